This design comes from an exercise in tuning for small area and a short achievable clock period on the open sky130 flow, not from production work.
At most, simulation tests tie the RTL to the original design; equivalence was not proved.
Order is by start time. A run may have started before the one above it ended, and the first run may already hold edits.
Some runs may be left out. An edit can pass the tests and still lose a function that they never use.
The RTL of runs 2, 3, 12, 21 to 26, 28, 34, 35 and 42 was laid out without a check of its function.
The flow treats the clock pin as an ideal source, which a real chip does not have.
Power is estimated from default activity; no workload was simulated.

<file path="config.mk">
export PLATFORM = sky130hd
export DESIGN_NAME = pe_mac
export DESIGN_NICKNAME = pe_mac
export VERILOG_FILES = /design/flow/design.v
export SDC_FILE = /design/flow/constraint.sdc
export NUM_CORES = 4
export LEC_CHECK = 0
export CAP_MARGIN = 20
export CORE_MARGIN = 2
export CORE_UTILIZATION = 40
export SLEW_MARGIN = 20
</file>
<file path="constraint.sdc">
create_clock -name core_clock -period 6.0 [get_ports {clk}]
set_input_delay 1.2000 -clock core_clock [delete_from_list [all_inputs] [get_ports {clk}]]
set_output_delay 1.2000 -clock core_clock [all_outputs]
set_load 0.01 [all_outputs]
</file>
<file path="design.v">
module pe_mac #(
  parameter int WA       = 16,     
  parameter int WB       = 16,     
  parameter int ACCW     = 40,     
  parameter int MULT_LAT = 1,      
  parameter int ADD_LAT  = 0       
) (
  input  logic                    clk,
  input  logic                    rst_n,
  input  logic                    in_valid,
  output logic                    in_ready,
  input  logic signed [WA-1:0]    a_in,
  input  logic signed [WB-1:0]    b_in,
  input  logic signed [ACCW-1:0]  psum_in,
  output logic                    out_valid,
  input  logic                    out_ready,
  output logic signed [WA-1:0]    a_out,
  output logic signed [WB-1:0]    b_out,
  output logic signed [ACCW-1:0]  psum_out
);
  localparam int PRODW = WA + WB;
  logic signed [WA-1:0]   a_reg;
  logic signed [WB-1:0]   b_reg;
  logic signed [ACCW-1:0] psum_reg;
  assign in_ready = out_ready;
  always_ff @(posedge clk) begin
    if (!rst_n) begin
      a_reg    <= '0;
      b_reg    <= '0;
      psum_reg <= '0;
    end else if (in_valid && in_ready) begin
      a_reg    <= a_in;
      b_reg    <= b_in;
      psum_reg <= psum_in;
    end
  end
  logic signed [PRODW-1:0] mult_pipe [0:MAX_MULT_PIPE-1];
  localparam int MAX_MULT_PIPE = (MULT_LAT>0)? MULT_LAT : 1;
  genvar i;
  generate
    if (MULT_LAT == 0) begin
      logic signed [PRODW-1:0] mult0;
      assign mult0 = a_reg * b_reg;
      assign mult_pipe[0] = mult0;
    end else begin
      for (i=0; i<MAX_MULT_PIPE; i=i+1) begin : mult_stages
        if (i==0) begin
          always_ff @(posedge clk) if (!rst_n) mult_pipe[i] <= '0; else mult_pipe[i] <= a_reg * b_reg; 
        end else begin
          always_ff @(posedge clk) if (!rst_n) mult_pipe[i] <= '0; else mult_pipe[i] <= mult_pipe[i-1];
        end
      end
    end
  endgenerate
  logic signed [ACCW-1:0] add_pipe [0:1];  
  logic signed [ACCW-1:0] mult_ext;
  assign mult_ext = $signed(mult_pipe[MAX_MULT_PIPE-1]);
  if (ADD_LAT == 0) begin : add_nopipe
    always_comb begin
      add_pipe[0] = psum_reg + mult_ext;
    end
    always_ff @(posedge clk) begin
      if (!rst_n) add_pipe[1] <= '0; else add_pipe[1] <= add_pipe[0];
    end
  end else begin : add_pipe_gen
    always_ff @(posedge clk) begin
      if (!rst_n) add_pipe[0] <= '0; else add_pipe[0] <= psum_reg + mult_ext;
      if (!rst_n) add_pipe[1] <= '0; else add_pipe[1] <= add_pipe[0];
    end
  end
  assign psum_out = add_pipe[1];
  assign a_out    = a_reg;
  assign b_out    = b_reg;
  logic valid_reg;
  always_ff @(posedge clk) begin
    if (!rst_n) valid_reg <= 1'b0;
    else valid_reg <= in_valid && in_ready;
  end
  logic [MAX_LAT-1:0] valid_pipe;
  localparam int MAX_LAT = MAX_MULT_PIPE + 2;  
  integer vp;
  always_ff @(posedge clk) begin
    if (!rst_n) valid_pipe <= '0;
    else begin
      valid_pipe <= {valid_pipe[MAX_LAT-2:0], valid_reg};
    end
  end
  assign out_valid = valid_pipe[MAX_LAT-1];
endmodule
</file>
<file path="run.sh">
#!/bin/bash
# synth_recipe.tcl (not shown) runs the flow's synth.tcl, then flattens the netlist and writes it again
# the make line also repeats each setting of config.mk as NAME=value (left out here)
make -C /OpenROAD-flow-scripts/flow DESIGN_CONFIG=/design/flow/config.mk WORK_HOME=/design/flow/orfs CLKGATE_MAP_FILE= SYNTH_SCRIPT=/design/flow/synth_recipe.tcl finish
</file>
==> results of run 1 <==
[area by class of cell]
type	count	area (sq um)
tap	525	657
inverter	303	1140
clock inverter	11	126
clock buffer	20	457
fill	3815	20000
timing repair buffer	262	2390
multi-input combinational	1312	11900
sequential	148	3040
[timing repair]
| item | 4_1_cts | 5_1_grt |
|---|---|---|
| gates resized for setup | 22 | 79 |
| buffers inserted | 0 | 23 |
| setup endpoints to repair | 6 | 11 |
| endpoints found under the hold margin | 0 | 0 |
| pin swaps | 0 | 37 |
[final timing paths]
kind / endpoint / slack (ns) / cells after the start
setup / recovery: mult_pipe[0][28] / 0.19 / 21
hold / removal: valid_pipe[1] / 0.43 / 1
hold reg to reg: valid_pipe[1] / 0.43 / 1
setup reg to reg: mult_pipe[0][28] / 0.19 / 21
[cell usage in the layout (no fill, tap or decap), types with 9 or more instances in the layout]
master and n:
nor2_1 85, ha_1 118, a211oi_1 9, buf_4 103, nand3_1 16, fa_2 12, clkdlybuf4s50_1 149, a21o_1 17
dfxtp_4 18, a21oi_1 131, dfxtp_2 11, and2_1 133, inv_1 296, nand2b_1 21, dfxtp_1 119, xor2_1 24
clkbuf_16 17, fa_1 251, nand2_1 293, o21ai_0 35, o21a_1 9, xnor2_1 32
[layer usage]
metal / track usage (%) / up-vias
met5: 0 / -
met4: 5.49 / 0
met3: 3.28 / 32
li1: - / 6121
met1: 28.8 / 5976
met2: 32.6 / 274
[kinds of logic after synthesis]
kind of cell	after synthesis	share of synthesized area (%)
AOI/OAI and AO/OA	274	10.5
and+or+nand+nor	593	17.0
xor gates and xnor gates	56	3.04
adders and majority gates	384	42.1
buffers and inverters	375	8.76
muxes	5	0.311
DFF	148	18.4
[stage by stage]
stage	worst slack (ns)	hold WS, ns	util [%]	std cells
6_report	0.193	0.435	49.6	2581
2_1_floorplan	0.0170	0.412	-	1835
5_1_grt	-0.0575	0.463	49.6	2581
3_3_place_gp	-0.0698	0.415	47.1	2528
4_1_cts	0.0103	0.432	48.6	2559
3_5_place_dp	-0.180	0.417	47.1	2528
[synth_stat cells (21+ instances only)]
cell        n
dfxtp_1   148
fa_1      263
and2_1    137
ha_1      121
nand2b_1   21
xor2_1     24
a21oi_1   135
o21ai_0    39
xnor2_1    32
nor2_1     85
nand2_1   296
inv_1     303
clkbuf_1   69
[power by group]
group	internal, mW	switching, mW	total, mW
clock	0.633	0.461	1.09
sequential	1.04	0.0480	1.09
combinational	0.336	0.377	0.713
total	2.01	0.887	2.90
==> results.txt, run 1 <==
starting density of the core=40.6%; Buf/Inv on CP=6; final hold vios=0; hold buffers post-CTS=0; post-DR wirelength/cell=15.8 um; clock latency on the worst-skew pair=0.46 ns; initial antenna violation count=0; DIE HEIGHT=between 200 and 250 um; Yosys cell types=52; area grow syn2layout=22.3%; core outline area=39700 sq um; Layout Skew=between 0.015 and 0.02 ns; crit path capture type=register; final wirelength=around 41000 um; ANT nets after route=0; Async SR Flop Fraction=0%; CTS tree=built; Mean Syn Cell Area=about 8.8 sq um; worst stage delay on the critical path=between 0.5 and 0.6 ns; post-synthesis register bit count=about 150; Die Wd=just over 200 um; RR Startpoint=b_reg[7]; Power, Total=~2.9 mW; number of port buffers=149; final setup vio count=0; largest net degree at the start of global routing=76; most used cell, CP=fa_1; mapped cell area=about 16000 sq um; row count=between 70 and 80; Worst EP arrival=6.13 ns; DRC=0; Synth top area share=32.7%; clk slew on worst S/H paths=roughly 0.06 ns; cell count after synthesis=1835; top_reg_cell synth=dfxtp_1; share of cells above drive strength 1=between 10 and 15%; Setup TNS=0 ns; max_slew headroom=a little over a third; GRT Residual Overflow=0; Post-DP Area=18700 sq um; HP Class=register to register; vias in the first global route=roughly 13000; status=complete, no violations; CTS Buf Count=17; MaxCap Viol Count=0; max-slew violations=0; routed vias=12400; Crit Path Max Fanout=5; IO Count=150; crit share post-route=96.8%; GPL Wtd Cong=a little under 0.9; WL met2=about 18000 um; post-synthesis sequential area ratio=about 18%; Post-synth EDFFs=0; Crit-path slowest cell=fa_1; H-tree Lvls=4; vias per cell=4.81; root buf cell=clkbuf_16; min-delay src=valid_pipe[0]; Sink Count=between 100 and 150; RSZ-0062 raised after global routing=true; area leader, netlist=fa_1; actual slew at the worst max-slew pin=0.950 ns; drt initial violations=533; max layer used=met4; met3 WL post-DR=1890 um; Peak VDD IR=roughly 0.19 mV; global-route wire length before repair=between 60000 and 70000 um; worst path cell trace=buf_6, buf_4, nand2_1, fa_1, inv_1, fa_1, fa_1, fa_1, fa_1, inv_1, fa_1, inv_1, ha_1, a21o_1, or2_2, o211a_1, o21ai_2, o21ai_2, buf_4, o2111ai_1, nand3_1; post-route cell area=roughly 20000 sq um; maximum clock insertion buffer count=2; Final Critical Period=approximately 5.8 ns; NumNets Final=about 2500; Lkg Pwr=about 9.4 nW; Overall Global Routing Usage=approximately a fifth; die area=about 42000 sq um; Synth warnings=3; Net Count, Synth=2295; Top Family by Delay on Critical Path=adder cells; Max Fclk=about 170 MHz; Synth area leaders=fa_1 (33%), dfxtp_1 (18%), ha_1 (9.4%); Critical Path Start Type=register; HPWL Detailed=33100 um; first-pass iteration count of the detailed router=5; critical path type=register to register; crit path from=b_reg[7]; ant diodes=0; routed length on met1=slightly above 20000 um; Cell Pwr Density=~150 nW/um^2; worst endpoint required time=roughly 6.3 ns
--- run 2: outline of the changes from run 1 ---
design.v: 89 -> 921 lines; modules unchanged: 0
  pe_mac: edited, 89 -> 921 lines, shown in part
==> module pe_mac, changes in run 2, first 68 of 975 lines <==
@@ -1,8 +1,8 @@
 module pe_mac #(
-  parameter int WA       = 16,     
-  parameter int WB       = 16,     
-  parameter int ACCW     = 40,     
-  parameter int MULT_LAT = 1,      
-  parameter int ADD_LAT  = 0       
+  parameter int WA       = 16,
+  parameter int WB       = 16,
+  parameter int ACCW     = 40,
+  parameter int MULT_LAT = 1,
+  parameter int ADD_LAT  = 0
 ) (
   input  logic                    clk,
@@ -19,71 +19,903 @@
   output logic signed [ACCW-1:0]  psum_out
 );
-  localparam int PRODW = WA + WB;
-  logic signed [WA-1:0]   a_reg;
-  logic signed [WB-1:0]   b_reg;
-  logic signed [ACCW-1:0] psum_reg;
+  logic        acc;
+  logic [15:0] A, B;
+  logic [39:0] P;           
+  logic [39:0] S;
+  logic [3:0]  V;
+  logic [39:0] psum_off;
   assign in_ready = out_ready;
+  assign acc      = in_valid & out_ready;
+  assign psum_off = {psum_in[39:31] - 9'd1, psum_in[30:0]};
   always_ff @(posedge clk) begin
     if (!rst_n) begin
-      a_reg    <= '0;
-      b_reg    <= '0;
-      psum_reg <= '0;
-    end else if (in_valid && in_ready) begin
-      a_reg    <= a_in;
-      b_reg    <= b_in;
-      psum_reg <= psum_in;
+      A <= '0;
+      B <= '0;
+      P <= 40'hFF80000000;
+    end else if (acc) begin
+      A <= a_in;
+      B <= b_in;
+      P <= psum_off;
     end
   end
-  logic signed [PRODW-1:0] mult_pipe [0:MAX_MULT_PIPE-1];
-  localparam int MAX_MULT_PIPE = (MULT_LAT>0)? MULT_LAT : 1;
-  genvar i;
-  generate
-    if (MULT_LAT == 0) begin
-      logic signed [PRODW-1:0] mult0;
-      assign mult0 = a_reg * b_reg;
-      assign mult_pipe[0] = mult0;
+  logic bo0;
+  logic bt0;
+  logic bn0;
+  logic pp0_0;
+  logic pp0_1;
+  logic pp0_2;
+  logic pp0_3;
+  logic pp0_4;
+  logic pp0_5;
+  logic pp0_6;
+  logic pp0_7;
+  logic pp0_8;
--- a/config.mk
+++ b/config.mk
@@ -9,3 +9,4 @@
 export CORE_MARGIN = 2
 export CORE_UTILIZATION = 40
+export SETUP_SLACK_MARGIN = 3.0
 export SLEW_MARGIN = 20
==> run 2 against run 1 <==
Compared with the run above:
- still clean on timing, DRC and antenna
- register-to-register slack improved by 2.3 ns
- cell count fell by 1.2%
- die area fell by 8.9%
- combinational power rose to 2.5 times the previous value
- first-iteration DRC count rose to 2.6 times the previous value
- critical path depth fell by 7
- power rose by 54%
- synthesized cell count rose by 5.8%
- clock skew fell by 0.0012 ns
- utilization rose by 2.6 points
- critical path type unchanged
- largest power group is now combinational cells
- highest routed layer unchanged
==> results.txt, run 2 <==
most frequent cells in the layout=nand2_1 (383), a21oi_1 (203), dfxtp_1 (148), clkdlybuf4s50_1 (144), nor2_1 (119); status=complete, no violations; min-delay src=V[0]; Max Fclk=289 MHz (+68%); post-synthesis register bit count=178 (+20%); Post-synth EDFFs=0 (unchanged); GRT Residual Overflow=0 (unchanged); Worst EP arrival=3.86 ns (-2.27 ns); number of port buffers=149 (unchanged); share of cells above drive strength 1=19.4% (+8.5 points); Synth top area share=24.3% (-8.4 points); Reg2Reg Capture Point=Ms[20]; mapped cell area=14700 sq um (-9.1%); Setup TNS=0 ns (unchanged); leading cell type in the layout, fill and taps excluded=nand2_1; RSZ-0062 raised after global routing=true; Power, Total=4.46 mW (+54%); post-route cell area=19000 sq um (-3.7%); RR Startpoint=B[5]; Cell Pwr Density=235 nW/um^2 (+60%); CTS Buf Count=17 (unchanged); final setup vio count=0 (unchanged); Lkg Pwr=7.44 nW (-21%); critical path type=register to register; final hold vios=0 (unchanged); Hold Path Stages=1 (unchanged); post-synthesis sequential area ratio=24.3% (+5.9 points); worst path cell trace=buf_12, buf_4, nand2_8, nand2_1, a21oi_1, nor2_1, a221oi_2, fa_1, inv_1, fa_1, fa_1, inv_1, fa_2, and2_1; Layout Skew=0.0152 ns (-0.00120 ns); Hold Path End=V[1]; crit path capture type=register; crit share post-route=57.7% (-39 points); clk slew on worst S/H paths=0.07 ns (about the same); Post-DP Area=16300 sq um (-13%); maximum clock insertion buffer count=2 (unchanged); count leader, synth=nand2_1; Die Wd=195 um (-4.5%); Overall Global Routing Usage=24.7% (+4.3 points); Sink Count=178 (+20%); multi-input combinational cell area=10800 sq um (-9.0%); Crit-path slowest cell=fa_2; worst reg-to-reg setup slack=2.54 ns (+2.34 ns); Synth warnings=1 (-2); max_slew headroom=34.6% (-1.8 points); initial antenna violation count=0 (unchanged); GPL Wtd Cong=0.896 (+2.2%); CTS tree=built; Yosys cell types=58 (+12%); drt initial violations=1360 (+160%); fill cell count=3430 (-10%); Mean Syn Cell Area=7.55 sq um (-14%); HPWL Detailed=31300 um (-5.6%); starting density of the core=40.3% (-0.24 points); Async SR Flop Fraction=0% (unchanged); post-DR wirelength/cell=18.9 um (+20%); area grow syn2layout=29.5%; NumNets Final=2314 (-7.6%); ANT nets after route=0 (unchanged); Critical Path Start Type=register; Crit Path Max Fanout=6 (+1); Synth area leaders=dfxtp_1 (24%), fa_1 (15%), nand2_1 (10%); routed vias=14200 (+14%); FF-to-FF path depth=14 (-33%); DRC=0 (unchanged); max-slew violations=0 (unchanged); top_reg_cell synth=dfxtp_1; root buf cell=clkbuf_16; actual slew at the worst max-slew pin=0.981 ns (+0.0307 ns); first-pass iteration count of the detailed router=5 (unchanged); Buf/Inv on CP=4 (-2); global-route wire length before repair=74100 um (+9.7%); cell count after synthesis=1942 (+5.8%); IO Count=150 (unchanged); die area=38200 sq um (-8.9%); H-tree Lvls=4 (unchanged); area leader, netlist=dfxtp_1; commonest cells in the netlist=nand2_1 (394), a21oi_1 (224), dfxtp_1 (178); Net Count, Synth=2188 (-4.7%); most used cell, CP=fa_1; MaxCap Viol Count=0 (unchanged); clock latency on the worst-skew pair=0.46 ns (about the same); vias per cell=5.56 (+16%); largest net degree at the start of global routing=87 (+14%); final wirelength=48300 um (+18%); worst stage delay on the critical path=0.51 ns (-0.06 ns); ant diodes=0 (unchanged); row count=70 (-4.1%); worst endpoint required time=6.40 ns (+0.07 ns); vias in the first global route=13400 (+2.8%); HP Class=register to register; Final Critical Period=3.46 ns (-2.34 ns); Top Family by Delay on Critical Path=adder cells; DIE HEIGHT=195 um (-4.5%); Reg area=3660 sq um (+20%); core outline area=36300 sq um (-8.5%); Peak VDD IR=0.225 mV (+20%)
## run 2: changes by cell type after synthesis, sizes merged, moves of 45 or more
cell / before / now
o21ai: 47 / 115
ha: 121 / 59
and2: 137 / 69
a22oi: 0 / 45
clkbuf: 69 / 148
nand2: 296 / 394
inv: 303 / 117
a21oi: 135 / 225
fa: 263 / 111
## run 2: logic make-up after synthesis
logic type / after synthesis / synth area share (%)
flip-flops: 178 / 24.3
multiplexers: 8 / 0.555
AO/OA/AOI/OAI: 524 / 21.5
adder cells (fa/ha/maj): 204 / 22.5
XOR/XNOR: 65 / 3.89
AND/OR/NAND/NOR: 657 / 19.1
buffers and inverters: 306 / 8.11
## run 2: layout make-up
type | instances | area share (%)
inverter | 117 | 2.34
timing repair inverter | 1 | 0.0396
tap | 468 | 3.09
clock buffer | 17 | 2.24
timing repair buffer | 290 | 15.2
sequential | 178 | 19.3
multi-input combinational | 1463 | 57.0
clock inverter | 15 | 0.890
## run 2: where the power goes
group          switching (mW)  leakage, nW  internal [mW]
clock                   0.546        0.297          0.627
sequential              0.125         1.48           1.35
combinational           0.987         5.66          0.824
total                    1.66         7.44           2.80
## run 2: repair_timing
action,CTS,global route
endpoints found under the hold margin,0,0
hold buffers,0,0
cloned,7,4
endpoints found under the setup margin,74,57
resized for setup,199,122
pin swaps,48,72
buffers inserted,70,34
## run 2: how the worst max path moves through the flow
stage / from / endpoint / cells after the start
after CTS: B[5] / Ms[18] / 11
after global routing: B[5] / Ms[17] / 12
final: B[5] / Ms[20] / 14
after global placement: B[7] / Ms[20] / 12
after detailed placement: B[7] / Ms[20] / 12
after floorplan: B[5] / Ms[14] / 15
## run 2: per-layer routing
| metal | vias up | GRT usage (%) | share of wire (%) |
|---|---|---|---|
| li1 | 6722 | - | - |
| met1 | 6717 | 34.2 | 45 |
| met2 | 631 | 38.9 | 44 |
| met3 | 110 | 4.04 | 6.7 |
| met4 | 0 | 8.91 | 3.7 |
| met5 | - | 0 | 0 |
## run 2: stage by stage
step                      worst slack (ns)  util (%)  hold WS [ns]  std cells
after floorplan                       2.54         -         0.412       1942
after global placement                1.77      44.9         0.429       2402
after detailed placement              1.73      44.9         0.427       2402
after CTS                             2.60      50.2         0.444       2511
after global routing                  2.45      52.2         0.459       2549
final                                 2.54      52.2         0.445       2549
==> run 3, diff against run 2 <==
--- a/config.mk
+++ b/config.mk
@@ -9,4 +9,3 @@
 export CORE_MARGIN = 2
 export CORE_UTILIZATION = 40
-export SETUP_SLACK_MARGIN = 3.0
 export SLEW_MARGIN = 20
==> run 3 against run 2 <==
Compared with the run above:
- routed wire length is 10% lower
- hold slack worse by 0.012 ns
- fmax is 19% lower
- highest routed layer unchanged
- count of clock-buffer cells in the layout up 1
==> results.txt, run 3 <==
area leader, netlist=dfxtp_1; worst hold slack=0.433 ns (-0.0123 ns); worst endpoint required time=6.35 ns (-0.05 ns); NumNets Final=2206 (-4.7%); fill cell count=3600 (+5.0%); clock latency on the worst-skew pair=0.46 ns (about the same); Synth warnings=1 (unchanged); H-tree Lvls=4 (unchanged); post-CTS setup buffers=0 (-100%); FF-to-FF path depth=12 (-2); CTS tree=built; share of cells above drive strength 1=4.26% (-15 points); Peak VDD IR=0.227 mV (+0.61%); final setup vio count=0 (unchanged); worst stage delay on the critical path=0.62 ns (+0.11 ns); Yosys cell types=58 (unchanged); Final Critical Period=4.25 ns (+0.789 ns); HP Class=register to register; MaxCap Viol Count=0 (unchanged); Reg2Reg Capture Point=Ms[14]; number of port buffers=149 (unchanged); Crit-path slowest cell=dfxtp_1; Cell Pwr Density=251 nW/um^2 (+6.9%); worst path cell trace=and2_1, nand2_1, a21oi_1, nor2_1, a221oi_1, fa_1, fa_1, inv_1, fa_1, inv_1, fa_1, and2_1; RR Startpoint=B[3]; Hold Path Stages=1 (unchanged); Post-synth EDFFs=0 (unchanged); root buf cell=clkbuf_16; cell count after synthesis=1942 (unchanged); leading cell type in the layout, fill and taps excluded=nand2_1; Clock Power Share=27.4% (+1.1 points); post_cts resized=0 (-100%); initial antenna violation count=1 (+1); vias in the first global route=12100 (-9.9%); max-slew violations=0 (unchanged); Mean Syn Cell Area=7.55 sq um (unchanged); post-synthesis sequential area ratio=24.3% (unchanged); critical path type=register to register; Setup TNS=0 ns (unchanged); RSZ-0062 raised after global routing=false; CTS Buf Count=17 (unchanged); HPWL Detailed=31800 um (+1.6%); most frequent cells in the layout=nand2_1 (393), a21oi_1 (224), dfxtp_1 (176), clkdlybuf4s50_1 (148), nor2_1 (124); cell-internal power=2.69 mW (-3.8%); Logic pwr share=38.1% (-2.5 points); actual slew at the worst max-slew pin=1.00 ns (+0.0191 ns); area grow syn2layout=15.2%; global-route wire length before repair=68400 um (-7.7%); row count=70 (unchanged); hold buffers post-CTS=0 (unchanged); commonest cells in the netlist=nand2_1 (394), a21oi_1 (224), dfxtp_1 (178); ant diodes=0 (unchanged); largest net degree at the start of global routing=74 (-15%); Die Wd=195 um (unchanged); Layout Skew=0.0165 ns (+0.00132 ns); first-pass iteration count of the detailed router=6 (+1); top_reg_cell synth=dfxtp_1; drt initial violations=1056 (-22%); count leader, synth=nand2_1; GPL Wtd Cong=0.881 (-1.7%); post-route cell area=16900 sq um (-11%); max_slew headroom=33.3% (-1.4 points); post-DR wirelength/cell=17.8 um (-6.1%); die area=38200 sq um (unchanged); vias per cell=5.41 (-2.8%); starting density of the core=40.3% (unchanged); Sink Count=178 (unchanged); Synth area leaders=dfxtp_1 (24%), fa_1 (15%), nand2_1 (10%); Net Count, Synth=2188 (unchanged); Overall Global Routing Usage=22.7% (-2.0 points); post-synthesis register bit count=178 (unchanged); Worst EP arrival=4.60 ns (+0.74 ns); Critical Path Start Type=register; crit share post-route=70.9% (+13 points); routed vias=13200 (-7.0%); Net Switching=1.55 mW (-6.8%); core outline area=36300 sq um (unchanged); DRC=0 (unchanged); final hold vios=0 (unchanged); ANT nets after route=0 (unchanged); Synth top area share=24.3% (unchanged); maximum clock insertion buffer count=2 (unchanged); final wirelength=43400 um (-10%); mapped cell area=14700 sq um (unchanged); crit path capture type=register; Sw Ratio=36.5% (-0.74 points); min-delay src=V[1]; Lkg Pwr=6.61 nW (-11%); DIE HEIGHT=195 um (unchanged); Crit Path Max Fanout=15 (+9); most used cell, CP=fa_1; Flop pwr share=34.6% (+1.6 points); Max Fclk=235 MHz (-19%); Power, Total=4.24 mW (-4.9%); GRT Residual Overflow=0 (unchanged); Async SR Flop Fraction=0% (unchanged); Post-DP Area=16300 sq um (-0.16%); IO Count=150 (unchanged); status=complete, no violations; clk slew on worst S/H paths=0.08 ns (about the same); Hold Path End=V[2]; worst reg-to-reg setup slack=1.75 ns (-0.79 ns)
run 3: cell counts after synthesis:
No cell type changed its count.
run 3: layout make-up:
type / count / area, sq um / share of cell area [%]
clock inverter: 12 / 149 / 0.882
inverter: 117 / 440 / 2.61
timing repair buffer: 188 / 1790 / 10.6
sequential: 178 / 3570 / 21.1
clock buffer: 18 / 439 / 2.60
multi-input combinational: 1458 / 9900 / 58.7
tap: 468 / 586 / 3.47
run 3: kinds of logic (layout without fill, tap and decap cells):
logic type               after synthesis  count (layout)  share of synthesized area [%]
XOR/XNOR                              65              65                           3.89
multiplexers                           8               8                          0.555
AND/OR/NAND/NOR                      657             657                           19.1
adder cells (fa/ha/maj)              204             204                           22.5
buffers and inverters                306             335                           8.11
AO/OA/AOI/OAI                        524             524                           21.5
flip-flops                           178             178                           24.3
run 3: critical path, delay by kind of cell (launching register included):
family	cells	cell delay, ns
DFF	1	0.62
adders and majority gates	4	2.01
buffers and inverters	2	0.11
and+or+nand+nor	4	0.85
AOI/OAI and AO/OA	2	0.54
run 3: per-layer routing:
layer / up-vias / part of all wire (%) / track usage [%]
li1: 6494 / - / -
met1: 6251 / 48 / 33.5
met2: 393 / 44 / 34.5
met3: 49 / 6.1 / 3.13
met4: 0 / 2.2 / 6.70
met5: - / 0 / 0
run 3: worst max path at each step:
stage	from	to	slack, ns	cells after the start
finish	B[3]	Ms[14]	1.75	12
global route	B[3]	Ms[14]	1.50	12
CTS	B[3]	Ms[14]	1.80	12
detailed placement	B[3]	Ms[14]	1.85	12
global placement	B[3]	Ms[14]	1.82	12
floorplan	B[2]	Ms[14]	2.11	14
run 3: power groups by stage:
stage          registers (mW)  logic [mW]  clock network [mW]
3_3_place_gp             1.49        1.58                   0
2_1_floorplan            1.49        1.03                   0
6_report                 1.46        1.61                1.16
5_1_grt                  1.49        1.82                1.23
3_5_place_dp             1.50        1.60                   0
4_1_cts                  1.47        1.61                1.18
run 3: through the flow:
stage | setup slack, ns | std cells | util (%)
floorplan | 2.11 | 1942 | -
global placement | 1.82 | 2409 | 44.8
detailed placement | 1.85 | 2409 | 44.8
CTS | 1.80 | 2439 | 46.4
global route | 1.50 | 2439 | 46.4
finish | 1.75 | 2439 | 46.4
==> run 4, diff against run 3 <==
--- a/design.v
+++ b/design.v
@@ -893,25 +893,365 @@
   assign mc_d[31] = 1'b0;
   always_ff @(posedge clk) begin
-    if (!rst_n) begin
-      Ms <= 32'h80000000;
-      Mc <= 32'h0;
-    end else begin
-      Ms <= ms_d;
-      Mc <= mc_d;
-    end
+    Ms <= ms_d;
+    Mc <= mc_d;
   end
+  logic rq, sclr;
+  always_ff @(posedge clk) rq <= ~rst_n;
+  assign sclr = ~rst_n | rq;
   logic [31:0] cs_s, cs_c;
   assign cs_s = P[31:0] ^ Ms ^ Mc;
   assign cs_c = (P[31:0] & Ms) | (P[31:0] & Mc) | (Ms & Mc);
-  logic [39:0] sum;
-  assign sum = {P[39:32], cs_s} + {7'd0, cs_c, 1'b0};
+  logic [39:0] xx, yy, sum;
+  assign xx = {P[39:32], cs_s};
+  assign yy = {7'd0, cs_c, 1'b0};
+  logic [39:0] a_g0, a_p0;
+  assign a_g0 = xx & yy;
+  assign a_p0 = xx ^ yy;
+  logic a_G0, a_P0;
+  assign a_G0 = a_g0[1] | (a_p0[1] & a_g0[0]);
+  assign a_P0 = a_p0[1] & a_p0[0];
+  logic a_G1, a_P1;
+  assign a_G1 = a_g0[3] | (a_p0[3] & a_g0[2]);
+  assign a_P1 = a_p0[3] & a_p0[2];
+  logic a_G2, a_P2;
+  assign a_G2 = a_g0[5] | (a_p0[5] & a_g0[4]);
+  assign a_P2 = a_p0[5] & a_p0[4];
+  logic a_G3, a_P3;
+  assign a_G3 = a_g0[7] | (a_p0[7] & a_g0[6]);
+  assign a_P3 = a_p0[7] & a_p0[6];
+  logic a_G4, a_P4;
+  assign a_G4 = a_g0[9] | (a_p0[9] & a_g0[8]);
+  assign a_P4 = a_p0[9] & a_p0[8];
+  logic a_G5, a_P5;
+  assign a_G5 = a_g0[11] | (a_p0[11] & a_g0[10]);
+  assign a_P5 = a_p0[11] & a_p0[10];
+  logic a_G6, a_P6;
+  assign a_G6 = a_g0[13] | (a_p0[13] & a_g0[12]);
+  assign a_P6 = a_p0[13] & a_p0[12];
+  logic a_G7, a_P7;
+  assign a_G7 = a_g0[15] | (a_p0[15] & a_g0[14]);
+  assign a_P7 = a_p0[15] & a_p0[14];
+  logic a_G8, a_P8;
+  assign a_G8 = a_g0[17] | (a_p0[17] & a_g0[16]);
+  assign a_P8 = a_p0[17] & a_p0[16];
+  logic a_G9, a_P9;
+  assign a_G9 = a_g0[19] | (a_p0[19] & a_g0[18]);
+  assign a_P9 = a_p0[19] & a_p0[18];
+  logic a_G10, a_P10;
+  assign a_G10 = a_g0[21] | (a_p0[21] & a_g0[20]);
+  assign a_P10 = a_p0[21] & a_p0[20];
+  logic a_G11, a_P11;
+  assign a_G11 = a_g0[23] | (a_p0[23] & a_g0[22]);
+  assign a_P11 = a_p0[23] & a_p0[22];
+  logic a_G12, a_P12;
+  assign a_G12 = a_g0[25] | (a_p0[25] & a_g0[24]);
+  assign a_P12 = a_p0[25] & a_p0[24];
+  logic a_G13, a_P13;
+  assign a_G13 = a_g0[27] | (a_p0[27] & a_g0[26]);
+  assign a_P13 = a_p0[27] & a_p0[26];
+  logic a_G14, a_P14;
+  assign a_G14 = a_g0[29] | (a_p0[29] & a_g0[28]);
+  assign a_P14 = a_p0[29] & a_p0[28];
+  logic a_G15, a_P15;
+  assign a_G15 = a_g0[31] | (a_p0[31] & a_g0[30]);
+  assign a_P15 = a_p0[31] & a_p0[30];
+  logic a_G16, a_P16;
+  assign a_G16 = a_g0[33] | (a_p0[33] & a_g0[32]);
+  assign a_P16 = a_p0[33] & a_p0[32];
+  logic a_G17, a_P17;
+  assign a_G17 = a_g0[35] | (a_p0[35] & a_g0[34]);
+  assign a_P17 = a_p0[35] & a_p0[34];
+  logic a_G18, a_P18;
+  assign a_G18 = a_g0[37] | (a_p0[37] & a_g0[36]);
+  assign a_P18 = a_p0[37] & a_p0[36];
+  logic a_G19, a_P19;
+  assign a_G19 = a_g0[39] | (a_p0[39] & a_g0[38]);
+  assign a_P19 = a_p0[39] & a_p0[38];
+  logic a_G20, a_P20;
+  assign a_G20 = a_g0[2] | (a_p0[2] & a_G0);
+  assign a_P20 = a_p0[2] & a_P0;
+  logic a_G21, a_P21;
+  assign a_G21 = a_G1 | (a_P1 & a_G0);
+  assign a_P21 = a_P1 & a_P0;
+  logic a_G22, a_P22;
+  assign a_G22 = a_g0[6] | (a_p0[6] & a_G2);
+  assign a_P22 = a_p0[6] & a_P2;
+  logic a_G23, a_P23;
+  assign a_G23 = a_G3 | (a_P3 & a_G2);
+  assign a_P23 = a_P3 & a_P2;
+  logic a_G24, a_P24;
+  assign a_G24 = a_g0[10] | (a_p0[10] & a_G4);
+  assign a_P24 = a_p0[10] & a_P4;
+  logic a_G25, a_P25;
+  assign a_G25 = a_G5 | (a_P5 & a_G4);
+  assign a_P25 = a_P5 & a_P4;
+  logic a_G26, a_P26;
+  assign a_G26 = a_g0[14] | (a_p0[14] & a_G6);
+  assign a_P26 = a_p0[14] & a_P6;
+  logic a_G27, a_P27;
+  assign a_G27 = a_G7 | (a_P7 & a_G6);
+  assign a_P27 = a_P7 & a_P6;
+  logic a_G28, a_P28;
+  assign a_G28 = a_g0[18] | (a_p0[18] & a_G8);
+  assign a_P28 = a_p0[18] & a_P8;
+  logic a_G29, a_P29;
+  assign a_G29 = a_G9 | (a_P9 & a_G8);
+  assign a_P29 = a_P9 & a_P8;
+  logic a_G30, a_P30;
+  assign a_G30 = a_g0[22] | (a_p0[22] & a_G10);
+  assign a_P30 = a_p0[22] & a_P10;
+  logic a_G31, a_P31;
+  assign a_G31 = a_G11 | (a_P11 & a_G10);
+  assign a_P31 = a_P11 & a_P10;
+  logic a_G32, a_P32;
+  assign a_G32 = a_g0[26] | (a_p0[26] & a_G12);
+  assign a_P32 = a_p0[26] & a_P12;
+  logic a_G33, a_P33;
+  assign a_G33 = a_G13 | (a_P13 & a_G12);
+  assign a_P33 = a_P13 & a_P12;
+  logic a_G34, a_P34;
+  assign a_G34 = a_g0[30] | (a_p0[30] & a_G14);
+  assign a_P34 = a_p0[30] & a_P14;
+  logic a_G35, a_P35;
+  assign a_G35 = a_G15 | (a_P15 & a_G14);
+  assign a_P35 = a_P15 & a_P14;
+  logic a_G36, a_P36;
+  assign a_G36 = a_g0[34] | (a_p0[34] & a_G16);
+  assign a_P36 = a_p0[34] & a_P16;
+  logic a_G37, a_P37;
+  assign a_G37 = a_G17 | (a_P17 & a_G16);
+  assign a_P37 = a_P17 & a_P16;
+  logic a_G38, a_P38;
+  assign a_G38 = a_g0[38] | (a_p0[38] & a_G18);
+  assign a_P38 = a_p0[38] & a_P18;
+  logic a_G39, a_P39;
+  assign a_G39 = a_G19 | (a_P19 & a_G18);
+  assign a_P39 = a_P19 & a_P18;
+  logic a_G40, a_P40;
+  assign a_G40 = a_g0[4] | (a_p0[4] & a_G21);
+  assign a_P40 = a_p0[4] & a_P21;
+  logic a_G41, a_P41;
+  assign a_G41 = a_G2 | (a_P2 & a_G21);
+  assign a_P41 = a_P2 & a_P21;
+  logic a_G42, a_P42;
+  assign a_G42 = a_G22 | (a_P22 & a_G21);
+  assign a_P42 = a_P22 & a_P21;
+  logic a_G43, a_P43;
+  assign a_G43 = a_G23 | (a_P23 & a_G21);
+  assign a_P43 = a_P23 & a_P21;
+  logic a_G44, a_P44;
+  assign a_G44 = a_g0[12] | (a_p0[12] & a_G25);
+  assign a_P44 = a_p0[12] & a_P25;
+  logic a_G45, a_P45;
+  assign a_G45 = a_G6 | (a_P6 & a_G25);
+  assign a_P45 = a_P6 & a_P25;
+  logic a_G46, a_P46;
+  assign a_G46 = a_G26 | (a_P26 & a_G25);
+  assign a_P46 = a_P26 & a_P25;
+  logic a_G47, a_P47;
+  assign a_G47 = a_G27 | (a_P27 & a_G25);
+  assign a_P47 = a_P27 & a_P25;
+  logic a_G48, a_P48;
+  assign a_G48 = a_g0[20] | (a_p0[20] & a_G29);
+  assign a_P48 = a_p0[20] & a_P29;
+  logic a_G49, a_P49;
+  assign a_G49 = a_G10 | (a_P10 & a_G29);
+  assign a_P49 = a_P10 & a_P29;
+  logic a_G50, a_P50;
+  assign a_G50 = a_G30 | (a_P30 & a_G29);
+  assign a_P50 = a_P30 & a_P29;
+  logic a_G51, a_P51;
+  assign a_G51 = a_G31 | (a_P31 & a_G29);
+  assign a_P51 = a_P31 & a_P29;
+  logic a_G52, a_P52;
+  assign a_G52 = a_g0[28] | (a_p0[28] & a_G33);
+  assign a_P52 = a_p0[28] & a_P33;
+  logic a_G53, a_P53;
+  assign a_G53 = a_G14 | (a_P14 & a_G33);
+  assign a_P53 = a_P14 & a_P33;
+  logic a_G54, a_P54;
+  assign a_G54 = a_G34 | (a_P34 & a_G33);
+  assign a_P54 = a_P34 & a_P33;
+  logic a_G55, a_P55;
+  assign a_G55 = a_G35 | (a_P35 & a_G33);
+  assign a_P55 = a_P35 & a_P33;
+  logic a_G56, a_P56;
+  assign a_G56 = a_g0[36] | (a_p0[36] & a_G37);
+  assign a_P56 = a_p0[36] & a_P37;
+  logic a_G57, a_P57;
+  assign a_G57 = a_G18 | (a_P18 & a_G37);
+  assign a_P57 = a_P18 & a_P37;
+  logic a_G58, a_P58;
+  assign a_G58 = a_G38 | (a_P38 & a_G37);
+  assign a_P58 = a_P38 & a_P37;
+  logic a_G59, a_P59;
+  assign a_G59 = a_G39 | (a_P39 & a_G37);
+  assign a_P59 = a_P39 & a_P37;
+  logic a_G60, a_P60;
+  assign a_G60 = a_g0[8] | (a_p0[8] & a_G43);
+  assign a_P60 = a_p0[8] & a_P43;
+  logic a_G61, a_P61;
+  assign a_G61 = a_G4 | (a_P4 & a_G43);
+  assign a_P61 = a_P4 & a_P43;
+  logic a_G62, a_P62;
+  assign a_G62 = a_G24 | (a_P24 & a_G43);
+  assign a_P62 = a_P24 & a_P43;
+  logic a_G63, a_P63;
+  assign a_G63 = a_G25 | (a_P25 & a_G43);
+  assign a_P63 = a_P25 & a_P43;
+  logic a_G64, a_P64;
+  assign a_G64 = a_G44 | (a_P44 & a_G43);
+  assign a_P64 = a_P44 & a_P43;
+  logic a_G65, a_P65;
+  assign a_G65 = a_G45 | (a_P45 & a_G43);
+  assign a_P65 = a_P45 & a_P43;
+  logic a_G66, a_P66;
+  assign a_G66 = a_G46 | (a_P46 & a_G43);
+  assign a_P66 = a_P46 & a_P43;
+  logic a_G67, a_P67;
+  assign a_G67 = a_G47 | (a_P47 & a_G43);
+  assign a_P67 = a_P47 & a_P43;
+  logic a_G68, a_P68;
+  assign a_G68 = a_g0[24] | (a_p0[24] & a_G51);
+  assign a_P68 = a_p0[24] & a_P51;
+  logic a_G69, a_P69;
+  assign a_G69 = a_G12 | (a_P12 & a_G51);
+  assign a_P69 = a_P12 & a_P51;
+  logic a_G70, a_P70;
+  assign a_G70 = a_G32 | (a_P32 & a_G51);
+  assign a_P70 = a_P32 & a_P51;
+  logic a_G71, a_P71;
+  assign a_G71 = a_G33 | (a_P33 & a_G51);
+  assign a_P71 = a_P33 & a_P51;
+  logic a_G72, a_P72;
+  assign a_G72 = a_G52 | (a_P52 & a_G51);
+  assign a_P72 = a_P52 & a_P51;
+  logic a_G73, a_P73;
+  assign a_G73 = a_G53 | (a_P53 & a_G51);
+  assign a_P73 = a_P53 & a_P51;
+  logic a_G74, a_P74;
+  assign a_G74 = a_G54 | (a_P54 & a_G51);
+  assign a_P74 = a_P54 & a_P51;
+  logic a_G75, a_P75;
+  assign a_G75 = a_G55 | (a_P55 & a_G51);
+  assign a_P75 = a_P55 & a_P51;
+  logic a_G76, a_P76;
+  assign a_G76 = a_g0[16] | (a_p0[16] & a_G67);
+  assign a_P76 = a_p0[16] & a_P67;
+  logic a_G77, a_P77;
+  assign a_G77 = a_G8 | (a_P8 & a_G67);
+  assign a_P77 = a_P8 & a_P67;
+  logic a_G78, a_P78;
+  assign a_G78 = a_G28 | (a_P28 & a_G67);
+  assign a_P78 = a_P28 & a_P67;
+  logic a_G79, a_P79;
+  assign a_G79 = a_G29 | (a_P29 & a_G67);
+  assign a_P79 = a_P29 & a_P67;
+  logic a_G80, a_P80;
+  assign a_G80 = a_G48 | (a_P48 & a_G67);
+  assign a_P80 = a_P48 & a_P67;
+  logic a_G81, a_P81;
+  assign a_G81 = a_G49 | (a_P49 & a_G67);
+  assign a_P81 = a_P49 & a_P67;
+  logic a_G82, a_P82;
+  assign a_G82 = a_G50 | (a_P50 & a_G67);
+  assign a_P82 = a_P50 & a_P67;
+  logic a_G83, a_P83;
+  assign a_G83 = a_G51 | (a_P51 & a_G67);
+  assign a_P83 = a_P51 & a_P67;
+  logic a_G84, a_P84;
+  assign a_G84 = a_G68 | (a_P68 & a_G67);
+  assign a_P84 = a_P68 & a_P67;
+  logic a_G85, a_P85;
+  assign a_G85 = a_G69 | (a_P69 & a_G67);
+  assign a_P85 = a_P69 & a_P67;
+  logic a_G86, a_P86;
+  assign a_G86 = a_G70 | (a_P70 & a_G67);
+  assign a_P86 = a_P70 & a_P67;
+  logic a_G87, a_P87;
+  assign a_G87 = a_G71 | (a_P71 & a_G67);
+  assign a_P87 = a_P71 & a_P67;
+  logic a_G88, a_P88;
+  assign a_G88 = a_G72 | (a_P72 & a_G67);
+  assign a_P88 = a_P72 & a_P67;
+  logic a_G89, a_P89;
+  assign a_G89 = a_G73 | (a_P73 & a_G67);
+  assign a_P89 = a_P73 & a_P67;
+  logic a_G90, a_P90;
+  assign a_G90 = a_G74 | (a_P74 & a_G67);
+  assign a_P90 = a_P74 & a_P67;
+  logic a_G91, a_P91;
+  assign a_G91 = a_G75 | (a_P75 & a_G67);
+  assign a_P91 = a_P75 & a_P67;
+  logic a_G92, a_P92;
+  assign a_G92 = a_g0[32] | (a_p0[32] & a_G91);
+  assign a_P92 = a_p0[32] & a_P91;
+  logic a_G93, a_P93;
+  assign a_G93 = a_G16 | (a_P16 & a_G91);
+  assign a_P93 = a_P16 & a_P91;
+  logic a_G94, a_P94;
+  assign a_G94 = a_G36 | (a_P36 & a_G91);
+  assign a_P94 = a_P36 & a_P91;
+  logic a_G95, a_P95;
+  assign a_G95 = a_G37 | (a_P37 & a_G91);
+  assign a_P95 = a_P37 & a_P91;
+  logic a_G96, a_P96;
+  assign a_G96 = a_G56 | (a_P56 & a_G91);
+  assign a_P96 = a_P56 & a_P91;
+  logic a_G97, a_P97;
+  assign a_G97 = a_G57 | (a_P57 & a_G91);
+  assign a_P97 = a_P57 & a_P91;
+  logic a_G98, a_P98;
+  assign a_G98 = a_G58 | (a_P58 & a_G91);
+  assign a_P98 = a_P58 & a_P91;
+  logic a_G99, a_P99;
+  assign a_G99 = a_G59 | (a_P59 & a_G91);
+  assign a_P99 = a_P59 & a_P91;
+  logic [39:0] a_cc;
+  assign a_cc[0] = 1'b0;
+  assign a_cc[1] = a_g0[0];
+  assign a_cc[2] = a_G0;
+  assign a_cc[3] = a_G20;
+  assign a_cc[4] = a_G21;
+  assign a_cc[5] = a_G40;
+  assign a_cc[6] = a_G41;
+  assign a_cc[7] = a_G42;
+  assign a_cc[8] = a_G43;
+  assign a_cc[9] = a_G60;
+  assign a_cc[10] = a_G61;
+  assign a_cc[11] = a_G62;
+  assign a_cc[12] = a_G63;
+  assign a_cc[13] = a_G64;
+  assign a_cc[14] = a_G65;
+  assign a_cc[15] = a_G66;
+  assign a_cc[16] = a_G67;
+  assign a_cc[17] = a_G76;
+  assign a_cc[18] = a_G77;
+  assign a_cc[19] = a_G78;
+  assign a_cc[20] = a_G79;
+  assign a_cc[21] = a_G80;
+  assign a_cc[22] = a_G81;
+  assign a_cc[23] = a_G82;
+  assign a_cc[24] = a_G83;
+  assign a_cc[25] = a_G84;
+  assign a_cc[26] = a_G85;
+  assign a_cc[27] = a_G86;
+  assign a_cc[28] = a_G87;
+  assign a_cc[29] = a_G88;
+  assign a_cc[30] = a_G89;
+  assign a_cc[31] = a_G90;
+  assign a_cc[32] = a_G91;
+  assign a_cc[33] = a_G92;
+  assign a_cc[34] = a_G93;
+  assign a_cc[35] = a_G94;
+  assign a_cc[36] = a_G95;
+  assign a_cc[37] = a_G96;
+  assign a_cc[38] = a_G97;
+  assign a_cc[39] = a_G98;
+  assign sum = a_p0 ^ a_cc;
   always_ff @(posedge clk) begin
-    if (!rst_n) begin
-      S <= '0;
-      V <= '0;
-    end else begin
-      S <= sum;
-      V <= {V[2:0], acc};
-    end
+    S <= sum & {40{~sclr}};
+    if (!rst_n) V <= '0;
+    else        V <= {V[2:0], acc};
   end
   assign a_out     = A;
--- a/config.mk
+++ b/config.mk
@@ -9,3 +9,4 @@
 export CORE_MARGIN = 2
 export CORE_UTILIZATION = 40
+export SETUP_SLACK_MARGIN = 3.0
 export SLEW_MARGIN = 20
==> run 4 against run 3 <==
Compared with the run above:
- still clean on timing, DRC and antenna
- worst setup slack improved by 0.93 ns
- sequential cell count did not move
- non-clock buffer count rose by 127
- fmax rose by 28%
- critical path type unchanged
- critical endpoint is now Ms[14]
- largest power group unchanged
- highest routed layer unchanged
==> results.txt, run 4 <==
clk slew on worst S/H paths=0.08 ns (about the same); Yosys cell types=57 (-1.7%); count leader, synth=nand2_1; DIE HEIGHT=186 um (-4.9%); worst endpoint required time=6.34 ns (about the same); Flop pwr share=32.0% (-2.6 points); initial antenna violation count=0 (-1); Critical Path Start Type=register; maximum clock insertion buffer count=2 (unchanged); Final Critical Period=3.32 ns (-0.934 ns); CTS Buf Count=17 (unchanged); cell-internal power=2.95 mW (+9.6%); setup ws final=2.68 ns (+0.934 ns); DRC=0 (unchanged); IO Count=150 (unchanged); Core Util, Final=55.6% (+9.1 points); final setup vio count=0 (unchanged); simple logic cell fraction of the synthesized area=16.8% (-2.4 points); Logic pwr share=42.3% (+4.2 points); post-synthesis sequential area ratio=26.9% (+2.6 points); routed vias=12400 (-6.1%); Crit-path slowest cell=fa_1; drt initial violations=1207 (+14%); Lkg Pwr=7.02 nW (+6.2%); leading cell type in the layout, fill and taps excluded=nand2_1; cell count after synthesis=1680 (-13%); Sink Count=178 (unchanged); post-synthesis register bit count=178 (unchanged); Mean Syn Cell Area=7.88 sq um (+4.4%); crit share post-route=55.3% (-16 points); hold buffers post-CTS=0 (unchanged); vias per cell=5.36 (-0.86%); global-route wire length before repair=63600 um (-7.0%); final hold vios=0 (unchanged); ANT nets after route=0 (unchanged); Crit Path Max Fanout=6 (-9); clock latency on the worst-skew pair=0.46 ns (about the same); mux share of post-synthesis cell area=0.624% (+0.069 points); top_reg_cell synth=dfxtp_1; pre-CTS setup slack=1.86 ns (+0.0128 ns); Max Fclk=301 MHz (+28%); Die Wd=186 um (-4.9%); worst path cell trace=xor2_2, and2_4, buf_4, a221oi_4, fa_1, fa_1, inv_1, fa_1, inv_1, fa_1; NumNets Final=2104 (-4.6%); Synth area leaders=dfxtp_1 (27%), fa_1 (17%), nand2_1 (11%); RSZ-0062 raised after global routing=true; area leader, netlist=dfxtp_1; core outline area=32500 sq um (-10%); most used cell, CP=fa_1; status=complete, no violations; commonest cells in the netlist=nand2_1 (386), a21oi_1 (199), dfxtp_1 (178); Sw Ratio=36.2% (-0.24 points); vias in the first global route=11700 (-3.3%); HP Class=register to register; xor/xnor share of the synthesized area=4.50% (+0.62 points); Cell Pwr Density=256 nW/um^2 (+1.9%); H-tree Lvls=4 (unchanged); largest net degree at the start of global routing=66 (-11%); row count=66 (-5.7%); MaxCap Viol Count=0 (unchanged); Setup TNS=0 ns (unchanged); area grow syn2layout=36.6%; max-slew violations=0 (unchanged); most frequent cells in the layout=nand2_1 (372), a21oi_1 (179), dfxtp_1 (146), clkdlybuf4s50_1 (144), buf_4 (128); Synth Area in Compound Gates=19.5% (-1.9 points); crit path capture type=register; share of cells above drive strength 1=23.8% (+20 points); max_slew headroom=46.7% (+13 points); Overall Global Routing Usage=23.9% (+1.2 points); Synth top area share=26.9% (+2.6 points); Net Switching=1.68 mW (+8.5%); GPL Wtd Cong=0.909 (+3.2%); FF-to-FF path depth=10 (-2); largest family of logic cells by synthesized area=adder cells; HPWL Detailed=26500 um (-17%); Net Count, Synth=1928 (-12%); Synth warnings=1 (unchanged); CTS tree=built; actual slew at the worst max-slew pin=0.797 ns (-0.203 ns); Post-synth EDFFs=0 (unchanged); worst stage delay on the critical path=0.52 ns (-0.10 ns); first-pass iteration count of the detailed router=6 (unchanged); starting density of the core=40.7% (+0.36 points); final wirelength=41900 um (-3.3%); Layout Skew=0.0146 ns (-0.00186 ns); mapped cell area=13200 sq um (-9.7%); fill cell count=2914 (-19%); GRT Residual Overflow=0 (unchanged); critical path type=register to register; Worst EP arrival=3.66 ns (-0.94 ns); die area=34600 sq um (-9.5%); Async SR Flop Fraction=0% (unchanged); post-DR wirelength/cell=18.2 um (+2.1%); Clock Power Share=25.8% (-1.6 points); ant diodes=0 (unchanged); Peak VDD IR=0.209 mV (-7.7%); root buf cell=clkbuf_16; Hold Path Stages=1 (unchanged); Power, Total=4.63 mW (+9.2%); Adder-Cell Fraction of Synth Area=23.4% (+0.89 points); number of port buffers=149 (unchanged)
==> run 4: timing repair <==
item / in CTS / in global routing
endpoints found under the setup margin: 76 / 50
pin swaps: 40 / 65
buffers inserted: 91 / 38
cloned: 7 / 4
gates resized for setup: 252 / 114
==> run 4: worst paths after layout <==
path / end / startpoint / slack (ns)
max: Ms[14] / B[4] / 2.68
min: V[2] / V[1] / 0.44
max reg2reg: Ms[14] / B[4] / 2.68
min reg2reg: V[2] / V[1] / 0.44
==> run 4: per-stage QoR <==
| stage | cells | area (sq um) | hold WS, ns |
|---|---|---|---|
| final | 2311 | 18100 | 0.437 |
| after global routing | 2311 | 18100 | 0.448 |
| after CTS | 2269 | 17200 | 0.440 |
| after detailed placement | 2139 | 14900 | 0.420 |
| after global placement | 2139 | 14900 | 0.415 |
| after floorplan | 1680 | 13500 | 0.349 |
==> run 4: power groups by stage <==
stage	clock, mW	sequential, mW	combinational [mW]
after floorplan	0	1.51	1.06
after global placement	0	1.52	1.51
after detailed placement	0	1.52	1.53
after CTS	1.22	1.48	1.71
after global routing	1.27	1.50	2.17
final	1.19	1.48	1.96
==> run 4: cell type report <==
| class | count | area [sq um] | share of cell area (%) |
|---|---|---|---|
| multi-input combinational | 1227 | 9800 | 54.2 |
| sequential | 178 | 3670 | 20.3 |
| timing repair buffer | 315 | 2990 | 16.6 |
| tap | 442 | 553 | 3.06 |
| clock buffer | 18 | 439 | 2.43 |
| inverter | 117 | 439 | 2.43 |
| clock inverter | 14 | 186 | 1.03 |
==> run 4: critical path: cells and delay by family, from the launching register on <==
family          cells  cell delay [ns]
compound gates      1             0.26
xor+xnor            1             0.19
fa+ha+maj           4             1.92
buf+inv             3             0.24
flops               1             0.39
simple gates        1             0.20
==> run 4: cells by family (layout without fill, tap and decap cells) <==
group / after synthesis / after routing
muxes: 8 / 8
xor gates and xnor gates: 68 / 68
and+or+nand+nor: 543 / 547
AOI/OAI and AO/OA: 423 / 423
adders and majority gates: 181 / 181
DFF: 178 / 178
buffers and inverters: 279 / 464
==> run 4: routing by layer <==
layer | vias up | track usage [%] | routed length, um
li1 | 5882 | - | -
met1 | 5868 | 32.3 | 18100
met2 | 553 | 37.2 | 18800
met3 | 84 | 6.20 | 3550
met4 | 0 | 8.03 | 1550
met5 | - | 0 | 0
==> run 5, diff against run 4 <==
--- a/config.mk
+++ b/config.mk
@@ -6,4 +6,5 @@
 export NUM_CORES = 4
 export LEC_CHECK = 0
+export ABC_AREA = 1
 export CAP_MARGIN = 20
 export CORE_MARGIN = 2
==> run 5 against run 4 <==
Compared with the run above:
- routed wire length down 18%
- power up 21%
- worst setup slack worse by 0.029 ns
- sequential share of layout area up 2.5 points
- still clean on timing, DRC and antenna
- critical endpoint is now Ms[18]
- sequential cell count unchanged
- cell count down 13%
- synthesized area down 7.7%
- largest power group unchanged
- die area down 7.5%
- first-iteration DRC count down 35%
- global-route usage down 1.9 points
- combinational power up 49%
==> results.txt, run 5 <==
post-synthesis register bit count=178 (unchanged); actual slew at the worst max-slew pin=0.687 ns (-0.109 ns); largest net degree at the start of global routing=58 (-12%); max_slew headroom=54.1% (+7.4 points); worst hold slack=0.412 ns (-0.0258 ns); final hold vios=0 (unchanged); Final Critical Period=3.35 ns (+0.0289 ns); final wirelength=34200 um (-18%); initial antenna violation count=0 (unchanged); Setup TNS=0 ns (unchanged); first-pass iteration count of the detailed router=5 (-1); number of port buffers=149 (unchanged); Die Wd=179 um (-3.8%); Async SR Flop Fraction=0% (unchanged); Synth warnings=1 (unchanged); routed vias=10300 (-17%); count leader, synth=inv_1; Cell Pwr Density=355 nW/um^2 (+39%); top_reg_cell synth=dfxtp_1; CTS tree=built; Lkg Pwr=7.16 nW (+1.9%); Synth area leaders=dfxtp_1 (29%), fa_1 (19%), xor2_1 (9.7%); clk slew on worst S/H paths=0.07 ns (about the same); final setup vio count=0 (unchanged); crit share post-route=55.8% (+0.48 points); GPL Wtd Cong=0.895 (-1.6%); DRC=0 (unchanged); die area=32000 sq um (-7.5%); Net Count, Synth=1696 (-12%); ant diodes=0 (unchanged); share of cells above drive strength 1=17.0% (-6.8 points); Synth top area share=29.2% (+2.2 points); post-DR wirelength/cell=17.0 um (-6.4%); vias in the first global route=10200 (-12%); Worst EP arrival=3.67 ns (about the same); maximum clock insertion buffer count=2 (unchanged); clock latency on the worst-skew pair=0.44 ns (-0.02 ns); post-synthesis sequential area ratio=29.2% (+2.2 points); Layout Skew=0.0185 ns (+0.00383 ns); RSZ-0062 raised after global routing=true; row count=63 (-4.5%); critical path type=register to register; area leader, netlist=dfxtp_1; core outline area=29900 sq um (-8.2%); GRT Residual Overflow=0 (unchanged); CTS Buf Count=17 (unchanged); DIE HEIGHT=179 um (-3.8%); MaxCap Viol Count=0 (unchanged); commonest cells in the netlist=inv_1 (186), dfxtp_1 (178), nand2_1 (154); crit path capture type=register; Max Fclk=299 MHz (-0.86%); area grow syn2layout=29.5%; HP Class=register to register; drt initial violations=787 (-35%); ANT nets after route=0 (unchanged); Overall Global Routing Usage=22.0% (-1.9 points); Post-synth EDFFs=0 (unchanged); Crit Path Max Fanout=5 (-1); Power, Total=5.62 mW (+21%); Sink Count=178 (unchanged); H-tree Lvls=4 (unchanged); cell count after synthesis=1448 (-14%); fill cell count=2741 (-5.9%); HPWL Detailed=24000 um (-9.7%); Mean Syn Cell Area=8.44 sq um (+7.1%); IO Count=150 (unchanged); Core Util, Final=53.0% (-2.6 points); worst endpoint required time=6.32 ns (-0.02 ns); max-slew violations=0 (unchanged); vias per cell=5.10 (-4.8%); NumNets Final=1861 (-12%); starting density of the core=40.9% (+0.23 points); Critical Path Start Type=register; most frequent cells in the layout=dfxtp_1 (163), inv_1 (163), clkdlybuf4s50_1 (146), nor2_1 (139), nand2_1 (133); global-route wire length before repair=54100 um (-15%); root buf cell=clkbuf_16; Yosys cell types=38 (-33%); status=complete, no violations; Peak VDD IR=0.229 mV (+9.4%); mapped cell area=12200 sq um (-7.7%)
run 5: cell count changes in the layout (fill, tap and decap cells not counted), sizes merged, moves of 26 or more:
cell    before  now
xnor2       30    4
xor2        38  135
nor2       102  145
a21oi      201   82
and2        26    0
nand2      386  164
a221oi      50    0
buf        164   82
inv        125  194
nand3        3   38
o22ai        1  119
a22oi       56    0
run 5: cell type report:
class | instances | area, sq um | share of cell area (%)
well taps | 390 | 488 | 3.08
multi-input cells | 979 | 8080 | 51.1
clock buffers | 19 | 443 | 2.80
clock inverters | 12 | 124 | 0.783
flip-flops and latches | 178 | 3600 | 22.8
inverters | 207 | 875 | 5.53
repair buffers | 230 | 2200 | 13.9
run 5: final timing paths:
| kind | from | to | slack, ns | depth (start not counted) |
|---|---|---|---|---|
| worst max register to register | B[7] | Ms[18] | 2.65 | 11 |
| worst min register to register | V[1] | V[2] | 0.41 | 2 |
| worst max-delay path | B[7] | Ms[18] | 2.65 | 11 |
| worst min-delay path | V[1] | V[2] | 0.41 | 2 |
run 5: what timing repair did:
item                                    in CTS  in global routing
pin swaps                                   49                 28
buffers inserted                            66                  9
hold buffers                                 0                  0
resized for setup                          123                 44
gates cloned                                 1                  0
endpoints found under the setup margin      41                 37
run 5: layer usage:
layer  share of wire (%)  wire length [um]  track usage, %
met4                 2.4               828            7.15
met5                   0                 0               0
met1                  46             15800            30.0
met3                 6.2              2120            4.18
met2                  45             15500            35.2
run 5: cells by family (layout without fill, tap and decap cells):
family,after synthesis,in the layout,synth area share (%)
simple gates,358,358,11.9
compound gates,309,310,14.5
buf+inv,292,468,9.86
flops,178,178,29.2
fa+ha+maj,172,172,24.6
xor+xnor,139,139,9.96
run 5: critical path: stages, from the launching register on:
cell     delay (ns)
dfxtp_4        0.39
buf_12         0.12
nand2_4        0.07
nand2_4        0.10
o21ai_4        0.10
o22ai_1        0.21
xor2_1         0.23
fa_1           0.48
fa_2           0.59
fa_1           0.42
inv_2          0.08
fa_2           0.43
run 5: per-stage QoR:
stage	worst slack [ns]	area, sq um	cells
floorplan	2.72	12500	1448
global placement	2.00	14000	1908
detailed placement	1.92	14000	1908
CTS	2.69	15600	2006
global route	2.59	15800	2015
finish	2.65	15800	2015
run 5: where the power goes:
part           switching (mW)  leakage [nW]  internal, mW
sequential              0.134          1.48          1.46
clock                   0.504         0.277         0.591
combinational            1.70          5.40          1.23
total                    2.33          7.16          3.28
==> run 6, diff against run 5 <==
==> flow/run.sh (new file) <==
#!/bin/bash
# Own flow: the standard layout, with the port buffers made of the
# smallest buffer cell (sky130_fd_sc_hd__buf_1) instead of the default.
set -euo pipefail
export BUFFER_PORTS_ARGS="-buffer_cell sky130_fd_sc_hd__buf_1"
bash standard.sh > standard.log 2>&1
==> standard.sh (new file) <==
#!/bin/bash
# synth_recipe.tcl (not shown) runs the flow's synth.tcl, then flattens the netlist and writes it again
# the make line also repeats each setting of config.mk as NAME=value (left out here)
make -C /OpenROAD-flow-scripts/flow DESIGN_CONFIG=/design/flow/config.mk WORK_HOME=/design/flow/orfs CLKGATE_MAP_FILE= SYNTH_SCRIPT=/design/flow/synth_recipe.tcl "${@:-finish}"
removed: run.sh
==> run 6 against run 5 <==
Compared with the run above:
- highest routed layer unchanged
- global-route usage rose by 0.098 points
- routed wire length fell by 0.49%
- hold slack barely moved
- design area fell by 5.6%
- synthesized area did not move
==> results.txt, run 6 <==
global-route wire length before repair=53900 um (-0.42%); vias in the first global route=10300 (+0.37%); root buf cell=clkbuf_16; initial antenna violation count=0 (unchanged); met1 GRT Util=29.4% (-0.59 points); cell-internal power=3.15 mW (-4.0%); final wirelength=34100 um (-0.49%); critical path type=register to register; DRC=0 (unchanged); Net Count, Synth=1696 (unchanged); Critical Path Start Type=register; Async SR Flop Fraction=0% (unchanged); starting density of the core=40.9% (unchanged); leading cell type in the layout, fill and taps excluded=inv_1; number of port buffers=149 (unchanged); count leader, synth=inv_1; row count=63 (unchanged); IO Count=150 (unchanged); GPL Wtd Cong=0.917 (+2.5%); RSZ-0062 raised after global routing=true; CTS tree=built; Layout Skew=0.0133 ns (-0.00520 ns); worst path cell trace=clkinvlp_4, o21ai_4, buf_4, o22ai_2, xor2_1, fa_1, fa_2, fa_1, inv_1, fa_1; worst reg-to-reg setup slack=2.65 ns (about the same); post-DR wirelength/cell=16.9 um (-0.24%); Crit Path Max Fanout=5 (unchanged); routed vias=10200 (-0.49%); status=complete, no violations; mapped cell area=12200 sq um (unchanged); most frequent cells in the layout=inv_1 (166), dfxtp_1 (162), buf_1 (148), nor2_1 (139), nand2_1 (135); xor/xnor share of the synthesized area=9.96% (unchanged); HPWL Detailed=23500 um (-2.1%); Synth area leaders=dfxtp_1 (29%), fa_1 (19%), xor2_1 (9.7%); Mean Syn Cell Area=8.44 sq um (unchanged); Worst EP arrival=3.68 ns (about the same); Sink Count=178 (unchanged); Synth Area in Compound Gates=14.5% (unchanged); Synth top area share=29.2% (unchanged); CTS Buf Count=17 (unchanged); clk slew on worst S/H paths=0.07 ns (about the same); largest net degree at the start of global routing=101 (+74%); GRT Residual Overflow=0 (unchanged); min-delay src=V[2]; share of cells above drive strength 1=17.2% (+0.11 points); crit path from=B[7]; final hold vios=0 (unchanged); Logic pwr share=50.9% (-1.2 points); commonest cells in the netlist=inv_1 (186), dfxtp_1 (178), nand2_1 (154); core outline area=29900 sq um (unchanged); first-pass iteration count of the detailed router=5 (unchanged); crit path capture type=register; most used cell, CP=fa_1; DIE HEIGHT=179 um (unchanged); fill cell count=2815 (+2.7%); Final Critical Period=3.35 ns (+0.00700 ns); post-synthesis register bit count=178 (unchanged); layer with the highest usage=met2; multi-input combinational cell area=8200 sq um (+1.4%); Reg2Reg Capture Point=Ms[15]; Yosys cell types=38 (unchanged); actual slew at the worst max-slew pin=0.987 ns (+0.300 ns); ANT nets after route=0 (unchanged); area leader, netlist=dfxtp_1; cell count after synthesis=1448 (unchanged); Sw Ratio=42.8% (+1.2 points); drt initial violations=679 (-14%); Reg area=3610 sq um (+0.10%); Hold Path Stages=2 (unchanged); Clock Power Share=20.1% (+0.6 points); Die Wd=179 um (unchanged); worst stage delay on the critical path=0.56 ns (-0.03 ns); GR Layer Usage met2=35.5% (+0.22 points); MaxCap Viol Count=0 (unchanged); Crit-path slowest cell=fa_2; final setup vio count=0 (unchanged); crit share post-route=55.9% (+0.12 points); NumNets Final=1855 (-0.32%); top_reg_cell synth=dfxtp_1; largest family of logic cells by synthesized area=adder cells; ant diodes=0 (unchanged); hold buffers post-CTS=0 (unchanged); Overall Global Routing Usage=22.1% (+0.098 points); FF-to-FF path depth=10 (-1); RR Startpoint=B[7]; post-synthesis sequential area ratio=29.2% (unchanged); Net Switching=2.36 mW (+0.97%); worst endpoint required time=6.33 ns (about the same); Synth warnings=1 (unchanged); Peak VDD IR=0.239 mV (+4.5%); maximum clock insertion buffer count=2 (unchanged); area grow syn2layout=22.2%; vias per cell=5.09 (-0.24%); Cell Pwr Density=369 nW/um^2 (+3.9%); GR Layer Usage met3=4.90% (+0.72 points); simple logic cell fraction of the synthesized area=11.9% (unchanged); Setup TNS=0 ns (unchanged); Flop pwr share=29.0% (+0.6 points); clock latency on the worst-skew pair=0.45 ns (about the same); Power, Total=5.51 mW (-2.0%); Lkg Pwr=6.71 nW (-6.2%); die area=32000 sq um (unchanged); max_slew headroom=34.1% (-20 points); Hold Path End=V[3]; mux share of post-synthesis cell area=0% (unchanged); Post-synth EDFFs=0 (unchanged); max-slew violations=0 (unchanged); H-tree Lvls=4 (unchanged); Adder-Cell Fraction of Synth Area=24.6% (unchanged); Max Fclk=298 MHz (-0.21%); HP Class=register to register
-- run 6: cell counts after synthesis --
Identical to the previous run, type by type.
-- run 6: worst max-delay path by stage --
stage / end / slack, ns / cells after the start
after floorplan: Ms[14] / 2.72 / 13
after global placement: Ms[15] / 1.93 / 11
after detailed placement: Ms[16] / 1.86 / 11
after CTS: Ms[14] / 2.72 / 12
after global routing: Ms[15] / 2.56 / 10
final: Ms[15] / 2.65 / 10
-- run 6: critical path, delay by kind of cell, from the launching register on --
family                     cells  cell delay, ns
DFF                            1            0.38
xor gates and xnor gates       1            0.24
buffers and inverters          3            0.43
adders and majority gates      4            1.86
AOI/OAI and AO/OA              2            0.33
-- run 6: routing by layer --
metal | wire, um | share of wire [%] | up-vias
met5 | 0 | 0 | -
li1 | - | - | 4979
met3 | 2080 | 6.1 | 62
met2 | 15300 | 45 | 356
met1 | 15700 | 46 | 4837
met4 | 972 | 2.9 | 0
-- run 6: timing repair --
item                                    CTS  global route
gates cloned                              3             1
pin swaps                                50            28
endpoints found under the setup margin   37            33
setup buffers                            61             5
gates resized for setup                 112            60
-- run 6: layout make-up --
cell class / instances / area share, %
clock buffer: 20 / 3.06
clock inverter: 12 / 0.813
inverter: 207 / 5.84
multi-input combinational: 982 / 54.9
sequential: 178 / 24.2
tap: 390 / 3.27
timing repair buffer: 221 / 7.93
-- run 6: cell families (layout without fill, tap and decap cells) --
kind of cell | count (synthesis) | count (layout)
buffers and inverters | 292 | 460
AO/OA/AOI/OAI | 309 | 311
AND/OR/NAND/NOR | 358 | 360
XOR/XNOR | 139 | 139
flip-flops | 178 | 178
adder cells (fa/ha/maj) | 172 | 172
-- run 6: stage by stage --
step | setup WS, ns | hold slack, ns | util, % | std cells | instance area, sq um
6_report | 2.65 | 0.412 | 50.0 | 2010 | 14900
5_1_grt | 2.56 | 0.451 | 50.0 | 2010 | 14900
4_1_cts | 2.72 | 0.416 | 49.0 | 2004 | 14600
3_5_place_dp | 1.86 | 0.398 | 43.9 | 1908 | 13100
3_3_place_gp | 1.93 | 0.393 | 43.9 | 1908 | 13100
2_1_floorplan | 2.72 | 0.352 | - | 1448 | 12500
-- run 6: power by group through the flow --
stage          Clock, mW  Combinational [mW]  Sequential [mW]
2_1_floorplan          0                1.96             1.64
3_3_place_gp           0                2.52             1.64
3_5_place_dp           0                2.60             1.64
4_1_cts             1.15                2.74             1.60
5_1_grt             1.20                3.28             1.62
6_report            1.11                2.80             1.60
==> run 7, diff against run 6 <==
--- a/config.mk
+++ b/config.mk
@@ -12,2 +12,3 @@
 export SETUP_SLACK_MARGIN = 3.0
 export SLEW_MARGIN = 20
+export TNS_END_PERCENT = 5
==> run 7 against run 6 <==
Compared with the run above:
- first-iteration DRC count rose by 15%
- synthesized area stayed put
- count of clock-buffer cells in the layout increased by 1
- utilization shrank 0.80 points
- routed wire length grew 0.36%
- still clean on timing, DRC and antenna
- critical path type unchanged
- register-to-register slack worse by 0.07 ns
- worst setup slack lost 0.066 ns
- clock power about the same
- largest power group unchanged
- fmax is 1.9% lower
- non-clock buffer count increased by 12
- synthesized cell count unchanged
- power decreased by 0.87%
==> results.txt, run 7 <==
CTS Buf Count=17 (unchanged); final hold vios=0 (unchanged); Overall Global Routing Usage=22.1% (-0.028 points); Cell Pwr Density=372 nW/um^2 (+0.75%); H-tree Lvls=4 (unchanged); vias in the first global route=9976 (-3.0%); Synth warnings=1 (unchanged); root buf cell=clkbuf_16; die area=32000 sq um (unchanged); Peak VDD IR=0.215 mV (-10%); crit path capture type=register; global-route wire length before repair=53700 um (-0.31%); final setup vio count=0 (unchanged); DRC=0 (unchanged); Die Wd=179 um (unchanged); Setup TNS=0 ns (unchanged); GPL Wtd Cong=0.920 (+0.34%); Max Fclk=292 MHz (-1.9%); Reg area=3600 sq um (-0.17%); status=complete, no violations; mapped cell area=12200 sq um (unchanged); ANT nets after route=0 (unchanged); drt initial violations=781 (+15%); first-pass iteration count of the detailed router=5 (unchanged); most frequent cells in the layout=inv_1 (177), dfxtp_1 (165), buf_1 (148), nor2_1 (139), nand2_1 (139); maximum clock insertion buffer count=2 (unchanged); Mean Syn Cell Area=8.44 sq um (unchanged); leading cell type in the layout, fill and taps excluded=inv_1; IO Count=150 (unchanged); post-synthesis sequential area ratio=29.2% (unchanged); area grow syn2layout=20.2%; initial antenna violation count=0 (unchanged); actual slew at the worst max-slew pin=1.00 ns (+0.0152 ns); Lkg Pwr=6.76 nW (+0.64%); Net Count, Synth=1696 (unchanged); fill cell count=2885 (+2.5%); CTS tree=built; Critical Path Start Type=register; share of cells above drive strength 1=14.1% (-3.0 points); multi-input combinational cell area=7840 sq um (-4.3%); crit share post-route=57.0% (+1.1 points); Synth area leaders=dfxtp_1 (29%), fa_1 (19%), xor2_1 (9.7%); number of port buffers=149 (unchanged); Core Util, Final=49.2% (-0.80 points); final wirelength=34200 um (+0.36%); ant diodes=0 (unchanged); Sink Count=178 (unchanged); count leader, synth=inv_1; core outline area=29900 sq um (unchanged); Hold Path Stages=2 (unchanged); area leader, netlist=dfxtp_1; post-DR wirelength/cell=16.9 um (about the same); row count=63 (unchanged); cell count after synthesis=1448 (unchanged); number of instances in the placed design=1909 (+0.052%); NumNets Final=1863 (+0.43%); post-synthesis register bit count=178 (unchanged); commonest cells in the netlist=inv_1 (186), dfxtp_1 (178), nand2_1 (154); Layout Skew=0.0137 ns (+0.000430 ns); Post-synth EDFFs=0 (unchanged); critical path type=register to register; Crit Path Max Fanout=5 (unchanged); starting density of the core=40.9% (unchanged); worst endpoint required time=6.40 ns (+0.07 ns); largest net degree at the start of global routing=55 (-46%); GRT Residual Overflow=0 (unchanged); RSZ-0062 raised after global routing=true; top_reg_cell synth=dfxtp_1; vias per cell=5.07 (-0.49%); DIE HEIGHT=179 um (unchanged); FF-to-FF path depth=13 (+3); Yosys cell types=38 (unchanged); HP Class=register to register; Async SR Flop Fraction=0% (unchanged); max_slew headroom=33.1% (-1.0 points); max-slew violations=0 (unchanged); Worst EP arrival=3.82 ns (+0.14 ns); MaxCap Viol Count=0 (unchanged); Synth top area share=29.2% (unchanged); routed vias=10200 (-0.098%); clk slew on worst S/H paths=0.07 ns (about the same); HPWL Detailed=23900 um (+1.7%); Finished Layout Cells=2018 (+0.40%); clock latency on the worst-skew pair=0.46 ns (about the same); Final Critical Period=3.42 ns (+0.0662 ns)
==> run 7: cell count changes in the layout (fill, tap and decap cells not counted), moves of 5 or more <==
| cell | before | now |
|---|---|---|
| inv_1 | 166 | 177 |
| o22ai_1 | 83 | 102 |
| buf_6 | 12 | 5 |
| buf_4 | 57 | 72 |
| fa_1 | 95 | 108 |
| o22ai_2 | 29 | 14 |
| nand2_4 | 16 | 11 |
| fa_2 | 19 | 6 |
| inv_2 | 15 | 6 |
==> run 7: area by class of cell <==
| type | instances | area share [%] |
|---|---|---|
| repair buffers | 233 | 8.87 |
| clock inverters | 11 | 0.852 |
| clock buffers | 21 | 3.20 |
| inverters | 207 | 5.84 |
| well taps | 390 | 3.32 |
| multi-input cells | 978 | 53.4 |
| flip-flops and latches | 178 | 24.5 |
==> run 7: through the flow <==
stage                     setup WS, ns  hold WS, ns  power [mW]  area [sq um]
after floorplan                   2.72        0.364        3.58         12400
after global placement            1.84        0.395        4.15         13000
after detailed placement          1.73        0.401        4.22         13000
after CTS                         2.65        0.417        5.45         14300
after global routing              2.49        0.434        6.02         14700
final                             2.58        0.414        5.46         14700
==> run 7: what timing repair did <==
item	in CTS	in global routing
endpoints found under the setup margin	41	36
resized for setup	72	46
gates cloned	0	1
pin swaps	21	32
setup buffers	53	23
hold buffers	0	0
==> run 7: logic make-up after synthesis <==
kind of cell	share of synthesized area [%]
XOR/XNOR	9.96
adder cells (fa/ha/maj)	24.6
flip-flops	29.2
AND/OR/NAND/NOR	11.9
buffers and inverters	9.86
AO/OA/AOI/OAI	14.5
==> run 7: final timing paths <==
kind                            startpoint  endpoint  slack [ns]
worst max register to register        B[7]    Ms[20]        2.58
worst min register to register        V[0]      V[1]        0.41
worst min-delay path                  V[0]      V[1]        0.41
worst max-delay path                  B[7]    Ms[20]        2.58
==> run 7: worst max-delay path, stage by stage, from the launching register on <==
cell and delay [ns]:
dfxtp_4 0.41, clkinvlp_4 0.16, nand2_2 0.11, o21ai_4 0.08, buf_6 0.12, buf_4 0.12
o22ai_2 0.10, xor2_1 0.23, fa_1 0.45, inv_1 0.08, fa_1 0.44, fa_1 0.50
inv_1 0.06, fa_1 0.52
==> run 7: layer usage <==
metal,track usage (%),vias up,routed length [um]
li1,-,4987,-
met1,30.6,4852,15700
met4,8.03,0,854
met3,3.46,48,2120
met2,34.9,337,15500
met5,0,-,0
==> run 7: where the power goes <==
part	switching (mW)	internal [mW]
Combinational	1.66	1.05
Sequential	0.136	1.46
Clock	0.496	0.649
Total	2.29	3.16
## Run 8: large edit since run 7, in outline
design.v: 1261 -> 1162 lines; modules unchanged: 0
  pe_mac: edited, 1261 -> 1154 lines, not shown
  pe_fa: new, 4 lines
  pe_ha: new, 4 lines
==> module pe_fa as of run 8 <==
module pe_fa (input logic a, input logic b, input logic c, output logic s, output logic co);
  assign s  = a ^ b ^ c;
  assign co = (a & b) | (a & c) | (b & c);
endmodule
==> module pe_ha as of run 8 <==
module pe_ha (input logic a, input logic b, output logic s, output logic co);
  assign s  = a ^ b;
  assign co = a & b;
endmodule
==> flow/run.sh (replaced) <==
#!/bin/bash
# Own flow: the standard layout (standard.sh, unchanged synthesis) with
#  - the port buffers made of the smallest buffer cell (buf_1), and
#  - useful skew for the internal M registers (flow/skew.tcl, run as the
#    PRE_CTS_TCL hook: it wraps clock_tree_synthesis and delays the clock of
#    Ms/Mc, which have no path from an input or to an output).
set -euo pipefail
here=$(pwd)
export BUFFER_PORTS_ARGS="-buffer_cell sky130_fd_sc_hd__buf_1"
export PRE_CTS_TCL="$here/flow/skew.tcl"

export SKEW_CELLS="clkbuf_2 clkbuf_2 clkbuf_4"
bash standard.sh > standard.log 2>&1
==> flow/skew.tcl (new file) <==
# Useful skew for the register-to-register paths A,B -> M -> S: the clock of
# the M registers (Ms, Mc), whose D and Q pins connect only to other
# registers through logic, is delayed by a chain of clock buffers after CTS,
# so the multiply stage borrows time from the accumulate stage.
rename clock_tree_synthesis my_cts_orig
proc clock_tree_synthesis {args} {
  my_cts_orig {*}$args
  # buffer cells of the delay chain, from the tree's leaf net to the registers
  set cells [expr {[info exists ::env(SKEW_CELLS)] ? $::env(SKEW_CELLS) : "clkbuf_2 clkbuf_4"}]
  set groups [dict create]
  foreach inst [get_cells -quiet {Ms[* Mc[*}] {
    set pin [get_pins -of_objects $inst -filter "name==CLK"]
    set net [get_nets -of_objects $pin]
    dict lappend groups [get_full_name $net] [list $pin [sta::sta_to_db_inst $inst]]
  }
  set block [ord::get_db_block]
  set k 0
  dict for {netname items} $groups {
    set xs 0; set ys 0; set pins {}
    foreach it $items {
      lappend pins [lindex $it 0]
      set bb [[lindex $it 1] getBBox]
      set xs [expr {$xs + (([$bb xMin] + [$bb xMax]) / 2)}]; set ys [expr {$ys + (([$bb yMin] + [$bb yMax]) / 2)}]
    }
    set n [llength $pins]
    set dbu [$block getDbUnitsPerMicron]
    set loc [list [expr {$xs / $n / double($dbu)}] [expr {$ys / $n / double($dbu)}]]
    set cur $netname
    # a stronger last buffer for a large group keeps the clock pin slew low
    set big [expr {[info exists ::env(SKEW_BIG)] ? $::env(SKEW_BIG) : 6}]
    set chain $cells
    if {$n > $big} { set chain [lreplace $chain end end clkbuf_8] }
    set s 0
    foreach cell $chain {
      insert_buffer -buffer_cell sky130_fd_sc_hd__$cell -net $cur -load_pins $pins -location $loc \
        -buffer_name skewbuf_${k}_$s -net_name skewnet_${k}_$s
      incr s
      set cur [get_full_name [get_nets -of_objects [lindex $pins 0]]]
    }
    puts "skew: $n M register clock pins of $netname behind $chain"
    incr k
  }
}
--- a/config.mk
+++ b/config.mk
@@ -12,3 +12,4 @@
 export SETUP_SLACK_MARGIN = 3.0
 export SLEW_MARGIN = 20
-export TNS_END_PERCENT = 5
+export SYNTH_HIERARCHICAL = 1
+export SYNTH_MINIMUM_KEEP_SIZE = 0
==> run 8 against run 7 <==
Compared with the run above:
- still clean on timing, DRC and antenna
- combinational power grew 4%
- worst setup slack gained 0.46 ns
- power grew 7.7%
- die area shrank 1.2%
- global-route usage shrank 1.5 points
- first-iteration DRC count shrank 18%
- largest power group unchanged
- highest routed layer unchanged
==> results.txt, run 8 <==
Crit-path slowest cell=fa_1; Sink Count=178 (unchanged); Mean Syn Cell Area=8.85 sq um (+4.8%); Setup TNS=0 ns (unchanged); Buf/Inv on CP=0 (-5); crit path capture type=register; core outline area=29700 sq um (-0.53%); post-synthesis sequential area ratio=29.5% (+0.35 points); cell count after synthesis=1365 (-5.7%); Cell Pwr Density=401 nW/um^2 (+8.0%); critical path type=register to register; actual slew at the worst max-slew pin=0.657 ns (-0.345 ns); largest net degree at the start of global routing=71 (+29%); crit share post-route=49.4% (-7.6 points); Peak VDD IR=0.193 mV (-10%); Top Family by Delay on Critical Path=adder cells; DRC=0 (unchanged); Synth warnings=7 (+6); Synth top area share=29.5% (+0.35 points); final wirelength=32500 um (-5.1%); Async SR Flop Fraction=0% (unchanged); global-route wire length before repair=50500 um (-5.9%); Final Critical Period=2.97 ns (-0.456 ns); most used cell, CP=fa_1; most frequent cells in the layout=dfxtp_1 (161), nor2_1 (155), buf_1 (148), fa_1 (120), nand2_1 (119); min-delay src=A[0]; worst stage delay on the critical path=0.58 ns (+0.06 ns); IO Count=150 (unchanged); Worst EP arrival=3.61 ns (-0.21 ns); die area=31600 sq um (-1.2%); Crit Path Max Fanout=11 (+6); final hold vios=0 (unchanged); Power, Total=5.88 mW (+7.7%); clock latency on the worst-skew pair=0.77 ns (+0.31 ns); HP Class=register to register; Core Util, Final=49.3% (+0.13 points); top_reg_cell synth=dfxtp_1; crit path from=B[1]; leading cell type in the layout, fill and taps excluded=dfxtp_1; post-DR wirelength/cell=16.5 um (-2.5%); Net Count, Synth=1620 (-4.5%); Post-synth EDFFs=0 (unchanged); initial antenna violation count=0 (unchanged); status=complete, no violations; Overall Global Routing Usage=20.6% (-1.5 points); NumNets Final=1818 (-2.4%); mapped cell area=12100 sq um (-1.2%); Layout Skew=0.351 ns (+0.338 ns); Critical Path Start Type=register; worst path cell trace=nand2_1, nand2_2, o21ai_4, o22ai_1, xor2_1, fa_1, fa_1, fa_1, fa_1; first-pass iteration count of the detailed router=7 (+2); CTS Buf Count=17 (unchanged); post-synthesis register bit count=178 (unchanged); number of port buffers=149 (unchanged); DIE HEIGHT=178 um (-0.58%); CTS tree=built; max-slew violations=0 (unchanged); Die Wd=178 um (-0.58%); ANT nets after route=0 (unchanged); vias per cell=5.09 (+0.47%); count leader, synth=dfxtp_1; max_slew headroom=56.2% (+23 points); area grow syn2layout=21.3%; RSZ-0062 raised after global routing=true; final setup vio count=0 (unchanged); Lkg Pwr=6.78 nW (+0.40%); worst hold slack=0.193 ns (-0.221 ns); worst endpoint required time=6.64 ns (+0.24 ns); vias in the first global route=9664 (-3.1%); GRT Residual Overflow=0 (unchanged); HPWL Detailed=22300 um (-6.6%); Max Fclk=337 MHz (+15%); row count=63 (unchanged); RR Startpoint=B[1]; GPL Wtd Cong=0.849 (-7.8%); hold buffers post-CTS=0 (unchanged); share of cells above drive strength 1=17.6% (+3.5 points); Synth area leaders=dfxtp_1 (30%), fa_1 (20%), xor2_1 (8.5%); commonest cells in the netlist=dfxtp_1 (178), nor2_1 (162), nand2_1 (135); routed vias=10000 (-2.1%); starting density of the core=40.6% (-0.27 points); clk slew on worst S/H paths=0.07 ns (about the same); Yosys cell types=40 (+5.3%); area leader, netlist=dfxtp_1; ant diodes=0 (unchanged); MaxCap Viol Count=0 (unchanged); drt initial violations=639 (-18%)
## run 8: changes by cell type after synthesis, sizes merged, moves of 6 or more
cell	change
a21oi	+12
clkinv	-14
fa	+7
inv	-67
nand2	-14
nand3	-7
nor2	+21
o21ai	+6
o22ai	-14
xor2	-18
## run 8: layer usage
layer	global-route usage [%]	vias to the layer above	wire [um]
met5	0	-	0
met4	7.17	0	523
met3	4.13	30	2030
met2	32.4	317	14900
met1	28.3	4806	15000
li1	-	4854	-
## run 8: path summary, 6_finish.rpt
path	depth (start not counted)	to	slack, ns
setup / recovery	9	Ms[16]	3.03
setup reg to reg	9	Ms[16]	3.03
hold reg to reg	2	Ms[0]	0.19
hold / removal	2	Ms[0]	0.19
## run 8: Yosys stat by module, one instance, submodules excluded
module  cell area, sq um  times used  cells  flops+latches
pe_mac             10100           1   1258            178
pe_ha               12.5          20      1              0
pe_fa               20.0          87      1              0
## run 8: final cells by class, clock buffers not listed
type	count	area [sq um]
fillers	2839	15100
well taps	390	488
multi-input cells	974	7930
repair buffers	226	1260
inverters	126	522
repair inverters	4	22.5
flip-flops and latches	178	3610
clock inverters	13	150
## run 8: worst register-to-register path, stage by stage, from the launching register on
cell and delay (ns):
dfxtp_4 0.42, nand2_1 0.17, nand2_2 0.12, o21ai_4 0.11
o22ai_1 0.16, xor2_1 0.23, fa_1 0.50, fa_1 0.49
fa_1 0.58, fa_1 0.40
## run 8: repair_timing
| action | CTS | global route |
|---|---|---|
| setup buffers | 39 | 33 |
| pin swaps | 9 | 10 |
| endpoints found under the setup margin | 33 | 22 |
| gates cloned | 2 | 2 |
| gates resized for setup | 28 | 27 |
## run 8: metrics by stage
stage | setup WS, ns | std cells | instance area (sq um)
final | 3.03 | 1966 | 14600
after global placement | 1.96 | 1821 | 12900
after global routing | 2.96 | 1966 | 14600
after floorplan | 2.87 | 1365 | 12300
after CTS | 3.00 | 1930 | 14200
after detailed placement | 1.88 | 1821 | 12900
## run 8: logic make-up after synthesis
kind of cell | after synthesis | share of synthesized area [%]
buffers and inverters | 213 | 7.74
adder cells (fa/ha/maj) | 179 | 26.1
AO/OA/AOI/OAI | 317 | 15.1
AND/OR/NAND/NOR | 356 | 12.7
XOR/XNOR | 122 | 8.85
flip-flops | 178 | 29.5
## run 8: where the power goes
part	internal, mW	switching, mW	leakage, nW
logic	1.14	1.68	4.85
registers	1.46	0.147	1.48
clock network	0.848	0.596	0.448
total	3.45	2.42	6.78
==> run 9, diff against run 8 <==
--- a/flow/run.sh
+++ b/flow/run.sh
@@ -10,4 +10,4 @@
 export PRE_CTS_TCL="$here/flow/skew.tcl"
 
-export SKEW_CELLS="clkbuf_2 clkbuf_2 clkbuf_4"
+export SKEW_CELLS="clkbuf_2 clkbuf_2 clkbuf_2 clkbuf_4"
 bash standard.sh > standard.log 2>&1
==> run 9 against run 8 <==
Compared with the run above:
- still clean on timing, DRC and antenna
- utilization fell by 0.58 points
- clock skew grew 0.083 ns
- fmax rose by 0.96%
- global-route usage shrank 0.15 points
==> results.txt, run 9 <==
mapped cell area=12100 sq um (unchanged); Hold Path End=Ms[0]; cell-internal power=3.52 mW (+1.9%); Die Wd=178 um (unchanged); Sink Count=178 (unchanged); GPL Wtd Cong=0.849 (unchanged); Layout Skew=0.434 ns (+0.0826 ns); Mean Syn Cell Area=8.85 sq um (unchanged); NumNets Final=1808 (-0.55%); DIE HEIGHT=178 um (unchanged); worst path cell trace=inv_1, o22ai_1, xor2_1, fa_1, fa_1, fa_1, fa_2; final setup vio count=0 (unchanged); FF-to-FF path depth=7 (-2); Lkg Pwr=6.75 nW (-0.48%); area grow syn2layout=19.9%; crit share post-route=49.0% (-0.47 points); final wirelength=32300 um (-0.58%); Hold Path Stages=2 (unchanged); actual slew at the worst max-slew pin=0.660 ns (+0.00302 ns); Post-DP Area=12900 sq um (unchanged); critical path type=register to register; count leader, synth=dfxtp_1; most used cell, CP=fa_1; DRC=0 (unchanged); Synth area leaders=dfxtp_1 (30%), fa_1 (20%), xor2_1 (8.5%); drt initial violations=608 (-4.9%); Setup TNS=0 ns (unchanged); first-pass iteration count of the detailed router=5 (-2); Max Fclk=340 MHz (+0.96%); top_reg_cell synth=dfxtp_1; IO Count=150 (unchanged); CTS tree=built; post-route cell area=14500 sq um (-1.2%); max_slew headroom=56.0% (-0.20 points); worst endpoint required time=6.78 ns (+0.14 ns); worst reg-to-reg setup slack=3.06 ns (+0.03 ns); Critical Path Start Type=register; final hold vios=0 (unchanged); CTS Buf Count=17 (unchanged); Power, Total=5.99 mW (+1.9%); Net Count, Synth=1620 (unchanged); Sw Ratio=41.2% (about the same); worst stage delay on the critical path=0.54 ns (-0.04 ns); core outline area=29700 sq um (unchanged); most frequent cells in the layout=dfxtp_1 (161), nor2_1 (155), buf_1 (148), nand2_1 (121), fa_1 (119); max-slew violations=0 (unchanged); Flop pwr share=26.9% (-0.5 points); Yosys cell types=40 (unchanged); ANT nets after route=0 (unchanged); number of port buffers=149 (unchanged); area leader, netlist=dfxtp_1; Peak VDD IR=0.200 mV (+3.6%); Crit Path Max Fanout=16 (+5); Reg2Reg Capture Point=Ms[13]; HPWL Detailed=22300 um (unchanged); Post-synth EDFFs=0 (unchanged); leading cell type in the layout, fill and taps excluded=dfxtp_1; Clock Power Share=25.4% (+0.8 points); fill cell count=2860 (+0.74%); post-synthesis register bit count=178 (unchanged); status=complete, no violations; RSZ-0062 raised after global routing=false; Synth top area share=29.5% (unchanged); vias in the first global route=9708 (+0.46%); HP Class=register to register; crit path capture type=register; ant diodes=0 (unchanged); die area=31600 sq um (unchanged); RR Startpoint=A[10]; Final Critical Period=2.94 ns (-0.0282 ns); Cell Pwr Density=414 nW/um^2 (+3.1%); clk slew on worst S/H paths=0.07 ns (about the same); Worst EP arrival=3.71 ns (+0.10 ns); initial antenna violation count=0 (unchanged); post-DR wirelength/cell=16.5 um (about the same); Async SR Flop Fraction=0% (unchanged); starting density of the core=40.6% (unchanged); routed vias=9985 (-0.22%); Crit-path slowest cell=fa_1; MaxCap Viol Count=0 (unchanged); clock latency on the worst-skew pair=0.86 ns (+0.09 ns); row count=63 (unchanged); vias per cell=5.10 (+0.29%); GRT Residual Overflow=0 (unchanged); cell count after synthesis=1365 (unchanged); commonest cells in the netlist=dfxtp_1 (178), nor2_1 (162), nand2_1 (135); global-route wire length before repair=50300 um (-0.48%); largest net degree at the start of global routing=71 (unchanged); Overall Global Routing Usage=20.5% (-0.15 points); share of cells above drive strength 1=16.6% (-1.0 points); min-delay src=A[0]; Synth warnings=7 (unchanged); post-synthesis sequential area ratio=29.5% (unchanged); Logic pwr share=47.7% (-0.3 points); Net Switching=2.47 mW (+1.8%)
## run 9: cell families (layout without fill, tap and decap cells)
| kind of cell | Yosys count | count (layout) | share of synthesized area, % |
|---|---|---|---|
| DFF | 178 | 178 | 29.5 |
| xor gates and xnor gates | 122 | 122 | 8.85 |
| adders and majority gates | 179 | 179 | 26.1 |
| AOI/OAI and AO/OA | 317 | 317 | 15.1 |
| buffers and inverters | 213 | 414 | 7.74 |
| and+or+nand+nor | 356 | 356 | 12.7 |
## run 9: timing repair
item,in CTS,in global routing
cloned,2,0
setup buffers,26,26
gates resized for setup,24,24
hold buffers,0,0
endpoints found under the setup margin,33,22
pin swaps,8,12
hold endpoints to repair,0,0
## run 9: layout make-up, clock buffers not listed
type	count	area (sq um)	share of cell area, %
Timing Repair inverter	2	10.0	0.0692
Timing Repair Buffer	206	1080	7.43
Clock inverter	13	150	1.04
Tap cell	390	488	3.37
Multi-Input combinational cell	974	7910	54.6
Sequential cell	178	3610	24.9
Inverter	126	503	3.47
## run 9: worst max-delay path, delay by kind of cell, from the launching register on
family                     cells  cell delay (ns)
DFF                            1             0.34
buffers and inverters          1             0.48
AOI/OAI and AO/OA              1             0.20
adders and majority gates      4             1.98
xor gates and xnor gates       1             0.25
## run 9: stage by stage
step                worst slack (ns)  hold slack (ns)  cells  utilization, %
floorplan                       2.87            0.352   1365               -
global placement                1.96            0.393   1821            43.4
detailed placement              1.88            0.397   1821            43.4
CTS                             3.03           0.0407   1929            47.5
global route                    2.98           0.0990   1956            48.7
finish                          3.06            0.102   1956            48.7
## run 9: worst max-delay path by stage
stage / startpoint / cells after the start / slack, ns / to
2_1_floorplan: B[7] / 10 / 2.87 / Ms[14]
3_3_place_gp: B[1] / 7 / 1.96 / Ms[18]
3_5_place_dp: B[1] / 7 / 1.88 / Ms[17]
4_1_cts: B[13] / 8 / 3.03 / Ms[20]
5_1_grt: Mc[10] / 11 / 2.98 / S[16]
6_report: A[10] / 7 / 3.06 / Ms[13]
## run 9: routing by layer
metal,up-vias,share of wire (%),global-route usage [%]
li1,4848,-,-
met1,4781,46,28.4
met2,327,46,32.3
met3,29,6.1,3.79
met4,0,1.3,6.56
met5,-,0,0
## run 9: power by group through the flow
| stage | logic, mW | registers (mW) | clock network (mW) |
|---|---|---|---|
| after detailed placement | 2.62 | 1.66 | 0 |
| final | 2.86 | 1.61 | 1.52 |
| after global routing | 3.26 | 1.64 | 1.63 |
| after CTS | 2.70 | 1.62 | 1.57 |
| after floorplan | 2.04 | 1.64 | 0 |
| after global placement | 2.55 | 1.66 | 0 |
## run 9: modules after synthesis (local to each module, per instance)
module,cell area [sq um],flops+latches,copies in the design
pe_fa,20.0,0,87
pe_ha,12.5,0,20
pe_mac,10100,178,1
==> run 10, diff against run 9 <==
--- a/config.mk
+++ b/config.mk
@@ -10,5 +10,5 @@
 export CORE_MARGIN = 2
 export CORE_UTILIZATION = 40
-export SETUP_SLACK_MARGIN = 3.0
+export SETUP_SLACK_MARGIN = 3.3
 export SLEW_MARGIN = 20
 export SYNTH_HIERARCHICAL = 1
==> run 10 against run 9 <==
Compared with the run above:
- synthesized area unchanged
- routed wire length up 13%
- sequential power about the same
- power up 16%
- cell count up 5.0%
- synthesized cell count unchanged
- critical path type unchanged
==> results.txt, run 10 <==
status=complete, no violations; max-slew violations=0 (unchanged); drt initial violations=788 (+30%); worst path cell trace=inv_6, o21ai_4, buf_4, o22ai_2, xor2_2, fa_1, fa_2, fa_1, fa_1; most frequent cells in the layout=dfxtp_1 (146), buf_1 (146), nor2_1 (145), buf_4 (109), xor2_1 (103); IO Count=150 (unchanged); commonest cells in the netlist=dfxtp_1 (178), nor2_1 (162), nand2_1 (135); Yosys cell types=40 (unchanged); Critical Path Start Type=register; Synth area leaders=dfxtp_1 (30%), fa_1 (20%), xor2_1 (8.5%); top_reg_cell synth=dfxtp_1; vias per cell=5.22 (+2.3%); Synth warnings=7 (unchanged); clk slew on worst S/H paths=0.08 ns (about the same); die area=31600 sq um (unchanged); DRC=0 (unchanged); area leader, netlist=dfxtp_1; ant diodes=0 (unchanged); max_slew headroom=50.9% (-5.0 points); Lkg Pwr=7.40 nW (+9.7%); MaxCap Viol Count=0 (unchanged); Overall Global Routing Usage=21.9% (+1.4 points); vias in the first global route=10400 (+7.1%); routed vias=10700 (+7.4%); CTS tree=built; mapped cell area=12100 sq um (unchanged); crit path capture type=register; worst endpoint required time=6.71 ns (-0.07 ns); Die Wd=178 um (unchanged); Max Fclk=343 MHz (+0.79%); Mean Syn Cell Area=8.85 sq um (unchanged); cell count after synthesis=1365 (unchanged); Sink Count=178 (unchanged); Post-synth EDFFs=0 (unchanged); Crit Path Max Fanout=6 (-10); core outline area=29700 sq um (unchanged); starting density of the core=40.6% (unchanged); ANT nets after route=0 (unchanged); Hold Path End=Ms[0]; Power, Total=6.94 mW (+16%); worst stage delay on the critical path=0.59 ns (+0.05 ns); share of cells above drive strength 1=33.3% (+17 points); HP Class=register to register; Async SR Flop Fraction=0% (unchanged); actual slew at the worst max-slew pin=0.736 ns (+0.0761 ns); Net Count, Synth=1620 (unchanged); GPL Wtd Cong=0.892 (+5.0%); final wirelength=36400 um (+13%); worst reg-to-reg setup slack=3.09 ns (+0.02 ns); post-synthesis sequential area ratio=29.5% (unchanged); FF-to-FF path depth=9 (+2); min-delay src=A[0]; Setup TNS=0 ns (unchanged); number of port buffers=149 (unchanged); multi-input combinational cell area=8980 sq um (+14%); crit share post-route=48.6% (-0.38 points); final hold vios=0 (unchanged); NumNets Final=1905 (+5.4%); row count=63 (unchanged); post-synthesis register bit count=178 (unchanged); GRT Residual Overflow=0 (unchanged); Reg area=3650 sq um (+1.1%); Peak VDD IR=0.270 mV (+35%); critical path type=register to register; Crit-path slowest cell=fa_2; count leader, synth=dfxtp_1; global-route wire length before repair=53900 um (+7.1%); initial antenna violation count=0 (unchanged); RSZ-0062 raised after global routing=true; Reg2Reg Capture Point=Ms[16]; Layout Skew=0.447 ns (+0.0128 ns); first-pass iteration count of the detailed router=7 (+2); clock latency on the worst-skew pair=0.86 ns (about the same); Synth top area share=29.5% (unchanged); DIE HEIGHT=178 um (unchanged); most used cell, CP=fa_1; post-DR wirelength/cell=17.7 um (+7.4%); Final Critical Period=2.91 ns (-0.0230 ns); fill cell count=2587 (-9.5%); crit path from=B[3]; largest net degree at the start of global routing=78 (+9.9%); Top Family by Delay on Critical Path=adder cells; Buf/Inv on CP=2 (+1); final setup vio count=0 (unchanged); Hold Path Stages=2 (unchanged); area grow syn2layout=37.2%; CTS Buf Count=17 (unchanged); Worst EP arrival=3.63 ns (-0.08 ns); RR Startpoint=B[3]; Cell Pwr Density=419 nW/um^2 (+1.3%); HPWL Detailed=22200 um (-0.28%)
## run 10: changes by cell type in the layout (fill, tap and decap cells not counted), sizes merged
cell	before	now
inv	124	123
clkinvlp	9	20
clkbuf	69	70
buf	204	295
nand2	150	151
clkinv	6	2
bufinv	2	0
## run 10: timing repair
action,4_1_cts,5_1_grt
hold buffers,0,0
endpoints found under the setup margin,78,70
gates resized for setup,113,206
buffers inserted,90,54
endpoints found under the hold margin,0,0
cloned,5,2
pin swaps,51,103
## run 10: how the worst max path moves through the flow
stage                        end  slack (ns)  cells after the start
after floorplan           Ms[14]        2.87                     10
after global placement    Ms[17]        1.98                      7
after detailed placement  Ms[17]        1.94                      7
after CTS                  S[16]        3.18                     11
after global routing       S[28]        3.05                     15
final                     Ms[16]        3.09                      9
## run 10: area by class of cell, clock buffers not listed
type,instances,area share [%]
well taps,390,2.95
repair buffers,299,12.0
clock inverters,14,0.786
multi-input cells,975,54.2
inverters,126,3.32
repair inverters,5,0.196
flip-flops and latches,178,22.0
## run 10: cell families after synthesis
group / after synthesis / synth area share, %
buffers and inverters: 213 / 7.74
XOR/XNOR: 122 / 8.85
adder cells (fa/ha/maj): 179 / 26.1
AND/OR/NAND/NOR: 356 / 12.7
AO/OA/AOI/OAI: 317 / 15.1
flip-flops: 178 / 29.5
## run 10: per-layer routing
layer / vias to the layer above / global-route usage [%] / share of wire (%)
li1: 5036 / - / -
met1: 5114 / 30.0 / 43
met2: 479 / 34.7 / 47
met3: 92 / 3.62 / 7.0
met4: 0 / 8.06 / 3.4
met5: - / 0 / 0
## run 10: worst register-to-register path, cell delays in order (launching register included)
cell     delay [ns]
dfxtp_4        0.43
inv_6          0.05
o21ai_4        0.24
buf_4          0.18
o22ai_2        0.08
xor2_2         0.26
fa_1           0.50
fa_2           0.59
fa_1           0.42
fa_1           0.43
## run 10: metrics by stage
stage	area, sq um	hold WS (ns)	cells	utilization (%)	worst slack [ns]
floorplan	12400	0.364	1365	-	2.87
global placement	12900	0.393	1822	43.5	1.98
detailed placement	12900	0.398	1822	43.5	1.94
CTS	15100	0.0925	1997	50.7	3.18
global route	16600	0.109	2053	55.7	3.05
finish	16600	0.100	2053	55.7	3.09
## run 10: modules after synthesis (local to each module, per instance)
module	cell area (sq um)	flip-flops and latches	times used	cells inside
pe_mac	10100	178	1	1258
pe_ha	12.5	0	20	1
pe_fa	20.0	0	87	1
## run 10: report_power, final
part,switching (mW),internal (mW)
Sequential,0.139,1.47
Combinational,2.14,1.67
Clock,0.662,0.855
Total,2.94,4.00
==> run 11: too many edits to list; what changed since run 10 <==
design.v: 1162 -> 1418 lines; modules unchanged: 2
  pe_mac: edited, 1154 -> 1410 lines, shown in part
==> module pe_mac, changes in run 11, first 110 of 610 lines <==
@@ -42,4 +42,20 @@
   logic bt0;
   logic bn0;
+  logic ax0_0;
+  logic ax0_1;
+  logic ax0_2;
+  logic ax0_3;
+  logic ax0_4;
+  logic ax0_5;
+  logic ax0_6;
+  logic ax0_7;
+  logic ax0_8;
+  logic ax0_9;
+  logic ax0_10;
+  logic ax0_11;
+  logic ax0_12;
+  logic ax0_13;
+  logic ax0_14;
+  logic ax0_15;
   logic pp0_0;
   logic pp0_1;
@@ -63,4 +79,20 @@
   logic bt1;
   logic bn1;
+  logic ax1_0;
+  logic ax1_1;
+  logic ax1_2;
+  logic ax1_3;
+  logic ax1_4;
+  logic ax1_5;
+  logic ax1_6;
+  logic ax1_7;
+  logic ax1_8;
+  logic ax1_9;
+  logic ax1_10;
+  logic ax1_11;
+  logic ax1_12;
+  logic ax1_13;
+  logic ax1_14;
+  logic ax1_15;
   logic pp1_0;
   logic pp1_1;
@@ -84,4 +116,20 @@
   logic bt2;
   logic bn2;
+  logic ax2_0;
+  logic ax2_1;
+  logic ax2_2;
+  logic ax2_3;
+  logic ax2_4;
+  logic ax2_5;
+  logic ax2_6;
+  logic ax2_7;
+  logic ax2_8;
+  logic ax2_9;
+  logic ax2_10;
+  logic ax2_11;
+  logic ax2_12;
+  logic ax2_13;
+  logic ax2_14;
+  logic ax2_15;
   logic pp2_0;
   logic pp2_1;
@@ -105,4 +153,20 @@
   logic bt3;
   logic bn3;
+  logic ax3_0;
+  logic ax3_1;
+  logic ax3_2;
+  logic ax3_3;
+  logic ax3_4;
+  logic ax3_5;
+  logic ax3_6;
+  logic ax3_7;
+  logic ax3_8;
+  logic ax3_9;
+  logic ax3_10;
+  logic ax3_11;
+  logic ax3_12;
+  logic ax3_13;
+  logic ax3_14;
+  logic ax3_15;
   logic pp3_0;
   logic pp3_1;
@@ -126,4 +190,20 @@
   logic bt4;
   logic bn4;
+  logic ax4_0;
+  logic ax4_1;
+  logic ax4_2;
+  logic ax4_3;
+  logic ax4_4;
+  logic ax4_5;
+  logic ax4_6;
+  logic ax4_7;
+  logic ax4_8;
+  logic ax4_9;
+  logic ax4_10;
+  logic ax4_11;
+  logic ax4_12;
+  logic ax4_13;
+  logic ax4_14;
+  logic ax4_15;
   logic pp4_0;
   logic pp4_1;
@@ -147,4 +227,20 @@
   logic bt5;
   logic bn5;
+  logic ax5_0;
+  logic ax5_1;
--- a/config.mk
+++ b/config.mk
@@ -10,5 +10,5 @@
 export CORE_MARGIN = 2
 export CORE_UTILIZATION = 40
-export SETUP_SLACK_MARGIN = 3.3
+export SETUP_SLACK_MARGIN = 3.0
 export SLEW_MARGIN = 20
 export SYNTH_HIERARCHICAL = 1
==> run 11 against run 10 <==
Compared with the run above:
- design area fell by 14%
- fmax shrank 1.1%
- highest routed layer unchanged
- sequential cell count did not move
- register-to-register slack got worse by 0.03 ns
- largest cell class unchanged
- critical path type unchanged
- hold slack better by 0.097 ns
- synthesized cell count shrank 1.7%
- die area is 0.76% lower
- critical path depth fell by 3
==> results.txt, run 11 <==
Post-synth EDFFs=0 (unchanged); final setup vio count=0 (unchanged); FF-to-FF path depth=6 (-3); Crit Path Max Fanout=11 (+5); DRC=0 (unchanged); Critical Path Start Type=register; vias in the first global route=9784 (-5.9%); Net Count, Synth=1604 (-0.99%); core outline area=29600 sq um (-0.53%); RSZ-0062 raised after global routing=false; Final Critical Period=2.95 ns (+0.0322 ns); worst reg-to-reg setup slack=3.05 ns (-0.03 ns); ant diodes=0 (unchanged); Hold Path End=Ms[2]; global-route wire length before repair=50200 um (-6.8%); Post-DP Area=13000 sq um (+0.36%); clock latency on the worst-skew pair=0.88 ns (+0.02 ns); actual slew at the worst max-slew pin=0.804 ns (+0.0683 ns); most frequent cells in the layout=nor2_1 (184), dfxtp_1 (152), buf_1 (148), fa_1 (120), xnor2_1 (114); Synth area leaders=dfxtp_1 (30%), fa_1 (20%), xnor2_1 (9.2%); area leader, netlist=dfxtp_1; NumNets Final=1763 (-7.5%); final wirelength=31500 um (-13%); post-DR wirelength/cell=16.6 um (-6.4%); Layout Skew=0.457 ns (+0.0106 ns); ANT nets after route=0 (unchanged); Worst EP arrival=3.65 ns (+0.02 ns); status=complete, no violations; Die Wd=177 um (-0.38%); routed vias=9609 (-10%); Hold Path Stages=2 (unchanged); fill cell count=2848 (+10%); top_reg_cell synth=dfxtp_1; max_slew headroom=46.3% (-4.6 points); number of port buffers=149 (unchanged); GPL Wtd Cong=0.898 (+0.67%); CTS tree=built; Core Util, Final=48.4% (-7.3 points); Sink Count=178 (unchanged); count leader, synth=nor2_1; area grow syn2layout=19.4%; HP Class=register to register; min-delay src=B[3]; CTS Buf Count=17 (unchanged); starting density of the core=40.5% (-0.10 points); critical path type=register to register; crit path capture type=register; vias per cell=5.05 (-3.3%); cell count after synthesis=1342 (-1.7%); share of cells above drive strength 1=15.7% (-18 points); Async SR Flop Fraction=0% (unchanged); mapped cell area=12000 sq um (-0.78%); MaxCap Viol Count=0 (unchanged); final hold vios=0 (unchanged); initial antenna violation count=0 (unchanged); post-synthesis register bit count=178 (unchanged); max-slew violations=0 (unchanged); row count=63 (unchanged); Lkg Pwr=5.98 nW (-19%); GRT Residual Overflow=0 (unchanged); largest net degree at the start of global routing=84 (+7.7%); HPWL Detailed=23200 um (+4.5%); post-synthesis sequential area ratio=29.7% (+0.23 points); drt initial violations=589 (-25%); Synth top area share=29.7% (+0.23 points); first-pass iteration count of the detailed router=7 (unchanged); Mean Syn Cell Area=8.93 sq um (+0.92%); RR Startpoint=A[5]; Yosys cell types=43 (+7.5%); Setup TNS=0 ns (unchanged); Synth warnings=7 (unchanged); Reg2Reg Capture Point=Ms[14]; Max Fclk=339 MHz (-1.1%); leading cell type in the layout, fill and taps excluded=nor2_1; Overall Global Routing Usage=20.9% (-1.0 points); worst endpoint required time=6.70 ns (about the same); Peak VDD IR=0.259 mV (-4.1%); crit share post-route=49.1% (+0.54 points); DIE HEIGHT=177 um (-0.38%); Cell Pwr Density=402 nW/um^2 (-4.1%); clk slew on worst S/H paths=0.07 ns (about the same); commonest cells in the netlist=nor2_1 (187), dfxtp_1 (178), xnor2_1 (126); IO Count=150 (unchanged); die area=31400 sq um (-0.76%); post-route cell area=14300 sq um (-14%)
[run 11: cell count changes in the layout (fill, tap and decap cells not counted), moves of 23 or more]
cell / before / now
nor2_1: 145 / 184
fa_1: 95 / 120
fa_2: 26 / 1
o22ai_1: 71 / 94
nand2_2: 37 / 13
xnor2_1: 5 / 114
nand2_1: 84 / 113
xor2_1: 103 / 10
buf_4: 109 / 18
[run 11: worst max-delay path by stage]
stage                     start      to  slack [ns]
after floorplan            B[5]  Ms[15]        2.99
after global placement     B[1]  Ms[18]        2.38
after detailed placement  B[15]  Ms[19]        2.27
after CTS                  B[0]  Ms[16]        3.00
after global routing      Mc[5]   S[16]        2.96
final                      A[5]  Ms[14]        3.05
[run 11: worst max-delay path, stage by stage (launching register included)]
cell and delay (ns):
dfxtp_1 0.84, xnor2_1 0.28, o22ai_2 0.14, fa_1 0.56
fa_1 0.45, fa_1 0.51, fa_1 0.41
[run 11: cell families (layout without fill, tap and decap cells)]
kind of cell    Yosys count  in the layout  synth area share [%]
compound gates          280            280                  13.4
xor+xnor                136            136                  9.94
fa+ha+maj               186            186                  27.0
buf+inv                 193            364                  6.71
flops                   178            178                  29.7
simple gates            369            369                  13.2
[run 11: power breakdown]
part           internal [mW]  leakage, nW  switching (mW)
clock                  0.929        0.489           0.602
combinational           1.06         4.01            1.53
sequential              1.45         1.48           0.178
total                   3.44         5.98            2.31
[run 11: through the flow]
stage	hold WS, ns	power [mW]	instances	worst slack (ns)
detailed placement	0.397	4.05	1809	2.27
floorplan	0.390	3.51	1342	2.99
global placement	0.394	3.98	1809	2.38
global route	0.219	6.32	1903	2.96
CTS	0.196	5.64	1889	3.00
finish	0.197	5.75	1903	3.05
[run 11: timing repair]
item                                    4_1_cts  5_1_grt
hold buffers                                  0        0
setup buffers                                 5       13
endpoints found under the setup margin       25       65
cloned                                        0        1
gates resized for setup                      11       55
pin swaps                                     2        6
[run 11: Yosys stat by module (local to each module, per instance)]
module	cells	flip-flops and latches
pe_mac	1235	178
pe_fa	1	0
pe_ha	1	0
[run 11: layout make-up, clock buffers not listed]
| class | count | area (sq um) | share of cell area, % |
|---|---|---|---|
| Clock inverter | 12 | 170 | 1.19 |
| Inverter | 115 | 458 | 3.20 |
| Multi-Input combinational cell | 971 | 8090 | 56.5 |
| Sequential cell | 178 | 3620 | 25.3 |
| Tap cell | 390 | 488 | 3.41 |
| Timing Repair Buffer | 173 | 767 | 5.36 |
| Timing Repair inverter | 1 | 5.00 | 0.0350 |
[run 11: routing by layer]
layer | GRT usage [%] | wire length, um
met2 | 35.3 | 15300
met5 | 0 | 0
met4 | 7.54 | 739
met3 | 3.84 | 1440
met1 | 26.5 | 14100
--- run 12: outline of the changes from run 11 ---
design.v: 1418 -> 1442 lines; modules unchanged: 2
  pe_mac: edited, 1410 -> 1434 lines, shown in part
==> module pe_mac, changes in run 12, first 53 of 506 lines <==
@@ -1118,284 +1118,308 @@
   assign a_P19 = a_p0[39] & a_p0[38];
   logic a_G20, a_P20;
-  assign a_G20 = a_g0[2] | (a_p0[2] & a_G0);
-  assign a_P20 = a_p0[2] & a_P0;
+  assign a_G20 = a_G1 | (a_P1 & a_G0);
+  assign a_P20 = a_P1 & a_P0;
   logic a_G21, a_P21;
-  assign a_G21 = a_G1 | (a_P1 & a_G0);
-  assign a_P21 = a_P1 & a_P0;
+  assign a_G21 = a_G2 | (a_P2 & a_G1);
+  assign a_P21 = a_P2 & a_P1;
   logic a_G22, a_P22;
-  assign a_G22 = a_g0[6] | (a_p0[6] & a_G2);
-  assign a_P22 = a_p0[6] & a_P2;
+  assign a_G22 = a_G3 | (a_P3 & a_G2);
+  assign a_P22 = a_P3 & a_P2;
   logic a_G23, a_P23;
-  assign a_G23 = a_G3 | (a_P3 & a_G2);
-  assign a_P23 = a_P3 & a_P2;
+  assign a_G23 = a_G4 | (a_P4 & a_G3);
+  assign a_P23 = a_P4 & a_P3;
   logic a_G24, a_P24;
-  assign a_G24 = a_g0[10] | (a_p0[10] & a_G4);
-  assign a_P24 = a_p0[10] & a_P4;
+  assign a_G24 = a_G5 | (a_P5 & a_G4);
+  assign a_P24 = a_P5 & a_P4;
   logic a_G25, a_P25;
-  assign a_G25 = a_G5 | (a_P5 & a_G4);
-  assign a_P25 = a_P5 & a_P4;
+  assign a_G25 = a_G6 | (a_P6 & a_G5);
+  assign a_P25 = a_P6 & a_P5;
   logic a_G26, a_P26;
-  assign a_G26 = a_g0[14] | (a_p0[14] & a_G6);
-  assign a_P26 = a_p0[14] & a_P6;
+  assign a_G26 = a_G7 | (a_P7 & a_G6);
+  assign a_P26 = a_P7 & a_P6;
   logic a_G27, a_P27;
-  assign a_G27 = a_G7 | (a_P7 & a_G6);
-  assign a_P27 = a_P7 & a_P6;
+  assign a_G27 = a_G8 | (a_P8 & a_G7);
+  assign a_P27 = a_P8 & a_P7;
   logic a_G28, a_P28;
-  assign a_G28 = a_g0[18] | (a_p0[18] & a_G8);
-  assign a_P28 = a_p0[18] & a_P8;
+  assign a_G28 = a_G9 | (a_P9 & a_G8);
+  assign a_P28 = a_P9 & a_P8;
   logic a_G29, a_P29;
-  assign a_G29 = a_G9 | (a_P9 & a_G8);
-  assign a_P29 = a_P9 & a_P8;
+  assign a_G29 = a_G10 | (a_P10 & a_G9);
+  assign a_P29 = a_P10 & a_P9;
   logic a_G30, a_P30;
==> run 12 against run 11 <==
Compared with the run above:
- synthesized cell count grew 3.4%
- critical path depth up 6
- largest power group unchanged
- highest routed layer unchanged
- fmax is 2.9% lower
- still clean on timing, DRC and antenna
- sequential share of layout area is 1.1 points lower
- critical path type unchanged
- first-iteration DRC count rose by 12%
- clock power is essentially flat
==> results.txt, run 12 <==
GRT Residual Overflow=0 (unchanged); Synth warnings=7 (unchanged); Sw Ratio=42.1% (+1.9 points); vias per cell=5.05 (about the same); DRC=0 (unchanged); crit path capture type=register; Layout Skew=0.481 ns (+0.0232 ns); count leader, synth=nor2_1; Mean Syn Cell Area=8.93 sq um (about the same); fill cell count=2900 (+1.8%); final setup vio count=0 (unchanged); first-pass iteration count of the detailed router=5 (-2); Synth top area share=28.8% (-0.96 points); Net Switching=2.71 mW (+17%); Lkg Pwr=6.22 nW (+4.0%); actual slew at the worst max-slew pin=0.748 ns (-0.0562 ns); CTS tree=built; post-DR wirelength/cell=17.4 um (+5.1%); HPWL Detailed=25600 um (+10%); commonest cells in the netlist=nor2_1 (200), dfxtp_1 (178), inv_1 (147); Net Count, Synth=1663 (+3.7%); worst stage delay on the critical path=0.55 ns (-0.29 ns); final wirelength=34100 um (+8.3%); CTS Buf Count=17 (unchanged); die area=32400 sq um (+3.3%); row count=64 (+1.6%); clk slew on worst S/H paths=0.08 ns (about the same); most used cell, CP=nor2_4; MaxCap Viol Count=0 (unchanged); global-route wire length before repair=53600 um (+6.8%); Clock Power Share=24.3% (-2.3 points); max_slew headroom=50.0% (+3.8 points); HP Class=register to register; initial antenna violation count=0 (unchanged); Logic pwr share=50.4% (+5.4 points); post-synthesis register bit count=178 (unchanged); cell-internal power=3.73 mW (+8.4%); Worst EP arrival=3.33 ns (-0.32 ns); DIE HEIGHT=180 um (+1.6%); max-slew violations=0 (unchanged); Cell Pwr Density=429 nW/um^2 (+6.7%); post-synthesis sequential area ratio=28.8% (-0.96 points); largest net degree at the start of global routing=68 (-19%); crit share post-route=50.6% (+1.5 points); top_reg_cell synth=dfxtp_1; Adder-Cell Fraction of Synth Area=28.2% (+1.2 points); NumNets Final=1828 (+3.7%); area leader, netlist=dfxtp_1; worst path cell trace=fa_1, ha_4, nand2_8, nor2_4, nand2_2, nand2_4, buf_4, nand3_2, inv_2, nor2_4, fa_2, nor2_1; Sink Count=178 (unchanged); ANT nets after route=0 (unchanged); Flop pwr share=25.3% (-3.0 points); GPL Wtd Cong=0.998 (+11%); critical path type=register to register; worst endpoint required time=6.30 ns (-0.40 ns); mux share of post-synthesis cell area=0% (unchanged); Crit Path Max Fanout=4 (-7); Yosys cell types=34 (-21%); IO Count=150 (unchanged); most frequent cells in the layout=nor2_1 (189), buf_1 (148), dfxtp_1 (146), xnor2_1 (122), inv_1 (120); drt initial violations=657 (+12%); starting density of the core=40.6% (+0.047 points); Peak VDD IR=0.235 mV (-9.2%); cell count after synthesis=1387 (+3.4%); xor/xnor share of the synthesized area=10.6% (+0.67 points); Async SR Flop Fraction=0% (unchanged); Max Fclk=330 MHz (-2.9%); final hold vios=0 (unchanged); Final Critical Period=3.03 ns (+0.0879 ns); area grow syn2layout=21.2%; ant diodes=0 (unchanged); Power, Total=6.43 mW (+12%); largest family of logic cells by synthesized area=adder cells; share of cells above drive strength 1=20.6% (+4.9 points); number of port buffers=149 (unchanged); vias in the first global route=10100 (+3.5%); Overall Global Routing Usage=21.2% (+0.37 points); leading cell type in the layout, fill and taps excluded=nor2_1; mapped cell area=12400 sq um (+3.3%); simple logic cell fraction of the synthesized area=12.2% (-1.0 points); RSZ-0062 raised after global routing=true; routed vias=9909 (+3.1%); clock latency on the worst-skew pair=0.90 ns (+0.02 ns); Synth Area in Compound Gates=11.3% (-2.1 points); Critical Path Start Type=register; core outline area=30500 sq um (+3.2%); status=complete, no violations; Die Wd=180 um (+1.6%); Synth area leaders=dfxtp_1 (29%), fa_1 (21%), xnor2_1 (9.1%); Setup TNS=0 ns (unchanged); Crit-path slowest cell=fa_2; Post-synth EDFFs=0 (unchanged)
-- run 12: cell count changes in the layout (fill, tap and decap cells not counted), sizes merged, moves of 7 or more --
cell   delta
inv      +46
a21oi    -25
nand3    -17
nand2    +13
nor2     +13
xor2     +12
fa       +11
buf       +7
-- run 12: critical path: cells and delay by family (launching register included) --
family / cells / cell delay (ns)
and+or+nand+nor: 7 / 0.53
buffers and inverters: 2 / 0.18
adders and majority gates: 3 / 1.39
DFF: 1 / 0.32
-- run 12: cell type report, clock buffers not listed --
cell class | count | area (sq um) | share of cell area, %
multi-input cells | 974 | 8550 | 57.0
flip-flops and latches | 178 | 3620 | 24.1
repair buffers | 180 | 823 | 5.49
inverters | 156 | 606 | 4.04
well taps | 396 | 495 | 3.30
clock inverters | 15 | 211 | 1.41
repair inverters | 1 | 5.00 | 0.0333
-- run 12: Yosys stat by module (local to each module, per instance) --
| module | times used | area, sq um |
|---|---|---|
| pe_fa | 87 | 20.0 |
| pe_ha | 20 | 12.5 |
| pe_mac | 1 | 10400 |
-- run 12: metal layers --
layer | part of all wire (%) | global-route usage, % | up-vias
met5 | 0 | 0 | -
met4 | 2.5 | 8.39 | 0
met3 | 5.1 | 3.73 | 52
met2 | 48 | 35.1 | 276
met1 | 45 | 27.6 | 4798
li1 | - | - | 4783
-- run 12: path summary, 6_finish.rpt --
path / to / slack [ns] / from / cells after the start
worst min register to register: Ms[2] / 0.22 / B[3] / 2
worst max register to register: S[24] / 2.97 / Ms[7] / 12
worst min-delay path: Ms[2] / 0.22 / B[3] / 2
worst max-delay path: S[24] / 2.97 / Ms[7] / 12
-- run 12: stage by stage --
| stage | instance area, sq um | setup slack [ns] | util, % | hold slack [ns] | std cells |
|---|---|---|---|---|---|
| floorplan | 12600 | 2.99 | - | 0.390 | 1387 |
| global placement | 13100 | 2.39 | 43.1 | 0.398 | 1858 |
| detailed placement | 13200 | 2.30 | 43.1 | 0.406 | 1858 |
| CTS | 14500 | 2.96 | 47.7 | 0.221 | 1943 |
| global route | 15000 | 2.83 | 49.2 | 0.233 | 1961 |
| finish | 15000 | 2.97 | 49.2 | 0.217 | 1961 |
-- run 12: power by group through the flow --
stage                     combinational (mW)  sequential (mW)  clock (mW)
final                                   3.24             1.63        1.56
after global routing                    3.63             1.66        1.66
after CTS                               2.89             1.63        1.60
after detailed placement                2.51             1.66           0
after global placement                  2.47             1.66           0
after floorplan                         1.87             1.63           0
-- run 12: timing repair --
action,in CTS,in global routing
setup endpoints to repair,53,46
pin swaps,36,46
gates resized for setup,96,96
cloned,0,1
hold buffers,0,0
buffers inserted,9,17
-- run 12: logic make-up after synthesis --
logic type,Yosys count
AOI/OAI and AO/OA,245
DFF,178
buffers and inverters,235
and+or+nand+nor,379
adders and majority gates,200
xor gates and xnor gates,150
==> run 13, diff against run 12 <==
==> design.v: back to that of run 11 <==
--- a/config.mk
+++ b/config.mk
@@ -10,4 +10,5 @@
 export CORE_MARGIN = 2
 export CORE_UTILIZATION = 40
+export CTS_BUF_LIST = sky130_fd_sc_hd__clkbuf_8
 export SETUP_SLACK_MARGIN = 3.0
 export SLEW_MARGIN = 20
==> run 13 against run 12 <==
Compared with the run above:
- highest routed layer unchanged
- critical endpoint is now Ms[14]
- clock skew shrank 0.037 ns
- sequential share of layout area grew 1.6 points
- sequential power is essentially flat
- routed wire length shrank 8.5%
==> results.txt, run 13 <==
min-delay src=B[3]; count leader, synth=nor2_1; cell count after synthesis=1342 (-3.2%); hold buffers post-CTS=0 (unchanged); RSZ-0062 raised after global routing=true; Max Fclk=339 MHz (+2.9%); post-route cell area=14100 sq um (-6.3%); clock latency on the worst-skew pair=0.89 ns (about the same); Synth warnings=7 (unchanged); final hold vios=0 (unchanged); Synth top area share=29.7% (+0.96 points); Clock Power Share=23.0% (-1.3 points); global-route wire length before repair=49900 um (-6.8%); simple logic cell fraction of the synthesized area=13.2% (+1.0 points); die area=31400 sq um (-3.2%); Crit Path Max Fanout=11 (+7); final setup vio count=0 (unchanged); top_reg_cell synth=dfxtp_1; Post-DP Area=13000 sq um (-1.3%); DIE HEIGHT=177 um (-1.6%); actual slew at the worst max-slew pin=0.874 ns (+0.125 ns); NumNets Final=1766 (-3.4%); area grow syn2layout=17.4%; drt initial violations=560 (-15%); area leader, netlist=dfxtp_1; ANT nets after route=0 (unchanged); DRC=0 (unchanged); Final Critical Period=2.95 ns (-0.0854 ns); core outline area=29600 sq um (-3.1%); first-pass iteration count of the detailed router=6 (+1); Adder-Cell Fraction of Synth Area=27.0% (-1.2 points); number of port buffers=149 (unchanged); worst path cell trace=xnor2_1, o22ai_2, fa_1, fa_1, fa_1, fa_1; Yosys cell types=43 (+26%); Layout Skew=0.444 ns (-0.0368 ns); xor/xnor share of the synthesized area=9.94% (-0.67 points); worst endpoint required time=6.73 ns (+0.43 ns); CTS Buf Count=17 (unchanged); starting density of the core=40.5% (-0.047 points); Mean Syn Cell Area=8.93 sq um (about the same); Net Count, Synth=1604 (-3.5%); Overall Global Routing Usage=20.7% (-0.49 points); Sink Count=178 (unchanged); Synth area leaders=dfxtp_1 (30%), fa_1 (20%), xnor2_1 (9.2%); IO Count=150 (unchanged); commonest cells in the netlist=nor2_1 (187), dfxtp_1 (178), xnor2_1 (126); Crit-path slowest cell=dfxtp_1; Peak VDD IR=0.232 mV (-1.4%); most frequent cells in the layout=nor2_1 (184), dfxtp_1 (153), buf_1 (148), fa_1 (121), nand2_1 (116); post-synthesis register bit count=178 (unchanged); Sw Ratio=41.3% (-0.79 points); Synth Area in Compound Gates=13.4% (+2.1 points); CTS tree=built; Die Wd=177 um (-1.6%); RR Startpoint=A[5]; row count=63 (-1.6%); crit path capture type=register; mapped cell area=12000 sq um (-3.2%); share of cells above drive strength 1=15.0% (-5.6 points); crit path from=A[5]; post-synthesis sequential area ratio=29.7% (+0.96 points); Net Switching=2.23 mW (-18%); largest family of logic cells by synthesized area=adder cells; Buf/Inv on CP=0 (-2); vias in the first global route=9657 (-4.7%); most used cell, CP=fa_1; largest net degree at the start of global routing=84 (+24%); initial antenna violation count=0 (unchanged); max_slew headroom=41.8% (-8.3 points); Cell Pwr Density=385 nW/um^2 (-10%); Worst EP arrival=3.68 ns (+0.35 ns); fill cell count=2863 (-1.3%); cell-internal power=3.18 mW (-15%); post-DR wirelength/cell=16.4 um (-5.8%); MaxCap Viol Count=0 (unchanged); Flop pwr share=30.1% (+4.8 points); Setup TNS=0 ns (unchanged); ant diodes=0 (unchanged); worst reg-to-reg setup slack=3.05 ns (+0.09 ns); Async SR Flop Fraction=0% (unchanged); crit share post-route=49.1% (-1.4 points); Critical Path Start Type=register; critical path type=register to register; final wirelength=31300 um (-8.5%); number of instances in the placed design=1809 (-2.6%); Finished Layout Cells=1906 (-2.8%); Post-synth EDFFs=0 (unchanged); max-slew violations=0 (unchanged); clk slew on worst S/H paths=0.10 ns (+0.02 ns); Logic pwr share=46.9% (-3.5 points); Top Family by Delay on Critical Path=adder cells; HP Class=register to register; leading cell type in the layout, fill and taps excluded=nor2_1; status=complete, no violations; worst stage delay on the critical path=0.85 ns (+0.30 ns); HPWL Detailed=23200 um (-9.5%); Lkg Pwr=5.91 nW (-5.1%); mux share of post-synthesis cell area=0% (unchanged); GPL Wtd Cong=0.898 (-10%); GRT Residual Overflow=0 (unchanged); vias per cell=5.05 (-0.13%); routed vias=9619 (-2.9%)
-- run 13: changes by cell type in the layout (fill, tap and decap cells not counted), moves of 10 or more --
cell	previous run	this run
fa_2	13	0
nand2_1	95	116
nand3_1	11	26
clkbuf_8	3	22
nand2_2	39	10
inv_1	120	98
inv_2	29	9
ha_4	21	11
clkbuf_16	17	0
a21oi_1	22	50
-- run 13: power by group through the flow --
stage                     logic, mW  clock network, mW  registers, mW
final                          2.54               1.24           1.63
after global routing           2.96               1.36           1.66
after CTS                      2.42               1.29           1.64
after detailed placement       2.37                  0           1.67
after global placement         2.31                  0           1.67
after floorplan                1.89                  0           1.63
-- run 13: tightest hold or removal path, stage by stage, from the launching register on --
cell	delay, ns
dfxtp_4	0.42
inv_1	0.11
nor2_1	0.05
-- run 13: per-module statistics from Yosys, one instance, submodules excluded --
module / copies in the design / flops+latches / area (sq um)
pe_mac: 1 / 178 / 9990
pe_fa: 87 / 0 / 20.0
pe_ha: 20 / 0 / 12.5
-- run 13: what timing repair did --
action                                 4_1_cts  5_1_grt
resized for setup                           15       39
setup buffers                                5       16
endpoints found under the hold margin        0        0
gates cloned                                 0        1
setup endpoints to repair                   25       36
pin swaps                                    1        4
-- run 13: per-stage QoR --
stage	total power [mW]	hold WS (ns)	setup WS (ns)	utilization [%]
floorplan	3.51	0.390	2.99	-
global placement	3.98	0.394	2.38	43.9
detailed placement	4.05	0.397	2.27	43.9
CTS	5.34	0.196	2.98	46.6
global route	5.97	0.221	2.95	47.6
finish	5.41	0.192	3.05	47.6
-- run 13: area by class of cell, clock buffers not listed --
cell class	count	area (sq um)	area share, %
Multi-Input combinational cell	971	8020	57.0
Sequential cell	178	3610	25.7
Timing Repair Buffer	176	790	5.61
Tap cell	390	488	3.47
Inverter	115	458	3.26
Clock inverter	13	174	1.24
Timing Repair inverter	1	5.00	0.0356
-- run 13: cell families after synthesis --
family,after synthesis
fa+ha+maj,186
buf+inv,193
flops,178
simple gates,369
compound gates,280
xor+xnor,136
-- run 13: final timing paths --
path                            depth (start not counted)      to
worst max-delay path                                    6  Ms[14]
worst min-delay path                                    2   Ms[2]
worst max register to register                          6  Ms[14]
worst min register to register                          2   Ms[2]
-- run 13: routing by layer --
layer,up-vias,track usage (%),wire [um]
met3,40,3.69,1650
li1,4735,-,-
met2,277,35.5,15300
met4,0,6.54,542
met5,-,0,0
met1,4567,26.5,13800
==> run 14, diff against run 13 <==
--- a/config.mk
+++ b/config.mk
@@ -9,5 +9,5 @@
 export CAP_MARGIN = 20
 export CORE_MARGIN = 2
-export CORE_UTILIZATION = 40
+export CORE_UTILIZATION = 55
 export CTS_BUF_LIST = sky130_fd_sc_hd__clkbuf_8
 export SETUP_SLACK_MARGIN = 3.0
==> run 14 against run 13 <==
Compared with the run above:
- still clean
- sequential power about the same
- hold slack better by 0.0016 ns
- fmax down 0.63%
- die area down 27%
- cell count down 5.9%
- power down 0.98%
- combinational power about the same
- routed wire length down 3.6%
- register-to-register slack worse by 0.02 ns
- sequential cell count unchanged
- worst setup slack worse by 0.019 ns
- sequential share of layout area up 0.34 points
- critical path type unchanged
- highest routed layer unchanged
==> results.txt, run 14 <==
Logic pwr share=46.9% (about the same); Finished Layout Cells=1793 (-5.9%); worst endpoint required time=6.75 ns (+0.02 ns); CTS tree=built; Buf/Inv on CP=0 (unchanged); Top Family by Delay on Critical Path=adder cells; Sw Ratio=42.2% (+0.95 points); actual slew at the worst max-slew pin=0.858 ns (-0.0160 ns); global-route wire length before repair=47300 um (-5.2%); Sink Count=178 (unchanged); IO Count=150 (unchanged); max_slew headroom=42.7% (+0.98 points); Synth warnings=7 (unchanged); cell count after synthesis=1342 (unchanged); Lkg Pwr=5.91 nW (about the same); Async SR Flop Fraction=0% (unchanged); Net Switching=2.26 mW (+1.3%); clk slew on worst S/H paths=0.11 ns (about the same); Setup TNS=0 ns (unchanged); share of cells above drive strength 1=14.8% (-0.22 points); count leader, synth=nor2_1; post-synthesis register bit count=178 (unchanged); post-DR wirelength/cell=16.8 um (+2.4%); Net Count, Synth=1604 (unchanged); critical path type=register to register; Cell Pwr Density=386 nW/um^2 (+0.38%); HP Class=register to register; final hold vios=0 (unchanged); worst hold slack=0.194 ns (+0.00157 ns); Clock Power Share=22.6% (-0.4 points); Overall Global Routing Usage=27.0% (+6.3 points); number of port buffers=149 (unchanged); Synth top area share=29.7% (unchanged); GPL Wtd Cong=0.909 (+1.3%); CTS Buf Count=17 (unchanged); Crit Path Max Fanout=11 (unchanged); Die Wd=152 um (-14%); DRC=0 (unchanged); post-route cell area=13900 sq um (-1.4%); RSZ-0062 raised after global routing=true; status=complete, no violations; vias per cell=5.37 (+6.3%); top_reg_cell synth=dfxtp_1; MaxCap Viol Count=0 (unchanged); routed vias=9622 (+0.031%); pre-CTS setup slack=2.29 ns (+0.0275 ns); number of instances in the placed design=1692 (-6.5%); drt initial violations=661 (+18%); setup ws final=3.03 ns (-0.0185 ns); final wirelength=30100 um (-3.6%); largest net degree at the start of global routing=69 (-18%); NumNets Final=1767 (+0.057%); ANT nets after route=0 (unchanged); Flop pwr share=30.4% (+0.3 points); post-synthesis sequential area ratio=29.7% (unchanged); mapped cell area=12000 sq um (unchanged); row count=53 (-16%); area leader, netlist=dfxtp_1; die area=23000 sq um (-27%); max-slew violations=0 (unchanged); Synth area leaders=dfxtp_1 (30%), fa_1 (20%), xnor2_1 (9.2%); Mean Syn Cell Area=8.93 sq um (unchanged); Final Critical Period=2.97 ns (+0.0185 ns); Yosys cell types=43 (unchanged); DIE HEIGHT=152 um (-14%); initial antenna violation count=0 (unchanged); crit path capture type=register; worst stage delay on the critical path=0.80 ns (-0.05 ns); ant diodes=0 (unchanged); cell-internal power=3.09 mW (-2.6%); GRT Residual Overflow=0 (unchanged); core outline area=21200 sq um (-28%); Layout Skew=0.458 ns (+0.0141 ns); hold buffers post-CTS=0 (unchanged); most used cell, CP=fa_1; HPWL Detailed=22000 um (-5.3%); clock latency on the worst-skew pair=0.91 ns (+0.02 ns); most frequent cells in the layout=nor2_1 (185), dfxtp_1 (155), buf_1 (148), fa_1 (121), nand2_1 (116); Post-synth EDFFs=0 (unchanged); Peak VDD IR=0.230 mV (-0.67%); vias in the first global route=9254 (-4.2%); Post-DP Area=12800 sq um (-1.2%); Critical Path Start Type=register; Crit-path slowest cell=dfxtp_1; crit share post-route=49.5% (+0.31 points); starting density of the core=56.5% (+16 points); first-pass iteration count of the detailed router=5 (-1); leading cell type in the layout, fill and taps excluded=nor2_1; Worst EP arrival=3.71 ns (+0.03 ns); final setup vio count=0 (unchanged); area grow syn2layout=15.8%; commonest cells in the netlist=nor2_1 (187), dfxtp_1 (178), xnor2_1 (126); Max Fclk=337 MHz (-0.63%); worst path cell trace=xnor2_1, o22ai_1, fa_1, fa_1, fa_1, fa_1
## run 14: cell types whose count changed in the layout (fill, tap and decap cells not counted), moves of 2 or more
| cell | change |
|---|---|
| inv_2 | +2 |
| ha_4 | -2 |
| inv_8 | +2 |
| clkinv_8 | +2 |
| ha_2 | -2 |
| clkinvlp_4 | -2 |
| o21ai_0 | +3 |
| buf_6 | +2 |
| ha_1 | +4 |
| dfxtp_2 | -2 |
| bufinv_16 | -2 |
| dfxtp_1 | +2 |
| o21ai_1 | -2 |
## run 14: stage by stage
stage / power (mW) / util [%]
4_1_cts: 5.31 / 64.1
6_report: 5.36 / 65.4
3_3_place_gp: 3.98 / 60.4
2_1_floorplan: 3.51 / -
5_1_grt: 5.86 / 65.4
3_5_place_dp: 4.04 / 60.4
## run 14: cell families (layout without fill, tap and decap cells)
| family | Yosys count | in the layout | share of synthesized area, % |
|---|---|---|---|
| flip-flops | 178 | 178 | 29.7 |
| AND/OR/NAND/NOR | 369 | 369 | 13.2 |
| adder cells (fa/ha/maj) | 186 | 186 | 27.0 |
| buffers and inverters | 193 | 369 | 6.71 |
| XOR/XNOR | 136 | 136 | 9.94 |
| AO/OA/AOI/OAI | 280 | 280 | 13.4 |
## run 14: repair_timing
action                                  in CTS  in global routing
setup buffers                                7                 17
endpoints found under the setup margin      25                 39
resized for setup                           15                 27
cloned                                       0                  1
pin swaps                                    2                  5
## run 14: area by class of cell, clock buffers not listed
cell class	count	area, sq um
multi-input combinational	971	7970
fill	1867	7350
sequential	178	3610
timing repair buffer	177	810
inverter	115	453
tap	275	344
clock inverter	14	161
timing repair inverter	1	5.00
## run 14: per-module statistics from Yosys, one instance, submodules excluded
module  cells inside  flip-flops and latches  copies in the design  area (sq um)
pe_fa              1                       0                    87          20.0
pe_ha              1                       0                    20          12.5
pe_mac          1235                     178                     1          9990
## run 14: path summary, 6_finish.rpt
path | start | to | slack (ns) | cells past startpoint
setup / recovery | A[14] | Ms[20] | 3.03 | 6
hold reg to reg | B[3] | Ms[2] | 0.19 | 2
hold / removal | B[3] | Ms[2] | 0.19 | 2
setup reg to reg | A[14] | Ms[20] | 3.03 | 6
## run 14: worst min-delay path, delay by kind of cell, from the launching register on
kind	cells	cell delay (ns)
buffers and inverters	1	0.11
flip-flops	1	0.43
AND/OR/NAND/NOR	1	0.05
## run 14: power by group through the flow
stage                     clock, mW  sequential, mW  combinational, mW
after floorplan                   0            1.63               1.89
after global placement            0            1.67               2.31
after CTS                      1.25            1.64               2.42
after detailed placement          0            1.67               2.37
after global routing           1.31            1.66               2.89
final                          1.21            1.63               2.51
## run 14: metal layers
| metal | part of all wire, % | up-vias | global-route usage [%] |
|---|---|---|---|
| met3 | 5.1 | 58 | 4.16 |
| met5 | 0 | - | 0 |
| met1 | 46 | 4540 | 37.3 |
| met2 | 46 | 295 | 43.8 |
| met4 | 2.7 | 0 | 8.80 |
| li1 | - | 4729 | - |
==> run 15, diff against run 14 <==
--- a/config.mk
+++ b/config.mk
@@ -9,7 +9,7 @@
 export CAP_MARGIN = 20
 export CORE_MARGIN = 2
-export CORE_UTILIZATION = 55
+export CORE_UTILIZATION = 40
 export CTS_BUF_LIST = sky130_fd_sc_hd__clkbuf_8
-export SETUP_SLACK_MARGIN = 3.0
+export SETUP_SLACK_MARGIN = 2.85
 export SLEW_MARGIN = 20
 export SYNTH_HIERARCHICAL = 1
==> run 15 against run 14 <==
Compared with the run above:
- still clean on timing, DRC and antenna
- design area decreased by 1.0%
- power decreased by 0.94%
- die area increased by 36%
- via count increased by 1.4%
- hold slack improved by 0.0047 ns
- combinational power decreased by 2%
- clock skew decreased by 0.014 ns
- synthesized area unchanged
- cell count increased by 6.5%
- first-iteration DRC count increased by 9.1%
- worst setup slack got worse by 0.15 ns
- critical path type unchanged
- critical endpoint is now Ms[17]
- largest cell class unchanged
- largest power group unchanged
==> results.txt, run 15 <==
mux share of post-synthesis cell area=0% (unchanged); Crit Path Max Fanout=11 (unchanged); final hold vios=0 (unchanged); routed vias=9752 (+1.4%); Max Fclk=321 MHz (-4.8%); crit path capture type=register; most used cell, CP=fa_1; Overall Global Routing Usage=21.1% (-6.0 points); Async SR Flop Fraction=0% (unchanged); worst path cell trace=xnor2_1, o22ai_1, fa_1, fa_1, fa_1, fa_1; Synth Area in Compound Gates=13.4% (unchanged); DIE HEIGHT=177 um (+17%); ANT nets after route=0 (unchanged); cell-internal power=3.12 mW (+0.76%); max-slew violations=0 (unchanged); actual slew at the worst max-slew pin=0.890 ns (+0.0328 ns); starting density of the core=40.5% (-16 points); Net Count, Synth=1604 (unchanged); Layout Skew=0.444 ns (-0.0141 ns); Yosys cell types=43 (unchanged); Synth warnings=7 (unchanged); Buf/Inv on CP=0 (unchanged); Synth area leaders=dfxtp_1 (30%), fa_1 (20%), xnor2_1 (9.2%); critical path type=register to register; Synth top area share=29.7% (unchanged); drt initial violations=721 (+9.1%); leading cell type in the layout, fill and taps excluded=nor2_1; commonest cells in the netlist=nor2_1 (187), dfxtp_1 (178), xnor2_1 (126); Critical Path Stages=6 (unchanged); Cell Pwr Density=386 nW/um^2 (+0.11%); fill cell count=2911 (+56%); die area=31400 sq um (+36%); setup ws final=2.88 ns (-0.149 ns); largest family of logic cells by synthesized area=adder cells; crit path from=A[8]; core outline area=29600 sq um (+39%); most frequent cells in the layout=nor2_1 (186), dfxtp_1 (165), buf_1 (148), xnor2_1 (126), fa_1 (121); first-pass iteration count of the detailed router=5 (unchanged); global-route wire length before repair=50200 um (+6.0%); Mean Syn Cell Area=8.93 sq um (unchanged); GPL Wtd Cong=0.923 (+1.5%); Flop pwr share=30.5% (about the same); HPWL Detailed=23600 um (+7.3%); row count=63 (+19%); status=complete, no violations; Critical Path Start Type=register; GRT Residual Overflow=0 (unchanged); crit path to=Ms[17]; post-synthesis sequential area ratio=29.7% (unchanged); Final Critical Period=3.12 ns (+0.149 ns); top_reg_cell synth=dfxtp_1; mapped cell area=12000 sq um (unchanged); FF-to-FF path depth=6 (unchanged); Logic pwr share=46.4% (-0.5 points); cell count after synthesis=1342 (unchanged); final setup vio count=0 (unchanged); DRC=0 (unchanged); crit share post-route=51.9% (+2.5 points); HP Class=register to register; post-synthesis register bit count=178 (unchanged); MaxCap Viol Count=0 (unchanged); simple logic cell fraction of the synthesized area=13.2% (unchanged); RR Startpoint=A[8]; worst reg-to-reg setup slack=2.88 ns (-0.15 ns); Worst EP arrival=3.85 ns (+0.14 ns); final wirelength=32300 um (+7.4%); Die Wd=177 um (+17%); worst endpoint required time=6.74 ns (about the same); number of port buffers=149 (unchanged); largest net degree at the start of global routing=84 (+22%); max_slew headroom=40.6% (-2.2 points); Reg2Reg Capture Point=Ms[17]; vias per cell=5.11 (-4.9%); xor/xnor share of the synthesized area=9.94% (unchanged); Power, Total=5.30 mW (-0.94%); worst hold slack=0.199 ns (+0.00472 ns); initial antenna violation count=1 (+1); vias in the first global route=9529 (+3.0%); Clock Power Share=23.1% (+0.5 points); Setup TNS=0 ns (unchanged); Crit-path slowest cell=dfxtp_1; number of instances in the placed design=1811 (+7.0%); area grow syn2layout=14.6%; Finished Layout Cells=1910 (+6.5%); area leader, netlist=dfxtp_1; IO Count=150 (unchanged); Adder-Cell Fraction of Synth Area=27.0% (unchanged); Peak VDD IR=0.184 mV (-20%); clk slew on worst S/H paths=0.10 ns (about the same); share of cells above drive strength 1=11.3% (-3.5 points); Sw Ratio=41.2% (-0.99 points); CTS Buf Count=17 (unchanged); worst stage delay on the critical path=0.92 ns (+0.12 ns); post-DR wirelength/cell=16.9 um (+0.78%); RSZ-0062 raised after global routing=true; Net Switching=2.19 mW (-3.3%); count leader, synth=nor2_1; Lkg Pwr=5.86 nW (-0.90%); Sink Count=178 (unchanged); CTS tree=built; NumNets Final=1770 (+0.17%); clock latency on the worst-skew pair=0.89 ns (-0.02 ns); Post-synth EDFFs=0 (unchanged); pre-CTS setup slack=1.97 ns (-0.326 ns); Top Family by Delay on Critical Path=adder cells
[run 15: cell counts after synthesis]
Identical to the previous run, type by type.
[run 15: worst min-delay path by stage]
stage	slack (ns)	endpoint	cells after the start	from
global route	0.21	Ms[2]	2	B[3]
CTS	0.19	Ms[2]	2	B[2]
finish	0.20	Ms[2]	2	B[2]
global placement	0.39	V[2]	2	V[1]
floorplan	0.39	V[1]	2	V[0]
detailed placement	0.40	V[2]	2	V[1]
[run 15: through the flow]
step | util [%] | area, sq um
after floorplan | - | 12100
after global placement | 43.1 | 12700
after detailed placement | 43.1 | 12700
after CTS | 45.6 | 13500
after global routing | 46.4 | 13700
final | 46.4 | 13700
[run 15: kinds of logic after synthesis]
group                      after synthesis
xor gates and xnor gates               136
DFF                                    178
buffers and inverters                  193
and+or+nand+nor                        369
AOI/OAI and AO/OA                      280
adders and majority gates              186
[run 15: worst min-delay path, delay by kind of cell (launching register included)]
kind | cells | cell delay, ns
DFF | 1 | 0.38
and+or+nand+nor | 1 | 0.04
adders and majority gates | 1 | 0.15
[run 15: layer usage]
| layer | GRT usage [%] | part of all wire [%] |
|---|---|---|
| met5 | 0 | 0 |
| met4 | 7.13 | 2.4 |
| met3 | 4.27 | 5.6 |
| met2 | 35.6 | 49 |
| met1 | 26.7 | 43 |
[run 15: power by group through the flow]
stage | combinational, mW | clock, mW | sequential (mW)
after floorplan | 1.85 | 0 | 1.63
after global placement | 2.31 | 0 | 1.66
after detailed placement | 2.37 | 0 | 1.66
after CTS | 2.40 | 1.27 | 1.63
after global routing | 2.84 | 1.35 | 1.65
final | 2.46 | 1.22 | 1.62
[run 15: layout make-up, clock buffers not listed]
cell class	count	area [sq um]	area share [%]
multi-input cells	971	7680	56.0
flip-flops and latches	178	3600	26.2
repair buffers	180	812	5.92
well taps	390	488	3.55
inverters	115	472	3.44
clock inverters	12	156	1.14
repair inverters	1	5.00	0.0365
diodes	1	2.50	0.0182
[run 15: modules after synthesis (local to each module, per instance)]
module	copies in the design	flip-flops and latches	cell area, sq um	cells inside
pe_ha	20	0	12.5	1
pe_mac	1	178	9990	1235
pe_fa	87	0	20.0	1
[run 15: timing repair]
action / CTS / global route
pin swaps: 0 / 4
setup endpoints to repair: 27 / 22
hold buffers: 0 / 0
gates resized for setup: 15 / 20
gates cloned: 0 / 1
setup buffers: 3 / 20
==> run 16, diff against run 15 <==
--- a/flow/run.sh
+++ b/flow/run.sh
@@ -10,4 +10,5 @@
 export PRE_CTS_TCL="$here/flow/skew.tcl"
 
-export SKEW_CELLS="clkbuf_2 clkbuf_2 clkbuf_2 clkbuf_4"
+export SKEW_CELLS="clkdlybuf4s25_1 clkbuf_4"
+export CTS_ARGS="-sink_clustering_enable -repair_clock_nets -buf_list sky130_fd_sc_hd__clkbuf_8 -dont_use_dummy_load"
 bash standard.sh > standard.log 2>&1
--- a/config.mk
+++ b/config.mk
@@ -9,7 +9,7 @@
 export CAP_MARGIN = 20
 export CORE_MARGIN = 2
-export CORE_UTILIZATION = 40
+export CORE_UTILIZATION = 55
 export CTS_BUF_LIST = sky130_fd_sc_hd__clkbuf_8
-export SETUP_SLACK_MARGIN = 2.85
+export SETUP_SLACK_MARGIN = 3.1
 export SLEW_MARGIN = 20
 export SYNTH_HIERARCHICAL = 1
==> run 16 against run 15 <==
Compared with the run above:
- power is 2.8% lower
- synthesized area unchanged
- synthesized cell count stayed put
- die area decreased by 27%
- register-to-register slack improved by 0.25 ns
- sequential share of layout area down 0.10 points
- critical path type unchanged
==> results.txt, run 16 <==
worst endpoint required time=6.73 ns (about the same); largest net degree at the start of global routing=84 (unchanged); largest family of logic cells by synthesized area=adder cells; share of cells above drive strength 1=14.0% (+2.7 points); Worst EP arrival=3.59 ns (-0.26 ns); core outline area=21200 sq um (-28%); ant diodes=0 (-1); Overall Global Routing Usage=27.2% (+6.1 points); worst stage delay on the critical path=0.85 ns (-0.07 ns); hold buffers post-CTS=0 (unchanged); status=complete, no violations; Core Util, Final=65.4% (+19 points); top_reg_cell synth=dfxtp_1; setup ws final=3.13 ns (+0.251 ns); HP Class=register to register; GPL Wtd Cong=0.889 (-3.7%); final wirelength=29900 um (-7.4%); first-pass iteration count of the detailed router=5 (unchanged); Post-synth EDFFs=0 (unchanged); ANT nets after route=0 (unchanged); area grow syn2layout=15.8%; post-synthesis sequential area ratio=29.7% (unchanged); xor/xnor share of the synthesized area=9.94% (unchanged); MaxCap Viol Count=0 (unchanged); count leader, synth=nor2_1; simple logic cell fraction of the synthesized area=13.2% (unchanged); Layout Skew=0.431 ns (-0.0128 ns); Die Wd=152 um (-14%); final hold vios=0 (unchanged); Final Critical Period=2.87 ns (-0.251 ns); max_slew headroom=45.2% (+4.6 points); clk slew on worst S/H paths=0.07 ns (-0.03 ns); DRC=0 (unchanged); Post-DP Area=12900 sq um (+1.5%); Async SR Flop Fraction=0% (unchanged); Critical Path Start Type=register; NumNets Final=1745 (-1.4%); IO Count=150 (unchanged); actual slew at the worst max-slew pin=0.821 ns (-0.0693 ns); Power, Total=5.15 mW (-2.8%); leading cell type in the layout, fill and taps excluded=nor2_1; fill cell count=1851 (-36%); Crit-path slowest cell=dfxtp_1; GRT Residual Overflow=0 (unchanged); most frequent cells in the layout=nor2_1 (184), dfxtp_1 (149), buf_1 (148), fa_1 (119), nand2_1 (115); commonest cells in the netlist=nor2_1 (187), dfxtp_1 (178), xnor2_1 (126); drt initial violations=650 (-9.8%); vias in the first global route=9230 (-3.1%); Setup TNS=0 ns (unchanged); Adder-Cell Fraction of Synth Area=27.0% (unchanged); Synth Area in Compound Gates=13.4% (unchanged); mapped cell area=12000 sq um (unchanged); Sink Count=178 (unchanged); Max Fclk=349 MHz (+8.7%); Net Count, Synth=1604 (unchanged); number of port buffers=149 (unchanged); DIE HEIGHT=152 um (-14%); die area=23000 sq um (-27%); Buf/Inv on CP=0 (unchanged); post-synthesis register bit count=178 (unchanged); multi-input combinational cell area=8180 sq um (+6.5%); Synth top area share=29.7% (unchanged); most used cell, CP=fa_1; Synth area leaders=dfxtp_1 (30%), fa_1 (20%), xnor2_1 (9.2%); Synth warnings=7 (unchanged); vias per cell=5.46 (+6.9%); Mean Syn Cell Area=8.93 sq um (unchanged); final setup vio count=0 (unchanged); pre-CTS setup slack=2.26 ns (+0.288 ns); Cell Pwr Density=372 nW/um^2 (-3.8%); initial antenna violation count=0 (-1); Reg area=3620 sq um (+0.63%); Peak VDD IR=0.212 mV (+15%); CTS tree=built; crit path capture type=register; clock latency on the worst-skew pair=0.85 ns (-0.04 ns); crit share post-route=47.8% (-4.2 points); cell count after synthesis=1342 (unchanged); critical path type=register to register; area leader, netlist=dfxtp_1; RSZ-0062 raised after global routing=true; global-route wire length before repair=47500 um (-5.2%); number of instances in the placed design=1693 (-6.5%); Yosys cell types=43 (unchanged); worst hold slack=0.172 ns (-0.0271 ns); max-slew violations=0 (unchanged); Finished Layout Cells=1756 (-8.1%); Crit Path Max Fanout=11 (unchanged); HPWL Detailed=22000 um (-6.8%); post-DR wirelength/cell=17.1 um (+0.73%); CTS Buf Count=17 (unchanged); post-route cell area=13900 sq um (+1.0%); starting density of the core=56.5% (+16 points); mux share of post-synthesis cell area=0% (unchanged); worst path cell trace=xnor2_2, o22ai_2, fa_1, fa_2, fa_1, fa_1; row count=53 (-16%); Lkg Pwr=5.78 nW (-1.4%); Top Family by Delay on Critical Path=adder cells; routed vias=9584 (-1.7%)
run 16: cell count changes in the layout (fill, tap and decap cells not counted), sizes merged:
cell and change:
clkbuf -34, clkdlybuf4s25 +11, clkinvlp -10, clkinv -4
inv +4, bufinv -3, buf -2, diode -1
run 16: layout make-up, clock buffers not listed:
type                       count  area share (%)
sequential                   178            26.1
multi-input combinational    971            59.0
tap                          275            2.48
inverter                     115            3.28
timing repair buffer         178            5.88
run 16: per-module statistics from Yosys, one instance, submodules excluded:
module	cell area, sq um	copies in the design
pe_fa	20.0	87
pe_ha	12.5	20
pe_mac	9990	1
run 16: worst register-to-register path, stage by stage, from the launching register on:
cell	delay [ns]
dfxtp_1	0.85
xnor2_2	0.20
o22ai_2	0.21
fa_1	0.48
fa_2	0.55
fa_1	0.42
fa_1	0.44
run 16: where the power goes:
part           leakage (nW)  internal (mW)  switching [mW]
Sequential             1.48           1.45           0.171
Combinational          4.07           1.09            1.54
Clock                 0.227          0.466           0.441
Total                  5.78           3.01            2.15
run 16: layer usage:
layer / GRT usage (%) / share of wire (%) / vias to the layer above
met1: 37.4 / 45 / 4543
met3: 4.25 / 5.5 / 56
li1: - / - / 4678
met4: 9.31 / 2.7 / 0
met5: 0 / 0 / -
met2: 43.9 / 46 / 307
run 16: kinds of logic (layout without fill, tap and decap cells):
kind of cell | count (synthesis) | after routing
simple gates | 369 | 369
compound gates | 280 | 280
buf+inv | 193 | 332
fa+ha+maj | 186 | 186
flops | 178 | 178
xor+xnor | 136 | 136
run 16: path summary, 6_finish.rpt:
| check | startpoint | cells after the start | to | slack, ns |
|---|---|---|---|---|
| max | A[6] | 6 | Ms[16] | 3.13 |
| min | B[3] | 2 | Ms[2] | 0.17 |
| max reg2reg | A[6] | 6 | Ms[16] | 3.13 |
| min reg2reg | B[3] | 2 | Ms[2] | 0.17 |
run 16: what timing repair did:
item                                    CTS  global route
pin swaps                                 2            21
gates resized for setup                  19            50
endpoints found under the setup margin   29            32
setup buffers                            10            14
==> run 17, diff against run 16 <==
--- a/config.mk
+++ b/config.mk
@@ -11,5 +11,5 @@
 export CORE_UTILIZATION = 55
 export CTS_BUF_LIST = sky130_fd_sc_hd__clkbuf_8
-export SETUP_SLACK_MARGIN = 3.1
+export SETUP_SLACK_MARGIN = 3.0
 export SLEW_MARGIN = 20
 export SYNTH_HIERARCHICAL = 1
==> run 17 against run 16 <==
Compared with the run above:
- utilization decreased by 1.2 points
- critical path type unchanged
- still clean on timing, DRC and antenna
- clock skew is 0.011 ns higher
- die area unchanged
- largest cell class unchanged
==> results.txt, run 17 <==
DIE HEIGHT=152 um (unchanged); row count=53 (unchanged); vias per cell=5.39 (-1.3%); final hold vios=0 (unchanged); Async SR Flop Fraction=0% (unchanged); ant diodes=0 (unchanged); DRC=0 (unchanged); Hold Path End=Ms[2]; starting density of the core=56.5% (unchanged); Hold Path Stages=2 (unchanged); worst reg-to-reg setup slack=3.05 ns (-0.08 ns); Final Critical Period=2.95 ns (+0.0835 ns); worst endpoint required time=6.68 ns (-0.05 ns); final wirelength=29900 um (-0.19%); drt initial violations=733 (+13%); hold buffers post-CTS=0 (unchanged); crit path capture type=register; post-synthesis register bit count=178 (unchanged); GRT Residual Overflow=0 (unchanged); Die Wd=152 um (unchanged); Worst EP arrival=3.63 ns (+0.04 ns); Cell Pwr Density=370 nW/um^2 (-0.54%); Lkg Pwr=5.71 nW (-1.1%); HPWL Detailed=22000 um (about the same); Reg2Reg Capture Point=Ms[20]; Net Count, Synth=1604 (unchanged); Layout Skew=0.442 ns (+0.0112 ns); Synth warnings=7 (unchanged); share of cells above drive strength 1=11.9% (-2.1 points); Overall Global Routing Usage=26.9% (-0.29 points); most frequent cells in the layout=nor2_1 (186), dfxtp_1 (153), buf_1 (148), fa_1 (120), nand2_1 (116); fill cell count=1877 (+1.4%); MaxCap Viol Count=0 (unchanged); RR Startpoint=B[5]; core outline area=21200 sq um (unchanged); Setup TNS=0 ns (unchanged); area grow syn2layout=13.6%; Power, Total=5.03 mW (-2.4%); post-route cell area=13600 sq um (-1.9%); vias in the first global route=9069 (-1.7%); worst hold slack=0.229 ns (+0.0569 ns); Peak VDD IR=0.228 mV (+7.6%); crit share post-route=49.2% (+1.4 points); ANT nets after route=0 (unchanged); global-route wire length before repair=46900 um (-1.3%); IO Count=150 (unchanged); HP Class=register to register; max_slew headroom=43.0% (-2.1 points); NumNets Final=1742 (-0.17%); top_reg_cell synth=dfxtp_1; status=complete, no violations; Core Util, Final=64.1% (-1.2 points); Post-synth EDFFs=0 (unchanged); post-synthesis sequential area ratio=29.7% (unchanged); die area=23000 sq um (unchanged); CTS tree=built; RSZ-0062 raised after global routing=true; actual slew at the worst max-slew pin=0.853 ns (+0.0319 ns); FF-to-FF path depth=9 (+3); first-pass iteration count of the detailed router=5 (unchanged); cell count after synthesis=1342 (unchanged); post-DR wirelength/cell=17.0 um (about the same); commonest cells in the netlist=nor2_1 (187), dfxtp_1 (178), xnor2_1 (126); Post-DP Area=12800 sq um (-0.82%); number of port buffers=149 (unchanged); CTS Buf Count=17 (unchanged); min-delay src=B[3]; Sink Count=178 (unchanged); Synth top area share=29.7% (unchanged); leading cell type in the layout, fill and taps excluded=nor2_1; Synth area leaders=dfxtp_1 (30%), fa_1 (20%), xnor2_1 (9.2%); largest net degree at the start of global routing=69 (-18%); clk slew on worst S/H paths=0.07 ns (about the same); Mean Syn Cell Area=8.93 sq um (unchanged); Yosys cell types=43 (unchanged); initial antenna violation count=0 (unchanged); final setup vio count=0 (unchanged); Max Fclk=339 MHz (-2.8%); area leader, netlist=dfxtp_1; critical path type=register to register; routed vias=9447 (-1.4%); mapped cell area=12000 sq um (unchanged); Crit Path Max Fanout=15 (+4); clock latency on the worst-skew pair=0.85 ns (about the same); Critical Path Start Type=register; max-slew violations=0 (unchanged); count leader, synth=nor2_1; GPL Wtd Cong=0.909 (+2.3%)
## run 17: cell counts after synthesis
Identical to the previous run, type by type.
## run 17: worst max-delay path by stage
stage,endpoint,slack (ns),depth (start not counted),from
CTS,Ms[19],2.99,11,B[15]
finish,Ms[20],3.05,9,B[5]
detailed placement,Ms[18],2.29,9,B[1]
global placement,Ms[20],2.37,9,B[15]
global route,S[9],2.94,11,Mc[7]
floorplan,Ms[15],2.99,11,B[5]
## run 17: layout make-up, clock buffers not listed
| class | instances | area (sq um) | share of cell area [%] |
|---|---|---|---|
| Inverter | 115 | 455 | 3.35 |
| Multi-Input combinational cell | 971 | 7970 | 58.6 |
| Sequential cell | 178 | 3610 | 26.6 |
| Tap cell | 275 | 344 | 2.53 |
| Timing Repair Buffer | 174 | 774 | 5.69 |
| Timing Repair inverter | 1 | 5.00 | 0.0368 |
## run 17: power by group
part           total, mW  switching [mW]  internal (mW)  leakage, nW
clock              0.888           0.436          0.452        0.222
combinational       2.52            1.49           1.03         4.01
sequential          1.63           0.177           1.45         1.48
total               5.03            2.10           2.93         5.71
## run 17: cells by family (layout without fill, tap and decap cells)
logic type | count (synthesis) | after routing | synth area share (%)
fa+ha+maj | 186 | 186 | 27.0
xor+xnor | 136 | 136 | 9.94
simple gates | 369 | 369 | 13.2
compound gates | 280 | 280 | 13.4
buf+inv | 193 | 329 | 6.71
flops | 178 | 178 | 29.7
## run 17: stage by stage
step | worst slack [ns] | instances
floorplan | 2.99 | 1342
global placement | 2.37 | 1692
detailed placement | 2.29 | 1692
CTS | 2.99 | 1740
global route | 2.94 | 1753
finish | 3.05 | 1753
## run 17: per-layer routing
layer / vias to the layer above / global-route usage [%] / share of wire, %
met1: 4459 / 37.2 / 47
met4: 0 / 8.19 / 2.4
li1: 4665 / - / -
met5: - / 0 / 0
met3: 38 / 4.04 / 5.1
met2: 285 / 43.8 / 46
## run 17: per-module statistics from Yosys (local to each module, per instance)
module | copies in the design | flip-flops and latches | cells inside | cell area, sq um
pe_fa | 87 | 0 | 1 | 20.0
pe_mac | 1 | 178 | 1235 | 9990
pe_ha | 20 | 0 | 1 | 12.5
## run 17: critical path: stages (launching register included)
cell	delay, ns
dfxtp_4	0.47
nor2_1	0.08
nand2_1	0.12
nand2_1	0.10
inv_2	0.24
o22ai_1	0.15
fa_1	0.56
fa_1	0.59
fa_1	0.44
fa_1	0.45
## run 17: what timing repair did
item,CTS,global route
gates resized for setup,13,29
buffers inserted,9,12
setup endpoints to repair,23,34
pin swaps,2,7
gates cloned,0,1
==> run 18, diff against run 17 <==
--- a/design.v
+++ b/design.v
@@ -857,13 +857,13 @@
   assign pp7_16 = (bo7 & ax7_15) | (bt7 & ax7_15);
   assign ns7 = ~pp7_16;
-  pe_ha u_ha0 (.a(pp0_10), .b(pp1_8), .s(hs0), .co(hc0));
+  pe_ha u_ha0 (.a(bn5), .b(pp0_10), .s(hs0), .co(hc0));
   pe_ha u_ha1 (.a(pp0_11), .b(pp1_9), .s(hs1), .co(hc1));
-  pe_fa u_fa2 (.a(pp0_12), .b(pp1_10), .c(pp2_8), .s(fs2), .co(fc2));
-  pe_ha u_ha3 (.a(pp3_6), .b(pp4_4), .s(hs3), .co(hc3));
+  pe_fa u_fa2 (.a(bn6), .b(pp0_12), .c(pp1_10), .s(fs2), .co(fc2));
+  pe_ha u_ha3 (.a(pp2_8), .b(pp3_6), .s(hs3), .co(hc3));
   pe_fa u_fa4 (.a(pp0_13), .b(pp1_11), .c(pp2_9), .s(fs4), .co(fc4));
   pe_ha u_ha5 (.a(pp3_7), .b(pp4_5), .s(hs5), .co(hc5));
-  pe_fa u_fa6 (.a(pp0_14), .b(pp1_12), .c(pp2_10), .s(fs6), .co(fc6));
-  pe_fa u_fa7 (.a(pp3_8), .b(pp4_6), .c(pp5_4), .s(fs7), .co(fc7));
-  pe_ha u_ha8 (.a(pp6_2), .b(pp7_0), .s(hs8), .co(hc8));
+  pe_fa u_fa6 (.a(bn7), .b(pp0_14), .c(pp1_12), .s(fs6), .co(fc6));
+  pe_fa u_fa7 (.a(pp2_10), .b(pp3_8), .c(pp4_6), .s(fs7), .co(fc7));
+  pe_ha u_ha8 (.a(pp5_4), .b(pp6_2), .s(hs8), .co(hc8));
   pe_fa u_fa9 (.a(pp0_15), .b(pp1_13), .c(pp2_11), .s(fs9), .co(fc9));
   pe_fa u_fa10 (.a(pp3_9), .b(pp4_7), .c(pp5_5), .s(fs10), .co(fc10));
@@ -875,109 +875,109 @@
   pe_fa u_fa16 (.a(pp3_11), .b(pp4_9), .c(pp5_7), .s(fs16), .co(fc16));
   pe_ha u_ha17 (.a(pp6_5), .b(pp7_3), .s(hs17), .co(hc17));
-  pe_fa u_fa18 (.a(ns0), .b(ns1), .c(pp2_14), .s(fs18), .co(fc18));
-  pe_fa u_fa19 (.a(pp3_12), .b(pp4_10), .c(pp5_8), .s(fs19), .co(fc19));
-  pe_ha u_ha20 (.a(pp6_6), .b(pp7_4), .s(hs20), .co(hc20));
-  pe_fa u_fa21 (.a(pp2_15), .b(pp3_13), .c(pp4_11), .s(fs21), .co(fc21));
-  pe_fa u_fa22 (.a(pp5_9), .b(pp6_7), .c(pp7_5), .s(fs22), .co(fc22));
-  pe_fa u_fa23 (.a(ns2), .b(pp3_14), .c(pp4_12), .s(fs23), .co(fc23));
-  pe_ha u_ha24 (.a(pp3_15), .b(pp4_13), .s(hs24), .co(hc24));
-  pe_ha u_ha25 (.a(pp0_6), .b(pp1_4), .s(hs25), .co(hc25));
+  pe_fa u_fa18 (.a(pp2_14), .b(pp3_12), .c(pp4_10), .s(fs18), .co(fc18));
+  pe_fa u_fa19 (.a(pp5_8), .b(pp6_6), .c(pp7_4), .s(fs19), .co(fc19));
+  pe_ha u_ha20 (.a(ns0), .b(ns1), .s(hs20), .co(hc20));
+  assign fs21 = 1'b1 ^ pp2_15 ^ pp3_13;
+  assign fc21 = (1'b1 & pp2_15) | (1'b1 & pp3_13) | (pp2_15 & pp3_13);
+  pe_fa u_fa22 (.a(pp4_11), .b(pp5_9), .c(pp6_7), .s(fs22), .co(fc22));
+  pe_fa u_fa23 (.a(pp3_14), .b(pp4_12), .c(pp5_10), .s(fs23), .co(fc23));
+  assign hs24 = 1'b1 ^ pp3_15;
+  assign hc24 = 1'b1 & pp3_15;
+  pe_ha u_ha25 (.a(bn3), .b(pp0_6), .s(hs25), .co(hc25));
   pe_ha u_ha26 (.a(pp0_7), .b(pp1_5), .s(hs26), .co(hc26));
-  pe_fa u_fa27 (.a(pp0_8), .b(pp1_6), .c(pp2_4), .s(fs27), .co(fc27));
-  pe_ha u_ha28 (.a(pp3_2), .b(pp4_0), .s(hs28), .co(hc28));
+  pe_fa u_fa27 (.a(bn4), .b(pp0_8), .c(pp1_6), .s(fs27), .co(fc27));
+  pe_ha u_ha28 (.a(pp2_4), .b(pp3_2), .s(hs28), .co(hc28));
   pe_fa u_fa29 (.a(pp0_9), .b(pp1_7), .c(pp2_5), .s(fs29), .co(fc29));
   pe_ha u_ha30 (.a(pp3_3), .b(pp4_1), .s(hs30), .co(hc30));
-  pe_fa u_fa31 (.a(pp2_6), .b(pp3_4), .c(pp4_2), .s(fs31), .co(fc31));
-  pe_fa u_fa32 (.a(pp5_0), .b(bn5), .c(hs0), .s(fs32), .co(fc32));
+  pe_fa u_fa31 (.a(pp1_8), .b(pp2_6), .c(pp3_4), .s(fs31), .co(fc31));
+  pe_fa u_fa32 (.a(pp4_2), .b(pp5_0), .c(hs0), .s(fs32), .co(fc32));
   pe_fa u_fa33 (.a(pp2_7), .b(pp3_5), .c(pp4_3), .s(fs33), .co(fc33));
-  pe_fa u_fa34 (.a(pp5_1), .b(hs1), .c(hc0), .s(fs34), .co(fc34));
-  pe_fa u_fa35 (.a(pp5_2), .b(pp6_0), .c(bn6), .s(fs35), .co(fc35));
-  pe_fa u_fa36 (.a(fs2), .b(hs3), .c(hc1), .s(fs36), .co(fc36));
-  pe_fa u_fa37 (.a(pp5_3), .b(pp6_1), .c(fs4), .s(fs37), .co(fc37));
-  pe_fa u_fa38 (.a(hs5), .b(fc2), .c(hc3), .s(fs38), .co(fc38));
-  pe_fa u_fa39 (.a(bn7), .b(fs6), .c(fs7), .s(fs39), .co(fc39));
-  pe_fa u_fa40 (.a(hs8), .b(fc4), .c(hc5), .s(fs40), .co(fc40));
-  pe_fa u_fa41 (.a(fs9), .b(fs10), .c(hs11), .s(fs41), .co(fc41));
-  pe_fa u_fa42 (.a(fc6), .b(fc7), .c(hc8), .s(fs42), .co(fc42));
-  pe_fa u_fa43 (.a(fs12), .b(fs13), .c(hs14), .s(fs43), .co(fc43));
-  pe_fa u_fa44 (.a(fc9), .b(fc10), .c(hc11), .s(fs44), .co(fc44));
-  pe_fa u_fa45 (.a(fs15), .b(fs16), .c(hs17), .s(fs45), .co(fc45));
-  pe_fa u_fa46 (.a(fc12), .b(fc13), .c(hc14), .s(fs46), .co(fc46));
-  pe_fa u_fa47 (.a(fs18), .b(fs19), .c(hs20), .s(fs47), .co(fc47));
-  pe_fa u_fa48 (.a(fc15), .b(fc16), .c(hc17), .s(fs48), .co(fc48));
-  assign fs49 = 1'b1 ^ fs21 ^ fs22;
-  assign fc49 = (1'b1 & fs21) | (1'b1 & fs22) | (fs21 & fs22);
-  pe_fa u_fa50 (.a(fc18), .b(fc19), .c(hc20), .s(fs50), .co(fc50));
-  pe_fa u_fa51 (.a(pp5_10), .b(pp6_8), .c(pp7_6), .s(fs51), .co(fc51));
-  pe_fa u_fa52 (.a(fs23), .b(fc21), .c(fc22), .s(fs52), .co(fc52));
-  pe_fa u_fa53 (.a(pp5_11), .b(pp6_9), .c(pp7_7), .s(fs53), .co(fc53));
-  assign fs54 = 1'b1 ^ hs24 ^ fc23;
-  assign fc54 = (1'b1 & hs24) | (1'b1 & fc23) | (hs24 & fc23);
-  pe_fa u_fa55 (.a(ns3), .b(pp4_14), .c(pp5_12), .s(fs55), .co(fc55));
-  pe_fa u_fa56 (.a(pp6_10), .b(pp7_8), .c(hc24), .s(fs56), .co(fc56));
-  pe_fa u_fa57 (.a(pp4_15), .b(pp5_13), .c(pp6_11), .s(fs57), .co(fc57));
-  assign hs58 = pp7_9 ^ 1'b1;
-  assign hc58 = pp7_9 & 1'b1;
-  pe_fa u_fa59 (.a(ns4), .b(pp5_14), .c(pp6_12), .s(fs59), .co(fc59));
-  pe_ha u_ha60 (.a(pp5_15), .b(pp6_13), .s(hs60), .co(hc60));
-  pe_ha u_ha61 (.a(pp0_4), .b(pp1_2), .s(hs61), .co(hc61));
+  pe_fa u_fa34 (.a(pp5_1), .b(hc0), .c(hs1), .s(fs34), .co(fc34));
+  pe_fa u_fa35 (.a(pp4_4), .b(pp5_2), .c(pp6_0), .s(fs35), .co(fc35));
+  pe_fa u_fa36 (.a(hc1), .b(hs3), .c(fs2), .s(fs36), .co(fc36));
+  pe_fa u_fa37 (.a(pp5_3), .b(pp6_1), .c(hc3), .s(fs37), .co(fc37));
+  pe_fa u_fa38 (.a(hs5), .b(fc2), .c(fs4), .s(fs38), .co(fc38));
+  pe_fa u_fa39 (.a(pp7_0), .b(hc5), .c(hs8), .s(fs39), .co(fc39));
+  pe_fa u_fa40 (.a(fc4), .b(fs6), .c(fs7), .s(fs40), .co(fc40));
+  pe_fa u_fa41 (.a(hc8), .b(hs11), .c(fc6), .s(fs41), .co(fc41));
+  pe_fa u_fa42 (.a(fc7), .b(fs9), .c(fs10), .s(fs42), .co(fc42));
+  pe_fa u_fa43 (.a(hc11), .b(hs14), .c(fc9), .s(fs43), .co(fc43));
+  pe_fa u_fa44 (.a(fc10), .b(fs12), .c(fs13), .s(fs44), .co(fc44));
+  pe_fa u_fa45 (.a(hc14), .b(hs17), .c(fc12), .s(fs45), .co(fc45));
+  pe_fa u_fa46 (.a(fc13), .b(fs15), .c(fs16), .s(fs46), .co(fc46));
+  pe_fa u_fa47 (.a(hc17), .b(fc15), .c(fc16), .s(fs47), .co(fc47));
+  pe_fa u_fa48 (.a(hs20), .b(fs18), .c(fs19), .s(fs48), .co(fc48));
+  pe_fa u_fa49 (.a(pp7_5), .b(hc20), .c(fc18), .s(fs49), .co(fc49));
+  pe_fa u_fa50 (.a(fc19), .b(fs21), .c(fs22), .s(fs50), .co(fc50));
+  pe_fa u_fa51 (.a(pp6_8), .b(pp7_6), .c(ns2), .s(fs51), .co(fc51));
+  pe_fa u_fa52 (.a(fc21), .b(fc22), .c(fs23), .s(fs52), .co(fc52));
+  pe_fa u_fa53 (.a(pp4_13), .b(pp5_11), .c(pp6_9), .s(fs53), .co(fc53));
+  pe_fa u_fa54 (.a(pp7_7), .b(hs24), .c(fc23), .s(fs54), .co(fc54));
+  pe_fa u_fa55 (.a(pp4_14), .b(pp5_12), .c(pp6_10), .s(fs55), .co(fc55));
+  pe_fa u_fa56 (.a(pp7_8), .b(ns3), .c(hc24), .s(fs56), .co(fc56));
+  assign fs57 = 1'b1 ^ pp4_15 ^ pp5_13;
+  assign fc57 = (1'b1 & pp4_15) | (1'b1 & pp5_13) | (pp4_15 & pp5_13);
+  pe_ha u_ha58 (.a(pp6_11), .b(pp7_9), .s(hs58), .co(hc58));
+  pe_fa u_fa59 (.a(pp5_14), .b(pp6_12), .c(pp7_10), .s(fs59), .co(fc59));
+  assign hs60 = 1'b1 ^ pp5_15;
+  assign hc60 = 1'b1 & pp5_15;
+  pe_ha u_ha61 (.a(bn2), .b(pp0_4), .s(hs61), .co(hc61));
   pe_ha u_ha62 (.a(pp0_5), .b(pp1_3), .s(hs62), .co(hc62));
-  pe_fa u_fa63 (.a(pp2_2), .b(pp3_0), .c(bn3), .s(fs63), .co(fc63));
-  pe_fa u_fa64 (.a(pp2_3), .b(pp3_1), .c(hs26), .s(fs64), .co(fc64));
-  pe_fa u_fa65 (.a(bn4), .b(fs27), .c(hs28), .s(fs65), .co(fc65));
-  pe_fa u_fa66 (.a(fs29), .b(hs30), .c(fc27), .s(fs66), .co(fc66));
-  pe_fa u_fa67 (.a(fs31), .b(fs32), .c(fc29), .s(fs67), .co(fc67));
-  pe_fa u_fa68 (.a(fs33), .b(fs34), .c(fc31), .s(fs68), .co(fc68));
-  pe_fa u_fa69 (.a(fs35), .b(fs36), .c(fc33), .s(fs69), .co(fc69));
-  pe_fa u_fa70 (.a(fs37), .b(fs38), .c(fc35), .s(fs70), .co(fc70));
-  pe_fa u_fa71 (.a(fs39), .b(fs40), .c(fc37), .s(fs71), .co(fc71));
-  pe_fa u_fa72 (.a(fs41), .b(fs42), .c(fc39), .s(fs72), .co(fc72));
-  pe_fa u_fa73 (.a(fs43), .b(fs44), .c(fc41), .s(fs73), .co(fc73));
-  pe_fa u_fa74 (.a(fs45), .b(fs46), .c(fc43), .s(fs74), .co(fc74));
-  pe_fa u_fa75 (.a(fs47), .b(fs48), .c(fc45), .s(fs75), .co(fc75));
-  pe_fa u_fa76 (.a(fs49), .b(fs50), .c(fc47), .s(fs76), .co(fc76));
-  pe_fa u_fa77 (.a(fs51), .b(fs52), .c(fc49), .s(fs77), .co(fc77));
-  pe_fa u_fa78 (.a(fs53), .b(fs54), .c(fc51), .s(fs78), .co(fc78));
-  pe_fa u_fa79 (.a(fs55), .b(fs56), .c(fc53), .s(fs79), .co(fc79));
-  pe_fa u_fa80 (.a(fs57), .b(hs58), .c(fc55), .s(fs80), .co(fc80));
-  pe_fa u_fa81 (.a(pp7_10), .b(fs59), .c(fc57), .s(fs81), .co(fc81));
-  assign fs82 = pp7_11 ^ 1'b1 ^ hs60;
-  assign fc82 = (pp7_11 & 1'b1) | (pp7_11 & hs60) | (1'b1 & hs60);
-  pe_fa u_fa83 (.a(ns5), .b(pp6_14), .c(pp7_12), .s(fs83), .co(fc83));
-  pe_ha u_ha84 (.a(pp6_15), .b(pp7_13), .s(hs84), .co(hc84));
-  pe_ha u_ha85 (.a(pp0_2), .b(pp1_0), .s(hs85), .co(hc85));
+  pe_fa u_fa63 (.a(pp1_4), .b(pp2_2), .c(pp3_0), .s(fs63), .co(fc63));
+  pe_fa u_fa64 (.a(pp2_3), .b(pp3_1), .c(hc25), .s(fs64), .co(fc64));
+  pe_fa u_fa65 (.a(pp4_0), .b(hc26), .c(hs28), .s(fs65), .co(fc65));
+  pe_fa u_fa66 (.a(hc28), .b(hs30), .c(fc27), .s(fs66), .co(fc66));
+  pe_fa u_fa67 (.a(hc30), .b(fc29), .c(fs31), .s(fs67), .co(fc67));
+  pe_fa u_fa68 (.a(fc31), .b(fs33), .c(fc32), .s(fs68), .co(fc68));
+  pe_fa u_fa69 (.a(fc33), .b(fs35), .c(fc34), .s(fs69), .co(fc69));
+  pe_fa u_fa70 (.a(fc35), .b(fs37), .c(fc36), .s(fs70), .co(fc70));
+  pe_fa u_fa71 (.a(fc37), .b(fs39), .c(fc38), .s(fs71), .co(fc71));
+  pe_fa u_fa72 (.a(fc39), .b(fs41), .c(fc40), .s(fs72), .co(fc72));
+  pe_fa u_fa73 (.a(fc41), .b(fs43), .c(fc42), .s(fs73), .co(fc73));
+  pe_fa u_fa74 (.a(fc43), .b(fs45), .c(fc44), .s(fs74), .co(fc74));
+  pe_fa u_fa75 (.a(fc45), .b(fs47), .c(fc46), .s(fs75), .co(fc75));
+  pe_fa u_fa76 (.a(fc47), .b(fs49), .c(fc48), .s(fs76), .co(fc76));
+  pe_fa u_fa77 (.a(fs51), .b(fc49), .c(fc50), .s(fs77), .co(fc77));
+  pe_fa u_fa78 (.a(fs53), .b(fc51), .c(fs54), .s(fs78), .co(fc78));
+  pe_fa u_fa79 (.a(fc53), .b(fs55), .c(fs56), .s(fs79), .co(fc79));
+  pe_fa u_fa80 (.a(hs58), .b(fc55), .c(fs57), .s(fs80), .co(fc80));
+  pe_fa u_fa81 (.a(ns4), .b(hc58), .c(fc57), .s(fs81), .co(fc81));
+  pe_fa u_fa82 (.a(pp6_13), .b(pp7_11), .c(hs60), .s(fs82), .co(fc82));
+  pe_fa u_fa83 (.a(pp6_14), .b(pp7_12), .c(ns5), .s(fs83), .co(fc83));
+  assign hs84 = 1'b1 ^ pp6_15;
+  assign hc84 = 1'b1 & pp6_15;
+  pe_ha u_ha85 (.a(bn1), .b(pp0_2), .s(hs85), .co(hc85));
   pe_ha u_ha86 (.a(pp0_3), .b(pp1_1), .s(hs86), .co(hc86));
-  pe_fa u_fa87 (.a(pp2_0), .b(bn2), .c(hs61), .s(fs87), .co(fc87));
-  pe_fa u_fa88 (.a(pp2_1), .b(hs62), .c(hc61), .s(fs88), .co(fc88));
-  pe_fa u_fa89 (.a(hs25), .b(fs63), .c(hc62), .s(fs89), .co(fc89));
-  pe_fa u_fa90 (.a(hc25), .b(fs64), .c(fc63), .s(fs90), .co(fc90));
-  pe_fa u_fa91 (.a(hc26), .b(fs65), .c(fc64), .s(fs91), .co(fc91));
-  pe_fa u_fa92 (.a(hc28), .b(fs66), .c(fc65), .s(fs92), .co(fc92));
-  pe_fa u_fa93 (.a(hc30), .b(fs67), .c(fc66), .s(fs93), .co(fc93));
-  pe_fa u_fa94 (.a(fc32), .b(fs68), .c(fc67), .s(fs94), .co(fc94));
-  pe_fa u_fa95 (.a(fc34), .b(fs69), .c(fc68), .s(fs95), .co(fc95));
-  pe_fa u_fa96 (.a(fc36), .b(fs70), .c(fc69), .s(fs96), .co(fc96));
-  pe_fa u_fa97 (.a(fc38), .b(fs71), .c(fc70), .s(fs97), .co(fc97));
-  pe_fa u_fa98 (.a(fc40), .b(fs72), .c(fc71), .s(fs98), .co(fc98));
-  pe_fa u_fa99 (.a(fc42), .b(fs73), .c(fc72), .s(fs99), .co(fc99));
-  pe_fa u_fa100 (.a(fc44), .b(fs74), .c(fc73), .s(fs100), .co(fc100));
-  pe_fa u_fa101 (.a(fc46), .b(fs75), .c(fc74), .s(fs101), .co(fc101));
-  pe_fa u_fa102 (.a(fc48), .b(fs76), .c(fc75), .s(fs102), .co(fc102));
-  pe_fa u_fa103 (.a(fc50), .b(fs77), .c(fc76), .s(fs103), .co(fc103));
-  pe_fa u_fa104 (.a(fc52), .b(fs78), .c(fc77), .s(fs104), .co(fc104));
+  pe_fa u_fa87 (.a(pp1_2), .b(pp2_0), .c(hs61), .s(fs87), .co(fc87));
+  pe_fa u_fa88 (.a(pp2_1), .b(hc61), .c(hs62), .s(fs88), .co(fc88));
+  pe_fa u_fa89 (.a(hc62), .b(hs25), .c(fs63), .s(fs89), .co(fc89));
+  pe_fa u_fa90 (.a(hs26), .b(fc63), .c(fs64), .s(fs90), .co(fc90));
+  pe_fa u_fa91 (.a(fs27), .b(fc64), .c(fs65), .s(fs91), .co(fc91));
+  pe_fa u_fa92 (.a(fs29), .b(fc65), .c(fs66), .s(fs92), .co(fc92));
+  pe_fa u_fa93 (.a(fc66), .b(fs32), .c(fs67), .s(fs93), .co(fc93));
+  pe_fa u_fa94 (.a(fs34), .b(fc67), .c(fs68), .s(fs94), .co(fc94));
+  pe_fa u_fa95 (.a(fs36), .b(fc68), .c(fs69), .s(fs95), .co(fc95));
+  pe_fa u_fa96 (.a(fs38), .b(fc69), .c(fs70), .s(fs96), .co(fc96));
+  pe_fa u_fa97 (.a(fs40), .b(fc70), .c(fs71), .s(fs97), .co(fc97));
+  pe_fa u_fa98 (.a(fs42), .b(fc71), .c(fs72), .s(fs98), .co(fc98));
+  pe_fa u_fa99 (.a(fs44), .b(fc72), .c(fs73), .s(fs99), .co(fc99));
+  pe_fa u_fa100 (.a(fs46), .b(fc73), .c(fs74), .s(fs100), .co(fc100));
+  pe_fa u_fa101 (.a(fs48), .b(fc74), .c(fs75), .s(fs101), .co(fc101));
+  pe_fa u_fa102 (.a(fs50), .b(fc75), .c(fs76), .s(fs102), .co(fc102));
+  pe_fa u_fa103 (.a(fs52), .b(fc76), .c(fs77), .s(fs103), .co(fc103));
+  pe_fa u_fa104 (.a(fc52), .b(fc77), .c(fs78), .s(fs104), .co(fc104));
   pe_fa u_fa105 (.a(fc54), .b(fs79), .c(fc78), .s(fs105), .co(fc105));
   pe_fa u_fa106 (.a(fc56), .b(fs80), .c(fc79), .s(fs106), .co(fc106));
-  pe_fa u_fa107 (.a(hc58), .b(fs81), .c(fc80), .s(fs107), .co(fc107));
-  pe_fa u_fa108 (.a(fc59), .b(fs82), .c(fc81), .s(fs108), .co(fc108));
+  pe_fa u_fa107 (.a(fs59), .b(fs81), .c(fc80), .s(fs107), .co(fc107));
+  pe_fa u_fa108 (.a(fc59), .b(fc81), .c(fs82), .s(fs108), .co(fc108));
   pe_fa u_fa109 (.a(hc60), .b(fs83), .c(fc82), .s(fs109), .co(fc109));
-  assign fs110 = 1'b1 ^ hs84 ^ fc83;
-  assign fc110 = (1'b1 & hs84) | (1'b1 & fc83) | (hs84 & fc83);
-  pe_fa u_fa111 (.a(ns6), .b(pp7_14), .c(hc84), .s(fs111), .co(fc111));
-  assign hs112 = pp7_15 ^ 1'b1;
-  assign hc112 = pp7_15 & 1'b1;
+  pe_fa u_fa110 (.a(pp7_13), .b(hs84), .c(fc83), .s(fs110), .co(fc110));
+  pe_fa u_fa111 (.a(pp7_14), .b(ns6), .c(hc84), .s(fs111), .co(fc111));
+  assign hs112 = 1'b1 ^ pp7_15;
+  assign hc112 = 1'b1 & pp7_15;
   logic [31:0] ms_d, mc_d, Ms, Mc;
-  assign ms_d[0] = pp0_0;
+  assign ms_d[0] = bn0;
   assign ms_d[1] = pp0_1;
-  assign ms_d[2] = bn1;
+  assign ms_d[2] = pp1_0;
   assign ms_d[3] = hs86;
   assign ms_d[4] = fs87;
@@ -1009,5 +1009,5 @@
   assign ms_d[30] = ns7;
   assign ms_d[31] = 1'b0;
-  assign mc_d[0] = bn0;
+  assign mc_d[0] = pp0_0;
   assign mc_d[1] = 1'b0;
   assign mc_d[2] = hs85;
==> run 18 against run 17 <==
Compared with the run above:
- clock power rose by 5.4%
- utilization rose by 0.31 points
- register-to-register slack barely moved
- power rose by 3.4%
- via count fell by 0.29%
==> results.txt, run 18 <==
mapped cell area=11900 sq um (-0.43%); worst stage delay on the critical path=0.51 ns (-0.08 ns); multi-input combinational cell area=7830 sq um (-1.7%); min-delay src=B[1]; cell count after synthesis=1328 (-1.0%); Reg area=3600 sq um (-0.35%); starting density of the core=56.4% (-0.066 points); Hold Path Stages=0 (-2); vias per cell=5.36 (-0.63%); crit path capture type=register; count leader, synth=nor2_1; Crit Path Max Fanout=12 (-3); top_reg_cell synth=dfxtp_1; DIE HEIGHT=151 um (-0.21%); Max Fclk=341 MHz (+0.46%); HPWL Detailed=23200 um (+5.6%); max-slew violations=0 (unchanged); Synth warnings=7 (unchanged); Async SR Flop Fraction=0% (unchanged); ANT nets after route=0 (unchanged); Buf/Inv on CP=1 (unchanged); GR Layer Usage met2=41.7% (-2.1 points); GPL Wtd Cong=0.930 (+2.4%); Final Critical Period=2.94 ns (-0.0136 ns); vias in the first global route=9070 (+0.011%); FF-to-FF path depth=7 (-2); post-synthesis sequential area ratio=29.9% (+0.13 points); ant diodes=0 (unchanged); Setup TNS=0 ns (unchanged); Synth area leaders=dfxtp_1 (30%), fa_1 (21%), xnor2_1 (9.5%); pre-CTS setup slack=2.05 ns (-0.248 ns); most frequent cells in the layout=nor2_1 (185), dfxtp_1 (163), buf_1 (148), xnor2_1 (130), fa_1 (121); clk slew on worst S/H paths=0.08 ns (about the same); area leader, netlist=dfxtp_1; crit share post-route=48.9% (-0.23 points); status=complete, no violations; Sink Count=178 (unchanged); number of port buffers=149 (unchanged); Overall Global Routing Usage=28.3% (+1.4 points); die area=22900 sq um (-0.42%); row count=53 (unchanged); Synth Area in Compound Gates=13.7% (+0.28 points); HP Class=register to register; CTS tree=built; largest family of logic cells by synthesized area=adder cells; final hold vios=0 (unchanged); GR Layer Usage met3=5.00% (+0.96 points); clock latency on the worst-skew pair=0.84 ns (about the same); Hold Path End=Ms[0]; leading cell type in the layout, fill and taps excluded=nor2_1; most used cell, CP=fa_1; commonest cells in the netlist=nor2_1 (188), dfxtp_1 (178), xnor2_1 (130); Reg2Reg Capture Point=Ms[13]; Lkg Pwr=5.68 nW (-0.52%); mux share of post-synthesis cell area=0% (unchanged); global-route wire length before repair=48900 um (+4.2%); critical path type=register to register; GRT Residual Overflow=0 (unchanged); Cell Pwr Density=381 nW/um^2 (+3.2%); share of cells above drive strength 1=11.7% (-0.25 points); initial antenna violation count=0 (unchanged); Critical Path Start Type=register; Net Count, Synth=1588 (-1.0%); RSZ-0062 raised after global routing=true; post-synthesis register bit count=178 (unchanged); Layout Skew=0.424 ns (-0.0183 ns); largest net degree at the start of global routing=83 (+20%); setup ws final=3.06 ns (+0.0136 ns); final wirelength=31400 um (+5.2%); post-DR wirelength/cell=17.9 um (+4.9%); first-pass iteration count of the detailed router=5 (unchanged); worst reg-to-reg setup slack=3.06 ns (about the same); core outline area=21200 sq um (-0.31%); simple logic cell fraction of the synthesized area=13.0% (-0.18 points); area grow syn2layout=14.3%; DRC=0 (unchanged); worst endpoint required time=6.69 ns (about the same); NumNets Final=1746 (+0.23%); Crit-path slowest cell=fa_1; Worst EP arrival=3.62 ns (about the same); met1 GRT Util=42.2% (+5.0 points); Synth top area share=29.9% (+0.13 points); RR Startpoint=B[2]; Die Wd=151 um (-0.21%); actual slew at the worst max-slew pin=0.868 ns (+0.0144 ns); Post-synth EDFFs=0 (unchanged); layer with the highest usage=met1; Peak VDD IR=0.203 mV (-11%); drt initial violations=626 (-15%); CTS Buf Count=17 (unchanged); Adder-Cell Fraction of Synth Area=27.0% (+0.032 points); Mean Syn Cell Area=8.98 sq um (+0.62%); fill cell count=1908 (+1.7%); worst path cell trace=ha_1, clkinvlp_4, o22ai_1, fa_1, fa_1, fa_1, fa_1; MaxCap Viol Count=0 (unchanged); max_slew headroom=42.1% (-0.95 points); xor/xnor share of the synthesized area=9.91% (-0.031 points); Critical Path Stages=7 (-2); final setup vio count=0 (unchanged); IO Count=150 (unchanged); Yosys cell types=40 (-7.0%); Top Family by Delay on Critical Path=adder cells; routed vias=9420 (-0.29%)
## run 18: cell count changes after synthesis, sizes merged, moves of 3 or more
| cell | previous run | this run |
|---|---|---|
| a21oi | 56 | 59 |
| ha | 65 | 61 |
| inv | 113 | 105 |
| nand2 | 133 | 129 |
| o21ai | 98 | 90 |
| o21bai | 2 | 6 |
| xnor2 | 126 | 130 |
| xor2 | 10 | 5 |
## run 18: cell families after synthesis
group,after synthesis
fa+ha+maj,184
flops,178
simple gates,363
buf+inv,185
compound gates,283
xor+xnor,135
## run 18: metrics by stage
stage	instance area, sq um	hold WS (ns)	total power, mW	instances	util [%]
2_1_floorplan	12000	0.389	3.50	1328	-
3_3_place_gp	12500	0.393	4.02	1679	59.2
3_5_place_dp	12500	0.400	4.06	1679	59.2
4_1_cts	13100	0.145	5.07	1727	62.1
5_1_grt	13600	0.144	5.71	1759	64.5
6_report	13600	0.150	5.20	1759	64.5
## run 18: area by class of cell, clock buffers not listed
| cell class | count | area share [%] |
|---|---|---|
| Timing Repair Buffer | 189 | 6.57 |
| Timing Repair inverter | 2 | 0.0918 |
| Tap cell | 275 | 2.52 |
| Multi-Input combinational cell | 965 | 57.5 |
| Inverter | 107 | 3.37 |
| Sequential cell | 178 | 26.4 |
## run 18: repair_timing
action                     4_1_cts  5_1_grt
buffers inserted                 5       30
setup endpoints to repair       42       32
gates cloned                     0        2
resized for setup               27       49
hold buffers                     0        0
pin swaps                        0        7
## run 18: worst max path at each step
stage,from,end,slack [ns]
final,B[2],Ms[13],3.06
after global routing,B[5],Ms[19],2.99
after CTS,B[3],Ms[19],2.96
after detailed placement,B[11],Ms[20],2.05
after global placement,B[1],Ms[17],2.14
after floorplan,B[13],Ms[20],3.00
## run 18: where the power goes
group,total (mW),internal (mW),leakage [nW],switching [mW]
Combinational,2.61,1.07,3.96,1.55
Clock,0.936,0.491,0.241,0.445
Sequential,1.65,1.45,1.48,0.197
Total,5.20,3.01,5.68,2.19
## run 18: routing by layer
layer | share of wire, % | routed length (um)
met5 | 0 | 0
met4 | 2.8 | 882
met3 | 7.0 | 2190
met2 | 43 | 13400
met1 | 48 | 15000
## run 18: Yosys stat by module (local to each module, per instance)
module  times used  cell area [sq um]  cells inside  flops+latches
pe_ha           18               12.5             1              0
pe_fa           89               20.0             1              0
pe_mac           1               9920          1221            178
==> run 19, diff against run 18 <==
==> design.v: back to that of run 11 <==
--- a/config.mk
+++ b/config.mk
@@ -11,6 +11,7 @@
 export CORE_UTILIZATION = 55
 export CTS_BUF_LIST = sky130_fd_sc_hd__clkbuf_8
-export SETUP_SLACK_MARGIN = 3.0
+export SETUP_SLACK_MARGIN = 3.15
 export SLEW_MARGIN = 20
 export SYNTH_HIERARCHICAL = 1
 export SYNTH_MINIMUM_KEEP_SIZE = 0
+export TNS_END_PERCENT = 20
==> run 19 against run 18 <==
Compared with the run above:
- utilization rose by 0.87 points
- first-iteration DRC count grew 6.9%
- sequential power about the same
- fmax rose by 0.99%
- sequential share of layout area shrank 0.32 points
- hold slack gained 0.010 ns
==> results.txt, run 19 <==
initial antenna violation count=0 (unchanged); Synth top area share=29.7% (-0.13 points); Core Util, Final=65.3% (+0.87 points); mapped cell area=12000 sq um (+0.43%); vias per cell=5.41 (+1.0%); setup ws final=3.09 ns (+0.0289 ns); starting density of the core=56.5% (+0.066 points); Mean Syn Cell Area=8.93 sq um (-0.62%); post-synthesis register bit count=178 (unchanged); max_slew headroom=49.0% (+6.9 points); row count=53 (unchanged); final wirelength=30500 um (-3.1%); DRC=0 (unchanged); Async SR Flop Fraction=0% (unchanged); drt initial violations=669 (+6.9%); actual slew at the worst max-slew pin=0.764 ns (-0.103 ns); critical path type=register to register; Yosys cell types=43 (+7.5%); global-route wire length before repair=47300 um (-3.2%); clock latency on the worst-skew pair=0.89 ns (+0.05 ns); final setup vio count=0 (unchanged); NumNets Final=1752 (+0.34%); leading cell type in the layout, fill and taps excluded=nor2_1; Net Count, Synth=1604 (+1.0%); RSZ-0062 raised after global routing=true; worst stage delay on the critical path=0.49 ns (-0.02 ns); CTS tree=built; Synth area leaders=dfxtp_1 (30%), fa_1 (20%), xnor2_1 (9.2%); CTS Buf Count=17 (unchanged); cell count after synthesis=1342 (+1.1%); Critical Path Stages=12 (+5); Synth warnings=7 (unchanged); area grow syn2layout=15.7%; Max Fclk=344 MHz (+0.99%); Sink Count=178 (unchanged); worst endpoint required time=6.34 ns (-0.35 ns); Post-DP Area=12900 sq um (+2.7%); worst reg-to-reg setup slack=3.09 ns (+0.03 ns); post-synthesis sequential area ratio=29.7% (-0.13 points); ant diodes=0 (unchanged); most frequent cells in the layout=nor2_1 (185), dfxtp_1 (151), buf_1 (148), fa_1 (119), xnor2_1 (113); Critical Path Start Type=register; HP Class=register to register; Hold Path Stages=2 (+2); crit path to=S[17]; number of port buffers=149 (unchanged); RR Startpoint=Ms[11]; max-slew violations=0 (unchanged); Crit Path Max Fanout=3 (-9); Layout Skew=0.466 ns (+0.0421 ns); Post-synth EDFFs=0 (unchanged); FF-to-FF path depth=12 (+5); Worst EP arrival=3.25 ns (-0.37 ns); commonest cells in the netlist=nor2_1 (187), dfxtp_1 (178), xnor2_1 (126); core outline area=21200 sq um (+0.31%); final hold vios=0 (unchanged); ANT nets after route=0 (unchanged); fill cell count=1893 (-0.79%); area leader, netlist=dfxtp_1; Top Family by Delay on Critical Path=adder cells; largest net degree at the start of global routing=84 (+1.2%); Die Wd=152 um (+0.21%); clk slew on worst S/H paths=0.08 ns (about the same); routed vias=9540 (+1.3%); Setup TNS=0 ns (unchanged); IO Count=150 (unchanged); share of cells above drive strength 1=14.0% (+2.3 points); MaxCap Viol Count=0 (unchanged); worst path cell trace=fa_1, ha_4, nand2_1, inv_1, nand2_2, nor3_4, nand2_4, nand2_8, inv_1, fa_1, xor2_1, nor2_1; die area=23000 sq um (+0.42%); Crit-path slowest cell=fa_1; HPWL Detailed=22100 um (-5.0%); worst hold slack=0.160 ns (+0.00997 ns); GPL Wtd Cong=0.900 (-3.2%); Overall Global Routing Usage=27.2% (-1.1 points); vias in the first global route=9241 (+1.9%); Peak VDD IR=0.214 mV (+5.5%); Reg2Reg Capture Point=S[17]; Final Critical Period=2.91 ns (-0.0289 ns); crit share post-route=48.4% (-0.48 points); first-pass iteration count of the detailed router=5 (unchanged); status=complete, no violations; top_reg_cell synth=dfxtp_1; pre-CTS setup slack=2.28 ns (+0.230 ns); Cell Pwr Density=373 nW/um^2 (-2.3%); Lkg Pwr=5.79 nW (+1.8%); post-DR wirelength/cell=17.3 um (-3.4%); GRT Residual Overflow=0 (unchanged); crit path capture type=register; DIE HEIGHT=152 um (+0.21%); count leader, synth=nor2_1; post-route cell area=13900 sq um (+1.7%); crit path from=Ms[11]; Buf/Inv on CP=2 (+1)
## run 19: final cells by class, clock buffers not listed
class                           count  area, sq um  share of cell area (%)
Timing Repair Buffer              182          855                    6.17
Sequential cell                   178         3620                    26.1
Multi-Input combinational cell    971         8100                    58.4
Tap cell                          275          344                    2.48
Inverter                          115          473                    3.41
Timing Repair inverter              1         7.51                  0.0542
## run 19: metal layers
layer	track usage, %	share of wire, %	vias to the layer above
li1	-	-	4674
met1	37.1	46	4512
met2	44.2	46	296
met3	4.34	5.4	58
met4	9.54	3.1	0
met5	0	0	-
## run 19: through the flow
step                      std cells  total power, mW
after global placement         1692             3.98
after detailed placement       1692             4.04
after CTS                      1746             5.04
after global routing           1763             5.65
after floorplan                1342             3.52
final                          1763             5.16
## run 19: where the power goes
group / switching [mW] / internal, mW
registers: 0.174 / 1.45
logic: 1.54 / 1.07
clock network: 0.446 / 0.475
total: 2.16 / 3.00
## run 19: timing repair
| action | 4_1_cts | 5_1_grt |
|---|---|---|
| buffers inserted | 13 | 16 |
| gates cloned | 0 | 1 |
| gates resized for setup | 26 | 52 |
| endpoints found under the setup margin | 33 | 81 |
| hold buffers | 0 | 0 |
| pin swaps | 1 | 2 |
## run 19: kinds of logic (layout without fill, tap and decap cells)
kind of cell | Yosys count | after routing | share of synthesized area, %
AOI/OAI and AO/OA | 280 | 280 | 13.4
xor gates and xnor gates | 136 | 136 | 9.94
adders and majority gates | 186 | 186 | 27.0
buffers and inverters | 193 | 339 | 6.71
DFF | 178 | 178 | 29.7
and+or+nand+nor | 369 | 369 | 13.2
## run 19: worst min path at each step
stage	startpoint	end	slack, ns
floorplan	V[0]	V[1]	0.39
global placement	V[2]	V[3]	0.39
detailed placement	V[2]	V[3]	0.40
CTS	B[3]	Ms[2]	0.21
global route	B[3]	Ms[2]	0.18
finish	B[3]	Ms[2]	0.16
## run 19: tightest hold or removal path, stage by stage, from the launching register on
cell,delay (ns)
dfxtp_4,0.37
inv_1,0.09
nor2_1,0.05
## run 19: modules after synthesis (local to each module, per instance)
module,area [sq um],cells inside,flip-flops and latches,copies in the design
pe_fa,20.0,1,0,87
pe_mac,9990,1235,178,1
pe_ha,12.5,1,0,20
==> run 20, diff against run 19 <==
==> design.v: back to that of run 18 <==
--- a/config.mk
+++ b/config.mk
@@ -11,7 +11,7 @@
 export CORE_UTILIZATION = 55
 export CTS_BUF_LIST = sky130_fd_sc_hd__clkbuf_8
-export SETUP_SLACK_MARGIN = 3.15
+export SETUP_SLACK_MARGIN = 3.2
 export SLEW_MARGIN = 20
 export SYNTH_HIERARCHICAL = 1
 export SYNTH_MINIMUM_KEEP_SIZE = 0
-export TNS_END_PERCENT = 20
+export TNS_END_PERCENT = 10
==> run 20 against run 19 <==
Compared with the run above:
- utilization hardly changed
- sequential share of layout area is 0.16 points higher
- synthesized cell count is 1.0% lower
- power is 2.6% higher
- largest power group unchanged
- synthesized area is 0.43% lower
- combinational power is 5% higher
- still clean on timing, DRC and antenna
- critical path type unchanged
==> results.txt, run 20 <==
status=complete, no violations; DIE HEIGHT=151 um (-0.21%); vias per cell=5.51 (+1.8%); number of port buffers=149 (unchanged); RSZ-0062 raised after global routing=true; commonest cells in the netlist=nor2_1 (188), dfxtp_1 (178), xnor2_1 (130); core outline area=21200 sq um (-0.31%); Setup TNS=0 ns (unchanged); vias in the first global route=9436 (+2.1%); Crit-path slowest cell=fa_1; worst stage delay on the critical path=0.50 ns (about the same); crit path capture type=register; mapped cell area=11900 sq um (-0.43%); hold buffers post-CTS=0 (unchanged); Top Family by Delay on Critical Path=adder cells; clock latency on the worst-skew pair=0.86 ns (-0.03 ns); CTS Buf Count=17 (unchanged); Net Count, Synth=1588 (-1.0%); routed vias=9640 (+1.0%); NumNets Final=1737 (-0.86%); MaxCap Viol Count=0 (unchanged); starting density of the core=56.4% (-0.066 points); Lkg Pwr=5.71 nW (-1.3%); GR Layer Usage met3=7.92% (+3.6 points); final hold vios=0 (unchanged); global-route wire length before repair=51400 um (+8.6%); worst path cell trace=fa_1, ha_4, nand2_4, nor2_2, nand3_1, nand2_2, nand2_4, nand2_8, inv_4, fa_2, nor2_1; Final Critical Period=2.85 ns (-0.0568 ns); post-synthesis sequential area ratio=29.9% (+0.13 points); leading cell type in the layout, fill and taps excluded=nor2_1; Peak VDD IR=0.197 mV (-7.7%); area grow syn2layout=15.8%; Async SR Flop Fraction=0% (unchanged); ANT nets after route=0 (unchanged); Buf/Inv on CP=1 (-1); largest net degree at the start of global routing=72 (-14%); GR Layer Usage met2=46.4% (+2.2 points); clk slew on worst S/H paths=0.09 ns (about the same); GRT Residual Overflow=0 (unchanged); Mean Syn Cell Area=8.98 sq um (+0.62%); share of cells above drive strength 1=15.3% (+1.3 points); Max Fclk=351 MHz (+2.0%); Power, Total=5.30 mW (+2.6%); die area=22900 sq um (-0.42%); CTS tree=built; fill cell count=1835 (-3.1%); Sink Count=178 (unchanged); worst hold slack=0.261 ns (+0.101 ns); met1 GRT Util=42.3% (+5.2 points); DRC=0 (unchanged); count leader, synth=nor2_1; Layout Skew=0.458 ns (-0.00756 ns); Die Wd=151 um (-0.21%); Crit Path Max Fanout=4 (+1); row count=53 (unchanged); Synth area leaders=dfxtp_1 (30%), fa_1 (21%), xnor2_1 (9.5%); Overall Global Routing Usage=30.2% (+3.0 points); max-slew violations=0 (unchanged); top_reg_cell synth=dfxtp_1; crit share post-route=47.5% (-0.95 points); cell count after synthesis=1328 (-1.0%); most frequent cells in the layout=nor2_1 (184), buf_1 (148), dfxtp_1 (142), xnor2_1 (122), fa_1 (111); Critical Path Start Type=register; IO Count=150 (unchanged); area leader, netlist=dfxtp_1; GPL Wtd Cong=0.945 (+5.0%); post-DR wirelength/cell=19.1 um (+11%); final setup vio count=0 (unchanged); Synth warnings=7 (unchanged); Yosys cell types=40 (-7.0%); max_slew headroom=38.6% (-10 points); HP Class=register to register; Worst EP arrival=3.17 ns (-0.08 ns); first-pass iteration count of the detailed router=7 (+2); initial antenna violation count=0 (unchanged); worst endpoint required time=6.32 ns (-0.02 ns); final wirelength=33400 um (+9.7%); critical path type=register to register; layer with the highest usage=met2; HPWL Detailed=24500 um (+11%); Synth top area share=29.9% (+0.13 points); post-synthesis register bit count=178 (unchanged); most used cell, CP=nand2_4; drt initial violations=575 (-14%); Post-synth EDFFs=0 (unchanged); ant diodes=0 (unchanged); Cell Pwr Density=383 nW/um^2 (+2.9%); actual slew at the worst max-slew pin=0.911 ns (+0.147 ns)
==> run 20: power breakdown <==
group / internal, mW / switching (mW)
clock: 0.452 / 0.455
sequential: 1.46 / 0.196
combinational: 1.12 / 1.62
==> run 20: layout make-up, clock buffers not listed <==
type                       instances  area, sq um  share of cell area (%)
multi-input combinational        965         8070                    58.4
inverter                         107          448                    3.24
timing repair inverter             2         12.5                  0.0906
tap                              275          344                    2.49
timing repair buffer             184          865                    6.26
sequential                       178         3630                    26.3
==> run 20: stage by stage <==
stage	cells	utilization (%)	setup slack (ns)	instance area, sq um
floorplan	1328	-	3.11	12400
global placement	1679	60.4	1.99	12800
detailed placement	1679	60.4	1.86	12800
CTS	1733	64.1	3.15	13600
global route	1750	65.3	3.05	13800
finish	1750	65.3	3.15	13800
==> run 20: path summary, 6_finish.rpt <==
check	from	cells past startpoint	slack (ns)	end
max	Ms[5]	11	3.15	S[16]
min	B[1]	1	0.26	Ms[0]
max reg2reg	Ms[5]	11	3.15	S[16]
min reg2reg	B[1]	1	0.26	Ms[0]
==> run 20: kinds of logic after synthesis <==
kind of cell	count (synthesis)	synth area share, %
and+or+nand+nor	363	13.0
AOI/OAI and AO/OA	283	13.7
buffers and inverters	185	6.49
adders and majority gates	184	27.0
DFF	178	29.9
xor gates and xnor gates	135	9.91
==> run 20: Yosys stat by module (local to each module, per instance) <==
| module | copies in the design | flops+latches | cells inside | area, sq um |
|---|---|---|---|---|
| pe_mac | 1 | 178 | 1221 | 9920 |
| pe_ha | 18 | 0 | 1 | 12.5 |
| pe_fa | 89 | 0 | 1 | 20.0 |
==> run 20: routing by layer <==
metal	vias up	wire, um
met5	-	0
met4	0	794
met3	43	2470
met2	335	14600
met1	4609	15500
li1	4653	-
==> run 20: repair_timing <==
action / CTS / global route
gates resized for setup: 50 / 53
setup buffers: 15 / 15
pin swaps: 15 / 12
endpoints found under the setup margin: 79 / 53
cloned: 0 / 2
==> run 21, diff against run 20 <==
--- a/design.v
+++ b/design.v
@@ -27,15 +27,12 @@
   assign in_ready = out_ready;
   assign acc      = in_valid & out_ready;
-  assign psum_off = {psum_in[39:31] - 9'd1, psum_in[30:0]};
+  assign psum_off = {psum_in[39:32], ~psum_in[31], psum_in[30:0]};
+  logic ld, hold;
+  assign ld   = rst_n & acc;
+  assign hold = rst_n & ~acc;
   always_ff @(posedge clk) begin
-    if (!rst_n) begin
-      A <= '0;
-      B <= '0;
-      P <= 40'hFF80000000;
-    end else if (acc) begin
-      A <= a_in;
-      B <= b_in;
-      P <= psum_off;
-    end
+    A <= (a_in & {16{ld}}) | (A & {16{hold}});
+    B <= (b_in & {16{ld}}) | (B & {16{hold}});
+    P <= (psum_off & {40{ld}}) | (P & {40{hold}}) | (40'h0080000000 & {40{~rst_n}});
   end
   logic bo0;
@@ -1052,6 +1049,6 @@
   assign cs_c = (P[31:0] & Ms) | (P[31:0] & Mc) | (Ms & Mc);
   logic [39:0] xx, yy, sum;
-  assign xx = {P[39:32], cs_s};
-  assign yy = {7'd0, cs_c, 1'b0};
+  assign xx = {P[39:32], P[31], cs_s[30:0]};
+  assign yy = {{8{P[31]}}, cs_c[30:0], 1'b0};
   logic [39:0] a_g0, a_p0;
   assign a_g0 = xx & yy;
--- a/flow/run.sh
+++ b/flow/run.sh
@@ -11,4 +11,4 @@
 
 export SKEW_CELLS="clkdlybuf4s25_1 clkbuf_4"
-export CTS_ARGS="-sink_clustering_enable -repair_clock_nets -buf_list sky130_fd_sc_hd__clkbuf_8 -dont_use_dummy_load"
+export CTS_ARGS="-sink_clustering_enable -repair_clock_nets -buf_list sky130_fd_sc_hd__clkbuf_8 -dont_use_dummy_load -sink_clustering_size 30 -sink_clustering_max_diameter 80"
 bash standard.sh > standard.log 2>&1
--- a/config.mk
+++ b/config.mk
@@ -11,7 +11,7 @@
 export CORE_UTILIZATION = 55
 export CTS_BUF_LIST = sky130_fd_sc_hd__clkbuf_8
-export SETUP_SLACK_MARGIN = 3.2
+export SETUP_SLACK_MARGIN = 3.1
 export SLEW_MARGIN = 20
 export SYNTH_HIERARCHICAL = 1
 export SYNTH_MINIMUM_KEEP_SIZE = 0
-export TNS_END_PERCENT = 10
+export TNS_END_PERCENT = 20
==> run 21 against run 20 <==
Compared with the run above:
- synthesized area hardly changed
- power is 24% lower
- first-iteration DRC count is 8.5% lower
- register-to-register slack worse by 0.07 ns
- clock power is 5.2% higher
- cell count is 1.4% lower
- clock skew is 0.0096 ns lower
- global-route usage is 3.0 points lower
- critical path type unchanged
- synthesized cell count is 1.1% lower
- largest cell class unchanged
- hold slack worse by 0.015 ns
- largest power group unchanged
- sequential share of layout area is 0.20 points higher
- routed wire length is 7.9% lower
==> results.txt, run 21 <==
Die Wd=151 um (about the same); leading cell type in the layout, fill and taps excluded=nand2_1; first-pass iteration count of the detailed router=5 (-2); cell-internal power=2.51 mW (-17%); post-DR wirelength/cell=17.8 um (-6.7%); DRC=0 (unchanged); Mean Syn Cell Area=9.08 sq um (+1.1%); MaxCap Viol Count=0 (unchanged); IO Count=150 (unchanged); critical path type=register to register; Finished Layout Cells=1726 (-1.4%); starting density of the core=56.3% (about the same); Cell Pwr Density=295 nW/um^2 (-23%); commonest cells in the netlist=nand2_1 (221), dfxtp_1 (178), xnor2_1 (129); hold buffers post-CTS=0 (unchanged); crit path capture type=register; HPWL Detailed=22100 um (-9.6%); core outline area=21200 sq um (unchanged); Worst EP arrival=3.25 ns (+0.08 ns); max-slew violations=0 (unchanged); worst stage delay on the critical path=0.45 ns (-0.05 ns); Reg area=3610 sq um (-0.48%); worst endpoint required time=6.33 ns (about the same); ANT nets after route=0 (unchanged); share of cells above drive strength 1=13.0% (-2.3 points); Net Switching=1.52 mW (-33%); Sink Count=178 (unchanged); top_reg_cell synth=dfxtp_1; Lkg Pwr=5.80 nW (+1.6%); Synth warnings=7 (unchanged); GRT Residual Overflow=0 (unchanged); largest net degree at the start of global routing=60 (-17%); most frequent cells in the layout=nand2_1 (210), dfxtp_1 (154), buf_1 (148), xnor2_1 (126), fa_1 (117); post-synthesis sequential area ratio=29.9% (about the same); routed vias=9480 (-1.7%); worst path cell trace=fa_1, ha_1, nand2_2, nor2_4, nand2_1, nor2_1, nand2_4, nand2_8, fa_2, inv_1, nor2_1; Logic pwr share=39.6% (-12 points); status=complete, no violations; number of port buffers=149 (unchanged); die area=22900 sq um (about the same); Final Critical Period=2.92 ns (+0.0684 ns); vias in the first global route=9198 (-2.5%); Crit-path slowest cell=fa_1; GPL Wtd Cong=0.986 (+4.3%); Synth area leaders=dfxtp_1 (30%), fa_1 (21%), xnor2_1 (9.5%); setup ws final=3.08 ns (-0.0684 ns); final setup vio count=0 (unchanged); actual slew at the worst max-slew pin=0.872 ns (-0.0387 ns); count leader, synth=nand2_1; area grow syn2layout=14.5%; Power, Total=4.03 mW (-24%); Overall Global Routing Usage=27.1% (-3.0 points); most used cell, CP=nor2_1; multi-input combinational cell area=8050 sq um (-0.29%); Max Fclk=343 MHz (-2.3%); ant diodes=0 (unchanged); CTS tree=built; crit share post-route=48.6% (+1.1 points); pre-CTS setup slack=2.32 ns (+0.464 ns); Net Count, Synth=1579 (-0.57%); vias per cell=5.49 (-0.29%); Sw Ratio=37.7% (-5.2 points); NumNets Final=1719 (-1.0%); Peak VDD IR=0.209 mV (+5.8%); Crit Path Max Fanout=4 (unchanged); final wirelength=30800 um (-7.9%); global-route wire length before repair=47300 um (-8.0%); Synth top area share=29.9% (about the same); number of instances in the placed design=1669 (-0.60%); RSZ-0062 raised after global routing=true; Yosys cell types=41 (+2.5%); row count=53 (unchanged); final hold vios=0 (unchanged); worst hold slack=0.246 ns (-0.0146 ns); DIE HEIGHT=151 um (about the same); mapped cell area=11900 sq um (about the same); fill cell count=1876 (+2.2%); Critical Path Start Type=register; max_slew headroom=41.8% (+3.1 points); post-synthesis register bit count=178 (unchanged); HP Class=register to register; area leader, netlist=dfxtp_1; Clock Power Share=23.7% (+6.6 points); CTS Buf Count=17 (unchanged); Flop pwr share=36.7% (+5.5 points); cell count after synthesis=1313 (-1.1%); Post-synth EDFFs=0 (unchanged); Setup TNS=0 ns (unchanged); clock latency on the worst-skew pair=0.87 ns (about the same); Async SR Flop Fraction=0% (unchanged); initial antenna violation count=0 (unchanged); Layout Skew=0.449 ns (-0.00955 ns); drt initial violations=526 (-8.5%); clk slew on worst S/H paths=0.10 ns (about the same)
==> run 21: changes by cell type after synthesis, sizes merged, moves of 2 or more <==
cell and delta:
nand2 +111, o21ai -53, nor2 -120, a21oi -12
o211ai -4, buf -3, and2 +2, ha +5
a21boi -3, nand3 +61
==> run 21: repair_timing <==
item	4_1_cts	5_1_grt
endpoints found under the hold margin	0	0
buffers inserted	3	12
gates cloned	0	1
resized for setup	26	45
pin swaps	8	20
setup endpoints to repair	25	62
==> run 21: cell families (layout without fill, tap and decap cells) <==
group | after synthesis | in the layout | share of synthesized area [%]
XOR/XNOR | 134 | 134 | 9.85
AO/OA/AOI/OAI | 212 | 212 | 10.7
buffers and inverters | 181 | 318 | 6.20
adder cells (fa/ha/maj) | 190 | 190 | 27.8
AND/OR/NAND/NOR | 418 | 419 | 15.6
flip-flops | 178 | 178 | 29.9
==> run 21: through the flow <==
step | utilization [%] | area [sq um]
2_1_floorplan | - | 12200
3_3_place_gp | 60.0 | 12700
3_5_place_dp | 60.0 | 12700
4_1_cts | 63.0 | 13300
5_1_grt | 64.5 | 13600
6_report | 64.5 | 13600
==> run 21: worst max-delay path, delay by kind of cell (launching register included) <==
family | cells | cell delay (ns)
buffers and inverters | 1 | 0.06
AND/OR/NAND/NOR | 7 | 0.77
adder cells (fa/ha/maj) | 3 | 1.25
flip-flops | 1 | 0.32
==> run 21: path summary, 6_finish.rpt <==
check / endpoint / slack, ns / depth (start not counted) / from
max: S[32] / 3.08 / 11 / Ms[24]
min: Ms[0] / 0.25 / 1 / B[1]
max reg2reg: S[32] / 3.08 / 11 / Ms[24]
min reg2reg: Ms[0] / 0.25 / 1 / B[1]
==> run 21: per-module statistics from Yosys, one instance, submodules excluded <==
module,copies in the design,area [sq um],flops+latches,cells inside
pe_fa,89,20.0,0,1
pe_ha,18,12.5,0,1
pe_mac,1,9910,178,1206
==> run 21: power groups by stage <==
stage	sequential, mW	combinational (mW)	clock [mW]
2_1_floorplan	1.49	1.07	0
3_3_place_gp	1.51	1.36	0
3_5_place_dp	1.51	1.38	0
4_1_cts	1.49	1.47	0.982
5_1_grt	1.50	1.81	1.03
6_report	1.48	1.60	0.954
==> run 21: final cells by class, clock buffers not listed <==
class                   instances  share of cell area, %
well taps                     275                   2.52
multi-input cells             955                   59.0
inverters                     106                   3.07
repair buffers                171                   5.48
flip-flops and latches        178                   26.5
==> run 21: layer usage <==
metal | GRT usage, % | wire length, um | vias to the layer above
met3 | 5.96 | 1890 | 55
met4 | 9.25 | 811 | 0
li1 | - | - | 4583
met1 | 36.3 | 14000 | 4541
met2 | 43.8 | 14100 | 301
met5 | 0 | 0 | -
==> run 22, diff against run 21 <==
--- a/flow/run.sh
+++ b/flow/run.sh
@@ -11,4 +11,4 @@
 
 export SKEW_CELLS="clkdlybuf4s25_1 clkbuf_4"
-export CTS_ARGS="-sink_clustering_enable -repair_clock_nets -buf_list sky130_fd_sc_hd__clkbuf_8 -dont_use_dummy_load -sink_clustering_size 30 -sink_clustering_max_diameter 80"
+export CTS_ARGS="-sink_clustering_enable -repair_clock_nets -buf_list sky130_fd_sc_hd__clkbuf_8 -dont_use_dummy_load"
 bash standard.sh > standard.log 2>&1
==> run 22 against run 21 <==
Compared with the run above:
- synthesized cell count did not move
- die area did not move
- synthesized area did not move
- still clean on timing, DRC and antenna
- highest routed layer unchanged
- fmax did not move
- cell count did not move
==> results.txt, run 22 <==
ANT nets after route=0 (unchanged); actual slew at the worst max-slew pin=0.872 ns (unchanged); Synth top area share=29.9% (unchanged); Hold Path End=Ms[0]; IO Count=150 (unchanged); die area=22900 sq um (unchanged); CTS Buf Count=17 (unchanged); mapped cell area=11900 sq um (unchanged); post-DR wirelength/cell=17.8 um (unchanged); initial antenna violation count=0 (unchanged); Net Switching=1.52 mW (unchanged); leading cell type in the layout, fill and taps excluded=nand2_1; Cell Pwr Density=295 nW/um^2 (unchanged); Layout Skew=0.449 ns (unchanged); Finished Layout Cells=1726 (unchanged); Yosys cell types=41 (unchanged); clock latency on the worst-skew pair=0.87 ns (about the same); post-synthesis register bit count=178 (unchanged); FF-to-FF path depth=11 (unchanged); Hold Path Stages=1 (unchanged); status=complete, no violations; GRT Residual Overflow=0 (unchanged); HPWL Detailed=22100 um (unchanged); count leader, synth=nand2_1; critical path type=register to register; Overall Global Routing Usage=27.1% (unchanged); Sw Ratio=37.7% (unchanged); hold buffers post-CTS=0 (unchanged); clk slew on worst S/H paths=0.10 ns (about the same); final setup vio count=0 (unchanged); number of port buffers=149 (unchanged); share of cells above drive strength 1=13.0% (unchanged); DRC=0 (unchanged); GPL Wtd Cong=0.986 (unchanged); max_slew headroom=41.8% (unchanged); area grow syn2layout=14.5% (unchanged); Synth area leaders=dfxtp_1 (30%), fa_1 (21%), xnor2_1 (9.5%); Peak VDD IR=0.209 mV (unchanged); Setup TNS=0 ns (unchanged); worst endpoint required time=6.33 ns (about the same); Flop pwr share=36.7% (about the same); min-delay src=B[1]; Logic pwr share=39.6% (about the same); Post-synth EDFFs=0 (unchanged); Mean Syn Cell Area=9.08 sq um (unchanged); commonest cells in the netlist=nand2_1 (221), dfxtp_1 (178), xnor2_1 (129); starting density of the core=56.3% (unchanged); Net Count, Synth=1579 (unchanged); max-slew violations=0 (unchanged); HP Class=register to register; number of instances in the placed design=1669 (unchanged); Sink Count=178 (unchanged); final wirelength=30800 um (unchanged); vias per cell=5.49 (unchanged); Crit Path Max Fanout=4 (unchanged); RR Startpoint=Ms[24]; Synth warnings=7 (unchanged); crit path capture type=register; pre-CTS setup slack=2.32 ns (unchanged); top_reg_cell synth=dfxtp_1; Worst EP arrival=3.25 ns (about the same); cell-internal power=2.51 mW (unchanged); area leader, netlist=dfxtp_1; largest net degree at the start of global routing=60 (unchanged); routed vias=9480 (unchanged); worst reg-to-reg setup slack=3.08 ns (about the same); CTS tree=built; first-pass iteration count of the detailed router=5 (unchanged); Reg2Reg Capture Point=S[32]; MaxCap Viol Count=0 (unchanged); global-route wire length before repair=47300 um (unchanged); Clock Power Share=23.7% (about the same); most frequent cells in the layout=nand2_1 (210), dfxtp_1 (154), buf_1 (148), xnor2_1 (126), fa_1 (117); core outline area=21200 sq um (unchanged); post-synthesis sequential area ratio=29.9% (unchanged); Critical Path Start Type=register; Core Util, Final=64.5% (unchanged); setup ws final=3.08 ns (unchanged); ant diodes=0 (unchanged); NumNets Final=1719 (unchanged); Final Critical Period=2.92 ns (unchanged); cell count after synthesis=1313 (unchanged); Async SR Flop Fraction=0% (unchanged); RSZ-0062 raised after global routing=true; vias in the first global route=9198 (unchanged); crit share post-route=48.6% (unchanged); final hold vios=0 (unchanged); Power, Total=4.03 mW (unchanged); row count=53 (unchanged); Max Fclk=343 MHz (unchanged); Die Wd=151 um (unchanged); DIE HEIGHT=151 um (unchanged); Lkg Pwr=5.80 nW (unchanged); drt initial violations=526 (unchanged)
## run 22: cell counts in the layout (fill, tap and decap cells not counted)
Identical to the previous run, type by type.
## run 22: modules after synthesis (local to each module, per instance)
module	times used	area, sq um
pe_mac	1	9910
pe_fa	89	20.0
pe_ha	18	12.5
## run 22: cell type report, clock buffers not listed
type,instances,area [sq um]
sequential,178,3610
multi-input combinational,955,8050
tap,275,344
inverter,106,419
fill,1876,7510
timing repair buffer,171,748
## run 22: power groups by stage
| stage | registers [mW] | clock network (mW) | logic [mW] |
|---|---|---|---|
| 3_5_place_dp | 1.51 | 0 | 1.38 |
| 2_1_floorplan | 1.49 | 0 | 1.07 |
| 3_3_place_gp | 1.51 | 0 | 1.36 |
| 4_1_cts | 1.49 | 0.982 | 1.47 |
| 5_1_grt | 1.50 | 1.03 | 1.81 |
| 6_report | 1.48 | 0.954 | 1.60 |
## run 22: cells by family (layout without fill, tap and decap cells)
kind of cell / Yosys count / after routing / synth area share [%]
AOI/OAI and AO/OA: 212 / 212 / 10.7
and+or+nand+nor: 418 / 419 / 15.6
buffers and inverters: 181 / 318 / 6.20
DFF: 178 / 178 / 29.9
adders and majority gates: 190 / 190 / 27.8
xor gates and xnor gates: 134 / 134 / 9.85
## run 22: worst max-delay path by stage
| stage | from | to | slack, ns | cells past startpoint |
|---|---|---|---|---|
| global placement | B[15] | Ms[15] | 2.41 | 9 |
| finish | Ms[24] | S[32] | 3.08 | 11 |
| global route | Ms[24] | S[32] | 2.96 | 11 |
| CTS | Ms[13] | S[32] | 3.06 | 13 |
| floorplan | B[9] | Ms[19] | 3.09 | 8 |
| detailed placement | B[15] | Ms[15] | 2.32 | 9 |
## run 22: what timing repair did
item                       4_1_cts  5_1_grt
setup buffers                    3       12
hold endpoints to repair         0        0
resized for setup               26       45
pin swaps                        8       20
setup endpoints to repair       25       62
cloned                           0        1
## run 22: through the flow
stage	hold WS [ns]	instance area, sq um
global route	0.249	13600
finish	0.246	13600
CTS	0.248	13300
floorplan	0.380	12200
detailed placement	0.398	12700
global placement	0.393	12700
## run 22: worst max-delay path, stage by stage, from the launching register on
cell	delay, ns
dfxtp_1	0.32
fa_1	0.45
ha_1	0.38
nand2_2	0.11
nor2_4	0.17
nand2_1	0.10
nor2_1	0.19
nand2_4	0.09
nand2_8	0.07
fa_2	0.42
inv_1	0.06
nor2_1	0.04
## run 22: metal layers
layer | part of all wire (%) | global-route usage, % | up-vias
li1 | - | - | 4583
met4 | 2.6 | 9.25 | 0
met3 | 6.2 | 5.96 | 55
met1 | 45 | 36.3 | 4541
met2 | 46 | 43.8 | 301
met5 | 0 | 0 | -
==> run 23, diff against run 22 <==
--- a/design.v
+++ b/design.v
@@ -21,5 +21,5 @@
   logic        acc;
   logic [15:0] A, B;
-  logic [39:0] P;           
+  logic [39:0] P;
   logic [39:0] S;
   logic [3:0]  V;
@@ -28,12 +28,60 @@
   assign acc      = in_valid & out_ready;
   assign psum_off = {psum_in[39:32], ~psum_in[31], psum_in[30:0]};
-  logic ld, hold;
-  assign ld   = rst_n & acc;
-  assign hold = rst_n & ~acc;
+  logic [7:0] BN, BO, BT, bn_in, bo_in, bt_in;
+  assign bn_in[0] = b_in[1];
+  assign bo_in[0] = b_in[0] ^ 1'b0;
+  assign bt_in[0] = (b_in[1] & ~b_in[0] & ~1'b0) | (~b_in[1] & b_in[0] & 1'b0);
+  assign bn_in[1] = b_in[3];
+  assign bo_in[1] = b_in[2] ^ b_in[1];
+  assign bt_in[1] = (b_in[3] & ~b_in[2] & ~b_in[1]) | (~b_in[3] & b_in[2] & b_in[1]);
+  assign bn_in[2] = b_in[5];
+  assign bo_in[2] = b_in[4] ^ b_in[3];
+  assign bt_in[2] = (b_in[5] & ~b_in[4] & ~b_in[3]) | (~b_in[5] & b_in[4] & b_in[3]);
+  assign bn_in[3] = b_in[7];
+  assign bo_in[3] = b_in[6] ^ b_in[5];
+  assign bt_in[3] = (b_in[7] & ~b_in[6] & ~b_in[5]) | (~b_in[7] & b_in[6] & b_in[5]);
+  assign bn_in[4] = b_in[9];
+  assign bo_in[4] = b_in[8] ^ b_in[7];
+  assign bt_in[4] = (b_in[9] & ~b_in[8] & ~b_in[7]) | (~b_in[9] & b_in[8] & b_in[7]);
+  assign bn_in[5] = b_in[11];
+  assign bo_in[5] = b_in[10] ^ b_in[9];
+  assign bt_in[5] = (b_in[11] & ~b_in[10] & ~b_in[9]) | (~b_in[11] & b_in[10] & b_in[9]);
+  assign bn_in[6] = b_in[13];
+  assign bo_in[6] = b_in[12] ^ b_in[11];
+  assign bt_in[6] = (b_in[13] & ~b_in[12] & ~b_in[11]) | (~b_in[13] & b_in[12] & b_in[11]);
+  assign bn_in[7] = b_in[15];
+  assign bo_in[7] = b_in[14] ^ b_in[13];
+  assign bt_in[7] = (b_in[15] & ~b_in[14] & ~b_in[13]) | (~b_in[15] & b_in[14] & b_in[13]);
   always_ff @(posedge clk) begin
-    A <= (a_in & {16{ld}}) | (A & {16{hold}});
-    B <= (b_in & {16{ld}}) | (B & {16{hold}});
-    P <= (psum_off & {40{ld}}) | (P & {40{hold}}) | (40'h0080000000 & {40{~rst_n}});
+    if (!rst_n) begin
+      A  <= '0;
+      BN <= '0;
+      BO <= '0;
+      BT <= '0;
+      P  <= 40'h0080000000;
+    end else if (acc) begin
+      A  <= a_in;
+      BN <= bn_in;
+      BO <= bo_in;
+      BT <= bt_in;
+      P  <= psum_off;
+    end
   end
+  assign B[1] = BN[0];
+  assign B[0] = BO[0];
+  assign B[3] = BN[1];
+  assign B[2] = BO[1] ^ BN[0];
+  assign B[5] = BN[2];
+  assign B[4] = BO[2] ^ BN[1];
+  assign B[7] = BN[3];
+  assign B[6] = BO[3] ^ BN[2];
+  assign B[9] = BN[4];
+  assign B[8] = BO[4] ^ BN[3];
+  assign B[11] = BN[5];
+  assign B[10] = BO[5] ^ BN[4];
+  assign B[13] = BN[6];
+  assign B[12] = BO[6] ^ BN[5];
+  assign B[15] = BN[7];
+  assign B[14] = BO[7] ^ BN[6];
   logic bo0;
   logic bt0;
@@ -558,24 +606,24 @@
   logic hs112;
   logic hc112;
-  assign bo0 = B[0] ^ 1'b0;
-  assign bt0 = (B[1] & ~B[0] & ~1'b0) | (~B[1] & B[0] & 1'b0);
-  assign bn0 = B[1] & ~(B[0] & 1'b0);
-  assign ax0_0 = A[0] ^ B[1];
-  assign ax0_1 = A[1] ^ B[1];
-  assign ax0_2 = A[2] ^ B[1];
-  assign ax0_3 = A[3] ^ B[1];
-  assign ax0_4 = A[4] ^ B[1];
-  assign ax0_5 = A[5] ^ B[1];
-  assign ax0_6 = A[6] ^ B[1];
-  assign ax0_7 = A[7] ^ B[1];
-  assign ax0_8 = A[8] ^ B[1];
-  assign ax0_9 = A[9] ^ B[1];
-  assign ax0_10 = A[10] ^ B[1];
-  assign ax0_11 = A[11] ^ B[1];
-  assign ax0_12 = A[12] ^ B[1];
-  assign ax0_13 = A[13] ^ B[1];
-  assign ax0_14 = A[14] ^ B[1];
-  assign ax0_15 = A[15] ^ B[1];
-  assign pp0_0 = (bo0 & ax0_0) | (bt0 & B[1]);
+  assign bo0 = BO[0];
+  assign bt0 = BT[0];
+  assign bn0 = BN[0] & (bo0 | bt0);
+  assign ax0_0 = A[0] ^ BN[0];
+  assign ax0_1 = A[1] ^ BN[0];
+  assign ax0_2 = A[2] ^ BN[0];
+  assign ax0_3 = A[3] ^ BN[0];
+  assign ax0_4 = A[4] ^ BN[0];
+  assign ax0_5 = A[5] ^ BN[0];
+  assign ax0_6 = A[6] ^ BN[0];
+  assign ax0_7 = A[7] ^ BN[0];
+  assign ax0_8 = A[8] ^ BN[0];
+  assign ax0_9 = A[9] ^ BN[0];
+  assign ax0_10 = A[10] ^ BN[0];
+  assign ax0_11 = A[11] ^ BN[0];
+  assign ax0_12 = A[12] ^ BN[0];
+  assign ax0_13 = A[13] ^ BN[0];
+  assign ax0_14 = A[14] ^ BN[0];
+  assign ax0_15 = A[15] ^ BN[0];
+  assign pp0_0 = (bo0 & ax0_0) | (bt0 & BN[0]);
   assign pp0_1 = (bo0 & ax0_1) | (bt0 & ax0_0);
   assign pp0_2 = (bo0 & ax0_2) | (bt0 & ax0_1);
@@ -595,24 +643,24 @@
   assign pp0_16 = (bo0 & ax0_15) | (bt0 & ax0_15);
   assign ns0 = ~pp0_16;
-  assign bo1 = B[2] ^ B[1];
-  assign bt1 = (B[3] & ~B[2] & ~B[1]) | (~B[3] & B[2] & B[1]);
-  assign bn1 = B[3] & ~(B[2] & B[1]);
-  assign ax1_0 = A[0] ^ B[3];
-  assign ax1_1 = A[1] ^ B[3];
-  assign ax1_2 = A[2] ^ B[3];
-  assign ax1_3 = A[3] ^ B[3];
-  assign ax1_4 = A[4] ^ B[3];
-  assign ax1_5 = A[5] ^ B[3];
-  assign ax1_6 = A[6] ^ B[3];
-  assign ax1_7 = A[7] ^ B[3];
-  assign ax1_8 = A[8] ^ B[3];
-  assign ax1_9 = A[9] ^ B[3];
-  assign ax1_10 = A[10] ^ B[3];
-  assign ax1_11 = A[11] ^ B[3];
-  assign ax1_12 = A[12] ^ B[3];
-  assign ax1_13 = A[13] ^ B[3];
-  assign ax1_14 = A[14] ^ B[3];
-  assign ax1_15 = A[15] ^ B[3];
-  assign pp1_0 = (bo1 & ax1_0) | (bt1 & B[3]);
+  assign bo1 = BO[1];
+  assign bt1 = BT[1];
+  assign bn1 = BN[1] & (bo1 | bt1);
+  assign ax1_0 = A[0] ^ BN[1];
+  assign ax1_1 = A[1] ^ BN[1];
+  assign ax1_2 = A[2] ^ BN[1];
+  assign ax1_3 = A[3] ^ BN[1];
+  assign ax1_4 = A[4] ^ BN[1];
+  assign ax1_5 = A[5] ^ BN[1];
+  assign ax1_6 = A[6] ^ BN[1];
+  assign ax1_7 = A[7] ^ BN[1];
+  assign ax1_8 = A[8] ^ BN[1];
+  assign ax1_9 = A[9] ^ BN[1];
+  assign ax1_10 = A[10] ^ BN[1];
+  assign ax1_11 = A[11] ^ BN[1];
+  assign ax1_12 = A[12] ^ BN[1];
+  assign ax1_13 = A[13] ^ BN[1];
+  assign ax1_14 = A[14] ^ BN[1];
+  assign ax1_15 = A[15] ^ BN[1];
+  assign pp1_0 = (bo1 & ax1_0) | (bt1 & BN[1]);
   assign pp1_1 = (bo1 & ax1_1) | (bt1 & ax1_0);
   assign pp1_2 = (bo1 & ax1_2) | (bt1 & ax1_1);
@@ -632,24 +680,24 @@
   assign pp1_16 = (bo1 & ax1_15) | (bt1 & ax1_15);
   assign ns1 = ~pp1_16;
-  assign bo2 = B[4] ^ B[3];
-  assign bt2 = (B[5] & ~B[4] & ~B[3]) | (~B[5] & B[4] & B[3]);
-  assign bn2 = B[5] & ~(B[4] & B[3]);
-  assign ax2_0 = A[0] ^ B[5];
-  assign ax2_1 = A[1] ^ B[5];
-  assign ax2_2 = A[2] ^ B[5];
-  assign ax2_3 = A[3] ^ B[5];
-  assign ax2_4 = A[4] ^ B[5];
-  assign ax2_5 = A[5] ^ B[5];
-  assign ax2_6 = A[6] ^ B[5];
-  assign ax2_7 = A[7] ^ B[5];
-  assign ax2_8 = A[8] ^ B[5];
-  assign ax2_9 = A[9] ^ B[5];
-  assign ax2_10 = A[10] ^ B[5];
-  assign ax2_11 = A[11] ^ B[5];
-  assign ax2_12 = A[12] ^ B[5];
-  assign ax2_13 = A[13] ^ B[5];
-  assign ax2_14 = A[14] ^ B[5];
-  assign ax2_15 = A[15] ^ B[5];
-  assign pp2_0 = (bo2 & ax2_0) | (bt2 & B[5]);
+  assign bo2 = BO[2];
+  assign bt2 = BT[2];
+  assign bn2 = BN[2] & (bo2 | bt2);
+  assign ax2_0 = A[0] ^ BN[2];
+  assign ax2_1 = A[1] ^ BN[2];
+  assign ax2_2 = A[2] ^ BN[2];
+  assign ax2_3 = A[3] ^ BN[2];
+  assign ax2_4 = A[4] ^ BN[2];
+  assign ax2_5 = A[5] ^ BN[2];
+  assign ax2_6 = A[6] ^ BN[2];
+  assign ax2_7 = A[7] ^ BN[2];
+  assign ax2_8 = A[8] ^ BN[2];
+  assign ax2_9 = A[9] ^ BN[2];
+  assign ax2_10 = A[10] ^ BN[2];
+  assign ax2_11 = A[11] ^ BN[2];
+  assign ax2_12 = A[12] ^ BN[2];
+  assign ax2_13 = A[13] ^ BN[2];
+  assign ax2_14 = A[14] ^ BN[2];
+  assign ax2_15 = A[15] ^ BN[2];
+  assign pp2_0 = (bo2 & ax2_0) | (bt2 & BN[2]);
   assign pp2_1 = (bo2 & ax2_1) | (bt2 & ax2_0);
   assign pp2_2 = (bo2 & ax2_2) | (bt2 & ax2_1);
@@ -669,24 +717,24 @@
   assign pp2_16 = (bo2 & ax2_15) | (bt2 & ax2_15);
   assign ns2 = ~pp2_16;
-  assign bo3 = B[6] ^ B[5];
-  assign bt3 = (B[7] & ~B[6] & ~B[5]) | (~B[7] & B[6] & B[5]);
-  assign bn3 = B[7] & ~(B[6] & B[5]);
-  assign ax3_0 = A[0] ^ B[7];
-  assign ax3_1 = A[1] ^ B[7];
-  assign ax3_2 = A[2] ^ B[7];
-  assign ax3_3 = A[3] ^ B[7];
-  assign ax3_4 = A[4] ^ B[7];
-  assign ax3_5 = A[5] ^ B[7];
-  assign ax3_6 = A[6] ^ B[7];
-  assign ax3_7 = A[7] ^ B[7];
-  assign ax3_8 = A[8] ^ B[7];
-  assign ax3_9 = A[9] ^ B[7];
-  assign ax3_10 = A[10] ^ B[7];
-  assign ax3_11 = A[11] ^ B[7];
-  assign ax3_12 = A[12] ^ B[7];
-  assign ax3_13 = A[13] ^ B[7];
-  assign ax3_14 = A[14] ^ B[7];
-  assign ax3_15 = A[15] ^ B[7];
-  assign pp3_0 = (bo3 & ax3_0) | (bt3 & B[7]);
+  assign bo3 = BO[3];
+  assign bt3 = BT[3];
+  assign bn3 = BN[3] & (bo3 | bt3);
+  assign ax3_0 = A[0] ^ BN[3];
+  assign ax3_1 = A[1] ^ BN[3];
+  assign ax3_2 = A[2] ^ BN[3];
+  assign ax3_3 = A[3] ^ BN[3];
+  assign ax3_4 = A[4] ^ BN[3];
+  assign ax3_5 = A[5] ^ BN[3];
+  assign ax3_6 = A[6] ^ BN[3];
+  assign ax3_7 = A[7] ^ BN[3];
+  assign ax3_8 = A[8] ^ BN[3];
+  assign ax3_9 = A[9] ^ BN[3];
+  assign ax3_10 = A[10] ^ BN[3];
+  assign ax3_11 = A[11] ^ BN[3];
+  assign ax3_12 = A[12] ^ BN[3];
+  assign ax3_13 = A[13] ^ BN[3];
+  assign ax3_14 = A[14] ^ BN[3];
+  assign ax3_15 = A[15] ^ BN[3];
+  assign pp3_0 = (bo3 & ax3_0) | (bt3 & BN[3]);
   assign pp3_1 = (bo3 & ax3_1) | (bt3 & ax3_0);
   assign pp3_2 = (bo3 & ax3_2) | (bt3 & ax3_1);
@@ -706,24 +754,24 @@
   assign pp3_16 = (bo3 & ax3_15) | (bt3 & ax3_15);
   assign ns3 = ~pp3_16;
-  assign bo4 = B[8] ^ B[7];
-  assign bt4 = (B[9] & ~B[8] & ~B[7]) | (~B[9] & B[8] & B[7]);
-  assign bn4 = B[9] & ~(B[8] & B[7]);
-  assign ax4_0 = A[0] ^ B[9];
-  assign ax4_1 = A[1] ^ B[9];
-  assign ax4_2 = A[2] ^ B[9];
-  assign ax4_3 = A[3] ^ B[9];
-  assign ax4_4 = A[4] ^ B[9];
-  assign ax4_5 = A[5] ^ B[9];
-  assign ax4_6 = A[6] ^ B[9];
-  assign ax4_7 = A[7] ^ B[9];
-  assign ax4_8 = A[8] ^ B[9];
-  assign ax4_9 = A[9] ^ B[9];
-  assign ax4_10 = A[10] ^ B[9];
-  assign ax4_11 = A[11] ^ B[9];
-  assign ax4_12 = A[12] ^ B[9];
-  assign ax4_13 = A[13] ^ B[9];
-  assign ax4_14 = A[14] ^ B[9];
-  assign ax4_15 = A[15] ^ B[9];
-  assign pp4_0 = (bo4 & ax4_0) | (bt4 & B[9]);
+  assign bo4 = BO[4];
+  assign bt4 = BT[4];
+  assign bn4 = BN[4] & (bo4 | bt4);
+  assign ax4_0 = A[0] ^ BN[4];
+  assign ax4_1 = A[1] ^ BN[4];
+  assign ax4_2 = A[2] ^ BN[4];
+  assign ax4_3 = A[3] ^ BN[4];
+  assign ax4_4 = A[4] ^ BN[4];
+  assign ax4_5 = A[5] ^ BN[4];
+  assign ax4_6 = A[6] ^ BN[4];
+  assign ax4_7 = A[7] ^ BN[4];
+  assign ax4_8 = A[8] ^ BN[4];
+  assign ax4_9 = A[9] ^ BN[4];
+  assign ax4_10 = A[10] ^ BN[4];
+  assign ax4_11 = A[11] ^ BN[4];
+  assign ax4_12 = A[12] ^ BN[4];
+  assign ax4_13 = A[13] ^ BN[4];
+  assign ax4_14 = A[14] ^ BN[4];
+  assign ax4_15 = A[15] ^ BN[4];
+  assign pp4_0 = (bo4 & ax4_0) | (bt4 & BN[4]);
   assign pp4_1 = (bo4 & ax4_1) | (bt4 & ax4_0);
   assign pp4_2 = (bo4 & ax4_2) | (bt4 & ax4_1);
@@ -743,24 +791,24 @@
   assign pp4_16 = (bo4 & ax4_15) | (bt4 & ax4_15);
   assign ns4 = ~pp4_16;
-  assign bo5 = B[10] ^ B[9];
-  assign bt5 = (B[11] & ~B[10] & ~B[9]) | (~B[11] & B[10] & B[9]);
-  assign bn5 = B[11] & ~(B[10] & B[9]);
-  assign ax5_0 = A[0] ^ B[11];
-  assign ax5_1 = A[1] ^ B[11];
-  assign ax5_2 = A[2] ^ B[11];
-  assign ax5_3 = A[3] ^ B[11];
-  assign ax5_4 = A[4] ^ B[11];
-  assign ax5_5 = A[5] ^ B[11];
-  assign ax5_6 = A[6] ^ B[11];
-  assign ax5_7 = A[7] ^ B[11];
-  assign ax5_8 = A[8] ^ B[11];
-  assign ax5_9 = A[9] ^ B[11];
-  assign ax5_10 = A[10] ^ B[11];
-  assign ax5_11 = A[11] ^ B[11];
-  assign ax5_12 = A[12] ^ B[11];
-  assign ax5_13 = A[13] ^ B[11];
-  assign ax5_14 = A[14] ^ B[11];
-  assign ax5_15 = A[15] ^ B[11];
-  assign pp5_0 = (bo5 & ax5_0) | (bt5 & B[11]);
+  assign bo5 = BO[5];
+  assign bt5 = BT[5];
+  assign bn5 = BN[5] & (bo5 | bt5);
+  assign ax5_0 = A[0] ^ BN[5];
+  assign ax5_1 = A[1] ^ BN[5];
+  assign ax5_2 = A[2] ^ BN[5];
+  assign ax5_3 = A[3] ^ BN[5];
+  assign ax5_4 = A[4] ^ BN[5];
+  assign ax5_5 = A[5] ^ BN[5];
+  assign ax5_6 = A[6] ^ BN[5];
+  assign ax5_7 = A[7] ^ BN[5];
+  assign ax5_8 = A[8] ^ BN[5];
+  assign ax5_9 = A[9] ^ BN[5];
+  assign ax5_10 = A[10] ^ BN[5];
+  assign ax5_11 = A[11] ^ BN[5];
+  assign ax5_12 = A[12] ^ BN[5];
+  assign ax5_13 = A[13] ^ BN[5];
+  assign ax5_14 = A[14] ^ BN[5];
+  assign ax5_15 = A[15] ^ BN[5];
+  assign pp5_0 = (bo5 & ax5_0) | (bt5 & BN[5]);
   assign pp5_1 = (bo5 & ax5_1) | (bt5 & ax5_0);
   assign pp5_2 = (bo5 & ax5_2) | (bt5 & ax5_1);
@@ -780,24 +828,24 @@
   assign pp5_16 = (bo5 & ax5_15) | (bt5 & ax5_15);
   assign ns5 = ~pp5_16;
-  assign bo6 = B[12] ^ B[11];
-  assign bt6 = (B[13] & ~B[12] & ~B[11]) | (~B[13] & B[12] & B[11]);
-  assign bn6 = B[13] & ~(B[12] & B[11]);
-  assign ax6_0 = A[0] ^ B[13];
-  assign ax6_1 = A[1] ^ B[13];
-  assign ax6_2 = A[2] ^ B[13];
-  assign ax6_3 = A[3] ^ B[13];
-  assign ax6_4 = A[4] ^ B[13];
-  assign ax6_5 = A[5] ^ B[13];
-  assign ax6_6 = A[6] ^ B[13];
-  assign ax6_7 = A[7] ^ B[13];
-  assign ax6_8 = A[8] ^ B[13];
-  assign ax6_9 = A[9] ^ B[13];
-  assign ax6_10 = A[10] ^ B[13];
-  assign ax6_11 = A[11] ^ B[13];
-  assign ax6_12 = A[12] ^ B[13];
-  assign ax6_13 = A[13] ^ B[13];
-  assign ax6_14 = A[14] ^ B[13];
-  assign ax6_15 = A[15] ^ B[13];
-  assign pp6_0 = (bo6 & ax6_0) | (bt6 & B[13]);
+  assign bo6 = BO[6];
+  assign bt6 = BT[6];
+  assign bn6 = BN[6] & (bo6 | bt6);
+  assign ax6_0 = A[0] ^ BN[6];
+  assign ax6_1 = A[1] ^ BN[6];
+  assign ax6_2 = A[2] ^ BN[6];
+  assign ax6_3 = A[3] ^ BN[6];
+  assign ax6_4 = A[4] ^ BN[6];
+  assign ax6_5 = A[5] ^ BN[6];
+  assign ax6_6 = A[6] ^ BN[6];
+  assign ax6_7 = A[7] ^ BN[6];
+  assign ax6_8 = A[8] ^ BN[6];
+  assign ax6_9 = A[9] ^ BN[6];
+  assign ax6_10 = A[10] ^ BN[6];
+  assign ax6_11 = A[11] ^ BN[6];
+  assign ax6_12 = A[12] ^ BN[6];
+  assign ax6_13 = A[13] ^ BN[6];
+  assign ax6_14 = A[14] ^ BN[6];
+  assign ax6_15 = A[15] ^ BN[6];
+  assign pp6_0 = (bo6 & ax6_0) | (bt6 & BN[6]);
   assign pp6_1 = (bo6 & ax6_1) | (bt6 & ax6_0);
   assign pp6_2 = (bo6 & ax6_2) | (bt6 & ax6_1);
@@ -817,24 +865,24 @@
   assign pp6_16 = (bo6 & ax6_15) | (bt6 & ax6_15);
   assign ns6 = ~pp6_16;
-  assign bo7 = B[14] ^ B[13];
-  assign bt7 = (B[15] & ~B[14] & ~B[13]) | (~B[15] & B[14] & B[13]);
-  assign bn7 = B[15] & ~(B[14] & B[13]);
-  assign ax7_0 = A[0] ^ B[15];
-  assign ax7_1 = A[1] ^ B[15];
-  assign ax7_2 = A[2] ^ B[15];
-  assign ax7_3 = A[3] ^ B[15];
-  assign ax7_4 = A[4] ^ B[15];
-  assign ax7_5 = A[5] ^ B[15];
-  assign ax7_6 = A[6] ^ B[15];
-  assign ax7_7 = A[7] ^ B[15];
-  assign ax7_8 = A[8] ^ B[15];
-  assign ax7_9 = A[9] ^ B[15];
-  assign ax7_10 = A[10] ^ B[15];
-  assign ax7_11 = A[11] ^ B[15];
-  assign ax7_12 = A[12] ^ B[15];
-  assign ax7_13 = A[13] ^ B[15];
-  assign ax7_14 = A[14] ^ B[15];
-  assign ax7_15 = A[15] ^ B[15];
-  assign pp7_0 = (bo7 & ax7_0) | (bt7 & B[15]);
+  assign bo7 = BO[7];
+  assign bt7 = BT[7];
+  assign bn7 = BN[7] & (bo7 | bt7);
+  assign ax7_0 = A[0] ^ BN[7];
+  assign ax7_1 = A[1] ^ BN[7];
+  assign ax7_2 = A[2] ^ BN[7];
+  assign ax7_3 = A[3] ^ BN[7];
+  assign ax7_4 = A[4] ^ BN[7];
+  assign ax7_5 = A[5] ^ BN[7];
+  assign ax7_6 = A[6] ^ BN[7];
+  assign ax7_7 = A[7] ^ BN[7];
+  assign ax7_8 = A[8] ^ BN[7];
+  assign ax7_9 = A[9] ^ BN[7];
+  assign ax7_10 = A[10] ^ BN[7];
+  assign ax7_11 = A[11] ^ BN[7];
+  assign ax7_12 = A[12] ^ BN[7];
+  assign ax7_13 = A[13] ^ BN[7];
+  assign ax7_14 = A[14] ^ BN[7];
+  assign ax7_15 = A[15] ^ BN[7];
+  assign pp7_0 = (bo7 & ax7_0) | (bt7 & BN[7]);
   assign pp7_1 = (bo7 & ax7_1) | (bt7 & ax7_0);
   assign pp7_2 = (bo7 & ax7_2) | (bt7 & ax7_1);
--- a/flow/run.sh
+++ b/flow/run.sh
@@ -10,5 +10,5 @@
 export PRE_CTS_TCL="$here/flow/skew.tcl"
 
-export SKEW_CELLS="clkdlybuf4s25_1 clkbuf_4"
+export SKEW_CELLS="clkbuf_2 clkbuf_4"
 export CTS_ARGS="-sink_clustering_enable -repair_clock_nets -buf_list sky130_fd_sc_hd__clkbuf_8 -dont_use_dummy_load"
 bash standard.sh > standard.log 2>&1
--- a/config.mk
+++ b/config.mk
@@ -11,5 +11,5 @@
 export CORE_UTILIZATION = 55
 export CTS_BUF_LIST = sky130_fd_sc_hd__clkbuf_8
-export SETUP_SLACK_MARGIN = 3.1
+export SETUP_SLACK_MARGIN = 3.2
 export SLEW_MARGIN = 20
 export SYNTH_HIERARCHICAL = 1
==> run 23 against run 22 <==
Compared with the run above:
- cell count is 3.8% higher
- combinational power up 12%
- first-iteration DRC count increased by 19%
- sequential power increased by 8%
- critical path depth decreased by 5
- power increased by 5.6%
- via count rose by 3.1%
==> results.txt, run 23 <==
status=complete, no violations; row count=54 (+1.9%); die area=23600 sq um (+3.1%); RR Startpoint=BO[7]; share of cells above drive strength 1=13.8% (+0.73 points); mapped cell area=12300 sq um (+3.2%); Hold Path Stages=1 (unchanged); MaxCap Viol Count=0 (unchanged); most used cell, CP=fa_1; Final Critical Period=2.80 ns (-0.122 ns); min-delay src=BT[7]; vias in the first global route=9327 (+1.4%); drt initial violations=624 (+19%); hold buffers post-CTS=0 (unchanged); Net Switching=1.63 mW (+7.4%); Power, Total=4.26 mW (+5.6%); number of port buffers=149 (unchanged); Sink Count=186 (+4.5%); IO Count=150 (unchanged); worst path cell trace=clkinvlp_4, o22ai_1, fa_1, fa_1, fa_1, fa_1; routed vias=9776 (+3.1%); count leader, synth=dfxtp_1; Layout Skew=0.260 ns (-0.189 ns); vias per cell=5.46 (-0.68%); HP Class=register to register; Critical Path Stages=6 (-5); Flop pwr share=37.5% (+0.8 points); crit path from=BO[7]; Overall Global Routing Usage=25.9% (-1.3 points); RSZ-0062 raised after global routing=true; fill cell count=1969 (+5.0%); post-synthesis register bit count=186 (+4.5%); post-DR wirelength/cell=17.1 um (-4.0%); top_reg_cell synth=dfxtp_1; Yosys cell types=43 (+4.9%); area grow syn2layout=14.0%; Cell Pwr Density=303 nW/um^2 (+2.8%); clock latency on the worst-skew pair=0.69 ns (-0.18 ns); Lkg Pwr=5.85 nW (+0.95%); GPL Wtd Cong=0.897 (-9.0%); worst endpoint required time=6.50 ns (+0.17 ns); leading cell type in the layout, fill and taps excluded=nor2_1; area leader, netlist=dfxtp_1; DIE HEIGHT=154 um (+1.6%); Finished Layout Cells=1792 (+3.8%); largest net degree at the start of global routing=74 (+23%); worst stage delay on the critical path=0.52 ns (+0.07 ns); Crit Path Max Fanout=9 (+5); max-slew violations=0 (unchanged); Die Wd=154 um (+1.6%); ant diodes=0 (unchanged); Mean Syn Cell Area=9.05 sq um (-0.28%); clk slew on worst S/H paths=0.10 ns (about the same); Peak VDD IR=0.137 mV (-34%); Sw Ratio=38.3% (+0.64 points); ANT nets after route=0 (unchanged); Net Count, Synth=1618 (+2.5%); DRC=0 (unchanged); core outline area=21900 sq um (+3.5%); most frequent cells in the layout=nor2_1 (172), dfxtp_1 (158), buf_1 (149), xnor2_1 (122), fa_1 (119); Synth warnings=7 (unchanged); Synth top area share=30.3% (+0.37 points); crit share post-route=46.6% (-2.0 points); final wirelength=30700 um (-0.31%); CTS tree=built; Max Fclk=358 MHz (+4.4%); GRT Residual Overflow=0 (unchanged); FF-to-FF path depth=6 (-5); Crit-path slowest cell=fa_1; multi-input combinational cell area=8090 sq um (+0.54%); Post-synth EDFFs=0 (unchanged); pre-CTS setup slack=2.60 ns (+0.273 ns); Clock Power Share=20.2% (-3.5 points); critical path type=register to register; Buf/Inv on CP=1 (unchanged); initial antenna violation count=0 (unchanged); Logic pwr share=42.4% (+2.8 points); max_slew headroom=41.6% (-0.14 points); crit path capture type=register; NumNets Final=1773 (+3.1%); commonest cells in the netlist=dfxtp_1 (186), nor2_1 (173), fa_1 (124); Synth area leaders=dfxtp_1 (30%), fa_1 (20%), xnor2_1 (8.8%); starting density of the core=56.2% (-0.15 points); Top Family by Delay on Critical Path=adder cells; Reg area=3780 sq um (+4.8%); number of instances in the placed design=1717 (+2.9%); Critical Path Start Type=register; Async SR Flop Fraction=0% (unchanged); Setup TNS=0 ns (unchanged); post-synthesis sequential area ratio=30.3% (+0.37 points); actual slew at the worst max-slew pin=0.875 ns (+0.00239 ns); CTS Buf Count=17 (unchanged); cell count after synthesis=1359 (+3.5%); worst reg-to-reg setup slack=3.20 ns (+0.12 ns); HPWL Detailed=22400 um (+1.3%); cell-internal power=2.63 mW (+4.5%); Worst EP arrival=3.30 ns (+0.05 ns); global-route wire length before repair=48200 um (+2.0%); final hold vios=0 (unchanged); first-pass iteration count of the detailed router=7 (+2); setup ws final=3.20 ns (+0.122 ns); final setup vio count=0 (unchanged)
-- run 23: worst register-to-register path, cell delays in order (launching register included) --
cell	delay [ns]
dfxtp_1	0.45
clkinvlp_4	0.23
o22ai_1	0.31
fa_1	0.51
fa_1	0.41
fa_1	0.52
fa_1	0.40
-- run 23: path summary, 6_finish.rpt --
check                              end
worst max-delay path            Ms[19]
worst min-delay path            Ms[30]
worst max register to register  Ms[19]
worst min register to register  Ms[30]
-- run 23: through the flow --
stage	cell area [sq um]	hold WS [ns]	util, %
4_1_cts	13600	0.334	62.2
5_1_grt	14000	0.428	64.1
6_report	14000	0.393	64.1
2_1_floorplan	12400	0.390	-
3_5_place_dp	12900	0.403	59.1
3_3_place_gp	12900	0.398	59.1
-- run 23: final cells by class, clock buffers not listed --
type | count | share of cell area [%]
multi-input combinational | 975 | 57.7
sequential | 186 | 27.0
timing repair buffer | 192 | 6.50
inverter | 120 | 3.50
tap | 280 | 2.50
-- run 23: power groups by stage --
stage	Combinational (mW)	Clock, mW	Sequential (mW)
6_report	1.80	0.858	1.60
3_3_place_gp	1.57	0	1.62
3_5_place_dp	1.59	0	1.62
4_1_cts	1.66	0.884	1.60
2_1_floorplan	1.25	0	1.58
5_1_grt	2.04	0.932	1.62
-- run 23: kinds of logic (layout without fill, tap and decap cells) --
| logic type | Yosys count | after routing | share of synthesized area (%) |
|---|---|---|---|
| xor gates and xnor gates | 140 | 140 | 9.97 |
| and+or+nand+nor | 351 | 351 | 12.7 |
| DFF | 186 | 186 | 30.3 |
| adders and majority gates | 183 | 183 | 26.2 |
| buffers and inverters | 198 | 351 | 6.43 |
| AOI/OAI and AO/OA | 301 | 301 | 14.5 |
-- run 23: what timing repair did --
action                                  in CTS  in global routing
pin swaps                                    6                 24
gates resized for setup                     54                 48
setup buffers                               10                 26
endpoints found under the setup margin      39                 27
-- run 23: Yosys stat by module, one instance, submodules excluded --
module | times used | area [sq um] | cells
pe_fa | 89 | 20.0 | 1
pe_ha | 18 | 12.5 | 1
pe_mac | 1 | 10300 | 1252
-- run 23: per-layer routing --
layer | share of wire [%] | up-vias | GRT usage [%]
li1 | - | 4786 | -
met2 | 43 | 321 | 38.3
met5 | 0 | - | 0
met1 | 49 | 4634 | 39.0
met4 | 2.0 | 0 | 8.21
met3 | 6.0 | 35 | 4.23
==> run 24, diff against run 23 <==
--- a/flow/run.sh
+++ b/flow/run.sh
@@ -10,5 +10,5 @@
 export PRE_CTS_TCL="$here/flow/skew.tcl"
 
-export SKEW_CELLS="clkbuf_2 clkbuf_4"
+export SKEW_CELLS="clkdlybuf4s25_1 clkbuf_4"
 export CTS_ARGS="-sink_clustering_enable -repair_clock_nets -buf_list sky130_fd_sc_hd__clkbuf_8 -dont_use_dummy_load"
 bash standard.sh > standard.log 2>&1
==> run 24 against run 23 <==
Compared with the run above:
- still clean
- sequential power about the same
- clock skew up 0.17 ns
- global-route usage rose by 0.21 points
- hold slack worse by 0.16 ns
- fmax down 4.8%
- routed wire length shrank 0.65%
- combinational power hardly changed
- largest power group unchanged
==> results.txt, run 24 <==
vias per cell=5.48 (+0.42%); number of port buffers=149 (unchanged); Net Count, Synth=1618 (unchanged); Yosys cell types=43 (unchanged); starting density of the core=56.2% (unchanged); Cell Pwr Density=311 nW/um^2 (+2.7%); top_reg_cell synth=dfxtp_1; crit share post-route=49.0% (+2.4 points); Post-synth EDFFs=0 (unchanged); critical path type=register to register; MaxCap Viol Count=0 (unchanged); final hold vios=0 (unchanged); worst endpoint required time=6.37 ns (-0.13 ns); Overall Global Routing Usage=26.1% (+0.21 points); setup ws final=3.06 ns (-0.142 ns); Sink Count=186 (unchanged); core outline area=21900 sq um (unchanged); Final Critical Period=2.94 ns (+0.142 ns); Synth top area share=30.3% (unchanged); clock latency on the worst-skew pair=0.85 ns (+0.16 ns); worst hold slack=0.236 ns (-0.156 ns); HPWL Detailed=22400 um (unchanged); Finished Layout Cells=1770 (-1.2%); row count=54 (unchanged); vias in the first global route=9370 (+0.46%); Max Fclk=340 MHz (-4.8%); NumNets Final=1751 (-1.2%); area leader, netlist=dfxtp_1; global-route wire length before repair=48500 um (+0.70%); share of cells above drive strength 1=11.0% (-2.7 points); leading cell type in the layout, fill and taps excluded=nor2_1; GPL Wtd Cong=0.897 (unchanged); final wirelength=30500 um (-0.65%); max-slew violations=0 (unchanged); initial antenna violation count=0 (unchanged); routed vias=9697 (-0.81%); commonest cells in the netlist=dfxtp_1 (186), nor2_1 (173), fa_1 (124); CTS tree=built; post-route cell area=13900 sq um (-0.98%); area grow syn2layout=12.9%; hold buffers post-CTS=0 (unchanged); ant diodes=0 (unchanged); most frequent cells in the layout=nor2_1 (171), dfxtp_1 (166), buf_1 (148), xnor2_1 (122); DRC=0 (unchanged); status=complete, no violations; Post-DP Area=12900 sq um (unchanged); RSZ-0062 raised after global routing=true; final setup vio count=0 (unchanged); Crit Path Max Fanout=4 (-5); post-synthesis register bit count=186 (unchanged); post-synthesis sequential area ratio=30.3% (unchanged); cell count after synthesis=1359 (unchanged); die area=23600 sq um (unchanged); Setup TNS=0 ns (unchanged); Synth area leaders=dfxtp_1 (30%), fa_1 (20%), xnor2_1 (8.8%); pre-CTS setup slack=2.60 ns (unchanged); DIE HEIGHT=154 um (unchanged); clk slew on worst S/H paths=0.10 ns (about the same); number of instances in the placed design=1717 (unchanged); Peak VDD IR=0.143 mV (+4.3%); Layout Skew=0.428 ns (+0.168 ns); first-pass iteration count of the detailed router=7 (unchanged); drt initial violations=521 (-17%); post-DR wirelength/cell=17.2 um (+0.59%); IO Count=150 (unchanged); Core Util, Final=63.4% (-0.63 points); actual slew at the worst max-slew pin=0.918 ns (+0.0437 ns); ANT nets after route=0 (unchanged); HP Class=register to register; largest net degree at the start of global routing=74 (unchanged); Power, Total=4.33 mW (+1.6%); Async SR Flop Fraction=0% (unchanged); GRT Residual Overflow=0 (unchanged); Worst EP arrival=3.31 ns (about the same); Lkg Pwr=5.77 nW (-1.5%); crit path capture type=register; Mean Syn Cell Area=9.05 sq um (unchanged); max_slew headroom=38.7% (-2.9 points); CTS Buf Count=17 (unchanged); Critical Path Start Type=register; Synth warnings=7 (unchanged); Die Wd=154 um (unchanged); count leader, synth=dfxtp_1; mapped cell area=12300 sq um (unchanged)
[run 24: modules after synthesis, one instance, submodules excluded]
module / cells / copies in the design / area (sq um)
pe_mac: 1252 / 1 / 10300
pe_fa: 1 / 89 / 20.0
pe_ha: 1 / 18 / 12.5
[run 24: power by group]
group | internal [mW] | total [mW] | switching [mW]
registers | 1.44 | 1.59 | 0.158
logic | 0.781 | 1.82 | 1.04
clock network | 0.459 | 0.908 | 0.449
[run 24: repair_timing]
item,in CTS,in global routing
resized for setup,30,51
pin swaps,10,22
buffers inserted,4,10
endpoints found under the setup margin,37,61
[run 24: logic make-up (layout without fill, tap and decap cells)]
logic type,count (synthesis),after routing,share of synthesized area (%)
fa+ha+maj,183,183,26.2
buf+inv,198,329,6.43
simple gates,351,351,12.7
flops,186,186,30.3
compound gates,301,301,14.5
xor+xnor,140,140,9.97
[run 24: final cells by class, clock buffers not listed]
cell class / count / area (sq um)
Multi-Input combinational cell: 975 / 8120
Fill cell: 1987 / 8000
Sequential cell: 186 / 3750
Timing Repair Buffer: 170 / 732
Inverter: 120 / 482
Tap cell: 280 / 350
[run 24: per-layer routing]
metal  GRT usage (%)  share of wire (%)
met3            4.14                6.6
met2            39.1                 43
met5               0                  0
met4            7.99                2.2
met1            39.0                 49
[run 24: path summary, 6_finish.rpt]
check	start	to	slack, ns	cells after the start
worst max-delay path	Mc[5]	S[32]	3.06	13
worst min-delay path	BT[7]	Ms[30]	0.24	1
worst max register to register	Mc[5]	S[32]	3.06	13
worst min register to register	BT[7]	Ms[30]	0.24	1
[run 24: worst max-delay path: stages, from the launching register on]
cell     delay (ns)
dfxtp_2        0.33
fa_1           0.55
ha_4           0.23
nand2_2        0.06
nand2_2        0.08
a21oi_4        0.17
nand2_4        0.10
nand2_4        0.10
nand2_8        0.07
nand2_8        0.09
nand2_8        0.06
fa_2           0.52
inv_1          0.04
nor2_1         0.07
==> run 25, diff against run 24 <==
--- a/flow/run.sh
+++ b/flow/run.sh
@@ -10,5 +10,5 @@
 export PRE_CTS_TCL="$here/flow/skew.tcl"
 
-export SKEW_CELLS="clkdlybuf4s25_1 clkbuf_4"
+export SKEW_CELLS="clkbuf_2 clkbuf_4"
 export CTS_ARGS="-sink_clustering_enable -repair_clock_nets -buf_list sky130_fd_sc_hd__clkbuf_8 -dont_use_dummy_load"
 bash standard.sh > standard.log 2>&1
--- a/config.mk
+++ b/config.mk
@@ -11,7 +11,7 @@
 export CORE_UTILIZATION = 55
 export CTS_BUF_LIST = sky130_fd_sc_hd__clkbuf_8
-export SETUP_SLACK_MARGIN = 3.2
+export SETUP_SLACK_MARGIN = 3.3
 export SLEW_MARGIN = 20
 export SYNTH_HIERARCHICAL = 1
 export SYNTH_MINIMUM_KEEP_SIZE = 0
-export TNS_END_PERCENT = 20
+export TNS_END_PERCENT = 5
==> run 25 against run 24 <==
Compared with the run above:
- utilization up 1.5 points
- fmax up 2.9%
- register-to-register slack better by 0.08 ns
- sequential power about the same
- largest cell class unchanged
==> results.txt, run 25 <==
status=complete, no violations; row count=54 (unchanged); commonest cells in the netlist=dfxtp_1 (186), nor2_1 (173), fa_1 (124); post-DR wirelength/cell=17.4 um (+1.2%); NumNets Final=1794 (+2.5%); Adder-Cell Fraction of Synth Area=26.2% (unchanged); simple logic cell fraction of the synthesized area=12.7% (unchanged); actual slew at the worst max-slew pin=0.717 ns (-0.201 ns); core outline area=21900 sq um (unchanged); final setup vio count=0 (unchanged); crit path capture type=register; Reg2Reg Capture Point=S[32]; DIE HEIGHT=154 um (unchanged); GR Layer Usage met3=4.76% (+0.62 points); Synth area leaders=dfxtp_1 (30%), fa_1 (20%), xnor2_1 (8.8%); clock latency on the worst-skew pair=0.69 ns (-0.16 ns); Synth warnings=7 (unchanged); worst endpoint required time=6.32 ns (-0.05 ns); largest net degree at the start of global routing=71 (-4.1%); area grow syn2layout=15.5%; Sink Count=186 (unchanged); Worst EP arrival=3.18 ns (-0.13 ns); HPWL Detailed=22800 um (+1.8%); first-pass iteration count of the detailed router=5 (-2); area leader, netlist=dfxtp_1; xor/xnor share of the synthesized area=9.97% (unchanged); crit path to=S[32]; largest family of logic cells by synthesized area=adder cells; GR Layer Usage met2=38.6% (-0.47 points); global-route wire length before repair=48800 um (+0.47%); Reg area=3800 sq um (+1.3%); leading cell type in the layout, fill and taps excluded=nor2_1; count leader, synth=dfxtp_1; post-synthesis sequential area ratio=30.3% (unchanged); ant diodes=0 (unchanged); drt initial violations=713 (+37%); Final Critical Period=2.86 ns (-0.0820 ns); RR Startpoint=Mc[5]; most frequent cells in the layout=nor2_1 (173), dfxtp_1 (156), buf_1 (148), o22ai_1 (122), xnor2_1 (121); Max Fclk=350 MHz (+2.9%); FF-to-FF path depth=13 (unchanged); Cell Pwr Density=305 nW/um^2 (-2.1%); Post-synth EDFFs=0 (unchanged); RSZ-0062 raised after global routing=true; Net Count, Synth=1618 (unchanged); share of cells above drive strength 1=15.3% (+4.3 points); crit share post-route=47.6% (-1.4 points); top_reg_cell synth=dfxtp_1; CTS tree=built; Crit Path Max Fanout=6 (+2); post-route cell area=14200 sq um (+2.3%); Synth top area share=30.3% (unchanged); critical path type=register to register; post-synthesis register bit count=186 (unchanged); final hold vios=0 (unchanged); cell count after synthesis=1359 (unchanged); MaxCap Viol Count=0 (unchanged); crit path from=Mc[5]; met1 GRT Util=39.7% (+0.66 points); fill cell count=1905 (-4.1%); Synth Area in Compound Gates=14.5% (unchanged); initial antenna violation count=0 (unchanged); Lkg Pwr=5.93 nW (+2.9%); Async SR Flop Fraction=0% (unchanged); max-slew violations=0 (unchanged); starting density of the core=56.2% (unchanged); Core Util, Final=64.9% (+1.5 points); Peak VDD IR=0.128 mV (-11%); multi-input combinational cell area=8120 sq um (about the same); Layout Skew=0.282 ns (-0.146 ns); vias per cell=5.47 (-0.15%); worst reg-to-reg setup slack=3.14 ns (+0.08 ns); DRC=0 (unchanged); max_slew headroom=51.7% (+13 points); mapped cell area=12300 sq um (unchanged); Mean Syn Cell Area=9.05 sq um (unchanged); Setup TNS=0 ns (unchanged); number of port buffers=149 (unchanged); IO Count=150 (unchanged); Yosys cell types=43 (unchanged); CTS Buf Count=17 (unchanged); routed vias=9918 (+2.3%); GPL Wtd Cong=0.900 (+0.30%); vias in the first global route=9404 (+0.36%); GRT Residual Overflow=0 (unchanged); final wirelength=31600 um (+3.7%); Post-DP Area=13000 sq um (about the same); Overall Global Routing Usage=26.2% (+0.11 points); layer with the highest usage=met1; HP Class=register to register; ANT nets after route=0 (unchanged); mux share of post-synthesis cell area=0% (unchanged); Critical Path Start Type=register; Power, Total=4.33 mW (+0.17%); clk slew on worst S/H paths=0.09 ns (about the same); Die Wd=154 um (unchanged); die area=23600 sq um (unchanged)
## run 25: cell counts after synthesis
No cell type changed its count.
## run 25: modules after synthesis, one instance, submodules excluded
module  cells inside  flip-flops and latches
pe_ha              1                       0
pe_fa              1                       0
pe_mac          1252                     186
## run 25: report_power, final
part	internal [mW]	switching [mW]	leakage, nW
Clock	0.410	0.456	0.229
Sequential	1.43	0.158	1.55
Combinational	0.823	1.05	4.16
## run 25: how the worst min path moves through the flow
stage | slack, ns | to | depth (start not counted) | from
finish | 0.36 | Ms[30] | 1 | BT[7]
global placement | 0.40 | V[3] | 2 | V[2]
detailed placement | 0.40 | V[3] | 2 | V[2]
floorplan | 0.39 | V[1] | 2 | V[0]
CTS | 0.37 | Ms[30] | 1 | BT[7]
global route | 0.35 | Ms[30] | 1 | BT[7]
## run 25: critical path, cell delays in order, from the launching register on
cell and delay, ns:
dfxtp_2 0.33, fa_1 0.49, ha_4 0.31, nand2_1 0.08
nor2_1 0.19, nand3_4 0.10, nand2_4 0.12, nand2_4 0.08
nand2_8 0.09, nand2_8 0.06, nand2_8 0.10, fa_2 0.43
inv_1 0.06, nor2_1 0.04
## run 25: cell families after synthesis
group	after synthesis
compound gates	301
xor+xnor	140
fa+ha+maj	183
buf+inv	198
flops	186
simple gates	351
## run 25: routing by layer
layer | routed length, um | up-vias
met5 | 0 | -
met4 | 694 | 0
met1 | 15500 | 4645
met3 | 2160 | 54
li1 | - | 4833
met2 | 13300 | 386
## run 25: repair_timing
action / CTS / global route
hold buffers: 0 / 0
setup buffers: 2 / 54
pin swaps: 6 / 25
gates cloned: 1 / 1
gates resized for setup: 32 / 70
setup endpoints to repair: 39 / 63
## run 25: cell type report, clock buffers not listed
class | instances | area share (%)
timing repair buffer | 211 | 7.30
tap | 280 | 2.47
sequential | 186 | 26.7
multi-input combinational | 976 | 57.1
inverter | 120 | 3.54
timing repair inverter | 1 | 0.0352
## run 25: through the flow
stage	worst slack, ns	hold WS (ns)	instances
global route	3.06	0.352	1813
finish	3.14	0.364	1813
CTS	3.14	0.367	1758
detailed placement	2.64	0.400	1716
floorplan	3.21	0.390	1359
global placement	2.63	0.395	1716
==> run 26, diff against run 25 <==
--- a/config.mk
+++ b/config.mk
@@ -15,3 +15,3 @@
 export SYNTH_HIERARCHICAL = 1
 export SYNTH_MINIMUM_KEEP_SIZE = 0
-export TNS_END_PERCENT = 5
+export TNS_END_PERCENT = 20
==> run 26 against run 25 <==
Compared with the run above:
- clock skew decreased by 0.013 ns
- design area is 1.5% higher
- largest cell class unchanged
- die area unchanged
- global-route usage is 0.62 points higher
- critical endpoint unchanged
- critical path type unchanged
- synthesized area unchanged
- power grew 1.0%
- sequential share of layout area down 0.26 points
- first-iteration DRC count fell by 14%
- via count is 0.79% lower
==> results.txt, run 26 <==
vias per cell=5.44 (-0.51%); routed vias=9840 (-0.79%); actual slew at the worst max-slew pin=0.790 ns (+0.0721 ns); Critical Path Stages=13 (unchanged); first-pass iteration count of the detailed router=6 (+1); worst reg-to-reg setup slack=3.19 ns (+0.04 ns); vias in the first global route=9416 (+0.13%); Final Critical Period=2.81 ns (-0.0421 ns); max_slew headroom=47.3% (-4.4 points); Mean Syn Cell Area=9.05 sq um (unchanged); crit path from=Mc[11]; number of port buffers=149 (unchanged); Lkg Pwr=5.98 nW (+0.74%); Post-synth EDFFs=0 (unchanged); Setup TNS=0 ns (unchanged); post-synthesis sequential area ratio=30.3% (unchanged); Crit Path Max Fanout=4 (-2); row count=54 (unchanged); count leader, synth=dfxtp_1; RSZ-0062 raised after global routing=true; starting density of the core=56.2% (unchanged); Overall Global Routing Usage=26.8% (+0.62 points); Core Util, Final=65.9% (+0.99 points); post-synthesis register bit count=186 (unchanged); Yosys cell types=43 (unchanged); Crit-path slowest cell=fa_1; Cell Pwr Density=303 nW/um^2 (-0.48%); FF-to-FF path depth=13 (unchanged); leading cell type in the layout, fill and taps excluded=nor2_1; CTS tree=built; RR Startpoint=Mc[11]; Top Family by Delay on Critical Path=adder cells; NumNets Final=1789 (-0.28%); setup ws final=3.19 ns (+0.0421 ns); GRT Residual Overflow=0 (unchanged); multi-input combinational cell area=8310 sq um (+2.3%); share of cells above drive strength 1=17.8% (+2.5 points); max-slew violations=0 (unchanged); worst stage delay on the critical path=0.51 ns (+0.02 ns); ANT nets after route=0 (unchanged); clk slew on worst S/H paths=0.10 ns (about the same); crit path to=S[32]; post-DR wirelength/cell=17.4 um (-0.21%); Critical Path Start Type=register; most frequent cells in the layout=nor2_1 (171), dfxtp_1 (149), buf_1 (148), o22ai_1 (118), xnor2_1 (115); MaxCap Viol Count=0 (unchanged); Layout Skew=0.269 ns (-0.0126 ns); top_reg_cell synth=dfxtp_1; final wirelength=31400 um (-0.48%); clock latency on the worst-skew pair=0.70 ns (about the same); Peak VDD IR=0.150 mV (+17%); largest net degree at the start of global routing=71 (unchanged); final setup vio count=0 (unchanged); worst path cell trace=fa_1, ha_4, nand2_2, inv_2, nand2_4, nor3_4, nand2_4, nand2_8, nand2_8, nand2_8, fa_2, inv_2, nor2_2; drt initial violations=611 (-14%); number of instances in the placed design=1715 (-0.058%); area grow syn2layout=17.2%; Async SR Flop Fraction=0% (unchanged); DRC=0 (unchanged); Power, Total=4.38 mW (+1.0%); pre-CTS setup slack=2.60 ns (-0.0393 ns); mapped cell area=12300 sq um (unchanged); die area=23600 sq um (unchanged); crit path capture type=register; crit share post-route=46.9% (-0.70 points); HP Class=register to register; most used cell, CP=nand2_8; GPL Wtd Cong=0.889 (-1.2%); worst endpoint required time=6.32 ns (about the same); critical path type=register to register; fill cell count=1885 (-1.0%); Die Wd=154 um (unchanged); initial antenna violation count=0 (unchanged); cell count after synthesis=1359 (unchanged); final hold vios=0 (unchanged); Max Fclk=355 MHz (+1.5%); IO Count=150 (unchanged); Net Count, Synth=1618 (unchanged); Synth warnings=7 (unchanged); Synth top area share=30.3% (unchanged); Reg area=3820 sq um (+0.56%); HPWL Detailed=22800 um (-0.23%); Finished Layout Cells=1808 (-0.28%); Reg2Reg Capture Point=S[32]; ant diodes=0 (unchanged); Worst EP arrival=3.13 ns (-0.05 ns); Buf/Inv on CP=2 (+1); DIE HEIGHT=154 um (unchanged); Synth area leaders=dfxtp_1 (30%), fa_1 (20%), xnor2_1 (8.8%); status=complete, no violations; global-route wire length before repair=49800 um (+2.2%); core outline area=21900 sq um (unchanged); Sink Count=186 (unchanged); area leader, netlist=dfxtp_1; CTS Buf Count=17 (unchanged); commonest cells in the netlist=dfxtp_1 (186), nor2_1 (173), fa_1 (124)
==> run 26: cell counts after synthesis <==
No cell type changed its count.
==> run 26: cell families (layout without fill, tap and decap cells) <==
group / after synthesis / count (layout) / share of synthesized area (%)
flip-flops: 186 / 186 / 30.3
buffers and inverters: 198 / 366 / 6.43
XOR/XNOR: 140 / 140 / 9.97
AO/OA/AOI/OAI: 301 / 301 / 14.5
AND/OR/NAND/NOR: 351 / 352 / 12.7
adder cells (fa/ha/maj): 183 / 183 / 26.2
==> run 26: worst min-delay path by stage <==
stage	from	end	slack [ns]	cells past startpoint
after global placement	V[2]	V[3]	0.39	2
after floorplan	V[0]	V[1]	0.39	2
after detailed placement	V[2]	V[3]	0.40	2
after CTS	BT[7]	Ms[30]	0.35	1
final	BT[7]	Ms[30]	0.34	1
after global routing	BT[7]	Ms[30]	0.36	1
==> run 26: metal layers <==
metal	vias to the layer above	GRT usage, %	share of wire, %
met2	322	40.6	43
met4	0	6.42	1.6
met5	-	0	0
met1	4655	40.1	48
met3	33	5.05	6.9
li1	4830	-	-
==> run 26: cell type report, clock buffers not listed <==
cell class	count	area share, %
flip-flops and latches	186	26.5
multi-input cells	976	57.6
repair buffers	209	7.37
inverters	120	3.48
well taps	280	2.43
==> run 26: metrics by stage <==
step | hold slack (ns) | instance area, sq um
final | 0.343 | 14400
after detailed placement | 0.400 | 13000
after global placement | 0.392 | 13000
after CTS | 0.350 | 13800
after floorplan | 0.390 | 12500
after global routing | 0.356 | 14400
==> run 26: what timing repair did <==
action                                  CTS  global route
pin swaps                                19            30
resized for setup                        80            83
hold buffers                              0             0
gates cloned                              1             1
endpoints found under the setup margin   37            83
buffers inserted                         21            33
==> run 26: Yosys stat by module, one instance, submodules excluded <==
module / flip-flops and latches / copies in the design
pe_fa: 0 / 89
pe_mac: 186 / 1
pe_ha: 0 / 18
==> run 26: power by group <==
group | switching (mW) | internal [mW] | leakage (nW)
combinational | 1.10 | 0.860 | 4.21
sequential | 0.153 | 1.43 | 1.55
clock | 0.438 | 0.397 | 0.220
total | 1.69 | 2.69 | 5.98
==> run 27, diff against run 26 <==
==> design.v: back to that of run 18 <==
--- a/flow/run.sh
+++ b/flow/run.sh
@@ -10,5 +10,5 @@
 export PRE_CTS_TCL="$here/flow/skew.tcl"
 
-export SKEW_CELLS="clkbuf_2 clkbuf_4"
+export SKEW_CELLS="clkdlybuf4s25_1 clkbuf_4"
 export CTS_ARGS="-sink_clustering_enable -repair_clock_nets -buf_list sky130_fd_sc_hd__clkbuf_8 -dont_use_dummy_load"
 bash standard.sh > standard.log 2>&1
--- a/config.mk
+++ b/config.mk
@@ -11,5 +11,5 @@
 export CORE_UTILIZATION = 55
 export CTS_BUF_LIST = sky130_fd_sc_hd__clkbuf_8
-export SETUP_SLACK_MARGIN = 3.3
+export SETUP_SLACK_MARGIN = 3.1
 export SLEW_MARGIN = 20
 export SYNTH_HIERARCHICAL = 1
==> run 27 against run 26 <==
Compared with the run above:
- fmax fell by 3.3%
- critical path type unchanged
- first-iteration DRC count rose by 6.5%
- via count fell by 3.9%
- largest power group unchanged
- still clean on timing, DRC and antenna
- largest cell class unchanged
==> results.txt, run 27 <==
status=complete, no violations; final wirelength=31500 um (about the same); Finished Layout Cells=1731 (-4.3%); clock latency on the worst-skew pair=0.87 ns (+0.17 ns); share of cells above drive strength 1=11.6% (-6.2 points); vias in the first global route=8871 (-5.8%); Peak VDD IR=0.197 mV (+32%); leading cell type in the layout, fill and taps excluded=nor2_1; NumNets Final=1718 (-4.0%); Overall Global Routing Usage=28.3% (+1.5 points); number of instances in the placed design=1679 (-2.1%); top_reg_cell synth=dfxtp_1; Die Wd=151 um (-1.5%); Flop pwr share=31.4% (-4.8 points); ANT nets after route=0 (unchanged); critical path type=register to register; ant diodes=0 (unchanged); count leader, synth=nor2_1; worst stage delay on the critical path=0.57 ns (+0.06 ns); DIE HEIGHT=151 um (-1.5%); HP Class=register to register; post-DR wirelength/cell=18.2 um (+4.5%); final hold vios=0 (unchanged); Sw Ratio=42.6% (+4.1 points); vias per cell=5.46 (+0.39%); routed vias=9458 (-3.9%); most frequent cells in the layout=nor2_1 (185), dfxtp_1 (156), buf_1 (148), xnor2_1 (125), fa_1 (115); Sink Count=178 (-4.3%); Net Switching=2.23 mW (+32%); crit path capture type=register; Logic pwr share=51.3% (+6.6 points); number of port buffers=149 (unchanged); commonest cells in the netlist=nor2_1 (188), dfxtp_1 (178), xnor2_1 (130); Post-DP Area=12700 sq um (-2.3%); Mean Syn Cell Area=8.98 sq um (-0.77%); Worst EP arrival=3.60 ns (+0.47 ns); MaxCap Viol Count=0 (unchanged); CTS tree=built; worst path cell trace=ha_1, inv_2, o22ai_1, fa_1, fa_1, fa_1, fa_1; CTS Buf Count=17 (unchanged); Synth top area share=29.9% (-0.40 points); DRC=0 (unchanged); Cell Pwr Density=388 nW/um^2 (+28%); pre-CTS setup slack=2.24 ns (-0.355 ns); Yosys cell types=40 (-7.0%); hold buffers post-CTS=0 (unchanged); most used cell, CP=fa_1; cell count after synthesis=1328 (-2.3%); cell-internal power=3.00 mW (+12%); Post-synth EDFFs=0 (unchanged); mapped cell area=11900 sq um (-3.0%); core outline area=21200 sq um (-3.4%); post-synthesis sequential area ratio=29.9% (-0.40 points); GRT Residual Overflow=0 (unchanged); Lkg Pwr=5.59 nW (-6.5%); Critical Path Start Type=register; post-route cell area=13500 sq um (-6.5%); clk slew on worst S/H paths=0.07 ns (-0.03 ns); IO Count=150 (unchanged); Crit-path slowest cell=dfxtp_4; max-slew violations=0 (unchanged); Synth warnings=7 (unchanged); drt initial violations=651 (+6.5%); row count=53 (-1.9%); GPL Wtd Cong=0.985 (+11%); Net Count, Synth=1588 (-1.9%); Synth area leaders=dfxtp_1 (30%), fa_1 (21%), xnor2_1 (9.5%); worst endpoint required time=6.69 ns (+0.37 ns); final setup vio count=0 (unchanged); crit share post-route=48.5% (+1.6 points); first-pass iteration count of the detailed router=5 (-1); Max Fclk=344 MHz (-3.3%); Async SR Flop Fraction=0% (unchanged); die area=22900 sq um (-3.0%); post-synthesis register bit count=178 (-4.3%); actual slew at the worst max-slew pin=0.782 ns (-0.00766 ns); max_slew headroom=47.8% (+0.50 points); setup ws final=3.09 ns (-0.0948 ns); RSZ-0062 raised after global routing=true; Setup TNS=0 ns (unchanged); area grow syn2layout=13.1%; Clock Power Share=17.3% (-1.8 points); Layout Skew=0.452 ns (+0.183 ns); Crit Path Max Fanout=22 (+18); Final Critical Period=2.91 ns (+0.0948 ns); initial antenna violation count=0 (unchanged); global-route wire length before repair=48300 um (-3.1%); largest net degree at the start of global routing=72 (+1.4%); area leader, netlist=dfxtp_1; HPWL Detailed=23400 um (+2.9%); starting density of the core=56.4% (+0.20 points)
## run 27: changes by cell type after synthesis, sizes merged, moves of 8 or more
cell / delta
buf: +18
clkbuf: -18
nor2: +13
xor2: -12
a21oi: -10
dfxtp: -8
o221ai: -8
o22ai: -8
## run 27: power by group through the flow
stage,Combinational (mW),Clock (mW),Sequential [mW]
4_1_cts,2.50,0.929,1.65
5_1_grt,3.07,0.978,1.67
3_5_place_dp,2.43,0,1.68
2_1_floorplan,1.90,0,1.63
3_3_place_gp,2.38,0,1.68
6_report,2.69,0.904,1.64
## run 27: metal layers
layer  vias to the layer above  share of wire, %  global-route usage [%]
li1                       4615                 -                       -
met2                       356                44                    42.3
met1                      4456                47                    42.0
met4                         0               1.5                    7.10
met3                        31               7.6                    5.93
met5                         -                 0                       0
## run 27: cells by family (layout without fill, tap and decap cells)
family                     Yosys count  count (layout)  synth area share, %
xor gates and xnor gates           135             135                 9.91
buffers and inverters              185             313                 6.49
AOI/OAI and AO/OA                  283             283                 13.7
DFF                                178             178                 29.9
adders and majority gates          184             184                 27.0
and+or+nand+nor                    363             363                 13.0
## run 27: path summary, 6_finish.rpt
kind | startpoint | to | slack, ns | depth (start not counted)
worst min register to register | B[3] | Ms[2] | 0.17 | 2
worst max-delay path | B[9] | Ms[18] | 3.09 | 7
worst max register to register | B[9] | Ms[18] | 3.09 | 7
worst min-delay path | B[3] | Ms[2] | 0.17 | 2
## run 27: area by class of cell, clock buffers not listed
cell class / count / area [sq um]
Fill cell: 1872 / 7660
Inverter: 107 / 427
Multi-Input combinational cell: 965 / 7920
Sequential cell: 178 / 3610
Tap cell: 275 / 344
Timing Repair Buffer: 169 / 746
## run 27: Yosys stat by module (local to each module, per instance)
| module | flops+latches | cells inside | cell area (sq um) | times used |
|---|---|---|---|---|
| pe_fa | 0 | 1 | 20.0 | 89 |
| pe_ha | 0 | 1 | 12.5 | 18 |
| pe_mac | 178 | 1221 | 9920 | 1 |
## run 27: metrics by stage
step                      total power [mW]  utilization [%]  hold WS [ns]
after floorplan                       3.53                -         0.389
after global placement                4.06             59.8         0.393
after detailed placement              4.11             59.8         0.401
after CTS                             5.08             62.5         0.225
after global routing                  5.73             63.8         0.180
final                                 5.23             63.8         0.175
## run 27: worst max-delay path: cells and delay by family, from the launching register on
kind / cells / cell delay, ns
AOI/OAI and AO/OA: 1 / 0.16
adders and majority gates: 5 / 2.17
buffers and inverters: 1 / 0.23
DFF: 1 / 0.57
## run 27: repair_timing
action | 4_1_cts | 5_1_grt
hold endpoints to repair | 0 | 0
cloned | 0 | 0
pin swaps | 1 | 14
resized for setup | 25 | 42
endpoints found under the setup margin | 40 | 35
setup buffers | 5 | 10
==> run 28, diff against run 27 <==
==> design.v: back to that of run 23 <==
--- a/flow/run.sh
+++ b/flow/run.sh
@@ -10,5 +10,5 @@
 export PRE_CTS_TCL="$here/flow/skew.tcl"
 
-export SKEW_CELLS="clkdlybuf4s25_1 clkbuf_4"
+export SKEW_CELLS="clkbuf_2 clkbuf_4"
 export CTS_ARGS="-sink_clustering_enable -repair_clock_nets -buf_list sky130_fd_sc_hd__clkbuf_8 -dont_use_dummy_load"
 bash standard.sh > standard.log 2>&1
--- a/config.mk
+++ b/config.mk
@@ -9,7 +9,7 @@
 export CAP_MARGIN = 20
 export CORE_MARGIN = 2
-export CORE_UTILIZATION = 55
+export CORE_UTILIZATION = 68
 export CTS_BUF_LIST = sky130_fd_sc_hd__clkbuf_8
-export SETUP_SLACK_MARGIN = 3.1
+export SETUP_SLACK_MARGIN = 3.2
 export SLEW_MARGIN = 20
 export SYNTH_HIERARCHICAL = 1
==> run 28 against run 27 <==
Compared with the run above:
- hold slack improved by 0.12 ns
- first-iteration DRC count is 10% higher
- still clean on timing, DRC and antenna
- design area grew 2.5%
- worst setup slack better by 0.089 ns
- clock skew fell by 0.16 ns
- via count grew 5.9%
- utilization grew 14 points
- highest routed layer unchanged
==> results.txt, run 28 <==
status=complete, no violations; share of cells above drive strength 1=13.2% (+1.6 points); Crit Path Max Fanout=4 (-82%); global-route wire length before repair=49400 um (+2.4%); Cell Pwr Density=310 nW/um^2 (-20%); Hold Path Stages=1 (-1); Mean Syn Cell Area=9.05 sq um (+0.77%); post-synthesis sequential area ratio=30.3% (+0.40 points); Async SR Flop Fraction=0% (unchanged); Logic pwr share=42.9% (-8.4 points); Sink Count=186 (+4.5%); RSZ-0062 raised after global routing=true; final setup vio count=0 (unchanged); Flop pwr share=37.4% (+6.0 points); row count=49 (-7.5%); Synth top area share=30.3% (+0.40 points); crit path capture type=register; die area=19200 sq um (-16%); CTS Buf Count=17 (unchanged); post-synthesis register bit count=186 (+4.5%); mapped cell area=12300 sq um (+3.1%); GPL Wtd Cong=0.940 (-4.6%); fill cell count=1267 (-32%); multi-input combinational cell area=8040 sq um (+1.5%); ANT nets after route=0 (unchanged); met3 WL post-DR=2550 um (+5.9%); DIE HEIGHT=139 um (-8.4%); Sw Ratio=39.0% (-3.6 points); GRT Residual Overflow=0 (unchanged); Clock Power Share=19.7% (+2.4 points); Lkg Pwr=5.80 nW (+3.7%); Peak VDD IR=0.240 mV (+22%); max_slew headroom=44.3% (-3.5 points); drt initial violations=718 (+10%); Overall Global Routing Usage=32.4% (+4.1 points); Power, Total=4.29 mW (-18%); Layout Skew=0.289 ns (-0.163 ns); FF-to-FF path depth=13 (+6); clk slew on worst S/H paths=0.09 ns (+0.02 ns); Net Switching=1.67 mW (-25%); final hold vios=0 (unchanged); post-DR wirelength/cell=18.0 um (-0.68%); number of port buffers=149 (unchanged); count leader, synth=dfxtp_1; ant diodes=0 (unchanged); Worst EP arrival=3.21 ns (-0.39 ns); top_reg_cell synth=dfxtp_1; Reg area=3780 sq um (+4.8%); starting density of the core=69.0% (+13 points); Post-DP Area=12900 sq um (+1.7%); Synth area leaders=dfxtp_1 (30%), fa_1 (20%), xnor2_1 (8.8%); Critical Path Start Type=register; worst endpoint required time=6.39 ns (-0.30 ns); CTS tree=built; DRC=0 (unchanged); Post-synth EDFFs=0 (unchanged); area leader, netlist=dfxtp_1; final wirelength=31300 um (-0.51%); most frequent cells in the layout=nor2_1 (173), dfxtp_1 (154), buf_1 (148), xnor2_1 (123), o22ai_1 (122); Synth warnings=7 (unchanged); Setup TNS=0 ns (unchanged); Yosys cell types=43 (+7.5%); actual slew at the worst max-slew pin=0.835 ns (+0.0526 ns); post-route cell area=13800 sq um (+2.5%); routed vias=10000 (+5.9%); Max Fclk=355 MHz (+3.2%); max-slew violations=0 (unchanged); routed length on met1=14000 um (-6.2%); initial antenna violation count=0 (unchanged); Core Util, Final=77.5% (+14 points); crit share post-route=47.0% (-1.5 points); vias in the first global route=9639 (+8.7%); max layer used=met4; Net Count, Synth=1618 (+1.9%); clock latency on the worst-skew pair=0.71 ns (-0.16 ns); area grow syn2layout=12.4%; core outline area=17800 sq um (-16%); Final Critical Period=2.82 ns (-0.0894 ns); NumNets Final=1766 (+2.8%); WL met2=14100 um (+2.9%); leading cell type in the layout, fill and taps excluded=nor2_1; commonest cells in the netlist=dfxtp_1 (186), nor2_1 (173), fa_1 (124); HPWL Detailed=22700 um (-3.1%); largest net degree at the start of global routing=71 (-1.4%); IO Count=150 (unchanged); vias per cell=5.77 (+5.7%); cell count after synthesis=1359 (+2.3%); cell-internal power=2.62 mW (-13%); Die Wd=139 um (-8.4%); first-pass iteration count of the detailed router=7 (+2); HP Class=register to register; critical path type=register to register; MaxCap Viol Count=0 (unchanged)
## run 28: cell types whose count changed after synthesis, moves of 7 or more
cell      change
a21oi_1       +8
xnor2_1       -7
o221ai_1      +8
nor2_1       -15
clkinv_1      +7
dfxtp_1       +8
o21ai_0       -7
xor2_1       +12
clkbuf_1     +17
buf_1         -7
o22ai_1       +8
## run 28: Yosys stat by module, one instance, submodules excluded
module | flip-flops and latches | cell area, sq um
pe_ha | 0 | 12.5
pe_fa | 0 | 20.0
pe_mac | 186 | 10300
## run 28: power groups by stage
stage               clock network, mW  logic (mW)  registers (mW)
finish                          0.844        1.84            1.60
global route                    0.904        2.06            1.63
CTS                             0.859        1.72            1.60
detailed placement                  0        1.60            1.63
global placement                    0        1.55            1.62
floorplan                           0        1.25            1.58
## run 28: critical path, stage by stage, from the launching register on
cell,delay [ns]
dfxtp_2,0.32
fa_1,0.58
ha_4,0.23
nand2_2,0.06
nand2_2,0.07
nand2_2,0.09
nand2_4,0.07
a21oi_4,0.19
nand2_8,0.10
nand2_8,0.09
nand2_8,0.05
fa_2,0.55
inv_2,0.03
nor2_1,0.07
## run 28: cell families after synthesis
logic type | after synthesis | synth area share (%)
buffers and inverters | 198 | 6.43
and+or+nand+nor | 351 | 12.7
xor gates and xnor gates | 140 | 9.97
AOI/OAI and AO/OA | 301 | 14.5
DFF | 186 | 30.3
adders and majority gates | 183 | 26.2
## run 28: timing repair
item	4_1_cts	5_1_grt
buffers inserted	6	25
gates cloned	1	1
pin swaps	13	20
hold buffers	0	0
setup endpoints to repair	40	35
resized for setup	43	45
## run 28: layer usage
metal,vias up,GRT usage [%]
li1,4773,-
met1,4742,45.7
met2,437,51.6
met3,60,7.07
met4,0,8.06
met5,-,0
## run 28: cell type report, clock buffers not listed
type                       instances  area share, %
tap                              229           2.07
timing repair inverter             1         0.0543
inverter                         120           3.56
timing repair buffer             185           6.01
sequential                       186           27.4
multi-input combinational        976           58.2
## run 28: worst paths after layout
check             start      to  slack [ns]
setup / recovery  Ms[9]   S[32]        3.18
hold / removal    BT[7]  Ms[30]        0.29
setup reg to reg  Ms[9]   S[32]        3.18
hold reg to reg   BT[7]  Ms[30]        0.29
## run 28: per-stage QoR
step                hold WS (ns)  worst slack, ns  cells
finish                     0.290             3.18   1734
global route               0.326             3.10   1734
floorplan                  0.390             3.14   1359
global placement           0.398             2.58   1664
detailed placement         0.403             2.53   1664
CTS                        0.286             3.17   1708
==> run 29, diff against run 28 <==
--- a/design.v
+++ b/design.v
@@ -28,29 +28,21 @@
   assign acc      = in_valid & out_ready;
   assign psum_off = {psum_in[39:32], ~psum_in[31], psum_in[30:0]};
-  logic [7:0] BN, BO, BT, bn_in, bo_in, bt_in;
+  logic [7:0] BN, BO, bn_in, bo_in;
   assign bn_in[0] = b_in[1];
   assign bo_in[0] = b_in[0] ^ 1'b0;
-  assign bt_in[0] = (b_in[1] & ~b_in[0] & ~1'b0) | (~b_in[1] & b_in[0] & 1'b0);
   assign bn_in[1] = b_in[3];
   assign bo_in[1] = b_in[2] ^ b_in[1];
-  assign bt_in[1] = (b_in[3] & ~b_in[2] & ~b_in[1]) | (~b_in[3] & b_in[2] & b_in[1]);
   assign bn_in[2] = b_in[5];
   assign bo_in[2] = b_in[4] ^ b_in[3];
-  assign bt_in[2] = (b_in[5] & ~b_in[4] & ~b_in[3]) | (~b_in[5] & b_in[4] & b_in[3]);
   assign bn_in[3] = b_in[7];
   assign bo_in[3] = b_in[6] ^ b_in[5];
-  assign bt_in[3] = (b_in[7] & ~b_in[6] & ~b_in[5]) | (~b_in[7] & b_in[6] & b_in[5]);
   assign bn_in[4] = b_in[9];
   assign bo_in[4] = b_in[8] ^ b_in[7];
-  assign bt_in[4] = (b_in[9] & ~b_in[8] & ~b_in[7]) | (~b_in[9] & b_in[8] & b_in[7]);
   assign bn_in[5] = b_in[11];
   assign bo_in[5] = b_in[10] ^ b_in[9];
-  assign bt_in[5] = (b_in[11] & ~b_in[10] & ~b_in[9]) | (~b_in[11] & b_in[10] & b_in[9]);
   assign bn_in[6] = b_in[13];
   assign bo_in[6] = b_in[12] ^ b_in[11];
-  assign bt_in[6] = (b_in[13] & ~b_in[12] & ~b_in[11]) | (~b_in[13] & b_in[12] & b_in[11]);
   assign bn_in[7] = b_in[15];
   assign bo_in[7] = b_in[14] ^ b_in[13];
-  assign bt_in[7] = (b_in[15] & ~b_in[14] & ~b_in[13]) | (~b_in[15] & b_in[14] & b_in[13]);
   always_ff @(posedge clk) begin
     if (!rst_n) begin
@@ -58,5 +50,4 @@
       BN <= '0;
       BO <= '0;
-      BT <= '0;
       P  <= 40'h0080000000;
     end else if (acc) begin
@@ -64,5 +55,4 @@
       BN <= bn_in;
       BO <= bo_in;
-      BT <= bt_in;
       P  <= psum_off;
     end
@@ -607,5 +597,5 @@
   logic hc112;
   assign bo0 = BO[0];
-  assign bt0 = BT[0];
+  assign bt0 = ~BO[0] & (BN[0] ^ 1'b0);
   assign bn0 = BN[0] & (bo0 | bt0);
   assign ax0_0 = A[0] ^ BN[0];
@@ -644,5 +634,5 @@
   assign ns0 = ~pp0_16;
   assign bo1 = BO[1];
-  assign bt1 = BT[1];
+  assign bt1 = ~BO[1] & (BN[1] ^ BN[0]);
   assign bn1 = BN[1] & (bo1 | bt1);
   assign ax1_0 = A[0] ^ BN[1];
@@ -681,5 +671,5 @@
   assign ns1 = ~pp1_16;
   assign bo2 = BO[2];
-  assign bt2 = BT[2];
+  assign bt2 = ~BO[2] & (BN[2] ^ BN[1]);
   assign bn2 = BN[2] & (bo2 | bt2);
   assign ax2_0 = A[0] ^ BN[2];
@@ -718,5 +708,5 @@
   assign ns2 = ~pp2_16;
   assign bo3 = BO[3];
-  assign bt3 = BT[3];
+  assign bt3 = ~BO[3] & (BN[3] ^ BN[2]);
   assign bn3 = BN[3] & (bo3 | bt3);
   assign ax3_0 = A[0] ^ BN[3];
@@ -755,5 +745,5 @@
   assign ns3 = ~pp3_16;
   assign bo4 = BO[4];
-  assign bt4 = BT[4];
+  assign bt4 = ~BO[4] & (BN[4] ^ BN[3]);
   assign bn4 = BN[4] & (bo4 | bt4);
   assign ax4_0 = A[0] ^ BN[4];
@@ -792,5 +782,5 @@
   assign ns4 = ~pp4_16;
   assign bo5 = BO[5];
-  assign bt5 = BT[5];
+  assign bt5 = ~BO[5] & (BN[5] ^ BN[4]);
   assign bn5 = BN[5] & (bo5 | bt5);
   assign ax5_0 = A[0] ^ BN[5];
@@ -829,5 +819,5 @@
   assign ns5 = ~pp5_16;
   assign bo6 = BO[6];
-  assign bt6 = BT[6];
+  assign bt6 = ~BO[6] & (BN[6] ^ BN[5]);
   assign bn6 = BN[6] & (bo6 | bt6);
   assign ax6_0 = A[0] ^ BN[6];
@@ -866,5 +856,5 @@
   assign ns6 = ~pp6_16;
   assign bo7 = BO[7];
-  assign bt7 = BT[7];
+  assign bt7 = ~BO[7] & (BN[7] ^ BN[6]);
   assign bn7 = BN[7] & (bo7 | bt7);
   assign ax7_0 = A[0] ^ BN[7];
==> run 29 against run 28 <==
Compared with the run above:
- first-iteration DRC count up 25%
- synthesized cell count down 4.3%
- still clean on timing, DRC and antenna
- combinational power increased by 47%
- sequential share of layout area is 1.2 points lower
==> results.txt, run 29 <==
status=complete, no violations; post-DR wirelength/cell=18.2 um (+1.1%); IO Count=150 (unchanged); max-slew violations=0 (unchanged); Setup TNS=0 ns (unchanged); Die Wd=136 um (-1.8%); number of port buffers=149 (unchanged); most frequent cells in the layout=nor2_1 (166), dfxtp_1 (149), buf_1 (148), xnor2_1 (123), fa_1 (117); clk slew on worst S/H paths=0.10 ns (about the same); HP Class=register to register; share of cells above drive strength 1=17.0% (+3.7 points); post-synthesis sequential area ratio=30.1% (-0.21 points); max_slew headroom=40.4% (-3.9 points); Overall Global Routing Usage=33.0% (+0.60 points); hold buffers post-CTS=0 (unchanged); actual slew at the worst max-slew pin=0.894 ns (+0.0590 ns); Async SR Flop Fraction=0% (unchanged); DRC=0 (unchanged); NumNets Final=1718 (-2.7%); Layout Skew=0.267 ns (-0.0218 ns); Crit Path Max Fanout=5 (+1); Synth area leaders=dfxtp_1 (30%), fa_1 (21%), xnor2_1 (9.9%); CTS Buf Count=17 (unchanged); fill cell count=1126 (-11%); crit path capture type=register; worst hold slack=0.381 ns (+0.0904 ns); clock latency on the worst-skew pair=0.70 ns (about the same); row count=48 (-2.0%); area grow syn2layout=17.5%; critical path type=register to register; largest net degree at the start of global routing=76 (+7.0%); Worst EP arrival=3.14 ns (-0.07 ns); starting density of the core=69.0% (about the same); vias in the first global route=9425 (-2.2%); mapped cell area=11900 sq um (-3.6%); Net Count, Synth=1560 (-3.6%); Cell Pwr Density=369 nW/um^2 (+19%); core outline area=17200 sq um (-3.7%); Max Fclk=357 MHz (+0.64%); multi-input combinational cell area=8290 sq um (+3.1%); Synth top area share=30.1% (-0.21 points); CTS tree=built; HPWL Detailed=20900 um (-8.0%); final setup vio count=0 (unchanged); worst endpoint required time=6.34 ns (-0.05 ns); die area=18500 sq um (-3.5%); routed vias=9996 (-0.16%); leading cell type in the layout, fill and taps excluded=nor2_1; GRT Residual Overflow=0 (unchanged); Yosys cell types=42 (-2.3%); cell count after synthesis=1301 (-4.3%); RSZ-0062 raised after global routing=true; post-synthesis register bit count=178 (-4.3%); Reg area=3640 sq um (-3.8%); Critical Path Start Type=register; MaxCap Viol Count=0 (unchanged); Lkg Pwr=5.71 nW (-1.5%); drt initial violations=896 (+25%); DIE HEIGHT=136 um (-1.8%); ANT nets after route=0 (unchanged); Peak VDD IR=0.343 mV (+43%); Post-synth EDFFs=0 (unchanged); area leader, netlist=dfxtp_1; count leader, synth=dfxtp_1; crit share post-route=46.7% (-0.30 points); final wirelength=30700 um (-2.0%); first-pass iteration count of the detailed router=7 (unchanged); top_reg_cell synth=dfxtp_1; final hold vios=0 (unchanged); initial antenna violation count=0 (unchanged); vias per cell=5.94 (+2.9%); Mean Syn Cell Area=9.11 sq um (+0.65%); GPL Wtd Cong=0.995 (+5.9%); Final Critical Period=2.80 ns (-0.0179 ns); Synth warnings=7 (unchanged); Sink Count=178 (-4.3%); commonest cells in the netlist=dfxtp_1 (178), nor2_1 (170), xnor2_1 (134); ant diodes=0 (unchanged); global-route wire length before repair=47000 um (-4.8%)
run 29: changes by cell type in the layout (fill, tap and decap cells not counted), sizes merged, moves of 10 or more:
| cell | change |
|---|---|
| inv | -20 |
| nand2 | -17 |
| xnor2 | +11 |
| o21ai | +10 |
| buf | +10 |
run 29: modules after synthesis (local to each module, per instance):
| module | copies in the design | cells | flip-flops and latches |
|---|---|---|---|
| pe_ha | 18 | 1 | 0 |
| pe_mac | 1 | 1194 | 178 |
| pe_fa | 89 | 1 | 0 |
run 29: metrics by stage:
stage | power, mW | worst slack [ns] | std cells | util [%] | instance area [sq um]
final | 5.14 | 3.20 | 1682 | 81.1 | 13900
after global routing | 5.53 | 3.12 | 1682 | 81.1 | 13900
after CTS | 4.88 | 3.18 | 1670 | 78.5 | 13500
after detailed placement | 3.87 | 2.42 | 1603 | 73.3 | 12600
after global placement | 3.78 | 2.53 | 1603 | 73.3 | 12600
after floorplan | 3.35 | 3.03 | 1301 | - | 12200
run 29: routing by layer:
| metal | wire length [um] | GRT usage [%] | vias up |
|---|---|---|---|
| li1 | - | - | 4624 |
| met1 | 12600 | 44.6 | 4734 |
| met2 | 14000 | 52.1 | 533 |
| met3 | 3150 | 8.20 | 105 |
| met4 | 987 | 11.3 | 0 |
| met5 | 0 | 0 | - |
run 29: worst paths after layout:
kind	startpoint	end	slack [ns]	cells past startpoint
worst min register to register	BN[1]	Ms[2]	0.38	2
worst min-delay path	BN[1]	Ms[2]	0.38	2
worst max register to register	Ms[5]	S[32]	3.20	13
worst max-delay path	Ms[5]	S[32]	3.20	13
run 29: report_power, final:
part | total [mW] | switching, mW | internal, mW
combinational | 2.70 | 1.54 | 1.15
clock | 0.834 | 0.431 | 0.404
sequential | 1.61 | 0.170 | 1.44
total | 5.14 | 2.14 | 3.00
run 29: what timing repair did:
item,CTS,global route
pin swaps,13,30
cloned,0,3
endpoints found under the hold margin,0,0
buffers inserted,30,9
resized for setup,60,78
setup endpoints to repair,31,35
run 29: logic make-up after synthesis:
family,after synthesis,synth area share (%)
XOR/XNOR,148,10.9
AND/OR/NAND/NOR,327,11.6
adder cells (fa/ha/maj),183,27.2
buffers and inverters,166,5.66
AO/OA/AOI/OAI,299,14.6
flip-flops,178,30.1
run 29: area by class of cell, clock buffers not listed:
type / count / area share [%]
flip-flops and latches: 178 / 26.1
repair buffers: 194 / 6.78
well taps: 225 / 2.02
multi-input cells: 959 / 59.5
inverters: 89 / 2.73
run 29: worst max-delay path, cell delays in order (launching register included):
cell and delay (ns):
dfxtp_1 0.36, fa_1 0.46, ha_4 0.32, nand2_1 0.10
nor2_2 0.13, nand3_2 0.11, nand2_4 0.13, nand2_4 0.08
nand2_8 0.08, nand2_4 0.07, nand2_8 0.07, fa_2 0.44
inv_2 0.07, nor2_2 0.03
==> run 30, diff against run 29 <==
--- a/flow/run.sh
+++ b/flow/run.sh
@@ -10,5 +10,5 @@
 export PRE_CTS_TCL="$here/flow/skew.tcl"
 
-export SKEW_CELLS="clkbuf_2 clkbuf_4"
+export SKEW_CELLS="clkdlybuf4s25_1 clkbuf_4"
 export CTS_ARGS="-sink_clustering_enable -repair_clock_nets -buf_list sky130_fd_sc_hd__clkbuf_8 -dont_use_dummy_load"
 bash standard.sh > standard.log 2>&1
==> run 30 against run 29 <==
Compared with the run above:
- still clean
- first-iteration DRC count is 20% lower
- sequential power hardly changed
- clock power is 6.6% higher
- critical endpoint unchanged
- highest routed layer unchanged
==> results.txt, run 30 <==
Synth warnings=7 (unchanged); share of cells above drive strength 1=13.9% (-3.1 points); Peak VDD IR=0.296 mV (-14%); Cell Pwr Density=387 nW/um^2 (+4.8%); clock latency on the worst-skew pair=0.88 ns (+0.18 ns); area grow syn2layout=15.3%; hold buffers post-CTS=0 (unchanged); starting density of the core=69.0% (unchanged); cell count after synthesis=1301 (unchanged); largest net degree at the start of global routing=76 (unchanged); final hold vios=0 (unchanged); Layout Skew=0.446 ns (+0.178 ns); ant diodes=0 (unchanged); routed vias=9751 (-2.5%); vias per cell=5.85 (-1.6%); vias in the first global route=9310 (-1.2%); area leader, netlist=dfxtp_1; DIE HEIGHT=136 um (unchanged); Lkg Pwr=5.58 nW (-2.3%); Max Fclk=339 MHz (-4.9%); Post-synth EDFFs=0 (unchanged); worst endpoint required time=6.41 ns (+0.07 ns); final setup vio count=0 (unchanged); CTS Buf Count=17 (unchanged); most frequent cells in the layout=nor2_1 (166), dfxtp_1 (160), buf_1 (148), xnor2_1 (134), fa_1 (116); number of port buffers=149 (unchanged); row count=48 (unchanged); critical path type=register to register; DRC=0 (unchanged); IO Count=150 (unchanged); Synth area leaders=dfxtp_1 (30%), fa_1 (21%), xnor2_1 (9.9%); top_reg_cell synth=dfxtp_1; status=complete, no violations; crit share post-route=49.1% (+2.4 points); number of instances in the placed design=1603 (unchanged); post-synthesis sequential area ratio=30.1% (unchanged); post-DR wirelength/cell=17.9 um (-2.1%); actual slew at the worst max-slew pin=0.921 ns (+0.0275 ns); Crit Path Max Fanout=3 (-2); worst stage delay on the critical path=0.54 ns (+0.08 ns); Net Count, Synth=1560 (unchanged); Yosys cell types=42 (unchanged); mapped cell area=11900 sq um (unchanged); max-slew violations=0 (unchanged); ANT nets after route=0 (unchanged); HPWL Detailed=20900 um (unchanged); final wirelength=29800 um (-2.9%); Critical Path Start Type=register; Sink Count=178 (unchanged); NumNets Final=1704 (-0.81%); initial antenna violation count=0 (unchanged); Overall Global Routing Usage=33.1% (+0.12 points); max_slew headroom=38.5% (-1.8 points); Final Critical Period=2.95 ns (+0.144 ns); crit path capture type=register; Setup TNS=0 ns (unchanged); commonest cells in the netlist=dfxtp_1 (178), nor2_1 (170), xnor2_1 (134); Mean Syn Cell Area=9.11 sq um (unchanged); Die Wd=136 um (unchanged); HP Class=register to register; Async SR Flop Fraction=0% (unchanged); CTS tree=built; Synth top area share=30.1% (unchanged); post-synthesis register bit count=178 (unchanged); Finished Layout Cells=1668 (-0.83%); GPL Wtd Cong=0.995 (unchanged); first-pass iteration count of the detailed router=8 (+1); die area=18500 sq um (unchanged); drt initial violations=714 (-20%); RSZ-0062 raised after global routing=true; Crit-path slowest cell=fa_2; leading cell type in the layout, fill and taps excluded=nor2_1; clk slew on worst S/H paths=0.10 ns (about the same); global-route wire length before repair=47000 um (about the same); MaxCap Viol Count=0 (unchanged); worst path cell trace=fa_1, ha_1, nand2_1, inv_2, nand2_2, nand2_4, a21oi_4, nand2_8, nand2_4, nand2_8, fa_2, inv_2, nor2_2; GRT Residual Overflow=0 (unchanged); Worst EP arrival=3.36 ns (+0.22 ns); core outline area=17200 sq um (unchanged); count leader, synth=dfxtp_1
==> run 30: cell count changes in the layout (fill, tap and decap cells not counted), sizes merged <==
cell	previous run	this run
o21ai	94	93
buf	192	181
nand3	26	25
inv	85	81
clkbuf	39	28
clkinv	3	5
clkinvlp	1	3
clkdlybuf4s25	0	10
==> run 30: area by class of cell, clock buffers not listed <==
| class | count | area, sq um |
|---|---|---|
| tap | 225 | 282 |
| inverter | 89 | 368 |
| sequential | 178 | 3600 |
| multi-input combinational | 957 | 8150 |
| fill | 1189 | 3510 |
| timing repair buffer | 182 | 828 |
==> run 30: repair_timing <==
item / in CTS / in global routing
gates cloned: 0 / 0
hold endpoints to repair: 0 / 0
setup endpoints to repair: 28 / 48
resized for setup: 45 / 48
pin swaps: 18 / 28
buffers inserted: 17 / 11
==> run 30: worst paths after layout <==
kind	start	slack [ns]	to	depth (start not counted)
worst max-delay path	Mc[10]	3.05	S[32]	13
worst min-delay path	BN[1]	0.29	Ms[2]	2
worst max register to register	Mc[10]	3.05	S[32]	13
worst min register to register	BN[1]	0.29	Ms[2]	2
==> run 30: metal layers <==
metal / up-vias / wire length, um / part of all wire [%] / track usage [%]
met2: 492 / 13400 / 45 / 51.6
met4: 0 / 976 / 3.3 / 13.8
met5: - / 0 / 0 / 0
met3: 85 / 2830 / 9.5 / 6.94
met1: 4594 / 12500 / 42 / 45.1
li1: 4580 / - / - / -
==> run 30: Yosys stat by module (local to each module, per instance) <==
module | times used | flip-flops and latches | cells | cell area [sq um]
pe_mac | 1 | 178 | 1194 | 9850
pe_ha | 18 | 0 | 1 | 12.5
pe_fa | 89 | 0 | 1 | 20.0
==> run 30: kinds of logic after synthesis <==
family,Yosys count,synth area share [%]
and+or+nand+nor,327,11.6
AOI/OAI and AO/OA,299,14.6
adders and majority gates,183,27.2
DFF,178,30.1
buffers and inverters,166,5.66
xor gates and xnor gates,148,10.9
==> run 30: metrics by stage <==
step / hold WS, ns / cell area (sq um) / utilization (%) / setup WS (ns) / total power [mW]
finish: 0.286 / 13700 / 79.6 / 3.05 / 5.29
global route: 0.283 / 13700 / 79.6 / 2.94 / 5.70
CTS: 0.280 / 13400 / 78.2 / 3.06 / 4.97
detailed placement: 0.403 / 12600 / 73.3 / 2.42 / 3.87
global placement: 0.395 / 12600 / 73.3 / 2.53 / 3.78
floorplan: 0.390 / 12200 / - / 3.03 / 3.35
==> run 30: critical path: cells and delay by family, from the launching register on <==
| family | cells | cell delay [ns] |
|---|---|---|
| compound gates | 1 | 0.19 |
| fa+ha+maj | 3 | 1.29 |
| buf+inv | 2 | 0.11 |
| flops | 1 | 0.35 |
| simple gates | 7 | 0.54 |
==> run 30: report_power, final <==
group / internal (mW) / leakage (nW) / total [mW] / switching (mW)
combinational: 1.20 / 3.88 / 2.77 / 1.57
clock: 0.448 / 0.219 / 0.889 / 0.440
sequential: 1.44 / 1.48 / 1.62 / 0.182
==> run 31, diff against run 30 <==
--- a/flow/run.sh
+++ b/flow/run.sh
@@ -10,5 +10,5 @@
 export PRE_CTS_TCL="$here/flow/skew.tcl"
 
-export SKEW_CELLS="clkdlybuf4s25_1 clkbuf_4"
+export SKEW_CELLS="clkbuf_2 clkbuf_4"
 export CTS_ARGS="-sink_clustering_enable -repair_clock_nets -buf_list sky130_fd_sc_hd__clkbuf_8 -dont_use_dummy_load"
 bash standard.sh > standard.log 2>&1
--- a/config.mk
+++ b/config.mk
@@ -11,7 +11,7 @@
 export CORE_UTILIZATION = 68
 export CTS_BUF_LIST = sky130_fd_sc_hd__clkbuf_8
-export SETUP_SLACK_MARGIN = 3.2
+export SETUP_SLACK_MARGIN = 3.25
 export SLEW_MARGIN = 20
 export SYNTH_HIERARCHICAL = 1
 export SYNTH_MINIMUM_KEEP_SIZE = 0
-export TNS_END_PERCENT = 20
+export TNS_END_PERCENT = 10
==> run 31 against run 30 <==
Compared with the run above:
- largest cell class unchanged
- sequential share of layout area down 0.20 points
- fmax up 3.7%
- critical path depth unchanged
- routed wire length up 2.8%
- highest routed layer unchanged
- still clean on timing, DRC and antenna
- worst setup slack improved by 0.11 ns
- combinational power about the same
- hold slack better by 0.091 ns
==> results.txt, run 31 <==
post-synthesis sequential area ratio=30.1% (unchanged); Synth Area in Compound Gates=14.6% (unchanged); clock latency on the worst-skew pair=0.72 ns (-0.16 ns); Top Family by Delay on Critical Path=adder cells; worst endpoint required time=6.39 ns (-0.02 ns); Max Fclk=352 MHz (+3.7%); Worst EP arrival=3.23 ns (-0.13 ns); final hold vios=0 (unchanged); CTS tree=built; IO Count=150 (unchanged); core outline area=17200 sq um (unchanged); ANT nets after route=0 (unchanged); crit share post-route=47.3% (-1.8 points); most used cell, CP=nand2_4; RSZ-0062 raised after global routing=true; Cell Pwr Density=377 nW/um^2 (-2.7%); Synth area leaders=dfxtp_1 (30%), fa_1 (21%), xnor2_1 (9.9%); final wirelength=30600 um (+2.8%); critical path type=register to register; drt initial violations=713 (-0.14%); cell count after synthesis=1301 (unchanged); area grow syn2layout=16.6%; crit path capture type=register; mapped cell area=11900 sq um (unchanged); count leader, synth=dfxtp_1; final setup vio count=0 (unchanged); Setup TNS=0 ns (unchanged); post-route cell area=13800 sq um (+1.1%); largest net degree at the start of global routing=78 (+2.6%); status=complete, no violations; GPL Wtd Cong=1.02 (+2.5%); area leader, netlist=dfxtp_1; vias in the first global route=9317 (+0.075%); CTS Buf Count=17 (unchanged); Adder-Cell Fraction of Synth Area=27.2% (unchanged); xor/xnor share of the synthesized area=10.9% (unchanged); MaxCap Viol Count=0 (unchanged); commonest cells in the netlist=dfxtp_1 (178), nor2_1 (170), xnor2_1 (134); pre-CTS setup slack=2.09 ns (-0.336 ns); Synth warnings=7 (unchanged); mux share of post-synthesis cell area=0% (unchanged); global-route wire length before repair=46500 um (-1.1%); simple logic cell fraction of the synthesized area=11.6% (unchanged); Overall Global Routing Usage=32.8% (-0.33 points); starting density of the core=69.0% (unchanged); Critical Path Start Type=register; DRC=0 (unchanged); row count=48 (unchanged); max-slew violations=0 (unchanged); Sink Count=178 (unchanged); Crit Path Max Fanout=6 (+3); Layout Skew=0.286 ns (-0.160 ns); worst path cell trace=fa_1, ha_4, nand2_1, nor2_1, nand3_4, nand2_4, nand2_4, nand2_8, nand2_4, nand2_8, fa_2, inv_1, nor2_1; number of port buffers=149 (unchanged); clk slew on worst S/H paths=0.10 ns (about the same); DIE HEIGHT=136 um (unchanged); top_reg_cell synth=dfxtp_1; Post-synth EDFFs=0 (unchanged); HPWL Detailed=20800 um (-0.63%); die area=18500 sq um (unchanged); Buf/Inv on CP=1 (-1); post-synthesis register bit count=178 (unchanged); GRT Residual Overflow=0 (unchanged); Die Wd=136 um (unchanged); max_slew headroom=55.4% (+17 points); vias per cell=5.84 (about the same); Async SR Flop Fraction=0% (unchanged); leading cell type in the layout, fill and taps excluded=nor2_1; initial antenna violation count=0 (unchanged); largest family of logic cells by synthesized area=adder cells; routed vias=9854 (+1.1%); Net Count, Synth=1560 (unchanged); post-DR wirelength/cell=18.2 um (+1.7%); Post-DP Area=12500 sq um (-0.44%); HP Class=register to register; Crit-path slowest cell=fa_1; worst stage delay on the critical path=0.50 ns (-0.04 ns); NumNets Final=1722 (+1.1%); first-pass iteration count of the detailed router=7 (-1); most frequent cells in the layout=nor2_1 (168), dfxtp_1 (154), buf_1 (148), xnor2_1 (134), fa_1 (120); hold buffers post-CTS=0 (unchanged); setup ws final=3.16 ns (+0.106 ns); Peak VDD IR=0.240 mV (-19%); Synth top area share=30.1% (unchanged); Mean Syn Cell Area=9.11 sq um (unchanged); worst reg-to-reg setup slack=3.16 ns (+0.11 ns); Power, Total=5.20 mW (-1.6%); Final Critical Period=2.84 ns (-0.106 ns); Lkg Pwr=5.66 nW (+1.5%); share of cells above drive strength 1=15.4% (+1.5 points); ant diodes=0 (unchanged); Yosys cell types=42 (unchanged); actual slew at the worst max-slew pin=0.662 ns (-0.259 ns)
run 31: final timing paths:
kind                             from    end  cells past startpoint
worst max-delay path            Ms[5]  S[32]                     13
worst min-delay path            BN[1]  Ms[2]                      2
worst min register to register  BN[1]  Ms[2]                      2
worst max register to register  Ms[5]  S[32]                     13
run 31: kinds of logic (layout without fill, tap and decap cells):
group,count (synthesis),in the layout
and+or+nand+nor,327,328
xor gates and xnor gates,148,148
buffers and inverters,166,325
adders and majority gates,183,183
AOI/OAI and AO/OA,299,299
DFF,178,178
run 31: power by group:
part	switching, mW	leakage [nW]	internal [mW]	total [mW]
logic	1.54	3.96	1.20	2.74
clock network	0.439	0.223	0.404	0.843
registers	0.177	1.48	1.44	1.62
total	2.15	5.66	3.05	5.20
run 31: final cells by class, clock buffers not listed:
class                      count  area [sq um]
fill                        1139          3360
inverter                      89           384
multi-input combinational    958          8150
sequential                   178          3620
tap                          225           282
timing repair buffer         198           986
timing repair inverter         1          7.51
run 31: layer usage:
metal | vias to the layer above | part of all wire (%) | GRT usage, % | wire length (um)
met3 | 92 | 9.5 | 7.72 | 2920
met2 | 500 | 45 | 49.9 | 13900
met1 | 4630 | 41 | 45.0 | 12700
met5 | - | 0 | 0 | 0
met4 | 0 | 3.6 | 14.4 | 1120
li1 | 4632 | - | - | -
run 31: worst reg2reg max path: stages (launching register included):
cell	delay, ns
dfxtp_1	0.31
fa_1	0.50
ha_4	0.31
nand2_1	0.10
nor2_1	0.23
nand3_4	0.11
nand2_4	0.12
nand2_4	0.08
nand2_8	0.09
nand2_4	0.07
nand2_8	0.08
fa_2	0.42
inv_1	0.06
nor2_1	0.04
run 31: repair_timing:
action | in CTS | in global routing
setup buffers | 28 | 15
hold endpoints to repair | 0 | 0
endpoints found under the setup margin | 63 | 68
gates cloned | 1 | 1
pin swaps | 5 | 23
gates resized for setup | 58 | 63
run 31: Yosys stat by module (local to each module, per instance):
module / flip-flops and latches / times used
pe_fa: 0 / 89
pe_ha: 0 / 18
pe_mac: 178 / 1
run 31: through the flow:
| stage | utilization [%] | hold slack [ns] | std cells |
|---|---|---|---|
| 6_report | 80.5 | 0.377 | 1686 |
| 5_1_grt | 80.5 | 0.375 | 1686 |
| 4_1_cts | 77.7 | 0.378 | 1670 |
| 3_5_place_dp | 73.0 | 0.402 | 1604 |
| 3_3_place_gp | 73.0 | 0.398 | 1604 |
| 2_1_floorplan | - | 0.390 | 1301 |
==> run 32, diff against run 31 <==
--- a/config.mk
+++ b/config.mk
@@ -11,5 +11,5 @@
 export CORE_UTILIZATION = 68
 export CTS_BUF_LIST = sky130_fd_sc_hd__clkbuf_8
-export SETUP_SLACK_MARGIN = 3.25
+export SETUP_SLACK_MARGIN = 3.15
 export SLEW_MARGIN = 20
 export SYNTH_HIERARCHICAL = 1
==> run 32 against run 31 <==
Compared with the run above:
- die area unchanged
- utilization decreased by 1.9 points
- worst setup slack got worse by 0.038 ns
- critical path type unchanged
==> results.txt, run 32 <==
cell count after synthesis=1301 (unchanged); largest net degree at the start of global routing=78 (unchanged); final setup vio count=0 (unchanged); CTS Buf Count=17 (unchanged); hold buffers post-CTS=0 (unchanged); setup ws final=3.12 ns (-0.0379 ns); crit share post-route=48.0% (+0.63 points); drt initial violations=720 (+0.98%); post-synthesis sequential area ratio=30.1% (unchanged); fill cell count=1219 (+7.0%); actual slew at the worst max-slew pin=0.617 ns (-0.0452 ns); Hold Path End=Ms[2]; Synth top area share=30.1% (unchanged); Critical Path Start Type=register; Post-synth EDFFs=0 (unchanged); RSZ-0062 raised after global routing=true; clk slew on worst S/H paths=0.07 ns (-0.03 ns); critical path type=register to register; pre-CTS setup slack=2.09 ns (unchanged); status=complete, no violations; DIE HEIGHT=136 um (unchanged); row count=48 (unchanged); Final Critical Period=2.88 ns (+0.0379 ns); Core Util, Final=78.6% (-1.9 points); Die Wd=136 um (unchanged); min-delay src=BN[1]; GPL Wtd Cong=1.02 (unchanged); CTS tree=built; Synth warnings=7 (unchanged); Net Count, Synth=1560 (unchanged); MaxCap Viol Count=0 (unchanged); most frequent cells in the layout=nor2_1 (169), dfxtp_1 (156), buf_1 (148), xnor2_1 (134), fa_1 (122); Async SR Flop Fraction=0% (unchanged); core outline area=17200 sq um (unchanged); Mean Syn Cell Area=9.11 sq um (unchanged); initial antenna violation count=0 (unchanged); DRC=0 (unchanged); final hold vios=0 (unchanged); share of cells above drive strength 1=12.7% (-2.7 points); Yosys cell types=42 (unchanged); vias in the first global route=9207 (-1.2%); Cell Pwr Density=369 nW/um^2 (-2.1%); routed vias=9656 (-2.0%); Peak VDD IR=0.237 mV (-1.6%); crit path capture type=register; starting density of the core=69.0% (unchanged); Overall Global Routing Usage=32.4% (-0.40 points); IO Count=150 (unchanged); multi-input combinational cell area=7960 sq um (-2.3%); Layout Skew=0.278 ns (-0.00822 ns); NumNets Final=1709 (-0.75%); Setup TNS=0 ns (unchanged); ant diodes=0 (unchanged); worst hold slack=0.393 ns (+0.0166 ns); area leader, netlist=dfxtp_1; Max Fclk=347 MHz (-1.3%); Crit Path Max Fanout=10 (+4); post-synthesis register bit count=178 (unchanged); area grow syn2layout=13.8%; commonest cells in the netlist=dfxtp_1 (178), nor2_1 (170), xnor2_1 (134); GRT Residual Overflow=0 (unchanged); Hold Path Stages=2 (unchanged); Reg area=3610 sq um (-0.28%); vias per cell=5.77 (-1.2%); final wirelength=29500 um (-3.6%); Synth area leaders=dfxtp_1 (30%), fa_1 (21%), xnor2_1 (9.9%); Power, Total=4.98 mW (-4.4%); leading cell type in the layout, fill and taps excluded=nor2_1; number of port buffers=149 (unchanged); max-slew violations=0 (unchanged); crit path from=BN[0]; top_reg_cell synth=dfxtp_1; first-pass iteration count of the detailed router=6 (-1); max_slew headroom=58.8% (+3.4 points); FF-to-FF path depth=7 (-6); RR Startpoint=BN[0]; post-DR wirelength/cell=17.6 um (-2.8%); Worst EP arrival=3.44 ns (+0.21 ns); Lkg Pwr=5.59 nW (-1.3%); HP Class=register to register; global-route wire length before repair=46000 um (-1.2%); clock latency on the worst-skew pair=0.71 ns (about the same); Reg2Reg Capture Point=Ms[18]; HPWL Detailed=20800 um (unchanged); ANT nets after route=0 (unchanged); count leader, synth=dfxtp_1; worst endpoint required time=6.56 ns (+0.17 ns); Sink Count=178 (unchanged); die area=18500 sq um (unchanged); mapped cell area=11900 sq um (unchanged); worst reg-to-reg setup slack=3.12 ns (-0.04 ns)
## run 32: cell count changes in the layout (fill, tap and decap cells not counted), sizes merged
cell	previous run	this run
nor2	174	173
buf	197	185
clkinv	6	5
clkinvlp	3	4
## run 32: repair_timing
| action | in CTS | in global routing |
|---|---|---|
| pin swaps | 4 | 12 |
| hold endpoints to repair | 0 | 0 |
| buffers inserted | 14 | 17 |
| endpoints found under the setup margin | 50 | 47 |
| gates resized for setup | 40 | 36 |
| cloned | 1 | 0 |
## run 32: kinds of logic after synthesis
logic type      synth area share [%]
simple gates                    11.6
compound gates                  14.6
fa+ha+maj                       27.2
flops                           30.1
buf+inv                         5.66
xor+xnor                        10.9
## run 32: metal layers
layer	wire, um	track usage, %	vias up
met5	0	0	-
met4	805	12.3	0
met3	2710	7.42	72
met2	13200	49.4	446
met1	12800	45.2	4540
li1	-	-	4598
## run 32: cell type report, clock buffers not listed
cell class | instances | area share, %
Inverter | 89 | 2.74
Multi-Input combinational cell | 957 | 59.0
Sequential cell | 178 | 26.7
Tap cell | 225 | 2.09
Timing Repair Buffer | 186 | 6.50
Timing Repair inverter | 1 | 0.0556
## run 32: worst max-delay path, cell delays in order, from the launching register on
cell	delay, ns
dfxtp_4	0.34
buf_4	0.19
o21ai_0	0.37
inv_1	0.17
fa_1	0.47
fa_1	0.49
fa_1	0.54
fa_1	0.40
## run 32: how the worst max path moves through the flow
stage	to	slack, ns	depth (start not counted)
6_report	Ms[18]	3.12	7
5_1_grt	Ms[16]	3.02	8
2_1_floorplan	Ms[17]	3.03	9
3_3_place_gp	S[26]	2.19	8
3_5_place_dp	S[26]	2.09	8
4_1_cts	S[32]	3.10	12
## run 32: stage by stage
step	std cells	instance area [sq um]
3_5_place_dp	1604	12500
3_3_place_gp	1604	12500
5_1_grt	1673	13500
6_report	1673	13500
2_1_floorplan	1301	12100
4_1_cts	1656	13100
## run 32: report_power, final
part           total [mW]  internal [mW]  switching (mW)
logic                2.52           1.07            1.45
registers            1.62           1.44           0.176
clock network       0.837          0.404           0.433
## run 32: Yosys stat by module, one instance, submodules excluded
module	copies in the design	cells inside
pe_ha	18	1
pe_fa	89	1
pe_mac	1	1194
==> run 33, diff against run 32 <==
--- a/config.mk
+++ b/config.mk
@@ -11,5 +11,5 @@
 export CORE_UTILIZATION = 68
 export CTS_BUF_LIST = sky130_fd_sc_hd__clkbuf_8
-export SETUP_SLACK_MARGIN = 3.15
+export SETUP_SLACK_MARGIN = 3.05
 export SLEW_MARGIN = 20
 export SYNTH_HIERARCHICAL = 1
==> run 33 against run 32 <==
Compared with the run above:
- worst setup slack got worse by 0.068 ns
- utilization shrank 1.0 points
- sequential cell count is the same
- design area decreased by 1.3%
- via count is 0.21% higher
- synthesized cell count unchanged
==> results.txt, run 33 <==
largest net degree at the start of global routing=78 (unchanged); Final Critical Period=2.95 ns (+0.0676 ns); Net Count, Synth=1560 (unchanged); area grow syn2layout=12.3%; initial antenna violation count=0 (unchanged); Synth warnings=7 (unchanged); IO Count=150 (unchanged); ANT nets after route=0 (unchanged); fill cell count=1216 (-0.25%); row count=48 (unchanged); final setup vio count=0 (unchanged); Power, Total=4.76 mW (-4.3%); core outline area=17200 sq um (unchanged); ant diodes=0 (unchanged); NumNets Final=1705 (-0.23%); worst endpoint required time=6.53 ns (-0.03 ns); DRC=0 (unchanged); Critical Path Start Type=register; RSZ-0062 raised after global routing=true; count leader, synth=dfxtp_1; Async SR Flop Fraction=0% (unchanged); leading cell type in the layout, fill and taps excluded=nor2_1; Mean Syn Cell Area=9.11 sq um (unchanged); vias in the first global route=9094 (-1.2%); number of port buffers=149 (unchanged); worst stage delay on the critical path=0.52 ns (-0.02 ns); first-pass iteration count of the detailed router=5 (-1); HP Class=register to register; Overall Global Routing Usage=33.1% (+0.72 points); crit path capture type=register; Buf/Inv on CP=1 (-1); crit share post-route=49.1% (+1.1 points); status=complete, no violations; final wirelength=30000 um (+1.5%); Worst EP arrival=3.47 ns (+0.03 ns); clk slew on worst S/H paths=0.07 ns (about the same); Layout Skew=0.264 ns (-0.0142 ns); Lkg Pwr=5.57 nW (-0.39%); post-synthesis register bit count=178 (unchanged); share of cells above drive strength 1=11.2% (-1.5 points); worst path cell trace=inv_1, a21oi_2, o21ai_4, o22ai_1, fa_1, fa_1, fa_1, fa_1; MaxCap Viol Count=0 (unchanged); mapped cell area=11900 sq um (unchanged); Reg area=3610 sq um (+0.17%); drt initial violations=761 (+5.7%); post-DR wirelength/cell=18.0 um (+1.7%); final hold vios=0 (unchanged); Finished Layout Cells=1669 (-0.24%); actual slew at the worst max-slew pin=0.728 ns (+0.110 ns); area leader, netlist=dfxtp_1; GRT Residual Overflow=0 (unchanged); post-synthesis sequential area ratio=30.1% (unchanged); Setup TNS=0 ns (unchanged); most used cell, CP=fa_1; Synth top area share=30.1% (unchanged); Die Wd=136 um (unchanged); vias per cell=5.80 (+0.45%); max-slew violations=0 (unchanged); most frequent cells in the layout=nor2_1 (170), dfxtp_1 (155), buf_1 (148), xnor2_1 (134), fa_1 (123); cell count after synthesis=1301 (unchanged); Max Fclk=339 MHz (-2.3%); HPWL Detailed=21400 um (+3.1%); number of instances in the placed design=1603 (-0.062%); global-route wire length before repair=47000 um (+2.3%); Yosys cell types=42 (unchanged); top_reg_cell synth=dfxtp_1; routed vias=9676 (+0.21%); Synth area leaders=dfxtp_1 (30%), fa_1 (21%), xnor2_1 (9.9%); GPL Wtd Cong=0.986 (-3.4%); Crit Path Max Fanout=12 (+2); Post-synth EDFFs=0 (unchanged); multi-input combinational cell area=7820 sq um (-1.8%); critical path type=register to register; clock latency on the worst-skew pair=0.69 ns (-0.02 ns); CTS Buf Count=17 (unchanged); commonest cells in the netlist=dfxtp_1 (178), nor2_1 (170), xnor2_1 (134); max_slew headroom=51.5% (-7.3 points); worst hold slack=0.259 ns (-0.134 ns); starting density of the core=69.0% (unchanged); DIE HEIGHT=136 um (unchanged); Crit-path slowest cell=fa_1; Peak VDD IR=0.207 mV (-13%); CTS tree=built; die area=18500 sq um (unchanged); Sink Count=178 (unchanged); Top Family by Delay on Critical Path=adder cells; Cell Pwr Density=357 nW/um^2 (-3.1%)
-- run 33: cell counts after synthesis --
Identical to the previous run, type by type.
-- run 33: repair_timing --
| action | in CTS | in global routing |
|---|---|---|
| pin swaps | 4 | 3 |
| setup buffers | 14 | 13 |
| cloned | 1 | 1 |
| hold buffers | 0 | 0 |
| setup endpoints to repair | 64 | 27 |
| gates resized for setup | 38 | 21 |
-- run 33: metrics by stage --
| step | util (%) | worst slack (ns) | area, sq um |
|---|---|---|---|
| global route | 77.5 | 2.93 | 13300 |
| global placement | 73.0 | 2.13 | 12500 |
| detailed placement | 73.0 | 1.94 | 12500 |
| CTS | 76.5 | 3.03 | 13100 |
| floorplan | - | 3.03 | 12100 |
| finish | 77.5 | 3.05 | 13300 |
-- run 33: area by class of cell, clock buffers not listed --
| class | count | area share [%] |
|---|---|---|
| Tap cell | 225 | 2.11 |
| Timing Repair Buffer | 181 | 6.24 |
| Timing Repair inverter | 1 | 0.0564 |
| Multi-Input combinational cell | 958 | 58.7 |
| Inverter | 89 | 2.84 |
| Sequential cell | 178 | 27.1 |
-- run 33: routing by layer --
metal,share of wire (%),vias up,track usage [%]
met5,0,-,0
met1,44,4539,46.3
li1,-,4590,-
met2,45,463,51.3
met4,2.8,0,10.4
met3,8.8,84,7.79
-- run 33: logic make-up after synthesis --
logic type	synth area share, %
AO/OA/AOI/OAI	14.6
buffers and inverters	5.66
AND/OR/NAND/NOR	11.6
adder cells (fa/ha/maj)	27.2
flip-flops	30.1
XOR/XNOR	10.9
-- run 33: final timing paths --
path	from	end	slack (ns)	cells past startpoint
worst max-delay path	BN[0]	Ms[15]	3.05	8
worst min register to register	BN[0]	Ms[0]	0.26	0
worst max register to register	BN[0]	Ms[15]	3.05	8
worst min-delay path	BN[0]	Ms[0]	0.26	0
-- run 33: report_power, final --
part           total [mW]  leakage [nW]  switching (mW)  internal [mW]
Sequential           1.62          1.48           0.178           1.44
Combinational        2.31          3.86            1.37          0.932
Clock               0.835         0.223           0.431          0.404
Total                4.76          5.57            1.98           2.78
-- run 33: Yosys stat by module, one instance, submodules excluded --
module,area (sq um),copies in the design,cells inside
pe_ha,12.5,18,1
pe_fa,20.0,89,1
pe_mac,9850,1,1194
--- run 34: outline of the changes from run 33 ---
design.v: 1453 -> 1398 lines; modules unchanged: 2
  pe_mac: edited, 1445 -> 1390 lines, shown in part
==> module pe_mac, changes in run 34, first 50 of 481 lines <==
@@ -1089,7 +1089,10 @@
   assign xx = {P[39:32], P[31], cs_s[30:0]};
   assign yy = {{8{P[31]}}, cs_c[30:0], 1'b0};
-  logic [39:0] a_g0, a_p0;
-  assign a_g0 = xx & yy;
-  assign a_p0 = xx ^ yy;
+  logic        c32;
+  logic [31:0] lo;
+  logic [7:0]  hi, an, orr, tk;
+  logic [31:0] a_g0, a_p0;
+  assign a_g0 = xx[31:0] & yy[31:0];
+  assign a_p0 = xx[31:0] ^ yy[31:0];
   logic a_G0, a_P0;
   assign a_G0 = a_g0[1] | (a_p0[1] & a_g0[0]);
@@ -1141,297 +1144,239 @@
   assign a_P15 = a_p0[31] & a_p0[30];
   logic a_G16, a_P16;
-  assign a_G16 = a_g0[33] | (a_p0[33] & a_g0[32]);
-  assign a_P16 = a_p0[33] & a_p0[32];
+  assign a_G16 = a_g0[2] | (a_p0[2] & a_G0);
+  assign a_P16 = a_p0[2] & a_P0;
   logic a_G17, a_P17;
-  assign a_G17 = a_g0[35] | (a_p0[35] & a_g0[34]);
-  assign a_P17 = a_p0[35] & a_p0[34];
+  assign a_G17 = a_G1 | (a_P1 & a_G0);
+  assign a_P17 = a_P1 & a_P0;
   logic a_G18, a_P18;
-  assign a_G18 = a_g0[37] | (a_p0[37] & a_g0[36]);
-  assign a_P18 = a_p0[37] & a_p0[36];
+  assign a_G18 = a_g0[6] | (a_p0[6] & a_G2);
+  assign a_P18 = a_p0[6] & a_P2;
   logic a_G19, a_P19;
-  assign a_G19 = a_g0[39] | (a_p0[39] & a_g0[38]);
-  assign a_P19 = a_p0[39] & a_p0[38];
+  assign a_G19 = a_G3 | (a_P3 & a_G2);
+  assign a_P19 = a_P3 & a_P2;
   logic a_G20, a_P20;
-  assign a_G20 = a_g0[2] | (a_p0[2] & a_G0);
-  assign a_P20 = a_p0[2] & a_P0;
+  assign a_G20 = a_g0[10] | (a_p0[10] & a_G4);
+  assign a_P20 = a_p0[10] & a_P4;
   logic a_G21, a_P21;
-  assign a_G21 = a_G1 | (a_P1 & a_G0);
-  assign a_P21 = a_P1 & a_P0;
+  assign a_G21 = a_G5 | (a_P5 & a_G4);
+  assign a_P21 = a_P5 & a_P4;
   logic a_G22, a_P22;
-  assign a_G22 = a_g0[6] | (a_p0[6] & a_G2);
-  assign a_P22 = a_p0[6] & a_P2;
+  assign a_G22 = a_g0[14] | (a_p0[14] & a_G6);
--- a/config.mk
+++ b/config.mk
@@ -11,5 +11,5 @@
 export CORE_UTILIZATION = 68
 export CTS_BUF_LIST = sky130_fd_sc_hd__clkbuf_8
-export SETUP_SLACK_MARGIN = 3.05
+export SETUP_SLACK_MARGIN = 3.15
 export SLEW_MARGIN = 20
 export SYNTH_HIERARCHICAL = 1
==> run 34 against run 33 <==
Compared with the run above:
- still clean
- synthesized area down 0.14%
- via count is 2.5% higher
- synthesized cell count rose by 0.69%
- register-to-register slack improved by 0.08 ns
- highest routed layer unchanged
==> results.txt, run 34 <==
status=complete, no violations; DRC=0 (unchanged); post-synthesis sequential area ratio=30.1% (+0.041 points); actual slew at the worst max-slew pin=0.906 ns (+0.178 ns); number of port buffers=149 (unchanged); Yosys cell types=40 (-4.8%); Synth area leaders=dfxtp_1 (30%), fa_1 (21%), xnor2_1 (9.8%); mapped cell area=11800 sq um (-0.14%); final hold vios=0 (unchanged); drt initial violations=813 (+6.8%); Hold Path Stages=2 (+2); Hold Path End=Ms[2]; GPL Wtd Cong=0.923 (-6.4%); Peak VDD IR=0.269 mV (+30%); global-route wire length before repair=49500 um (+5.3%); crit share post-route=47.7% (-1.4 points); NumNets Final=1735 (+1.8%); post-DR wirelength/cell=18.8 um (+4.8%); final wirelength=32100 um (+7.2%); ant diodes=0 (unchanged); core outline area=17200 sq um (unchanged); MaxCap Viol Count=0 (unchanged); commonest cells in the netlist=dfxtp_1 (178), nor2_1 (161), xnor2_1 (133); max-slew violations=0 (unchanged); worst endpoint required time=6.56 ns (+0.03 ns); top_reg_cell synth=dfxtp_1; max_slew headroom=39.6% (-12 points); area leader, netlist=dfxtp_1; Die Wd=136 um (about the same); count leader, synth=dfxtp_1; Reg2Reg Capture Point=Ms[13]; Worst EP arrival=3.43 ns (-0.04 ns); clk slew on worst S/H paths=0.08 ns (about the same); vias in the first global route=9562 (+5.1%); largest net degree at the start of global routing=76 (-2.6%); initial antenna violation count=0 (unchanged); Net Count, Synth=1561 (+0.064%); leading cell type in the layout, fill and taps excluded=nor2_1; FF-to-FF path depth=6 (-2); share of cells above drive strength 1=14.1% (+2.9 points); most used cell, CP=fa_1; Async SR Flop Fraction=0% (unchanged); post-synthesis register bit count=178 (unchanged); RSZ-0062 raised after global routing=true; die area=18500 sq um (-0.13%); Synth top area share=30.1% (+0.041 points); worst reg-to-reg setup slack=3.14 ns (+0.08 ns); Crit Path Max Fanout=18 (+6); Sink Count=178 (unchanged); final setup vio count=0 (unchanged); Core Util, Final=79.4% (+1.9 points); IO Count=150 (unchanged); Synth warnings=7 (unchanged); most frequent cells in the layout=nor2_1 (160), dfxtp_1 (155), buf_1 (148), xnor2_1 (132), fa_1 (120); Mean Syn Cell Area=9.04 sq um (-0.82%); CTS Buf Count=17 (unchanged); area grow syn2layout=15.2%; Post-synth EDFFs=0 (unchanged); GRT Residual Overflow=0 (unchanged); HP Class=register to register; HPWL Detailed=22200 um (+3.9%); ANT nets after route=0 (unchanged); Layout Skew=0.282 ns (+0.0187 ns); Final Critical Period=2.86 ns (-0.0844 ns); first-pass iteration count of the detailed router=6 (+1); Overall Global Routing Usage=35.1% (+2.0 points); worst hold slack=0.311 ns (+0.0517 ns); Critical Path Start Type=register; Max Fclk=349 MHz (+2.9%); row count=48 (unchanged); starting density of the core=68.9% (-0.095 points); Lkg Pwr=5.72 nW (+2.8%); crit path capture type=register; CTS tree=built; Cell Pwr Density=366 nW/um^2 (+2.3%); routed vias=9921 (+2.5%); vias per cell=5.81 (+0.25%); Setup TNS=0 ns (unchanged); min-delay src=BN[1]; RR Startpoint=BO[6]; Crit-path slowest cell=fa_1; critical path type=register to register; worst path cell trace=clkinv_2, a21oi_1, fa_1, fa_1, fa_1, fa_1; clock latency on the worst-skew pair=0.70 ns (about the same); cell count after synthesis=1310 (+0.69%); DIE HEIGHT=136 um (about the same); worst stage delay on the critical path=0.51 ns (about the same)
==> run 34: what timing repair did <==
action                                  4_1_cts  5_1_grt
gates cloned                                  1        1
endpoints found under the setup margin       49       41
buffers inserted                             26       20
hold buffers                                  0        0
pin swaps                                     8       13
gates resized for setup                      46       36
==> run 34: Yosys stat by module, one instance, submodules excluded <==
module	copies in the design	flops+latches	cells	area, sq um
pe_mac	1	178	1203	9830
pe_fa	89	0	1	20.0
pe_ha	18	0	1	12.5
==> run 34: cell type report, clock buffers not listed <==
type                       count  area (sq um)
tap                          225           282
multi-input combinational    956          7860
inverter                      99           423
timing repair buffer         206          1030
sequential                   178          3620
fill                        1152          3540
==> run 34: kinds of logic (layout without fill, tap and decap cells) <==
logic type	Yosys count	after routing	synth area share (%)
AO/OA/AOI/OAI	299	300	14.6
XOR/XNOR	146	146	10.8
adder cells (fa/ha/maj)	175	175	26.3
buffers and inverters	177	348	6.17
flip-flops	178	178	30.1
AND/OR/NAND/NOR	335	335	12.0
==> run 34: per-layer routing <==
| layer | vias up | GRT usage (%) | wire [um] |
|---|---|---|---|
| li1 | 4672 | - | - |
| met1 | 4699 | 48.2 | 13800 |
| met2 | 493 | 55.2 | 14800 |
| met3 | 57 | 9.28 | 2810 |
| met4 | 0 | 10.3 | 723 |
| met5 | - | 0 | 0 |
==> run 34: worst max-delay path by stage <==
stage                start     end  cells past startpoint
floorplan            BN[7]  Ms[19]                     10
global placement     BN[0]  Ms[18]                      7
detailed placement   BN[0]  Ms[17]                      7
CTS                  BN[3]  Ms[14]                      9
global route        Ms[19]   S[39]                     14
finish               BO[6]  Ms[13]                      6
==> run 34: worst max-delay path, delay by kind of cell (launching register included) <==
family,cells,cell delay [ns]
fa+ha+maj,4,1.79
compound gates,1,0.38
buf+inv,1,0.33
flops,1,0.47
==> run 34: metrics by stage <==
step	area (sq um)	instances	setup slack, ns	total power, mW
after global placement	12500	1616	2.04	3.80
after CTS	13300	1686	3.14	4.89
final	13600	1707	3.14	4.99
after global routing	13600	1707	3.08	5.39
after detailed placement	12500	1616	1.91	3.91
after floorplan	12100	1310	3.03	3.38
==> run 34: report_power, final <==
part           switching [mW]  leakage [nW]  internal [mW]
clock network           0.466         0.246          0.433
registers               0.170          1.48           1.44
logic                    1.49          4.00          0.996
==> run 35, diff against run 34 <==
--- a/flow/run.sh
+++ b/flow/run.sh
@@ -10,5 +10,5 @@
 export PRE_CTS_TCL="$here/flow/skew.tcl"
 
-export SKEW_CELLS="clkbuf_2 clkbuf_4"
+export SKEW_CELLS="clkdlybuf4s25_1 clkbuf_4"
 export CTS_ARGS="-sink_clustering_enable -repair_clock_nets -buf_list sky130_fd_sc_hd__clkbuf_8 -dont_use_dummy_load"
 bash standard.sh > standard.log 2>&1
--- a/config.mk
+++ b/config.mk
@@ -11,5 +11,5 @@
 export CORE_UTILIZATION = 68
 export CTS_BUF_LIST = sky130_fd_sc_hd__clkbuf_8
-export SETUP_SLACK_MARGIN = 3.15
+export SETUP_SLACK_MARGIN = 3.25
 export SLEW_MARGIN = 20
 export SYNTH_HIERARCHICAL = 1
==> run 35 against run 34 <==
Compared with the run above:
- still clean
- global-route usage shrank 0.33 points
- hold slack lost 0.095 ns
- power grew 9.3%
- cell count shrank 1.1%
- worst setup slack lost 0.040 ns
- synthesized cell count is the same
- first-iteration DRC count grew 7.9%
- utilization grew 0.71 points
- sequential cell count is the same
- register-to-register slack lost 0.04 ns
- design area grew 0.89%
- fmax shrank 1.4%
- highest routed layer unchanged
==> results.txt, run 35 <==
status=complete, no violations; post-DR wirelength/cell=19.5 um (+3.4%); leading cell type in the layout, fill and taps excluded=nor2_1; worst path cell trace=fa_1, ha_4, nand2_2, nor2_2, nand3_2, nand2_4, nand2_4, nand2_8, inv_2, fa_2, nor2_1; crit share post-route=48.4% (+0.67 points); count leader, synth=dfxtp_1; Synth warnings=7 (unchanged); worst stage delay on the critical path=0.51 ns (about the same); Yosys cell types=40 (unchanged); clk slew on worst S/H paths=0.08 ns (about the same); drt initial violations=877 (+7.9%); IO Count=150 (unchanged); DIE HEIGHT=136 um (unchanged); crit path from=Mc[7]; final wirelength=32900 um (+2.3%); row count=48 (unchanged); Hold Path End=Ms[2]; number of port buffers=149 (unchanged); RSZ-0062 raised after global routing=true; commonest cells in the netlist=dfxtp_1 (178), nor2_1 (161), xnor2_1 (133); Final Critical Period=2.90 ns (+0.0399 ns); post-synthesis register bit count=178 (unchanged); Async SR Flop Fraction=0% (unchanged); GRT Residual Overflow=0 (unchanged); min-delay src=BN[1]; Layout Skew=0.461 ns (+0.179 ns); vias per cell=5.96 (+2.5%); worst reg-to-reg setup slack=3.10 ns (-0.04 ns); Top Family by Delay on Critical Path=adder cells; cell count after synthesis=1310 (unchanged); Net Count, Synth=1561 (unchanged); Hold Path Stages=2 (unchanged); ant diodes=0 (unchanged); die area=18500 sq um (unchanged); Worst EP arrival=3.20 ns (-0.23 ns); most frequent cells in the layout=nor2_1 (156), dfxtp_1 (153), buf_1 (148), xnor2_1 (133), fa_1 (119); final setup vio count=0 (unchanged); MaxCap Viol Count=0 (unchanged); Max Fclk=345 MHz (-1.4%); Post-DP Area=12500 sq um (unchanged); CTS Buf Count=17 (unchanged); RR Startpoint=Mc[7]; HPWL Detailed=22200 um (unchanged); Critical Path Start Type=register; mapped cell area=11800 sq um (unchanged); first-pass iteration count of the detailed router=7 (+1); Synth top area share=30.1% (unchanged); Peak VDD IR=0.288 mV (+6.7%); post-route cell area=13800 sq um (+0.89%); global-route wire length before repair=49100 um (-0.77%); max_slew headroom=39.1% (-0.43 points); Buf/Inv on CP=1 (unchanged); core outline area=17200 sq um (unchanged); NumNets Final=1717 (-1.0%); Setup TNS=0 ns (unchanged); HP Class=register to register; clock latency on the worst-skew pair=0.87 ns (+0.17 ns); area grow syn2layout=16.2%; Synth area leaders=dfxtp_1 (30%), fa_1 (21%), xnor2_1 (9.8%); routed vias=10100 (+1.4%); Crit Path Max Fanout=4 (-14); Overall Global Routing Usage=34.8% (-0.33 points); hold buffers post-CTS=0 (unchanged); initial antenna violation count=0 (unchanged); CTS tree=built; post-synthesis sequential area ratio=30.1% (unchanged); share of cells above drive strength 1=14.5% (+0.38 points); starting density of the core=68.9% (unchanged); max-slew violations=0 (unchanged); critical path type=register to register; Lkg Pwr=5.61 nW (-2.0%); Mean Syn Cell Area=9.04 sq um (unchanged); area leader, netlist=dfxtp_1; Post-synth EDFFs=0 (unchanged); largest net degree at the start of global routing=76 (unchanged); final hold vios=0 (unchanged); worst endpoint required time=6.30 ns (-0.26 ns); Sink Count=178 (unchanged); crit path capture type=register; FF-to-FF path depth=11 (+5); Reg2Reg Capture Point=S[16]; GPL Wtd Cong=0.923 (unchanged); Crit-path slowest cell=fa_2; vias in the first global route=9550 (-0.13%); DRC=0 (unchanged); Cell Pwr Density=396 nW/um^2 (+8.3%); most used cell, CP=nand2_4; actual slew at the worst max-slew pin=0.912 ns (+0.00648 ns); Die Wd=136 um (unchanged); ANT nets after route=0 (unchanged); top_reg_cell synth=dfxtp_1
[run 35: cell count changes in the layout (fill, tap and decap cells not counted), moves of 4 or more]
| cell | before | now |
|---|---|---|
| buf_4 | 53 | 35 |
| nand2_1 | 105 | 87 |
| nand2_2 | 7 | 24 |
| ha_1 | 48 | 34 |
| ha_4 | 4 | 18 |
| clkbuf_2 | 14 | 1 |
| clkdlybuf4s25_1 | 0 | 13 |
| dfxtp_2 | 12 | 19 |
| o22ai_1 | 108 | 114 |
| o22ai_2 | 12 | 6 |
| dfxtp_4 | 11 | 6 |
| nor2_1 | 160 | 156 |
[run 35: per-module statistics from Yosys (local to each module, per instance)]
| module | cells inside | times used | flip-flops and latches | cell area [sq um] |
|---|---|---|---|---|
| pe_mac | 1203 | 1 | 178 | 9830 |
| pe_fa | 1 | 89 | 0 | 20.0 |
| pe_ha | 1 | 18 | 0 | 12.5 |
[run 35: worst reg2reg max path, stage by stage, from the launching register on]
cell	delay [ns]
dfxtp_2	0.33
fa_1	0.50
ha_4	0.32
nand2_2	0.06
nor2_2	0.12
nand3_2	0.09
nand2_4	0.12
nand2_4	0.08
nand2_8	0.12
inv_2	0.05
fa_2	0.51
nor2_1	0.05
[run 35: cell type report, clock buffers not listed]
cell class,instances,area [sq um]
multi-input cells,955,8090
repair buffers,189,888
well taps,225,282
flip-flops and latches,178,3610
fillers,1110,3410
inverters,99,409
[run 35: repair_timing]
action,in CTS,in global routing
setup endpoints to repair,68,49
buffers inserted,21,9
pin swaps,16,25
resized for setup,48,59
[run 35: power by group]
| group | internal (mW) | switching, mW | leakage, nW |
|---|---|---|---|
| Sequential | 1.44 | 0.182 | 1.48 |
| Clock | 0.492 | 0.474 | 0.241 |
| Combinational | 1.22 | 1.65 | 3.89 |
| Total | 3.15 | 2.30 | 5.61 |
[run 35: worst max-delay path by stage]
stage          slack [ns]     end  depth (start not counted)
2_1_floorplan        3.03  Ms[19]                         10
3_3_place_gp         2.04  Ms[18]                          7
3_5_place_dp         1.91  Ms[17]                          7
4_1_cts              3.15   S[16]                         11
5_1_grt              2.96   S[16]                         11
6_report             3.10   S[16]                         11
[run 35: cell families (layout without fill, tap and decap cells)]
logic type | count (synthesis) | in the layout | synth area share [%]
compound gates | 299 | 299 | 14.6
xor+xnor | 146 | 146 | 10.8
fa+ha+maj | 175 | 175 | 26.3
buf+inv | 177 | 331 | 6.17
flops | 178 | 178 | 30.1
simple gates | 335 | 335 | 12.0
[run 35: metal layers]
metal / global-route usage, % / wire, um / share of wire [%]
met2: 54.9 / 15300 / 47
met4: 9.72 / 623 / 1.9
met3: 9.32 / 2910 / 8.8
met5: 0 / 0 / 0
met1: 47.7 / 14000 / 43
[run 35: through the flow]
stage	std cells	setup WS [ns]	hold slack [ns]	utilization [%]	power (mW)
global route	1689	2.96	0.211	80.1	5.84
finish	1689	3.10	0.216	80.1	5.45
global placement	1616	2.04	0.395	73.1	3.80
CTS	1680	3.15	0.179	77.8	4.99
detailed placement	1616	1.91	0.408	73.1	3.91
floorplan	1310	3.03	0.390	-	3.38
==> run 36, diff against run 35 <==
==> design.v: back to that of run 29 <==
--- a/flow/run.sh
+++ b/flow/run.sh
@@ -10,5 +10,5 @@
 export PRE_CTS_TCL="$here/flow/skew.tcl"
 
-export SKEW_CELLS="clkdlybuf4s25_1 clkbuf_4"
-export CTS_ARGS="-sink_clustering_enable -repair_clock_nets -buf_list sky130_fd_sc_hd__clkbuf_8 -dont_use_dummy_load"
+export SKEW_CELLS="clkbuf_2 clkbuf_4"
+export CTS_ARGS='-sink_clustering_enable -repair_clock_nets -buf_list {sky130_fd_sc_hd__clkbuf_4 sky130_fd_sc_hd__clkbuf_8} -dont_use_dummy_load'
 bash standard.sh > standard.log 2>&1
--- a/config.mk
+++ b/config.mk
@@ -11,5 +11,5 @@
 export CORE_UTILIZATION = 68
 export CTS_BUF_LIST = sky130_fd_sc_hd__clkbuf_8
-export SETUP_SLACK_MARGIN = 3.25
+export SETUP_SLACK_MARGIN = 3.15
 export SLEW_MARGIN = 20
 export SYNTH_HIERARCHICAL = 1
==> run 36 against run 35 <==
Compared with the run above:
- combinational power shrank 12%
- die area up 0.13%
- still clean on timing, DRC and antenna
- hold slack improved by 0.18 ns
- synthesized area grew 0.14%
==> results.txt, run 36 <==
status=complete, no violations; first-pass iteration count of the detailed router=6 (-1); number of port buffers=149 (unchanged); mux share of post-synthesis cell area=0% (unchanged); Overall Global Routing Usage=32.4% (-2.4 points); max_slew headroom=58.8% (+20 points); worst path cell trace=buf_4, o21ai_0, inv_1, fa_1, fa_1, fa_1, fa_1; RSZ-0062 raised after global routing=true; Final Critical Period=2.88 ns (-0.0231 ns); row count=48 (unchanged); final setup vio count=0 (unchanged); Yosys cell types=42 (+5.0%); Worst EP arrival=3.44 ns (+0.24 ns); crit path capture type=register; starting density of the core=69.0% (+0.095 points); cell count after synthesis=1301 (-0.69%); vias per cell=5.77 (-3.1%); HP Class=register to register; Setup TNS=0 ns (unchanged); actual slew at the worst max-slew pin=0.617 ns (-0.295 ns); Hold Path End=Ms[2]; final wirelength=29500 um (-10%); most frequent cells in the layout=nor2_1 (169), dfxtp_1 (156), buf_1 (148), xnor2_1 (134), fa_1 (122); IO Count=150 (unchanged); crit share post-route=48.0% (-0.38 points); routed vias=9656 (-4.0%); count leader, synth=dfxtp_1; FF-to-FF path depth=7 (-4); die area=18500 sq um (+0.13%); area grow syn2layout=13.8%; worst endpoint required time=6.56 ns (+0.26 ns); MaxCap Viol Count=0 (unchanged); clock latency on the worst-skew pair=0.71 ns (-0.16 ns); min-delay src=BN[1]; Crit-path slowest cell=fa_1; max-slew violations=0 (unchanged); vias in the first global route=9207 (-3.6%); global-route wire length before repair=46000 um (-6.5%); post-DR wirelength/cell=17.6 um (-9.3%); CTS tree=built; largest net degree at the start of global routing=78 (+2.6%); RR Startpoint=BN[0]; critical path type=register to register; Cell Pwr Density=369 nW/um^2 (-6.9%); post-synthesis sequential area ratio=30.1% (-0.041 points); Die Wd=136 um (about the same); Crit Path Max Fanout=10 (+6); HPWL Detailed=20800 um (-6.6%); mapped cell area=11900 sq um (+0.14%); most used cell, CP=fa_1; Adder-Cell Fraction of Synth Area=27.2% (+0.87 points); Finished Layout Cells=1673 (-0.95%); pre-CTS setup slack=2.09 ns (+0.180 ns); GPL Wtd Cong=1.02 (+11%); Sink Count=178 (unchanged); Synth Area in Compound Gates=14.6% (about the same); number of instances in the placed design=1604 (-0.74%); GRT Residual Overflow=0 (unchanged); final hold vios=0 (unchanged); Async SR Flop Fraction=0% (unchanged); Mean Syn Cell Area=9.11 sq um (+0.83%); Post-synth EDFFs=0 (unchanged); CTS Buf Count=17 (unchanged); setup ws final=3.12 ns (+0.0231 ns); DIE HEIGHT=136 um (about the same); Critical Path Start Type=register; commonest cells in the netlist=dfxtp_1 (178), nor2_1 (170), xnor2_1 (134); Reg2Reg Capture Point=Ms[18]; clk slew on worst S/H paths=0.07 ns (about the same); Hold Path Stages=2 (unchanged); post-synthesis register bit count=178 (unchanged); xor/xnor share of the synthesized area=10.9% (+0.13 points); Peak VDD IR=0.237 mV (-18%); simple logic cell fraction of the synthesized area=11.6% (-0.44 points); share of cells above drive strength 1=12.7% (-1.8 points); top_reg_cell synth=dfxtp_1; worst reg-to-reg setup slack=3.12 ns (+0.02 ns); area leader, netlist=dfxtp_1; drt initial violations=720 (-18%); DRC=0 (unchanged); Net Count, Synth=1560 (-0.064%); Lkg Pwr=5.59 nW (-0.39%); Synth top area share=30.1% (-0.041 points); Max Fclk=347 MHz (+0.80%); fill cell count=1219 (+9.8%); initial antenna violation count=0 (unchanged); core outline area=17200 sq um (unchanged); Synth area leaders=dfxtp_1 (30%), fa_1 (21%), xnor2_1 (9.9%); NumNets Final=1709 (-0.47%); ant diodes=0 (unchanged); Layout Skew=0.278 ns (-0.183 ns); largest family of logic cells by synthesized area=adder cells; worst hold slack=0.393 ns (+0.178 ns); worst stage delay on the critical path=0.54 ns (+0.03 ns); ANT nets after route=0 (unchanged); Synth warnings=7 (unchanged); leading cell type in the layout, fill and taps excluded=nor2_1
-- run 36: cell type report, clock buffers not listed --
class / count / area [sq um] / share of cell area, %
multi-input cells: 957 / 7960 / 59.0
repair buffers: 186 / 877 / 6.50
inverters: 89 / 370 / 2.74
flip-flops and latches: 178 / 3610 / 26.7
well taps: 225 / 282 / 2.09
repair inverters: 1 / 7.51 / 0.0556
-- run 36: logic make-up after synthesis --
kind of cell,count (synthesis)
compound gates,299
fa+ha+maj,183
flops,178
simple gates,327
xor+xnor,148
buf+inv,166
-- run 36: stage by stage --
stage               power, mW  utilization, %  area [sq um]
floorplan                3.33               -         12100
global placement         3.77            73.0         12500
detailed placement       3.85            73.0         12500
CTS                      4.72            76.6         13100
global route             5.40            78.6         13500
finish                   4.98            78.6         13500
-- run 36: metal layers --
metal	vias to the layer above	part of all wire (%)	wire length, um	track usage [%]
li1	4598	-	-	-
met3	72	9.2	2710	7.42
met5	-	0	0	0
met2	446	45	13200	49.4
met1	4540	43	12800	45.2
met4	0	2.7	805	12.3
-- run 36: timing repair --
action                                 CTS  global route
endpoints found under the hold margin    0             0
pin swaps                                4            12
resized for setup                       40            36
hold buffers                             0             0
buffers inserted                        14            17
cloned                                   1             0
setup endpoints to repair               50            47
-- run 36: worst max-delay path by stage --
stage                      from  cells after the start  endpoint  slack (ns)
after CTS                 Ms[3]                     12     S[32]        3.10
after floorplan           BN[3]                      9    Ms[17]        3.03
after detailed placement  rst_n                      8     S[26]        2.09
after global placement    rst_n                      8     S[26]        2.19
final                     BN[0]                      7    Ms[18]        3.12
after global routing      BN[5]                      8    Ms[16]        3.02
-- run 36: worst max-delay path: cells and delay by family (launching register included) --
family	cells	cell delay, ns
buffers and inverters	2	0.36
flip-flops	1	0.34
AO/OA/AOI/OAI	1	0.37
adder cells (fa/ha/maj)	4	1.90
-- run 36: Yosys stat by module, one instance, submodules excluded --
module | cell area, sq um | copies in the design | flops+latches
pe_fa | 20.0 | 89 | 0
pe_ha | 12.5 | 18 | 0
pe_mac | 9850 | 1 | 178
-- run 36: power by group --
group	switching [mW]	leakage, nW	internal (mW)	total (mW)
Combinational	1.45	3.89	1.07	2.52
Sequential	0.176	1.48	1.44	1.62
Clock	0.433	0.223	0.404	0.837
Total	2.06	5.59	2.92	4.98
==> run 37, diff against run 36 <==
--- a/flow/run.sh
+++ b/flow/run.sh
@@ -11,4 +11,4 @@
 
 export SKEW_CELLS="clkbuf_2 clkbuf_4"
-export CTS_ARGS='-sink_clustering_enable -repair_clock_nets -buf_list {sky130_fd_sc_hd__clkbuf_4 sky130_fd_sc_hd__clkbuf_8} -dont_use_dummy_load'
+export CTS_ARGS="-sink_clustering_enable -repair_clock_nets -buf_list sky130_fd_sc_hd__clkbuf_8 -dont_use_dummy_load"
 bash standard.sh > standard.log 2>&1
--- a/config.mk
+++ b/config.mk
@@ -11,4 +11,6 @@
 export CORE_UTILIZATION = 68
 export CTS_BUF_LIST = sky130_fd_sc_hd__clkbuf_8
+export GPL_ROUTABILITY_DRIVEN = 0
+export PLACE_DENSITY = 0.8
 export SETUP_SLACK_MARGIN = 3.15
 export SLEW_MARGIN = 20
==> run 37 against run 36 <==
Compared with the run above:
- critical path depth fell by 1
- via count rose by 11%
- worst setup slack got worse by 0.16 ns
- highest routed layer unchanged
- clock power rose by 2%
- critical endpoint is now Ms[20]
- still clean on timing, DRC and antenna
- cell count rose by 1.7%
- register-to-register slack got worse by 0.16 ns
==> results.txt, run 37 <==
Max Fclk=329 MHz (-5.4%); area leader, netlist=dfxtp_1; largest family of logic cells by synthesized area=adder cells; Synth area leaders=dfxtp_1 (30%), fa_1 (21%), xnor2_1 (9.9%); Sink Count=178 (unchanged); cell-internal power=2.89 mW (-0.99%); Peak VDD IR=0.188 mV (-21%); hold buffers post-CTS=0 (unchanged); mux share of post-synthesis cell area=0% (unchanged); global-route wire length before repair=49400 um (+7.5%); worst path cell trace=xnor2_1, o22ai_1, fa_1, fa_2, fa_1, fa_1; ant diodes=0 (unchanged); RSZ-0062 raised after global routing=true; Synth Area in Compound Gates=14.6% (unchanged); critical path type=register to register; count leader, synth=dfxtp_1; commonest cells in the netlist=dfxtp_1 (178), nor2_1 (170), xnor2_1 (134); max_slew headroom=40.6% (-18 points); fill cell count=1042 (-15%); Final Critical Period=3.04 ns (+0.164 ns); Flop pwr share=32.3% (-0.2 points); RR Startpoint=A[7]; Finished Layout Cells=1701 (+1.7%); final wirelength=35000 um (+19%); DIE HEIGHT=136 um (unchanged); crit share post-route=50.7% (+2.7 points); HP Class=register to register; Net Count, Synth=1560 (unchanged); Post-synth EDFFs=0 (unchanged); Sw Ratio=42.4% (+1.1 points); Reg2Reg Capture Point=Ms[20]; Setup TNS=0 ns (unchanged); share of cells above drive strength 1=15.7% (+2.9 points); Yosys cell types=42 (unchanged); Synth warnings=7 (unchanged); Synth top area share=30.1% (unchanged); ANT nets after route=0 (unchanged); largest net degree at the start of global routing=78 (unchanged); Crit-path slowest cell=dfxtp_2; GRT Residual Overflow=0 (unchanged); leading cell type in the layout, fill and taps excluded=nor2_1; Lkg Pwr=5.78 nW (+3.3%); starting density of the core=69.0% (unchanged); Critical Path Start Type=register; crit path capture type=register; post-DR wirelength/cell=20.6 um (+17%); number of instances in the placed design=1604 (unchanged); Async SR Flop Fraction=0% (unchanged); core outline area=17200 sq um (unchanged); Net Switching=2.13 mW (+3.4%); actual slew at the worst max-slew pin=0.890 ns (+0.273 ns); area grow syn2layout=17.3%; Worst EP arrival=3.58 ns (+0.14 ns); DRC=0 (unchanged); CTS tree=built; drt initial violations=1613 (+120%); Mean Syn Cell Area=9.11 sq um (unchanged); top_reg_cell synth=dfxtp_1; Layout Skew=0.262 ns (-0.0161 ns); worst reg-to-reg setup slack=2.96 ns (-0.16 ns); simple logic cell fraction of the synthesized area=11.6% (unchanged); worst stage delay on the critical path=0.66 ns (+0.12 ns); initial antenna violation count=1 (+1); mapped cell area=11900 sq um (unchanged); Overall Global Routing Usage=34.6% (+2.2 points); xor/xnor share of the synthesized area=10.9% (unchanged); cell count after synthesis=1301 (unchanged); Clock Power Share=17.0% (+0.2 points); Buf/Inv on CP=0 (-2); status=complete, no violations; most used cell, CP=fa_1; worst endpoint required time=6.53 ns (-0.03 ns); Critical Path Stages=6 (-1); MaxCap Viol Count=0 (unchanged); HPWL Detailed=20800 um (+0.15%); most frequent cells in the layout=nor2_1 (170), dfxtp_1 (155), buf_1 (148), xnor2_1 (130), fa_1 (115); first-pass iteration count of the detailed router=8 (+2); final hold vios=0 (unchanged); row count=48 (unchanged); die area=18500 sq um (unchanged); Hold Path Stages=2 (unchanged); Top Family by Delay on Critical Path=adder cells; FF-to-FF path depth=6 (-1); clock latency on the worst-skew pair=0.69 ns (-0.02 ns); max-slew violations=0 (unchanged); Die Wd=136 um (unchanged); Adder-Cell Fraction of Synth Area=27.2% (unchanged); NumNets Final=1737 (+1.6%); crit path from=A[7]; vias in the first global route=9875 (+7.3%); post-synthesis sequential area ratio=30.1% (unchanged); final setup vio count=0 (unchanged); clk slew on worst S/H paths=0.09 ns (+0.02 ns); CTS Buf Count=17 (unchanged); Logic pwr share=50.7% (about the same); post-synthesis register bit count=178 (unchanged); IO Count=150 (unchanged); number of port buffers=149 (unchanged); vias per cell=6.31 (+9.3%); routed vias=10700 (+11%); crit path to=Ms[20]; Crit Path Max Fanout=11 (+1); Cell Pwr Density=361 nW/um^2 (-2.1%)
==> run 37: area by class of cell, clock buffers not listed <==
class,instances,area (sq um),area share [%]
inverters,89,380,2.74
well taps,225,282,2.03
repair buffers,210,1140,8.19
multi-input cells,960,8090,58.2
flip-flops and latches,178,3610,26.0
==> run 37: repair_timing <==
action	CTS	global route
pin swaps	10	14
buffers inserted	25	28
setup endpoints to repair	39	46
cloned	3	2
gates resized for setup	59	50
==> run 37: how the worst min path moves through the flow <==
stage          startpoint    to  slack, ns
6_report             V[0]  V[1]       0.42
5_1_grt              V[2]  V[3]       0.43
4_1_cts              V[0]  V[1]       0.42
3_5_place_dp         V[0]  V[1]       0.40
3_3_place_gp         V[1]  V[2]       0.39
2_1_floorplan        V[0]  V[1]       0.39
==> run 37: cell families (layout without fill, tap and decap cells) <==
| kind of cell | count (synthesis) | in the layout |
|---|---|---|
| buffers and inverters | 166 | 338 |
| AOI/OAI and AO/OA | 299 | 301 |
| and+or+nand+nor | 327 | 328 |
| xor gates and xnor gates | 148 | 148 |
| adders and majority gates | 183 | 183 |
| DFF | 178 | 178 |
==> run 37: power by group through the flow <==
stage	Combinational, mW	Sequential [mW]	Clock, mW
after global placement	2.11	1.65	0
after CTS	2.33	1.62	0.853
after floorplan	1.72	1.61	0
after global routing	2.84	1.65	0.912
final	2.54	1.62	0.854
after detailed placement	2.21	1.65	0
==> run 37: worst register-to-register path: cells and delay by family (launching register included) <==
| kind | cells | cell delay [ns] |
|---|---|---|
| fa+ha+maj | 4 | 1.96 |
| flops | 1 | 0.66 |
| xor+xnor | 1 | 0.30 |
| compound gates | 1 | 0.19 |
==> run 37: Yosys stat by module (local to each module, per instance) <==
module / area (sq um) / cells inside
pe_mac: 9850 / 1194
pe_fa: 20.0 / 1
pe_ha: 12.5 / 1
==> run 37: through the flow <==
step           hold slack (ns)  setup slack [ns]  instance area [sq um]  power [mW]  utilization [%]
3_5_place_dp             0.401              1.99                  12500        3.86             73.0
3_3_place_gp             0.392              2.15                  12500        3.75             73.0
5_1_grt                  0.434              2.91                  13900        5.39             80.9
4_1_cts                  0.420              3.10                  13400        4.80             78.1
6_report                 0.417              2.96                  13900        5.02             80.9
2_1_floorplan            0.390              3.03                  12100        3.33                -
==> run 37: layer usage <==
layer / share of wire [%] / global-route usage [%] / wire length, um
met5: 0 / 0 / 0
met4: 5.6 / 14.8 / 1960
met3: 13 / 8.50 / 4560
met2: 44 / 52.6 / 15300
met1: 38 / 47.4 / 13200
==> run 38, diff against run 37 <==
--- a/flow/run.sh
+++ b/flow/run.sh
@@ -10,5 +10,5 @@
 export PRE_CTS_TCL="$here/flow/skew.tcl"
 
-export SKEW_CELLS="clkbuf_2 clkbuf_4"
+export SKEW_CELLS="clkbuf_1 clkbuf_2 clkbuf_4"
 export CTS_ARGS="-sink_clustering_enable -repair_clock_nets -buf_list sky130_fd_sc_hd__clkbuf_8 -dont_use_dummy_load"
 bash standard.sh > standard.log 2>&1
--- a/config.mk
+++ b/config.mk
@@ -11,6 +11,4 @@
 export CORE_UTILIZATION = 68
 export CTS_BUF_LIST = sky130_fd_sc_hd__clkbuf_8
-export GPL_ROUTABILITY_DRIVEN = 0
-export PLACE_DENSITY = 0.8
 export SETUP_SLACK_MARGIN = 3.15
 export SLEW_MARGIN = 20
==> run 38 against run 37 <==
Compared with the run above:
- worst setup slack better by 0.097 ns
- die area stayed put
- cell count is 1.5% lower
- power is 2.0% higher
- hold slack worse by 0.032 ns
- via count is 9.8% lower
- largest cell class unchanged
==> results.txt, run 38 <==
Post-synth EDFFs=0 (unchanged); post-synthesis register bit count=178 (unchanged); leading cell type in the layout, fill and taps excluded=nor2_1; GPL Wtd Cong=roughly 1; worst endpoint required time=6.64 ns (+0.11 ns); clk slew on worst S/H paths=0.06 ns (-0.03 ns); Crit-path slowest cell=a21oi_1; worst stage delay on the critical path=0.51 ns (-0.15 ns); ant diodes=0 (unchanged); core outline area=17200 sq um (unchanged); Setup TNS=0 ns (unchanged); Synth top area share=30.1% (unchanged); most frequent cells in the layout=nor2_1 (168), dfxtp_1 (161), buf_1 (148), xnor2_1 (134), fa_1 (120); routed vias=9680 (-9.8%); NumNets Final=1711 (-1.5%); ANT nets after route=0 (unchanged); number of port buffers=149 (unchanged); status=complete, no violations; final hold vios=0 (unchanged); initial antenna violation count=0 (-1); CTS tree=built; row count=48 (unchanged); Critical Path Start Type=register; HP Class=register to register; largest net degree at the start of global routing=78 (unchanged); max-slew violations=0 (unchanged); post-synthesis sequential area ratio=30.1% (unchanged); Async SR Flop Fraction=0% (unchanged); vias per cell=5.78 (-8.4%); GRT Residual Overflow=0 (unchanged); commonest cells in the netlist=dfxtp_1 (178), nor2_1 (170), xnor2_1 (134); DRC=0 (unchanged); Synth warnings=7 (unchanged); count leader, synth=dfxtp_1; Worst EP arrival=3.59 ns (about the same); mapped cell area=11900 sq um (unchanged); Mean Syn Cell Area=9.11 sq um (unchanged); Power, Total=5.12 mW (+2.0%); Sink Count=178 (unchanged); Yosys cell types=42 (unchanged); starting density of the core=69.0% (unchanged); CTS Buf Count=17 (unchanged); crit path capture type=register; max_slew headroom=45.6% (+5.1 points); most used cell, CP=fa_1; fill cell count=1194 (+15%); die area=18500 sq um (unchanged); crit share post-route=49.1% (-1.6 points); DIE HEIGHT=136 um (unchanged); IO Count=150 (unchanged); area leader, netlist=dfxtp_1; Net Count, Synth=1560 (unchanged); actual slew at the worst max-slew pin=0.814 ns (-0.0761 ns); Cell Pwr Density=379 nW/um^2 (+5.1%); final wirelength=29400 um (-16%); Lkg Pwr=5.53 nW (-4.2%); Buf/Inv on CP=1 (+1); MaxCap Viol Count=0 (unchanged); post-DR wirelength/cell=17.6 um (-15%); Peak VDD IR=0.261 mV (+39%); cell count after synthesis=1301 (unchanged); first-pass iteration count of the detailed router=5 (-3); vias in the first global route=9189 (-6.9%); Die Wd=136 um (unchanged); Layout Skew=0.384 ns (+0.122 ns); Top Family by Delay on Critical Path=adder cells; critical path type=register to register; Crit Path Max Fanout=18 (+7); drt initial violations=672 (-58%); area grow syn2layout=13.9%; Synth area leaders=dfxtp_1 (30%), fa_1 (21%), xnor2_1 (9.9%); RSZ-0062 raised after global routing=true; global-route wire length before repair=45800 um (-7.4%); Max Fclk=340 MHz (+3.3%); hold buffers post-CTS=0 (unchanged); top_reg_cell synth=dfxtp_1; Final Critical Period=2.94 ns (-0.0972 ns); worst path cell trace=clkinv_1, a21oi_1, fa_1, fa_1, fa_1, fa_1; share of cells above drive strength 1=12.7% (-3.0 points); final setup vio count=0 (unchanged); clock latency on the worst-skew pair=0.82 ns (+0.13 ns); HPWL Detailed=20800 um (-0.15%); Overall Global Routing Usage=32.2% (-2.4 points)
[run 38: routing by layer]
| metal | vias up | GRT usage (%) | share of wire, % | wire length, um |
|---|---|---|---|---|
| li1 | 4601 | - | - | - |
| met1 | 4525 | 45.2 | 43 | 12800 |
| met2 | 481 | 47.9 | 44 | 13100 |
| met3 | 73 | 7.79 | 9.3 | 2730 |
| met4 | 0 | 13.5 | 2.9 | 842 |
| met5 | - | 0 | 0 | 0 |
[run 38: cell type report, clock buffers not listed]
class	count	area, sq um	share of cell area (%)
multi-input combinational	957	8040	59.5
sequential	178	3600	26.7
timing repair buffer	178	782	5.79
tap	225	282	2.09
timing repair inverter	1	7.51	0.0556
inverter	89	368	2.72
[run 38: power breakdown]
part | total [mW] | switching [mW] | internal [mW]
sequential | 1.63 | 0.185 | 1.44
combinational | 2.61 | 1.48 | 1.13
clock | 0.884 | 0.453 | 0.431
total | 5.12 | 2.11 | 3.01
[run 38: cell families after synthesis]
family / synth area share [%]
AOI/OAI and AO/OA: 14.6
xor gates and xnor gates: 10.9
adders and majority gates: 27.2
buffers and inverters: 5.66
DFF: 30.1
and+or+nand+nor: 11.6
[run 38: worst register-to-register path, cell delays in order (launching register included)]
cell and delay (ns):
dfxtp_1 0.40, clkinv_1 0.40, a21oi_1 0.51, fa_1 0.49, fa_1 0.42, fa_1 0.51
fa_1 0.40
[run 38: metrics by stage]
step | cells | worst slack [ns] | instance area, sq um | hold slack, ns | utilization, %
3_3_place_gp | 1604 | 2.19 | 12500 | 0.398 | 73.0
2_1_floorplan | 1301 | 3.03 | 12100 | 0.390 | -
4_1_cts | 1658 | 3.07 | 13100 | 0.377 | 76.3
3_5_place_dp | 1604 | 2.09 | 12500 | 0.402 | 73.0
5_1_grt | 1675 | 2.90 | 13500 | 0.385 | 78.6
6_report | 1675 | 3.06 | 13500 | 0.385 | 78.6
[run 38: path summary, 6_finish.rpt]
path         start  endpoint  slack (ns)  cells past startpoint
max          BO[7]    Ms[15]        3.06                      6
min reg2reg  BN[0]     Ms[0]        0.39                      1
max reg2reg  BO[7]    Ms[15]        3.06                      6
min          BN[0]     Ms[0]        0.39                      1
[run 38: modules after synthesis, one instance, submodules excluded]
| module | cell area (sq um) | cells | flops+latches | copies in the design |
|---|---|---|---|---|
| pe_mac | 9850 | 1194 | 178 | 1 |
| pe_fa | 20.0 | 1 | 0 | 89 |
| pe_ha | 12.5 | 1 | 0 | 18 |
[run 38: what timing repair did]
| action | CTS | global route |
|---|---|---|
| pin swaps | 5 | 21 |
| setup buffers | 6 | 17 |
| gates cloned | 1 | 0 |
| setup endpoints to repair | 48 | 49 |
| gates resized for setup | 26 | 50 |
==> run 39, diff against run 38 <==
--- a/flow/run.sh
+++ b/flow/run.sh
@@ -10,5 +10,5 @@
 export PRE_CTS_TCL="$here/flow/skew.tcl"
 
-export SKEW_CELLS="clkbuf_1 clkbuf_2 clkbuf_4"
+export SKEW_CELLS="clkbuf_2 clkbuf_4"
 export CTS_ARGS="-sink_clustering_enable -repair_clock_nets -buf_list sky130_fd_sc_hd__clkbuf_8 -dont_use_dummy_load"
 bash standard.sh > standard.log 2>&1
--- a/config.mk
+++ b/config.mk
@@ -7,10 +7,10 @@
 export LEC_CHECK = 0
 export ABC_AREA = 1
-export CAP_MARGIN = 20
+export CAP_MARGIN = 5
 export CORE_MARGIN = 2
 export CORE_UTILIZATION = 68
 export CTS_BUF_LIST = sky130_fd_sc_hd__clkbuf_8
 export SETUP_SLACK_MARGIN = 3.15
-export SLEW_MARGIN = 20
+export SLEW_MARGIN = 5
 export SYNTH_HIERARCHICAL = 1
 export SYNTH_MINIMUM_KEEP_SIZE = 0
==> run 39 against run 38 <==
Compared with the run above:
- still clean
- via count is 0.25% lower
- sequential share of layout area is 0.056 points higher
- clock power is 5.3% lower
- routed wire length is 0.27% higher
- fmax is 2.3% higher
- design area hardly changed
- power is 2.8% lower
- global-route usage is 0.19 points higher
- sequential power hardly changed
- utilization hardly changed
- largest cell class unchanged
==> results.txt, run 39 <==
max_slew headroom=58.8% (+13 points); actual slew at the worst max-slew pin=0.617 ns (-0.197 ns); Mean Syn Cell Area=9.11 sq um (unchanged); RR Startpoint=BN[0]; ANT nets after route=0 (unchanged); NumNets Final=1709 (-0.12%); FF-to-FF path depth=7 (+1); worst hold slack=0.393 ns (+0.00830 ns); routed vias=9656 (-0.25%); Net Count, Synth=1560 (unchanged); Crit-path slowest cell=fa_1; worst stage delay on the critical path=0.54 ns (+0.03 ns); min-delay src=BN[1]; final wirelength=29500 um (+0.27%); initial antenna violation count=0 (unchanged); starting density of the core=69.0% (unchanged); MaxCap Viol Count=0 (unchanged); most frequent cells in the layout=nor2_1 (169), dfxtp_1 (156), buf_1 (148), xnor2_1 (134), fa_1 (122); post-synthesis register bit count=178 (unchanged); post-route cell area=13500 sq um (about the same); number of instances in the placed design=1604 (unchanged); first-pass iteration count of the detailed router=6 (+1); area leader, netlist=dfxtp_1; most used cell, CP=fa_1; Yosys cell types=42 (unchanged); Overall Global Routing Usage=32.4% (+0.19 points); critical path type=register to register; CTS Buf Count=17 (unchanged); post-DR wirelength/cell=17.6 um (+0.39%); hold buffers post-CTS=0 (unchanged); Final Critical Period=2.88 ns (-0.0664 ns); Crit Path Max Fanout=10 (-8); worst reg-to-reg setup slack=3.12 ns (+0.07 ns); ant diodes=0 (unchanged); max-slew violations=0 (unchanged); Sink Count=178 (unchanged); Peak VDD IR=0.237 mV (-9.5%); core outline area=17200 sq um (unchanged); share of cells above drive strength 1=12.7% (+0.018 points); Power, Total=4.98 mW (-2.8%); largest net degree at the start of global routing=78 (unchanged); Synth warnings=7 (unchanged); Lkg Pwr=5.59 nW (+1.0%); post-synthesis sequential area ratio=30.1% (unchanged); number of port buffers=149 (unchanged); DIE HEIGHT=136 um (unchanged); Synth top area share=30.1% (unchanged); row count=48 (unchanged); leading cell type in the layout, fill and taps excluded=nor2_1; Cell Pwr Density=369 nW/um^2 (-2.8%); Post-DP Area=12500 sq um (unchanged); DRC=0 (unchanged); cell count after synthesis=1301 (unchanged); Finished Layout Cells=1673 (-0.12%); top_reg_cell synth=dfxtp_1; Async SR Flop Fraction=0% (unchanged); clock latency on the worst-skew pair=0.71 ns (-0.11 ns); GPL Wtd Cong=1.02 (unchanged); vias per cell=5.77 (-0.13%); Reg2Reg Capture Point=Ms[18]; final setup vio count=0 (unchanged); crit share post-route=48.0% (-1.1 points); HP Class=register to register; Hold Path End=Ms[2]; Layout Skew=0.278 ns (-0.106 ns); Post-synth EDFFs=0 (unchanged); final hold vios=0 (unchanged); Hold Path Stages=2 (+1); drt initial violations=720 (+7.1%); RSZ-0062 raised after global routing=true; global-route wire length before repair=46000 um (+0.44%); setup ws final=3.12 ns (+0.0664 ns); commonest cells in the netlist=dfxtp_1 (178), nor2_1 (170), xnor2_1 (134); HPWL Detailed=20800 um (unchanged); CTS tree=built; Core Util, Final=78.6% (about the same); Synth area leaders=dfxtp_1 (30%), fa_1 (21%), xnor2_1 (9.9%); IO Count=150 (unchanged); mapped cell area=11900 sq um (unchanged); Setup TNS=0 ns (unchanged); area grow syn2layout=13.8% (about the same); status=complete, no violations; pre-CTS setup slack=2.09 ns (unchanged); Critical Path Start Type=register; Worst EP arrival=3.44 ns (-0.15 ns); crit path capture type=register; worst path cell trace=buf_4, o21ai_0, inv_1, fa_1, fa_1, fa_1, fa_1; Max Fclk=347 MHz (+2.3%); vias in the first global route=9207 (+0.20%); worst endpoint required time=6.56 ns (-0.08 ns); die area=18500 sq um (unchanged); clk slew on worst S/H paths=0.07 ns (about the same); count leader, synth=dfxtp_1; GRT Residual Overflow=0 (unchanged); Die Wd=136 um (unchanged)
run 39: critical path: cells and delay by family (launching register included):
family,cells,cell delay (ns)
adders and majority gates,4,1.90
AOI/OAI and AO/OA,1,0.37
buffers and inverters,2,0.36
DFF,1,0.34
run 39: final cells by class, clock buffers not listed:
class                           instances  area [sq um]
Multi-Input combinational cell        957          7960
Fill cell                            1219          3680
Sequential cell                       178          3610
Timing Repair Buffer                  186           877
Inverter                               89           370
Tap cell                              225           282
Timing Repair inverter                  1          7.51
run 39: timing repair:
action	CTS	global route
hold endpoints to repair	0	0
endpoints found under the setup margin	50	47
pin swaps	4	12
resized for setup	40	36
setup buffers	14	17
cloned	1	0
run 39: how the worst max path moves through the flow:
| stage | from | to | slack, ns | cells after the start |
|---|---|---|---|---|
| finish | BN[0] | Ms[18] | 3.12 | 7 |
| global route | BN[5] | Ms[16] | 3.02 | 8 |
| CTS | Ms[3] | S[32] | 3.10 | 12 |
| detailed placement | rst_n | S[26] | 2.09 | 8 |
| global placement | rst_n | S[26] | 2.19 | 8 |
| floorplan | BN[3] | Ms[17] | 3.03 | 9 |
run 39: cells by family after synthesis:
| kind of cell | share of synthesized area [%] |
|---|---|
| AND/OR/NAND/NOR | 11.6 |
| AO/OA/AOI/OAI | 14.6 |
| adder cells (fa/ha/maj) | 27.2 |
| flip-flops | 30.1 |
| buffers and inverters | 5.66 |
| XOR/XNOR | 10.9 |
run 39: power by group:
| part | internal (mW) | switching, mW |
|---|---|---|
| clock network | 0.404 | 0.433 |
| registers | 1.44 | 0.176 |
| logic | 1.07 | 1.45 |
| total | 2.92 | 2.06 |
run 39: metal layers:
| metal | track usage [%] | vias up | wire [um] |
|---|---|---|---|
| li1 | - | 4598 | - |
| met1 | 45.2 | 4540 | 12800 |
| met2 | 49.4 | 446 | 13200 |
| met3 | 7.42 | 72 | 2710 |
| met4 | 12.3 | 0 | 805 |
| met5 | 0 | - | 0 |
run 39: modules after synthesis, one instance, submodules excluded:
module	times used	flops+latches	cells inside
pe_mac	1	178	1194
pe_fa	89	0	1
pe_ha	18	0	1
==> run 40, diff against run 39 <==
--- a/config.mk
+++ b/config.mk
@@ -7,10 +7,10 @@
 export LEC_CHECK = 0
 export ABC_AREA = 1
-export CAP_MARGIN = 5
+export CAP_MARGIN = 20
 export CORE_MARGIN = 2
-export CORE_UTILIZATION = 68
+export CORE_UTILIZATION = 76
 export CTS_BUF_LIST = sky130_fd_sc_hd__clkbuf_8
 export SETUP_SLACK_MARGIN = 3.15
-export SLEW_MARGIN = 5
+export SLEW_MARGIN = 20
 export SYNTH_HIERARCHICAL = 1
 export SYNTH_MINIMUM_KEEP_SIZE = 0
==> run 40 against run 39 <==
Compared with the run above:
- register-to-register slack lost 0.16 ns
- largest power group unchanged
- routed wire length up 27%
- clock power rose by 4.7%
- critical path type unchanged
- clock skew down 0.013 ns
- global-route usage up 9.2 points
- critical endpoint is now Ms[21]
- worst setup slack got worse by 0.16 ns
- still clean on timing, DRC and antenna
- cell count down 2.1%
==> results.txt, run 40 <==
Yosys cell types=42 (unchanged); Overall Global Routing Usage=41.6% (+9.2 points); fill cell count=685 (-44%); Finished Layout Cells=1638 (-2.1%); Synth top area share=30.1% (unchanged); RR Startpoint=BN[5]; core outline area=15200 sq um (-11%); simple logic cell fraction of the synthesized area=11.6% (unchanged); Net Count, Synth=1560 (unchanged); share of cells above drive strength 1=13.6% (+0.88 points); ant diodes=0 (unchanged); Crit-path slowest cell=fa_1; HP Class=register to register; row count=45 (-6.3%); min-delay src=V[0]; Max Fclk=329 MHz (-5.3%); Flop pwr share=30.5% (-2.0 points); hold buffers post-CTS=0 (unchanged); cell-internal power=2.99 mW (+2.4%); area leader, netlist=dfxtp_1; vias per cell=6.66 (+15%); DRC=0 (unchanged); MaxCap Viol Count=0 (unchanged); final setup vio count=0 (unchanged); post-synthesis register bit count=178 (unchanged); Setup TNS=0 ns (unchanged); status=complete, no violations; clock latency on the worst-skew pair=0.70 ns (about the same); post-DR wirelength/cell=22.9 um (+30%); largest family of logic cells by synthesized area=adder cells; Top Family by Delay on Critical Path=adder cells; post-route cell area=13500 sq um (+0.22%); most frequent cells in the layout=nor2_1 (169), dfxtp_1 (156), buf_1 (148), xnor2_1 (133), fa_1 (121); vias in the first global route=10100 (+10%); mapped cell area=11900 sq um (unchanged); Synth area leaders=dfxtp_1 (30%), fa_1 (21%), xnor2_1 (9.9%); Post-DP Area=12500 sq um (-0.49%); starting density of the core=78.0% (+9.0 points); Core Util, Final=89.0% (+10 points); first-pass iteration count of the detailed router=8 (+2); DIE HEIGHT=129 um (-5.2%); Mean Syn Cell Area=9.11 sq um (unchanged); largest net degree at the start of global routing=78 (unchanged); Power, Total=5.38 mW (+8.2%); Synth Area in Compound Gates=14.6% (unchanged); GRT Residual Overflow=0 (unchanged); die area=16600 sq um (-10%); post-synthesis sequential area ratio=30.1% (unchanged); number of port buffers=149 (unchanged); Lkg Pwr=5.60 nW (+0.26%); Sink Count=178 (unchanged); Buf/Inv on CP=2 (unchanged); worst endpoint required time=6.53 ns (-0.03 ns); Post-synth EDFFs=0 (unchanged); crit path from=BN[5]; critical path type=register to register; area grow syn2layout=14.1%; worst stage delay on the critical path=0.51 ns (-0.03 ns); most used cell, CP=fa_1; number of instances in the placed design=1565 (-2.4%); GPL Wtd Cong=0.983 (-3.7%); max-slew violations=0 (unchanged); worst path cell trace=inv_2, nand2_1, nand3_4, buf_12, o22ai_1, fa_1, fa_1, fa_1, fa_1; IO Count=150 (unchanged); xor/xnor share of the synthesized area=10.9% (unchanged); cell count after synthesis=1301 (unchanged); actual slew at the worst max-slew pin=0.790 ns (+0.173 ns); CTS Buf Count=17 (unchanged); Cell Pwr Density=398 nW/um^2 (+7.9%); top_reg_cell synth=dfxtp_1; Sw Ratio=44.5% (+3.1 points); RSZ-0062 raised after global routing=true; worst hold slack=0.457 ns (+0.0635 ns); Layout Skew=0.265 ns (-0.0133 ns); NumNets Final=1711 (+0.12%); global-route wire length before repair=52200 um (+14%); setup ws final=2.96 ns (-0.161 ns); Worst EP arrival=3.57 ns (+0.13 ns); final wirelength=37600 um (+27%); count leader, synth=dfxtp_1; Adder-Cell Fraction of Synth Area=27.2% (unchanged); Peak VDD IR=0.244 mV (+3.0%); Crit Path Max Fanout=12 (+2); leading cell type in the layout, fill and taps excluded=nor2_1; Async SR Flop Fraction=0% (unchanged); drt initial violations=1235 (+72%); initial antenna violation count=0 (unchanged); Die Wd=129 um (-5.2%); routed vias=10900 (+13%); Final Critical Period=3.04 ns (+0.161 ns); Net Switching=2.39 mW (+16%); clk slew on worst S/H paths=0.11 ns (+0.04 ns); Synth warnings=7 (unchanged); Critical Path Start Type=register; Clock Power Share=16.3% (-0.5 points); final hold vios=0 (unchanged); pre-CTS setup slack=1.94 ns (-0.148 ns); CTS tree=built; crit share post-route=50.7% (+2.7 points); crit path capture type=register; max_slew headroom=47.3% (-11 points); commonest cells in the netlist=dfxtp_1 (178), nor2_1 (170), xnor2_1 (134); mux share of post-synthesis cell area=0% (unchanged); Logic pwr share=53.2% (+2.5 points); HPWL Detailed=23000 um (+11%); ANT nets after route=0 (unchanged)
==> run 40: cell type report, clock buffers not listed <==
| cell class | instances | area (sq um) | share of cell area, % |
|---|---|---|---|
| Inverter | 89 | 368 | 2.72 |
| Multi-Input combinational cell | 957 | 8040 | 59.4 |
| Sequential cell | 178 | 3610 | 26.7 |
| Tap cell | 188 | 235 | 1.74 |
| Timing Repair Buffer | 186 | 871 | 6.44 |
| Timing Repair inverter | 1 | 7.51 | 0.0555 |
==> run 40: path summary, 6_finish.rpt <==
kind | to | slack, ns | cells past startpoint
max | Ms[21] | 2.96 | 9
min | V[1] | 0.46 | 2
max reg2reg | Ms[21] | 2.96 | 9
min reg2reg | V[1] | 0.46 | 2
==> run 40: layer usage <==
layer	routed length, um	vias up	share of wire [%]	global-route usage, %
met4	2630	0	7.0	21.2
met3	4470	280	12	10.9
met1	13400	5144	36	52.0
li1	-	4593	-	-
met5	0	-	0	0
met2	17100	890	45	67.4
==> run 40: per-module statistics from Yosys, one instance, submodules excluded <==
module  cells  flip-flops and latches  area (sq um)  copies in the design
pe_fa       1                       0          20.0                    89
pe_mac   1194                     178          9850                     1
pe_ha       1                       0          12.5                    18
==> run 40: repair_timing <==
item / in CTS / in global routing
setup endpoints to repair: 67 / 43
buffers inserted: 20 / 13
pin swaps: 5 / 11
resized for setup: 45 / 43
cloned: 1 / 0
==> run 40: kinds of logic after synthesis <==
logic type / Yosys count
flip-flops: 178
AO/OA/AOI/OAI: 299
XOR/XNOR: 148
AND/OR/NAND/NOR: 327
adder cells (fa/ha/maj): 183
buffers and inverters: 166
==> run 40: worst reg2reg max path: stages, from the launching register on <==
cell and delay [ns]:
dfxtp_4 0.49, inv_2 0.13, nand2_1 0.14, nand3_4 0.19
buf_12 0.21, o22ai_1 0.30, fa_1 0.29, fa_1 0.44
fa_1 0.51, fa_1 0.41
==> run 40: power groups by stage <==
stage | logic [mW] | clock network (mW) | registers (mW)
after floorplan | 1.72 | 0 | 1.61
after global placement | 2.09 | 0 | 1.65
after detailed placement | 2.27 | 0 | 1.66
after CTS | 2.38 | 0.848 | 1.63
after global routing | 3.09 | 0.921 | 1.66
final | 2.87 | 0.876 | 1.64
==> run 41, diff against run 40 <==
--- a/config.mk
+++ b/config.mk
@@ -9,5 +9,5 @@
 export CAP_MARGIN = 20
 export CORE_MARGIN = 2
-export CORE_UTILIZATION = 76
+export CORE_UTILIZATION = 55
 export CTS_BUF_LIST = sky130_fd_sc_hd__clkbuf_8
 export SETUP_SLACK_MARGIN = 3.15
==> run 41 against run 40 <==
Compared with the run above:
- design area rose by 1.8%
- clock power fell by 5.7%
- sequential power fell by 2%
- sequential cell count did not move
- synthesized cell count did not move
- power fell by 8.3%
- worst setup slack improved by 0.15 ns
- synthesized area did not move
- fmax rose by 5.2%
- routed wire length fell by 20%
- combinational power fell by 13%
- critical endpoint is now Ms[16]
- highest routed layer unchanged
==> results.txt, run 41 <==
Adder-Cell Fraction of Synth Area=27.2% (unchanged); area leader, netlist=dfxtp_1; worst reg-to-reg setup slack=3.11 ns (+0.15 ns); met1 GRT Util=38.0% (-14 points); most frequent cells in the layout=nor2_1 (169), dfxtp_1 (159), buf_1 (148), xnor2_1 (133), fa_1 (118); clock latency on the worst-skew pair=0.70 ns (about the same); largest net degree at the start of global routing=76 (-2.6%); worst stage delay on the critical path=0.76 ns (+0.25 ns); starting density of the core=56.2% (-22 points); Critical Path Start Type=register; ANT nets after route=0 (unchanged); most used cell, CP=fa_1; largest family of logic cells by synthesized area=adder cells; area grow syn2layout=16.2%; Cell Pwr Density=358 nW/um^2 (-10%); xor/xnor share of the synthesized area=10.9% (unchanged); critical path type=register to register; DIE HEIGHT=151 um (+17%); first-pass iteration count of the detailed router=5 (-3); Core Util, Final=65.3% (-24 points); core outline area=21100 sq um (+39%); cell count after synthesis=1301 (unchanged); cell-internal power=2.90 mW (-2.8%); CTS tree=built; count leader, synth=dfxtp_1; worst path cell trace=xnor2_1, o22ai_1, ha_1, fa_1, fa_1, fa_1; commonest cells in the netlist=dfxtp_1 (178), nor2_1 (170), xnor2_1 (134); ant diodes=0 (unchanged); Sw Ratio=41.1% (-3.3 points); crit path from=A[2]; Setup TNS=0 ns (unchanged); DRC=0 (unchanged); status=complete, no violations; GR Layer Usage met2=42.8% (-25 points); vias per cell=5.44 (-18%); Synth warnings=7 (unchanged); multi-input combinational cell area=8070 sq um (+0.40%); mapped cell area=11900 sq um (unchanged); RSZ-0062 raised after global routing=true; routed vias=9458 (-13%); post-DR wirelength/cell=17.2 um (-25%); Synth Area in Compound Gates=14.6% (unchanged); layer with the highest usage=met2; CTS Buf Count=17 (unchanged); crit path to=Ms[16]; pre-CTS setup slack=1.98 ns (+0.0457 ns); GPL Wtd Cong=0.889 (-9.5%); Overall Global Routing Usage=27.1% (-15 points); crit share post-route=48.2% (-2.5 points); fill cell count=1830 (+170%); Worst EP arrival=3.40 ns (-0.17 ns); Reg2Reg Capture Point=Ms[16]; Post-synth EDFFs=0 (unchanged); top_reg_cell synth=dfxtp_1; Net Switching=2.03 mW (-15%); number of port buffers=149 (unchanged); drt initial violations=603 (-51%); Sink Count=178 (unchanged); final hold vios=0 (unchanged); GRT Residual Overflow=0 (unchanged); Reg area=3600 sq um (-0.17%); Crit Path Max Fanout=11 (-1); Logic pwr share=50.8% (-2.4 points); initial antenna violation count=0 (unchanged); setup ws final=3.11 ns (+0.151 ns); Clock Power Share=16.7% (+0.4 points); crit path capture type=register; max-slew violations=0 (unchanged); NumNets Final=1724 (+0.76%); Flop pwr share=32.5% (+2.0 points); share of cells above drive strength 1=14.5% (+0.90 points); worst endpoint required time=6.51 ns (-0.02 ns); Synth area leaders=dfxtp_1 (30%), fa_1 (21%), xnor2_1 (9.9%); GR Layer Usage met3=5.15% (-5.7 points); global-route wire length before repair=47200 um (-9.7%); Lkg Pwr=5.69 nW (+1.5%); Yosys cell types=42 (unchanged); simple logic cell fraction of the synthesized area=11.6% (unchanged); row count=53 (+18%); Peak VDD IR=0.227 mV (-7.0%); FF-to-FF path depth=6 (-3); Max Fclk=346 MHz (+5.2%); leading cell type in the layout, fill and taps excluded=nor2_1; Net Count, Synth=1560 (unchanged); clk slew on worst S/H paths=0.08 ns (-0.03 ns); Mean Syn Cell Area=9.11 sq um (unchanged); Synth top area share=30.1% (unchanged); Final Critical Period=2.89 ns (-0.151 ns); MaxCap Viol Count=0 (unchanged); max_slew headroom=44.2% (-3.1 points); Layout Skew=0.274 ns (+0.00906 ns); Async SR Flop Fraction=0% (unchanged); mux share of post-synthesis cell area=0% (unchanged); Die Wd=151 um (+17%); final wirelength=29900 um (-20%); final setup vio count=0 (unchanged); post-synthesis sequential area ratio=30.1% (unchanged); Crit-path slowest cell=dfxtp_1; Power, Total=4.94 mW (-8.3%); RR Startpoint=A[2]; post-synthesis register bit count=178 (unchanged); vias in the first global route=9030 (-11%); actual slew at the worst max-slew pin=0.838 ns (+0.0472 ns); HP Class=register to register; die area=22700 sq um (+37%); HPWL Detailed=21400 um (-7.0%); IO Count=150 (unchanged)
run 41: layout make-up, clock buffers not listed:
class / count / area share, %
inverter: 89 / 2.75
timing repair inverter: 1 / 0.0363
multi-input combinational: 959 / 58.6
tap: 275 / 2.50
timing repair buffer: 199 / 7.16
sequential: 178 / 26.2
run 41: stage by stage:
stage	hold slack [ns]	instance area, sq um	instances
finish	0.411	13800	1738
global route	0.424	13800	1738
CTS	0.407	13400	1715
detailed placement	0.397	12600	1654
global placement	0.393	12600	1654
floorplan	0.390	12100	1301
run 41: worst max-delay path, delay by kind of cell, from the launching register on:
| kind | cells | cell delay, ns |
|---|---|---|
| fa+ha+maj | 4 | 1.76 |
| flops | 1 | 0.76 |
| compound gates | 1 | 0.26 |
| xor+xnor | 1 | 0.18 |
run 41: routing by layer:
metal / wire length, um / up-vias
li1: - / 4635
met3: 2020 / 38
met1: 13800 / 4459
met4: 573 / 0
met5: 0 / -
met2: 13600 / 326
run 41: power by group through the flow:
stage                     registers (mW)  logic [mW]  clock network [mW]
after floorplan                     1.61        1.72                   0
after global placement              1.65        2.18                   0
after detailed placement            1.65        2.21                   0
after CTS                           1.60        2.34               0.855
after global routing                1.63        2.85               0.905
final                               1.60        2.51               0.826
run 41: modules after synthesis (local to each module, per instance):
module	flops+latches	cells inside	area, sq um	copies in the design
pe_mac	178	1194	9850	1
pe_ha	0	1	12.5	18
pe_fa	0	1	20.0	89
run 41: kinds of logic (layout without fill, tap and decap cells):
logic type / count (synthesis) / in the layout
AOI/OAI and AO/OA: 299 / 301
xor gates and xnor gates: 148 / 148
adders and majority gates: 183 / 183
buffers and inverters: 166 / 326
DFF: 178 / 178
and+or+nand+nor: 327 / 327
run 41: worst min-delay path by stage:
stage	startpoint	cells past startpoint	slack [ns]	end
finish	V[0]	2	0.41	V[1]
global route	V[0]	2	0.42	V[1]
CTS	V[1]	2	0.41	V[2]
detailed placement	V[0]	2	0.40	V[1]
global placement	V[0]	2	0.39	V[1]
floorplan	V[0]	2	0.39	V[1]
run 41: timing repair:
item,in CTS,in global routing
setup buffers,21,22
gates cloned,3,1
gates resized for setup,56,40
endpoints found under the setup margin,40,23
pin swaps,11,15
hold buffers,0,0
==> run 42, diff against run 41 <==
--- a/design.v
+++ b/design.v
@@ -598,5 +598,5 @@
   assign bo0 = BO[0];
   assign bt0 = ~BO[0] & (BN[0] ^ 1'b0);
-  assign bn0 = BN[0] & (bo0 | bt0);
+  assign bn0 = BN[0] & (BO[0] | ~1'b0);
   assign ax0_0 = A[0] ^ BN[0];
   assign ax0_1 = A[1] ^ BN[0];
@@ -635,5 +635,5 @@
   assign bo1 = BO[1];
   assign bt1 = ~BO[1] & (BN[1] ^ BN[0]);
-  assign bn1 = BN[1] & (bo1 | bt1);
+  assign bn1 = BN[1] & (BO[1] | ~BN[0]);
   assign ax1_0 = A[0] ^ BN[1];
   assign ax1_1 = A[1] ^ BN[1];
@@ -672,5 +672,5 @@
   assign bo2 = BO[2];
   assign bt2 = ~BO[2] & (BN[2] ^ BN[1]);
-  assign bn2 = BN[2] & (bo2 | bt2);
+  assign bn2 = BN[2] & (BO[2] | ~BN[1]);
   assign ax2_0 = A[0] ^ BN[2];
   assign ax2_1 = A[1] ^ BN[2];
@@ -709,5 +709,5 @@
   assign bo3 = BO[3];
   assign bt3 = ~BO[3] & (BN[3] ^ BN[2]);
-  assign bn3 = BN[3] & (bo3 | bt3);
+  assign bn3 = BN[3] & (BO[3] | ~BN[2]);
   assign ax3_0 = A[0] ^ BN[3];
   assign ax3_1 = A[1] ^ BN[3];
@@ -746,5 +746,5 @@
   assign bo4 = BO[4];
   assign bt4 = ~BO[4] & (BN[4] ^ BN[3]);
-  assign bn4 = BN[4] & (bo4 | bt4);
+  assign bn4 = BN[4] & (BO[4] | ~BN[3]);
   assign ax4_0 = A[0] ^ BN[4];
   assign ax4_1 = A[1] ^ BN[4];
@@ -783,5 +783,5 @@
   assign bo5 = BO[5];
   assign bt5 = ~BO[5] & (BN[5] ^ BN[4]);
-  assign bn5 = BN[5] & (bo5 | bt5);
+  assign bn5 = BN[5] & (BO[5] | ~BN[4]);
   assign ax5_0 = A[0] ^ BN[5];
   assign ax5_1 = A[1] ^ BN[5];
@@ -820,5 +820,5 @@
   assign bo6 = BO[6];
   assign bt6 = ~BO[6] & (BN[6] ^ BN[5]);
-  assign bn6 = BN[6] & (bo6 | bt6);
+  assign bn6 = BN[6] & (BO[6] | ~BN[5]);
   assign ax6_0 = A[0] ^ BN[6];
   assign ax6_1 = A[1] ^ BN[6];
@@ -857,5 +857,5 @@
   assign bo7 = BO[7];
   assign bt7 = ~BO[7] & (BN[7] ^ BN[6]);
-  assign bn7 = BN[7] & (bo7 | bt7);
+  assign bn7 = BN[7] & (BO[7] | ~BN[6]);
   assign ax7_0 = A[0] ^ BN[7];
   assign ax7_1 = A[1] ^ BN[7];
--- a/config.mk
+++ b/config.mk
@@ -9,5 +9,5 @@
 export CAP_MARGIN = 20
 export CORE_MARGIN = 2
-export CORE_UTILIZATION = 55
+export CORE_UTILIZATION = 68
 export CTS_BUF_LIST = sky130_fd_sc_hd__clkbuf_8
 export SETUP_SLACK_MARGIN = 3.15
==> run 42 against run 41 <==
Compared with the run above:
- clock skew is 0.029 ns higher
- synthesized area is 1.6% higher
- highest routed layer unchanged
- power is 5.6% higher
- utilization is 15 points higher
- design area is 0.99% higher
- critical endpoint is now Ms[13]
==> results.txt, run 42 <==
post-synthesis register bit count=178 (unchanged); crit path capture type=register; Die Wd=137 um (-9.1%); Worst EP arrival=3.40 ns (about the same); RR Startpoint=BO[6]; crit share post-route=47.8% (-0.33 points); CTS tree=built; most frequent cells in the layout=nor2_1 (178), dfxtp_1 (151), buf_1 (148), xnor2_1 (134), fa_1 (120); clock latency on the worst-skew pair=0.71 ns (about the same); Final Critical Period=2.87 ns (-0.0199 ns); post-synthesis sequential area ratio=29.6% (-0.47 points); Post-synth EDFFs=0 (unchanged); cell count after synthesis=1314 (+1.0%); HP Class=register to register; Net Count, Synth=1580 (+1.3%); Peak VDD IR=0.245 mV (+8.1%); pre-CTS setup slack=2.20 ns (+0.219 ns); RSZ-0062 raised after global routing=true; Lkg Pwr=5.78 nW (+1.7%); worst path cell trace=clkinv_4, ha_1, nor2_1, fa_1, fa_1, fa_1, fa_1; Setup TNS=0 ns (unchanged); worst stage delay on the critical path=0.51 ns (-0.25 ns); routed vias=9888 (+4.5%); vias in the first global route=9013 (-0.19%); drt initial violations=814 (+35%); actual slew at the worst max-slew pin=0.761 ns (-0.0766 ns); Synth area leaders=dfxtp_1 (30%), fa_1 (21%), xnor2_1 (9.8%); ANT nets after route=0 (unchanged); final hold vios=0 (unchanged); row count=48 (-9.4%); most used cell, CP=fa_1; starting density of the core=69.6% (+13 points); Crit Path Max Fanout=18 (+7); GRT Residual Overflow=0 (unchanged); post-DR wirelength/cell=18.0 um (+4.7%); max-slew violations=0 (unchanged); share of cells above drive strength 1=16.1% (+1.6 points); CTS Buf Count=17 (unchanged); number of port buffers=149 (unchanged); critical path type=register to register; area leader, netlist=dfxtp_1; Sink Count=178 (unchanged); final wirelength=30600 um (+2.3%); clk slew on worst S/H paths=0.07 ns (about the same); largest net degree at the start of global routing=75 (-1.3%); Overall Global Routing Usage=32.3% (+5.2 points); commonest cells in the netlist=dfxtp_1 (178), nor2_1 (178), xnor2_1 (135); Async SR Flop Fraction=0% (unchanged); DRC=0 (unchanged); top_reg_cell synth=dfxtp_1; core outline area=17300 sq um (-18%); mapped cell area=12000 sq um (+1.6%); met1 GRT Util=48.1% (+10 points); Power, Total=5.21 mW (+5.6%); GPL Wtd Cong=0.931 (+4.6%); GR Layer Usage met3=6.04% (+0.89 points); Core Util, Final=80.4% (+15 points); Max Fclk=348 MHz (+0.69%); Yosys cell types=43 (+2.4%); DIE HEIGHT=137 um (-9.1%); Layout Skew=0.302 ns (+0.0287 ns); IO Count=150 (unchanged); worst endpoint required time=6.53 ns (+0.02 ns); setup ws final=3.13 ns (+0.0199 ns); Mean Syn Cell Area=9.17 sq um (+0.59%); first-pass iteration count of the detailed router=5 (unchanged); Synth top area share=29.6% (-0.47 points); Synth warnings=7 (unchanged); Post-DP Area=12700 sq um (+0.62%); die area=18800 sq um (-17%); Critical Path Start Type=register; Crit-path slowest cell=fa_1; status=complete, no violations; post-route cell area=13900 sq um (+0.99%); GR Layer Usage met2=48.6% (+5.8 points); layer with the highest usage=met2; initial antenna violation count=0 (unchanged); global-route wire length before repair=46300 um (-1.8%); MaxCap Viol Count=0 (unchanged); max_slew headroom=49.2% (+5.0 points); final setup vio count=0 (unchanged); Cell Pwr Density=375 nW/um^2 (+4.6%); vias per cell=5.82 (+7.0%); HPWL Detailed=21500 um (+0.79%); crit path from=BO[6]; min-delay src=BN[0]; area grow syn2layout=15.5%; NumNets Final=1741 (+0.99%); ant diodes=0 (unchanged); leading cell type in the layout, fill and taps excluded=nor2_1
run 42: cell types whose count changed in the layout (fill, tap and decap cells not counted), sizes merged, moves of 3 or more:
| cell | change |
|---|---|
| xor2 | -7 |
| nand3 | +4 |
| inv | +12 |
| clkinvlp | -3 |
| ha | +7 |
| a21oi | -4 |
| o21ai | -6 |
| nor2 | +10 |
| nor3b | -4 |
run 42: power breakdown:
| part | internal [mW] | switching (mW) | total, mW |
|---|---|---|---|
| logic | 1.18 | 1.58 | 2.76 |
| clock network | 0.404 | 0.422 | 0.826 |
| registers | 1.44 | 0.178 | 1.62 |
| total | 3.03 | 2.18 | 5.21 |
run 42: repair_timing:
item                                    CTS  global route
pin swaps                                 3            21
gates resized for setup                  51            61
hold buffers                              0             0
buffers inserted                         14            31
gates cloned                              0             1
endpoints found under the setup margin   42            32
run 42: cells by family (layout without fill, tap and decap cells):
kind of cell / count (synthesis) / after routing / share of synthesized area (%)
xor gates and xnor gates: 142 / 142 / 10.3
and+or+nand+nor: 338 / 339 / 12.6
buffers and inverters: 177 / 335 / 6.00
DFF: 178 / 178 / 29.6
adders and majority gates: 190 / 190 / 27.5
AOI/OAI and AO/OA: 289 / 289 / 14.0
run 42: final cells by class, clock buffers not listed:
class	instances	area, sq um
Timing Repair Buffer	198	941
Inverter	100	408
Multi-Input combinational cell	960	8270
Tap cell	225	282
Fill cell	1132	3390
Sequential cell	178	3620
run 42: Yosys stat by module (local to each module, per instance):
module,area [sq um],copies in the design,flops+latches
pe_fa,20.0,89,0
pe_mac,10000,1,178
pe_ha,12.5,18,0
run 42: layer usage:
metal  routed length (um)  part of all wire [%]
met2                13500                    44
met4                  757                   2.5
met3                 2990                   9.8
met1                13300                    44
met5                    0                     0
run 42: worst max-delay path: cells and delay by family, from the launching register on:
kind	cells	cell delay, ns
fa+ha+maj	5	2.03
flops	1	0.43
simple gates	1	0.30
buf+inv	1	0.19
run 42: worst paths after layout:
kind / endpoint / slack [ns] / cells after the start
min: Ms[0] / 0.24 / 0
min reg2reg: Ms[0] / 0.24 / 0
max: Ms[13] / 3.13 / 7
max reg2reg: Ms[13] / 3.13 / 7
run 42: stage by stage:
| stage | std cells | hold slack, ns |
|---|---|---|
| global route | 1698 | 0.223 |
| floorplan | 1314 | 0.387 |
| detailed placement | 1615 | 0.404 |
| finish | 1698 | 0.236 |
| global placement | 1615 | 0.392 |
| CTS | 1666 | 0.226 |
==> run 43, diff against run 42 <==
--- a/design.v
+++ b/design.v
@@ -598,5 +598,5 @@
   assign bo0 = BO[0];
   assign bt0 = ~BO[0] & (BN[0] ^ 1'b0);
-  assign bn0 = BN[0] & (BO[0] | ~1'b0);
+  assign bn0 = BN[0] & (bo0 | bt0);
   assign ax0_0 = A[0] ^ BN[0];
   assign ax0_1 = A[1] ^ BN[0];
@@ -635,5 +635,5 @@
   assign bo1 = BO[1];
   assign bt1 = ~BO[1] & (BN[1] ^ BN[0]);
-  assign bn1 = BN[1] & (BO[1] | ~BN[0]);
+  assign bn1 = BN[1] & (bo1 | bt1);
   assign ax1_0 = A[0] ^ BN[1];
   assign ax1_1 = A[1] ^ BN[1];
@@ -672,5 +672,5 @@
   assign bo2 = BO[2];
   assign bt2 = ~BO[2] & (BN[2] ^ BN[1]);
-  assign bn2 = BN[2] & (BO[2] | ~BN[1]);
+  assign bn2 = BN[2] & (bo2 | bt2);
   assign ax2_0 = A[0] ^ BN[2];
   assign ax2_1 = A[1] ^ BN[2];
@@ -709,5 +709,5 @@
   assign bo3 = BO[3];
   assign bt3 = ~BO[3] & (BN[3] ^ BN[2]);
-  assign bn3 = BN[3] & (BO[3] | ~BN[2]);
+  assign bn3 = BN[3] & (bo3 | bt3);
   assign ax3_0 = A[0] ^ BN[3];
   assign ax3_1 = A[1] ^ BN[3];
@@ -746,5 +746,5 @@
   assign bo4 = BO[4];
   assign bt4 = ~BO[4] & (BN[4] ^ BN[3]);
-  assign bn4 = BN[4] & (BO[4] | ~BN[3]);
+  assign bn4 = BN[4] & (bo4 | bt4);
   assign ax4_0 = A[0] ^ BN[4];
   assign ax4_1 = A[1] ^ BN[4];
@@ -783,5 +783,5 @@
   assign bo5 = BO[5];
   assign bt5 = ~BO[5] & (BN[5] ^ BN[4]);
-  assign bn5 = BN[5] & (BO[5] | ~BN[4]);
+  assign bn5 = BN[5] & (bo5 | bt5);
   assign ax5_0 = A[0] ^ BN[5];
   assign ax5_1 = A[1] ^ BN[5];
@@ -820,5 +820,5 @@
   assign bo6 = BO[6];
   assign bt6 = ~BO[6] & (BN[6] ^ BN[5]);
-  assign bn6 = BN[6] & (BO[6] | ~BN[5]);
+  assign bn6 = BN[6] & (bo6 | bt6);
   assign ax6_0 = A[0] ^ BN[6];
   assign ax6_1 = A[1] ^ BN[6];
@@ -857,5 +857,5 @@
   assign bo7 = BO[7];
   assign bt7 = ~BO[7] & (BN[7] ^ BN[6]);
-  assign bn7 = BN[7] & (BO[7] | ~BN[6]);
+  assign bn7 = BN[7] & (bo7 | bt7);
   assign ax7_0 = A[0] ^ BN[7];
   assign ax7_1 = A[1] ^ BN[7];
--- a/flow/run.sh
+++ b/flow/run.sh
@@ -12,3 +12,5 @@
 export SKEW_CELLS="clkbuf_2 clkbuf_4"
 export CTS_ARGS="-sink_clustering_enable -repair_clock_nets -buf_list sky130_fd_sc_hd__clkbuf_8 -dont_use_dummy_load"
+export PRE_GLOBAL_ROUTE_TCL="$here/flow/recover.tcl"
+export RECOVER_POWER=${RECOVER_POWER:-100}
 bash standard.sh > standard.log 2>&1
==> flow/recover.tcl (new file) <==
# PRE_GLOBAL_ROUTE_TCL hook: the power-recovery pass after global routing
# (downsizing gates off the critical paths) keeps the setup slack margin.
proc recover_power_helper { } {
  if { $::env(RECOVER_POWER) == 0 } {
    return
  }
  report_wns
  log_cmd repair_timing -recover_power $::env(RECOVER_POWER) \
    -setup_margin $::env(SETUP_SLACK_MARGIN) -verbose
  report_wns
}
==> run 43 against run 42 <==
Compared with the run above:
- the layout now fails its checks (capacitance limit, slew limit)
- utilization fell by 2.8 points
- combinational power is 9.4% lower
- sequential power barely moved
- sequential share of layout area rose by 0.79 points
- register-to-register slack got worse by 1.2 ns
- synthesized cell count is 0.99% lower
- die area down 1.5%
- critical path type unchanged
- highest routed layer unchanged
==> results.txt, run 43 <==
status=finished with violations; violated checks=capacitance limit, slew limit; RSZ-0062 raised after global routing=true; most frequent cells in the layout=dfxtp_1 (176), nor2_1 (170), buf_1 (148), xnor2_1 (134), fa_1 (123); Power, Total=4.96 mW (-4.9%); final hold vios=0 (unchanged); HP Class=register to register; post-route cell area=13300 sq um (-4.2%); area leader, netlist=dfxtp_1; starting density of the core=69.0% (-0.61 points); FF-to-FF path depth=7 (unchanged); ANT nets after route=0 (unchanged); global-route wire length before repair=46000 um (-0.81%); crit path capture type=register; share of cells above drive strength 1=9.88% (-6.2 points); Async SR Flop Fraction=0% (unchanged); DRC=0 (unchanged); clk slew on worst S/H paths=0.10 ns (+0.03 ns); final setup vio count=0 (unchanged); Lkg Pwr=5.51 nW (-4.7%); Synth warnings=7 (unchanged); Buf/Inv on CP=2 (+1); Post-DP Area=12500 sq um (-1.1%); GRT Residual Overflow=0 (unchanged); mapped cell area=11900 sq um (-1.6%); Final Critical Period=4.04 ns (+1.17 ns); Hold Path Stages=2 (+2); largest net degree at the start of global routing=78 (+4.0%); max-slew violations=43 (+43); MaxCap Viol Count=2 (+2); Synth top area share=30.1% (+0.47 points); worst path cell trace=clkinvlp_2, o21ai_0, clkbuf_1, o22ai_1, fa_1, fa_1, fa_1; Sink Count=178 (unchanged); routed vias=9680 (-2.1%); ant diodes=0 (unchanged); leading cell type in the layout, fill and taps excluded=dfxtp_1; CTS Buf Count=17 (unchanged); number of instances in the placed design=1604 (-0.68%); actual slew at the worst max-slew pin=1.87 ns (+1.11 ns); max_slew headroom=-24.5% (-74 points); crit share post-route=67.3% (+19 points); Yosys cell types=42 (-2.3%); met3 WL post-DR=2900 um (-3.0%); Overall Global Routing Usage=32.4% (+0.095 points); vias in the first global route=9207 (+2.2%); clock latency on the worst-skew pair=0.71 ns (about the same); Max Fclk=248 MHz (-29%); IO Count=150 (unchanged); die area=18500 sq um (-1.5%); GPL Wtd Cong=1.02 (+9.6%); most used cell, CP=fa_1; HPWL Detailed=20800 um (-3.7%); initial antenna violation count=0 (unchanged); cell count after synthesis=1301 (-0.99%); Finished Layout Cells=1673 (-1.5%); max layer used=met4; Core Util, Final=77.6% (-2.8 points); Synth area leaders=dfxtp_1 (30%), fa_1 (21%), xnor2_1 (9.9%); setup ws final=1.96 ns (-1.17 ns); post-DR wirelength/cell=17.7 um (-2.0%); count leader, synth=dfxtp_1; Critical Path Start Type=register; final wirelength=29500 um (-3.5%); Crit Path Max Fanout=11 (-7); Top Family by Delay on Critical Path=adder cells; commonest cells in the netlist=dfxtp_1 (178), nor2_1 (170), xnor2_1 (134); DIE HEIGHT=136 um (-0.77%); number of port buffers=149 (unchanged); worst stage delay on the critical path=0.94 ns (+0.43 ns); Die Wd=136 um (-0.77%); core outline area=17200 sq um (-0.69%); Worst EP arrival=4.59 ns (+1.19 ns); Post-synth EDFFs=0 (unchanged); post-synthesis register bit count=178 (unchanged); Mean Syn Cell Area=9.11 sq um (-0.59%); WL met2=13200 um (-2.7%); worst hold slack=0.425 ns (+0.189 ns); row count=48 (unchanged); post-synthesis sequential area ratio=30.1% (+0.47 points); pre-CTS setup slack=2.09 ns (-0.116 ns); CTS tree=built; top_reg_cell synth=dfxtp_1; Critical Path Stages=7 (unchanged); worst endpoint required time=6.56 ns (+0.03 ns); Peak VDD IR=0.232 mV (-5.3%); Setup TNS=0 ns (unchanged); critical path type=register to register; Crit-path slowest cell=o21ai_0; Net Count, Synth=1560 (-1.3%); area grow syn2layout=12.4%; NumNets Final=1709 (-1.8%); routed length on met1=12700 um (-4.9%); drt initial violations=706 (-13%); vias per cell=5.79 (-0.64%); first-pass iteration count of the detailed router=5 (unchanged); Layout Skew=0.279 ns (-0.0233 ns); Cell Pwr Density=372 nW/um^2 (-0.75%)
## run 43: area by class of cell, clock buffers not listed
type	count	area, sq um
Multi-Input combinational cell	957	7920
Fill cell	1265	3850
Sequential cell	178	3570
Timing Repair Buffer	186	806
Inverter	89	358
Tap cell	225	282
Timing Repair inverter	1	5.00
## run 43: final timing paths
kind	from	slack, ns	end
worst min register to register	V[2]	0.43	V[3]
worst max register to register	BN[6]	1.96	Ms[20]
worst max-delay path	BN[6]	1.96	Ms[20]
worst min-delay path	V[2]	0.43	V[3]
## run 43: kinds of logic (layout without fill, tap and decap cells)
group | Yosys count | after routing | share of synthesized area (%)
xor+xnor | 148 | 148 | 10.9
compound gates | 299 | 299 | 14.6
buf+inv | 166 | 313 | 5.66
simple gates | 327 | 327 | 11.6
fa+ha+maj | 183 | 183 | 27.2
flops | 178 | 178 | 30.1
## run 43: Yosys stat by module (local to each module, per instance)
module | times used | flops+latches | cells | area (sq um)
pe_fa | 89 | 0 | 1 | 20.0
pe_ha | 18 | 0 | 1 | 12.5
pe_mac | 1 | 178 | 1194 | 9850
## run 43: power breakdown
part,switching (mW),total (mW),internal [mW]
clock network,0.432,0.835,0.404
logic,1.44,2.50,1.06
registers,0.175,1.62,1.44
## run 43: metal layers
metal  global-route usage, %  vias to the layer above
li1                        -                     4596
met1                    45.2                     4532
met2                    49.4                      464
met3                    7.42                       88
met4                    12.3                        0
met5                       0                        -
## run 43: repair_timing
| item | in CTS | in global routing |
|---|---|---|
| resized for setup | 40 | 36 |
| cloned | 1 | 0 |
| buffers inserted | 14 | 17 |
| setup endpoints to repair | 50 | 47 |
| hold buffers | 0 | 0 |
| pin swaps | 4 | 12 |
## run 43: tightest hold or removal path: stages, from the launching register on
cell	delay (ns)
dfxtp_1	0.32
nand2_1	0.05
inv_1	0.04
==> run 44, diff against run 43 <==
--- a/flow/run.sh
+++ b/flow/run.sh
@@ -10,7 +10,5 @@
 export PRE_CTS_TCL="$here/flow/skew.tcl"
 
-export SKEW_CELLS="clkbuf_2 clkbuf_4"
+export SKEW_CELLS="clkdlybuf4s25_1 clkbuf_4"
 export CTS_ARGS="-sink_clustering_enable -repair_clock_nets -buf_list sky130_fd_sc_hd__clkbuf_8 -dont_use_dummy_load"
-export PRE_GLOBAL_ROUTE_TCL="$here/flow/recover.tcl"
-export RECOVER_POWER=${RECOVER_POWER:-100}
 bash standard.sh > standard.log 2>&1
--- a/config.mk
+++ b/config.mk
@@ -9,9 +9,9 @@
 export CAP_MARGIN = 20
 export CORE_MARGIN = 2
-export CORE_UTILIZATION = 68
+export CORE_UTILIZATION = 55
 export CTS_BUF_LIST = sky130_fd_sc_hd__clkbuf_8
-export SETUP_SLACK_MARGIN = 3.15
+export SETUP_SLACK_MARGIN = 3.1
 export SLEW_MARGIN = 20
 export SYNTH_HIERARCHICAL = 1
 export SYNTH_MINIMUM_KEEP_SIZE = 0
-export TNS_END_PERCENT = 10
+export TNS_END_PERCENT = 20
removed: flow/recover.tcl
==> run 44 against run 43 <==
Compared with the run above:
- now clean on timing, DRC and antenna
- clock skew increased by 0.16 ns
- die area increased by 23%
- register-to-register slack improved by 1.1 ns
- combinational power increased by 9.2%
- design area increased by 2.9%
- via count decreased by 2.3%
- sequential power about the same
- cell count increased by 2.5%
- global-route usage decreased by 4.7 points
- critical path depth increased by 5
- utilization decreased by 13 points
- clock power increased by 3.4%
- critical path type unchanged
- largest cell class unchanged
==> results.txt, run 44 <==
largest net degree at the start of global routing=75 (-3.8%); Final Critical Period=2.89 ns (-1.15 ns); Mean Syn Cell Area=9.11 sq um (unchanged); HPWL Detailed=21600 um (+4.0%); post-synthesis register bit count=178 (unchanged); first-pass iteration count of the detailed router=6 (+1); final hold vios=0 (unchanged); Crit-path slowest cell=fa_1; routed vias=9457 (-2.3%); Synth Area in Compound Gates=14.6% (unchanged); most frequent cells in the layout=nor2_1 (168), dfxtp_1 (159), buf_1 (148), xnor2_1 (134), fa_1 (119); Buf/Inv on CP=1 (-1); simple logic cell fraction of the synthesized area=11.6% (unchanged); leading cell type in the layout, fill and taps excluded=nor2_1; Die Wd=151 um (+11%); initial antenna violation count=0 (unchanged); Setup TNS=0 ns (unchanged); number of port buffers=149 (unchanged); post-synthesis sequential area ratio=30.1% (unchanged); worst endpoint required time=6.39 ns (-0.17 ns); critical path type=register to register; Reg area=3610 sq um (+1.0%); clk slew on worst S/H paths=0.10 ns (about the same); actual slew at the worst max-slew pin=0.881 ns (-0.987 ns); Finished Layout Cells=1715 (+2.5%); GPL Wtd Cong=0.936 (-8.2%); setup ws final=3.11 ns (+1.15 ns); share of cells above drive strength 1=12.9% (+3.0 points); status=complete, no violations; post-route cell area=13700 sq um (+2.9%); multi-input combinational cell area=8140 sq um (+2.9%); Synth warnings=7 (unchanged); Overall Global Routing Usage=27.7% (-4.7 points); Yosys cell types=42 (unchanged); pre-CTS setup slack=2.03 ns (-0.0547 ns); Cell Pwr Density=380 nW/um^2 (+2.2%); area grow syn2layout=15.7%; max-slew violations=0 (-100%); max_slew headroom=40.6% (+65 points); ANT nets after route=0 (unchanged); crit path capture type=register; mapped cell area=11900 sq um (unchanged); post-DR wirelength/cell=18.0 um (+1.7%); DRC=0 (unchanged); most used cell, CP=nand2_4; GRT Residual Overflow=0 (unchanged); ant diodes=0 (unchanged); Async SR Flop Fraction=0% (unchanged); NumNets Final=1701 (-0.47%); vias in the first global route=9025 (-2.0%); cell count after synthesis=1301 (unchanged); Synth area leaders=dfxtp_1 (30%), fa_1 (21%), xnor2_1 (9.9%); Layout Skew=0.442 ns (+0.163 ns); DIE HEIGHT=151 um (+11%); Post-DP Area=12600 sq um (+0.60%); core outline area=21100 sq um (+23%); RSZ-0062 raised after global routing=true; area leader, netlist=dfxtp_1; Net Count, Synth=1560 (unchanged); top_reg_cell synth=dfxtp_1; Post-synth EDFFs=0 (unchanged); Top Family by Delay on Critical Path=adder cells; starting density of the core=56.2% (-13 points); crit share post-route=48.1% (-19 points); global-route wire length before repair=47900 um (+4.2%); CTS Buf Count=17 (unchanged); commonest cells in the netlist=dfxtp_1 (178), nor2_1 (170), xnor2_1 (134); largest family of logic cells by synthesized area=adder cells; Sink Count=178 (unchanged); final setup vio count=0 (unchanged); Peak VDD IR=0.264 mV (+14%); Lkg Pwr=5.57 nW (+0.96%); final wirelength=30800 um (+4.3%); Crit Path Max Fanout=3 (-8); count leader, synth=dfxtp_1; Worst EP arrival=3.28 ns (-1.31 ns); row count=53 (+10%); HP Class=register to register; Synth top area share=30.1% (unchanged); clock latency on the worst-skew pair=0.87 ns (+0.16 ns); Max Fclk=346 MHz (+40%); MaxCap Viol Count=0 (-2); drt initial violations=588 (-17%); mux share of post-synthesis cell area=0% (unchanged); Adder-Cell Fraction of Synth Area=27.2% (unchanged); worst hold slack=0.325 ns (-0.0999 ns); xor/xnor share of the synthesized area=10.9% (unchanged); worst stage delay on the critical path=0.56 ns (-0.38 ns); number of instances in the placed design=1653 (+3.1%); worst path cell trace=fa_1, ha_4, or2_4, nand3_2, nand2_4, nand2_4, nand2_8, nand2_4, nand2_4, fa_2, inv_1, nor2_1; fill cell count=1841 (+46%); vias per cell=5.51 (-4.7%); die area=22700 sq um (+23%); Critical Path Start Type=register; CTS tree=built; IO Count=150 (unchanged)
-- run 44: cell counts after synthesis --
No cell type changed its count.
-- run 44: final cells by class, clock buffers not listed --
class	count	share of cell area, %
repair buffers	180	5.98
flip-flops and latches	178	26.3
repair inverters	1	0.0365
inverters	89	2.69
well taps	275	2.51
multi-input cells	957	59.4
-- run 44: power by group --
group | switching (mW) | leakage, nW | internal (mW)
combinational | 1.53 | 3.87 | 1.20
clock | 0.423 | 0.213 | 0.440
sequential | 0.176 | 1.48 | 1.44
-- run 44: final timing paths --
kind                            start     to  slack, ns  cells past startpoint
worst max-delay path            Ms[3]  S[32]       3.11                     12
worst min-delay path            BN[0]  Ms[0]       0.33                      1
worst max register to register  Ms[3]  S[32]       3.11                     12
worst min register to register  BN[0]  Ms[0]       0.33                      1
-- run 44: layer usage --
metal  up-vias  GRT usage [%]  wire length, um
met5         -              0                0
met4         0           6.68              515
met3        40           5.60             2390
met2       364           44.0            13900
met1      4469           39.2            14000
li1       4584              -                -
-- run 44: through the flow --
stage	power [mW]	util, %
after floorplan	3.34	-
after global placement	3.84	59.8
after detailed placement	3.89	59.8
after CTS	4.90	63.3
after global routing	5.67	65.1
final	5.21	65.1
-- run 44: worst register-to-register path, delay by kind of cell (launching register included) --
kind                     cells  cell delay [ns]
adder cells (fa/ha/maj)      3             1.30
buffers and inverters        1             0.04
flip-flops                   1             0.31
AND/OR/NAND/NOR              8             0.79
-- run 44: kinds of logic after synthesis --
group	after synthesis
compound gates	299
xor+xnor	148
fa+ha+maj	183
buf+inv	166
flops	178
simple gates	327
-- run 44: timing repair --
item / in CTS / in global routing
gates resized for setup: 36 / 54
setup buffers: 18 / 8
pin swaps: 12 / 17
cloned: 0 / 1
hold buffers: 0 / 0
setup endpoints to repair: 36 / 40
-- run 44: Yosys stat by module, one instance, submodules excluded --
module,flip-flops and latches,cells inside
pe_mac,178,1194
pe_fa,0,1
pe_ha,0,1
==> run 45, diff against run 44 <==
--- a/flow/run.sh
+++ b/flow/run.sh
@@ -10,5 +10,5 @@
 export PRE_CTS_TCL="$here/flow/skew.tcl"
 
-export SKEW_CELLS="clkdlybuf4s25_1 clkbuf_4"
+export SKEW_CELLS="clkbuf_1 clkbuf_4"
 export CTS_ARGS="-sink_clustering_enable -repair_clock_nets -buf_list sky130_fd_sc_hd__clkbuf_8 -dont_use_dummy_load"
 bash standard.sh > standard.log 2>&1
--- a/config.mk
+++ b/config.mk
@@ -9,9 +9,9 @@
 export CAP_MARGIN = 20
 export CORE_MARGIN = 2
-export CORE_UTILIZATION = 55
+export CORE_UTILIZATION = 68
 export CTS_BUF_LIST = sky130_fd_sc_hd__clkbuf_8
-export SETUP_SLACK_MARGIN = 3.1
+export SETUP_SLACK_MARGIN = 3.15
 export SLEW_MARGIN = 20
 export SYNTH_HIERARCHICAL = 1
 export SYNTH_MINIMUM_KEEP_SIZE = 0
-export TNS_END_PERCENT = 20
+export TNS_END_PERCENT = 10
==> run 45 against run 44 <==
Compared with the run above:
- first-iteration DRC count up 9.9%
- critical path depth down 4
- synthesized area unchanged
- sequential cell count unchanged
- sequential share of layout area up 0.73 points
- design area down 2.8%
- fmax down 0.26%
- utilization up 13 points
- critical path type unchanged
- largest power group unchanged
==> results.txt, run 45 <==
critical path type=register to register; HP Class=register to register; crit path from=BN[1]; final setup vio count=0 (unchanged); Post-synth EDFFs=0 (unchanged); Critical Path Start Type=register; vias in the first global route=9150 (+1.4%); Yosys cell types=42 (unchanged); largest net degree at the start of global routing=78 (+4.0%); Synth Area in Compound Gates=14.6% (unchanged); mux share of post-synthesis cell area=0% (unchanged); count leader, synth=dfxtp_1; Top Family by Delay on Critical Path=adder cells; DIE HEIGHT=136 um (-9.8%); worst endpoint required time=6.54 ns (+0.15 ns); clock latency on the worst-skew pair=0.70 ns (-0.17 ns); ANT nets after route=0 (unchanged); most frequent cells in the layout=nor2_1 (170), dfxtp_1 (159), buf_1 (148), xnor2_1 (134), fa_1 (121); routed vias=9571 (+1.2%); share of cells above drive strength 1=11.0% (-1.9 points); Clock Power Share=16.6% (about the same); drt initial violations=646 (+9.9%); largest family of logic cells by synthesized area=adder cells; row count=48 (-9.4%); vias per cell=5.76 (+4.4%); worst reg-to-reg setup slack=3.11 ns (about the same); NumNets Final=1698 (-0.18%); Synth top area share=30.1% (unchanged); RR Startpoint=BN[1]; Sink Count=178 (unchanged); area leader, netlist=dfxtp_1; cell-internal power=2.86 mW (-7.4%); area grow syn2layout=12.5%; final wirelength=29100 um (-5.5%); Die Wd=136 um (-9.8%); FF-to-FF path depth=8 (-4); Crit Path Max Fanout=11 (+8); number of instances in the placed design=1604 (-3.0%); Lkg Pwr=5.49 nW (-1.4%); ant diodes=0 (unchanged); cell count after synthesis=1301 (unchanged); most used cell, CP=fa_1; core outline area=17200 sq um (-19%); global-route wire length before repair=45700 um (-4.6%); Overall Global Routing Usage=32.1% (+4.4 points); commonest cells in the netlist=dfxtp_1 (178), nor2_1 (170), xnor2_1 (134); status=complete, no violations; crit share post-route=48.2% (+0.13 points); Max Fclk=345 MHz (-0.26%); Synth area leaders=dfxtp_1 (30%), fa_1 (21%), xnor2_1 (9.9%); die area=18500 sq um (-19%); post-DR wirelength/cell=17.5 um (-2.5%); worst stage delay on the critical path=0.51 ns (-0.05 ns); DRC=0 (unchanged); hold buffers post-CTS=0 (unchanged); post-synthesis register bit count=178 (unchanged); GPL Wtd Cong=1.02 (+9.0%); simple logic cell fraction of the synthesized area=11.6% (unchanged); top_reg_cell synth=dfxtp_1; crit path to=Ms[17]; clk slew on worst S/H paths=0.10 ns (about the same); Flop pwr share=33.4% (+2.3 points); CTS Buf Count=17 (unchanged); Layout Skew=0.286 ns (-0.155 ns); initial antenna violation count=0 (unchanged); actual slew at the worst max-slew pin=0.767 ns (-0.114 ns); post-synthesis sequential area ratio=30.1% (unchanged); max_slew headroom=48.8% (+8.2 points); starting density of the core=69.0% (+13 points); final hold vios=0 (unchanged); HPWL Detailed=20800 um (-3.9%); mapped cell area=11900 sq um (unchanged); Setup TNS=0 ns (unchanged); Worst EP arrival=3.43 ns (+0.15 ns); Reg2Reg Capture Point=Ms[17]; Async SR Flop Fraction=0% (unchanged); IO Count=150 (unchanged); worst path cell trace=inv_4, a21oi_2, o21ai_4, o22ai_1, fa_1, fa_1, fa_1, fa_1; Finished Layout Cells=1662 (-3.1%); max-slew violations=0 (unchanged); RSZ-0062 raised after global routing=true; Sw Ratio=41.4% (+0.54 points); Buf/Inv on CP=1 (unchanged); Final Critical Period=2.89 ns (+0.00759 ns); worst hold slack=0.425 ns (+0.0996 ns); CTS tree=built; Mean Syn Cell Area=9.11 sq um (unchanged); leading cell type in the layout, fill and taps excluded=nor2_1; Peak VDD IR=0.240 mV (-9.1%); GRT Residual Overflow=0 (unchanged); Critical Path Stages=8 (-4); Adder-Cell Fraction of Synth Area=27.2% (unchanged); first-pass iteration count of the detailed router=6 (unchanged); Crit-path slowest cell=fa_1; crit path capture type=register; Net Count, Synth=1560 (unchanged); Cell Pwr Density=365 nW/um^2 (-3.8%); xor/xnor share of the synthesized area=10.9% (unchanged); Net Switching=2.01 mW (-5.3%); MaxCap Viol Count=0 (unchanged); Logic pwr share=50.0% (-2.4 points); number of port buffers=149 (unchanged); Synth warnings=7 (unchanged)
-- run 45: changes by cell type in the layout (fill, tap and decap cells not counted), moves of 4 or more --
cell	change
ha_4	-10
ha_1	+8
clkbuf_1	+10
nand2_1	+7
a21oi_2	+4
nand2_4	-5
clkdlybuf4s25_1	-9
-- run 45: timing repair --
action | 4_1_cts | 5_1_grt
gates cloned | 1 | 0
pin swaps | 4 | 9
setup buffers | 10 | 10
endpoints found under the setup margin | 50 | 45
gates resized for setup | 41 | 23
-- run 45: layout make-up, clock buffers not listed --
class | count | area [sq um]
multi-input combinational | 957 | 7930
fill | 1221 | 3840
sequential | 178 | 3600
timing repair buffer | 175 | 767
inverter | 89 | 365
tap | 225 | 282
timing repair inverter | 1 | 7.51
-- run 45: per-layer routing --
layer  part of all wire (%)  track usage, %
met5                      0               0
met4                    2.9            11.1
met3                    9.7            8.24
met2                     44            48.9
met1                     43            44.7
-- run 45: worst min-delay path, stage by stage, from the launching register on --
cell	delay, ns
dfxtp_1	0.32
nand2_1	0.05
inv_1	0.04
-- run 45: worst min-delay path by stage --
stage / start / end / slack [ns] / cells past startpoint
floorplan: V[0] / V[1] / 0.39 / 2
global placement: V[2] / V[3] / 0.40 / 2
detailed placement: V[2] / V[3] / 0.40 / 2
CTS: V[2] / V[3] / 0.43 / 2
global route: V[2] / V[3] / 0.45 / 2
finish: V[2] / V[3] / 0.42 / 2
-- run 45: modules after synthesis (local to each module, per instance) --
module,cells inside,times used,flops+latches
pe_ha,1,18,0
pe_mac,1194,1,178
pe_fa,1,89,0
-- run 45: through the flow --
| stage | power, mW | cell area (sq um) | utilization (%) | worst slack [ns] |
|---|---|---|---|---|
| after floorplan | 3.33 | 12100 | - | 3.03 |
| after global placement | 3.77 | 12500 | 73.0 | 2.19 |
| after detailed placement | 3.85 | 12500 | 73.0 | 2.09 |
| after CTS | 4.69 | 13100 | 76.3 | 3.08 |
| after global routing | 5.30 | 13300 | 77.6 | 2.96 |
| final | 4.87 | 13300 | 77.6 | 3.11 |
-- run 45: power by group through the flow --
stage	Combinational, mW	Clock [mW]	Sequential, mW
global placement	2.13	0	1.65
global route	2.75	0.893	1.65
detailed placement	2.20	0	1.66
CTS	2.24	0.827	1.62
floorplan	1.72	0	1.61
finish	2.43	0.810	1.63
-- run 45: kinds of logic after synthesis --
group                    Yosys count
adder cells (fa/ha/maj)          183
flip-flops                       178
buffers and inverters            166
AND/OR/NAND/NOR                  327
XOR/XNOR                         148
AO/OA/AOI/OAI                    299

-- afterwards: timing with drivers on the ports --
The flow's constraints put no driver on any port. The routed layouts listed below were extracted and timed again, unchanged, in two steps. Step 1 assumes that a clkbuf_16 drives the clock port and a buf_2 every other input. Step 2, shift: input delay + t, output delay - t, t = (earliest + latest rising clock arrival at the registers) / 2. This alone moves slack from input paths to output paths. a / b / c = ideal / step 1 / step 2; a / b = the first two.
| run | t, ns | setup WS [ns] | hold WS [ns] | worst setup path at the end | clock arrival spread, ns | slew at the worst register clock pin (ns) |
|---|---|---|---|---|---|---|
| run 1 | 0.504 | 0.193 / 0.193 / 0.193 | 0.435 / 0.435 / 0.435 | register to register | 0.017 / 0.016 | 0.07 / 0.07 |
| run 2 | 0.505 | 2.537 / 2.537 / 2.537 | 0.445 / 0.445 / 0.445 | register to register | 0.016 / 0.016 | 0.08 / 0.08 |
| run 3 | 0.505 | 1.747 / 1.747 / 1.747 | 0.433 / 0.433 / 0.433 | register to register | 0.018 / 0.018 | 0.08 / 0.08 |
| run 4 | 0.509 | 2.681 / 2.681 / 2.681 | 0.437 / 0.437 / 0.437 | register to register | 0.016 / 0.016 | 0.08 / 0.08 |
| run 5 | 0.477 | 2.652 / 2.652 / 2.652 | 0.412 / 0.412 / 0.412 | register to register | 0.019 / 0.019 | 0.07 / 0.07 |
| run 6 | 0.497 | 2.645 / 2.645 / 2.645 | 0.412 / 0.412 / 0.412 | register to register | 0.017 / 0.017 | 0.07 / 0.07 |
| run 7 | 0.497 | 2.579 / 2.579 / 2.579 | 0.414 / 0.414 / 0.414 | register to register | 0.014 / 0.014 | 0.07 / 0.07 |
| run 8 | 0.648 | 3.035 / 3.035 / 2.718 | 0.193 / 0.193 / 0.193 | input to register | 0.352 / 0.352 | 0.08 / 0.08 |
| run 9 | 0.686 | 3.063 / 3.063 / 2.685 | 0.102 / 0.102 / 0.102 | input to register | 0.441 / 0.441 | 0.08 / 0.08 |
| run 10 | 0.696 | 3.086 / 3.086 / 2.674 | 0.100 / 0.100 / 0.100 | input to register | 0.457 / 0.457 | 0.08 / 0.08 |
| run 11 | 0.700 | 3.054 / 3.054 / 2.648 | 0.197 / 0.197 / 0.197 | input to register | 0.462 / 0.462 | 0.08 / 0.08 |
| run 12 | 0.710 | 2.966 / 2.966 / 2.654 | 0.217 / 0.217 / 0.217 | input to register | 0.481 / 0.480 | 0.09 / 0.09 |
| run 13 | 0.714 | 3.051 / 3.051 / 2.521 | 0.192 / 0.192 / 0.192 | input to register | 0.453 / 0.453 | 0.11 / 0.11 |
| run 14 | 0.720 | 3.033 / 3.033 / 2.599 | 0.194 / 0.194 / 0.194 | input to register | 0.469 / 0.469 | 0.11 / 0.11 |
| run 15 | 0.713 | 2.884 / 2.884 / 2.474 | 0.199 / 0.199 / 0.199 | input to register | 0.460 / 0.460 | 0.11 / 0.11 |
| run 16 | 0.682 | 3.134 / 3.134 / 2.724 | 0.172 / 0.172 / 0.172 | input to register | 0.431 / 0.431 | 0.12 / 0.12 |
| run 17 | 0.677 | 3.051 / 3.051 / 2.614 | 0.229 / 0.229 / 0.229 | input to register | 0.442 / 0.443 | 0.11 / 0.11 |
| run 18 | 0.671 | 3.065 / 3.065 / 2.562 | 0.150 / 0.150 / 0.150 | input to register | 0.447 / 0.446 | 0.10 / 0.10 |
| run 19 | 0.706 | 3.093 / 3.093 / 2.654 | 0.160 / 0.160 / 0.160 | input to register | 0.466 / 0.466 | 0.11 / 0.11 |
| run 20 | 0.675 | 3.150 / 3.150 / 2.506 | 0.261 / 0.261 / 0.261 | input to register | 0.468 / 0.468 | 0.10 / 0.10 |
| run 21 | 0.677 | 3.082 / 3.082 / 2.729 | 0.246 / 0.246 / 0.246 | input to register | 0.472 / 0.472 | 0.10 / 0.10 |
| run 22 | 0.677 | 3.082 / 3.082 / 2.729 | 0.246 / 0.246 / 0.246 | input to register | 0.472 / 0.472 | 0.10 / 0.10 |
| run 23 | 0.595 | 3.204 / 3.204 / 2.826 | 0.393 / 0.393 / 0.393 | input to register | 0.288 / 0.288 | 0.10 / 0.10 |
| run 24 | 0.670 | 3.061 / 3.061 / 2.723 | 0.236 / 0.236 / 0.236 | input to register | 0.450 / 0.449 | 0.11 / 0.11 |
| run 25 | 0.601 | 3.143 / 3.143 / 2.810 | 0.364 / 0.364 / 0.364 | input to register | 0.301 / 0.301 | 0.10 / 0.10 |
| run 26 | 0.604 | 3.185 / 3.185 / 2.729 | 0.343 / 0.343 / 0.343 | input to register | 0.290 / 0.289 | 0.10 / 0.10 |
| run 27 | 0.684 | 3.090 / 3.090 / 2.632 | 0.175 / 0.175 / 0.175 | input to register | 0.452 / 0.452 | 0.10 / 0.10 |
| run 28 | 0.604 | 3.180 / 3.180 / 2.867 | 0.290 / 0.290 / 0.290 | input to register | 0.289 / 0.289 | 0.09 / 0.09 |
| run 29 | 0.595 | 3.198 / 3.198 / 2.690 | 0.381 / 0.381 / 0.381 | input to register | 0.279 / 0.279 | 0.10 / 0.10 |
| run 30 | 0.690 | 3.054 / 3.054 / 2.667 | 0.286 / 0.286 / 0.286 | input to register | 0.454 / 0.455 | 0.10 / 0.10 |
| run 31 | 0.615 | 3.159 / 3.159 / 2.830 | 0.377 / 0.377 / 0.377 | input to register | 0.292 / 0.292 | 0.10 / 0.10 |
| run 32 | 0.613 | 3.122 / 3.121 / 2.675 | 0.393 / 0.393 / 0.393 | input to register | 0.284 / 0.283 | 0.10 / 0.10 |
| run 33 | 0.595 | 3.054 / 3.054 / 2.611 | 0.259 / 0.259 / 0.259 | input to register | 0.278 / 0.278 | 0.10 / 0.10 |
| run 34 | 0.596 | 3.138 / 3.138 / 2.798 | 0.311 / 0.311 / 0.311 | input to register | 0.283 / 0.283 | 0.10 / 0.10 |
| run 35 | 0.679 | 3.098 / 3.098 / 2.682 | 0.216 / 0.216 / 0.216 | input to register | 0.461 / 0.462 | 0.10 / 0.10 |
| run 36 | 0.613 | 3.122 / 3.121 / 2.675 | 0.393 / 0.393 / 0.393 | input to register | 0.284 / 0.283 | 0.10 / 0.10 |
| run 37 | 0.596 | 2.958 / 2.958 / 2.717 | 0.417 / 0.417 / 0.417 | input to register | 0.282 / 0.282 | 0.09 / 0.09 |
| run 38 | 0.665 | 3.055 / 3.055 / 2.565 | 0.385 / 0.385 / 0.385 | input to register | 0.403 / 0.403 | 0.10 / 0.10 |
| run 39 | 0.613 | 3.122 / 3.121 / 2.675 | 0.393 / 0.393 / 0.393 | input to register | 0.284 / 0.283 | 0.10 / 0.10 |
| run 40 | 0.599 | 2.960 / 2.960 / 2.424 | 0.457 / 0.457 / 0.457 | input to register | 0.289 / 0.289 | 0.11 / 0.11 |
| run 41 | 0.600 | 3.111 / 3.111 / 2.920 | 0.411 / 0.411 / 0.411 | input to register | 0.300 / 0.300 | 0.10 / 0.10 |
| run 42 | 0.602 | 3.131 / 3.124 / 2.650 | 0.236 / 0.236 / 0.236 | input to register | 0.303 / 0.302 | 0.10 / 0.10 |
| run 43 | 0.607 | 1.963 / 1.963 / 1.431 | 0.425 / 0.425 / 0.425 | input to register | 0.286 / 0.286 | 0.10 / 0.10 |
| run 44 | 0.682 | 3.113 / 3.113 / 2.720 | 0.325 / 0.325 / 0.325 | input to register | 0.459 / 0.459 | 0.10 / 0.10 |
| run 45 | 0.600 | 3.105 / 3.105 / 2.648 | 0.425 / 0.425 / 0.425 | input to register | 0.292 / 0.292 | 0.10 / 0.10 |
In 23 of these runs the clock reaches the registers at very different times; t lies between them, and the last value is a rough guide only. The setup slack of run 20, which loses most, moves by 0.000 ns with the drivers and by -0.644 ns with both steps.
